From an optimization exercise on the open Yosys and OpenROAD flow, aimed at small area; shortcuts taken in it are not production practice. RTL that was checked went through simulation tests only; none was proved equivalent to the original. Runs are listed by start time; runs that overlapped did not see each other's results, and the first one shown may already differ from the original design. The series may have gaps, and a smaller design here may also do less where the tests do not look. For runs 1 to 4, only the layout was checked, not whether the RTL still works.

## flow/design.v

```verilog
module cordic(
			clk,
            reset,
           operands_val,
            x_start,
            y_start,
            angle,
            sine,
            cosine,
            out_valid
);
  parameter width =16;
  input clk,reset,operands_val;
  input signed [width-1:0] x_start,y_start;
  input signed [width-1:0]angle;
  output signed [width-1:0] sine,cosine;
  output out_valid;
  reg [15:0] vld;
  reg signed [width-1:0] x0;
  reg signed [width-1:0] y0;
  reg signed [width-1:0] theta0;
  reg signed [width-1:0] x1;
  reg signed [width-1:0] y1;
  reg signed [width-1:0] theta1;
  reg signed [width-1:0] x2;
  reg signed [width-1:0] y2;
  reg signed [width-1:0] theta2;
  reg signed [width-1:0] x3;
  reg signed [width-1:0] y3;
  reg signed [width-1:0] theta3;
  reg signed [width-1:0] x4;
  reg signed [width-1:0] y4;
  reg signed [width-1:0] theta4;
  reg signed [width-1:0] x5;
  reg signed [width-1:0] y5;
  reg signed [width-1:0] theta5;
  reg signed [width-1:0] x6;
  reg signed [width-1:0] y6;
  reg signed [width-1:0] theta6;
  reg signed [width-1:0] x7;
  reg signed [width-1:0] y7;
  reg signed [width-1:0] theta7;
  reg signed [width-1:0] x8;
  reg signed [width-1:0] y8;
  reg signed [width-1:0] theta8;
  reg signed [width-1:0] x9;
  reg signed [width-1:0] y9;
  reg signed [width-1:0] theta9;
  reg signed [width-1:0] x10;
  reg signed [width-1:0] y10;
  reg signed [width-1:0] theta10;
  reg signed [width-1:0] x11;
  reg signed [width-1:0] y11;
  reg signed [width-1:0] theta11;
  reg signed [width-1:0] x12;
  reg signed [width-1:0] y12;
  reg signed [width-1:0] theta12;
  reg signed [width-1:0] x13;
  reg signed [width-1:0] y13;
  reg signed [width-1:0] theta13;
  reg signed [width-1:0] x14;
  reg signed [width-1:0] y14;
  reg signed [width-1:0] theta14;
  reg signed [width-1:0] x15;
  reg signed [width-1:0] y15;
  reg signed [width-1:0] theta15;
  wire signed [width-1:0] x_add_out0,y_add_out0,theta_add_out0;
  reg signed[width-1:0] x_add_out1,y_add_out1,theta_add_out1,
                        x_add_out2,y_add_out2,theta_add_out2,
                          x_add_out3,y_add_out3,theta_add_out3,
                        x_add_out4,y_add_out4,theta_add_out4,
                          x_add_out5,y_add_out5,theta_add_out5,
                        x_add_out6,y_add_out6,theta_add_out6,
                          x_add_out7,y_add_out7,theta_add_out7,
                        x_add_out8,y_add_out8,theta_add_out8,
                          x_add_out9,y_add_out9,theta_add_out9,
                        x_add_out10,y_add_out10,theta_add_out10,
                          x_add_out11,y_add_out11,theta_add_out11,
                        x_add_out12,y_add_out12,theta_add_out12, 
                          x_add_out13,y_add_out13,theta_add_out13,
                        x_add_out14,y_add_out14,theta_add_out14,
                          x_add_out15,y_add_out15,theta_add_out15;
	parameter [15:0] del0 = 16'b0011001001000100;
    parameter [15:0] del1 = 16'b0001110110101100;
    parameter [15:0] del2 = 16'b0000111110101101;
    parameter [15:0] del3 = 16'b0000011111110101;
    parameter [15:0] del4 = 16'b0000001111111110;
    parameter [15:0] del5 = 16'b0000001000000000;
    parameter [15:0] del6 = 16'b0000000100000000;
    parameter [15:0] del7 = 16'b0000000010000000;
    parameter [15:0] del8 = 16'b0000000001000000;
    parameter [15:0] del9 = 16'b0000000000100000;
    parameter [15:0] del10 =16'b0000000000010000;
    parameter [15:0] del11 =16'b0000000000001000;
    parameter [15:0] del12 =16'b0000000000000100;
    parameter [15:0] del13= 16'b0000000000000010;
    parameter [15:0] del14= 16'b0000000000000001;
    parameter [15:0] del15= 16'b0000000000000000;
assign x_add_out0=x0-y0;
assign y_add_out0=x0+y0;
assign theta_add_out0=theta0-del0;
  assign cosine=x_add_out15;
  assign sine=y_add_out15;
  assign out_valid=vld[15];
  always@(posedge clk)
    begin 
      if(reset)
        begin
          vld<=0;
          x0<=0;
          y0<=0;
          theta0<=0;
          x1<=0;
          y1<=0;
          theta1<=0;
          x2<=0;
          y2<=0;
          theta2<=0;
          x3<=0;
          y3<=0;
          theta3<=0;
          x4<=0;
          y4<=0;
          theta4<=0;
          x5<=0;
          y5<=0;
          theta5<=0;
          x6<=0;
          y6<=0;
          theta6<=0;
          x7<=0;
          y7<=0;
          theta7<=0;
          x8<=0;
          y8<=0;
          theta8<=0;
          x9<=0;
          y9<=0;
          theta9<=0;
          x10<=0;
          y10<=0;
          theta10<=0;
          x11<=0;
          y11<=0;
          theta11<=0;
          x12<=0;
          y12<=0;
          theta12<=0;
          x13<=0;
          y13<=0;
          theta13<=0;
           x14<=0;
          y14<=0;
          theta14<=0;
            x15<=0;
          y15<=0;
          theta15<=0;
        end
      else
        begin
      vld<={vld[14:0],operands_val};
      x0<=x_start;
      y0<=y_start;
      theta0<=angle;
       x1<=x_add_out0;
      y1<=y_add_out0;
      theta1<=theta_add_out0;
         x2<=x_add_out1;
      y2<=y_add_out1;
      theta2<=theta_add_out1;
       x3<=x_add_out2;
      y3<=y_add_out2;
      theta3<=theta_add_out2;
       x4<=x_add_out3;
      y4<=y_add_out3;
      theta4<=theta_add_out3;
        x5<=x_add_out4;
      y5<=y_add_out4;
      theta5<=theta_add_out4;
        x6<=x_add_out5;
      y6<=y_add_out5;
      theta6<=theta_add_out5;
         x7<=x_add_out6;
      y7<=y_add_out6;
      theta7<=theta_add_out6;
         x8<=x_add_out7;
      y8<=y_add_out7;
      theta8<=theta_add_out7;
         x9<=x_add_out8;
      y9<=y_add_out8;
      theta9<=theta_add_out8;
      x10<=x_add_out9;
      y10<=y_add_out9;
      theta10<=theta_add_out9;
       x11<=x_add_out10;
      y11<=y_add_out10;
      theta11<=theta_add_out10;
      x12<=x_add_out11;
      y12<=y_add_out11;
      theta12<=theta_add_out11;
       x13<=x_add_out12;
      y13<=y_add_out12;
      theta13<=theta_add_out12;
          x14<=x_add_out13;
      y14<=y_add_out13;
      theta14<=theta_add_out13;
          x15<=x_add_out14;
      y15<=y_add_out14;
      theta15<=theta_add_out14;
        end
    end
  always@(*)
  	begin
  case(theta1[15])
    1'b1:
    begin
      x_add_out1=x1+(y1>>>1);
      y_add_out1=y1-(x1>>>1);
 	  theta_add_out1=theta1+del1; 
    end
    1'b0:
      begin
        x_add_out1=x1-(y1>>>1);
        y_add_out1=y1+(x1>>>1);
 		 theta_add_out1=theta1-del1;
      end
  endcase
      case(theta2[15])
    1'b1:
    begin
      x_add_out2=x2+(y2>>>2);
      y_add_out2=y2-(x2>>>2);
 		theta_add_out2=theta2+del2; 
    end
    1'b0:
      begin
        x_add_out2=x2-(y2>>>2);
        y_add_out2=y2+(x2>>>2);
 		 theta_add_out2=theta2-del2;
      end
  endcase
      case(theta3[15])
    1'b1:
    begin
      x_add_out3=x3+(y3>>>3);
      y_add_out3=y3-(x3>>>3);
 		theta_add_out3=theta3+del3; 
    end
    1'b0:
      begin
        x_add_out3=x3-(y3>>>3);
        y_add_out3=y3+(x3>>>3);
 		 theta_add_out3=theta3-del3;
      end
  endcase
      case(theta4[15])
    1'b1:
    begin
      x_add_out4=x4+(y4>>>4);
      y_add_out4=y4-(x4>>>4);
 		theta_add_out4=theta4+del4; 
    end
    1'b0:
      begin
        x_add_out4=x4-(y4>>>4);
        y_add_out4=y4+(x4>>>4);
 		 theta_add_out4=theta4-del4;
      end
  endcase
      case(theta5[15])
    1'b1:
    begin
      x_add_out5=x5+(y5>>>5);
      y_add_out5=y5-(x5>>>5);
 		theta_add_out5=theta5+del5; 
    end
    1'b0:
      begin
        x_add_out5=x5-(y5>>>5);
        y_add_out5=y5+(x5>>>5);
 		 theta_add_out5=theta5-del5;
      end
  endcase
      case(theta6[15])
    1'b1:
    begin
      x_add_out6=x6+(y6>>>6);
      y_add_out6=y6-(x6>>>6);
 		theta_add_out6=theta6+del6; 
    end
    1'b0:
      begin
        x_add_out6=x6-(y6>>>6);
        y_add_out6=y6+(x6>>>6);
 		 theta_add_out6=theta6-del6;
      end
  endcase
      case(theta7[15])
    1'b1:
    begin
      x_add_out7=x7+(y7>>>7);
      y_add_out7=y7-(x7>>>7);
 		theta_add_out7=theta7+del7; 
    end
    1'b0:
      begin
        x_add_out7=x7-(y7>>>7);
        y_add_out7=y7+(x7>>>7);
 		 theta_add_out7=theta7-del7;
      end
  endcase
      case(theta8[15])
    1'b1:
    begin
      x_add_out8=x8+(y8>>>8);
      y_add_out8=y8-(x8>>>8);
 		theta_add_out8=theta8+del8; 
    end
    1'b0:
      begin
        x_add_out8=x8-(y8>>>8);
        y_add_out8=y8+(x8>>>8);
 		 theta_add_out8=theta8-del8;
      end
  endcase
      case(theta9[15])
    1'b1:
    begin
      x_add_out9=x9+(y9>>>9);
      y_add_out9=y9-(x9>>>9);
 		theta_add_out9=theta9+del9; 
    end
    1'b0:
      begin
        x_add_out9=x9-(y9>>>9);
        y_add_out9=y9+(x9>>>9);
 		 theta_add_out9=theta9-del9;
      end
  endcase
      case(theta10[15])
    1'b1:
    begin
      x_add_out10=x10+(y10>>>10);
      y_add_out10=y10-(x10>>>10);
 		theta_add_out10=theta10+del10; 
    end
    1'b0:
      begin
        x_add_out10=x10-(y10>>>10);
        y_add_out10=y10+(x10>>>10);
 		 theta_add_out10=theta10-del10;
      end
  endcase  
      case(theta11[15])
    1'b1:
    begin
      x_add_out11=x11+(y11>>>11);
      y_add_out11=y11-(x11>>>11);
 		theta_add_out11=theta11+del11; 
    end
    1'b0:
      begin
        x_add_out11=x11-(y11>>>11);
        y_add_out11=y11+(x11>>>11);
 		 theta_add_out11=theta11-del11;
      end
  endcase 
      case(theta12[15])
    1'b1:
    begin
      x_add_out12=x12+(y12>>>12);
      y_add_out12=y12-(x12>>>12);
 		theta_add_out12=theta12+del12; 
    end
    1'b0:
      begin
        x_add_out12=x12-(y12>>>12);
        y_add_out12=y12+(x12>>>12);
 		 theta_add_out12=theta12-del12;
      end
  endcase 
      case(theta13[15])
    1'b1:
    begin
      x_add_out13=x13+(y13>>>13);
      y_add_out13=y13-(x13>>>13);
 		theta_add_out13=theta13+del13; 
    end
    1'b0:
      begin
        x_add_out13=x13-(y13>>>13);
        y_add_out13=y13+(x13>>>13);
 		 theta_add_out13=theta13-del13;
      end
  endcase 
      case(theta14[15])
    1'b1:
    begin
      x_add_out14=x14+(y14>>>14);
      y_add_out14=y14-(x14>>>14);
 		theta_add_out14=theta14+del14; 
    end
    1'b0:
      begin
        x_add_out14=x14-(y14>>>14);
        y_add_out14=y14+(x14>>>14);
 		 theta_add_out14=theta14-del14;
      end
  endcase 
      case(theta15[15])
    1'b1:
    begin
      x_add_out15=x15+(y15>>>15);
      y_add_out15=y15-(x15>>>15);
 		theta_add_out15=theta15+del15; 
    end
    1'b0:
      begin
        x_add_out15=x15-(y15>>>15);
        y_add_out15=y15+(x15>>>15);
 		 theta_add_out15=theta15-del15;
      end
  endcase 
  end
endmodule
```

## flow/run.sh

```bash
#!/bin/bash
# synth_recipe.tcl (not shown) runs the flow's synth.tcl, then flattens the netlist and writes it again
# the make line also repeats each setting of config.mk as NAME=value (left out here)
make -C /OpenROAD-flow-scripts/flow DESIGN_CONFIG=/design/flow/config.mk WORK_HOME=/design/flow/orfs CLKGATE_MAP_FILE= SYNTH_SCRIPT=/design/flow/synth_recipe.tcl finish
```

## flow/config.mk

```make
export PLATFORM = sky130hd
export DESIGN_NAME = cordic
export DESIGN_NICKNAME = cordic
export VERILOG_FILES = /design/flow/design.v
export SDC_FILE = /design/flow/constraint.sdc
export NUM_CORES = 4
export LEC_CHECK = 0
export CAP_MARGIN = 20
export CORE_MARGIN = 2
export CORE_UTILIZATION = 40
export SLEW_MARGIN = 20
```

## flow/constraint.sdc

```tcl
create_clock -name core_clock -period 5.0 [get_ports {clk}]
set_input_delay 1.0000 -clock core_clock [delete_from_list [all_inputs] [get_ports {clk}]]
set_output_delay 1.0000 -clock core_clock [all_outputs]
set_load 0.01 [all_outputs]
```

==> results of run 1 <==
## final cells by class
class                   instances  area (µm²)  area share, %
clock buffers                 123        2620           4.46
well taps                    1755        2200           3.74
inverters                     320        1200           2.05
repair buffers                113        1110           1.89
clock inverters                47         572          0.974
flip-flops and latches        768       15400           26.2
multi-input cells            4991       35600           60.7
## cells in the final DEF, fill, tap and decap left out, types with 23 or more instances in the layout
| cell | n |
|---|---|
| inv_1 | 312 |
| nor2b_1 | 277 |
| and2_1 | 29 |
| a21oi_1 | 483 |
| nor4_1 | 26 |
| nand2_1 | 250 |
| nand2b_1 | 69 |
| a211oi_1 | 64 |
| fa_1 | 45 |
| buf_4 | 26 |
| nor3_1 | 207 |
| o21bai_1 | 49 |
| mux2_2 | 30 |
| or3_1 | 32 |
| and3_1 | 45 |
| nand4_1 | 36 |
| o21ai_1 | 69 |
| a21o_1 | 194 |
| nor2_1 | 823 |
| clkbuf_16 | 92 |
| dfxtp_1 | 768 |
| xnor2_1 | 373 |
| a31oi_1 | 81 |
| clkdlybuf4s50_1 | 82 |
| ha_1 | 714 |
| o211ai_1 | 29 |
| or4_1 | 25 |
| nand3_1 | 86 |
| o31ai_1 | 28 |
| o21a_1 | 83 |
| nor3b_1 | 27 |
| nor4b_1 | 23 |
| o21ai_0 | 207 |
| mux2i_1 | 45 |
| xor2_1 | 237 |
## per-stage QoR
step / utilization, % / area (µm²) / worst slack [ps] / hold WS, ps
after global routing: 44.7 / 58700 / 67.0 / 448
after floorplan: - / 52800 / 1640 / 414
after detailed placement: 42.3 / 55500 / 881 / 422
after CTS: 44.7 / 58700 / 100 / 426
final: 44.7 / 58700 / 323 / 419
after global placement: 42.3 / 55500 / 850 / 417
## worst max-delay path, delay by kind of cell, from the launching register on
family | cells | cell delay (ps)
buffers and inverters | 3 | 940
adders and majority gates | 1 | 360
DFF | 1 | 340
AOI/OAI and AO/OA | 6 | 1030
and+or+nand+nor | 1 | 190
xor gates and xnor gates | 1 | 130
## timing repair
item                       CTS  global route
hold buffers                 0             0
setup endpoints to repair    0             6
gates resized for setup      0             1
setup buffers                0             3
## kinds of logic after synthesis
kind of cell / Yosys count
simple gates: 2012
fa+ha+maj: 759
flops: 768
mux: 98
buf+inv: 475
compound gates: 1512
xor+xnor: 610
## path summary, 6_finish.rpt
| kind | startpoint | to | slack, ps | cells past startpoint |
|---|---|---|---|---|
| max | y15[15] | cosine[15] | 320 | 12 |
| min | vld[13] | vld[14] | 420 | 1 |
| max reg2reg | x11[11] | y12[14] | 1270 | 14 |
| min reg2reg | vld[13] | vld[14] | 420 | 1 |
## routing by layer
metal	vias to the layer above	track usage, %	share of wire, %
met5	-	0	0
met4	0	6.12	3.4
met3	227	2.39	3.0
met2	651	32.0	48
met1	19600	21.7	45
li1	22100	-	-
==> results by group, run 1 <==
Status
  • Status: timing/DRC/antenna clean

Layout
  • Layout cells sized above 1: 4.18%
  • Fill count: 12900
  • Fin nets: 7094
  • Area delta synth->final: 11.2%
  • Diode count: 0
  • Post-Layout Cell Count: 8117

STA
  • Setup Skew: 31.0 ps
  • Fin crit period: 4680 ps
  • Slew headroom: 18.2%
  • Count of final setup violators: 0
  • RSZ-0062 raised after global routing: no
  • Slew Limit Fails: 0
  • FMAX: 214 MHz
  • Slew @ Worst Pin: 1220 ps
  • Fin crit share: 93.5%
  • Final Hold Viols: 0
  • Setup tns final: 0 ps

GRT
  • Largest net degree at the start of global routing: 141
  • Total track usage: 17.8%
  • Gr ovfl total: 0
  • First-pass GRT wire length: 203000 µm
  • Initial antenna violation count: 0
  • Vias in the first global route: 40900

Detailed routing
  • Via/cell ratio: 5.25
  • DRT iter0 DRCs: 2101
  • DRC errors left: 0
  • DR WL/cell: 15.1 µm
  • Vias after detailed routing: 42600
  • DRT Pass-1 Iters: 5
  • Detailed Route WL: 123000 µm
  • Routed Antenna Nets: 0

Clock tree
  • TritonCTS clock tree: yes
  • Clock Tree Buf Depth: 3
  • Clk latency of the worst-skew pair: 700 ps
  • Clock Tree Root: clkbuf_16
  • Num CTS Buffers: 90
  • CTS Sinks: 768
  • H-tree lvl count: 3
  • Clock Pin Slew Worst Setup and Hold Paths: 60 ps

Critical path
  • Crit-path slowest cell: clkdlybuf4s50_1
  • Critical Path RT: 4000 ps
  • Crit-path max FO: 8
  • Crit-path cells: nand2_1, clkinvlp_4, buf_4, ha_1, a21o_1, a21o_1, a21o_1, a21oi_1, o21ai_1, a21oi_1, xnor2_1, clkdlybuf4s50_1
  • Worst setup EP type: output pin
  • Setup crit start kind: flop
  • CP arrival: 3680 ps
  • CP Class: reg2out
  • Largest stage delay on the critical path: 550 ps
  • CP most frequent cell: a21o_1

Synth
  • Mean Syn Cell Area: 8.47 µm²
  • Synth top cells by count: nor2_1, dfxtp_1, ha_1
  • Largest family of logic cells by synthesized area: adder cells
  • Most common cell in the netlist: nor2_1
  • Adder-cell share of the synthesized area: 18.6%
  • Xor/xnor share of the synthesized area: 10.1%
  • EDFF count, synth: 0
  • Register area share after synthesis: 29.1%
  • Top post-synthesis cells by area: dfxtp_1, ha_1, xnor2_1
  • Synth Area in Simple Gates: 18.5%
  • Async S/R FF share, synth: 0%
  • Post-synthesis mux area share: 1.99%
  • Syn Inst Count: 6234
  • Primary FF master, synth: dfxtp_1
  • Yosys top cell area share: 29.1%
  • Yosys warns: 1
  • Synth Area in Compound Gates: 18.3%
  • Synth area leader: dfxtp_1
  • Unique masters post-synth: 90
  • #FFs+latches synth: 768
  • Mapped Area: 52800 µm²

Die
  • Ports: 84
  • Die width: 367 µm
  • Initial Utilization: 40.2%
  • Row Count: 133
  • Die ar.: 135000 µm²
  • Core outline area: 131000 µm²
  • Die H: 367 µm

Placed design
  • Buffers on Ports: 83
  • Placed Instances: 7944
  • GPL Wtd Cong: 0.907
  • DP Wirelength: 95800 µm

Flow run
  • MaxCap Viol Count: 0

Min path
  • Min-delay worst type: reg2reg
Power of run 1 is left out: the tool's default activity adds up to more than one toggle a clock period on the data nets, which glitch-free logic cannot reach.
==> run 2: changes to the inputs <==
==> flow/design.v (replaced) <==
module cr_xor #(parameter W = 8) (
  input  [W-1:0] a,
  input  [W-1:0] b,
  output [W-1:0] y
);
  assign y = a ^ b;
endmodule
module cr_xnor #(parameter W = 8) (
  input  [W-1:0] a,
  input  [W-1:0] b,
  output [W-1:0] y
);
  assign y = ~(a ^ b);
endmodule
module cr_cmux (
  input  s,
  input  a1,
  input  a0,
  output y
);
  assign y = ~(s ? a1 : a0);
endmodule
module cr_addn #(parameter N = 16) (
  input  [N-1:0] a,
  input  [N-1:0] bn,
  input          cin,
  output [N-1:0] s,
  output         co
);
  wire [N-1:0] p;       
  wire [N:0]   c;
  assign c[0] = cin;
  genvar i;
  generate
    for (i = 0; i < N; i = i + 1) begin : g_b
      if (i % 2 == 0) begin : g_e
        cr_xor  #(.W(1)) u_p (.a(a[i]), .b(bn[i]), .y(p[i]));
        cr_xor  #(.W(1)) u_s (.a(p[i]), .b(c[i]),  .y(s[i]));
      end else begin : g_o
        cr_xnor #(.W(1)) u_p (.a(a[i]), .b(bn[i]), .y(p[i]));
        cr_xnor #(.W(1)) u_s (.a(p[i]), .b(c[i]),  .y(s[i]));
      end
      cr_cmux u_c (.s(p[i]), .a1(c[i]), .a0(bn[i]), .y(c[i+1]));
    end
  endgenerate
  assign co = c[N];
endmodule
module cr_prefix #(parameter W = 8) (
  input  [W-1:0] x,
  output [W-1:0] a1,
  output [W-1:0] a0
);
  assign a1[0] = 1'b1;
  assign a0[0] = 1'b1;
  genvar i;
  generate
    for (i = 1; i < W; i = i + 1) begin : g_b
      assign a1[i] = a1[i-1] & x[i-1];
      assign a0[i] = a0[i-1] & ~x[i-1];
    end
  endgenerate
endmodule
module cr_idbit (
  input  x,
  input  a1,
  input  a0,
  input  inc,
  input  dec,
  output y
);
  assign y = x ^ ((inc & a1) | (dec & a0));
endmodule
module cr_incdec #(parameter W = 8) (
  input  [W-1:0] x,
  input          inc,
  input          dec,
  output [W-1:0] y
);
  wire [W-1:0] a1, a0;
  cr_prefix #(.W(W)) u_p (.x(x), .a1(a1), .a0(a0));
  genvar i;
  generate
    for (i = 0; i < W; i = i + 1) begin : g_b
      cr_idbit u_b (.x(x[i]), .a1(a1[i]), .a0(a0[i]), .inc(inc), .dec(dec), .y(y[i]));
    end
  endgenerate
endmodule
module cr_addsh #(parameter K = 1, parameter FAST = 0) (
  input  [15:0] a,
  input  [15:0] b,       
  input         inv,     
  output [15:0] s
);
  localparam [15:0] ODD = 16'haaaa;
  wire [15:0] bs = $signed(b) >>> K;
  generate
    if (FAST) begin : g_f
      localparam N = 16 - K;
      wire co;
      cr_addn #(.N(N)) u_lo (.a(a[N-1:0]), .bn(bs[N-1:0] ^ {N{inv}} ^ ODD[N-1:0]),
                             .cin(inv), .s(s[N-1:0]), .co(co));
      wire cl = (N % 2) ? ~co : co;    
      wire sg = b[15] ^ inv;           
      cr_incdec #(.W(K)) u_hi (.x(a[15:N]), .inc(cl & ~sg), .dec(~cl & sg), .y(s[15:N]));
    end else begin : g_r
      wire co;
      cr_addn #(.N(16)) u_a (.a(a), .bn(bs ^ {16{inv}} ^ ODD), .cin(inv), .s(s), .co(co));
    end
  endgenerate
endmodule
module cr_step #(parameter K = 1, parameter FAST = 0) (
  input  [15:0] x,
  input  [15:0] y,
  input         dir,
  output [15:0] xo,
  output [15:0] yo
);
  cr_addsh #(.K(K), .FAST(FAST)) u_x (.a(x), .b(y), .inv(dir),  .s(xo));
  cr_addsh #(.K(K), .FAST(FAST)) u_y (.a(y), .b(x), .inv(~dir), .s(yo));
endmodule
module cordic (
  input                clk,
  input                reset,
  input                operands_val,
  input  signed [15:0] x_start,
  input  signed [15:0] y_start,
  input  signed [15:0] angle,
  output signed [15:0] sine,
  output signed [15:0] cosine,
  output               out_valid
);
  reg [7:0] vld;
  always @(posedge clk) begin
    if (reset) vld <= 8'd0;
    else       vld <= {vld[6:0], operands_val};
  end
  assign out_valid = vld[7];
  wire [15:0] t0 = angle - 16'd12868;
  wire [15:0] x0, y0;
  cr_addsh #(.K(0)) u_x0 (.a(x_start), .b(y_start), .inv(1'b1), .s(x0));
  cr_addsh #(.K(0)) u_y0 (.a(x_start), .b(y_start), .inv(1'b0), .s(y0));
  wire [15:0] t1 = t0 + ({16{~t0[15]}} ^ 16'd7596) + {15'd0, ~t0[15]};
  reg [15:0] xr0, yr0;
  reg [15:0] tr0;
  reg [1:1] dr0;
  always @(posedge clk) begin
    xr0 <= x0;
    yr0 <= y0;
    tr0 <= t1;
    dr0 <= {~t0[15]};
  end
  wire [15:0] x1, y1;
  cr_step #(.K(1), .FAST(0)) u_s1 (.x(xr0), .y(yr0), .dir(dr0[1]), .xo(x1), .yo(y1));
  wire [15:0] x2, y2;
  cr_step #(.K(2), .FAST(1)) u_s2 (.x(x1), .y(y1), .dir(~tr0[15]), .xo(x2), .yo(y2));
  wire [15:0] t2 = tr0 + ({16{~tr0[15]}} ^ 16'd4013) + {15'd0, ~tr0[15]};
  wire [15:0] t3 = t2 + ({16{~t2[15]}} ^ 16'd2037) + {15'd0, ~t2[15]};
  reg [15:0] xr1, yr1;
  reg [15:0] tr1;
  reg [3:3] dr1;
  always @(posedge clk) begin
    xr1 <= x2;
    yr1 <= y2;
    tr1 <= t3;
    dr1 <= {~t2[15]};
  end
  wire [15:0] x3, y3;
  cr_step #(.K(3), .FAST(1)) u_s3 (.x(xr1), .y(yr1), .dir(dr1[3]), .xo(x3), .yo(y3));
  wire [15:0] x4, y4;
  cr_step #(.K(4), .FAST(1)) u_s4 (.x(x3), .y(y3), .dir(~tr1[15]), .xo(x4), .yo(y4));
  wire [15:0] t4 = tr1 + ({16{~tr1[15]}} ^ 16'd1022) + {15'd0, ~tr1[15]};
  wire        t4_hi = ~t4[15] & (|t4[14:10]);
  wire        t4_lo =  t4[15] & ~(&t4[14:10]);
  wire [10:0] u_dir = t4_hi ? 11'h7ff : t4_lo ? 11'h000 : {~t4[10], t4[9:0]};
  reg [15:0] xr2, yr2;
  reg [15:5] dr2;
  always @(posedge clk) begin
    xr2 <= x4;
    yr2 <= y4;
    dr2 <= {u_dir[0], u_dir[1], u_dir[2], u_dir[3], u_dir[4], u_dir[5], u_dir[6], u_dir[7], u_dir[8], u_dir[9], u_dir[10]};
  end
  wire [15:0] x5, y5;
  cr_step #(.K(5), .FAST(1)) u_s5 (.x(xr2), .y(yr2), .dir(dr2[5]), .xo(x5), .yo(y5));
  wire [15:0] x6, y6;
  cr_step #(.K(6), .FAST(1)) u_s6 (.x(x5), .y(y5), .dir(dr2[6]), .xo(x6), .yo(y6));
  reg [15:0] xr3, yr3;
  reg [15:7] dr3;
  always @(posedge clk) begin
    xr3 <= x6;
    yr3 <= y6;
    dr3 <= {dr2[15], dr2[14], dr2[13], dr2[12], dr2[11], dr2[10], dr2[9], dr2[8], dr2[7]};
  end
  wire [15:0] x7, y7;
  cr_step #(.K(7), .FAST(1)) u_s7 (.x(xr3), .y(yr3), .dir(dr3[7]), .xo(x7), .yo(y7));
  wire [15:0] x8, y8;
  cr_step #(.K(8), .FAST(1)) u_s8 (.x(x7), .y(y7), .dir(dr3[8]), .xo(x8), .yo(y8));
  reg [15:0] xr4, yr4;
  reg [15:9] dr4;
  always @(posedge clk) begin
    xr4 <= x8;
    yr4 <= y8;
    dr4 <= {dr3[15], dr3[14], dr3[13], dr3[12], dr3[11], dr3[10], dr3[9]};
  end
  wire [15:0] x9, y9;
  cr_step #(.K(9), .FAST(1)) u_s9 (.x(xr4), .y(yr4), .dir(dr4[9]), .xo(x9), .yo(y9));
  wire [15:0] x10, y10;
  cr_step #(.K(10), .FAST(1)) u_s10 (.x(x9), .y(y9), .dir(dr4[10]), .xo(x10), .yo(y10));
  reg [15:0] xr5, yr5;
  reg [15:11] dr5;
  always @(posedge clk) begin
    xr5 <= x10;
    yr5 <= y10;
    dr5 <= {dr4[15], dr4[14], dr4[13], dr4[12], dr4[11]};
  end
  wire [15:0] x11, y11;
  cr_step #(.K(11), .FAST(1)) u_s11 (.x(xr5), .y(yr5), .dir(dr5[11]), .xo(x11), .yo(y11));
  wire [15:0] x12, y12;
  cr_step #(.K(12), .FAST(1)) u_s12 (.x(x11), .y(y11), .dir(dr5[12]), .xo(x12), .yo(y12));
  reg [15:0] xr6, yr6;
  reg [15:13] dr6;
  always @(posedge clk) begin
    xr6 <= x12;
    yr6 <= y12;
    dr6 <= {dr5[15], dr5[14], dr5[13]};
  end
  wire [15:0] x13, y13;
  cr_step #(.K(13), .FAST(1)) u_s13 (.x(xr6), .y(yr6), .dir(dr6[13]), .xo(x13), .yo(y13));
  wire [15:0] x14, y14;
  cr_step #(.K(14), .FAST(1)) u_s14 (.x(x13), .y(y13), .dir(dr6[14]), .xo(x14), .yo(y14));
  reg [15:0] xr7, yr7;
  reg [15:15] dr7;
  always @(posedge clk) begin
    xr7 <= x14;
    yr7 <= y14;
    dr7 <= {dr6[15]};
  end
  wire [15:0] x15, y15;
  cr_step #(.K(15), .FAST(1)) u_s15 (.x(xr7), .y(yr7), .dir(dr7[15]), .xo(x15), .yo(y15));
  assign cosine = x15;
  assign sine   = y15;
endmodule
--- a/flow/config.mk
+++ b/flow/config.mk
@@ -8,4 +8,6 @@
 export CAP_MARGIN = 20
 export CORE_MARGIN = 2
-export CORE_UTILIZATION = 40
+export CORE_UTILIZATION = 50
 export SLEW_MARGIN = 20
+export SYNTH_HIERARCHICAL = 1
+export SYNTH_MINIMUM_KEEP_SIZE = 0
==> run 2 against run 1 <==
  * The layout now fails its checks (setup timing)
  * Die area is 53% lower
  * Highest routed layer is now met5
  * Area after synthesis is 42% lower
  * Via count is 42% lower
  * Sequential share of layout area is 10 points lower
  * Clock skew is 12 ps lower
  * Cell count is 40% lower
  * Flip-flop and latch count is 434 lower
  * Critical endpoint is now xr4[14]
  * Critical path depth is 16 higher
  * Count of clock-buffer cells in the layout is 71 lower
==> results by group, run 2 <==
STA
  • Slew @ Worst Pin: 909 ps (-310 ps)
  • Slew headroom: 39.2% (+21 points)
  • Count of final setup violators: 73 (+73)
  • RSZ-0062 raised after global routing: yes
  • Worst Setup Slack, final: -730 ps (-1050 ps)
  • Setup Skew: 19.2 ps (-11.8 ps)
  • Fin crit share: 115% (+21 points)
  • Slew Limit Fails: 0 (unchanged)
  • Final Hold Viols: 0 (unchanged)
  • FMAX: 175 MHz (-18%)
  • Fin crit period: 5730 ps (+1050 ps)
  • Setup tns final: -27410 ps (-27410 ps)

Placed design
  • DP Area: 35400 µm² (-36%)
  • Placed Instances: 4430 (-44%)
  • Buffers on Ports: 83 (unchanged)
  • GPL Wtd Cong: 0.838 (-7.6%)
  • DP Wirelength: 51500 µm (-46%)

Detailed routing
  • Met3 WL: 1520 µm (-59%)
  • DRC errors left: 0 (unchanged)
  • Routed Antenna Nets: 0 (unchanged)
  • Max layer used: met5
  • Via/cell ratio: 5.05 (-3.7%)
  • DR WL/cell: 14.9 µm (-1.6%)
  • DRT iter0 DRCs: 948 (-55%)
  • Met1 WL: 30000 µm (-46%)
  • Vias after detailed routing: 24700 (-42%)
  • Detailed Route WL: 72800 µm (-41%)
  • DRT Pass-1 Iters: 5 (unchanged)
  • DR WL met2: 39200 µm (-34%)

Clock tree
  • Clock Tree Root: clkbuf_16
  • Clock Pin Slew Worst Setup and Hold Paths: 60 ps (about the same)
  • Clk latency of the worst-skew pair: 570 ps (-130 ps)
  • Num CTS Buffers: 40 (-56%)
  • CTS Sinks: 334 (-57%)
  • TritonCTS clock tree: yes
  • H-tree lvl count: 2 (-1)
  • Clock Tree Buf Depth: 3 (unchanged)

Layout
  • Commonest cells after routing, fill and taps aside: buf_4, xnor2_1, xor2_1, dfxtp_1, mux2i_1
  • Diode count: 0 (unchanged)
  • Area delta synth->final: 36.5%
  • Fin nets: 4170 (-41%)
  • Final instance area: 41500 µm² (-29%)
  • Post-Layout Cell Count: 4884 (-40%)
  • Commonest non-fill, non-tap cell in the layout: buf_4
  • Fill count: 4475 (-65%)
  • Area occupied by multi-input gates: 24000 µm² (-33%)
  • Register cell area after layout: 6720 µm² (-56%)
  • Layout cells sized above 1: 40.4% (+36 points)

Die
  • Die width: 250 µm (-32%)
  • Row Count: 90 (-32%)
  • Initial Utilization: 50.4% (+10 points)
  • Core outline area: 60200 µm² (-54%)
  • Die ar.: 62700 µm² (-53%)
  • Die H: 250 µm (-32%)
  • Ports: 84 (unchanged)

Critical path
  • R2r startpoint: dr3[7]
  • CP most frequent cell: mux2i_1
  • CP startpoint: dr3[7]
  • Crit-path slowest cell: dfxtp_4
  • Setup crit start kind: flop
  • FF-to-FF End: xr4[14]
  • Critical Path RT: 5450 ps (+1450 ps)
  • Largest stage delay on the critical path: 380 ps (-170 ps)
  • Reg2reg setup slack: -730 ps (-2000 ps)
  • CP Class: reg2reg
  • CP arrival: 6180 ps (+2500 ps)
  • Critical path endpoint: xr4[14]
  • Crit-path max FO: 7 (-1)
  • Worst Reg-to-Reg Cells: 28 (+14)
  • Worst setup EP type: flop

Status
  • Fail Reasons: setup timing
  • Status: finished with violations

Min path
  • Min-delay worst type: reg2reg

GRT
  • Largest net degree at the start of global routing: 20 (-86%)
  • Gr ovfl total: 0 (unchanged)
  • Vias in the first global route: 25100 (-39%)
  • Initial antenna violation count: 1 (+1)
  • Total track usage: 21.8% (+4.0 points)
  • First-pass GRT wire length: 116000 µm (-43%)

Synth
  • Syn Inst Count: 3143 (-50%)
  • Mean Syn Cell Area: 9.66 µm² (+14%)
  • Yosys warns: 7 (+6)
  • Mapped Area: 30400 µm² (-42%)

Flow run
  • MaxCap Viol Count: 0 (unchanged)
==> run 2: cell types whose count changed in the layout (fill, tap and decap cells not counted), moves of 204 or more <==
cell / previous run / this run
a22oi_2: 0 / 238
ha_1: 714 / 47
mux2i_1: 45 / 249
buf_4: 26 / 893
nor2_1: 823 / 135
a21oi_1: 483 / 38
nor2b_1: 277 / 17
dfxtp_1: 768 / 321
==> run 2: how the worst min path moves through the flow <==
stage,startpoint,end,slack [ps],cells past startpoint
5_1_grt,dr3[12],dr4[12],330,0
4_1_cts,dr4[11],dr5[11],330,0
2_1_floorplan,dr3[9],dr4[9],310,0
3_3_place_gp,dr3[12],dr4[12],310,0
6_report,dr4[11],dr5[11],330,0
3_5_place_dp,dr2[13],dr3[13],310,0
==> run 2: area by class of cell <==
class	count	share of cell area, %
multi-input combinational	2572	57.9
timing repair buffer	995	18.9
sequential	334	16.2
clock buffer	52	2.70
tap	782	2.36
inverter	128	1.23
clock inverter	21	0.694
==> run 2: metal layers <==
metal	global-route usage, %	up-vias
li1	-	12500
met1	24.8	11800
met2	42.3	294
met3	2.34	131
met4	7.13	2
met5	0	-
==> run 2: critical path: cells and delay by family (launching register included) <==
kind,cells,cell delay [ps]
muxes,15,3110
DFF,1,380
buffers and inverters,5,670
xor gates and xnor gates,6,1270
and+or+nand+nor,1,100
AOI/OAI and AO/OA,1,60
==> run 2: what timing repair did <==
item / CTS / global route
gates resized for setup: 97 / 157
endpoints found under the setup margin: 74 / 121
setup buffers: 315 / 123
hold endpoints to repair: 0 / 0
cloned: 2 / 1
hold buffers: 0 / 0
pin swaps: 162 / 154
==> run 2: metrics by stage <==
stage               hold WS (ps)  utilization, %  worst slack, ps
floorplan                    309               -             -671
CTS                          325            66.2             -295
finish                       325            68.8             -730
global placement             311            58.8             -399
global route                 330            68.8            -1190
detailed placement           312            58.8             -558
Power of run 2 is left out for the same reason.
==> run 3: changes to the inputs <==
==> flow/design.v (replaced) <==
module cr_xor #(parameter W = 8) (
  input  [W-1:0] a,
  input  [W-1:0] b,
  output [W-1:0] y
);
  assign y = a ^ b;
endmodule
module cr_xnor #(parameter W = 8) (
  input  [W-1:0] a,
  input  [W-1:0] b,
  output [W-1:0] y
);
  assign y = ~(a ^ b);
endmodule
module cr_cmux (
  input  s,
  input  a1,
  input  a0,
  output y
);
  assign y = ~(s ? a1 : a0);
endmodule
module cr_addn #(parameter N = 16) (
  input  [N-1:0] a,
  input  [N-1:0] bn,
  input          cin,
  output [N-1:0] s,
  output         co
);
  wire [N-1:0] p;       
  wire [N:0]   c;
  assign c[0] = cin;
  genvar i;
  generate
    for (i = 0; i < N; i = i + 1) begin : g_b
      if (i % 2 == 0) begin : g_e
        cr_xor  #(.W(1)) u_p (.a(a[i]), .b(bn[i]), .y(p[i]));
        cr_xor  #(.W(1)) u_s (.a(p[i]), .b(c[i]),  .y(s[i]));
      end else begin : g_o
        cr_xnor #(.W(1)) u_p (.a(a[i]), .b(bn[i]), .y(p[i]));
        cr_xnor #(.W(1)) u_s (.a(p[i]), .b(c[i]),  .y(s[i]));
      end
      cr_cmux u_c (.s(p[i]), .a1(c[i]), .a0(bn[i]), .y(c[i+1]));
    end
  endgenerate
  assign co = c[N];
endmodule
module cr_prefix #(parameter W = 8) (
  input  [W-1:0] x,
  output [W-1:0] a1,
  output [W-1:0] a0
);
  assign a1[0] = 1'b1;
  assign a0[0] = 1'b1;
  genvar i;
  generate
    for (i = 1; i < W; i = i + 1) begin : g_b
      assign a1[i] = a1[i-1] & x[i-1];
      assign a0[i] = a0[i-1] & ~x[i-1];
    end
  endgenerate
endmodule
module cr_idbit (
  input  x,
  input  a1,
  input  a0,
  input  inc,
  input  dec,
  output y
);
  assign y = x ^ ((inc & a1) | (dec & a0));
endmodule
module cr_incdec #(parameter W = 8) (
  input  [W-1:0] x,
  input          inc,
  input          dec,
  output [W-1:0] y
);
  wire [W-1:0] a1, a0;
  cr_prefix #(.W(W)) u_p (.x(x), .a1(a1), .a0(a0));
  genvar i;
  generate
    for (i = 0; i < W; i = i + 1) begin : g_b
      cr_idbit u_b (.x(x[i]), .a1(a1[i]), .a0(a0[i]), .inc(inc), .dec(dec), .y(y[i]));
    end
  endgenerate
endmodule
module cordic (
  input                clk,
  input                reset,
  input                operands_val,
  input  signed [15:0] x_start,
  input  signed [15:0] y_start,
  input  signed [15:0] angle,
  output signed [15:0] sine,
  output signed [15:0] cosine,
  output               out_valid
);
  localparam [15:0] ODD = 16'haaaa;
  reg [12:0] vld;
  always @(posedge clk) begin
    if (reset) vld <= 13'd0;
    else       vld <= {vld[11:0], operands_val};
  end
  assign out_valid = vld[12];
  wire [15:0] t0 = angle - 16'd12868;
  wire [15:0] x0_0_s;
  wire x0_0_co;
  wire [15:0] x0_0_bn = {~(y_start[15] ^ 1'b1), y_start[14] ^ 1'b1, ~(y_start[13] ^ 1'b1), y_start[12] ^ 1'b1, ~(y_start[11] ^ 1'b1), y_start[10] ^ 1'b1, ~(y_start[9] ^ 1'b1), y_start[8] ^ 1'b1, ~(y_start[7] ^ 1'b1), y_start[6] ^ 1'b1, ~(y_start[5] ^ 1'b1), y_start[4] ^ 1'b1, ~(y_start[3] ^ 1'b1), y_start[2] ^ 1'b1, ~(y_start[1] ^ 1'b1), y_start[0] ^ 1'b1};
  cr_addn #(.N(16)) u_x0_0 (.a(x_start[15:0]), .bn(x0_0_bn), .cin(1'b1), .s(x0_0_s), .co(x0_0_co));
  wire [15:0] y0_0_s;
  wire y0_0_co;
  wire [15:0] y0_0_bn = {~(x_start[15] ^ 1'b0), x_start[14] ^ 1'b0, ~(x_start[13] ^ 1'b0), x_start[12] ^ 1'b0, ~(x_start[11] ^ 1'b0), x_start[10] ^ 1'b0, ~(x_start[9] ^ 1'b0), x_start[8] ^ 1'b0, ~(x_start[7] ^ 1'b0), x_start[6] ^ 1'b0, ~(x_start[5] ^ 1'b0), x_start[4] ^ 1'b0, ~(x_start[3] ^ 1'b0), x_start[2] ^ 1'b0, ~(x_start[1] ^ 1'b0), x_start[0] ^ 1'b0};
  cr_addn #(.N(16)) u_y0_0 (.a(y_start[15:0]), .bn(y0_0_bn), .cin(1'b0), .s(y0_0_s), .co(y0_0_co));
  wire [15:0] x0 = {x0_0_s};
  wire [15:0] y0 = {y0_0_s};
  wire dir1 = ~t0[15];
  wire [5:0] x1_0_s;
  wire x1_0_co;
  wire [5:0] x1_0_bn = {~(y0[6] ^ dir1), y0[5] ^ dir1, ~(y0[4] ^ dir1), y0[3] ^ dir1, ~(y0[2] ^ dir1), y0[1] ^ dir1};
  cr_addn #(.N(6)) u_x1_0 (.a(x0[5:0]), .bn(x1_0_bn), .cin(dir1), .s(x1_0_s), .co(x1_0_co));
  wire [5:0] y1_0_s;
  wire y1_0_co;
  wire [5:0] y1_0_bn = {~(x0[6] ^ ~dir1), x0[5] ^ ~dir1, ~(x0[4] ^ ~dir1), x0[3] ^ ~dir1, ~(x0[2] ^ ~dir1), x0[1] ^ ~dir1};
  cr_addn #(.N(6)) u_y1_0 (.a(y0[5:0]), .bn(y1_0_bn), .cin(~dir1), .s(y1_0_s), .co(y1_0_co));
  wire [15:0] t1 = t0 + ({16{~t0[15]}} ^ 16'd7596) + {15'd0, ~t0[15]};
  reg [5:0] xl0, yl0;
  reg cx0, cy0;
  reg [15:6] xa0, ya0;
  reg [15:0] tr0;
  reg [1:1] dr0;
  always @(posedge clk) begin
    xl0 <= {x1_0_s};
    yl0 <= {y1_0_s};
    cx0 <= x1_0_co;
    cy0 <= y1_0_co;
    xa0 <= x0[15:6];
    ya0 <= y0[15:6];
    tr0 <= t1;
    dr0 <= {~t0[15]};
  end
  wire [15:0] xv0 = {xa0, 6'd0};
  wire [15:0] yv0 = {ya0, 6'd0};
  wire [9:0] x1_6_s;
  wire x1_6_co;
  wire [9:0] x1_6_bn = {~(yv0[15] ^ dr0[1]), yv0[15] ^ dr0[1], ~(yv0[14] ^ dr0[1]), yv0[13] ^ dr0[1], ~(yv0[12] ^ dr0[1]), yv0[11] ^ dr0[1], ~(yv0[10] ^ dr0[1]), yv0[9] ^ dr0[1], ~(yv0[8] ^ dr0[1]), yv0[7] ^ dr0[1]};
  cr_addn #(.N(10)) u_x1_6 (.a(xv0[15:6]), .bn(x1_6_bn), .cin(cx0), .s(x1_6_s), .co(x1_6_co));
  wire [9:0] y1_6_s;
  wire y1_6_co;
  wire [9:0] y1_6_bn = {~(xv0[15] ^ ~dr0[1]), xv0[15] ^ ~dr0[1], ~(xv0[14] ^ ~dr0[1]), xv0[13] ^ ~dr0[1], ~(xv0[12] ^ ~dr0[1]), xv0[11] ^ ~dr0[1], ~(xv0[10] ^ ~dr0[1]), xv0[9] ^ ~dr0[1], ~(xv0[8] ^ ~dr0[1]), xv0[7] ^ ~dr0[1]};
  cr_addn #(.N(10)) u_y1_6 (.a(yv0[15:6]), .bn(y1_6_bn), .cin(cy0), .s(y1_6_s), .co(y1_6_co));
  wire [15:0] x1 = {x1_6_s, xl0};
  wire [15:0] y1 = {y1_6_s, yl0};
  wire dir2 = ~tr0[15];
  wire [11:0] x2_0_s;
  wire x2_0_co;
  wire [11:0] x2_0_bn = {~(y1[13] ^ dir2), y1[12] ^ dir2, ~(y1[11] ^ dir2), y1[10] ^ dir2, ~(y1[9] ^ dir2), y1[8] ^ dir2, ~(y1[7] ^ dir2), y1[6] ^ dir2, ~(y1[5] ^ dir2), y1[4] ^ dir2, ~(y1[3] ^ dir2), y1[2] ^ dir2};
  cr_addn #(.N(12)) u_x2_0 (.a(x1[11:0]), .bn(x2_0_bn), .cin(dir2), .s(x2_0_s), .co(x2_0_co));
  wire [11:0] y2_0_s;
  wire y2_0_co;
  wire [11:0] y2_0_bn = {~(x1[13] ^ ~dir2), x1[12] ^ ~dir2, ~(x1[11] ^ ~dir2), x1[10] ^ ~dir2, ~(x1[9] ^ ~dir2), x1[8] ^ ~dir2, ~(x1[7] ^ ~dir2), x1[6] ^ ~dir2, ~(x1[5] ^ ~dir2), x1[4] ^ ~dir2, ~(x1[3] ^ ~dir2), x1[2] ^ ~dir2};
  cr_addn #(.N(12)) u_y2_0 (.a(y1[11:0]), .bn(y2_0_bn), .cin(~dir2), .s(y2_0_s), .co(y2_0_co));
  wire [15:0] t2 = tr0 + ({16{~tr0[15]}} ^ 16'd4013) + {15'd0, ~tr0[15]};
  reg [11:0] xl1, yl1;
  reg cx1, cy1;
  reg [15:12] xa1, ya1;
  reg [15:0] tr1;
  reg [2:2] dr1;
  always @(posedge clk) begin
    xl1 <= {x2_0_s};
    yl1 <= {y2_0_s};
    cx1 <= x2_0_co;
    cy1 <= y2_0_co;
    xa1 <= x1[15:12];
    ya1 <= y1[15:12];
    tr1 <= t2;
    dr1 <= {~tr0[15]};
  end
  wire [15:0] xv1 = {xa1, 12'd0};
  wire [15:0] yv1 = {ya1, 12'd0};
  wire [1:0] x2_12_s;
  wire x2_12_co;
  wire [1:0] x2_12_bn = {~(yv1[15] ^ dr1[2]), yv1[14] ^ dr1[2]};
  cr_addn #(.N(2)) u_x2_12 (.a(xv1[13:12]), .bn(x2_12_bn), .cin(cx1), .s(x2_12_s), .co(x2_12_co));
  wire [1:0] y2_12_s;
  wire y2_12_co;
  wire [1:0] y2_12_bn = {~(xv1[15] ^ ~dr1[2]), xv1[14] ^ ~dr1[2]};
  cr_addn #(.N(2)) u_y2_12 (.a(yv1[13:12]), .bn(y2_12_bn), .cin(cy1), .s(y2_12_s), .co(y2_12_co));
  wire x2_t_cl = x2_12_co;
  wire x2_t_sg = yv1[15] ^ dr1[2];
  wire [1:0] x2_t_s;
  cr_incdec #(.W(2)) u_x2_t (.x(xv1[15:14]), .inc(x2_t_cl & ~x2_t_sg), .dec(~x2_t_cl & x2_t_sg), .y(x2_t_s));
  wire y2_t_cl = y2_12_co;
  wire y2_t_sg = xv1[15] ^ ~dr1[2];
  wire [1:0] y2_t_s;
  cr_incdec #(.W(2)) u_y2_t (.x(yv1[15:14]), .inc(y2_t_cl & ~y2_t_sg), .dec(~y2_t_cl & y2_t_sg), .y(y2_t_s));
  wire [15:0] x2 = {x2_t_s, x2_12_s, xl1};
  wire [15:0] y2 = {y2_t_s, y2_12_s, yl1};
  wire dir3 = ~tr1[15];
  wire [11:0] x3_0_s;
  wire x3_0_co;
  wire [11:0] x3_0_bn = {~(y2[14] ^ dir3), y2[13] ^ dir3, ~(y2[12] ^ dir3), y2[11] ^ dir3, ~(y2[10] ^ dir3), y2[9] ^ dir3, ~(y2[8] ^ dir3), y2[7] ^ dir3, ~(y2[6] ^ dir3), y2[5] ^ dir3, ~(y2[4] ^ dir3), y2[3] ^ dir3};
  cr_addn #(.N(12)) u_x3_0 (.a(x2[11:0]), .bn(x3_0_bn), .cin(dir3), .s(x3_0_s), .co(x3_0_co));
  wire [11:0] y3_0_s;
  wire y3_0_co;
  wire [11:0] y3_0_bn = {~(x2[14] ^ ~dir3), x2[13] ^ ~dir3, ~(x2[12] ^ ~dir3), x2[11] ^ ~dir3, ~(x2[10] ^ ~dir3), x2[9] ^ ~dir3, ~(x2[8] ^ ~dir3), x2[7] ^ ~dir3, ~(x2[6] ^ ~dir3), x2[5] ^ ~dir3, ~(x2[4] ^ ~dir3), x2[3] ^ ~dir3};
  cr_addn #(.N(12)) u_y3_0 (.a(y2[11:0]), .bn(y3_0_bn), .cin(~dir3), .s(y3_0_s), .co(y3_0_co));
  wire [15:0] t3 = tr1 + ({16{~tr1[15]}} ^ 16'd2037) + {15'd0, ~tr1[15]};
  reg [11:0] xl2, yl2;
  reg cx2, cy2;
  reg [15:12] xa2, ya2;
  reg [15:0] tr2;
  reg [3:3] dr2;
  always @(posedge clk) begin
    xl2 <= {x3_0_s};
    yl2 <= {y3_0_s};
    cx2 <= x3_0_co;
    cy2 <= y3_0_co;
    xa2 <= x2[15:12];
    ya2 <= y2[15:12];
    tr2 <= t3;
    dr2 <= {~tr1[15]};
  end
  wire [15:0] xv2 = {xa2, 12'd0};
  wire [15:0] yv2 = {ya2, 12'd0};
  wire [0:0] x3_12_s;
  wire x3_12_co;
  wire [0:0] x3_12_bn = {yv2[15] ^ dr2[3]};
  cr_addn #(.N(1)) u_x3_12 (.a(xv2[12:12]), .bn(x3_12_bn), .cin(cx2), .s(x3_12_s), .co(x3_12_co));
  wire [0:0] y3_12_s;
  wire y3_12_co;
  wire [0:0] y3_12_bn = {xv2[15] ^ ~dr2[3]};
  cr_addn #(.N(1)) u_y3_12 (.a(yv2[12:12]), .bn(y3_12_bn), .cin(cy2), .s(y3_12_s), .co(y3_12_co));
  wire x3_t_cl = ~x3_12_co;
  wire x3_t_sg = yv2[15] ^ dr2[3];
  wire [2:0] x3_t_s;
  cr_incdec #(.W(3)) u_x3_t (.x(xv2[15:13]), .inc(x3_t_cl & ~x3_t_sg), .dec(~x3_t_cl & x3_t_sg), .y(x3_t_s));
  wire y3_t_cl = ~y3_12_co;
  wire y3_t_sg = xv2[15] ^ ~dr2[3];
  wire [2:0] y3_t_s;
  cr_incdec #(.W(3)) u_y3_t (.x(yv2[15:13]), .inc(y3_t_cl & ~y3_t_sg), .dec(~y3_t_cl & y3_t_sg), .y(y3_t_s));
  wire [15:0] x3 = {x3_t_s, x3_12_s, xl2};
  wire [15:0] y3 = {y3_t_s, y3_12_s, yl2};
  wire dir4 = ~tr2[15];
  wire [11:0] x4_0_s;
  wire x4_0_co;
  wire [11:0] x4_0_bn = {~(y3[15] ^ dir4), y3[14] ^ dir4, ~(y3[13] ^ dir4), y3[12] ^ dir4, ~(y3[11] ^ dir4), y3[10] ^ dir4, ~(y3[9] ^ dir4), y3[8] ^ dir4, ~(y3[7] ^ dir4), y3[6] ^ dir4, ~(y3[5] ^ dir4), y3[4] ^ dir4};
  cr_addn #(.N(12)) u_x4_0 (.a(x3[11:0]), .bn(x4_0_bn), .cin(dir4), .s(x4_0_s), .co(x4_0_co));
  wire [11:0] y4_0_s;
  wire y4_0_co;
  wire [11:0] y4_0_bn = {~(x3[15] ^ ~dir4), x3[14] ^ ~dir4, ~(x3[13] ^ ~dir4), x3[12] ^ ~dir4, ~(x3[11] ^ ~dir4), x3[10] ^ ~dir4, ~(x3[9] ^ ~dir4), x3[8] ^ ~dir4, ~(x3[7] ^ ~dir4), x3[6] ^ ~dir4, ~(x3[5] ^ ~dir4), x3[4] ^ ~dir4};
  cr_addn #(.N(12)) u_y4_0 (.a(y3[11:0]), .bn(y4_0_bn), .cin(~dir4), .s(y4_0_s), .co(y4_0_co));
  wire x4_t_cl = x4_0_co;
  wire x4_t_sg = y3[15] ^ dir4;
  wire [3:0] x4_t_s;
  cr_incdec #(.W(4)) u_x4_t (.x(x3[15:12]), .inc(x4_t_cl & ~x4_t_sg), .dec(~x4_t_cl & x4_t_sg), .y(x4_t_s));
  wire y4_t_cl = y4_0_co;
  wire y4_t_sg = x3[15] ^ ~dir4;
  wire [3:0] y4_t_s;
  cr_incdec #(.W(4)) u_y4_t (.x(y3[15:12]), .inc(y4_t_cl & ~y4_t_sg), .dec(~y4_t_cl & y4_t_sg), .y(y4_t_s));
  wire [15:0] x4 = {x4_t_s, x4_0_s};
  wire [15:0] y4 = {y4_t_s, y4_0_s};
  wire [15:0] t4 = tr2 + ({16{~tr2[15]}} ^ 16'd1022) + {15'd0, ~tr2[15]};
  wire        t4_hi = ~t4[15] & (|t4[14:10]);
  wire        t4_lo =  t4[15] & ~(&t4[14:10]);
  wire [10:0] u_dir = t4_hi ? 11'h7ff : t4_lo ? 11'h000 : {~t4[10], t4[9:0]};
  reg [15:0] xr3, yr3;
  reg [15:5] dr3;
  always @(posedge clk) begin
    xr3 <= x4;
    yr3 <= y4;
    dr3 <= {u_dir[0], u_dir[1], u_dir[2], u_dir[3], u_dir[4], u_dir[5], u_dir[6], u_dir[7], u_dir[8], u_dir[9], u_dir[10]};
  end
  wire dir5 = dr3[5];
  wire [10:0] x5_0_s;
  wire x5_0_co;
  wire [10:0] x5_0_bn = {yr3[15] ^ dir5, ~(yr3[14] ^ dir5), yr3[13] ^ dir5, ~(yr3[12] ^ dir5), yr3[11] ^ dir5, ~(yr3[10] ^ dir5), yr3[9] ^ dir5, ~(yr3[8] ^ dir5), yr3[7] ^ dir5, ~(yr3[6] ^ dir5), yr3[5] ^ dir5};
  cr_addn #(.N(11)) u_x5_0 (.a(xr3[10:0]), .bn(x5_0_bn), .cin(dir5), .s(x5_0_s), .co(x5_0_co));
  wire [10:0] y5_0_s;
  wire y5_0_co;
  wire [10:0] y5_0_bn = {xr3[15] ^ ~dir5, ~(xr3[14] ^ ~dir5), xr3[13] ^ ~dir5, ~(xr3[12] ^ ~dir5), xr3[11] ^ ~dir5, ~(xr3[10] ^ ~dir5), xr3[9] ^ ~dir5, ~(xr3[8] ^ ~dir5), xr3[7] ^ ~dir5, ~(xr3[6] ^ ~dir5), xr3[5] ^ ~dir5};
  cr_addn #(.N(11)) u_y5_0 (.a(yr3[10:0]), .bn(y5_0_bn), .cin(~dir5), .s(y5_0_s), .co(y5_0_co));
  wire x5_t_cl = ~x5_0_co;
  wire x5_t_sg = yr3[15] ^ dir5;
  wire [4:0] x5_t_s;
  cr_incdec #(.W(5)) u_x5_t (.x(xr3[15:11]), .inc(x5_t_cl & ~x5_t_sg), .dec(~x5_t_cl & x5_t_sg), .y(x5_t_s));
  wire y5_t_cl = ~y5_0_co;
  wire y5_t_sg = xr3[15] ^ ~dir5;
  wire [4:0] y5_t_s;
  cr_incdec #(.W(5)) u_y5_t (.x(yr3[15:11]), .inc(y5_t_cl & ~y5_t_sg), .dec(~y5_t_cl & y5_t_sg), .y(y5_t_s));
  wire [15:0] x5 = {x5_t_s, x5_0_s};
  wire [15:0] y5 = {y5_t_s, y5_0_s};
  wire dir6 = dr3[6];
  wire [3:0] x6_0_s;
  wire x6_0_co;
  wire [3:0] x6_0_bn = {~(y5[9] ^ dir6), y5[8] ^ dir6, ~(y5[7] ^ dir6), y5[6] ^ dir6};
  cr_addn #(.N(4)) u_x6_0 (.a(x5[3:0]), .bn(x6_0_bn), .cin(dir6), .s(x6_0_s), .co(x6_0_co));
  wire [3:0] y6_0_s;
  wire y6_0_co;
  wire [3:0] y6_0_bn = {~(x5[9] ^ ~dir6), x5[8] ^ ~dir6, ~(x5[7] ^ ~dir6), x5[6] ^ ~dir6};
  cr_addn #(.N(4)) u_y6_0 (.a(y5[3:0]), .bn(y6_0_bn), .cin(~dir6), .s(y6_0_s), .co(y6_0_co));
  reg [3:0] xl4, yl4;
  reg cx4, cy4;
  reg [15:4] xa4, ya4;
  reg [15:6] dr4;
  always @(posedge clk) begin
    xl4 <= {x6_0_s};
    yl4 <= {y6_0_s};
    cx4 <= x6_0_co;
    cy4 <= y6_0_co;
    xa4 <= x5[15:4];
    ya4 <= y5[15:4];
    dr4 <= {dr3[15], dr3[14], dr3[13], dr3[12], dr3[11], dr3[10], dr3[9], dr3[8], dr3[7], dr3[6]};
  end
  wire [15:0] xv4 = {xa4, 4'd0};
  wire [15:0] yv4 = {ya4, 4'd0};
  wire [5:0] x6_4_s;
  wire x6_4_co;
  wire [5:0] x6_4_bn = {~(yv4[15] ^ dr4[6]), yv4[14] ^ dr4[6], ~(yv4[13] ^ dr4[6]), yv4[12] ^ dr4[6], ~(yv4[11] ^ dr4[6]), yv4[10] ^ dr4[6]};
  cr_addn #(.N(6)) u_x6_4 (.a(xv4[9:4]), .bn(x6_4_bn), .cin(cx4), .s(x6_4_s), .co(x6_4_co));
  wire [5:0] y6_4_s;
  wire y6_4_co;
  wire [5:0] y6_4_bn = {~(xv4[15] ^ ~dr4[6]), xv4[14] ^ ~dr4[6], ~(xv4[13] ^ ~dr4[6]), xv4[12] ^ ~dr4[6], ~(xv4[11] ^ ~dr4[6]), xv4[10] ^ ~dr4[6]};
  cr_addn #(.N(6)) u_y6_4 (.a(yv4[9:4]), .bn(y6_4_bn), .cin(cy4), .s(y6_4_s), .co(y6_4_co));
  wire x6_t_cl = x6_4_co;
  wire x6_t_sg = yv4[15] ^ dr4[6];
  wire [5:0] x6_t_s;
  cr_incdec #(.W(6)) u_x6_t (.x(xv4[15:10]), .inc(x6_t_cl & ~x6_t_sg), .dec(~x6_t_cl & x6_t_sg), .y(x6_t_s));
  wire y6_t_cl = y6_4_co;
  wire y6_t_sg = xv4[15] ^ ~dr4[6];
  wire [5:0] y6_t_s;
  cr_incdec #(.W(6)) u_y6_t (.x(yv4[15:10]), .inc(y6_t_cl & ~y6_t_sg), .dec(~y6_t_cl & y6_t_sg), .y(y6_t_s));
  wire [15:0] x6 = {x6_t_s, x6_4_s, xl4};
  wire [15:0] y6 = {y6_t_s, y6_4_s, yl4};
  wire dir7 = dr4[7];
  wire [5:0] x7_0_s;
  wire x7_0_co;
  wire [5:0] x7_0_bn = {~(y6[12] ^ dir7), y6[11] ^ dir7, ~(y6[10] ^ dir7), y6[9] ^ dir7, ~(y6[8] ^ dir7), y6[7] ^ dir7};
  cr_addn #(.N(6)) u_x7_0 (.a(x6[5:0]), .bn(x7_0_bn), .cin(dir7), .s(x7_0_s), .co(x7_0_co));
  wire [5:0] y7_0_s;
  wire y7_0_co;
  wire [5:0] y7_0_bn = {~(x6[12] ^ ~dir7), x6[11] ^ ~dir7, ~(x6[10] ^ ~dir7), x6[9] ^ ~dir7, ~(x6[8] ^ ~dir7), x6[7] ^ ~dir7};
  cr_addn #(.N(6)) u_y7_0 (.a(y6[5:0]), .bn(y7_0_bn), .cin(~dir7), .s(y7_0_s), .co(y7_0_co));
  reg [5:0] xl5, yl5;
  reg cx5, cy5;
  reg [15:6] xa5, ya5;
  reg [15:7] dr5;
  always @(posedge clk) begin
    xl5 <= {x7_0_s};
    yl5 <= {y7_0_s};
    cx5 <= x7_0_co;
    cy5 <= y7_0_co;
    xa5 <= x6[15:6];
    ya5 <= y6[15:6];
    dr5 <= {dr4[15], dr4[14], dr4[13], dr4[12], dr4[11], dr4[10], dr4[9], dr4[8], dr4[7]};
  end
  wire [15:0] xv5 = {xa5, 6'd0};
  wire [15:0] yv5 = {ya5, 6'd0};
  wire [2:0] x7_6_s;
  wire x7_6_co;
  wire [2:0] x7_6_bn = {yv5[15] ^ dr5[7], ~(yv5[14] ^ dr5[7]), yv5[13] ^ dr5[7]};
  cr_addn #(.N(3)) u_x7_6 (.a(xv5[8:6]), .bn(x7_6_bn), .cin(cx5), .s(x7_6_s), .co(x7_6_co));
  wire [2:0] y7_6_s;
  wire y7_6_co;
  wire [2:0] y7_6_bn = {xv5[15] ^ ~dr5[7], ~(xv5[14] ^ ~dr5[7]), xv5[13] ^ ~dr5[7]};
  cr_addn #(.N(3)) u_y7_6 (.a(yv5[8:6]), .bn(y7_6_bn), .cin(cy5), .s(y7_6_s), .co(y7_6_co));
  wire x7_t_cl = ~x7_6_co;
  wire x7_t_sg = yv5[15] ^ dr5[7];
  wire [6:0] x7_t_s;
  cr_incdec #(.W(7)) u_x7_t (.x(xv5[15:9]), .inc(x7_t_cl & ~x7_t_sg), .dec(~x7_t_cl & x7_t_sg), .y(x7_t_s));
  wire y7_t_cl = ~y7_6_co;
  wire y7_t_sg = xv5[15] ^ ~dr5[7];
  wire [6:0] y7_t_s;
  cr_incdec #(.W(7)) u_y7_t (.x(yv5[15:9]), .inc(y7_t_cl & ~y7_t_sg), .dec(~y7_t_cl & y7_t_sg), .y(y7_t_s));
  wire [15:0] x7 = {x7_t_s, x7_6_s, xl5};
  wire [15:0] y7 = {y7_t_s, y7_6_s, yl5};
  wire dir8 = dr5[8];
  wire [5:0] x8_0_s;
  wire x8_0_co;
  wire [5:0] x8_0_bn = {~(y7[13] ^ dir8), y7[12] ^ dir8, ~(y7[11] ^ dir8), y7[10] ^ dir8, ~(y7[9] ^ dir8), y7[8] ^ dir8};
  cr_addn #(.N(6)) u_x8_0 (.a(x7[5:0]), .bn(x8_0_bn), .cin(dir8), .s(x8_0_s), .co(x8_0_co));
  wire [5:0] y8_0_s;
  wire y8_0_co;
  wire [5:0] y8_0_bn = {~(x7[13] ^ ~dir8), x7[12] ^ ~dir8, ~(x7[11] ^ ~dir8), x7[10] ^ ~dir8, ~(x7[9] ^ ~dir8), x7[8] ^ ~dir8};
  cr_addn #(.N(6)) u_y8_0 (.a(y7[5:0]), .bn(y8_0_bn), .cin(~dir8), .s(y8_0_s), .co(y8_0_co));
  reg [5:0] xl6, yl6;
  reg cx6, cy6;
  reg [15:6] xa6, ya6;
  reg [15:8] dr6;
  always @(posedge clk) begin
    xl6 <= {x8_0_s};
    yl6 <= {y8_0_s};
    cx6 <= x8_0_co;
    cy6 <= y8_0_co;
    xa6 <= x7[15:6];
    ya6 <= y7[15:6];
    dr6 <= {dr5[15], dr5[14], dr5[13], dr5[12], dr5[11], dr5[10], dr5[9], dr5[8]};
  end
  wire [15:0] xv6 = {xa6, 6'd0};
  wire [15:0] yv6 = {ya6, 6'd0};
  wire [1:0] x8_6_s;
  wire x8_6_co;
  wire [1:0] x8_6_bn = {~(yv6[15] ^ dr6[8]), yv6[14] ^ dr6[8]};
  cr_addn #(.N(2)) u_x8_6 (.a(xv6[7:6]), .bn(x8_6_bn), .cin(cx6), .s(x8_6_s), .co(x8_6_co));
  wire [1:0] y8_6_s;
  wire y8_6_co;
  wire [1:0] y8_6_bn = {~(xv6[15] ^ ~dr6[8]), xv6[14] ^ ~dr6[8]};
  cr_addn #(.N(2)) u_y8_6 (.a(yv6[7:6]), .bn(y8_6_bn), .cin(cy6), .s(y8_6_s), .co(y8_6_co));
  wire x8_t_cl = x8_6_co;
  wire x8_t_sg = yv6[15] ^ dr6[8];
  wire [7:0] x8_t_s;
  cr_incdec #(.W(8)) u_x8_t (.x(xv6[15:8]), .inc(x8_t_cl & ~x8_t_sg), .dec(~x8_t_cl & x8_t_sg), .y(x8_t_s));
  wire y8_t_cl = y8_6_co;
  wire y8_t_sg = xv6[15] ^ ~dr6[8];
  wire [7:0] y8_t_s;
  cr_incdec #(.W(8)) u_y8_t (.x(yv6[15:8]), .inc(y8_t_cl & ~y8_t_sg), .dec(~y8_t_cl & y8_t_sg), .y(y8_t_s));
  wire [15:0] x8 = {x8_t_s, x8_6_s, xl6};
  wire [15:0] y8 = {y8_t_s, y8_6_s, yl6};
  wire dir9 = dr6[9];
  wire [5:0] x9_0_s;
  wire x9_0_co;
  wire [5:0] x9_0_bn = {~(y8[14] ^ dir9), y8[13] ^ dir9, ~(y8[12] ^ dir9), y8[11] ^ dir9, ~(y8[10] ^ dir9), y8[9] ^ dir9};
  cr_addn #(.N(6)) u_x9_0 (.a(x8[5:0]), .bn(x9_0_bn), .cin(dir9), .s(x9_0_s), .co(x9_0_co));
  wire [5:0] y9_0_s;
  wire y9_0_co;
  wire [5:0] y9_0_bn = {~(x8[14] ^ ~dir9), x8[13] ^ ~dir9, ~(x8[12] ^ ~dir9), x8[11] ^ ~dir9, ~(x8[10] ^ ~dir9), x8[9] ^ ~dir9};
  cr_addn #(.N(6)) u_y9_0 (.a(y8[5:0]), .bn(y9_0_bn), .cin(~dir9), .s(y9_0_s), .co(y9_0_co));
  reg [5:0] xl7, yl7;
  reg cx7, cy7;
  reg [15:6] xa7, ya7;
  reg [15:9] dr7;
  always @(posedge clk) begin
    xl7 <= {x9_0_s};
    yl7 <= {y9_0_s};
    cx7 <= x9_0_co;
    cy7 <= y9_0_co;
    xa7 <= x8[15:6];
    ya7 <= y8[15:6];
    dr7 <= {dr6[15], dr6[14], dr6[13], dr6[12], dr6[11], dr6[10], dr6[9]};
  end
  wire [15:0] xv7 = {xa7, 6'd0};
  wire [15:0] yv7 = {ya7, 6'd0};
  wire [0:0] x9_6_s;
  wire x9_6_co;
  wire [0:0] x9_6_bn = {yv7[15] ^ dr7[9]};
  cr_addn #(.N(1)) u_x9_6 (.a(xv7[6:6]), .bn(x9_6_bn), .cin(cx7), .s(x9_6_s), .co(x9_6_co));
  wire [0:0] y9_6_s;
  wire y9_6_co;
  wire [0:0] y9_6_bn = {xv7[15] ^ ~dr7[9]};
  cr_addn #(.N(1)) u_y9_6 (.a(yv7[6:6]), .bn(y9_6_bn), .cin(cy7), .s(y9_6_s), .co(y9_6_co));
  wire x9_t_cl = ~x9_6_co;
  wire x9_t_sg = yv7[15] ^ dr7[9];
  wire [8:0] x9_t_s;
  cr_incdec #(.W(9)) u_x9_t (.x(xv7[15:7]), .inc(x9_t_cl & ~x9_t_sg), .dec(~x9_t_cl & x9_t_sg), .y(x9_t_s));
  wire y9_t_cl = ~y9_6_co;
  wire y9_t_sg = xv7[15] ^ ~dr7[9];
  wire [8:0] y9_t_s;
  cr_incdec #(.W(9)) u_y9_t (.x(yv7[15:7]), .inc(y9_t_cl & ~y9_t_sg), .dec(~y9_t_cl & y9_t_sg), .y(y9_t_s));
  wire [15:0] x9 = {x9_t_s, x9_6_s, xl7};
  wire [15:0] y9 = {y9_t_s, y9_6_s, yl7};
  wire dir10 = dr7[10];
  wire [3:0] x10_0_s;
  wire x10_0_co;
  wire [3:0] x10_0_bn = {~(y9[13] ^ dir10), y9[12] ^ dir10, ~(y9[11] ^ dir10), y9[10] ^ dir10};
  cr_addn #(.N(4)) u_x10_0 (.a(x9[3:0]), .bn(x10_0_bn), .cin(dir10), .s(x10_0_s), .co(x10_0_co));
  wire [3:0] y10_0_s;
  wire y10_0_co;
  wire [3:0] y10_0_bn = {~(x9[13] ^ ~dir10), x9[12] ^ ~dir10, ~(x9[11] ^ ~dir10), x9[10] ^ ~dir10};
  cr_addn #(.N(4)) u_y10_0 (.a(y9[3:0]), .bn(y10_0_bn), .cin(~dir10), .s(y10_0_s), .co(y10_0_co));
  reg [3:0] xl8, yl8;
  reg cx8, cy8;
  reg [15:4] xa8, ya8;
  reg [15:10] dr8;
  always @(posedge clk) begin
    xl8 <= {x10_0_s};
    yl8 <= {y10_0_s};
    cx8 <= x10_0_co;
    cy8 <= y10_0_co;
    xa8 <= x9[15:4];
    ya8 <= y9[15:4];
    dr8 <= {dr7[15], dr7[14], dr7[13], dr7[12], dr7[11], dr7[10]};
  end
  wire [15:0] xv8 = {xa8, 4'd0};
  wire [15:0] yv8 = {ya8, 4'd0};
  wire [1:0] x10_4_s;
  wire x10_4_co;
  wire [1:0] x10_4_bn = {~(yv8[15] ^ dr8[10]), yv8[14] ^ dr8[10]};
  cr_addn #(.N(2)) u_x10_4 (.a(xv8[5:4]), .bn(x10_4_bn), .cin(cx8), .s(x10_4_s), .co(x10_4_co));
  wire [1:0] y10_4_s;
  wire y10_4_co;
  wire [1:0] y10_4_bn = {~(xv8[15] ^ ~dr8[10]), xv8[14] ^ ~dr8[10]};
  cr_addn #(.N(2)) u_y10_4 (.a(yv8[5:4]), .bn(y10_4_bn), .cin(cy8), .s(y10_4_s), .co(y10_4_co));
  wire x10_t_cl = x10_4_co;
  wire x10_t_sg = yv8[15] ^ dr8[10];
  wire [9:0] x10_t_s;
  cr_incdec #(.W(10)) u_x10_t (.x(xv8[15:6]), .inc(x10_t_cl & ~x10_t_sg), .dec(~x10_t_cl & x10_t_sg), .y(x10_t_s));
  wire y10_t_cl = y10_4_co;
  wire y10_t_sg = xv8[15] ^ ~dr8[10];
  wire [9:0] y10_t_s;
  cr_incdec #(.W(10)) u_y10_t (.x(yv8[15:6]), .inc(y10_t_cl & ~y10_t_sg), .dec(~y10_t_cl & y10_t_sg), .y(y10_t_s));
  wire [15:0] x10 = {x10_t_s, x10_4_s, xl8};
  wire [15:0] y10 = {y10_t_s, y10_4_s, yl8};
  wire dir11 = dr8[11];
  wire [3:0] x11_0_s;
  wire x11_0_co;
  wire [3:0] x11_0_bn = {~(y10[14] ^ dir11), y10[13] ^ dir11, ~(y10[12] ^ dir11), y10[11] ^ dir11};
  cr_addn #(.N(4)) u_x11_0 (.a(x10[3:0]), .bn(x11_0_bn), .cin(dir11), .s(x11_0_s), .co(x11_0_co));
  wire [3:0] y11_0_s;
  wire y11_0_co;
  wire [3:0] y11_0_bn = {~(x10[14] ^ ~dir11), x10[13] ^ ~dir11, ~(x10[12] ^ ~dir11), x10[11] ^ ~dir11};
  cr_addn #(.N(4)) u_y11_0 (.a(y10[3:0]), .bn(y11_0_bn), .cin(~dir11), .s(y11_0_s), .co(y11_0_co));
  reg [3:0] xl9, yl9;
  reg cx9, cy9;
  reg [15:4] xa9, ya9;
  reg [15:11] dr9;
  always @(posedge clk) begin
    xl9 <= {x11_0_s};
    yl9 <= {y11_0_s};
    cx9 <= x11_0_co;
    cy9 <= y11_0_co;
    xa9 <= x10[15:4];
    ya9 <= y10[15:4];
    dr9 <= {dr8[15], dr8[14], dr8[13], dr8[12], dr8[11]};
  end
  wire [15:0] xv9 = {xa9, 4'd0};
  wire [15:0] yv9 = {ya9, 4'd0};
  wire [0:0] x11_4_s;
  wire x11_4_co;
  wire [0:0] x11_4_bn = {yv9[15] ^ dr9[11]};
  cr_addn #(.N(1)) u_x11_4 (.a(xv9[4:4]), .bn(x11_4_bn), .cin(cx9), .s(x11_4_s), .co(x11_4_co));
  wire [0:0] y11_4_s;
  wire y11_4_co;
  wire [0:0] y11_4_bn = {xv9[15] ^ ~dr9[11]};
  cr_addn #(.N(1)) u_y11_4 (.a(yv9[4:4]), .bn(y11_4_bn), .cin(cy9), .s(y11_4_s), .co(y11_4_co));
  wire x11_t_cl = ~x11_4_co;
  wire x11_t_sg = yv9[15] ^ dr9[11];
  wire [10:0] x11_t_s;
  cr_incdec #(.W(11)) u_x11_t (.x(xv9[15:5]), .inc(x11_t_cl & ~x11_t_sg), .dec(~x11_t_cl & x11_t_sg), .y(x11_t_s));
  wire y11_t_cl = ~y11_4_co;
  wire y11_t_sg = xv9[15] ^ ~dr9[11];
  wire [10:0] y11_t_s;
  cr_incdec #(.W(11)) u_y11_t (.x(yv9[15:5]), .inc(y11_t_cl & ~y11_t_sg), .dec(~y11_t_cl & y11_t_sg), .y(y11_t_s));
  wire [15:0] x11 = {x11_t_s, x11_4_s, xl9};
  wire [15:0] y11 = {y11_t_s, y11_4_s, yl9};
  wire dir12 = dr9[12];
  wire [1:0] x12_0_s;
  wire x12_0_co;
  wire [1:0] x12_0_bn = {~(y11[13] ^ dir12), y11[12] ^ dir12};
  cr_addn #(.N(2)) u_x12_0 (.a(x11[1:0]), .bn(x12_0_bn), .cin(dir12), .s(x12_0_s), .co(x12_0_co));
  wire [1:0] y12_0_s;
  wire y12_0_co;
  wire [1:0] y12_0_bn = {~(x11[13] ^ ~dir12), x11[12] ^ ~dir12};
  cr_addn #(.N(2)) u_y12_0 (.a(y11[1:0]), .bn(y12_0_bn), .cin(~dir12), .s(y12_0_s), .co(y12_0_co));
  reg [1:0] xl10, yl10;
  reg cx10, cy10;
  reg [15:2] xa10, ya10;
  reg [15:12] dr10;
  always @(posedge clk) begin
    xl10 <= {x12_0_s};
    yl10 <= {y12_0_s};
    cx10 <= x12_0_co;
    cy10 <= y12_0_co;
    xa10 <= x11[15:2];
    ya10 <= y11[15:2];
    dr10 <= {dr9[15], dr9[14], dr9[13], dr9[12]};
  end
  wire [15:0] xv10 = {xa10, 2'd0};
  wire [15:0] yv10 = {ya10, 2'd0};
  wire [1:0] x12_2_s;
  wire x12_2_co;
  wire [1:0] x12_2_bn = {~(yv10[15] ^ dr10[12]), yv10[14] ^ dr10[12]};
  cr_addn #(.N(2)) u_x12_2 (.a(xv10[3:2]), .bn(x12_2_bn), .cin(cx10), .s(x12_2_s), .co(x12_2_co));
  wire [1:0] y12_2_s;
  wire y12_2_co;
  wire [1:0] y12_2_bn = {~(xv10[15] ^ ~dr10[12]), xv10[14] ^ ~dr10[12]};
  cr_addn #(.N(2)) u_y12_2 (.a(yv10[3:2]), .bn(y12_2_bn), .cin(cy10), .s(y12_2_s), .co(y12_2_co));
  wire x12_t_cl = x12_2_co;
  wire x12_t_sg = yv10[15] ^ dr10[12];
  wire [11:0] x12_t_s;
  cr_incdec #(.W(12)) u_x12_t (.x(xv10[15:4]), .inc(x12_t_cl & ~x12_t_sg), .dec(~x12_t_cl & x12_t_sg), .y(x12_t_s));
  wire y12_t_cl = y12_2_co;
  wire y12_t_sg = xv10[15] ^ ~dr10[12];
  wire [11:0] y12_t_s;
  cr_incdec #(.W(12)) u_y12_t (.x(yv10[15:4]), .inc(y12_t_cl & ~y12_t_sg), .dec(~y12_t_cl & y12_t_sg), .y(y12_t_s));
  wire [15:0] x12 = {x12_t_s, x12_2_s, xl10};
  wire [15:0] y12 = {y12_t_s, y12_2_s, yl10};
  wire dir13 = dr10[13];
  wire [2:0] x13_0_s;
  wire x13_0_co;
  wire [2:0] x13_0_bn = {y12[15] ^ dir13, ~(y12[14] ^ dir13), y12[13] ^ dir13};
  cr_addn #(.N(3)) u_x13_0 (.a(x12[2:0]), .bn(x13_0_bn), .cin(dir13), .s(x13_0_s), .co(x13_0_co));
  wire [2:0] y13_0_s;
  wire y13_0_co;
  wire [2:0] y13_0_bn = {x12[15] ^ ~dir13, ~(x12[14] ^ ~dir13), x12[13] ^ ~dir13};
  cr_addn #(.N(3)) u_y13_0 (.a(y12[2:0]), .bn(y13_0_bn), .cin(~dir13), .s(y13_0_s), .co(y13_0_co));
  wire x13_t_cl = ~x13_0_co;
  wire x13_t_sg = y12[15] ^ dir13;
  wire [12:0] x13_t_s;
  cr_incdec #(.W(13)) u_x13_t (.x(x12[15:3]), .inc(x13_t_cl & ~x13_t_sg), .dec(~x13_t_cl & x13_t_sg), .y(x13_t_s));
  wire y13_t_cl = ~y13_0_co;
  wire y13_t_sg = x12[15] ^ ~dir13;
  wire [12:0] y13_t_s;
  cr_incdec #(.W(13)) u_y13_t (.x(y12[15:3]), .inc(y13_t_cl & ~y13_t_sg), .dec(~y13_t_cl & y13_t_sg), .y(y13_t_s));
  wire [15:0] x13 = {x13_t_s, x13_0_s};
  wire [15:0] y13 = {y13_t_s, y13_0_s};
  reg [15:0] xr11, yr11;
  reg [15:14] dr11;
  always @(posedge clk) begin
    xr11 <= x13;
    yr11 <= y13;
    dr11 <= {dr10[15], dr10[14]};
  end
  wire dir14 = dr11[14];
  wire [1:0] x14_0_s;
  wire x14_0_co;
  wire [1:0] x14_0_bn = {~(yr11[15] ^ dir14), yr11[14] ^ dir14};
  cr_addn #(.N(2)) u_x14_0 (.a(xr11[1:0]), .bn(x14_0_bn), .cin(dir14), .s(x14_0_s), .co(x14_0_co));
  wire [1:0] y14_0_s;
  wire y14_0_co;
  wire [1:0] y14_0_bn = {~(xr11[15] ^ ~dir14), xr11[14] ^ ~dir14};
  cr_addn #(.N(2)) u_y14_0 (.a(yr11[1:0]), .bn(y14_0_bn), .cin(~dir14), .s(y14_0_s), .co(y14_0_co));
  wire x14_t_cl = x14_0_co;
  wire x14_t_sg = yr11[15] ^ dir14;
  wire [13:0] x14_t_s;
  cr_incdec #(.W(14)) u_x14_t (.x(xr11[15:2]), .inc(x14_t_cl & ~x14_t_sg), .dec(~x14_t_cl & x14_t_sg), .y(x14_t_s));
  wire y14_t_cl = y14_0_co;
  wire y14_t_sg = xr11[15] ^ ~dir14;
  wire [13:0] y14_t_s;
  cr_incdec #(.W(14)) u_y14_t (.x(yr11[15:2]), .inc(y14_t_cl & ~y14_t_sg), .dec(~y14_t_cl & y14_t_sg), .y(y14_t_s));
  wire [15:0] x14 = {x14_t_s, x14_0_s};
  wire [15:0] y14 = {y14_t_s, y14_0_s};
  reg [15:0] xr12, yr12;
  reg [15:15] dr12;
  always @(posedge clk) begin
    xr12 <= x14;
    yr12 <= y14;
    dr12 <= {dr11[15]};
  end
  wire dir15 = dr12[15];
  wire [0:0] x15_0_s;
  wire x15_0_co;
  wire [0:0] x15_0_bn = {yr12[15] ^ dir15};
  cr_addn #(.N(1)) u_x15_0 (.a(xr12[0:0]), .bn(x15_0_bn), .cin(dir15), .s(x15_0_s), .co(x15_0_co));
  wire [0:0] y15_0_s;
  wire y15_0_co;
  wire [0:0] y15_0_bn = {xr12[15] ^ ~dir15};
  cr_addn #(.N(1)) u_y15_0 (.a(yr12[0:0]), .bn(y15_0_bn), .cin(~dir15), .s(y15_0_s), .co(y15_0_co));
  wire x15_t_cl = ~x15_0_co;
  wire x15_t_sg = yr12[15] ^ dir15;
  wire [14:0] x15_t_s;
  cr_incdec #(.W(15)) u_x15_t (.x(xr12[15:1]), .inc(x15_t_cl & ~x15_t_sg), .dec(~x15_t_cl & x15_t_sg), .y(x15_t_s));
  wire y15_t_cl = ~y15_0_co;
  wire y15_t_sg = xr12[15] ^ ~dir15;
  wire [14:0] y15_t_s;
  cr_incdec #(.W(15)) u_y15_t (.x(yr12[15:1]), .inc(y15_t_cl & ~y15_t_sg), .dec(~y15_t_cl & y15_t_sg), .y(y15_t_s));
  wire [15:0] x15 = {x15_t_s, x15_0_s};
  wire [15:0] y15 = {y15_t_s, y15_0_s};
  assign cosine = x15;
  assign sine   = y15;
endmodule
--- a/flow/config.mk
+++ b/flow/config.mk
@@ -6,8 +6,8 @@
 export NUM_CORES = 4
 export LEC_CHECK = 0
-export CAP_MARGIN = 20
+export CAP_MARGIN = 0
 export CORE_MARGIN = 2
-export CORE_UTILIZATION = 50
-export SLEW_MARGIN = 20
+export CORE_UTILIZATION = 60
+export SLEW_MARGIN = 0
 export SYNTH_HIERARCHICAL = 1
 export SYNTH_MINIMUM_KEEP_SIZE = 0
==> run 3 against run 2 <==
  * Now clean on timing, DRC and antenna
  * Count of clock-buffer cells in the layout rose by 31
  * Sequential share of layout area rose by 14 points
  * Core utilization fell by 2.3 points
  * Cell count fell by 14%
==> results by group, run 3 <==
Status
  • Status: timing/DRC/antenna clean

Critical path
  • Critical Path RT: 5440 ps (about the same)
  • CP arrival: 4990 ps (-1190 ps)
  • CP Class: reg2reg
  • Setup crit start kind: flop
  • Worst setup EP type: flop
  • Crit-path max FO: 9 (+2)

STA
  • Final Hold Viols: 0 (unchanged)
  • Setup Skew: 7.74 ps (-11.4 ps)
  • Fin crit share: 90.9% (-24 points)
  • RSZ-0062 raised after global routing: no
  • Slew @ Worst Pin: 957 ps (+47.4 ps)
  • Slew headroom: 35.8% (-3.4 points)
  • Fin crit period: 4540 ps (-1190 ps)
  • Setup tns final: 0 ps (+27410 ps)
  • FMAX: 220 MHz (+26%)
  • Count of final setup violators: 0 (-100%)
  • Slew Limit Fails: 0 (unchanged)

Min path
  • Min-delay worst type: reg2reg

Clock tree
  • Post-CTS Setup Inserts: 0 (-100%)
  • CTS Sinks: 563 (+69%)
  • Num CTS Buffers: 59 (+48%)
  • TritonCTS clock tree: yes
  • CTS Hold Bufs: 0 (unchanged)
  • Post-CTS sizing: 0 (-100%)
  • Clock Pin Slew Worst Setup and Hold Paths: 60 ps (about the same)
  • Clock Tree Buf Depth: 3 (unchanged)
  • H-tree lvl count: 2 (unchanged)
  • Clk latency of the worst-skew pair: 610 ps (+40 ps)
  • Clock Tree Root: clkbuf_16

Synth
  • Mapped Area: 33800 µm² (+11%)
  • Syn Inst Count: 3319 (+5.6%)
  • Mean Syn Cell Area: 10.2 µm² (+5.5%)
  • Yosys warns: 7 (unchanged)

GRT
  • First-pass GRT wire length: 101000 µm (-13%)
  • Initial antenna violation count: 0 (-1)
  • Total track usage: 20.8% (-1.1 points)
  • Vias in the first global route: 21900 (-12%)
  • Largest net degree at the start of global routing: 25 (+25%)
  • Gr ovfl total: 0 (unchanged)

Layout
  • Area delta synth->final: 10.2%
  • Diode count: 0 (unchanged)
  • Final cell utilization of the core: 66.5% (-2.3 points)
  • Post-Layout Cell Count: 4207 (-14%)
  • Area occupied by multi-input gates: 21200 µm² (-12%)
  • Fin nets: 3514 (-16%)
  • Fill count: 4557 (+1.8%)
  • Register cell area after layout: 11300 µm² (+68%)
  • Commonest cells after routing, fill and taps aside: xnor2_1, dfxtp_1, xor2_1, mux2i_1, a22oi_2
  • Commonest non-fill, non-tap cell in the layout: xnor2_1
  • Layout cells sized above 1: 15.3% (-25 points)

Flow run
  • MaxCap Viol Count: 0 (unchanged)

Detailed routing
  • DRT iter0 DRCs: 659 (-30%)
  • DRC errors left: 0 (unchanged)
  • DRT Pass-1 Iters: 5 (unchanged)
  • Detailed Route WL: 60900 µm (-16%)
  • DR WL/cell: 14.5 µm (-2.9%)
  • Via/cell ratio: 5.23 (+3.5%)
  • Routed Antenna Nets: 0 (unchanged)
  • Vias after detailed routing: 22000 (-11%)

Placed design
  • Buffers on Ports: 83 (unchanged)
  • DP Wirelength: 47800 µm (-7.1%)
  • Placed Instances: 4098 (-7.5%)
  • GPL Wtd Cong: 0.875 (+4.4%)

Die
  • Die H: 241 µm (-3.6%)
  • Die ar.: 58300 µm² (-7.1%)
  • Die width: 241 µm (-3.6%)
  • Row Count: 87 (-3.3%)
  • Initial Utilization: 60.3% (+9.9 points)
  • Ports: 84 (unchanged)
  • Core outline area: 56100 µm² (-6.9%)
[run 3: cell count changes in the layout (fill, tap and decap cells not counted), moves of 18 or more]
cell / before / now
buf_4: 893 / 46
inv_1: 119 / 140
xor2_1: 364 / 422
mux2i_2: 23 / 0
xor2_2: 67 / 1
clkbuf_16: 42 / 61
nor2_1: 135 / 163
xnor2_1: 566 / 671
mux2i_1: 249 / 272
and2_4: 24 / 2
and2_1: 29 / 47
xnor2_2: 94 / 0
dfxtp_1: 321 / 560
xor2_4: 25 / 0
[run 3: metal layers]
metal | track usage, % | wire length (µm) | vias up
met5 | 0 | 0 | -
met2 | 41.7 | 33600 | 233
met1 | 21.8 | 24100 | 10300
met4 | 6.73 | 1680 | 0
met3 | 3.02 | 1530 | 99
li1 | - | - | 11300
[run 3: path summary, 6_finish.rpt]
path	startpoint	end	slack, ps	cells after the start
worst min-delay path	dr4[14]	dr5[14]	320	0
worst max-delay path	dr3[5]	ya4[11]	460	16
worst min register to register	dr4[14]	dr5[14]	320	0
worst max register to register	dr3[5]	ya4[11]	460	16
[run 3: worst max-delay path: stages, from the launching register on]
cell and delay [ps]:
dfxtp_1 590, xnor2_1 210, xor2_1 270, mux2i_1 150, mux2i_1 260, mux2i_1 160, mux2i_1 270, mux2i_1 160
mux2i_1 260, mux2i_1 160, mux2i_1 250, mux2i_1 160, mux2i_1 240, mux2i_1 140, nor2_1 470, a22oi_2 160
xnor2_1 460
[run 3: through the flow]
stage               setup slack (ps)  area (µm²)  hold WS (ps)
detailed placement             -51.2       35200           312
global route                    59.2       37300           331
global placement                97.7       35200           311
finish                           455       37300           324
CTS                              469       37300           326
floorplan                        339       33900           310
[run 3: area by class of cell]
| type | instances | area share, % |
|---|---|---|
| timing repair buffer | 129 | 3.16 |
| inverter | 145 | 1.46 |
| multi-input combinational | 2505 | 56.9 |
| tap | 756 | 2.54 |
| sequential | 563 | 30.3 |
| clock buffer | 83 | 4.64 |
| clock inverter | 26 | 1.01 |
Power of run 3 is left out for the same reason.
==> run 4: changes to the inputs <==
--- a/flow/config.mk
+++ b/flow/config.mk
@@ -6,8 +6,8 @@
 export NUM_CORES = 4
 export LEC_CHECK = 0
-export CAP_MARGIN = 0
+export CAP_MARGIN = 20
 export CORE_MARGIN = 2
-export CORE_UTILIZATION = 60
-export SLEW_MARGIN = 0
+export CORE_UTILIZATION = 45
+export SLEW_MARGIN = 20
 export SYNTH_HIERARCHICAL = 1
 export SYNTH_MINIMUM_KEEP_SIZE = 0
==> run 4 against run 3 <==
  * Count of clock-buffer cells in the layout increased by 15
  * Setup slack better by 91 ps
  * Global-route usage fell by 4.9 points
  * Die area rose by 33%
  * First-iteration DRC count grew 18%
  * Clock skew is 17 ps higher
  * Core utilization down 16 points
  * Wire length increased by 1.1%
  * Non-clock buffer count fell by 4
  * Register-to-register slack gained 140 ps
  * Area after synthesis unchanged
  * Sequential share of layout area fell by 0.28 points
  * Critical endpoint is now ya0[15]
  * Largest cell class unchanged
  * Highest routed layer unchanged
==> results by group, run 4 <==
Detailed routing
  • DRT iter0 DRCs: 775 (+18%)
  • Vias after detailed routing: 22100 (+0.45%)
  • DRT Pass-1 Iters: 5 (unchanged)
  • Via/cell ratio: 5.00 (-4.5%)
  • Routed Antenna Nets: 0 (unchanged)
  • DRC errors left: 0 (unchanged)
  • DR WL/cell: 13.9 µm (-3.9%)
  • Detailed Route WL: 61600 µm (+1.1%)

Placed design
  • Placed Instances: 4307 (+5.1%)
  • GPL Wtd Cong: 0.827 (-5.5%)
  • Buffers on Ports: 83 (unchanged)
  • DP Wirelength: 48700 µm (+1.8%)

Critical path
  • Crit-path max FO: 3 (-6)
  • Worst setup EP type: flop
  • Setup crit start kind: primary input
  • Reg2reg setup slack: 600 ps (+140 ps)
  • R2r startpoint: tr2[15]
  • CP arrival: 4920 ps (-70 ps)
  • FF-to-FF End: yr3[13]
  • Critical Path RT: 5470 ps (+30 ps)
  • Worst Reg-to-Reg Cells: 17 (+1)
  • CP Class: in2reg

Die
  • Die H: 278 µm (+15%)
  • Ports: 84 (unchanged)
  • Initial Utilization: 45.4% (-15 points)
  • Row Count: 100 (+15%)
  • Core outline area: 74400 µm² (+33%)
  • Die ar.: 77400 µm² (+33%)
  • Die width: 278 µm (+15%)

STA
  • RSZ-0062 raised after global routing: no
  • FMAX: 225 MHz (+2.0%)
  • Fin crit share: 89.1% (-1.8 points)
  • Count of final setup violators: 0 (unchanged)
  • Slew headroom: 36.4% (+0.69 points)
  • Fin crit period: 4450 ps (-90.8 ps)
  • Final Hold Viols: 0 (unchanged)
  • Setup Skew: 24.9 ps (+17.2 ps)
  • Slew @ Worst Pin: 947 ps (-10.2 ps)
  • Slew Limit Fails: 0 (unchanged)

Layout
  • Post-Layout Cell Count: 4423 (+5.1%)
  • Fin nets: 3517 (+0.085%)
  • Commonest cells after routing, fill and taps aside: xnor2_1, dfxtp_1, xor2_1, mux2i_1, a22oi_2
  • Area delta synth->final: 11.2%
  • Commonest non-fill, non-tap cell in the layout: xnor2_1
  • Fill count: 6667 (+46%)
  • Layout cells sized above 1: 15.4% (+0.13 points)
  • Diode count: 0 (unchanged)

Min path
  • Min-delay worst type: reg2reg
  • Worst Hold Path EP: xa10[2]
  • HP Start: xl9[2]
  • WHS Path Cells: 0 (unchanged)

GRT
  • Initial antenna violation count: 0 (unchanged)
  • Gr ovfl total: 0 (unchanged)
  • First-pass GRT wire length: 104000 µm (+3.5%)
  • Largest net degree at the start of global routing: 26 (+4.0%)
  • Total track usage: 15.9% (-4.9 points)
  • Vias in the first global route: 22500 (+2.7%)

Clock tree
  • TritonCTS clock tree: yes
  • Post-CTS sizing: 0 (unchanged)
  • Post-CTS Setup Inserts: 0 (unchanged)
  • Clock Tree Buf Depth: 3 (unchanged)
  • Clk latency of the worst-skew pair: 590 ps (-20 ps)
  • Num CTS Buffers: 66 (+12%)
  • Clock Pin Slew Worst Setup and Hold Paths: 60 ps (about the same)
  • CTS Sinks: 563 (unchanged)
  • Clock Tree Root: clkbuf_16
  • H-tree lvl count: 3 (+1)
  • CTS Hold Bufs: 0 (unchanged)

Flow run
  • MaxCap Viol Count: 0 (unchanged)

Status
  • Status: timing/DRC/antenna clean

Synth
  • Mapped Area: 33800 µm² (unchanged)
  • Mean Syn Cell Area: 10.2 µm² (unchanged)
  • Yosys warns: 7 (unchanged)
  • Syn Inst Count: 3319 (unchanged)
-- run 4: metrics by stage --
step	setup slack (ps)	instance area [µm²]	hold slack [ps]	utilization [%]	setup TNS, ps
5_1_grt	150	37600	322	50.5	0
2_1_floorplan	339	33900	310	-	0
4_1_cts	471	37600	315	50.5	0
6_report	546	37600	314	50.5	0
3_5_place_dp	-102	35400	312	47.6	-234
3_3_place_gp	112	35400	310	47.6	0
-- run 4: metal layers --
layer	global-route usage, %	vias up	share of wire (%)
met5	0	-	0
met4	5.82	0	2.6
met3	2.35	106	2.8
met2	31.5	300	55
met1	16.7	10300	40
li1	-	11400	-
-- run 4: worst max-delay path by stage --
stage / start / end / slack, ps
floorplan: dr10[12] / yr11[11] / 340
global placement: y_start[0] / xa0[14] / 110
detailed placement: x_start[0] / ya0[15] / -100
CTS: dr12 / sine[4] / 470
global route: tr2[15] / yr3[13] / 150
finish: x_start[0] / ya0[15] / 550
-- run 4: worst max-delay path: stages --
cell and delay (ps):
clkdlybuf4s50_1 530, xor2_1 260, mux2i_1 330, mux2i_1 160, mux2i_1 240, mux2i_1 140
mux2i_1 250, mux2i_1 150, mux2i_1 210, mux2i_1 150, mux2i_1 230, mux2i_1 140
mux2i_1 250, mux2i_1 160, mux2i_1 230, mux2i_1 160, mux2i_1 230, xnor2_1 100
-- run 4: layout make-up --
cell class / count / area, µm² / area share (%)
clock buffer: 98 / 2050 / 5.44
timing repair buffer: 125 / 1150 / 3.05
clock inverter: 18 / 171 / 0.456
inverter: 145 / 544 / 1.45
sequential: 563 / 11300 / 30.0
tap: 969 / 1210 / 3.22
multi-input combinational: 2505 / 21200 / 56.4
Power of run 4 is left out for the same reason.
==> run 5: changes to the inputs <==
--- a/flow/design.v
+++ b/flow/design.v
@@ -48,41 +48,41 @@
 module cr_prefix #(parameter W = 8) (
   input  [W-1:0] x,
-  output [W-1:0] a1,
-  output [W-1:0] a0
+  output [W-1:0] a1n,
+  output [W-1:0] a0n
 );
-  assign a1[0] = 1'b1;
-  assign a0[0] = 1'b1;
+  assign a1n[0] = 1'b0;
+  assign a0n[0] = 1'b0;
   genvar i;
   generate
     for (i = 1; i < W; i = i + 1) begin : g_b
-      assign a1[i] = a1[i-1] & x[i-1];
-      assign a0[i] = a0[i-1] & ~x[i-1];
+      assign a1n[i] = a1n[i-1] | ~x[i-1];
+      assign a0n[i] = a0n[i-1] | x[i-1];
     end
   endgenerate
 endmodule
-module cr_idbit (
-  input  x,
+module cr_o22ai (
   input  a1,
-  input  a0,
-  input  inc,
-  input  dec,
+  input  b1,
+  input  a2,
+  input  b2,
   output y
 );
-  assign y = x ^ ((inc & a1) | (dec & a0));
+  assign y = ~((a1 | b1) & (a2 | b2));
 endmodule
 module cr_incdec #(parameter W = 8) (
   input  [W-1:0] x,
-  input          inc,
-  input          dec,
+  input          incn,
+  input          decn,
   output [W-1:0] y
 );
-  wire [W-1:0] a1, a0;
-  cr_prefix #(.W(W)) u_p (.x(x), .a1(a1), .a0(a0));
+  wire [W-1:0] a1n, a0n, f;
+  cr_prefix #(.W(W)) u_p (.x(x), .a1n(a1n), .a0n(a0n));
   genvar i;
   generate
     for (i = 0; i < W; i = i + 1) begin : g_b
-      cr_idbit u_b (.x(x[i]), .a1(a1[i]), .a0(a0[i]), .inc(inc), .dec(dec), .y(y[i]));
+      cr_o22ai u_f (.a1(incn), .b1(a1n[i]), .a2(decn), .b2(a0n[i]), .y(f[i]));
     end
   endgenerate
+  cr_xor #(.W(W)) u_y (.a(x), .b(f), .y(y));
 endmodule
 module cordic (
@@ -190,9 +190,9 @@
   wire x2_t_sg = yv1[15] ^ dr1[2];
   wire [1:0] x2_t_s;
-  cr_incdec #(.W(2)) u_x2_t (.x(xv1[15:14]), .inc(x2_t_cl & ~x2_t_sg), .dec(~x2_t_cl & x2_t_sg), .y(x2_t_s));
+  cr_incdec #(.W(2)) u_x2_t (.x(xv1[15:14]), .incn(~(x2_t_cl & ~x2_t_sg)), .decn(~(~x2_t_cl & x2_t_sg)), .y(x2_t_s));
   wire y2_t_cl = y2_12_co;
   wire y2_t_sg = xv1[15] ^ ~dr1[2];
   wire [1:0] y2_t_s;
-  cr_incdec #(.W(2)) u_y2_t (.x(yv1[15:14]), .inc(y2_t_cl & ~y2_t_sg), .dec(~y2_t_cl & y2_t_sg), .y(y2_t_s));
+  cr_incdec #(.W(2)) u_y2_t (.x(yv1[15:14]), .incn(~(y2_t_cl & ~y2_t_sg)), .decn(~(~y2_t_cl & y2_t_sg)), .y(y2_t_s));
   wire [15:0] x2 = {x2_t_s, x2_12_s, xl1};
   wire [15:0] y2 = {y2_t_s, y2_12_s, yl1};
@@ -235,9 +235,9 @@
   wire x3_t_sg = yv2[15] ^ dr2[3];
   wire [2:0] x3_t_s;
-  cr_incdec #(.W(3)) u_x3_t (.x(xv2[15:13]), .inc(x3_t_cl & ~x3_t_sg), .dec(~x3_t_cl & x3_t_sg), .y(x3_t_s));
+  cr_incdec #(.W(3)) u_x3_t (.x(xv2[15:13]), .incn(~(x3_t_cl & ~x3_t_sg)), .decn(~(~x3_t_cl & x3_t_sg)), .y(x3_t_s));
   wire y3_t_cl = ~y3_12_co;
   wire y3_t_sg = xv2[15] ^ ~dr2[3];
   wire [2:0] y3_t_s;
-  cr_incdec #(.W(3)) u_y3_t (.x(yv2[15:13]), .inc(y3_t_cl & ~y3_t_sg), .dec(~y3_t_cl & y3_t_sg), .y(y3_t_s));
+  cr_incdec #(.W(3)) u_y3_t (.x(yv2[15:13]), .incn(~(y3_t_cl & ~y3_t_sg)), .decn(~(~y3_t_cl & y3_t_sg)), .y(y3_t_s));
   wire [15:0] x3 = {x3_t_s, x3_12_s, xl2};
   wire [15:0] y3 = {y3_t_s, y3_12_s, yl2};
@@ -254,9 +254,9 @@
   wire x4_t_sg = y3[15] ^ dir4;
   wire [3:0] x4_t_s;
-  cr_incdec #(.W(4)) u_x4_t (.x(x3[15:12]), .inc(x4_t_cl & ~x4_t_sg), .dec(~x4_t_cl & x4_t_sg), .y(x4_t_s));
+  cr_incdec #(.W(4)) u_x4_t (.x(x3[15:12]), .incn(~(x4_t_cl & ~x4_t_sg)), .decn(~(~x4_t_cl & x4_t_sg)), .y(x4_t_s));
   wire y4_t_cl = y4_0_co;
   wire y4_t_sg = x3[15] ^ ~dir4;
   wire [3:0] y4_t_s;
-  cr_incdec #(.W(4)) u_y4_t (.x(y3[15:12]), .inc(y4_t_cl & ~y4_t_sg), .dec(~y4_t_cl & y4_t_sg), .y(y4_t_s));
+  cr_incdec #(.W(4)) u_y4_t (.x(y3[15:12]), .incn(~(y4_t_cl & ~y4_t_sg)), .decn(~(~y4_t_cl & y4_t_sg)), .y(y4_t_s));
   wire [15:0] x4 = {x4_t_s, x4_0_s};
   wire [15:0] y4 = {y4_t_s, y4_0_s};
@@ -284,9 +284,9 @@
   wire x5_t_sg = yr3[15] ^ dir5;
   wire [4:0] x5_t_s;
-  cr_incdec #(.W(5)) u_x5_t (.x(xr3[15:11]), .inc(x5_t_cl & ~x5_t_sg), .dec(~x5_t_cl & x5_t_sg), .y(x5_t_s));
+  cr_incdec #(.W(5)) u_x5_t (.x(xr3[15:11]), .incn(~(x5_t_cl & ~x5_t_sg)), .decn(~(~x5_t_cl & x5_t_sg)), .y(x5_t_s));
   wire y5_t_cl = ~y5_0_co;
   wire y5_t_sg = xr3[15] ^ ~dir5;
   wire [4:0] y5_t_s;
-  cr_incdec #(.W(5)) u_y5_t (.x(yr3[15:11]), .inc(y5_t_cl & ~y5_t_sg), .dec(~y5_t_cl & y5_t_sg), .y(y5_t_s));
+  cr_incdec #(.W(5)) u_y5_t (.x(yr3[15:11]), .incn(~(y5_t_cl & ~y5_t_sg)), .decn(~(~y5_t_cl & y5_t_sg)), .y(y5_t_s));
   wire [15:0] x5 = {x5_t_s, x5_0_s};
   wire [15:0] y5 = {y5_t_s, y5_0_s};
@@ -326,9 +326,9 @@
   wire x6_t_sg = yv4[15] ^ dr4[6];
   wire [5:0] x6_t_s;
-  cr_incdec #(.W(6)) u_x6_t (.x(xv4[15:10]), .inc(x6_t_cl & ~x6_t_sg), .dec(~x6_t_cl & x6_t_sg), .y(x6_t_s));
+  cr_incdec #(.W(6)) u_x6_t (.x(xv4[15:10]), .incn(~(x6_t_cl & ~x6_t_sg)), .decn(~(~x6_t_cl & x6_t_sg)), .y(x6_t_s));
   wire y6_t_cl = y6_4_co;
   wire y6_t_sg = xv4[15] ^ ~dr4[6];
   wire [5:0] y6_t_s;
-  cr_incdec #(.W(6)) u_y6_t (.x(yv4[15:10]), .inc(y6_t_cl & ~y6_t_sg), .dec(~y6_t_cl & y6_t_sg), .y(y6_t_s));
+  cr_incdec #(.W(6)) u_y6_t (.x(yv4[15:10]), .incn(~(y6_t_cl & ~y6_t_sg)), .decn(~(~y6_t_cl & y6_t_sg)), .y(y6_t_s));
   wire [15:0] x6 = {x6_t_s, x6_4_s, xl4};
   wire [15:0] y6 = {y6_t_s, y6_4_s, yl4};
@@ -368,9 +368,9 @@
   wire x7_t_sg = yv5[15] ^ dr5[7];
   wire [6:0] x7_t_s;
-  cr_incdec #(.W(7)) u_x7_t (.x(xv5[15:9]), .inc(x7_t_cl & ~x7_t_sg), .dec(~x7_t_cl & x7_t_sg), .y(x7_t_s));
+  cr_incdec #(.W(7)) u_x7_t (.x(xv5[15:9]), .incn(~(x7_t_cl & ~x7_t_sg)), .decn(~(~x7_t_cl & x7_t_sg)), .y(x7_t_s));
   wire y7_t_cl = ~y7_6_co;
   wire y7_t_sg = xv5[15] ^ ~dr5[7];
   wire [6:0] y7_t_s;
-  cr_incdec #(.W(7)) u_y7_t (.x(yv5[15:9]), .inc(y7_t_cl & ~y7_t_sg), .dec(~y7_t_cl & y7_t_sg), .y(y7_t_s));
+  cr_incdec #(.W(7)) u_y7_t (.x(yv5[15:9]), .incn(~(y7_t_cl & ~y7_t_sg)), .decn(~(~y7_t_cl & y7_t_sg)), .y(y7_t_s));
   wire [15:0] x7 = {x7_t_s, x7_6_s, xl5};
   wire [15:0] y7 = {y7_t_s, y7_6_s, yl5};
@@ -410,9 +410,9 @@
   wire x8_t_sg = yv6[15] ^ dr6[8];
   wire [7:0] x8_t_s;
-  cr_incdec #(.W(8)) u_x8_t (.x(xv6[15:8]), .inc(x8_t_cl & ~x8_t_sg), .dec(~x8_t_cl & x8_t_sg), .y(x8_t_s));
+  cr_incdec #(.W(8)) u_x8_t (.x(xv6[15:8]), .incn(~(x8_t_cl & ~x8_t_sg)), .decn(~(~x8_t_cl & x8_t_sg)), .y(x8_t_s));
   wire y8_t_cl = y8_6_co;
   wire y8_t_sg = xv6[15] ^ ~dr6[8];
   wire [7:0] y8_t_s;
-  cr_incdec #(.W(8)) u_y8_t (.x(yv6[15:8]), .inc(y8_t_cl & ~y8_t_sg), .dec(~y8_t_cl & y8_t_sg), .y(y8_t_s));
+  cr_incdec #(.W(8)) u_y8_t (.x(yv6[15:8]), .incn(~(y8_t_cl & ~y8_t_sg)), .decn(~(~y8_t_cl & y8_t_sg)), .y(y8_t_s));
   wire [15:0] x8 = {x8_t_s, x8_6_s, xl6};
   wire [15:0] y8 = {y8_t_s, y8_6_s, yl6};
@@ -452,9 +452,9 @@
   wire x9_t_sg = yv7[15] ^ dr7[9];
   wire [8:0] x9_t_s;
-  cr_incdec #(.W(9)) u_x9_t (.x(xv7[15:7]), .inc(x9_t_cl & ~x9_t_sg), .dec(~x9_t_cl & x9_t_sg), .y(x9_t_s));
+  cr_incdec #(.W(9)) u_x9_t (.x(xv7[15:7]), .incn(~(x9_t_cl & ~x9_t_sg)), .decn(~(~x9_t_cl & x9_t_sg)), .y(x9_t_s));
   wire y9_t_cl = ~y9_6_co;
   wire y9_t_sg = xv7[15] ^ ~dr7[9];
   wire [8:0] y9_t_s;
-  cr_incdec #(.W(9)) u_y9_t (.x(yv7[15:7]), .inc(y9_t_cl & ~y9_t_sg), .dec(~y9_t_cl & y9_t_sg), .y(y9_t_s));
+  cr_incdec #(.W(9)) u_y9_t (.x(yv7[15:7]), .incn(~(y9_t_cl & ~y9_t_sg)), .decn(~(~y9_t_cl & y9_t_sg)), .y(y9_t_s));
   wire [15:0] x9 = {x9_t_s, x9_6_s, xl7};
   wire [15:0] y9 = {y9_t_s, y9_6_s, yl7};
@@ -494,9 +494,9 @@
   wire x10_t_sg = yv8[15] ^ dr8[10];
   wire [9:0] x10_t_s;
-  cr_incdec #(.W(10)) u_x10_t (.x(xv8[15:6]), .inc(x10_t_cl & ~x10_t_sg), .dec(~x10_t_cl & x10_t_sg), .y(x10_t_s));
+  cr_incdec #(.W(10)) u_x10_t (.x(xv8[15:6]), .incn(~(x10_t_cl & ~x10_t_sg)), .decn(~(~x10_t_cl & x10_t_sg)), .y(x10_t_s));
   wire y10_t_cl = y10_4_co;
   wire y10_t_sg = xv8[15] ^ ~dr8[10];
   wire [9:0] y10_t_s;
-  cr_incdec #(.W(10)) u_y10_t (.x(yv8[15:6]), .inc(y10_t_cl & ~y10_t_sg), .dec(~y10_t_cl & y10_t_sg), .y(y10_t_s));
+  cr_incdec #(.W(10)) u_y10_t (.x(yv8[15:6]), .incn(~(y10_t_cl & ~y10_t_sg)), .decn(~(~y10_t_cl & y10_t_sg)), .y(y10_t_s));
   wire [15:0] x10 = {x10_t_s, x10_4_s, xl8};
   wire [15:0] y10 = {y10_t_s, y10_4_s, yl8};
@@ -536,9 +536,9 @@
   wire x11_t_sg = yv9[15] ^ dr9[11];
   wire [10:0] x11_t_s;
-  cr_incdec #(.W(11)) u_x11_t (.x(xv9[15:5]), .inc(x11_t_cl & ~x11_t_sg), .dec(~x11_t_cl & x11_t_sg), .y(x11_t_s));
+  cr_incdec #(.W(11)) u_x11_t (.x(xv9[15:5]), .incn(~(x11_t_cl & ~x11_t_sg)), .decn(~(~x11_t_cl & x11_t_sg)), .y(x11_t_s));
   wire y11_t_cl = ~y11_4_co;
   wire y11_t_sg = xv9[15] ^ ~dr9[11];
   wire [10:0] y11_t_s;
-  cr_incdec #(.W(11)) u_y11_t (.x(yv9[15:5]), .inc(y11_t_cl & ~y11_t_sg), .dec(~y11_t_cl & y11_t_sg), .y(y11_t_s));
+  cr_incdec #(.W(11)) u_y11_t (.x(yv9[15:5]), .incn(~(y11_t_cl & ~y11_t_sg)), .decn(~(~y11_t_cl & y11_t_sg)), .y(y11_t_s));
   wire [15:0] x11 = {x11_t_s, x11_4_s, xl9};
   wire [15:0] y11 = {y11_t_s, y11_4_s, yl9};
@@ -578,9 +578,9 @@
   wire x12_t_sg = yv10[15] ^ dr10[12];
   wire [11:0] x12_t_s;
-  cr_incdec #(.W(12)) u_x12_t (.x(xv10[15:4]), .inc(x12_t_cl & ~x12_t_sg), .dec(~x12_t_cl & x12_t_sg), .y(x12_t_s));
+  cr_incdec #(.W(12)) u_x12_t (.x(xv10[15:4]), .incn(~(x12_t_cl & ~x12_t_sg)), .decn(~(~x12_t_cl & x12_t_sg)), .y(x12_t_s));
   wire y12_t_cl = y12_2_co;
   wire y12_t_sg = xv10[15] ^ ~dr10[12];
   wire [11:0] y12_t_s;
-  cr_incdec #(.W(12)) u_y12_t (.x(yv10[15:4]), .inc(y12_t_cl & ~y12_t_sg), .dec(~y12_t_cl & y12_t_sg), .y(y12_t_s));
+  cr_incdec #(.W(12)) u_y12_t (.x(yv10[15:4]), .incn(~(y12_t_cl & ~y12_t_sg)), .decn(~(~y12_t_cl & y12_t_sg)), .y(y12_t_s));
   wire [15:0] x12 = {x12_t_s, x12_2_s, xl10};
   wire [15:0] y12 = {y12_t_s, y12_2_s, yl10};
@@ -597,9 +597,9 @@
   wire x13_t_sg = y12[15] ^ dir13;
   wire [12:0] x13_t_s;
-  cr_incdec #(.W(13)) u_x13_t (.x(x12[15:3]), .inc(x13_t_cl & ~x13_t_sg), .dec(~x13_t_cl & x13_t_sg), .y(x13_t_s));
+  cr_incdec #(.W(13)) u_x13_t (.x(x12[15:3]), .incn(~(x13_t_cl & ~x13_t_sg)), .decn(~(~x13_t_cl & x13_t_sg)), .y(x13_t_s));
   wire y13_t_cl = ~y13_0_co;
   wire y13_t_sg = x12[15] ^ ~dir13;
   wire [12:0] y13_t_s;
-  cr_incdec #(.W(13)) u_y13_t (.x(y12[15:3]), .inc(y13_t_cl & ~y13_t_sg), .dec(~y13_t_cl & y13_t_sg), .y(y13_t_s));
+  cr_incdec #(.W(13)) u_y13_t (.x(y12[15:3]), .incn(~(y13_t_cl & ~y13_t_sg)), .decn(~(~y13_t_cl & y13_t_sg)), .y(y13_t_s));
   wire [15:0] x13 = {x13_t_s, x13_0_s};
   wire [15:0] y13 = {y13_t_s, y13_0_s};
@@ -623,9 +623,9 @@
   wire x14_t_sg = yr11[15] ^ dir14;
   wire [13:0] x14_t_s;
-  cr_incdec #(.W(14)) u_x14_t (.x(xr11[15:2]), .inc(x14_t_cl & ~x14_t_sg), .dec(~x14_t_cl & x14_t_sg), .y(x14_t_s));
+  cr_incdec #(.W(14)) u_x14_t (.x(xr11[15:2]), .incn(~(x14_t_cl & ~x14_t_sg)), .decn(~(~x14_t_cl & x14_t_sg)), .y(x14_t_s));
   wire y14_t_cl = y14_0_co;
   wire y14_t_sg = xr11[15] ^ ~dir14;
   wire [13:0] y14_t_s;
-  cr_incdec #(.W(14)) u_y14_t (.x(yr11[15:2]), .inc(y14_t_cl & ~y14_t_sg), .dec(~y14_t_cl & y14_t_sg), .y(y14_t_s));
+  cr_incdec #(.W(14)) u_y14_t (.x(yr11[15:2]), .incn(~(y14_t_cl & ~y14_t_sg)), .decn(~(~y14_t_cl & y14_t_sg)), .y(y14_t_s));
   wire [15:0] x14 = {x14_t_s, x14_0_s};
   wire [15:0] y14 = {y14_t_s, y14_0_s};
@@ -649,9 +649,9 @@
   wire x15_t_sg = yr12[15] ^ dir15;
   wire [14:0] x15_t_s;
-  cr_incdec #(.W(15)) u_x15_t (.x(xr12[15:1]), .inc(x15_t_cl & ~x15_t_sg), .dec(~x15_t_cl & x15_t_sg), .y(x15_t_s));
+  cr_incdec #(.W(15)) u_x15_t (.x(xr12[15:1]), .incn(~(x15_t_cl & ~x15_t_sg)), .decn(~(~x15_t_cl & x15_t_sg)), .y(x15_t_s));
   wire y15_t_cl = ~y15_0_co;
   wire y15_t_sg = xr12[15] ^ ~dir15;
   wire [14:0] y15_t_s;
-  cr_incdec #(.W(15)) u_y15_t (.x(yr12[15:1]), .inc(y15_t_cl & ~y15_t_sg), .dec(~y15_t_cl & y15_t_sg), .y(y15_t_s));
+  cr_incdec #(.W(15)) u_y15_t (.x(yr12[15:1]), .incn(~(y15_t_cl & ~y15_t_sg)), .decn(~(~y15_t_cl & y15_t_sg)), .y(y15_t_s));
   wire [15:0] x15 = {x15_t_s, x15_0_s};
   wire [15:0] y15 = {y15_t_s, y15_0_s};
--- a/flow/config.mk
+++ b/flow/config.mk
@@ -6,8 +6,8 @@
 export NUM_CORES = 4
 export LEC_CHECK = 0
-export CAP_MARGIN = 20
+export CAP_MARGIN = 0
 export CORE_MARGIN = 2
-export CORE_UTILIZATION = 45
-export SLEW_MARGIN = 20
+export CORE_UTILIZATION = 60
+export SLEW_MARGIN = 0
 export SYNTH_HIERARCHICAL = 1
 export SYNTH_MINIMUM_KEEP_SIZE = 0
==> run 5 against run 4 <==
  * First-iteration DRC count is 3.4% higher
  * Area after synthesis is 5.3% lower
  * Global-route usage is 5.7 points higher
  * Non-clock buffer count is 23 lower
  * Wire length is 0.98% lower
  * Maximum frequency is 0.11% lower
  * Core utilization is 16 points higher
  * Synthesized cell count is 0.48% lower
  * Worst hold slack better by 7.2 ps
  * Critical endpoint is now yr11[6]
==> results by group, run 5 <==
Critical path
  • CP arrival: 4980 ps (+60 ps)
  • Largest stage delay on the critical path: 430 ps (-100 ps)
  • Crit-path max FO: 13 (+10)
  • Critical Path RT: 5530 ps (+60 ps)
  • Setup crit start kind: flop
  • Crit-path slowest cell: dfxtp_1
  • Reg2reg setup slack: 540 ps (-60 ps)
  • Worst setup EP type: flop
  • Buf+Inv Stages, Crit Path: 0 (-1)
  • Critical path's top delay family: XOR/XNOR gates
  • CP Class: reg2reg
  • Crit-path cells: xor2_1, xor2_1, mux2i_1, mux2i_1, or2_2, o22ai_1, xor2_1, xnor2_1, xor2_1, mux2i_1, mux2i_1, mux2i_1, nand2_1, o22ai_1, xor2_1

Layout
  • Area delta synth->final: 10.1%
  • Fill count: 4263 (-36%)
  • Register cell area after layout: 11300 µm² (unchanged)
  • Post-Layout Cell Count: 4100 (-7.3%)
  • Final instance area: 35300 µm² (-6.2%)
  • Layout cells sized above 1: 7.80% (-7.6 points)
  • Commonest non-fill, non-tap cell in the layout: xor2_1
  • Area occupied by multi-input gates: 19600 µm² (-7.4%)
  • Diode count: 0 (unchanged)
  • Commonest cells after routing, fill and taps aside: xor2_1, dfxtp_1, xnor2_1, mux2i_1, o22ai_1
  • Fin nets: 3473 (-1.3%)
  • Final cell utilization of the core: 67.0% (+16 points)

STA
  • Setup Skew: 16.4 ps (-8.54 ps)
  • RSZ-0062 raised after global routing: no
  • Fin crit share: 89.2% (+0.099 points)
  • Count of final setup violators: 0 (unchanged)
  • Slew headroom: 36.1% (-0.30 points)
  • FMAX: 224 MHz (-0.11%)
  • Slew @ Worst Pin: 951 ps (+4.49 ps)
  • Final Hold Viols: 0 (unchanged)
  • Slew Limit Fails: 0 (unchanged)
  • Fin crit period: 4460 ps (+4.93 ps)
  • Worst Setup Slack, final: 541 ps (-4.93 ps)

Clock tree
  • TritonCTS clock tree: yes
  • Clk latency of the worst-skew pair: 620 ps (+30 ps)
  • Post-CTS Setup Inserts: 0 (unchanged)
  • CTS Sinks: 563 (unchanged)
  • Clock Pin Slew Worst Setup and Hold Paths: 60 ps (about the same)
  • Num CTS Buffers: 59 (-11%)
  • Clock Tree Buf Depth: 3 (unchanged)
  • Post-CTS sizing: 0 (unchanged)
  • H-tree lvl count: 2 (-1)
  • Clock Tree Root: clkbuf_16
  • CTS Hold Bufs: 0 (unchanged)

Placed design
  • Buffers on Ports: 83 (unchanged)
  • DP Wirelength: 47200 µm (-3.1%)
  • Placed Instances: 3989 (-7.4%)
  • DP Area: 33200 µm² (-6.4%)
  • GPL Wtd Cong: 0.848 (+2.5%)
  • Placement Setup Slack: -88.0 ps (+13.7 ps)

Detailed routing
  • DRT iter0 DRCs: 801 (+3.4%)
  • Detailed Route WL: 61000 µm (-0.98%)
  • Via/cell ratio: 5.40 (+8.0%)
  • DRT Pass-1 Iters: 5 (unchanged)
  • Routed Antenna Nets: 0 (unchanged)
  • Vias after detailed routing: 22100 (+0.16%)
  • DRC errors left: 0 (unchanged)
  • DR WL/cell: 14.9 µm (+6.8%)

Die
  • Die ar.: 55300 µm² (-29%)
  • Row Count: 84 (-16%)
  • Die H: 235 µm (-15%)
  • Ports: 84 (unchanged)
  • Core outline area: 52700 µm² (-29%)
  • Die width: 235 µm (-15%)
  • Initial Utilization: 60.9% (+15 points)

GRT
  • Vias in the first global route: 21800 (-3.3%)
  • Gr ovfl total: 0 (unchanged)
  • Largest net degree at the start of global routing: 23 (-12%)
  • First-pass GRT wire length: 102000 µm (-2.4%)
  • Initial antenna violation count: 0 (unchanged)
  • Total track usage: 21.6% (+5.7 points)

Flow run
  • MaxCap Viol Count: 0 (unchanged)

Synth
  • Syn Inst Count: 3303 (-0.48%)
  • Mean Syn Cell Area: 9.70 µm² (-4.8%)
  • Mapped Area: 32000 µm² (-5.3%)
  • Yosys warns: 7 (unchanged)

Min path
  • Min-delay worst type: reg2reg

Status
  • Status: timing/DRC/antenna clean
## run 5: changes by cell type in the layout (fill, tap and decap cells not counted), moves of 36 or more
cell / change
a22oi_2: -238
nand2_1: +94
nor3_1: -78
xnor2_1: -238
inv_1: -36
nand3_1: +74
xor2_1: +238
nor2_1: -90
or2_2: +72
o22ai_1: +238
and2_1: -44
## run 5: metrics by stage
stage | TNS (ps) | hold WS (ps)
floorplan | 0 | 310
global placement | 0 | 310
detailed placement | -88.0 | 312
CTS | 0 | 322
global route | 0 | 329
finish | 0 | 322
## run 5: worst paths after layout
kind,startpoint,endpoint,cells after the start
hold / removal,dr4[10],dr5[10],0
setup / recovery,ya10[14],yr11[6],15
setup reg to reg,ya10[14],yr11[6],15
hold reg to reg,dr4[10],dr5[10],0
## run 5: layout make-up
class	instances	area share, %
Sequential cell	563	31.9
Inverter	105	1.12
Timing Repair Buffer	102	2.76
Multi-Input combinational cell	2531	55.7
Tap cell	688	2.44
Clock buffer	92	5.10
Clock inverter	19	0.957
## run 5: worst register-to-register path: stages (launching register included)
cell and delay (ps):
dfxtp_1 430, xor2_1 240, xor2_1 300, mux2i_1 320, mux2i_1 130, or2_2 430
o22ai_1 180, xor2_1 430, xnor2_1 220, xor2_1 270, mux2i_1 290, mux2i_1 160
mux2i_1 190, nand2_1 300, o22ai_1 280, xor2_1 200
## run 5: per-layer routing
metal  wire (µm)  global-route usage, %  part of all wire, %
met5           0                      0                    0
met4        1960                   7.69                  3.2
met3        1740                   3.44                  2.9
met2       31800                   41.0                   52
met1       25400                   24.2                   42
Power of run 5 is left out for the same reason.
==> run 6: changes to the inputs <==
--- a/flow/config.mk
+++ b/flow/config.mk
@@ -9,4 +9,6 @@
 export CORE_MARGIN = 2
 export CORE_UTILIZATION = 60
+export CTS_BUF_LIST = sky130_fd_sc_hd__clkbuf_4 sky130_fd_sc_hd__clkbuf_8
+export CTS_CLUSTER_SIZE = 30
 export SLEW_MARGIN = 0
 export SYNTH_HIERARCHICAL = 1
==> run 6 against run 5 <==
  * Register-to-register slack hardly changed
  * Global-route usage is 0.060 points higher
  * Design area is 0.68% lower
  * Highest routed layer unchanged
  * Still clean on timing, DRC and antenna
==> results by group, run 6 <==
Status
  • Status: timing/DRC/antenna clean

STA
  • FMAX: 224 MHz (-0.20%)
  • Count of final setup violators: 0 (unchanged)
  • Fin crit period: 4470 ps (+8.78 ps)
  • Final Hold Viols: 0 (unchanged)
  • Fin crit share: 89.3% (+0.18 points)
  • Setup Skew: 29.5 ps (+13.1 ps)
  • Slew @ Worst Pin: 983 ps (+32.3 ps)
  • Slew Limit Fails: 0 (unchanged)
  • Slew headroom: 34.0% (-2.2 points)
  • Worst Setup Slack, final: 533 ps (-8.78 ps)
  • RSZ-0062 raised after global routing: no

Detailed routing
  • DRC errors left: 0 (unchanged)
  • Routed Antenna Nets: 0 (unchanged)
  • DRT Pass-1 Iters: 6 (+1)
  • Detailed Route WL: 61100 µm (+0.16%)
  • DRT iter0 DRCs: 798 (-0.37%)
  • DR WL/cell: 14.7 µm (-0.95%)
  • Via/cell ratio: 5.36 (-0.71%)
  • Vias after detailed routing: 22200 (+0.41%)

Die
  • Initial Utilization: 60.9% (unchanged)
  • Die H: 235 µm (unchanged)
  • Die ar.: 55300 µm² (unchanged)
  • Row Count: 84 (unchanged)
  • Core outline area: 52700 µm² (unchanged)
  • Ports: 84 (unchanged)
  • Die width: 235 µm (unchanged)

Critical path
  • Setup crit start kind: primary input
  • Worst setup EP type: flop
  • CP arrival: 5010 ps (+30 ps)
  • Critical path depth in cells: 18 (+3)
  • Buf+Inv Stages, Crit Path: 1 (+1)
  • CP Class: in2reg
  • Critical path endpoint: ya0[15]
  • CP startpoint: x_start[0]
  • Reg2reg setup slack: 550 ps (about the same)
  • Crit-path cells: clkdlybuf4s50_1, xor2_1, mux2i_1, mux2i_1, mux2i_1, mux2i_1, mux2i_1, mux2i_1, mux2i_1, mux2i_1, mux2i_1, mux2i_1, mux2i_1, mux2i_1, mux2i_1, mux2i_1, mux2i_1, xnor2_1
  • Critical Path RT: 5540 ps (about the same)
  • Crit-path max FO: 3 (-10)
  • R2r startpoint: ya10[14]
  • CP most frequent cell: mux2i_1
  • FF-to-FF End: yr11[6]
  • Worst Reg-to-Reg Cells: 15 (unchanged)
  • Crit-path slowest cell: clkdlybuf4s50_1
  • Critical path's top delay family: multiplexers
  • Largest stage delay on the critical path: 520 ps (+90 ps)

Layout
  • Layout cells sized above 1: 9.37% (+1.6 points)
  • Fill count: 4329 (+1.5%)
  • Register cell area after layout: 11300 µm² (unchanged)
  • Area occupied by multi-input gates: 19600 µm² (unchanged)
  • Commonest non-fill, non-tap cell in the layout: xor2_1
  • Commonest cells after routing, fill and taps aside: xor2_1, dfxtp_1, xnor2_1, mux2i_1, o22ai_1
  • Fin nets: 3506 (+0.95%)
  • Final instance area: 35000 µm² (-0.68%)
  • Area delta synth->final: 9.36%

Clock tree
  • Post-CTS Setup Inserts: 0 (unchanged)
  • Clock Tree Buf Depth: 3 (unchanged)
  • Clock Pin Slew Worst Setup and Hold Paths: 60 ps (about the same)
  • Clk latency of the worst-skew pair: 660 ps (+40 ps)
  • Clock Tree Root: clkbuf_8
  • Num CTS Buffers: 92 (+56%)
  • TritonCTS clock tree: yes
  • CTS Hold Bufs: 0 (unchanged)
  • CTS Sinks: 563 (unchanged)
  • Post-CTS sizing: 0 (unchanged)
  • H-tree lvl count: 3 (+1)

Placed design
  • Buffers on Ports: 83 (unchanged)
  • DP Wirelength: 47200 µm (unchanged)
  • GPL Wtd Cong: 0.848 (unchanged)
  • DP Area: 33200 µm² (unchanged)
  • Placement Setup Slack: -88.0 ps (unchanged)

GRT
  • First-pass GRT wire length: 102000 µm (about the same)
  • Largest net degree at the start of global routing: 23 (unchanged)
  • Gr ovfl total: 0 (unchanged)
  • Initial antenna violation count: 2 (+2)
  • Total track usage: 21.7% (+0.060 points)
  • Vias in the first global route: 22000 (+1.1%)

Synth
  • Yosys warns: 7 (unchanged)
  • Mapped Area: 32000 µm² (unchanged)
  • Syn Inst Count: 3303 (unchanged)
  • Mean Syn Cell Area: 9.70 µm² (unchanged)

Min path
  • Min-delay worst type: reg2reg

Flow run
  • MaxCap Viol Count: 0 (unchanged)
[run 6: cell types whose count changed in the layout (fill, tap and decap cells not counted), sizes merged]
cell / delta
clkinvlp: +1
clkinv: -4
bufinv: -7
diode: +1
inv: +1
clkbuf: +54
[run 6: worst min-delay path by stage]
stage,start,endpoint,slack [ps],cells past startpoint
floorplan,dr9[13],dr10[13],310,0
global placement,dr3[9],dr4[9],310,0
global route,dr4[12],dr5[12],310,0
detailed placement,dr9[14],dr10[14],310,0
CTS,dr4[12],dr5[12],300,0
finish,dr4[12],dr5[12],310,0
[run 6: routing by layer]
metal	share of wire, %	GRT usage, %
met1	42	23.9
met2	52	40.5
met3	3.2	3.86
met4	3.6	9.11
met5	0	0
[run 6: per-stage QoR]
| stage | utilization, % | TNS [ps] | hold WS, ps | cells |
|---|---|---|---|---|
| after floorplan | - | 0 | 310 | 3333 |
| after global routing | 66.6 | 0 | 313 | 4146 |
| final | 66.6 | 0 | 314 | 4146 |
| after detailed placement | 63.0 | -88.0 | 312 | 3989 |
| after global placement | 63.0 | 0 | 310 | 3989 |
| after CTS | 66.6 | 0 | 305 | 4145 |
[run 6: final cells by class]
| class | instances | area share [%] |
|---|---|---|
| Timing Repair Buffer | 102 | 2.78 |
| Sequential cell | 563 | 32.2 |
| Inverter | 105 | 1.12 |
| Antenna cell | 1 | 0.00714 |
| Multi-Input combinational cell | 2531 | 56.1 |
| Clock inverter | 10 | 0.264 |
| Tap cell | 688 | 2.46 |
| Clock buffer | 146 | 5.14 |
Power of run 6 is left out for the same reason.
==> run 7: changes to the inputs <==
--- a/flow/design.v
+++ b/flow/design.v
@@ -51,14 +51,21 @@
   output [W-1:0] a0n
 );
-  assign a1n[0] = 1'b0;
-  assign a0n[0] = 1'b0;
+  assign a1n[0] = ~x[0];
+  assign a0n[0] = x[0];
   genvar i;
   generate
     for (i = 1; i < W; i = i + 1) begin : g_b
-      assign a1n[i] = a1n[i-1] | ~x[i-1];
-      assign a0n[i] = a0n[i-1] | x[i-1];
+      assign a1n[i] = a1n[i-1] | ~x[i];
+      assign a0n[i] = a0n[i-1] | x[i];
     end
   endgenerate
 endmodule
+module cr_nand2 (
+  input  a,
+  input  b,
+  output y
+);
+  assign y = ~(a & b);
+endmodule
 module cr_o22ai (
   input  a1,
@@ -76,10 +83,14 @@
   output [W-1:0] y
 );
-  wire [W-1:0] a1n, a0n, f;
-  cr_prefix #(.W(W)) u_p (.x(x), .a1n(a1n), .a0n(a0n));
-  genvar i;
+  wire [W-1:0] f;
+  cr_nand2 u_f0 (.a(incn), .b(decn), .y(f[0]));
   generate
-    for (i = 0; i < W; i = i + 1) begin : g_b
-      cr_o22ai u_f (.a1(incn), .b1(a1n[i]), .a2(decn), .b2(a0n[i]), .y(f[i]));
+    if (W > 1) begin : g_p
+      wire [W-2:0] a1n, a0n;
+      cr_prefix #(.W(W-1)) u_p (.x(x[W-2:0]), .a1n(a1n), .a0n(a0n));
+      genvar i;
+      for (i = 1; i < W; i = i + 1) begin : g_b
+        cr_o22ai u_f (.a1(incn), .b1(a1n[i-1]), .a2(decn), .b2(a0n[i-1]), .y(f[i]));
+      end
     end
   endgenerate
@@ -98,10 +109,10 @@
 );
   localparam [15:0] ODD = 16'haaaa;
-  reg [12:0] vld;
+  reg [11:0] vld;
   always @(posedge clk) begin
-    if (reset) vld <= 13'd0;
-    else       vld <= {vld[11:0], operands_val};
+    if (reset) vld <= 12'd0;
+    else       vld <= {vld[10:0], operands_val};
   end
-  assign out_valid = vld[12];
+  assign out_valid = vld[11];
   wire [15:0] t0 = angle - 16'd12868;
   wire [15:0] x0_0_s;
@@ -124,10 +135,8 @@
   wire [5:0] y1_0_bn = {~(x0[6] ^ ~dir1), x0[5] ^ ~dir1, ~(x0[4] ^ ~dir1), x0[3] ^ ~dir1, ~(x0[2] ^ ~dir1), x0[1] ^ ~dir1};
   cr_addn #(.N(6)) u_y1_0 (.a(y0[5:0]), .bn(y1_0_bn), .cin(~dir1), .s(y1_0_s), .co(y1_0_co));
-  wire [15:0] t1 = t0 + ({16{~t0[15]}} ^ 16'd7596) + {15'd0, ~t0[15]};
   reg [5:0] xl0, yl0;
   reg cx0, cy0;
   reg [15:6] xa0, ya0;
   reg [15:0] tr0;
-  reg [1:1] dr0;
   always @(posedge clk) begin
     xl0 <= {x1_0_s};
@@ -137,6 +146,5 @@
     xa0 <= x0[15:6];
     ya0 <= y0[15:6];
-    tr0 <= t1;
-    dr0 <= {~t0[15]};
+    tr0 <= t0;
   end
   wire [15:0] xv0 = {xa0, 6'd0};
@@ -144,13 +152,35 @@
   wire [9:0] x1_6_s;
   wire x1_6_co;
-  wire [9:0] x1_6_bn = {~(yv0[15] ^ dr0[1]), yv0[15] ^ dr0[1], ~(yv0[14] ^ dr0[1]), yv0[13] ^ dr0[1], ~(yv0[12] ^ dr0[1]), yv0[11] ^ dr0[1], ~(yv0[10] ^ dr0[1]), yv0[9] ^ dr0[1], ~(yv0[8] ^ dr0[1]), yv0[7] ^ dr0[1]};
+  wire [9:0] x1_6_bn = {~(yv0[15] ^ (~tr0[15])), yv0[15] ^ (~tr0[15]), ~(yv0[14] ^ (~tr0[15])), yv0[13] ^ (~tr0[15]), ~(yv0[12] ^ (~tr0[15])), yv0[11] ^ (~tr0[15]), ~(yv0[10] ^ (~tr0[15])), yv0[9] ^ (~tr0[15]), ~(yv0[8] ^ (~tr0[15])), yv0[7] ^ (~tr0[15])};
   cr_addn #(.N(10)) u_x1_6 (.a(xv0[15:6]), .bn(x1_6_bn), .cin(cx0), .s(x1_6_s), .co(x1_6_co));
   wire [9:0] y1_6_s;
   wire y1_6_co;
-  wire [9:0] y1_6_bn = {~(xv0[15] ^ ~dr0[1]), xv0[15] ^ ~dr0[1], ~(xv0[14] ^ ~dr0[1]), xv0[13] ^ ~dr0[1], ~(xv0[12] ^ ~dr0[1]), xv0[11] ^ ~dr0[1], ~(xv0[10] ^ ~dr0[1]), xv0[9] ^ ~dr0[1], ~(xv0[8] ^ ~dr0[1]), xv0[7] ^ ~dr0[1]};
+  wire [9:0] y1_6_bn = {~(xv0[15] ^ ~(~tr0[15])), xv0[15] ^ ~(~tr0[15]), ~(xv0[14] ^ ~(~tr0[15])), xv0[13] ^ ~(~tr0[15]), ~(xv0[12] ^ ~(~tr0[15])), xv0[11] ^ ~(~tr0[15]), ~(xv0[10] ^ ~(~tr0[15])), xv0[9] ^ ~(~tr0[15]), ~(xv0[8] ^ ~(~tr0[15])), xv0[7] ^ ~(~tr0[15])};
   cr_addn #(.N(10)) u_y1_6 (.a(yv0[15:6]), .bn(y1_6_bn), .cin(cy0), .s(y1_6_s), .co(y1_6_co));
   wire [15:0] x1 = {x1_6_s, xl0};
   wire [15:0] y1 = {y1_6_s, yl0};
-  wire dir2 = ~tr0[15];
+  wire        a_sat = tr0[15] ^ tr0[14];
+  wire [14:0] a_tu = {~tr0[14], tr0[13:0]};    
+  wire a_s1 = ~tr0[15];
+  wire a_ge_7596 = (a_tu[14] & (a_tu[13] | (a_tu[12] & (a_tu[11] & (a_tu[10] & (a_tu[9] | (a_tu[8] & (a_tu[7] & (a_tu[6] | (a_tu[5] & (a_tu[4] | (a_tu[3] & (a_tu[2] & (a_tu[1] | (a_tu[0] | 1'b1)))))))))))))));    
+  wire a_ge_m7596 = (a_tu[14] | (a_tu[13] & (a_tu[12] | (a_tu[11] | (a_tu[10] | (a_tu[9] & (a_tu[8] | (a_tu[7] | (a_tu[6] & (a_tu[5] | (a_tu[4] & (a_tu[3] | (a_tu[2] & (a_tu[1] | (a_tu[0] | 1'b1)))))))))))))));    
+  wire a_s2 = a_sat ? a_s1 : a_s1 ? a_ge_7596 : a_ge_m7596;
+  wire a_ge_11609 = (a_tu[14] & (a_tu[13] & (a_tu[12] | (a_tu[11] & (a_tu[10] & (a_tu[9] | (a_tu[8] & (a_tu[7] | (a_tu[6] & (a_tu[5] | (a_tu[4] & (a_tu[3] & (a_tu[2] | (a_tu[1] | (a_tu[0] & 1'b1)))))))))))))));    
+  wire a_ge_3583 = (a_tu[14] & (a_tu[13] | (a_tu[12] | (a_tu[11] & (a_tu[10] & (a_tu[9] | (a_tu[8] & (a_tu[7] & (a_tu[6] & (a_tu[5] & (a_tu[4] & (a_tu[3] & (a_tu[2] & (a_tu[1] & (a_tu[0] & 1'b1)))))))))))))));    
+  wire a_ge_m3583 = (a_tu[14] | (a_tu[13] & (a_tu[12] & (a_tu[11] | (a_tu[10] | (a_tu[9] & (a_tu[8] | (a_tu[7] | (a_tu[6] | (a_tu[5] | (a_tu[4] | (a_tu[3] | (a_tu[2] | (a_tu[1] | (a_tu[0] & 1'b1)))))))))))))));    
+  wire a_ge_m11609 = (a_tu[14] | (a_tu[13] | (a_tu[12] & (a_tu[11] | (a_tu[10] | (a_tu[9] & (a_tu[8] | (a_tu[7] & (a_tu[6] | (a_tu[5] & (a_tu[4] | (a_tu[3] | (a_tu[2] & (a_tu[1] & (a_tu[0] & 1'b1)))))))))))))));    
+  wire a_s3 = a_sat ? a_s1 : a_s1 ? (a_s2 ? a_ge_11609 : a_ge_3583) : (a_s2 ? a_ge_m3583 : a_ge_m11609);
+  wire a_ge_13646 = (a_tu[14] & (a_tu[13] & (a_tu[12] & (a_tu[11] | (a_tu[10] & (a_tu[9] | (a_tu[8] & (a_tu[7] | (a_tu[6] & (a_tu[5] | (a_tu[4] | (a_tu[3] & (a_tu[2] & (a_tu[1] & (a_tu[0] | 1'b1)))))))))))))));    
+  wire a_ge_9572 = (a_tu[14] & (a_tu[13] & (a_tu[12] | (a_tu[11] | (a_tu[10] & (a_tu[9] | (a_tu[8] & (a_tu[7] | (a_tu[6] & (a_tu[5] & (a_tu[4] | (a_tu[3] | (a_tu[2] & (a_tu[1] | (a_tu[0] | 1'b1)))))))))))))));    
+  wire a_ge_5620 = (a_tu[14] & (a_tu[13] | (a_tu[12] & (a_tu[11] | (a_tu[10] & (a_tu[9] | (a_tu[8] & (a_tu[7] & (a_tu[6] & (a_tu[5] & (a_tu[4] & (a_tu[3] | (a_tu[2] & (a_tu[1] | (a_tu[0] | 1'b1)))))))))))))));    
+  wire a_ge_1546 = (a_tu[14] & (a_tu[13] | (a_tu[12] | (a_tu[11] | (a_tu[10] & (a_tu[9] & (a_tu[8] | (a_tu[7] | (a_tu[6] | (a_tu[5] | (a_tu[4] | (a_tu[3] & (a_tu[2] | (a_tu[1] & (a_tu[0] | 1'b1)))))))))))))));    
+  wire a_ge_m1546 = (a_tu[14] | (a_tu[13] & (a_tu[12] & (a_tu[11] & (a_tu[10] | (a_tu[9] | (a_tu[8] & (a_tu[7] & (a_tu[6] & (a_tu[5] & (a_tu[4] & (a_tu[3] | (a_tu[2] & (a_tu[1] & (a_tu[0] | 1'b1)))))))))))))));    
+  wire a_ge_m5620 = (a_tu[14] | (a_tu[13] & (a_tu[12] | (a_tu[11] & (a_tu[10] | (a_tu[9] & (a_tu[8] | (a_tu[7] | (a_tu[6] | (a_tu[5] | (a_tu[4] | (a_tu[3] & (a_tu[2] & (a_tu[1] | (a_tu[0] | 1'b1)))))))))))))));    
+  wire a_ge_m9572 = (a_tu[14] | (a_tu[13] | (a_tu[12] & (a_tu[11] & (a_tu[10] | (a_tu[9] & (a_tu[8] | (a_tu[7] & (a_tu[6] | (a_tu[5] | (a_tu[4] & (a_tu[3] & (a_tu[2] & (a_tu[1] | (a_tu[0] | 1'b1)))))))))))))));    
+  wire a_ge_m13646 = (a_tu[14] | (a_tu[13] | (a_tu[12] | (a_tu[11] & (a_tu[10] | (a_tu[9] & (a_tu[8] | (a_tu[7] & (a_tu[6] | (a_tu[5] & (a_tu[4] & (a_tu[3] | (a_tu[2] | (a_tu[1] & (a_tu[0] | 1'b1)))))))))))))));    
+  wire [7:0] a_g4 = {a_ge_m13646, a_ge_m9572, a_ge_m5620, a_ge_m1546, a_ge_1546, a_ge_5620, a_ge_9572, a_ge_13646};
+  wire a_s4 = a_sat ? a_s1 : a_g4[~{a_s1, a_s2, a_s3}];
+  wire [11:0] a_t = tr0[11:0];
+  wire dir2 = a_s2;
   wire [11:0] x2_0_s;
   wire x2_0_co;
@@ -161,10 +191,10 @@
   wire [11:0] y2_0_bn = {~(x1[13] ^ ~dir2), x1[12] ^ ~dir2, ~(x1[11] ^ ~dir2), x1[10] ^ ~dir2, ~(x1[9] ^ ~dir2), x1[8] ^ ~dir2, ~(x1[7] ^ ~dir2), x1[6] ^ ~dir2, ~(x1[5] ^ ~dir2), x1[4] ^ ~dir2, ~(x1[3] ^ ~dir2), x1[2] ^ ~dir2};
   cr_addn #(.N(12)) u_y2_0 (.a(y1[11:0]), .bn(y2_0_bn), .cin(~dir2), .s(y2_0_s), .co(y2_0_co));
-  wire [15:0] t2 = tr0 + ({16{~tr0[15]}} ^ 16'd4013) + {15'd0, ~tr0[15]};
   reg [11:0] xl1, yl1;
   reg cx1, cy1;
   reg [15:12] xa1, ya1;
-  reg [15:0] tr1;
-  reg [2:2] dr1;
+  reg [11:0] tr1;
+  reg sr1;
+  reg [4:1] dr1;
   always @(posedge clk) begin
     xl1 <= {x2_0_s};
@@ -174,6 +204,7 @@
     xa1 <= x1[15:12];
     ya1 <= y1[15:12];
-    tr1 <= t2;
-    dr1 <= {~tr0[15]};
+    tr1 <= a_t;
+    sr1 <= a_sat;
+    dr1 <= {a_s4, a_s3, a_s2, a_s1};
   end
   wire [15:0] xv1 = {xa1, 12'd0};
@@ -181,21 +212,46 @@
   wire [1:0] x2_12_s;
   wire x2_12_co;
-  wire [1:0] x2_12_bn = {~(yv1[15] ^ dr1[2]), yv1[14] ^ dr1[2]};
+  wire [1:0] x2_12_bn = {~(yv1[15] ^ (dr1[2])), yv1[14] ^ (dr1[2])};
   cr_addn #(.N(2)) u_x2_12 (.a(xv1[13:12]), .bn(x2_12_bn), .cin(cx1), .s(x2_12_s), .co(x2_12_co));
   wire [1:0] y2_12_s;
   wire y2_12_co;
-  wire [1:0] y2_12_bn = {~(xv1[15] ^ ~dr1[2]), xv1[14] ^ ~dr1[2]};
+  wire [1:0] y2_12_bn = {~(xv1[15] ^ ~(dr1[2])), xv1[14] ^ ~(dr1[2])};
   cr_addn #(.N(2)) u_y2_12 (.a(yv1[13:12]), .bn(y2_12_bn), .cin(cy1), .s(y2_12_s), .co(y2_12_co));
   wire x2_t_cl = x2_12_co;
-  wire x2_t_sg = yv1[15] ^ dr1[2];
+  wire x2_t_sg = yv1[15] ^ (dr1[2]);
   wire [1:0] x2_t_s;
   cr_incdec #(.W(2)) u_x2_t (.x(xv1[15:14]), .incn(~(x2_t_cl & ~x2_t_sg)), .decn(~(~x2_t_cl & x2_t_sg)), .y(x2_t_s));
   wire y2_t_cl = y2_12_co;
-  wire y2_t_sg = xv1[15] ^ ~dr1[2];
+  wire y2_t_sg = xv1[15] ^ ~(dr1[2]);
   wire [1:0] y2_t_s;
   cr_incdec #(.W(2)) u_y2_t (.x(yv1[15:14]), .incn(~(y2_t_cl & ~y2_t_sg)), .decn(~(~y2_t_cl & y2_t_sg)), .y(y2_t_s));
   wire [15:0] x2 = {x2_t_s, x2_12_s, xl1};
   wire [15:0] y2 = {y2_t_s, y2_12_s, yl1};
-  wire dir3 = ~tr1[15];
+  reg [11:0] b_c;    
+  always @(*) begin
+    case ({dr1[1], dr1[2], dr1[3], dr1[4]})
+      4'b1111: b_c = 12'h94c;
+      4'b1110: b_c = 12'h150;
+      4'b1101: b_c = 12'h962;
+      4'b1100: b_c = 12'h166;
+      4'b1011: b_c = 12'h9f2;
+      4'b1010: b_c = 12'h1f6;
+      4'b1001: b_c = 12'ha08;
+      4'b1000: b_c = 12'h20c;
+      4'b0111: b_c = 12'hdf4;
+      4'b0110: b_c = 12'h5f8;
+      4'b0101: b_c = 12'he0a;
+      4'b0100: b_c = 12'h60e;
+      4'b0011: b_c = 12'he9a;
+      4'b0010: b_c = 12'h69e;
+      4'b0001: b_c = 12'heb0;
+      4'b0000: b_c = 12'h6b4;
+    endcase
+  end
+  wire [11:0] b_u = tr1 - b_c;    
+  wire b_hi = ~b_u[11] & b_u[10];
+  wire b_lo = b_u[11] & ~b_u[10];
+  wire [10:0] u_dir = sr1 ? {11{dr1[1]}} : b_hi ? 11'h7ff : b_lo ? 11'h000 : {~b_u[10], b_u[9:0]};
+  wire dir3 = dr1[3];
   wire [11:0] x3_0_s;
   wire x3_0_co;
@@ -206,10 +262,8 @@
   wire [11:0] y3_0_bn = {~(x2[14] ^ ~dir3), x2[13] ^ ~dir3, ~(x2[12] ^ ~dir3), x2[11] ^ ~dir3, ~(x2[10] ^ ~dir3), x2[9] ^ ~dir3, ~(x2[8] ^ ~dir3), x2[7] ^ ~dir3, ~(x2[6] ^ ~dir3), x2[5] ^ ~dir3, ~(x2[4] ^ ~dir3), x2[3] ^ ~dir3};
   cr_addn #(.N(12)) u_y3_0 (.a(y2[11:0]), .bn(y3_0_bn), .cin(~dir3), .s(y3_0_s), .co(y3_0_co));
-  wire [15:0] t3 = tr1 + ({16{~tr1[15]}} ^ 16'd2037) + {15'd0, ~tr1[15]};
   reg [11:0] xl2, yl2;
   reg cx2, cy2;
   reg [15:12] xa2, ya2;
-  reg [15:0] tr2;
-  reg [3:3] dr2;
+  reg [15:3] dr2;
   always @(posedge clk) begin
     xl2 <= {x3_0_s};
@@ -219,6 +273,5 @@
     xa2 <= x2[15:12];
     ya2 <= y2[15:12];
-    tr2 <= t3;
-    dr2 <= {~tr1[15]};
+    dr2 <= {u_dir[0], u_dir[1], u_dir[2], u_dir[3], u_dir[4], u_dir[5], u_dir[6], u_dir[7], u_dir[8], u_dir[9], u_dir[10], dr1[4], dr1[3]};
   end
   wire [15:0] xv2 = {xa2, 12'd0};
@@ -226,21 +279,21 @@
   wire [0:0] x3_12_s;
   wire x3_12_co;
-  wire [0:0] x3_12_bn = {yv2[15] ^ dr2[3]};
+  wire [0:0] x3_12_bn = {yv2[15] ^ (dr2[3])};
   cr_addn #(.N(1)) u_x3_12 (.a(xv2[12:12]), .bn(x3_12_bn), .cin(cx2), .s(x3_12_s), .co(x3_12_co));
   wire [0:0] y3_12_s;
   wire y3_12_co;
-  wire [0:0] y3_12_bn = {xv2[15] ^ ~dr2[3]};
+  wire [0:0] y3_12_bn = {xv2[15] ^ ~(dr2[3])};
   cr_addn #(.N(1)) u_y3_12 (.a(yv2[12:12]), .bn(y3_12_bn), .cin(cy2), .s(y3_12_s), .co(y3_12_co));
   wire x3_t_cl = ~x3_12_co;
-  wire x3_t_sg = yv2[15] ^ dr2[3];
+  wire x3_t_sg = yv2[15] ^ (dr2[3]);
   wire [2:0] x3_t_s;
   cr_incdec #(.W(3)) u_x3_t (.x(xv2[15:13]), .incn(~(x3_t_cl & ~x3_t_sg)), .decn(~(~x3_t_cl & x3_t_sg)), .y(x3_t_s));
   wire y3_t_cl = ~y3_12_co;
-  wire y3_t_sg = xv2[15] ^ ~dr2[3];
+  wire y3_t_sg = xv2[15] ^ ~(dr2[3]);
   wire [2:0] y3_t_s;
   cr_incdec #(.W(3)) u_y3_t (.x(yv2[15:13]), .incn(~(y3_t_cl & ~y3_t_sg)), .decn(~(~y3_t_cl & y3_t_sg)), .y(y3_t_s));
   wire [15:0] x3 = {x3_t_s, x3_12_s, xl2};
   wire [15:0] y3 = {y3_t_s, y3_12_s, yl2};
-  wire dir4 = ~tr2[15];
+  wire dir4 = dr2[4];
   wire [11:0] x4_0_s;
   wire x4_0_co;
@@ -261,8 +314,4 @@
   wire [15:0] x4 = {x4_t_s, x4_0_s};
   wire [15:0] y4 = {y4_t_s, y4_0_s};
-  wire [15:0] t4 = tr2 + ({16{~tr2[15]}} ^ 16'd1022) + {15'd0, ~tr2[15]};
-  wire        t4_hi = ~t4[15] & (|t4[14:10]);
-  wire        t4_lo =  t4[15] & ~(&t4[14:10]);
-  wire [10:0] u_dir = t4_hi ? 11'h7ff : t4_lo ? 11'h000 : {~t4[10], t4[9:0]};
   reg [15:0] xr3, yr3;
   reg [15:5] dr3;
@@ -270,5 +319,5 @@
     xr3 <= x4;
     yr3 <= y4;
-    dr3 <= {u_dir[0], u_dir[1], u_dir[2], u_dir[3], u_dir[4], u_dir[5], u_dir[6], u_dir[7], u_dir[8], u_dir[9], u_dir[10]};
+    dr3 <= {dr2[15], dr2[14], dr2[13], dr2[12], dr2[11], dr2[10], dr2[9], dr2[8], dr2[7], dr2[6], dr2[5]};
   end
   wire dir5 = dr3[5];
@@ -317,16 +366,16 @@
   wire [5:0] x6_4_s;
   wire x6_4_co;
-  wire [5:0] x6_4_bn = {~(yv4[15] ^ dr4[6]), yv4[14] ^ dr4[6], ~(yv4[13] ^ dr4[6]), yv4[12] ^ dr4[6], ~(yv4[11] ^ dr4[6]), yv4[10] ^ dr4[6]};
+  wire [5:0] x6_4_bn = {~(yv4[15] ^ (dr4[6])), yv4[14] ^ (dr4[6]), ~(yv4[13] ^ (dr4[6])), yv4[12] ^ (dr4[6]), ~(yv4[11] ^ (dr4[6])), yv4[10] ^ (dr4[6])};
   cr_addn #(.N(6)) u_x6_4 (.a(xv4[9:4]), .bn(x6_4_bn), .cin(cx4), .s(x6_4_s), .co(x6_4_co));
   wire [5:0] y6_4_s;
   wire y6_4_co;
-  wire [5:0] y6_4_bn = {~(xv4[15] ^ ~dr4[6]), xv4[14] ^ ~dr4[6], ~(xv4[13] ^ ~dr4[6]), xv4[12] ^ ~dr4[6], ~(xv4[11] ^ ~dr4[6]), xv4[10] ^ ~dr4[6]};
+  wire [5:0] y6_4_bn = {~(xv4[15] ^ ~(dr4[6])), xv4[14] ^ ~(dr4[6]), ~(xv4[13] ^ ~(dr4[6])), xv4[12] ^ ~(dr4[6]), ~(xv4[11] ^ ~(dr4[6])), xv4[10] ^ ~(dr4[6])};
   cr_addn #(.N(6)) u_y6_4 (.a(yv4[9:4]), .bn(y6_4_bn), .cin(cy4), .s(y6_4_s), .co(y6_4_co));
   wire x6_t_cl = x6_4_co;
-  wire x6_t_sg = yv4[15] ^ dr4[6];
+  wire x6_t_sg = yv4[15] ^ (dr4[6]);
   wire [5:0] x6_t_s;
   cr_incdec #(.W(6)) u_x6_t (.x(xv4[15:10]), .incn(~(x6_t_cl & ~x6_t_sg)), .decn(~(~x6_t_cl & x6_t_sg)), .y(x6_t_s));
   wire y6_t_cl = y6_4_co;
-  wire y6_t_sg = xv4[15] ^ ~dr4[6];
+  wire y6_t_sg = xv4[15] ^ ~(dr4[6]);
   wire [5:0] y6_t_s;
   cr_incdec #(.W(6)) u_y6_t (.x(yv4[15:10]), .incn(~(y6_t_cl & ~y6_t_sg)), .decn(~(~y6_t_cl & y6_t_sg)), .y(y6_t_s));
@@ -359,16 +408,16 @@
   wire [2:0] x7_6_s;
   wire x7_6_co;
-  wire [2:0] x7_6_bn = {yv5[15] ^ dr5[7], ~(yv5[14] ^ dr5[7]), yv5[13] ^ dr5[7]};
+  wire [2:0] x7_6_bn = {yv5[15] ^ (dr5[7]), ~(yv5[14] ^ (dr5[7])), yv5[13] ^ (dr5[7])};
   cr_addn #(.N(3)) u_x7_6 (.a(xv5[8:6]), .bn(x7_6_bn), .cin(cx5), .s(x7_6_s), .co(x7_6_co));
   wire [2:0] y7_6_s;
   wire y7_6_co;
-  wire [2:0] y7_6_bn = {xv5[15] ^ ~dr5[7], ~(xv5[14] ^ ~dr5[7]), xv5[13] ^ ~dr5[7]};
+  wire [2:0] y7_6_bn = {xv5[15] ^ ~(dr5[7]), ~(xv5[14] ^ ~(dr5[7])), xv5[13] ^ ~(dr5[7])};
   cr_addn #(.N(3)) u_y7_6 (.a(yv5[8:6]), .bn(y7_6_bn), .cin(cy5), .s(y7_6_s), .co(y7_6_co));
   wire x7_t_cl = ~x7_6_co;
-  wire x7_t_sg = yv5[15] ^ dr5[7];
+  wire x7_t_sg = yv5[15] ^ (dr5[7]);
   wire [6:0] x7_t_s;
   cr_incdec #(.W(7)) u_x7_t (.x(xv5[15:9]), .incn(~(x7_t_cl & ~x7_t_sg)), .decn(~(~x7_t_cl & x7_t_sg)), .y(x7_t_s));
   wire y7_t_cl = ~y7_6_co;
-  wire y7_t_sg = xv5[15] ^ ~dr5[7];
+  wire y7_t_sg = xv5[15] ^ ~(dr5[7]);
   wire [6:0] y7_t_s;
   cr_incdec #(.W(7)) u_y7_t (.x(yv5[15:9]), .incn(~(y7_t_cl & ~y7_t_sg)), .decn(~(~y7_t_cl & y7_t_sg)), .y(y7_t_s));
@@ -401,16 +450,16 @@
   wire [1:0] x8_6_s;
   wire x8_6_co;
-  wire [1:0] x8_6_bn = {~(yv6[15] ^ dr6[8]), yv6[14] ^ dr6[8]};
+  wire [1:0] x8_6_bn = {~(yv6[15] ^ (dr6[8])), yv6[14] ^ (dr6[8])};
   cr_addn #(.N(2)) u_x8_6 (.a(xv6[7:6]), .bn(x8_6_bn), .cin(cx6), .s(x8_6_s), .co(x8_6_co));
   wire [1:0] y8_6_s;
   wire y8_6_co;
-  wire [1:0] y8_6_bn = {~(xv6[15] ^ ~dr6[8]), xv6[14] ^ ~dr6[8]};
+  wire [1:0] y8_6_bn = {~(xv6[15] ^ ~(dr6[8])), xv6[14] ^ ~(dr6[8])};
   cr_addn #(.N(2)) u_y8_6 (.a(yv6[7:6]), .bn(y8_6_bn), .cin(cy6), .s(y8_6_s), .co(y8_6_co));
   wire x8_t_cl = x8_6_co;
-  wire x8_t_sg = yv6[15] ^ dr6[8];
+  wire x8_t_sg = yv6[15] ^ (dr6[8]);
   wire [7:0] x8_t_s;
   cr_incdec #(.W(8)) u_x8_t (.x(xv6[15:8]), .incn(~(x8_t_cl & ~x8_t_sg)), .decn(~(~x8_t_cl & x8_t_sg)), .y(x8_t_s));
   wire y8_t_cl = y8_6_co;
-  wire y8_t_sg = xv6[15] ^ ~dr6[8];
+  wire y8_t_sg = xv6[15] ^ ~(dr6[8]);
   wire [7:0] y8_t_s;
   cr_incdec #(.W(8)) u_y8_t (.x(yv6[15:8]), .incn(~(y8_t_cl & ~y8_t_sg)), .decn(~(~y8_t_cl & y8_t_sg)), .y(y8_t_s));
@@ -443,16 +492,16 @@
   wire [0:0] x9_6_s;
   wire x9_6_co;
-  wire [0:0] x9_6_bn = {yv7[15] ^ dr7[9]};
+  wire [0:0] x9_6_bn = {yv7[15] ^ (dr7[9])};
   cr_addn #(.N(1)) u_x9_6 (.a(xv7[6:6]), .bn(x9_6_bn), .cin(cx7), .s(x9_6_s), .co(x9_6_co));
   wire [0:0] y9_6_s;
   wire y9_6_co;
-  wire [0:0] y9_6_bn = {xv7[15] ^ ~dr7[9]};
+  wire [0:0] y9_6_bn = {xv7[15] ^ ~(dr7[9])};
   cr_addn #(.N(1)) u_y9_6 (.a(yv7[6:6]), .bn(y9_6_bn), .cin(cy7), .s(y9_6_s), .co(y9_6_co));
   wire x9_t_cl = ~x9_6_co;
-  wire x9_t_sg = yv7[15] ^ dr7[9];
+  wire x9_t_sg = yv7[15] ^ (dr7[9]);
   wire [8:0] x9_t_s;
   cr_incdec #(.W(9)) u_x9_t (.x(xv7[15:7]), .incn(~(x9_t_cl & ~x9_t_sg)), .decn(~(~x9_t_cl & x9_t_sg)), .y(x9_t_s));
   wire y9_t_cl = ~y9_6_co;
-  wire y9_t_sg = xv7[15] ^ ~dr7[9];
+  wire y9_t_sg = xv7[15] ^ ~(dr7[9]);
   wire [8:0] y9_t_s;
   cr_incdec #(.W(9)) u_y9_t (.x(yv7[15:7]), .incn(~(y9_t_cl & ~y9_t_sg)), .decn(~(~y9_t_cl & y9_t_sg)), .y(y9_t_s));
@@ -485,16 +534,16 @@
   wire [1:0] x10_4_s;
   wire x10_4_co;
-  wire [1:0] x10_4_bn = {~(yv8[15] ^ dr8[10]), yv8[14] ^ dr8[10]};
+  wire [1:0] x10_4_bn = {~(yv8[15] ^ (dr8[10])), yv8[14] ^ (dr8[10])};
   cr_addn #(.N(2)) u_x10_4 (.a(xv8[5:4]), .bn(x10_4_bn), .cin(cx8), .s(x10_4_s), .co(x10_4_co));
   wire [1:0] y10_4_s;
   wire y10_4_co;
-  wire [1:0] y10_4_bn = {~(xv8[15] ^ ~dr8[10]), xv8[14] ^ ~dr8[10]};
+  wire [1:0] y10_4_bn = {~(xv8[15] ^ ~(dr8[10])), xv8[14] ^ ~(dr8[10])};
   cr_addn #(.N(2)) u_y10_4 (.a(yv8[5:4]), .bn(y10_4_bn), .cin(cy8), .s(y10_4_s), .co(y10_4_co));
   wire x10_t_cl = x10_4_co;
-  wire x10_t_sg = yv8[15] ^ dr8[10];
+  wire x10_t_sg = yv8[15] ^ (dr8[10]);
   wire [9:0] x10_t_s;
   cr_incdec #(.W(10)) u_x10_t (.x(xv8[15:6]), .incn(~(x10_t_cl & ~x10_t_sg)), .decn(~(~x10_t_cl & x10_t_sg)), .y(x10_t_s));
   wire y10_t_cl = y10_4_co;
-  wire y10_t_sg = xv8[15] ^ ~dr8[10];
+  wire y10_t_sg = xv8[15] ^ ~(dr8[10]);
   wire [9:0] y10_t_s;
   cr_incdec #(.W(10)) u_y10_t (.x(yv8[15:6]), .incn(~(y10_t_cl & ~y10_t_sg)), .decn(~(~y10_t_cl & y10_t_sg)), .y(y10_t_s));
@@ -527,16 +576,16 @@
   wire [0:0] x11_4_s;
   wire x11_4_co;
-  wire [0:0] x11_4_bn = {yv9[15] ^ dr9[11]};
+  wire [0:0] x11_4_bn = {yv9[15] ^ (dr9[11])};
   cr_addn #(.N(1)) u_x11_4 (.a(xv9[4:4]), .bn(x11_4_bn), .cin(cx9), .s(x11_4_s), .co(x11_4_co));
   wire [0:0] y11_4_s;
   wire y11_4_co;
-  wire [0:0] y11_4_bn = {xv9[15] ^ ~dr9[11]};
+  wire [0:0] y11_4_bn = {xv9[15] ^ ~(dr9[11])};
   cr_addn #(.N(1)) u_y11_4 (.a(yv9[4:4]), .bn(y11_4_bn), .cin(cy9), .s(y11_4_s), .co(y11_4_co));
   wire x11_t_cl = ~x11_4_co;
-  wire x11_t_sg = yv9[15] ^ dr9[11];
+  wire x11_t_sg = yv9[15] ^ (dr9[11]);
   wire [10:0] x11_t_s;
   cr_incdec #(.W(11)) u_x11_t (.x(xv9[15:5]), .incn(~(x11_t_cl & ~x11_t_sg)), .decn(~(~x11_t_cl & x11_t_sg)), .y(x11_t_s));
   wire y11_t_cl = ~y11_4_co;
-  wire y11_t_sg = xv9[15] ^ ~dr9[11];
+  wire y11_t_sg = xv9[15] ^ ~(dr9[11]);
   wire [10:0] y11_t_s;
   cr_incdec #(.W(11)) u_y11_t (.x(yv9[15:5]), .incn(~(y11_t_cl & ~y11_t_sg)), .decn(~(~y11_t_cl & y11_t_sg)), .y(y11_t_s));
@@ -544,62 +593,46 @@
   wire [15:0] y11 = {y11_t_s, y11_4_s, yl9};
   wire dir12 = dr9[12];
-  wire [1:0] x12_0_s;
+  wire [3:0] x12_0_s;
   wire x12_0_co;
-  wire [1:0] x12_0_bn = {~(y11[13] ^ dir12), y11[12] ^ dir12};
-  cr_addn #(.N(2)) u_x12_0 (.a(x11[1:0]), .bn(x12_0_bn), .cin(dir12), .s(x12_0_s), .co(x12_0_co));
-  wire [1:0] y12_0_s;
+  wire [3:0] x12_0_bn = {~(y11[15] ^ dir12), y11[14] ^ dir12, ~(y11[13] ^ dir12), y11[12] ^ dir12};
+  cr_addn #(.N(4)) u_x12_0 (.a(x11[3:0]), .bn(x12_0_bn), .cin(dir12), .s(x12_0_s), .co(x12_0_co));
+  wire [3:0] y12_0_s;
   wire y12_0_co;
-  wire [1:0] y12_0_bn = {~(x11[13] ^ ~dir12), x11[12] ^ ~dir12};
-  cr_addn #(.N(2)) u_y12_0 (.a(y11[1:0]), .bn(y12_0_bn), .cin(~dir12), .s(y12_0_s), .co(y12_0_co));
-  reg [1:0] xl10, yl10;
-  reg cx10, cy10;
-  reg [15:2] xa10, ya10;
-  reg [15:12] dr10;
-  always @(posedge clk) begin
-    xl10 <= {x12_0_s};
-    yl10 <= {y12_0_s};
-    cx10 <= x12_0_co;
-    cy10 <= y12_0_co;
-    xa10 <= x11[15:2];
-    ya10 <= y11[15:2];
-    dr10 <= {dr9[15], dr9[14], dr9[13], dr9[12]};
-  end
-  wire [15:0] xv10 = {xa10, 2'd0};
-  wire [15:0] yv10 = {ya10, 2'd0};
-  wire [1:0] x12_2_s;
-  wire x12_2_co;
-  wire [1:0] x12_2_bn = {~(yv10[15] ^ dr10[12]), yv10[14] ^ dr10[12]};
-  cr_addn #(.N(2)) u_x12_2 (.a(xv10[3:2]), .bn(x12_2_bn), .cin(cx10), .s(x12_2_s), .co(x12_2_co));
-  wire [1:0] y12_2_s;
-  wire y12_2_co;
-  wire [1:0] y12_2_bn = {~(xv10[15] ^ ~dr10[12]), xv10[14] ^ ~dr10[12]};
-  cr_addn #(.N(2)) u_y12_2 (.a(yv10[3:2]), .bn(y12_2_bn), .cin(cy10), .s(y12_2_s), .co(y12_2_co));
-  wire x12_t_cl = x12_2_co;
-  wire x12_t_sg = yv10[15] ^ dr10[12];
+  wire [3:0] y12_0_bn = {~(x11[15] ^ ~dir12), x11[14] ^ ~dir12, ~(x11[13] ^ ~dir12), x11[12] ^ ~dir12};
+  cr_addn #(.N(4)) u_y12_0 (.a(y11[3:0]), .bn(y12_0_bn), .cin(~dir12), .s(y12_0_s), .co(y12_0_co));
+  wire x12_t_cl = x12_0_co;
+  wire x12_t_sg = y11[15] ^ dir12;
   wire [11:0] x12_t_s;
-  cr_incdec #(.W(12)) u_x12_t (.x(xv10[15:4]), .incn(~(x12_t_cl & ~x12_t_sg)), .decn(~(~x12_t_cl & x12_t_sg)), .y(x12_t_s));
-  wire y12_t_cl = y12_2_co;
-  wire y12_t_sg = xv10[15] ^ ~dr10[12];
+  cr_incdec #(.W(12)) u_x12_t (.x(x11[15:4]), .incn(~(x12_t_cl & ~x12_t_sg)), .decn(~(~x12_t_cl & x12_t_sg)), .y(x12_t_s));
+  wire y12_t_cl = y12_0_co;
+  wire y12_t_sg = x11[15] ^ ~dir12;
   wire [11:0] y12_t_s;
-  cr_incdec #(.W(12)) u_y12_t (.x(yv10[15:4]), .incn(~(y12_t_cl & ~y12_t_sg)), .decn(~(~y12_t_cl & y12_t_sg)), .y(y12_t_s));
-  wire [15:0] x12 = {x12_t_s, x12_2_s, xl10};
-  wire [15:0] y12 = {y12_t_s, y12_2_s, yl10};
+  cr_incdec #(.W(12)) u_y12_t (.x(y11[15:4]), .incn(~(y12_t_cl & ~y12_t_sg)), .decn(~(~y12_t_cl & y12_t_sg)), .y(y12_t_s));
+  wire [15:0] x12 = {x12_t_s, x12_0_s};
+  wire [15:0] y12 = {y12_t_s, y12_0_s};
+  reg [15:0] xr10, yr10;
+  reg [15:13] dr10;
+  always @(posedge clk) begin
+    xr10 <= x12;
+    yr10 <= y12;
+    dr10 <= {dr9[15], dr9[14], dr9[13]};
+  end
   wire dir13 = dr10[13];
   wire [2:0] x13_0_s;
   wire x13_0_co;
-  wire [2:0] x13_0_bn = {y12[15] ^ dir13, ~(y12[14] ^ dir13), y12[13] ^ dir13};
-  cr_addn #(.N(3)) u_x13_0 (.a(x12[2:0]), .bn(x13_0_bn), .cin(dir13), .s(x13_0_s), .co(x13_0_co));
+  wire [2:0] x13_0_bn = {yr10[15] ^ dir13, ~(yr10[14] ^ dir13), yr10[13] ^ dir13};
+  cr_addn #(.N(3)) u_x13_0 (.a(xr10[2:0]), .bn(x13_0_bn), .cin(dir13), .s(x13_0_s), .co(x13_0_co));
   wire [2:0] y13_0_s;
   wire y13_0_co;
-  wire [2:0] y13_0_bn = {x12[15] ^ ~dir13, ~(x12[14] ^ ~dir13), x12[13] ^ ~dir13};
-  cr_addn #(.N(3)) u_y13_0 (.a(y12[2:0]), .bn(y13_0_bn), .cin(~dir13), .s(y13_0_s), .co(y13_0_co));
+  wire [2:0] y13_0_bn = {xr10[15] ^ ~dir13, ~(xr10[14] ^ ~dir13), xr10[13] ^ ~dir13};
+  cr_addn #(.N(3)) u_y13_0 (.a(yr10[2:0]), .bn(y13_0_bn), .cin(~dir13), .s(y13_0_s), .co(y13_0_co));
   wire x13_t_cl = ~x13_0_co;
-  wire x13_t_sg = y12[15] ^ dir13;
+  wire x13_t_sg = yr10[15] ^ dir13;
   wire [12:0] x13_t_s;
-  cr_incdec #(.W(13)) u_x13_t (.x(x12[15:3]), .incn(~(x13_t_cl & ~x13_t_sg)), .decn(~(~x13_t_cl & x13_t_sg)), .y(x13_t_s));
+  cr_incdec #(.W(13)) u_x13_t (.x(xr10[15:3]), .incn(~(x13_t_cl & ~x13_t_sg)), .decn(~(~x13_t_cl & x13_t_sg)), .y(x13_t_s));
   wire y13_t_cl = ~y13_0_co;
-  wire y13_t_sg = x12[15] ^ ~dir13;
+  wire y13_t_sg = xr10[15] ^ ~dir13;
   wire [12:0] y13_t_s;
-  cr_incdec #(.W(13)) u_y13_t (.x(y12[15:3]), .incn(~(y13_t_cl & ~y13_t_sg)), .decn(~(~y13_t_cl & y13_t_sg)), .y(y13_t_s));
+  cr_incdec #(.W(13)) u_y13_t (.x(yr10[15:3]), .incn(~(y13_t_cl & ~y13_t_sg)), .decn(~(~y13_t_cl & y13_t_sg)), .y(y13_t_s));
   wire [15:0] x13 = {x13_t_s, x13_0_s};
   wire [15:0] y13 = {y13_t_s, y13_0_s};
@@ -630,28 +663,21 @@
   wire [15:0] x14 = {x14_t_s, x14_0_s};
   wire [15:0] y14 = {y14_t_s, y14_0_s};
-  reg [15:0] xr12, yr12;
-  reg [15:15] dr12;
-  always @(posedge clk) begin
-    xr12 <= x14;
-    yr12 <= y14;
-    dr12 <= {dr11[15]};
-  end
-  wire dir15 = dr12[15];
+  wire dir15 = dr11[15];
   wire [0:0] x15_0_s;
   wire x15_0_co;
-  wire [0:0] x15_0_bn = {yr12[15] ^ dir15};
-  cr_addn #(.N(1)) u_x15_0 (.a(xr12[0:0]), .bn(x15_0_bn), .cin(dir15), .s(x15_0_s), .co(x15_0_co));
+  wire [0:0] x15_0_bn = {y14[15] ^ dir15};
+  cr_addn #(.N(1)) u_x15_0 (.a(x14[0:0]), .bn(x15_0_bn), .cin(dir15), .s(x15_0_s), .co(x15_0_co));
   wire [0:0] y15_0_s;
   wire y15_0_co;
-  wire [0:0] y15_0_bn = {xr12[15] ^ ~dir15};
-  cr_addn #(.N(1)) u_y15_0 (.a(yr12[0:0]), .bn(y15_0_bn), .cin(~dir15), .s(y15_0_s), .co(y15_0_co));
+  wire [0:0] y15_0_bn = {x14[15] ^ ~dir15};
+  cr_addn #(.N(1)) u_y15_0 (.a(y14[0:0]), .bn(y15_0_bn), .cin(~dir15), .s(y15_0_s), .co(y15_0_co));
   wire x15_t_cl = ~x15_0_co;
-  wire x15_t_sg = yr12[15] ^ dir15;
+  wire x15_t_sg = y14[15] ^ dir15;
   wire [14:0] x15_t_s;
-  cr_incdec #(.W(15)) u_x15_t (.x(xr12[15:1]), .incn(~(x15_t_cl & ~x15_t_sg)), .decn(~(~x15_t_cl & x15_t_sg)), .y(x15_t_s));
+  cr_incdec #(.W(15)) u_x15_t (.x(x14[15:1]), .incn(~(x15_t_cl & ~x15_t_sg)), .decn(~(~x15_t_cl & x15_t_sg)), .y(x15_t_s));
   wire y15_t_cl = ~y15_0_co;
-  wire y15_t_sg = xr12[15] ^ ~dir15;
+  wire y15_t_sg = x14[15] ^ ~dir15;
   wire [14:0] y15_t_s;
-  cr_incdec #(.W(15)) u_y15_t (.x(yr12[15:1]), .incn(~(y15_t_cl & ~y15_t_sg)), .decn(~(~y15_t_cl & y15_t_sg)), .y(y15_t_s));
+  cr_incdec #(.W(15)) u_y15_t (.x(y14[15:1]), .incn(~(y15_t_cl & ~y15_t_sg)), .decn(~(~y15_t_cl & y15_t_sg)), .y(y15_t_s));
   wire [15:0] x15 = {x15_t_s, x15_0_s};
   wire [15:0] y15 = {y15_t_s, y15_0_s};
==> run 7 against run 6 <==
  * Now fails the layout checks on setup timing
  * Wire length down 5.4%
  * Cell count down 4.1%
  * Worst hold slack worse by 1.7 ps
  * Flip-flop and latch count down 33
  * Area after synthesis down 7.5%
  * Setup slack worse by 820 ps
  * Synthesized cell count down 8.5%
  * Via count down 4.4%
  * Critical path type is now reg2out
==> results by group, run 7 <==
STA
  • Fin crit period: 5290 ps (+821 ps)
  • Setup tns final: -4630 ps (-4630 ps)
  • Worst Setup Slack, final: -288 ps (-821 ps)
  • Fin crit share: 106% (+16 points)
  • Count of final setup violators: 29 (+29)
  • RSZ-0062 raised after global routing: yes
  • FMAX: 189 MHz (-16%)
  • Slew @ Worst Pin: 942 ps (-41.7 ps)
  • Slew Limit Fails: 0 (unchanged)
  • Final Hold Viols: 0 (unchanged)
  • Slew headroom: 37.0% (+3.0 points)
  • Setup Skew: 26.4 ps (-3.10 ps)

GRT
  • Initial antenna violation count: 0 (-2)
  • Gr ovfl total: 0 (unchanged)
  • Largest net degree at the start of global routing: 25 (+8.7%)
  • Total track usage: 22.4% (+0.71 points)
  • First-pass GRT wire length: 95800 µm (-6.0%)
  • Vias in the first global route: 21100 (-4.3%)

Placed design
  • Placed Instances: 3749 (-6.0%)
  • Buffers on Ports: 83 (unchanged)
  • Placement Setup Slack: -234 ps (-146 ps)
  • GPL Wtd Cong: 0.818 (-3.5%)
  • DP Wirelength: 42800 µm (-9.2%)

Critical path
  • Setup crit start kind: flop
  • Worst setup EP type: output pin
  • Crit-path max FO: 7 (+4)
  • Critical Path RT: 4000 ps (-1540 ps)
  • CP arrival: 4290 ps (-720 ps)
  • CP Class: reg2out

Detailed routing
  • Routed Antenna Nets: 0 (unchanged)
  • Detailed Route WL: 57800 µm (-5.4%)
  • Vias after detailed routing: 21200 (-4.4%)
  • DR WL/cell: 14.5 µm (-1.3%)
  • Via/cell ratio: 5.35 (-0.29%)
  • DRT Pass-1 Iters: 5 (-1)
  • DRC errors left: 0 (unchanged)
  • DRT iter0 DRCs: 799 (+0.13%)

Layout
  • Fin nets: 3317 (-5.4%)
  • Layout cells sized above 1: 16.6% (+7.2 points)
  • Commonest non-fill, non-tap cell in the layout: xor2_1
  • Commonest cells after routing, fill and taps aside: xor2_1, dfxtp_1, xnor2_1, mux2i_1, o22ai_1
  • Post-Layout Cell Count: 3974 (-4.1%)
  • Fill count: 3833 (-11%)
  • Register cell area after layout: 10600 µm² (-5.8%)
  • Area delta synth->final: 15.7%
  • Area occupied by multi-input gates: 18800 µm² (-4.5%)
  • Diode count: 0 (-1)

Die
  • Ports: 84 (unchanged)
  • Initial Utilization: 60.7% (-0.17 points)
  • Die H: 226 µm (-3.7%)
  • Die ar.: 51200 µm² (-7.4%)
  • Core outline area: 48800 µm² (-7.2%)
  • Die width: 226 µm (-3.7%)
  • Row Count: 81 (-3.6%)

Clock tree
  • Num CTS Buffers: 87 (-5.4%)
  • CTS Sinks: 530 (-5.9%)
  • Clock Pin Slew Worst Setup and Hold Paths: 60 ps (about the same)
  • Clk latency of the worst-skew pair: 650 ps (about the same)
  • CTS Hold Bufs: 0 (unchanged)
  • H-tree lvl count: 3 (unchanged)
  • TritonCTS clock tree: yes
  • Clock Tree Buf Depth: 3 (unchanged)
  • Clock Tree Root: clkbuf_8

Synth
  • Syn Inst Count: 3023 (-8.5%)
  • Mean Syn Cell Area: 9.81 µm² (+1.1%)
  • Mapped Area: 29700 µm² (-7.5%)
  • Yosys warns: 7 (unchanged)

Min path
  • Min-delay worst type: reg2reg

Flow run
  • MaxCap Viol Count: 0 (unchanged)

Status
  • Fail Reasons: setup timing
  • Status: finished with violations
==> run 7: final cells by class <==
type	instances	area share (%)
multi-input combinational	2308	54.7
sequential	530	31.0
timing repair buffer	213	5.06
clock buffer	133	4.97
tap	664	2.42
inverter	104	1.14
clock inverter	22	0.726
==> run 7: critical path, cell delays in order (launching register included) <==
cell	delay, ps
dfxtp_4	390
xnor2_4	200
xor2_2	190
mux2i_1	300
mux2i_1	150
or2_4	270
o22ai_4	110
xor2_2	220
xor2_1	270
xor2_1	300
mux2i_2	140
buf_4	160
buf_6	110
or2_4	280
o22ai_2	180
xor2_1	190
buf_2	170
==> run 7: what timing repair did <==
action,CTS,global route
gates cloned,5,0
resized for setup,210,38
pin swaps,47,33
buffers inserted,58,9
setup endpoints to repair,30,39
==> run 7: worst paths after layout <==
kind                               start         to  slack (ps)  cells after the start
worst max-delay path            dr11[14]  cosine[5]        -290                     16
worst min register to register   dr4[10]    dr5[10]         310                      0
worst max register to register    tr0[2]        cy1         440                     19
worst min-delay path             dr4[10]    dr5[10]         310                      0
==> run 7: stage by stage <==
stage	utilization [%]	hold slack, ps	cell area [µm²]
after floorplan	-	310	29700
after global placement	64.1	311	31300
after detailed placement	64.1	312	31300
after CTS	69.7	313	34100
after global routing	70.2	314	34300
final	70.2	312	34300
==> run 7: routing by layer <==
layer  routed length [µm]  global-route usage, %
met3                 1740                   3.81
met1                23800                   25.2
met5                    0                      0
met2                30800                   42.2
met4                 1520                   7.87
Power of run 7 is left out for the same reason.
==> run 8: changes to the inputs <==
==> flow/flow/run.sh (new file) <==
#!/bin/bash
# Own layout flow: the standard ORFS flow (standard.sh, including its
# standard synthesis), with two changes to how the layout is built:
#  - the input/output port buffers are sky130_fd_sc_hd__buf_1 cells;
#  - clock tree synthesis uses clkbuf_4/clkbuf_8 and inserts no dummy loads.
# ORFS writes each step's full log under orfs/logs/; make's own output goes
# to make.log in this folder.
set -euo pipefail
export BUFFER_PORTS_ARGS="-buffer_cell sky130_fd_sc_hd__buf_1"
export CTS_ARGS="-sink_clustering_enable -repair_clock_nets -dont_use_dummy_load -sink_clustering_size 30 -buf_list {sky130_fd_sc_hd__clkbuf_4 sky130_fd_sc_hd__clkbuf_8}"
bash standard.sh finish > make.log 2>&1
==> flow/standard.sh (new file) <==
#!/bin/bash
# synth_recipe.tcl (not shown) runs the flow's synth.tcl, then flattens the netlist and writes it again
# the make line also repeats each setting of config.mk as NAME=value (left out here)
make -C /OpenROAD-flow-scripts/flow DESIGN_CONFIG=/design/flow/config.mk WORK_HOME=/design/flow/orfs CLKGATE_MAP_FILE= SYNTH_SCRIPT=/design/flow/synth_recipe.tcl "${@:-finish}"
--- a/flow/config.mk
+++ b/flow/config.mk
@@ -9,6 +9,4 @@
 export CORE_MARGIN = 2
 export CORE_UTILIZATION = 60
-export CTS_BUF_LIST = sky130_fd_sc_hd__clkbuf_4 sky130_fd_sc_hd__clkbuf_8
-export CTS_CLUSTER_SIZE = 30
 export SLEW_MARGIN = 0
 export SYNTH_HIERARCHICAL = 1
removed: flow/run.sh
==> run 8 against run 7 <==
  * Clock skew is 17 ps higher
  * Maximum frequency is 4.3% higher
  * Still fails the layout checks on setup timing
  * Wire length shrank 2.4%
  * Worst hold slack improved by 2.6 ps
  * Design area down 4.1%
  * Cell count decreased by 2.9%
  * Non-clock buffer count fell by 48
  * Sequential share of layout area increased by 1.3 points
  * Setup slack better by 220 ps
  * Largest cell class unchanged
  * First-iteration DRC count rose by 11%
  * Critical endpoint is now cosine[2]
==> results by group, run 8 <==
Die
  • Die H: 226 µm (unchanged)
  • Die width: 226 µm (unchanged)
  • Die ar.: 51200 µm² (unchanged)
  • Ports: 84 (unchanged)
  • Core outline area: 48800 µm² (unchanged)
  • Row Count: 81 (unchanged)
  • Initial Utilization: 60.7% (unchanged)

STA
  • Slew Limit Fails: 0 (unchanged)
  • RSZ-0062 raised after global routing: yes
  • Slew headroom: 33.0% (-4.1 points)
  • Final Hold Viols: 0 (unchanged)
  • Worst Setup Slack, final: -68.4 ps (+220 ps)
  • Count of final setup violators: 6 (-79%)
  • Slew @ Worst Pin: 999 ps (+56.8 ps)
  • Setup Skew: 43.1 ps (+16.7 ps)
  • FMAX: 197 MHz (+4.3%)
  • Fin crit period: 5070 ps (-220 ps)
  • Fin crit share: 101% (-4.4 points)

Detailed routing
  • DR WL met2: 30100 µm (-2.3%)
  • Max layer used: met4
  • DRT iter0 DRCs: 888 (+11%)
  • DRC errors left: 0 (unchanged)
  • Detailed Route WL: 56400 µm (-2.4%)
  • Routed Antenna Nets: 0 (unchanged)
  • Vias after detailed routing: 20800 (-2.2%)
  • Via/cell ratio: 5.38 (+0.67%)
  • DRT Pass-1 Iters: 5 (unchanged)
  • Met1 WL: 23500 µm (-1.2%)
  • Met3 WL: 1630 µm (-6.0%)
  • DR WL/cell: 14.6 µm (+0.50%)

Min path
  • Worst Hold Path EP: dr10[14]
  • Min-delay worst type: reg2reg
  • HP Start: dr9[14]
  • WHS Path Cells: 0 (unchanged)

Placed design
  • GPL Wtd Cong: 0.825 (+0.89%)
  • DP Wirelength: 42500 µm (-0.79%)
  • Placed Instances: 3714 (-0.93%)
  • Buffers on Ports: 83 (unchanged)

GRT
  • Initial antenna violation count: 0 (unchanged)
  • Total track usage: 22.0% (-0.35 points)
  • Vias in the first global route: 20400 (-3.3%)
  • Largest net degree at the start of global routing: 32 (+28%)
  • Gr ovfl total: 0 (unchanged)
  • First-pass GRT wire length: 94000 µm (-1.9%)

Critical path
  • Setup crit start kind: flop
  • Critical Path RT: 4000 ps (about the same)
  • FF-to-FF End: yr10[15]
  • Worst Reg-to-Reg Cells: 15 (-4)
  • Reg2reg setup slack: 490 ps (+50 ps)
  • Worst setup EP type: output pin
  • CP Class: reg2out
  • R2r startpoint: ya9[15]
  • CP arrival: 4070 ps (-220 ps)
  • Crit-path max FO: 8 (+1)

Layout
  • Layout cells sized above 1: 13.8% (-2.8 points)
  • Area delta synth->final: 10.9%
  • Post-Layout Cell Count: 3860 (-2.9%)
  • Commonest cells after routing, fill and taps aside: xor2_1, dfxtp_1, xnor2_1, mux2i_1, o22ai_1
  • Commonest non-fill, non-tap cell in the layout: xor2_1
  • Diode count: 0 (unchanged)
  • Final cell utilization of the core: 67.3% (-2.9 points)
  • Fin nets: 3271 (-1.4%)

Clock tree
  • Clk latency of the worst-skew pair: 650 ps (about the same)
  • Clock Pin Slew Worst Setup and Hold Paths: 60 ps (about the same)
  • Num CTS Buffers: 89 (+2.3%)
  • Clock Tree Buf Depth: 3 (unchanged)
  • Clock Tree Root: clkbuf_8
  • CTS Sinks: 530 (unchanged)
  • H-tree lvl count: 3 (unchanged)
  • TritonCTS clock tree: yes

Flow run
  • MaxCap Viol Count: 0 (unchanged)

Synth
  • Mapped Area: 29700 µm² (unchanged)
  • Yosys warns: 7 (unchanged)
  • Mean Syn Cell Area: 9.81 µm² (unchanged)
  • Syn Inst Count: 3023 (unchanged)

Status
  • Fail Reasons: setup timing
  • Status: finished with violations
run 8: what timing repair did:
| action | 4_1_cts | 5_1_grt |
|---|---|---|
| gates cloned | 4 | 0 |
| resized for setup | 80 | 68 |
| hold buffers | 0 | 0 |
| pin swaps | 36 | 18 |
| endpoints found under the setup margin | 30 | 33 |
| buffers inserted | 46 | 8 |
run 8: worst max-delay path by stage:
stage,start,to,cells past startpoint
2_1_floorplan,dr11[14],cosine[10],14
3_3_place_gp,dr11[14],sine[15],15
3_5_place_dp,yr11[14],cosine[12],15
4_1_cts,dr11[14],cosine[12],15
5_1_grt,dr11[14],cosine[2],14
6_report,xr11[14],cosine[2],14
run 8: cell type report:
type / count / area (µm²)
Clock buffer: 89 / 1220
Inverter: 104 / 390
Sequential cell: 530 / 10600
Multi-Input combinational cell: 2308 / 18800
Timing Repair Buffer: 165 / 995
Tap cell: 664 / 831
Fill cell: 3949 / 16000
run 8: metrics by stage:
step / hold WS, ps / setup WS, ps / area, µm² / setup TNS [ps]
after floorplan: 310 / 323 / 29700 / 0
after global placement: 311 / 242 / 30500 / 0
after detailed placement: 312 / 99.9 / 30500 / 0
after CTS: 313 / -8.95 / 32600 / -9.99
after global routing: 310 / -261 / 32900 / -5480
final: 315 / -68.4 / 32900 / -132
run 8: layer usage:
metal / GRT usage, % / up-vias
li1: - / 10600
met1: 24.9 / 9730
met2: 41.9 / 301
met3: 3.84 / 98
met4: 6.60 / 0
met5: 0 / -
run 8: critical path, cell delays in order, from the launching register on:
cell     delay, ps
dfxtp_2        360
xnor2_4        200
xor2_2         190
mux2i_1        300
mux2i_2        130
or2_4          280
o22ai_4        140
xor2_2         260
xor2_2         230
xor2_2         240
mux2i_4        390
or2_4          250
o22ai_1        110
xor2_1         220
buf_2          140
Power of run 8 is left out for the same reason.
==> run 9: changes to the inputs <==
--- a/flow/design.v
+++ b/flow/design.v
@@ -637,47 +637,47 @@
   wire [15:0] x13 = {x13_t_s, x13_0_s};
   wire [15:0] y13 = {y13_t_s, y13_0_s};
-  reg [15:0] xr11, yr11;
-  reg [15:14] dr11;
-  always @(posedge clk) begin
-    xr11 <= x13;
-    yr11 <= y13;
-    dr11 <= {dr10[15], dr10[14]};
-  end
-  wire dir14 = dr11[14];
+  wire dir14 = dr10[14];
   wire [1:0] x14_0_s;
   wire x14_0_co;
-  wire [1:0] x14_0_bn = {~(yr11[15] ^ dir14), yr11[14] ^ dir14};
-  cr_addn #(.N(2)) u_x14_0 (.a(xr11[1:0]), .bn(x14_0_bn), .cin(dir14), .s(x14_0_s), .co(x14_0_co));
+  wire [1:0] x14_0_bn = {~(y13[15] ^ dir14), y13[14] ^ dir14};
+  cr_addn #(.N(2)) u_x14_0 (.a(x13[1:0]), .bn(x14_0_bn), .cin(dir14), .s(x14_0_s), .co(x14_0_co));
   wire [1:0] y14_0_s;
   wire y14_0_co;
-  wire [1:0] y14_0_bn = {~(xr11[15] ^ ~dir14), xr11[14] ^ ~dir14};
-  cr_addn #(.N(2)) u_y14_0 (.a(yr11[1:0]), .bn(y14_0_bn), .cin(~dir14), .s(y14_0_s), .co(y14_0_co));
+  wire [1:0] y14_0_bn = {~(x13[15] ^ ~dir14), x13[14] ^ ~dir14};
+  cr_addn #(.N(2)) u_y14_0 (.a(y13[1:0]), .bn(y14_0_bn), .cin(~dir14), .s(y14_0_s), .co(y14_0_co));
   wire x14_t_cl = x14_0_co;
-  wire x14_t_sg = yr11[15] ^ dir14;
+  wire x14_t_sg = y13[15] ^ dir14;
   wire [13:0] x14_t_s;
-  cr_incdec #(.W(14)) u_x14_t (.x(xr11[15:2]), .incn(~(x14_t_cl & ~x14_t_sg)), .decn(~(~x14_t_cl & x14_t_sg)), .y(x14_t_s));
+  cr_incdec #(.W(14)) u_x14_t (.x(x13[15:2]), .incn(~(x14_t_cl & ~x14_t_sg)), .decn(~(~x14_t_cl & x14_t_sg)), .y(x14_t_s));
   wire y14_t_cl = y14_0_co;
-  wire y14_t_sg = xr11[15] ^ ~dir14;
+  wire y14_t_sg = x13[15] ^ ~dir14;
   wire [13:0] y14_t_s;
-  cr_incdec #(.W(14)) u_y14_t (.x(yr11[15:2]), .incn(~(y14_t_cl & ~y14_t_sg)), .decn(~(~y14_t_cl & y14_t_sg)), .y(y14_t_s));
+  cr_incdec #(.W(14)) u_y14_t (.x(y13[15:2]), .incn(~(y14_t_cl & ~y14_t_sg)), .decn(~(~y14_t_cl & y14_t_sg)), .y(y14_t_s));
   wire [15:0] x14 = {x14_t_s, x14_0_s};
   wire [15:0] y14 = {y14_t_s, y14_0_s};
+  reg [15:0] xr11, yr11;
+  reg [15:15] dr11;
+  always @(posedge clk) begin
+    xr11 <= x14;
+    yr11 <= y14;
+    dr11 <= {dr10[15]};
+  end
   wire dir15 = dr11[15];
   wire [0:0] x15_0_s;
   wire x15_0_co;
-  wire [0:0] x15_0_bn = {y14[15] ^ dir15};
-  cr_addn #(.N(1)) u_x15_0 (.a(x14[0:0]), .bn(x15_0_bn), .cin(dir15), .s(x15_0_s), .co(x15_0_co));
+  wire [0:0] x15_0_bn = {yr11[15] ^ dir15};
+  cr_addn #(.N(1)) u_x15_0 (.a(xr11[0:0]), .bn(x15_0_bn), .cin(dir15), .s(x15_0_s), .co(x15_0_co));
   wire [0:0] y15_0_s;
   wire y15_0_co;
-  wire [0:0] y15_0_bn = {x14[15] ^ ~dir15};
-  cr_addn #(.N(1)) u_y15_0 (.a(y14[0:0]), .bn(y15_0_bn), .cin(~dir15), .s(y15_0_s), .co(y15_0_co));
+  wire [0:0] y15_0_bn = {xr11[15] ^ ~dir15};
+  cr_addn #(.N(1)) u_y15_0 (.a(yr11[0:0]), .bn(y15_0_bn), .cin(~dir15), .s(y15_0_s), .co(y15_0_co));
   wire x15_t_cl = ~x15_0_co;
-  wire x15_t_sg = y14[15] ^ dir15;
+  wire x15_t_sg = yr11[15] ^ dir15;
   wire [14:0] x15_t_s;
-  cr_incdec #(.W(15)) u_x15_t (.x(x14[15:1]), .incn(~(x15_t_cl & ~x15_t_sg)), .decn(~(~x15_t_cl & x15_t_sg)), .y(x15_t_s));
+  cr_incdec #(.W(15)) u_x15_t (.x(xr11[15:1]), .incn(~(x15_t_cl & ~x15_t_sg)), .decn(~(~x15_t_cl & x15_t_sg)), .y(x15_t_s));
   wire y15_t_cl = ~y15_0_co;
-  wire y15_t_sg = x14[15] ^ ~dir15;
+  wire y15_t_sg = xr11[15] ^ ~dir15;
   wire [14:0] y15_t_s;
-  cr_incdec #(.W(15)) u_y15_t (.x(y14[15:1]), .incn(~(y15_t_cl & ~y15_t_sg)), .decn(~(~y15_t_cl & y15_t_sg)), .y(y15_t_s));
+  cr_incdec #(.W(15)) u_y15_t (.x(yr11[15:1]), .incn(~(y15_t_cl & ~y15_t_sg)), .decn(~(~y15_t_cl & y15_t_sg)), .y(y15_t_s));
   wire [15:0] x15 = {x15_t_s, x15_0_s};
   wire [15:0] y15 = {y15_t_s, y15_0_s};
==> flow/run.sh (new file) <==
#!/bin/bash
# synth_recipe.tcl (not shown) runs the flow's synth.tcl, then flattens the netlist and writes it again
# the make line also repeats each setting of config.mk as NAME=value (left out here)
make -C /OpenROAD-flow-scripts/flow DESIGN_CONFIG=/design/flow/config.mk WORK_HOME=/design/flow/orfs CLKGATE_MAP_FILE= SYNTH_SCRIPT=/design/flow/synth_recipe.tcl finish
removed: flow/flow/run.sh
removed: flow/standard.sh
==> run 9 against run 8 <==
  * Now clean on timing, DRC and antenna
  * Sequential share of layout area down 0.19 points
  * Count of clock-buffer cells in the layout down 10
  * Global-route usage down 0.56 points
  * Cell count down 1.2%
  * First-iteration DRC count down 11%
  * Wire length down 3.3%
  * Highest routed layer unchanged
==> results by group, run 9 <==
Detailed routing
  • Via/cell ratio: 5.35 (-0.59%)
  • Vias after detailed routing: 20400 (-1.8%)
  • DRC errors left: 0 (unchanged)
  • DRT Pass-1 Iters: 5 (unchanged)
  • DRT iter0 DRCs: 792 (-11%)
  • DR WL/cell: 14.3 µm (-2.2%)
  • Routed Antenna Nets: 0 (unchanged)
  • Detailed Route WL: 54600 µm (-3.3%)

Min path
  • Min-delay worst type: reg2reg
  • HP Start: dr3[9]
  • WHS Path Cells: 0 (unchanged)
  • Worst Hold Path EP: dr4[9]

Critical path
  • Critical path's top delay family: XOR/XNOR gates
  • CP arrival: 5060 ps (+990 ps)
  • Critical Path RT: 5510 ps (+1510 ps)
  • FF-to-FF End: yr11[15]
  • Worst setup EP type: flop
  • Setup crit start kind: flop
  • Buf+Inv Stages, Crit Path: 0 (-1)
  • Reg2reg setup slack: 460 ps (-30 ps)
  • Crit-path max FO: 14 (+6)
  • Worst Reg-to-Reg Cells: 15 (unchanged)
  • Largest stage delay on the critical path: 590 ps (+200 ps)
  • R2r startpoint: dr10[13]
  • Crit-path slowest cell: dfxtp_1
  • Crit-path cells: xor2_1, xor2_1, mux2i_1, mux2i_1, mux2i_1, or2_2, o22ai_1, xor2_1, xnor2_1, xor2_1, mux2i_1, mux2i_1, or2_2, o22ai_1, xor2_1
  • CP Class: reg2reg

Clock tree
  • Post-CTS sizing: 0 (-100%)
  • CTS Sinks: 529 (-0.19%)
  • CTS Hold Bufs: 0 (unchanged)
  • Clock Pin Slew Worst Setup and Hold Paths: 60 ps (about the same)
  • Clock Tree Buf Depth: 3 (unchanged)
  • Clk latency of the worst-skew pair: 600 ps (-50 ps)
  • H-tree lvl count: 2 (-1)
  • Clock Tree Root: clkbuf_16
  • TritonCTS clock tree: yes
  • Post-CTS Setup Inserts: 0 (-100%)
  • Num CTS Buffers: 58 (-35%)

Layout
  • Commonest cells after routing, fill and taps aside: xor2_1, dfxtp_1, xnor2_1, mux2i_1, o22ai_1
  • Layout cells sized above 1: 9.08% (-4.7 points)
  • Area delta synth->final: 11.3%
  • Fin nets: 3180 (-2.8%)
  • Diode count: 0 (unchanged)
  • Commonest non-fill, non-tap cell in the layout: xor2_1

Placed design
  • GPL Wtd Cong: 0.856 (+3.7%)
  • Buffers on Ports: 83 (unchanged)
  • DP Wirelength: 42000 µm (-1.0%)

Synth
  • Mapped Area: 29600 µm² (about the same)
  • Mean Syn Cell Area: 9.81 µm² (about the same)
  • Syn Inst Count: 3022 (-0.033%)
  • Yosys warns: 7 (unchanged)

STA
  • Setup Skew: 17.6 ps (-25.5 ps)
  • Fin crit share: 90.9% (-11 points)
  • Final Hold Viols: 0 (unchanged)
  • RSZ-0062 raised after global routing: no
  • Count of final setup violators: 0 (-6)
  • Slew Limit Fails: 0 (unchanged)
  • Slew headroom: 38.5% (+5.6 points)
  • FMAX: 220 MHz (+12%)
  • Setup tns final: 0 ps (+132 ps)
  • Fin crit period: 4540 ps (-526 ps)
  • Slew @ Worst Pin: 919 ps (-79.3 ps)

Die
  • Core outline area: 48800 µm² (unchanged)
  • Die width: 226 µm (about the same)
  • Ports: 84 (unchanged)
  • Die ar.: 51200 µm² (about the same)
  • Row Count: 81 (unchanged)
  • Die H: 226 µm (about the same)
  • Initial Utilization: 60.7% (about the same)

Status
  • Status: timing/DRC/antenna clean

Flow run
  • MaxCap Viol Count: 0 (unchanged)

GRT
  • Gr ovfl total: 0 (unchanged)
  • Initial antenna violation count: 0 (unchanged)
  • Total track usage: 21.5% (-0.56 points)
  • First-pass GRT wire length: 92100 µm (-2.0%)
  • Vias in the first global route: 20000 (-1.7%)
  • Largest net degree at the start of global routing: 32 (unchanged)
-- run 9: cell type report --
type	instances	area, µm²
clock buffers	79	1670
clock inverters	25	292
fillers	3981	15900
inverters	104	390
multi-input cells	2304	18200
flip-flops and latches	529	10600
well taps	664	831
repair buffers	110	1040
-- run 9: worst register-to-register path: stages (launching register included) --
cell	delay [ps]
dfxtp_1	590
xor2_1	260
xor2_1	320
mux2i_1	160
mux2i_1	260
mux2i_1	130
or2_2	430
o22ai_1	220
xor2_1	370
xnor2_1	210
xor2_1	270
mux2i_1	290
mux2i_1	120
or2_2	440
o22ai_1	190
xor2_1	190
-- run 9: how the worst max path moves through the flow --
| stage | startpoint | to | slack (ps) | depth (start not counted) |
|---|---|---|---|---|
| after floorplan | dr2[4] | xr3[13] | 660 | 19 |
| after detailed placement | x_start[0] | ya0[15] | -130 | 18 |
| after global routing | dr10[13] | yr11[15] | 50 | 15 |
| final | dr10[13] | yr11[15] | 460 | 15 |
| after global placement | x_start[0] | ya0[15] | -20 | 18 |
| after CTS | tr0[6] | yl1[11] | 300 | 19 |
-- run 9: per-layer routing --
| layer | vias to the layer above | part of all wire, % | global-route usage, % | wire, µm |
|---|---|---|---|---|
| met3 | 81 | 2.8 | 3.38 | 1520 |
| met4 | 0 | 2.1 | 5.52 | 1170 |
| met1 | 9611 | 41 | 24.0 | 22600 |
| li1 | 10500 | - | - | - |
| met5 | - | 0 | 0 | 0 |
| met2 | 211 | 54 | 41.7 | 29300 |
-- run 9: stage by stage --
step / util, % / hold slack (ps) / setup slack, ps / cell area, µm² / cells
after CTS: 67.5 / 318 / 297 / 33000 / 3815
after floorplan: - / 310 / 656 / 29600 / 3024
final: 67.5 / 313 / 457 / 33000 / 3815
after global placement: 63.5 / 311 / -15.0 / 31000 / 3711
after global routing: 67.5 / 320 / 50.8 / 33000 / 3815
after detailed placement: 63.5 / 312 / -135 / 31000 / 3711
Power of run 9 is left out for the same reason.
==> run 10: changes to the inputs <==
==> flow/flow/run.sh (new file) <==
#!/bin/bash
# Own layout flow: the standard ORFS flow (standard.sh, including its
# standard synthesis), with two changes to how the layout is built:
#  - the input/output port buffers are sky130_fd_sc_hd__buf_1 cells;
#  - clock tree synthesis inserts no dummy loads.
# ORFS writes each step's full log under orfs/logs/; make's own output goes
# to make.log in this folder.
set -euo pipefail
export BUFFER_PORTS_ARGS="-buffer_cell sky130_fd_sc_hd__buf_1"
export CTS_ARGS="-sink_clustering_enable -repair_clock_nets -dont_use_dummy_load"
bash standard.sh finish > make.log 2>&1
==> flow/standard.sh (new file) <==
#!/bin/bash
# synth_recipe.tcl (not shown) runs the flow's synth.tcl, then flattens the netlist and writes it again
# the make line also repeats each setting of config.mk as NAME=value (left out here)
make -C /OpenROAD-flow-scripts/flow DESIGN_CONFIG=/design/flow/config.mk WORK_HOME=/design/flow/orfs CLKGATE_MAP_FILE= SYNTH_SCRIPT=/design/flow/synth_recipe.tcl "${@:-finish}"
removed: flow/run.sh
==> run 10 against run 9 <==
  * Still clean
  * Flip-flop and latch count is the same
  * Design area shrank 3.5%
  * Cell count shrank 1.5%
  * Area after synthesis is the same
  * Clock skew grew 36 ps
  * Wire length is essentially flat
  * Synthesized cell count is the same
  * Via count shrank 0.44%
  * Non-clock buffer count shrank 10
  * Die area is the same
  * Global-route usage shrank 0.11 points
  * Core utilization shrank 2.4 points
  * Highest routed layer unchanged
==> results by group, run 10 <==
Detailed routing
  • Vias after detailed routing: 20300 (-0.44%)
  • Routed Antenna Nets: 0 (unchanged)
  • DRC errors left: 0 (unchanged)
  • DRT iter0 DRCs: 889 (+12%)
  • DR WL/cell: 14.5 µm (+1.5%)
  • DRT Pass-1 Iters: 5 (unchanged)
  • Detailed Route WL: 54500 µm (about the same)
  • Via/cell ratio: 5.41 (+1.1%)

GRT
  • M3 GR Usage: 2.99% (-0.39 points)
  • First-pass GRT wire length: 91200 µm (-1.0%)
  • Initial antenna violation count: 0 (unchanged)
  • Grt peak-use layer: met2
  • Gr ovfl total: 0 (unchanged)
  • Vias in the first global route: 19800 (-1.3%)
  • M1 GR Usage: 23.7% (-0.31 points)
  • GR Layer Usage met2: 41.0% (-0.69 points)
  • Largest net degree at the start of global routing: 32 (unchanged)
  • Total track usage: 21.3% (-0.11 points)

Clock tree
  • Num CTS Buffers: 56 (-3.4%)
  • CTS Hold Bufs: 0 (unchanged)
  • Clock Tree Buf Depth: 3 (unchanged)
  • Clk latency of the worst-skew pair: 610 ps (about the same)
  • Clock Pin Slew Worst Setup and Hold Paths: 50 ps (about the same)
  • TritonCTS clock tree: yes
  • Post-CTS Setup Inserts: 0 (unchanged)
  • Post-CTS sizing: 0 (unchanged)
  • CTS Sinks: 529 (unchanged)
  • H-tree lvl count: 2 (unchanged)
  • Clock Tree Root: clkbuf_16

Die
  • Initial Utilization: 60.7% (unchanged)
  • Row Count: 81 (unchanged)
  • Die H: 226 µm (unchanged)
  • Core outline area: 48800 µm² (unchanged)
  • Die width: 226 µm (unchanged)
  • Ports: 84 (unchanged)
  • Die ar.: 51200 µm² (unchanged)

STA
  • FMAX: 221 MHz (+0.28%)
  • Final Hold Viols: 0 (unchanged)
  • Fin crit period: 4530 ps (-12.7 ps)
  • RSZ-0062 raised after global routing: no
  • Setup tns final: 0 ps (unchanged)
  • Slew headroom: 36.0% (-2.5 points)
  • Setup Skew: 53.5 ps (+35.9 ps)
  • Slew @ Worst Pin: 956 ps (+36.8 ps)
  • Slew Limit Fails: 0 (unchanged)
  • Count of final setup violators: 0 (unchanged)
  • Fin crit share: 90.6% (-0.25 points)

Layout
  • Commonest cells after routing, fill and taps aside: xor2_1, dfxtp_1, xnor2_1, mux2i_1, o22ai_1
  • Commonest non-fill, non-tap cell in the layout: xor2_1
  • Area delta synth->final: 7.43%
  • Fin nets: 3168 (-0.38%)
  • Fill count: 4105 (+3.1%)
  • Layout cells sized above 1: 7.63% (-1.4 points)
  • Diode count: 0 (unchanged)

Placed design
  • Buffers on Ports: 83 (unchanged)
  • DP Wirelength: 42200 µm (+0.34%)
  • GPL Wtd Cong: 0.879 (+2.7%)

Critical path
  • CP arrival: 5020 ps (-40 ps)
  • Reg2reg setup slack: 470 ps (about the same)
  • Critical Path RT: 5490 ps (-20 ps)
  • Worst setup EP type: flop
  • CP Class: reg2reg
  • Setup crit start kind: flop
  • Crit-path max FO: 14 (unchanged)

Min path
  • Min-delay worst type: reg2reg

Flow run
  • MaxCap Viol Count: 0 (unchanged)

Synth
  • Mapped Area: 29600 µm² (unchanged)
  • Mean Syn Cell Area: 9.81 µm² (unchanged)
  • Syn Inst Count: 3022 (unchanged)
  • Yosys warns: 7 (unchanged)

Status
  • Status: timing/DRC/antenna clean
## run 10: final timing paths
| kind | from | to | cells after the start |
|---|---|---|---|
| max | dr10[13] | xr11[9] | 15 |
| min reg2reg | dr4[9] | dr5[9] | 0 |
| max reg2reg | dr10[13] | xr11[9] | 15 |
| min | dr4[9] | dr5[9] | 0 |
## run 10: area by class of cell
cell class / count / area (µm²) / area share (%)
Tap cell: 664 / 831 / 2.61
Sequential cell: 529 / 10600 / 33.3
Inverter: 104 / 390 / 1.23
Clock buffer: 56 / 1400 / 4.40
Timing Repair Buffer: 100 / 443 / 1.39
Multi-Input combinational cell: 2304 / 18200 / 57.1
## run 10: layer usage
metal	share of wire (%)	up-vias
met5	0	-
met4	2.8	0
met2	53	302
met1	41	9470
met3	3.1	95
li1	-	10500
## run 10: per-stage QoR
step / std cells / utilization [%] / setup WS [ps] / hold WS [ps] / instance area, µm²
global placement: 3701 / 62.3 / 285 / 312 / 30400
CTS: 3757 / 65.1 / 366 / 300 / 31800
detailed placement: 3701 / 62.3 / 23.0 / 312 / 30400
floorplan: 3024 / - / 656 / 310 / 29600
global route: 3757 / 65.2 / 6.82 / 300 / 31800
finish: 3757 / 65.2 / 470 / 292 / 31800
## run 10: worst max-delay path, stage by stage (launching register included)
cell,delay [ps]
dfxtp_1,560
xnor2_1,210
xor2_1,280
mux2i_1,150
mux2i_1,260
mux2i_1,140
or2_2,440
o22ai_1,240
xor2_1,380
xor2_1,260
xor2_1,270
mux2i_1,290
mux2i_1,140
or2_2,450
o22ai_1,200
xor2_1,180
Power of run 10 is left out for the same reason.
==> run 11: changes to the inputs <==
--- a/flow/flow/run.sh
+++ b/flow/flow/run.sh
@@ -8,4 +8,4 @@
 set -euo pipefail
 export BUFFER_PORTS_ARGS="-buffer_cell sky130_fd_sc_hd__buf_1"
-export CTS_ARGS="-sink_clustering_enable -repair_clock_nets -dont_use_dummy_load"
+export CTS_ARGS="-sink_clustering_enable -repair_clock_nets -dont_use_dummy_load -sink_clustering_size 30 -sink_clustering_max_diameter 100"
 bash standard.sh finish > make.log 2>&1
==> run 11 against run 10 <==
  * Synthesized cell count unchanged
  * Worst hold slack better by 27 ps
  * Non-clock buffer count unchanged
  * Register-to-register slack about the same
  * Wire length down 2.5%
  * Clock skew down 20 ps
  * Area after synthesis unchanged
  * Count of clock-buffer cells in the layout down 34
  * Global-route usage down 0.66 points
==> results by group, run 11 <==
Critical path
  • Critical Path RT: 5470 ps (-20 ps)
  • Crit-path cells: a211oi_1, o21ai_2, o211a_1, a31oi_4, buf_4, xnor2_1, xnor2_1, mux2i_1, mux2i_1, mux2i_1, mux2i_1, mux2i_1, mux2i_1, mux2i_1, mux2i_1, mux2i_1, mux2i_1, xnor2_1
  • Buf+Inv Stages, Crit Path: 1 (+1)
  • Crit-path slowest cell: dfxtp_1
  • CP Class: reg2reg
  • Crit-path max FO: 31 (+17)
  • CP arrival: 5010 ps (about the same)
  • Critical path's top delay family: multiplexers
  • Reg2reg setup slack: 460 ps (about the same)
  • Worst setup EP type: flop
  • CP most frequent cell: mux2i_1
  • Setup crit start kind: flop
  • Largest stage delay on the critical path: 440 ps (-120 ps)

Detailed routing
  • DRT iter0 DRCs: 859 (-3.4%)
  • Via/cell ratio: 5.39 (-0.38%)
  • Vias after detailed routing: 20100 (-1.3%)
  • Routed Antenna Nets: 0 (unchanged)
  • DRT Pass-1 Iters: 5 (unchanged)
  • DR WL/cell: 14.3 µm (-1.6%)
  • DRC errors left: 0 (unchanged)
  • Detailed Route WL: 53200 µm (-2.5%)

Die
  • Die H: 226 µm (unchanged)
  • Die ar.: 51200 µm² (unchanged)
  • Core outline area: 48800 µm² (unchanged)
  • Row Count: 81 (unchanged)
  • Initial Utilization: 60.7% (unchanged)
  • Ports: 84 (unchanged)
  • Die width: 226 µm (unchanged)

Clock tree
  • Clock Tree Buf Depth: 3 (unchanged)
  • CTS Sinks: 529 (unchanged)
  • CTS Hold Bufs: 0 (unchanged)
  • TritonCTS clock tree: yes
  • Clock Pin Slew Worst Setup and Hold Paths: 110 ps (+60 ps)
  • Clock Tree Root: clkbuf_16
  • Clk latency of the worst-skew pair: 570 ps (-40 ps)
  • H-tree lvl count: 1 (-1)
  • Num CTS Buffers: 22 (-61%)

Synth
  • Mapped Area: 29600 µm² (unchanged)
  • Syn Inst Count: 3022 (unchanged)
  • Yosys warns: 7 (unchanged)
  • Mean Syn Cell Area: 9.81 µm² (unchanged)

Status
  • Status: timing/DRC/antenna clean

STA
  • Slew headroom: 37.7% (+1.6 points)
  • FMAX: 220 MHz (-0.26%)
  • Fin crit period: 4540 ps (+11.7 ps)
  • Fin crit share: 90.8% (+0.23 points)
  • Slew Limit Fails: 0 (unchanged)
  • Count of final setup violators: 0 (unchanged)
  • Setup Skew: 33.5 ps (-20.0 ps)
  • Final Hold Viols: 0 (unchanged)
  • Slew @ Worst Pin: 932 ps (-24.4 ps)
  • RSZ-0062 raised after global routing: no
  • Setup tns final: 0 ps (unchanged)

GRT
  • Total track usage: 20.7% (-0.66 points)
  • Largest net degree at the start of global routing: 32 (unchanged)
  • Gr ovfl total: 0 (unchanged)
  • Initial antenna violation count: 0 (unchanged)
  • Vias in the first global route: 19400 (-2.1%)
  • First-pass GRT wire length: 89400 µm (-1.9%)

Layout
  • Final cell utilization of the core: 63.4% (-1.7 points)
  • Area delta synth->final: 4.55%
  • Layout cells sized above 1: 6.64% (-0.99 points)
  • Area occupied by multi-input gates: 18200 µm² (unchanged)
  • Fin nets: 3134 (-1.1%)
  • Commonest non-fill, non-tap cell in the layout: xor2_1
  • Diode count: 0 (unchanged)
  • Commonest cells after routing, fill and taps aside: xor2_1, dfxtp_1, xnor2_1, mux2i_1, o22ai_1
  • Register cell area after layout: 10600 µm² (about the same)
  • Fill count: 4198 (+2.3%)

Placed design
  • DP Wirelength: 42200 µm (unchanged)
  • Buffers on Ports: 83 (unchanged)
  • GPL Wtd Cong: 0.879 (unchanged)

Flow run
  • MaxCap Viol Count: 0 (unchanged)

Min path
  • Min-delay worst type: reg2reg
-- run 11: final timing paths --
path | startpoint | cells past startpoint | to
hold reg to reg | dr6[11] | 0 | dr7[11]
setup reg to reg | tr0[3] | 18 | yl1[11]
setup / recovery | tr0[3] | 18 | yl1[11]
hold / removal | dr6[11] | 0 | dr7[11]
-- run 11: area by class of cell --
| class | instances | share of cell area, % |
|---|---|---|
| Multi-Input combinational cell | 2304 | 58.7 |
| Sequential cell | 529 | 34.2 |
| Tap cell | 664 | 2.68 |
| Clock buffer | 22 | 1.78 |
| Timing Repair Buffer | 100 | 1.42 |
| Inverter | 104 | 1.26 |
-- run 11: metrics by stage --
| stage | setup slack (ps) | hold slack, ps | cells | instance area, µm² |
|---|---|---|---|---|
| floorplan | 656 | 310 | 3024 | 29600 |
| CTS | 415 | 313 | 3723 | 31000 |
| finish | 458 | 318 | 3723 | 31000 |
| detailed placement | 23.0 | 312 | 3701 | 30400 |
| global placement | 285 | 312 | 3701 | 30400 |
| global route | 25.9 | 317 | 3723 | 31000 |
-- run 11: per-layer routing --
| metal | routed length (µm) | part of all wire [%] | GRT usage (%) | vias to the layer above |
|---|---|---|---|---|
| li1 | - | - | - | 10400 |
| met4 | 1210 | 2.3 | 5.31 | 0 |
| met2 | 28600 | 54 | 40.8 | 220 |
| met3 | 1140 | 2.2 | 1.74 | 68 |
| met5 | 0 | 0 | 0 | - |
| met1 | 22300 | 42 | 23.7 | 9400 |
-- run 11: timing repair --
action | CTS | global route
setup endpoints to repair | 0 | 6
gates resized for setup | 0 | 3
endpoints found under the hold margin | 0 | 0
setup buffers | 0 | 0
Power of run 11 is left out for the same reason.
==> run 12: changes to the inputs <==
==> flow/design.v (replaced) <==
module cr_xor #(parameter W = 8) (
  input  [W-1:0] a,
  input  [W-1:0] b,
  output [W-1:0] y
);
  assign y = a ^ b;
endmodule
module cr_xnor #(parameter W = 8) (
  input  [W-1:0] a,
  input  [W-1:0] b,
  output [W-1:0] y
);
  assign y = ~(a ^ b);
endmodule
module cr_cmux (
  input  s,
  input  a1,
  input  a0,
  output y
);
  assign y = ~(s ? a1 : a0);
endmodule
module cr_addn #(parameter N = 16) (
  input  [N-1:0] a,
  input  [N-1:0] bn,
  input          cin,
  output [N-1:0] s,
  output         co
);
  wire [N-1:0] p;       
  wire [N:0]   c;
  assign c[0] = cin;
  genvar i;
  generate
    for (i = 0; i < N; i = i + 1) begin : g_b
      if (i % 2 == 0) begin : g_e
        cr_xor  #(.W(1)) u_p (.a(a[i]), .b(bn[i]), .y(p[i]));
        cr_xor  #(.W(1)) u_s (.a(p[i]), .b(c[i]),  .y(s[i]));
      end else begin : g_o
        cr_xnor #(.W(1)) u_p (.a(a[i]), .b(bn[i]), .y(p[i]));
        cr_xnor #(.W(1)) u_s (.a(p[i]), .b(c[i]),  .y(s[i]));
      end
      cr_cmux u_c (.s(p[i]), .a1(c[i]), .a0(bn[i]), .y(c[i+1]));
    end
  endgenerate
  assign co = c[N];
endmodule
module cr_prefix #(parameter W = 8) (
  input  [W-1:0] x,
  output [W-1:0] a1n,
  output [W-1:0] a0n
);
  assign a1n[0] = ~x[0];
  assign a0n[0] = x[0];
  genvar i;
  generate
    for (i = 1; i < W; i = i + 1) begin : g_b
      assign a1n[i] = a1n[i-1] | ~x[i];
      assign a0n[i] = a0n[i-1] | x[i];
    end
  endgenerate
endmodule
module cr_nand2 (
  input  a,
  input  b,
  output y
);
  assign y = ~(a & b);
endmodule
module cr_o22ai (
  input  a1,
  input  b1,
  input  a2,
  input  b2,
  output y
);
  assign y = ~((a1 | b1) & (a2 | b2));
endmodule
module cr_incdec #(parameter W = 8) (
  input  [W-1:0] x,
  input          incn,
  input          decn,
  output [W-1:0] y
);
  wire [W-1:0] f;
  cr_nand2 u_f0 (.a(incn), .b(decn), .y(f[0]));
  generate
    if (W > 1) begin : g_p
      wire [W-2:0] a1n, a0n;
      cr_prefix #(.W(W-1)) u_p (.x(x[W-2:0]), .a1n(a1n), .a0n(a0n));
      genvar i;
      for (i = 1; i < W; i = i + 1) begin : g_b
        cr_o22ai u_f (.a1(incn), .b1(a1n[i-1]), .a2(decn), .b2(a0n[i-1]), .y(f[i]));
      end
    end
  endgenerate
  cr_xor #(.W(W)) u_y (.a(x), .b(f), .y(y));
endmodule
module cordic (
  input                clk,
  input                reset,
  input                operands_val,
  input  signed [15:0] x_start,
  input  signed [15:0] y_start,
  input  signed [15:0] angle,
  output signed [15:0] sine,
  output signed [15:0] cosine,
  output               out_valid
);
  localparam [15:0] ODD = 16'haaaa;
  reg [8:0] vld;
  always @(posedge clk) begin
    if (reset) vld <= 9'd0;
    else       vld <= {vld[7:0], operands_val};
  end
  assign out_valid = vld[8];
  wire [15:0] t0 = angle - 16'd12868;
  wire [15:0] x0_0_s;
  wire x0_0_co;
  wire [15:0] x0_0_bn = {~(y_start[15] ^ 1'b1), y_start[14] ^ 1'b1, ~(y_start[13] ^ 1'b1), y_start[12] ^ 1'b1, ~(y_start[11] ^ 1'b1), y_start[10] ^ 1'b1, ~(y_start[9] ^ 1'b1), y_start[8] ^ 1'b1, ~(y_start[7] ^ 1'b1), y_start[6] ^ 1'b1, ~(y_start[5] ^ 1'b1), y_start[4] ^ 1'b1, ~(y_start[3] ^ 1'b1), y_start[2] ^ 1'b1, ~(y_start[1] ^ 1'b1), y_start[0] ^ 1'b1};
  cr_addn #(.N(16)) u_x0_0 (.a(x_start[15:0]), .bn(x0_0_bn), .cin(1'b1), .s(x0_0_s), .co(x0_0_co));
  wire [15:0] y0_0_s;
  wire y0_0_co;
  wire [15:0] y0_0_bn = {~(x_start[15] ^ 1'b0), x_start[14] ^ 1'b0, ~(x_start[13] ^ 1'b0), x_start[12] ^ 1'b0, ~(x_start[11] ^ 1'b0), x_start[10] ^ 1'b0, ~(x_start[9] ^ 1'b0), x_start[8] ^ 1'b0, ~(x_start[7] ^ 1'b0), x_start[6] ^ 1'b0, ~(x_start[5] ^ 1'b0), x_start[4] ^ 1'b0, ~(x_start[3] ^ 1'b0), x_start[2] ^ 1'b0, ~(x_start[1] ^ 1'b0), x_start[0] ^ 1'b0};
  cr_addn #(.N(16)) u_y0_0 (.a(y_start[15:0]), .bn(y0_0_bn), .cin(1'b0), .s(y0_0_s), .co(y0_0_co));
  wire [15:0] x0 = {x0_0_s};
  wire [15:0] y0 = {y0_0_s};
  wire dir1 = ~t0[15];
  wire [9:0] x1_0_s;
  wire x1_0_co;
  wire [9:0] x1_0_bn = {~(y0[10] ^ dir1), y0[9] ^ dir1, ~(y0[8] ^ dir1), y0[7] ^ dir1, ~(y0[6] ^ dir1), y0[5] ^ dir1, ~(y0[4] ^ dir1), y0[3] ^ dir1, ~(y0[2] ^ dir1), y0[1] ^ dir1};
  cr_addn #(.N(10)) u_x1_0 (.a(x0[9:0]), .bn(x1_0_bn), .cin(dir1), .s(x1_0_s), .co(x1_0_co));
  wire [9:0] y1_0_s;
  wire y1_0_co;
  wire [9:0] y1_0_bn = {~(x0[10] ^ ~dir1), x0[9] ^ ~dir1, ~(x0[8] ^ ~dir1), x0[7] ^ ~dir1, ~(x0[6] ^ ~dir1), x0[5] ^ ~dir1, ~(x0[4] ^ ~dir1), x0[3] ^ ~dir1, ~(x0[2] ^ ~dir1), x0[1] ^ ~dir1};
  cr_addn #(.N(10)) u_y1_0 (.a(y0[9:0]), .bn(y1_0_bn), .cin(~dir1), .s(y1_0_s), .co(y1_0_co));
  reg [9:0] xl0, yl0;
  reg cx0, cy0;
  reg [15:10] xa0, ya0;
  reg [15:0] tr0;
  always @(posedge clk) begin
    xl0 <= {x1_0_s};
    yl0 <= {y1_0_s};
    cx0 <= x1_0_co;
    cy0 <= y1_0_co;
    xa0 <= x0[15:10];
    ya0 <= y0[15:10];
    tr0 <= t0;
  end
  wire [15:0] xv0 = {xa0, 10'd0};
  wire [15:0] yv0 = {ya0, 10'd0};
  wire [5:0] x1_10_s;
  wire x1_10_co;
  wire [5:0] x1_10_bn = {~(yv0[15] ^ (~tr0[15])), yv0[15] ^ (~tr0[15]), ~(yv0[14] ^ (~tr0[15])), yv0[13] ^ (~tr0[15]), ~(yv0[12] ^ (~tr0[15])), yv0[11] ^ (~tr0[15])};
  cr_addn #(.N(6)) u_x1_10 (.a(xv0[15:10]), .bn(x1_10_bn), .cin(cx0), .s(x1_10_s), .co(x1_10_co));
  wire [5:0] y1_10_s;
  wire y1_10_co;
  wire [5:0] y1_10_bn = {~(xv0[15] ^ ~(~tr0[15])), xv0[15] ^ ~(~tr0[15]), ~(xv0[14] ^ ~(~tr0[15])), xv0[13] ^ ~(~tr0[15]), ~(xv0[12] ^ ~(~tr0[15])), xv0[11] ^ ~(~tr0[15])};
  cr_addn #(.N(6)) u_y1_10 (.a(yv0[15:10]), .bn(y1_10_bn), .cin(cy0), .s(y1_10_s), .co(y1_10_co));
  wire [15:0] x1 = {x1_10_s, xl0};
  wire [15:0] y1 = {y1_10_s, yl0};
  wire        a_sat = tr0[15] ^ tr0[14];
  wire [14:0] a_tu = {~tr0[14], tr0[13:0]};    
  wire a_s1 = ~tr0[15];
  wire a_ge_7596 = (a_tu[14] & (a_tu[13] | (a_tu[12] & (a_tu[11] & (a_tu[10] & (a_tu[9] | (a_tu[8] & (a_tu[7] & (a_tu[6] | (a_tu[5] & (a_tu[4] | (a_tu[3] & (a_tu[2] & (a_tu[1] | (a_tu[0] | 1'b1)))))))))))))));    
  wire a_ge_m7596 = (a_tu[14] | (a_tu[13] & (a_tu[12] | (a_tu[11] | (a_tu[10] | (a_tu[9] & (a_tu[8] | (a_tu[7] | (a_tu[6] & (a_tu[5] | (a_tu[4] & (a_tu[3] | (a_tu[2] & (a_tu[1] | (a_tu[0] | 1'b1)))))))))))))));    
  wire a_s2 = a_sat ? a_s1 : a_s1 ? a_ge_7596 : a_ge_m7596;
  wire a_ge_11609 = (a_tu[14] & (a_tu[13] & (a_tu[12] | (a_tu[11] & (a_tu[10] & (a_tu[9] | (a_tu[8] & (a_tu[7] | (a_tu[6] & (a_tu[5] | (a_tu[4] & (a_tu[3] & (a_tu[2] | (a_tu[1] | (a_tu[0] & 1'b1)))))))))))))));    
  wire a_ge_3583 = (a_tu[14] & (a_tu[13] | (a_tu[12] | (a_tu[11] & (a_tu[10] & (a_tu[9] | (a_tu[8] & (a_tu[7] & (a_tu[6] & (a_tu[5] & (a_tu[4] & (a_tu[3] & (a_tu[2] & (a_tu[1] & (a_tu[0] & 1'b1)))))))))))))));    
  wire a_ge_m3583 = (a_tu[14] | (a_tu[13] & (a_tu[12] & (a_tu[11] | (a_tu[10] | (a_tu[9] & (a_tu[8] | (a_tu[7] | (a_tu[6] | (a_tu[5] | (a_tu[4] | (a_tu[3] | (a_tu[2] | (a_tu[1] | (a_tu[0] & 1'b1)))))))))))))));    
  wire a_ge_m11609 = (a_tu[14] | (a_tu[13] | (a_tu[12] & (a_tu[11] | (a_tu[10] | (a_tu[9] & (a_tu[8] | (a_tu[7] & (a_tu[6] | (a_tu[5] & (a_tu[4] | (a_tu[3] | (a_tu[2] & (a_tu[1] & (a_tu[0] & 1'b1)))))))))))))));    
  wire a_s3 = a_sat ? a_s1 : a_s1 ? (a_s2 ? a_ge_11609 : a_ge_3583) : (a_s2 ? a_ge_m3583 : a_ge_m11609);
  wire a_ge_13646 = (a_tu[14] & (a_tu[13] & (a_tu[12] & (a_tu[11] | (a_tu[10] & (a_tu[9] | (a_tu[8] & (a_tu[7] | (a_tu[6] & (a_tu[5] | (a_tu[4] | (a_tu[3] & (a_tu[2] & (a_tu[1] & (a_tu[0] | 1'b1)))))))))))))));    
  wire a_ge_9572 = (a_tu[14] & (a_tu[13] & (a_tu[12] | (a_tu[11] | (a_tu[10] & (a_tu[9] | (a_tu[8] & (a_tu[7] | (a_tu[6] & (a_tu[5] & (a_tu[4] | (a_tu[3] | (a_tu[2] & (a_tu[1] | (a_tu[0] | 1'b1)))))))))))))));    
  wire a_ge_5620 = (a_tu[14] & (a_tu[13] | (a_tu[12] & (a_tu[11] | (a_tu[10] & (a_tu[9] | (a_tu[8] & (a_tu[7] & (a_tu[6] & (a_tu[5] & (a_tu[4] & (a_tu[3] | (a_tu[2] & (a_tu[1] | (a_tu[0] | 1'b1)))))))))))))));    
  wire a_ge_1546 = (a_tu[14] & (a_tu[13] | (a_tu[12] | (a_tu[11] | (a_tu[10] & (a_tu[9] & (a_tu[8] | (a_tu[7] | (a_tu[6] | (a_tu[5] | (a_tu[4] | (a_tu[3] & (a_tu[2] | (a_tu[1] & (a_tu[0] | 1'b1)))))))))))))));    
  wire a_ge_m1546 = (a_tu[14] | (a_tu[13] & (a_tu[12] & (a_tu[11] & (a_tu[10] | (a_tu[9] | (a_tu[8] & (a_tu[7] & (a_tu[6] & (a_tu[5] & (a_tu[4] & (a_tu[3] | (a_tu[2] & (a_tu[1] & (a_tu[0] | 1'b1)))))))))))))));    
  wire a_ge_m5620 = (a_tu[14] | (a_tu[13] & (a_tu[12] | (a_tu[11] & (a_tu[10] | (a_tu[9] & (a_tu[8] | (a_tu[7] | (a_tu[6] | (a_tu[5] | (a_tu[4] | (a_tu[3] & (a_tu[2] & (a_tu[1] | (a_tu[0] | 1'b1)))))))))))))));    
  wire a_ge_m9572 = (a_tu[14] | (a_tu[13] | (a_tu[12] & (a_tu[11] & (a_tu[10] | (a_tu[9] & (a_tu[8] | (a_tu[7] & (a_tu[6] | (a_tu[5] | (a_tu[4] & (a_tu[3] & (a_tu[2] & (a_tu[1] | (a_tu[0] | 1'b1)))))))))))))));    
  wire a_ge_m13646 = (a_tu[14] | (a_tu[13] | (a_tu[12] | (a_tu[11] & (a_tu[10] | (a_tu[9] & (a_tu[8] | (a_tu[7] & (a_tu[6] | (a_tu[5] & (a_tu[4] & (a_tu[3] | (a_tu[2] | (a_tu[1] & (a_tu[0] | 1'b1)))))))))))))));    
  wire [7:0] a_g4 = {a_ge_m13646, a_ge_m9572, a_ge_m5620, a_ge_m1546, a_ge_1546, a_ge_5620, a_ge_9572, a_ge_13646};
  wire a_s4 = a_sat ? a_s1 : a_g4[~{a_s1, a_s2, a_s3}];
  wire [11:0] a_t = tr0[11:0];
  wire dir2 = a_s2;
  wire [11:0] x2_0_s;
  wire x2_0_co;
  wire [11:0] x2_0_bn = {~(y1[13] ^ dir2), y1[12] ^ dir2, ~(y1[11] ^ dir2), y1[10] ^ dir2, ~(y1[9] ^ dir2), y1[8] ^ dir2, ~(y1[7] ^ dir2), y1[6] ^ dir2, ~(y1[5] ^ dir2), y1[4] ^ dir2, ~(y1[3] ^ dir2), y1[2] ^ dir2};
  cr_addn #(.N(12)) u_x2_0 (.a(x1[11:0]), .bn(x2_0_bn), .cin(dir2), .s(x2_0_s), .co(x2_0_co));
  wire [11:0] y2_0_s;
  wire y2_0_co;
  wire [11:0] y2_0_bn = {~(x1[13] ^ ~dir2), x1[12] ^ ~dir2, ~(x1[11] ^ ~dir2), x1[10] ^ ~dir2, ~(x1[9] ^ ~dir2), x1[8] ^ ~dir2, ~(x1[7] ^ ~dir2), x1[6] ^ ~dir2, ~(x1[5] ^ ~dir2), x1[4] ^ ~dir2, ~(x1[3] ^ ~dir2), x1[2] ^ ~dir2};
  cr_addn #(.N(12)) u_y2_0 (.a(y1[11:0]), .bn(y2_0_bn), .cin(~dir2), .s(y2_0_s), .co(y2_0_co));
  reg [11:0] xl1, yl1;
  reg cx1, cy1;
  reg [15:12] xa1, ya1;
  reg [11:0] tr1;
  reg sr1;
  reg [4:1] dr1;
  always @(posedge clk) begin
    xl1 <= {x2_0_s};
    yl1 <= {y2_0_s};
    cx1 <= x2_0_co;
    cy1 <= y2_0_co;
    xa1 <= x1[15:12];
    ya1 <= y1[15:12];
    tr1 <= a_t;
    sr1 <= a_sat;
    dr1 <= {a_s4, a_s3, a_s2, a_s1};
  end
  wire [15:0] xv1 = {xa1, 12'd0};
  wire [15:0] yv1 = {ya1, 12'd0};
  wire [1:0] x2_12_s;
  wire x2_12_co;
  wire [1:0] x2_12_bn = {~(yv1[15] ^ (dr1[2])), yv1[14] ^ (dr1[2])};
  cr_addn #(.N(2)) u_x2_12 (.a(xv1[13:12]), .bn(x2_12_bn), .cin(cx1), .s(x2_12_s), .co(x2_12_co));
  wire [1:0] y2_12_s;
  wire y2_12_co;
  wire [1:0] y2_12_bn = {~(xv1[15] ^ ~(dr1[2])), xv1[14] ^ ~(dr1[2])};
  cr_addn #(.N(2)) u_y2_12 (.a(yv1[13:12]), .bn(y2_12_bn), .cin(cy1), .s(y2_12_s), .co(y2_12_co));
  wire x2_t_cl = x2_12_co;
  wire x2_t_sg = yv1[15] ^ (dr1[2]);
  wire [1:0] x2_t_s;
  cr_incdec #(.W(2)) u_x2_t (.x(xv1[15:14]), .incn(~(x2_t_cl & ~x2_t_sg)), .decn(~(~x2_t_cl & x2_t_sg)), .y(x2_t_s));
  wire y2_t_cl = y2_12_co;
  wire y2_t_sg = xv1[15] ^ ~(dr1[2]);
  wire [1:0] y2_t_s;
  cr_incdec #(.W(2)) u_y2_t (.x(yv1[15:14]), .incn(~(y2_t_cl & ~y2_t_sg)), .decn(~(~y2_t_cl & y2_t_sg)), .y(y2_t_s));
  wire [15:0] x2 = {x2_t_s, x2_12_s, xl1};
  wire [15:0] y2 = {y2_t_s, y2_12_s, yl1};
  reg [11:0] b_c;    
  always @(*) begin
    case ({dr1[1], dr1[2], dr1[3], dr1[4]})
      4'b1111: b_c = 12'h94c;
      4'b1110: b_c = 12'h150;
      4'b1101: b_c = 12'h962;
      4'b1100: b_c = 12'h166;
      4'b1011: b_c = 12'h9f2;
      4'b1010: b_c = 12'h1f6;
      4'b1001: b_c = 12'ha08;
      4'b1000: b_c = 12'h20c;
      4'b0111: b_c = 12'hdf4;
      4'b0110: b_c = 12'h5f8;
      4'b0101: b_c = 12'he0a;
      4'b0100: b_c = 12'h60e;
      4'b0011: b_c = 12'he9a;
      4'b0010: b_c = 12'h69e;
      4'b0001: b_c = 12'heb0;
      4'b0000: b_c = 12'h6b4;
    endcase
  end
  wire [11:0] b_u = tr1 - b_c;    
  wire b_hi = ~b_u[11] & b_u[10];
  wire b_lo = b_u[11] & ~b_u[10];
  wire [10:0] u_dir = sr1 ? {11{dr1[1]}} : b_hi ? 11'h7ff : b_lo ? 11'h000 : {~b_u[10], b_u[9:0]};
  wire dir3 = dr1[3];
  wire [12:0] x3_0_s;
  wire x3_0_co;
  wire [12:0] x3_0_bn = {y2[15] ^ dir3, ~(y2[14] ^ dir3), y2[13] ^ dir3, ~(y2[12] ^ dir3), y2[11] ^ dir3, ~(y2[10] ^ dir3), y2[9] ^ dir3, ~(y2[8] ^ dir3), y2[7] ^ dir3, ~(y2[6] ^ dir3), y2[5] ^ dir3, ~(y2[4] ^ dir3), y2[3] ^ dir3};
  cr_addn #(.N(13)) u_x3_0 (.a(x2[12:0]), .bn(x3_0_bn), .cin(dir3), .s(x3_0_s), .co(x3_0_co));
  wire [12:0] y3_0_s;
  wire y3_0_co;
  wire [12:0] y3_0_bn = {x2[15] ^ ~dir3, ~(x2[14] ^ ~dir3), x2[13] ^ ~dir3, ~(x2[12] ^ ~dir3), x2[11] ^ ~dir3, ~(x2[10] ^ ~dir3), x2[9] ^ ~dir3, ~(x2[8] ^ ~dir3), x2[7] ^ ~dir3, ~(x2[6] ^ ~dir3), x2[5] ^ ~dir3, ~(x2[4] ^ ~dir3), x2[3] ^ ~dir3};
  cr_addn #(.N(13)) u_y3_0 (.a(y2[12:0]), .bn(y3_0_bn), .cin(~dir3), .s(y3_0_s), .co(y3_0_co));
  wire x3_t_cl = ~x3_0_co;
  wire x3_t_sg = y2[15] ^ dir3;
  wire [2:0] x3_t_s;
  cr_incdec #(.W(3)) u_x3_t (.x(x2[15:13]), .incn(~(x3_t_cl & ~x3_t_sg)), .decn(~(~x3_t_cl & x3_t_sg)), .y(x3_t_s));
  wire y3_t_cl = ~y3_0_co;
  wire y3_t_sg = x2[15] ^ ~dir3;
  wire [2:0] y3_t_s;
  cr_incdec #(.W(3)) u_y3_t (.x(y2[15:13]), .incn(~(y3_t_cl & ~y3_t_sg)), .decn(~(~y3_t_cl & y3_t_sg)), .y(y3_t_s));
  wire [15:0] x3 = {x3_t_s, x3_0_s};
  wire [15:0] y3 = {y3_t_s, y3_0_s};
  wire dir4 = dr1[4];
  wire [7:0] x4_0_s;
  wire x4_0_co;
  wire [7:0] x4_0_bn = {~(y3[11] ^ dir4), y3[10] ^ dir4, ~(y3[9] ^ dir4), y3[8] ^ dir4, ~(y3[7] ^ dir4), y3[6] ^ dir4, ~(y3[5] ^ dir4), y3[4] ^ dir4};
  cr_addn #(.N(8)) u_x4_0 (.a(x3[7:0]), .bn(x4_0_bn), .cin(dir4), .s(x4_0_s), .co(x4_0_co));
  wire [7:0] y4_0_s;
  wire y4_0_co;
  wire [7:0] y4_0_bn = {~(x3[11] ^ ~dir4), x3[10] ^ ~dir4, ~(x3[9] ^ ~dir4), x3[8] ^ ~dir4, ~(x3[7] ^ ~dir4), x3[6] ^ ~dir4, ~(x3[5] ^ ~dir4), x3[4] ^ ~dir4};
  cr_addn #(.N(8)) u_y4_0 (.a(y3[7:0]), .bn(y4_0_bn), .cin(~dir4), .s(y4_0_s), .co(y4_0_co));
  reg [7:0] xl2, yl2;
  reg cx2, cy2;
  reg [15:8] xa2, ya2;
  reg [15:4] dr2;
  always @(posedge clk) begin
    xl2 <= {x4_0_s};
    yl2 <= {y4_0_s};
    cx2 <= x4_0_co;
    cy2 <= y4_0_co;
    xa2 <= x3[15:8];
    ya2 <= y3[15:8];
    dr2 <= {u_dir[0], u_dir[1], u_dir[2], u_dir[3], u_dir[4], u_dir[5], u_dir[6], u_dir[7], u_dir[8], u_dir[9], u_dir[10], dr1[4]};
  end
  wire [15:0] xv2 = {xa2, 8'd0};
  wire [15:0] yv2 = {ya2, 8'd0};
  wire [3:0] x4_8_s;
  wire x4_8_co;
  wire [3:0] x4_8_bn = {~(yv2[15] ^ (dr2[4])), yv2[14] ^ (dr2[4]), ~(yv2[13] ^ (dr2[4])), yv2[12] ^ (dr2[4])};
  cr_addn #(.N(4)) u_x4_8 (.a(xv2[11:8]), .bn(x4_8_bn), .cin(cx2), .s(x4_8_s), .co(x4_8_co));
  wire [3:0] y4_8_s;
  wire y4_8_co;
  wire [3:0] y4_8_bn = {~(xv2[15] ^ ~(dr2[4])), xv2[14] ^ ~(dr2[4]), ~(xv2[13] ^ ~(dr2[4])), xv2[12] ^ ~(dr2[4])};
  cr_addn #(.N(4)) u_y4_8 (.a(yv2[11:8]), .bn(y4_8_bn), .cin(cy2), .s(y4_8_s), .co(y4_8_co));
  wire x4_t_cl = x4_8_co;
  wire x4_t_sg = yv2[15] ^ (dr2[4]);
  wire [3:0] x4_t_s;
  cr_incdec #(.W(4)) u_x4_t (.x(xv2[15:12]), .incn(~(x4_t_cl & ~x4_t_sg)), .decn(~(~x4_t_cl & x4_t_sg)), .y(x4_t_s));
  wire y4_t_cl = y4_8_co;
  wire y4_t_sg = xv2[15] ^ ~(dr2[4]);
  wire [3:0] y4_t_s;
  cr_incdec #(.W(4)) u_y4_t (.x(yv2[15:12]), .incn(~(y4_t_cl & ~y4_t_sg)), .decn(~(~y4_t_cl & y4_t_sg)), .y(y4_t_s));
  wire [15:0] x4 = {x4_t_s, x4_8_s, xl2};
  wire [15:0] y4 = {y4_t_s, y4_8_s, yl2};
  wire dir5 = dr2[5];
  wire [10:0] x5_0_s;
  wire x5_0_co;
  wire [10:0] x5_0_bn = {y4[15] ^ dir5, ~(y4[14] ^ dir5), y4[13] ^ dir5, ~(y4[12] ^ dir5), y4[11] ^ dir5, ~(y4[10] ^ dir5), y4[9] ^ dir5, ~(y4[8] ^ dir5), y4[7] ^ dir5, ~(y4[6] ^ dir5), y4[5] ^ dir5};
  cr_addn #(.N(11)) u_x5_0 (.a(x4[10:0]), .bn(x5_0_bn), .cin(dir5), .s(x5_0_s), .co(x5_0_co));
  wire [10:0] y5_0_s;
  wire y5_0_co;
  wire [10:0] y5_0_bn = {x4[15] ^ ~dir5, ~(x4[14] ^ ~dir5), x4[13] ^ ~dir5, ~(x4[12] ^ ~dir5), x4[11] ^ ~dir5, ~(x4[10] ^ ~dir5), x4[9] ^ ~dir5, ~(x4[8] ^ ~dir5), x4[7] ^ ~dir5, ~(x4[6] ^ ~dir5), x4[5] ^ ~dir5};
  cr_addn #(.N(11)) u_y5_0 (.a(y4[10:0]), .bn(y5_0_bn), .cin(~dir5), .s(y5_0_s), .co(y5_0_co));
  wire x5_t_cl = ~x5_0_co;
  wire x5_t_sg = y4[15] ^ dir5;
  wire [4:0] x5_t_s;
  cr_incdec #(.W(5)) u_x5_t (.x(x4[15:11]), .incn(~(x5_t_cl & ~x5_t_sg)), .decn(~(~x5_t_cl & x5_t_sg)), .y(x5_t_s));
  wire y5_t_cl = ~y5_0_co;
  wire y5_t_sg = x4[15] ^ ~dir5;
  wire [4:0] y5_t_s;
  cr_incdec #(.W(5)) u_y5_t (.x(y4[15:11]), .incn(~(y5_t_cl & ~y5_t_sg)), .decn(~(~y5_t_cl & y5_t_sg)), .y(y5_t_s));
  wire [15:0] x5 = {x5_t_s, x5_0_s};
  wire [15:0] y5 = {y5_t_s, y5_0_s};
  wire dir6 = dr2[6];
  wire [3:0] x6_0_s;
  wire x6_0_co;
  wire [3:0] x6_0_bn = {~(y5[9] ^ dir6), y5[8] ^ dir6, ~(y5[7] ^ dir6), y5[6] ^ dir6};
  cr_addn #(.N(4)) u_x6_0 (.a(x5[3:0]), .bn(x6_0_bn), .cin(dir6), .s(x6_0_s), .co(x6_0_co));
  wire [3:0] y6_0_s;
  wire y6_0_co;
  wire [3:0] y6_0_bn = {~(x5[9] ^ ~dir6), x5[8] ^ ~dir6, ~(x5[7] ^ ~dir6), x5[6] ^ ~dir6};
  cr_addn #(.N(4)) u_y6_0 (.a(y5[3:0]), .bn(y6_0_bn), .cin(~dir6), .s(y6_0_s), .co(y6_0_co));
  reg [3:0] xl3, yl3;
  reg cx3, cy3;
  reg [15:4] xa3, ya3;
  reg [15:6] dr3;
  always @(posedge clk) begin
    xl3 <= {x6_0_s};
    yl3 <= {y6_0_s};
    cx3 <= x6_0_co;
    cy3 <= y6_0_co;
    xa3 <= x5[15:4];
    ya3 <= y5[15:4];
    dr3 <= {dr2[15], dr2[14], dr2[13], dr2[12], dr2[11], dr2[10], dr2[9], dr2[8], dr2[7], dr2[6]};
  end
  wire [15:0] xv3 = {xa3, 4'd0};
  wire [15:0] yv3 = {ya3, 4'd0};
  wire [5:0] x6_4_s;
  wire x6_4_co;
  wire [5:0] x6_4_bn = {~(yv3[15] ^ (dr3[6])), yv3[14] ^ (dr3[6]), ~(yv3[13] ^ (dr3[6])), yv3[12] ^ (dr3[6]), ~(yv3[11] ^ (dr3[6])), yv3[10] ^ (dr3[6])};
  cr_addn #(.N(6)) u_x6_4 (.a(xv3[9:4]), .bn(x6_4_bn), .cin(cx3), .s(x6_4_s), .co(x6_4_co));
  wire [5:0] y6_4_s;
  wire y6_4_co;
  wire [5:0] y6_4_bn = {~(xv3[15] ^ ~(dr3[6])), xv3[14] ^ ~(dr3[6]), ~(xv3[13] ^ ~(dr3[6])), xv3[12] ^ ~(dr3[6]), ~(xv3[11] ^ ~(dr3[6])), xv3[10] ^ ~(dr3[6])};
  cr_addn #(.N(6)) u_y6_4 (.a(yv3[9:4]), .bn(y6_4_bn), .cin(cy3), .s(y6_4_s), .co(y6_4_co));
  wire x6_t_cl = x6_4_co;
  wire x6_t_sg = yv3[15] ^ (dr3[6]);
  wire [5:0] x6_t_s;
  cr_incdec #(.W(6)) u_x6_t (.x(xv3[15:10]), .incn(~(x6_t_cl & ~x6_t_sg)), .decn(~(~x6_t_cl & x6_t_sg)), .y(x6_t_s));
  wire y6_t_cl = y6_4_co;
  wire y6_t_sg = xv3[15] ^ ~(dr3[6]);
  wire [5:0] y6_t_s;
  cr_incdec #(.W(6)) u_y6_t (.x(yv3[15:10]), .incn(~(y6_t_cl & ~y6_t_sg)), .decn(~(~y6_t_cl & y6_t_sg)), .y(y6_t_s));
  wire [15:0] x6 = {x6_t_s, x6_4_s, xl3};
  wire [15:0] y6 = {y6_t_s, y6_4_s, yl3};
  wire dir7 = dr3[7];
  wire [7:0] x7_0_s;
  wire x7_0_co;
  wire [7:0] x7_0_bn = {~(y6[14] ^ dir7), y6[13] ^ dir7, ~(y6[12] ^ dir7), y6[11] ^ dir7, ~(y6[10] ^ dir7), y6[9] ^ dir7, ~(y6[8] ^ dir7), y6[7] ^ dir7};
  cr_addn #(.N(8)) u_x7_0 (.a(x6[7:0]), .bn(x7_0_bn), .cin(dir7), .s(x7_0_s), .co(x7_0_co));
  wire [7:0] y7_0_s;
  wire y7_0_co;
  wire [7:0] y7_0_bn = {~(x6[14] ^ ~dir7), x6[13] ^ ~dir7, ~(x6[12] ^ ~dir7), x6[11] ^ ~dir7, ~(x6[10] ^ ~dir7), x6[9] ^ ~dir7, ~(x6[8] ^ ~dir7), x6[7] ^ ~dir7};
  cr_addn #(.N(8)) u_y7_0 (.a(y6[7:0]), .bn(y7_0_bn), .cin(~dir7), .s(y7_0_s), .co(y7_0_co));
  reg [7:0] xl4, yl4;
  reg cx4, cy4;
  reg [15:8] xa4, ya4;
  reg [15:7] dr4;
  always @(posedge clk) begin
    xl4 <= {x7_0_s};
    yl4 <= {y7_0_s};
    cx4 <= x7_0_co;
    cy4 <= y7_0_co;
    xa4 <= x6[15:8];
    ya4 <= y6[15:8];
    dr4 <= {dr3[15], dr3[14], dr3[13], dr3[12], dr3[11], dr3[10], dr3[9], dr3[8], dr3[7]};
  end
  wire [15:0] xv4 = {xa4, 8'd0};
  wire [15:0] yv4 = {ya4, 8'd0};
  wire [0:0] x7_8_s;
  wire x7_8_co;
  wire [0:0] x7_8_bn = {yv4[15] ^ (dr4[7])};
  cr_addn #(.N(1)) u_x7_8 (.a(xv4[8:8]), .bn(x7_8_bn), .cin(cx4), .s(x7_8_s), .co(x7_8_co));
  wire [0:0] y7_8_s;
  wire y7_8_co;
  wire [0:0] y7_8_bn = {xv4[15] ^ ~(dr4[7])};
  cr_addn #(.N(1)) u_y7_8 (.a(yv4[8:8]), .bn(y7_8_bn), .cin(cy4), .s(y7_8_s), .co(y7_8_co));
  wire x7_t_cl = ~x7_8_co;
  wire x7_t_sg = yv4[15] ^ (dr4[7]);
  wire [6:0] x7_t_s;
  cr_incdec #(.W(7)) u_x7_t (.x(xv4[15:9]), .incn(~(x7_t_cl & ~x7_t_sg)), .decn(~(~x7_t_cl & x7_t_sg)), .y(x7_t_s));
  wire y7_t_cl = ~y7_8_co;
  wire y7_t_sg = xv4[15] ^ ~(dr4[7]);
  wire [6:0] y7_t_s;
  cr_incdec #(.W(7)) u_y7_t (.x(yv4[15:9]), .incn(~(y7_t_cl & ~y7_t_sg)), .decn(~(~y7_t_cl & y7_t_sg)), .y(y7_t_s));
  wire [15:0] x7 = {x7_t_s, x7_8_s, xl4};
  wire [15:0] y7 = {y7_t_s, y7_8_s, yl4};
  wire dir8 = dr4[8];
  wire [7:0] x8_0_s;
  wire x8_0_co;
  wire [7:0] x8_0_bn = {~(y7[15] ^ dir8), y7[14] ^ dir8, ~(y7[13] ^ dir8), y7[12] ^ dir8, ~(y7[11] ^ dir8), y7[10] ^ dir8, ~(y7[9] ^ dir8), y7[8] ^ dir8};
  cr_addn #(.N(8)) u_x8_0 (.a(x7[7:0]), .bn(x8_0_bn), .cin(dir8), .s(x8_0_s), .co(x8_0_co));
  wire [7:0] y8_0_s;
  wire y8_0_co;
  wire [7:0] y8_0_bn = {~(x7[15] ^ ~dir8), x7[14] ^ ~dir8, ~(x7[13] ^ ~dir8), x7[12] ^ ~dir8, ~(x7[11] ^ ~dir8), x7[10] ^ ~dir8, ~(x7[9] ^ ~dir8), x7[8] ^ ~dir8};
  cr_addn #(.N(8)) u_y8_0 (.a(y7[7:0]), .bn(y8_0_bn), .cin(~dir8), .s(y8_0_s), .co(y8_0_co));
  wire x8_t_cl = x8_0_co;
  wire x8_t_sg = y7[15] ^ dir8;
  wire [7:0] x8_t_s;
  cr_incdec #(.W(8)) u_x8_t (.x(x7[15:8]), .incn(~(x8_t_cl & ~x8_t_sg)), .decn(~(~x8_t_cl & x8_t_sg)), .y(x8_t_s));
  wire y8_t_cl = y8_0_co;
  wire y8_t_sg = x7[15] ^ ~dir8;
  wire [7:0] y8_t_s;
  cr_incdec #(.W(8)) u_y8_t (.x(y7[15:8]), .incn(~(y8_t_cl & ~y8_t_sg)), .decn(~(~y8_t_cl & y8_t_sg)), .y(y8_t_s));
  wire [15:0] x8 = {x8_t_s, x8_0_s};
  wire [15:0] y8 = {y8_t_s, y8_0_s};
  reg [15:0] xr5, yr5;
  reg [15:9] dr5;
  always @(posedge clk) begin
    xr5 <= x8;
    yr5 <= y8;
    dr5 <= {dr4[15], dr4[14], dr4[13], dr4[12], dr4[11], dr4[10], dr4[9]};
  end
  wire dir9 = dr5[9];
  wire [6:0] x9_0_s;
  wire x9_0_co;
  wire [6:0] x9_0_bn = {yr5[15] ^ dir9, ~(yr5[14] ^ dir9), yr5[13] ^ dir9, ~(yr5[12] ^ dir9), yr5[11] ^ dir9, ~(yr5[10] ^ dir9), yr5[9] ^ dir9};
  cr_addn #(.N(7)) u_x9_0 (.a(xr5[6:0]), .bn(x9_0_bn), .cin(dir9), .s(x9_0_s), .co(x9_0_co));
  wire [6:0] y9_0_s;
  wire y9_0_co;
  wire [6:0] y9_0_bn = {xr5[15] ^ ~dir9, ~(xr5[14] ^ ~dir9), xr5[13] ^ ~dir9, ~(xr5[12] ^ ~dir9), xr5[11] ^ ~dir9, ~(xr5[10] ^ ~dir9), xr5[9] ^ ~dir9};
  cr_addn #(.N(7)) u_y9_0 (.a(yr5[6:0]), .bn(y9_0_bn), .cin(~dir9), .s(y9_0_s), .co(y9_0_co));
  wire x9_t_cl = ~x9_0_co;
  wire x9_t_sg = yr5[15] ^ dir9;
  wire [8:0] x9_t_s;
  cr_incdec #(.W(9)) u_x9_t (.x(xr5[15:7]), .incn(~(x9_t_cl & ~x9_t_sg)), .decn(~(~x9_t_cl & x9_t_sg)), .y(x9_t_s));
  wire y9_t_cl = ~y9_0_co;
  wire y9_t_sg = xr5[15] ^ ~dir9;
  wire [8:0] y9_t_s;
  cr_incdec #(.W(9)) u_y9_t (.x(yr5[15:7]), .incn(~(y9_t_cl & ~y9_t_sg)), .decn(~(~y9_t_cl & y9_t_sg)), .y(y9_t_s));
  wire [15:0] x9 = {x9_t_s, x9_0_s};
  wire [15:0] y9 = {y9_t_s, y9_0_s};
  wire dir10 = dr5[10];
  wire [3:0] x10_0_s;
  wire x10_0_co;
  wire [3:0] x10_0_bn = {~(y9[13] ^ dir10), y9[12] ^ dir10, ~(y9[11] ^ dir10), y9[10] ^ dir10};
  cr_addn #(.N(4)) u_x10_0 (.a(x9[3:0]), .bn(x10_0_bn), .cin(dir10), .s(x10_0_s), .co(x10_0_co));
  wire [3:0] y10_0_s;
  wire y10_0_co;
  wire [3:0] y10_0_bn = {~(x9[13] ^ ~dir10), x9[12] ^ ~dir10, ~(x9[11] ^ ~dir10), x9[10] ^ ~dir10};
  cr_addn #(.N(4)) u_y10_0 (.a(y9[3:0]), .bn(y10_0_bn), .cin(~dir10), .s(y10_0_s), .co(y10_0_co));
  reg [3:0] xl6, yl6;
  reg cx6, cy6;
  reg [15:4] xa6, ya6;
  reg [15:10] dr6;
  always @(posedge clk) begin
    xl6 <= {x10_0_s};
    yl6 <= {y10_0_s};
    cx6 <= x10_0_co;
    cy6 <= y10_0_co;
    xa6 <= x9[15:4];
    ya6 <= y9[15:4];
    dr6 <= {dr5[15], dr5[14], dr5[13], dr5[12], dr5[11], dr5[10]};
  end
  wire [15:0] xv6 = {xa6, 4'd0};
  wire [15:0] yv6 = {ya6, 4'd0};
  wire [1:0] x10_4_s;
  wire x10_4_co;
  wire [1:0] x10_4_bn = {~(yv6[15] ^ (dr6[10])), yv6[14] ^ (dr6[10])};
  cr_addn #(.N(2)) u_x10_4 (.a(xv6[5:4]), .bn(x10_4_bn), .cin(cx6), .s(x10_4_s), .co(x10_4_co));
  wire [1:0] y10_4_s;
  wire y10_4_co;
  wire [1:0] y10_4_bn = {~(xv6[15] ^ ~(dr6[10])), xv6[14] ^ ~(dr6[10])};
  cr_addn #(.N(2)) u_y10_4 (.a(yv6[5:4]), .bn(y10_4_bn), .cin(cy6), .s(y10_4_s), .co(y10_4_co));
  wire x10_t_cl = x10_4_co;
  wire x10_t_sg = yv6[15] ^ (dr6[10]);
  wire [9:0] x10_t_s;
  cr_incdec #(.W(10)) u_x10_t (.x(xv6[15:6]), .incn(~(x10_t_cl & ~x10_t_sg)), .decn(~(~x10_t_cl & x10_t_sg)), .y(x10_t_s));
  wire y10_t_cl = y10_4_co;
  wire y10_t_sg = xv6[15] ^ ~(dr6[10]);
  wire [9:0] y10_t_s;
  cr_incdec #(.W(10)) u_y10_t (.x(yv6[15:6]), .incn(~(y10_t_cl & ~y10_t_sg)), .decn(~(~y10_t_cl & y10_t_sg)), .y(y10_t_s));
  wire [15:0] x10 = {x10_t_s, x10_4_s, xl6};
  wire [15:0] y10 = {y10_t_s, y10_4_s, yl6};
  wire dir11 = dr6[11];
  wire [4:0] x11_0_s;
  wire x11_0_co;
  wire [4:0] x11_0_bn = {y10[15] ^ dir11, ~(y10[14] ^ dir11), y10[13] ^ dir11, ~(y10[12] ^ dir11), y10[11] ^ dir11};
  cr_addn #(.N(5)) u_x11_0 (.a(x10[4:0]), .bn(x11_0_bn), .cin(dir11), .s(x11_0_s), .co(x11_0_co));
  wire [4:0] y11_0_s;
  wire y11_0_co;
  wire [4:0] y11_0_bn = {x10[15] ^ ~dir11, ~(x10[14] ^ ~dir11), x10[13] ^ ~dir11, ~(x10[12] ^ ~dir11), x10[11] ^ ~dir11};
  cr_addn #(.N(5)) u_y11_0 (.a(y10[4:0]), .bn(y11_0_bn), .cin(~dir11), .s(y11_0_s), .co(y11_0_co));
  wire x11_t_cl = ~x11_0_co;
  wire x11_t_sg = y10[15] ^ dir11;
  wire [10:0] x11_t_s;
  cr_incdec #(.W(11)) u_x11_t (.x(x10[15:5]), .incn(~(x11_t_cl & ~x11_t_sg)), .decn(~(~x11_t_cl & x11_t_sg)), .y(x11_t_s));
  wire y11_t_cl = ~y11_0_co;
  wire y11_t_sg = x10[15] ^ ~dir11;
  wire [10:0] y11_t_s;
  cr_incdec #(.W(11)) u_y11_t (.x(y10[15:5]), .incn(~(y11_t_cl & ~y11_t_sg)), .decn(~(~y11_t_cl & y11_t_sg)), .y(y11_t_s));
  wire [15:0] x11 = {x11_t_s, x11_0_s};
  wire [15:0] y11 = {y11_t_s, y11_0_s};
  reg [15:0] xr7, yr7;
  reg [15:12] dr7;
  always @(posedge clk) begin
    xr7 <= x11;
    yr7 <= y11;
    dr7 <= {dr6[15], dr6[14], dr6[13], dr6[12]};
  end
  wire dir12 = dr7[12];
  wire [3:0] x12_0_s;
  wire x12_0_co;
  wire [3:0] x12_0_bn = {~(yr7[15] ^ dir12), yr7[14] ^ dir12, ~(yr7[13] ^ dir12), yr7[12] ^ dir12};
  cr_addn #(.N(4)) u_x12_0 (.a(xr7[3:0]), .bn(x12_0_bn), .cin(dir12), .s(x12_0_s), .co(x12_0_co));
  wire [3:0] y12_0_s;
  wire y12_0_co;
  wire [3:0] y12_0_bn = {~(xr7[15] ^ ~dir12), xr7[14] ^ ~dir12, ~(xr7[13] ^ ~dir12), xr7[12] ^ ~dir12};
  cr_addn #(.N(4)) u_y12_0 (.a(yr7[3:0]), .bn(y12_0_bn), .cin(~dir12), .s(y12_0_s), .co(y12_0_co));
  wire x12_t_cl = x12_0_co;
  wire x12_t_sg = yr7[15] ^ dir12;
  wire [11:0] x12_t_s;
  cr_incdec #(.W(12)) u_x12_t (.x(xr7[15:4]), .incn(~(x12_t_cl & ~x12_t_sg)), .decn(~(~x12_t_cl & x12_t_sg)), .y(x12_t_s));
  wire y12_t_cl = y12_0_co;
  wire y12_t_sg = xr7[15] ^ ~dir12;
  wire [11:0] y12_t_s;
  cr_incdec #(.W(12)) u_y12_t (.x(yr7[15:4]), .incn(~(y12_t_cl & ~y12_t_sg)), .decn(~(~y12_t_cl & y12_t_sg)), .y(y12_t_s));
  wire [15:0] x12 = {x12_t_s, x12_0_s};
  wire [15:0] y12 = {y12_t_s, y12_0_s};
  wire dir13 = dr7[13];
  wire [2:0] x13_0_s;
  wire x13_0_co;
  wire [2:0] x13_0_bn = {y12[15] ^ dir13, ~(y12[14] ^ dir13), y12[13] ^ dir13};
  cr_addn #(.N(3)) u_x13_0 (.a(x12[2:0]), .bn(x13_0_bn), .cin(dir13), .s(x13_0_s), .co(x13_0_co));
  wire [2:0] y13_0_s;
  wire y13_0_co;
  wire [2:0] y13_0_bn = {x12[15] ^ ~dir13, ~(x12[14] ^ ~dir13), x12[13] ^ ~dir13};
  cr_addn #(.N(3)) u_y13_0 (.a(y12[2:0]), .bn(y13_0_bn), .cin(~dir13), .s(y13_0_s), .co(y13_0_co));
  wire x13_t_cl = ~x13_0_co;
  wire x13_t_sg = y12[15] ^ dir13;
  wire [12:0] x13_t_s;
  cr_incdec #(.W(13)) u_x13_t (.x(x12[15:3]), .incn(~(x13_t_cl & ~x13_t_sg)), .decn(~(~x13_t_cl & x13_t_sg)), .y(x13_t_s));
  wire y13_t_cl = ~y13_0_co;
  wire y13_t_sg = x12[15] ^ ~dir13;
  wire [12:0] y13_t_s;
  cr_incdec #(.W(13)) u_y13_t (.x(y12[15:3]), .incn(~(y13_t_cl & ~y13_t_sg)), .decn(~(~y13_t_cl & y13_t_sg)), .y(y13_t_s));
  wire [15:0] x13 = {x13_t_s, x13_0_s};
  wire [15:0] y13 = {y13_t_s, y13_0_s};
  reg [15:0] xr8, yr8;
  reg [15:14] dr8;
  always @(posedge clk) begin
    xr8 <= x13;
    yr8 <= y13;
    dr8 <= {dr7[15], dr7[14]};
  end
  wire dir14 = dr8[14];
  wire [1:0] x14_0_s;
  wire x14_0_co;
  wire [1:0] x14_0_bn = {~(yr8[15] ^ dir14), yr8[14] ^ dir14};
  cr_addn #(.N(2)) u_x14_0 (.a(xr8[1:0]), .bn(x14_0_bn), .cin(dir14), .s(x14_0_s), .co(x14_0_co));
  wire [1:0] y14_0_s;
  wire y14_0_co;
  wire [1:0] y14_0_bn = {~(xr8[15] ^ ~dir14), xr8[14] ^ ~dir14};
  cr_addn #(.N(2)) u_y14_0 (.a(yr8[1:0]), .bn(y14_0_bn), .cin(~dir14), .s(y14_0_s), .co(y14_0_co));
  wire x14_t_cl = x14_0_co;
  wire x14_t_sg = yr8[15] ^ dir14;
  wire [13:0] x14_t_s;
  cr_incdec #(.W(14)) u_x14_t (.x(xr8[15:2]), .incn(~(x14_t_cl & ~x14_t_sg)), .decn(~(~x14_t_cl & x14_t_sg)), .y(x14_t_s));
  wire y14_t_cl = y14_0_co;
  wire y14_t_sg = xr8[15] ^ ~dir14;
  wire [13:0] y14_t_s;
  cr_incdec #(.W(14)) u_y14_t (.x(yr8[15:2]), .incn(~(y14_t_cl & ~y14_t_sg)), .decn(~(~y14_t_cl & y14_t_sg)), .y(y14_t_s));
  wire [15:0] x14 = {x14_t_s, x14_0_s};
  wire [15:0] y14 = {y14_t_s, y14_0_s};
  wire dir15 = dr8[15];
  wire [0:0] x15_0_s;
  wire x15_0_co;
  wire [0:0] x15_0_bn = {y14[15] ^ dir15};
  cr_addn #(.N(1)) u_x15_0 (.a(x14[0:0]), .bn(x15_0_bn), .cin(dir15), .s(x15_0_s), .co(x15_0_co));
  wire [0:0] y15_0_s;
  wire y15_0_co;
  wire [0:0] y15_0_bn = {x14[15] ^ ~dir15};
  cr_addn #(.N(1)) u_y15_0 (.a(y14[0:0]), .bn(y15_0_bn), .cin(~dir15), .s(y15_0_s), .co(y15_0_co));
  wire x15_t_cl = ~x15_0_co;
  wire x15_t_sg = y14[15] ^ dir15;
  wire [14:0] x15_t_s;
  cr_incdec #(.W(15)) u_x15_t (.x(x14[15:1]), .incn(~(x15_t_cl & ~x15_t_sg)), .decn(~(~x15_t_cl & x15_t_sg)), .y(x15_t_s));
  wire y15_t_cl = ~y15_0_co;
  wire y15_t_sg = x14[15] ^ ~dir15;
  wire [14:0] y15_t_s;
  cr_incdec #(.W(15)) u_y15_t (.x(y14[15:1]), .incn(~(y15_t_cl & ~y15_t_sg)), .decn(~(~y15_t_cl & y15_t_sg)), .y(y15_t_s));
  wire [15:0] x15 = {x15_t_s, x15_0_s};
  wire [15:0] y15 = {y15_t_s, y15_0_s};
  assign cosine = x15;
  assign sine   = y15;
endmodule
--- a/flow/flow/run.sh
+++ b/flow/flow/run.sh
@@ -8,4 +8,4 @@
 set -euo pipefail
 export BUFFER_PORTS_ARGS="-buffer_cell sky130_fd_sc_hd__buf_1"
-export CTS_ARGS="-sink_clustering_enable -repair_clock_nets -dont_use_dummy_load -sink_clustering_size 30 -sink_clustering_max_diameter 100"
+export CTS_ARGS="-sink_clustering_enable -repair_clock_nets -dont_use_dummy_load"
 bash standard.sh finish > make.log 2>&1
==> run 12 against run 11 <==
  * Now fails the layout checks on setup timing
  * Count of clock-buffer cells in the layout is 21 higher
  * Setup slack worse by 480 ps
  * Core utilization increased by 5.3 points
  * Wire length grew 5.0%
  * Via count grew 0.61%
  * Critical path depth shrank 4
  * Die area is 9.2% lower
  * Sequential share of layout area decreased by 7.7 points
  * Area after synthesis fell by 9.3%
  * Clock skew is 6.6 ps higher
  * Global-route usage is 2.5 points higher
==> results by group, run 12 <==
Detailed routing
  • Via/cell ratio: 5.52 (+2.5%)
  • DRC errors left: 0 (unchanged)
  • DRT iter0 DRCs: 1063 (+24%)
  • Detailed Route WL: 55900 µm (+5.0%)
  • DR WL/cell: 15.3 µm (+7.0%)
  • Vias after detailed routing: 20200 (+0.61%)
  • Routed Antenna Nets: 0 (unchanged)
  • DRT Pass-1 Iters: 5 (unchanged)

STA
  • Setup Skew: 40.1 ps (+6.59 ps)
  • Final Hold Viols: 0 (unchanged)
  • Slew headroom: 28.2% (-9.5 points)
  • RSZ-0062 raised after global routing: yes
  • FMAX: 199 MHz (-9.6%)
  • Fin crit period: 5020 ps (+480 ps)
  • Worst Setup Slack, final: -22.1 ps (-480 ps)
  • Slew Limit Fails: 0 (unchanged)
  • Fin crit share: 100% (+9.6 points)
  • Count of final setup violators: 2 (+2)
  • Slew @ Worst Pin: 1060 ps (+129 ps)

GRT
  • Vias in the first global route: 19400 (+0.39%)
  • Total track usage: 23.1% (+2.5 points)
  • Initial antenna violation count: 1 (+1)
  • First-pass GRT wire length: 91200 µm (+2.0%)
  • Gr ovfl total: 0 (unchanged)
  • Largest net degree at the start of global routing: 23 (-28%)

Layout
  • Commonest non-fill, non-tap cell in the layout: xor2_1
  • Diode count: 0 (unchanged)
  • Final cell utilization of the core: 68.7% (+5.3 points)
  • Area delta synth->final: 13.1%
  • Final instance area: 30400 µm² (-1.9%)
  • Layout cells sized above 1: 14.5% (+7.9 points)
  • Commonest cells after routing, fill and taps aside: xor2_1, dfxtp_1, xnor2_1, mux2i_1, o22ai_1
  • Post-Layout Cell Count: 3654 (-1.9%)
  • Fin nets: 3137 (+0.096%)

Placed design
  • Placed Instances: 3539 (-4.4%)
  • DP Wirelength: 42100 µm (-0.11%)
  • GPL Wtd Cong: 0.870 (-1.0%)
  • DP Area: 27900 µm² (-8.3%)
  • Buffers on Ports: 83 (unchanged)

Die
  • Die H: 216 µm (-4.7%)
  • Initial Utilization: 60.8% (+0.099 points)
  • Core outline area: 44200 µm² (-9.5%)
  • Row Count: 77 (-4.9%)
  • Die width: 216 µm (-4.7%)
  • Die ar.: 46500 µm² (-9.2%)
  • Ports: 84 (unchanged)

Critical path
  • CP most frequent cell: xor2_2
  • Critical Path RT: 4000 ps (-1470 ps)
  • Worst Reg-to-Reg Cells: 17 (-1)
  • Crit-path slowest cell: dfxtp_4
  • R2r startpoint: yr7[12]
  • Crit-path max FO: 8 (-74%)
  • Crit-path cells: xor2_4, xor2_2, mux2i_1, mux2i_1, or2_4, o22ai_4, xor2_2, xnor2_2, xor2_2, mux2i_4, or2_4, o22ai_2, xor2_1, clkbuf_2
  • Largest stage delay on the critical path: 410 ps (-30 ps)
  • Critical path's top delay family: XOR/XNOR gates
  • Critical path depth in cells: 14 (-4)
  • CP startpoint: dr8[14]
  • Reg2reg setup slack: 280 ps (-180 ps)
  • CP arrival: 4020 ps (-990 ps)
  • Buf+Inv Stages, Crit Path: 1 (unchanged)
  • CP Class: reg2out
  • FF-to-FF End: yr8[14]
  • Worst setup EP type: output pin
  • Setup crit start kind: flop

Synth
  • Mapped Area: 26900 µm² (-9.3%)
  • Syn Inst Count: 2890 (-4.4%)
  • Mean Syn Cell Area: 9.30 µm² (-5.2%)
  • Yosys warns: 7 (unchanged)

Min path
  • Worst Hold Path EP: dr6[13]
  • WHS Path Cells: 0 (unchanged)
  • HP Start: dr5[13]
  • Min-delay worst type: reg2reg

Clock tree
  • Clock Tree Buf Depth: 3 (unchanged)
  • Clock Pin Slew Worst Setup and Hold Paths: 60 ps (-50 ps)
  • Clock Tree Root: clkbuf_16
  • Num CTS Buffers: 43 (+95%)
  • CTS Sinks: 401 (-24%)
  • TritonCTS clock tree: yes
  • Clk latency of the worst-skew pair: 560 ps (about the same)
  • H-tree lvl count: 2 (+1)

Flow run
  • MaxCap Viol Count: 0 (unchanged)

Status
  • Fail Reasons: setup timing
  • Status: finished with violations
[run 12: how the worst max path moves through the flow]
stage                      end  slack, ps
global placement           cx0         50
floorplan                  cx0        170
detailed placement         cx0        -90
CTS                 cosine[12]         -4
global route          sine[14]       -240
finish                sine[14]        -20
[run 12: layout make-up]
class                      instances  area (µm²)
clock buffer                      43        1080
timing repair buffer             209        1330
multi-input combinational       2303       18800
fill                            3518       13800
inverter                         106         398
tap                              592         741
sequential                       401        8050
[run 12: worst register-to-register path, stage by stage (launching register included)]
cell     delay [ps]
dfxtp_1         470
xor2_1          240
xor2_1          280
mux2i_1         270
mux2i_1         140
mux2i_1         230
mux2i_1         120
or2_2           420
o22ai_1         190
xor2_1          250
xnor2_1         200
xor2_1          320
mux2i_1         190
mux2i_1         270
mux2i_1         150
or2_2           450
o22ai_1         220
xor2_1          210
[run 12: layer usage]
layer | part of all wire, % | vias to the layer above | global-route usage (%)
met5 | 0.023 | - | 0
met2 | 54 | 270 | 45.0
met1 | 42 | 9633 | 26.6
li1 | - | 10200 | -
met4 | 1.7 | 2 | 5.08
met3 | 2.7 | 72 | 3.13
[run 12: timing repair]
item,4_1_cts,5_1_grt
cloned,4,0
buffers inserted,31,38
endpoints found under the setup margin,30,111
hold buffers,0,0
pin swaps,24,45
resized for setup,32,155
[run 12: stage by stage]
step | hold slack, ps | setup TNS, ps | setup WS (ps)
2_1_floorplan | 310 | 0 | 167
3_3_place_gp | 310 | 0 | 54.3
3_5_place_dp | 312 | -315 | -92.3
4_1_cts | 302 | -5.80 | -4.20
5_1_grt | 320 | -5450 | -237
6_report | 300 | -43.7 | -22.1
Power of run 12 is left out for the same reason.
==> run 13: changes to the inputs <==
==> flow/flow/run.sh (replaced) <==
#!/bin/bash
# Own layout flow: the standard ORFS flow (standard.sh, including its
# standard synthesis), with two changes to how the layout is built:
#  - the input/output port buffers are sky130_fd_sc_hd__buf_1 cells;
#  - clock tree synthesis inserts no dummy loads and clusters up to 24 sinks.
# ORFS writes each step's full log under orfs/logs/; make's own output goes
# to make.log in this folder.
set -euo pipefail
export BUFFER_PORTS_ARGS="-buffer_cell sky130_fd_sc_hd__buf_1"
export CTS_ARGS="-sink_clustering_enable -repair_clock_nets -dont_use_dummy_load -sink_clustering_size 24 -sink_clustering_max_diameter 100"
bash standard.sh finish > make.log 2>&1
--- a/flow/config.mk
+++ b/flow/config.mk
@@ -9,4 +9,5 @@
 export CORE_MARGIN = 2
 export CORE_UTILIZATION = 60
+export SETUP_SLACK_MARGIN = 0.2
 export SLEW_MARGIN = 0
 export SYNTH_HIERARCHICAL = 1
==> run 13 against run 12 <==
  * Critical path depth is 2 higher
  * Core utilization is 0.10 points higher
  * Cell count is 0.66% higher
  * Maximum frequency is 0.71% lower
  * Register-to-register slack better by 70 ps
  * The layout still fails its checks (setup timing)
==> results by group, run 13 <==
GRT
  • Vias in the first global route: 19300 (-0.58%)
  • GR Layer Usage met2: 45.0% (-0.096 points)
  • Total track usage: 22.9% (-0.23 points)
  • Grt peak-use layer: met2
  • First-pass GRT wire length: 91200 µm (about the same)
  • M3 GR Usage: 1.65% (-1.5 points)
  • Largest net degree at the start of global routing: 25 (+8.7%)
  • M1 GR Usage: 27.0% (+0.45 points)
  • Gr ovfl total: 0 (unchanged)
  • Initial antenna violation count: 0 (-1)

Clock tree
  • TritonCTS clock tree: yes
  • Clock Pin Slew Worst Setup and Hold Paths: 90 ps (+30 ps)
  • Clock Tree Root: clkbuf_16
  • CTS Sinks: 401 (unchanged)
  • Clk latency of the worst-skew pair: 560 ps (about the same)
  • H-tree lvl count: 1 (-1)
  • Num CTS Buffers: 20 (-53%)
  • Clock Tree Buf Depth: 3 (unchanged)

STA
  • Fin crit share: 101% (+0.72 points)
  • Final Hold Viols: 0 (unchanged)
  • FMAX: 198 MHz (-0.71%)
  • Slew headroom: 21.1% (-7.1 points)
  • Slew Limit Fails: 0 (unchanged)
  • Worst Setup Slack, final: -58.2 ps (-36.1 ps)
  • Count of final setup violators: 10 (+8)
  • Slew @ Worst Pin: 1170 ps (+105 ps)
  • RSZ-0062 raised after global routing: yes
  • Setup Skew: 58.2 ps (+18.1 ps)
  • Fin crit period: 5060 ps (+36.1 ps)

Detailed routing
  • Detailed Route WL: 56200 µm (+0.68%)
  • DR WL/cell: 15.3 µm (about the same)
  • Via/cell ratio: 5.51 (-0.23%)
  • DRT Pass-1 Iters: 5 (unchanged)
  • DRC errors left: 0 (unchanged)
  • DRT iter0 DRCs: 1062 (-0.094%)
  • Vias after detailed routing: 20300 (+0.42%)
  • Routed Antenna Nets: 0 (unchanged)

Critical path
  • Buf+Inv Stages, Crit Path: 4 (+3)
  • Reg2reg setup slack: 350 ps (+70 ps)
  • Worst setup EP type: output pin
  • Critical Path RT: 4000 ps (about the same)
  • CP Class: reg2out
  • Crit-path slowest cell: dfxtp_4
  • Setup crit start kind: flop
  • Largest stage delay on the critical path: 420 ps (about the same)
  • CP arrival: 4060 ps (+40 ps)
  • Crit-path cells: buf_6, xor2_4, xnor2_2, mux2i_1, nand2_1, o22ai_2, xor2_1, buf_4, xor2_4, xor2_2, mux2i_2, buf_4, or2_4, o22ai_4, xor2_1, buf_2
  • Critical path's top delay family: XOR/XNOR gates
  • Worst Reg-to-Reg Cells: 17 (unchanged)
  • FF-to-FF End: yr8[15]
  • R2r startpoint: yr7[12]
  • Crit-path max FO: 8 (unchanged)

Flow run
  • MaxCap Viol Count: 0 (unchanged)

Synth
  • Mean Syn Cell Area: 9.30 µm² (unchanged)
  • Mapped Area: 26900 µm² (unchanged)
  • Yosys warns: 7 (unchanged)
  • Syn Inst Count: 2890 (unchanged)

Min path
  • Min-delay worst type: reg2reg
  • Worst Hold Path EP: dr3[10]
  • HP Start: dr2[10]
  • WHS Path Cells: 0 (unchanged)

Die
  • Die H: 216 µm (unchanged)
  • Die ar.: 46500 µm² (unchanged)
  • Core outline area: 44200 µm² (unchanged)
  • Initial Utilization: 60.8% (unchanged)
  • Die width: 216 µm (unchanged)
  • Row Count: 77 (unchanged)
  • Ports: 84 (unchanged)

Placed design
  • DP Wirelength: 41800 µm (-0.70%)
  • GPL Wtd Cong: 0.848 (-2.6%)
  • Placement Setup Slack: -56.9 ps (+35.4 ps)
  • Buffers on Ports: 83 (unchanged)
  • DP Area: 27800 µm² (-0.22%)

Status
  • Status: finished with violations
  • Fail Reasons: setup timing

Layout
  • Layout cells sized above 1: 16.8% (+2.3 points)
  • Final instance area: 30400 µm² (+0.15%)
  • Area delta synth->final: 13.2%
  • Fin nets: 3161 (+0.77%)
  • Commonest non-fill, non-tap cell in the layout: xor2_1
  • Commonest cells after routing, fill and taps aside: xor2_1, dfxtp_1, xnor2_1, mux2i_1, o22ai_1
  • Diode count: 0 (unchanged)
-- run 13: how the worst max path moves through the flow --
stage          startpoint         end  slack (ps)  cells after the start
3_3_place_gp     angle[3]         cx0          60                     19
6_report          dr8[14]  cosine[15]         -60                     16
5_1_grt           dr8[14]  cosine[15]        -280                     16
2_1_floorplan    angle[3]         cy0         200                     19
4_1_cts           dr8[14]     sine[6]         200                     15
3_5_place_dp     angle[3]         cx0         -60                     19
-- run 13: stage by stage --
stage          std cells  TNS (ps)  utilization (%)  hold slack, ps
4_1_cts             3607         0             66.1             299
3_3_place_gp        3531         0             63.0             310
2_1_floorplan       2892         0                -             310
3_5_place_dp        3531      -141             63.0             313
5_1_grt             3678     -4720             68.8             299
6_report            3678      -238             68.8             299
-- run 13: worst reg2reg max path: cells and delay by family (launching register included) --
kind / cells / cell delay [ps]
xor gates and xnor gates: 6 / 1500
muxes: 7 / 1370
and+or+nand+nor: 2 / 800
DFF: 1 / 480
AOI/OAI and AO/OA: 2 / 390
-- run 13: routing by layer --
layer / share of wire [%] / vias up
li1: - / 10300
met1: 42 / 9663
met2: 54 / 279
met3: 2.3 / 57
met4: 1.6 / 0
met5: 0 / -
-- run 13: area by class of cell --
type / instances / area, µm²
clock buffers: 20 / 500
fillers: 3525 / 13800
inverters: 106 / 398
multi-input cells: 2307 / 19100
flip-flops and latches: 401 / 8060
well taps: 592 / 741
repair buffers: 252 / 1660
-- run 13: timing repair --
item,CTS,global route
gates resized for setup,96,147
hold buffers,0,0
hold endpoints to repair,0,0
setup buffers,52,67
endpoints found under the setup margin,42,138
pin swaps,38,49
cloned,4,4
Power of run 13 is left out for the same reason.
==> run 14: changes to the inputs <==
--- a/flow/design.v
+++ b/flow/design.v
@@ -109,10 +109,10 @@
 );
   localparam [15:0] ODD = 16'haaaa;
-  reg [8:0] vld;
+  reg [9:0] vld;
   always @(posedge clk) begin
-    if (reset) vld <= 9'd0;
-    else       vld <= {vld[7:0], operands_val};
+    if (reset) vld <= 10'd0;
+    else       vld <= {vld[8:0], operands_val};
   end
-  assign out_valid = vld[8];
+  assign out_valid = vld[9];
   wire [15:0] t0 = angle - 16'd12868;
   wire [15:0] x0_0_s;
@@ -505,110 +505,133 @@
   wire [15:0] y10 = {y10_t_s, y10_4_s, yl6};
   wire dir11 = dr6[11];
-  wire [4:0] x11_0_s;
+  wire [3:0] x11_0_s;
   wire x11_0_co;
-  wire [4:0] x11_0_bn = {y10[15] ^ dir11, ~(y10[14] ^ dir11), y10[13] ^ dir11, ~(y10[12] ^ dir11), y10[11] ^ dir11};
-  cr_addn #(.N(5)) u_x11_0 (.a(x10[4:0]), .bn(x11_0_bn), .cin(dir11), .s(x11_0_s), .co(x11_0_co));
-  wire [4:0] y11_0_s;
+  wire [3:0] x11_0_bn = {~(y10[14] ^ dir11), y10[13] ^ dir11, ~(y10[12] ^ dir11), y10[11] ^ dir11};
+  cr_addn #(.N(4)) u_x11_0 (.a(x10[3:0]), .bn(x11_0_bn), .cin(dir11), .s(x11_0_s), .co(x11_0_co));
+  wire [3:0] y11_0_s;
   wire y11_0_co;
-  wire [4:0] y11_0_bn = {x10[15] ^ ~dir11, ~(x10[14] ^ ~dir11), x10[13] ^ ~dir11, ~(x10[12] ^ ~dir11), x10[11] ^ ~dir11};
-  cr_addn #(.N(5)) u_y11_0 (.a(y10[4:0]), .bn(y11_0_bn), .cin(~dir11), .s(y11_0_s), .co(y11_0_co));
-  wire x11_t_cl = ~x11_0_co;
-  wire x11_t_sg = y10[15] ^ dir11;
+  wire [3:0] y11_0_bn = {~(x10[14] ^ ~dir11), x10[13] ^ ~dir11, ~(x10[12] ^ ~dir11), x10[11] ^ ~dir11};
+  cr_addn #(.N(4)) u_y11_0 (.a(y10[3:0]), .bn(y11_0_bn), .cin(~dir11), .s(y11_0_s), .co(y11_0_co));
+  reg [3:0] xl7, yl7;
+  reg cx7, cy7;
+  reg [15:4] xa7, ya7;
+  reg [15:11] dr7;
+  always @(posedge clk) begin
+    xl7 <= {x11_0_s};
+    yl7 <= {y11_0_s};
+    cx7 <= x11_0_co;
+    cy7 <= y11_0_co;
+    xa7 <= x10[15:4];
+    ya7 <= y10[15:4];
+    dr7 <= {dr6[15], dr6[14], dr6[13], dr6[12], dr6[11]};
+  end
+  wire [15:0] xv7 = {xa7, 4'd0};
+  wire [15:0] yv7 = {ya7, 4'd0};
+  wire [0:0] x11_4_s;
+  wire x11_4_co;
+  wire [0:0] x11_4_bn = {yv7[15] ^ (dr7[11])};
+  cr_addn #(.N(1)) u_x11_4 (.a(xv7[4:4]), .bn(x11_4_bn), .cin(cx7), .s(x11_4_s), .co(x11_4_co));
+  wire [0:0] y11_4_s;
+  wire y11_4_co;
+  wire [0:0] y11_4_bn = {xv7[15] ^ ~(dr7[11])};
+  cr_addn #(.N(1)) u_y11_4 (.a(yv7[4:4]), .bn(y11_4_bn), .cin(cy7), .s(y11_4_s), .co(y11_4_co));
+  wire x11_t_cl = ~x11_4_co;
+  wire x11_t_sg = yv7[15] ^ (dr7[11]);
   wire [10:0] x11_t_s;
-  cr_incdec #(.W(11)) u_x11_t (.x(x10[15:5]), .incn(~(x11_t_cl & ~x11_t_sg)), .decn(~(~x11_t_cl & x11_t_sg)), .y(x11_t_s));
-  wire y11_t_cl = ~y11_0_co;
-  wire y11_t_sg = x10[15] ^ ~dir11;
+  cr_incdec #(.W(11)) u_x11_t (.x(xv7[15:5]), .incn(~(x11_t_cl & ~x11_t_sg)), .decn(~(~x11_t_cl & x11_t_sg)), .y(x11_t_s));
+  wire y11_t_cl = ~y11_4_co;
+  wire y11_t_sg = xv7[15] ^ ~(dr7[11]);
   wire [10:0] y11_t_s;
-  cr_incdec #(.W(11)) u_y11_t (.x(y10[15:5]), .incn(~(y11_t_cl & ~y11_t_sg)), .decn(~(~y11_t_cl & y11_t_sg)), .y(y11_t_s));
-  wire [15:0] x11 = {x11_t_s, x11_0_s};
-  wire [15:0] y11 = {y11_t_s, y11_0_s};
-  reg [15:0] xr7, yr7;
-  reg [15:12] dr7;
-  always @(posedge clk) begin
-    xr7 <= x11;
-    yr7 <= y11;
-    dr7 <= {dr6[15], dr6[14], dr6[13], dr6[12]};
-  end
+  cr_incdec #(.W(11)) u_y11_t (.x(yv7[15:5]), .incn(~(y11_t_cl & ~y11_t_sg)), .decn(~(~y11_t_cl & y11_t_sg)), .y(y11_t_s));
+  wire [15:0] x11 = {x11_t_s, x11_4_s, xl7};
+  wire [15:0] y11 = {y11_t_s, y11_4_s, yl7};
   wire dir12 = dr7[12];
   wire [3:0] x12_0_s;
   wire x12_0_co;
-  wire [3:0] x12_0_bn = {~(yr7[15] ^ dir12), yr7[14] ^ dir12, ~(yr7[13] ^ dir12), yr7[12] ^ dir12};
-  cr_addn #(.N(4)) u_x12_0 (.a(xr7[3:0]), .bn(x12_0_bn), .cin(dir12), .s(x12_0_s), .co(x12_0_co));
+  wire [3:0] x12_0_bn = {~(y11[15] ^ dir12), y11[14] ^ dir12, ~(y11[13] ^ dir12), y11[12] ^ dir12};
+  cr_addn #(.N(4)) u_x12_0 (.a(x11[3:0]), .bn(x12_0_bn), .cin(dir12), .s(x12_0_s), .co(x12_0_co));
   wire [3:0] y12_0_s;
   wire y12_0_co;
-  wire [3:0] y12_0_bn = {~(xr7[15] ^ ~dir12), xr7[14] ^ ~dir12, ~(xr7[13] ^ ~dir12), xr7[12] ^ ~dir12};
-  cr_addn #(.N(4)) u_y12_0 (.a(yr7[3:0]), .bn(y12_0_bn), .cin(~dir12), .s(y12_0_s), .co(y12_0_co));
+  wire [3:0] y12_0_bn = {~(x11[15] ^ ~dir12), x11[14] ^ ~dir12, ~(x11[13] ^ ~dir12), x11[12] ^ ~dir12};
+  cr_addn #(.N(4)) u_y12_0 (.a(y11[3:0]), .bn(y12_0_bn), .cin(~dir12), .s(y12_0_s), .co(y12_0_co));
   wire x12_t_cl = x12_0_co;
-  wire x12_t_sg = yr7[15] ^ dir12;
+  wire x12_t_sg = y11[15] ^ dir12;
   wire [11:0] x12_t_s;
-  cr_incdec #(.W(12)) u_x12_t (.x(xr7[15:4]), .incn(~(x12_t_cl & ~x12_t_sg)), .decn(~(~x12_t_cl & x12_t_sg)), .y(x12_t_s));
+  cr_incdec #(.W(12)) u_x12_t (.x(x11[15:4]), .incn(~(x12_t_cl & ~x12_t_sg)), .decn(~(~x12_t_cl & x12_t_sg)), .y(x12_t_s));
   wire y12_t_cl = y12_0_co;
-  wire y12_t_sg = xr7[15] ^ ~dir12;
+  wire y12_t_sg = x11[15] ^ ~dir12;
   wire [11:0] y12_t_s;
-  cr_incdec #(.W(12)) u_y12_t (.x(yr7[15:4]), .incn(~(y12_t_cl & ~y12_t_sg)), .decn(~(~y12_t_cl & y12_t_sg)), .y(y12_t_s));
+  cr_incdec #(.W(12)) u_y12_t (.x(y11[15:4]), .incn(~(y12_t_cl & ~y12_t_sg)), .decn(~(~y12_t_cl & y12_t_sg)), .y(y12_t_s));
   wire [15:0] x12 = {x12_t_s, x12_0_s};
   wire [15:0] y12 = {y12_t_s, y12_0_s};
-  wire dir13 = dr7[13];
+  reg [15:0] xr8, yr8;
+  reg [15:13] dr8;
+  always @(posedge clk) begin
+    xr8 <= x12;
+    yr8 <= y12;
+    dr8 <= {dr7[15], dr7[14], dr7[13]};
+  end
+  wire dir13 = dr8[13];
   wire [2:0] x13_0_s;
   wire x13_0_co;
-  wire [2:0] x13_0_bn = {y12[15] ^ dir13, ~(y12[14] ^ dir13), y12[13] ^ dir13};
-  cr_addn #(.N(3)) u_x13_0 (.a(x12[2:0]), .bn(x13_0_bn), .cin(dir13), .s(x13_0_s), .co(x13_0_co));
+  wire [2:0] x13_0_bn = {yr8[15] ^ dir13, ~(yr8[14] ^ dir13), yr8[13] ^ dir13};
+  cr_addn #(.N(3)) u_x13_0 (.a(xr8[2:0]), .bn(x13_0_bn), .cin(dir13), .s(x13_0_s), .co(x13_0_co));
   wire [2:0] y13_0_s;
   wire y13_0_co;
-  wire [2:0] y13_0_bn = {x12[15] ^ ~dir13, ~(x12[14] ^ ~dir13), x12[13] ^ ~dir13};
-  cr_addn #(.N(3)) u_y13_0 (.a(y12[2:0]), .bn(y13_0_bn), .cin(~dir13), .s(y13_0_s), .co(y13_0_co));
+  wire [2:0] y13_0_bn = {xr8[15] ^ ~dir13, ~(xr8[14] ^ ~dir13), xr8[13] ^ ~dir13};
+  cr_addn #(.N(3)) u_y13_0 (.a(yr8[2:0]), .bn(y13_0_bn), .cin(~dir13), .s(y13_0_s), .co(y13_0_co));
   wire x13_t_cl = ~x13_0_co;
-  wire x13_t_sg = y12[15] ^ dir13;
+  wire x13_t_sg = yr8[15] ^ dir13;
   wire [12:0] x13_t_s;
-  cr_incdec #(.W(13)) u_x13_t (.x(x12[15:3]), .incn(~(x13_t_cl & ~x13_t_sg)), .decn(~(~x13_t_cl & x13_t_sg)), .y(x13_t_s));
+  cr_incdec #(.W(13)) u_x13_t (.x(xr8[15:3]), .incn(~(x13_t_cl & ~x13_t_sg)), .decn(~(~x13_t_cl & x13_t_sg)), .y(x13_t_s));
   wire y13_t_cl = ~y13_0_co;
-  wire y13_t_sg = x12[15] ^ ~dir13;
+  wire y13_t_sg = xr8[15] ^ ~dir13;
   wire [12:0] y13_t_s;
-  cr_incdec #(.W(13)) u_y13_t (.x(y12[15:3]), .incn(~(y13_t_cl & ~y13_t_sg)), .decn(~(~y13_t_cl & y13_t_sg)), .y(y13_t_s));
+  cr_incdec #(.W(13)) u_y13_t (.x(yr8[15:3]), .incn(~(y13_t_cl & ~y13_t_sg)), .decn(~(~y13_t_cl & y13_t_sg)), .y(y13_t_s));
   wire [15:0] x13 = {x13_t_s, x13_0_s};
   wire [15:0] y13 = {y13_t_s, y13_0_s};
-  reg [15:0] xr8, yr8;
-  reg [15:14] dr8;
-  always @(posedge clk) begin
-    xr8 <= x13;
-    yr8 <= y13;
-    dr8 <= {dr7[15], dr7[14]};
-  end
   wire dir14 = dr8[14];
   wire [1:0] x14_0_s;
   wire x14_0_co;
-  wire [1:0] x14_0_bn = {~(yr8[15] ^ dir14), yr8[14] ^ dir14};
-  cr_addn #(.N(2)) u_x14_0 (.a(xr8[1:0]), .bn(x14_0_bn), .cin(dir14), .s(x14_0_s), .co(x14_0_co));
+  wire [1:0] x14_0_bn = {~(y13[15] ^ dir14), y13[14] ^ dir14};
+  cr_addn #(.N(2)) u_x14_0 (.a(x13[1:0]), .bn(x14_0_bn), .cin(dir14), .s(x14_0_s), .co(x14_0_co));
   wire [1:0] y14_0_s;
   wire y14_0_co;
-  wire [1:0] y14_0_bn = {~(xr8[15] ^ ~dir14), xr8[14] ^ ~dir14};
-  cr_addn #(.N(2)) u_y14_0 (.a(yr8[1:0]), .bn(y14_0_bn), .cin(~dir14), .s(y14_0_s), .co(y14_0_co));
+  wire [1:0] y14_0_bn = {~(x13[15] ^ ~dir14), x13[14] ^ ~dir14};
+  cr_addn #(.N(2)) u_y14_0 (.a(y13[1:0]), .bn(y14_0_bn), .cin(~dir14), .s(y14_0_s), .co(y14_0_co));
   wire x14_t_cl = x14_0_co;
-  wire x14_t_sg = yr8[15] ^ dir14;
+  wire x14_t_sg = y13[15] ^ dir14;
   wire [13:0] x14_t_s;
-  cr_incdec #(.W(14)) u_x14_t (.x(xr8[15:2]), .incn(~(x14_t_cl & ~x14_t_sg)), .decn(~(~x14_t_cl & x14_t_sg)), .y(x14_t_s));
+  cr_incdec #(.W(14)) u_x14_t (.x(x13[15:2]), .incn(~(x14_t_cl & ~x14_t_sg)), .decn(~(~x14_t_cl & x14_t_sg)), .y(x14_t_s));
   wire y14_t_cl = y14_0_co;
-  wire y14_t_sg = xr8[15] ^ ~dir14;
+  wire y14_t_sg = x13[15] ^ ~dir14;
   wire [13:0] y14_t_s;
-  cr_incdec #(.W(14)) u_y14_t (.x(yr8[15:2]), .incn(~(y14_t_cl & ~y14_t_sg)), .decn(~(~y14_t_cl & y14_t_sg)), .y(y14_t_s));
+  cr_incdec #(.W(14)) u_y14_t (.x(y13[15:2]), .incn(~(y14_t_cl & ~y14_t_sg)), .decn(~(~y14_t_cl & y14_t_sg)), .y(y14_t_s));
   wire [15:0] x14 = {x14_t_s, x14_0_s};
   wire [15:0] y14 = {y14_t_s, y14_0_s};
-  wire dir15 = dr8[15];
+  reg [15:0] xr9, yr9;
+  reg [15:15] dr9;
+  always @(posedge clk) begin
+    xr9 <= x14;
+    yr9 <= y14;
+    dr9 <= {dr8[15]};
+  end
+  wire dir15 = dr9[15];
   wire [0:0] x15_0_s;
   wire x15_0_co;
-  wire [0:0] x15_0_bn = {y14[15] ^ dir15};
-  cr_addn #(.N(1)) u_x15_0 (.a(x14[0:0]), .bn(x15_0_bn), .cin(dir15), .s(x15_0_s), .co(x15_0_co));
+  wire [0:0] x15_0_bn = {yr9[15] ^ dir15};
+  cr_addn #(.N(1)) u_x15_0 (.a(xr9[0:0]), .bn(x15_0_bn), .cin(dir15), .s(x15_0_s), .co(x15_0_co));
   wire [0:0] y15_0_s;
   wire y15_0_co;
-  wire [0:0] y15_0_bn = {x14[15] ^ ~dir15};
-  cr_addn #(.N(1)) u_y15_0 (.a(y14[0:0]), .bn(y15_0_bn), .cin(~dir15), .s(y15_0_s), .co(y15_0_co));
+  wire [0:0] y15_0_bn = {xr9[15] ^ ~dir15};
+  cr_addn #(.N(1)) u_y15_0 (.a(yr9[0:0]), .bn(y15_0_bn), .cin(~dir15), .s(y15_0_s), .co(y15_0_co));
   wire x15_t_cl = ~x15_0_co;
-  wire x15_t_sg = y14[15] ^ dir15;
+  wire x15_t_sg = yr9[15] ^ dir15;
   wire [14:0] x15_t_s;
-  cr_incdec #(.W(15)) u_x15_t (.x(x14[15:1]), .incn(~(x15_t_cl & ~x15_t_sg)), .decn(~(~x15_t_cl & x15_t_sg)), .y(x15_t_s));
+  cr_incdec #(.W(15)) u_x15_t (.x(xr9[15:1]), .incn(~(x15_t_cl & ~x15_t_sg)), .decn(~(~x15_t_cl & x15_t_sg)), .y(x15_t_s));
   wire y15_t_cl = ~y15_0_co;
-  wire y15_t_sg = x14[15] ^ ~dir15;
+  wire y15_t_sg = xr9[15] ^ ~dir15;
   wire [14:0] y15_t_s;
-  cr_incdec #(.W(15)) u_y15_t (.x(y14[15:1]), .incn(~(y15_t_cl & ~y15_t_sg)), .decn(~(~y15_t_cl & y15_t_sg)), .y(y15_t_s));
+  cr_incdec #(.W(15)) u_y15_t (.x(yr9[15:1]), .incn(~(y15_t_cl & ~y15_t_sg)), .decn(~(~y15_t_cl & y15_t_sg)), .y(y15_t_s));
   wire [15:0] x15 = {x15_t_s, x15_0_s};
   wire [15:0] y15 = {y15_t_s, y15_0_s};
--- a/flow/config.mk
+++ b/flow/config.mk
@@ -9,5 +9,5 @@
 export CORE_MARGIN = 2
 export CORE_UTILIZATION = 60
-export SETUP_SLACK_MARGIN = 0.2
+export SETUP_SLACK_MARGIN = 0.1
 export SLEW_MARGIN = 0
 export SYNTH_HIERARCHICAL = 1
==> run 14 against run 13 <==
  * The run now finishes clean
  * Design area fell by 3.3%
  * Critical endpoint is now xa3[14]
  * Core utilization fell by 4.1 points
  * Global-route usage fell by 0.83 points
  * Register-to-register slack improved by 98 ps
  * First-iteration DRC count fell by 6.3%
  * Setup slack improved by 510 ps
  * Cell count fell by 2.1%
  * Critical path depth rose by 2
  * Highest routed layer unchanged
==> results by group, run 14 <==
Critical path
  • Worst setup EP type: flop
  • FF-to-FF End: xa3[14]
  • Reg2reg setup slack: 450 ps (+100 ps)
  • Setup crit start kind: flop
  • Critical Path RT: 5490 ps (+1490 ps)
  • R2r startpoint: xa2[12]
  • CP Class: reg2reg
  • CP arrival: 5040 ps (+980 ps)
  • Crit-path max FO: 8 (unchanged)
  • Worst Reg-to-Reg Cells: 18 (+1)

Die
  • Initial Utilization: 61.0% (+0.23 points)
  • Die ar.: 48000 µm² (+3.2%)
  • Die H: 219 µm (+1.6%)
  • Ports: 84 (unchanged)
  • Die width: 219 µm (+1.6%)
  • Core outline area: 45500 µm² (+2.8%)
  • Row Count: 78 (+1.3%)

Layout
  • Register cell area after layout: 8800 µm² (+9.2%)
  • Post-Layout Cell Count: 3600 (-2.1%)
  • Fill count: 3866 (+9.7%)
  • Area delta synth->final: 6.07%
  • Commonest non-fill, non-tap cell in the layout: xor2_1
  • Layout cells sized above 1: 8.13% (-8.7 points)
  • Area occupied by multi-input gates: 18300 µm² (-4.2%)
  • Fin nets: 3075 (-2.7%)
  • Commonest cells after routing, fill and taps aside: xor2_1, dfxtp_1, xnor2_1, mux2i_1, o22ai_1
  • Diode count: 0 (unchanged)

Synth
  • Yosys warns: 7 (unchanged)
  • Syn Inst Count: 2937 (+1.6%)
  • Mean Syn Cell Area: 9.44 µm² (+1.6%)
  • Mapped Area: 27700 µm² (+3.2%)

STA
  • Slew @ Worst Pin: 917 ps (-248 ps)
  • RSZ-0062 raised after global routing: no
  • Slew Limit Fails: 0 (unchanged)
  • Setup Skew: 44.9 ps (-13.3 ps)
  • FMAX: 220 MHz (+11%)
  • Fin crit share: 91.0% (-10 points)
  • Slew headroom: 38.6% (+18 points)
  • Count of final setup violators: 0 (-10)
  • Final Hold Viols: 0 (unchanged)
  • Fin crit period: 4550 ps (-506 ps)

Clock tree
  • H-tree lvl count: 1 (unchanged)
  • Clk latency of the worst-skew pair: 570 ps (about the same)
  • CTS Hold Bufs: 0 (unchanged)
  • Num CTS Buffers: 22 (+10%)
  • Clock Tree Root: clkbuf_16
  • Clock Tree Buf Depth: 3 (unchanged)
  • CTS Sinks: 439 (+9.5%)
  • Clock Pin Slew Worst Setup and Hold Paths: 100 ps (about the same)
  • TritonCTS clock tree: yes

Detailed routing
  • DRC errors left: 0 (unchanged)
  • DRT Pass-1 Iters: 5 (unchanged)
  • Detailed Route WL: 53800 µm (-4.3%)
  • Vias after detailed routing: 19900 (-2.0%)
  • Via/cell ratio: 5.52 (+0.13%)
  • DRT iter0 DRCs: 995 (-6.3%)
  • Routed Antenna Nets: 0 (unchanged)
  • DR WL/cell: 15.0 µm (-2.2%)

GRT
  • Total track usage: 22.1% (-0.83 points)
  • Gr ovfl total: 0 (unchanged)
  • Initial antenna violation count: 0 (unchanged)
  • First-pass GRT wire length: 89500 µm (-1.9%)
  • Vias in the first global route: 19100 (-1.1%)
  • Largest net degree at the start of global routing: 25 (unchanged)

Min path
  • Min-delay worst type: reg2reg
  • HP Start: dr7[13]
  • WHS Path Cells: 0 (unchanged)
  • Worst Hold Path EP: dr8[13]

Placed design
  • Buffers on Ports: 83 (unchanged)
  • DP Wirelength: 42300 µm (+1.2%)
  • GPL Wtd Cong: 0.840 (-0.90%)
  • Placed Instances: 3568 (+1.0%)

Flow run
  • MaxCap Viol Count: 0 (unchanged)

Status
  • Status: timing/DRC/antenna clean
[run 14: final cells by class]
| cell class | count | share of cell area (%) |
|---|---|---|
| sequential | 439 | 29.9 |
| inverter | 109 | 1.39 |
| multi-input combinational | 2304 | 62.1 |
| timing repair buffer | 126 | 2.18 |
| tap | 600 | 2.55 |
| clock buffer | 22 | 1.87 |
[run 14: per-layer routing]
metal  up-vias  track usage (%)  routed length, µm
met5         -                0                  0
met4         0             5.07               1110
met3        64             1.75                977
met2       229             43.5              29000
met1      9421             25.6              22800
li1      10100                -                  -
[run 14: what timing repair did]
| action | CTS | global route |
|---|---|---|
| gates resized for setup | 0 | 37 |
| setup buffers | 0 | 10 |
| endpoints found under the setup margin | 0 | 68 |
[run 14: stage by stage]
| step | instance area, µm² | setup TNS [ps] | setup WS [ps] | util, % | hold slack (ps) |
|---|---|---|---|---|---|
| 2_1_floorplan | 27700 | 0 | 167 | - | 310 |
| 3_3_place_gp | 28600 | 0 | 85.5 | 62.9 | 310 |
| 3_5_place_dp | 28600 | -98.9 | -58.4 | 62.9 | 312 |
| 4_1_cts | 29200 | 0 | 202 | 64.1 | 334 |
| 5_1_grt | 29400 | 0 | 35.7 | 64.7 | 336 |
| 6_report | 29400 | 0 | 448 | 64.7 | 330 |
[run 14: worst max-delay path, cell delays in order (launching register included)]
cell     delay, ps
dfxtp_2        380
xnor2_1        250
xor2_1         280
mux2i_1        260
mux2i_1        140
mux2i_2        260
mux2i_1        140
or2_2          350
nand2_1        120
xor2_2         240
xnor2_1        230
xnor2_1        220
mux2i_1        310
mux2i_1        160
mux2i_1        240
mux2i_1        140
or2_2          360
o22ai_1        200
xor2_1         190
[run 14: worst max-delay path by stage]
stage,end,cells after the start,from,slack (ps)
2_1_floorplan,cx0,19,angle[3],170
3_3_place_gp,cx0,19,angle[3],90
3_5_place_dp,cx0,19,angle[3],-60
4_1_cts,xa3[14],17,xa2[12],200
5_1_grt,yl6[3],18,yr5[9],40
6_report,xa3[14],18,xa2[12],450
Power of run 14 is left out for the same reason.
==> run 15: changes to the inputs <==
--- a/flow/design.v
+++ b/flow/design.v
@@ -97,4 +97,388 @@
   cr_xor #(.W(W)) u_y (.a(x), .b(f), .y(y));
 endmodule
+module cr_tmsbx (
+  input      p1,
+  input      p0,
+  input      d,
+  input      q15,
+  input      q14,
+  output reg inc,
+  output reg dec
+);
+  always @(*) begin
+    case ({p1, p0, d, q15, q14})
+      5'd0: {inc, dec} = 2'b00;
+      5'd1: {inc, dec} = 2'b00;
+      5'd2: {inc, dec} = 2'b01;
+      5'd3: {inc, dec} = 2'b01;
+      5'd4: {inc, dec} = 2'b00;
+      5'd5: {inc, dec} = 2'b01;
+      5'd6: {inc, dec} = 2'b00;
+      5'd7: {inc, dec} = 2'b00;
+      5'd8: {inc, dec} = 2'b00;
+      5'd9: {inc, dec} = 2'b00;
+      5'd10: {inc, dec} = 2'b01;
+      5'd11: {inc, dec} = 2'b00;
+      5'd12: {inc, dec} = 2'b00;
+      5'd13: {inc, dec} = 2'b00;
+      5'd14: {inc, dec} = 2'b00;
+      5'd15: {inc, dec} = 2'b00;
+      5'd16: {inc, dec} = 2'b00;
+      5'd17: {inc, dec} = 2'b00;
+      5'd18: {inc, dec} = 2'b00;
+      5'd19: {inc, dec} = 2'b00;
+      5'd20: {inc, dec} = 2'b00;
+      5'd21: {inc, dec} = 2'b00;
+      5'd22: {inc, dec} = 2'b10;
+      5'd23: {inc, dec} = 2'b00;
+      5'd24: {inc, dec} = 2'b00;
+      5'd25: {inc, dec} = 2'b10;
+      5'd26: {inc, dec} = 2'b00;
+      5'd27: {inc, dec} = 2'b00;
+      5'd28: {inc, dec} = 2'b00;
+      5'd29: {inc, dec} = 2'b00;
+      5'd30: {inc, dec} = 2'b10;
+      5'd31: {inc, dec} = 2'b10;
+    endcase
+  end
+endmodule
+module cr_toutx (
+  input      p1,
+  input      p0,
+  input      d14,
+  input      q15,
+  input      q14,
+  input      d15,
+  input      s14,
+  output reg s1,
+  output reg s0,
+  output reg inc,
+  output reg dec
+);
+  always @(*) begin
+    case ({p1, p0, d14, q15, q14, d15, s14})
+      7'd0: {s1, s0, inc, dec} = 4'b0000;
+      7'd1: {s1, s0, inc, dec} = 4'b1101;
+      7'd2: {s1, s0, inc, dec} = 4'b0000;
+      7'd3: {s1, s0, inc, dec} = 4'b0100;
+      7'd4: {s1, s0, inc, dec} = 4'b0100;
+      7'd5: {s1, s0, inc, dec} = 4'b0000;
+      7'd6: {s1, s0, inc, dec} = 4'b0100;
+      7'd7: {s1, s0, inc, dec} = 4'b1000;
+      7'd8: {s1, s0, inc, dec} = 4'b1001;
+      7'd9: {s1, s0, inc, dec} = 4'b0101;
+      7'd10: {s1, s0, inc, dec} = 4'b1001;
+      7'd11: {s1, s0, inc, dec} = 4'b1101;
+      7'd12: {s1, s0, inc, dec} = 4'b1101;
+      7'd13: {s1, s0, inc, dec} = 4'b1001;
+      7'd14: {s1, s0, inc, dec} = 4'b1101;
+      7'd15: {s1, s0, inc, dec} = 4'b0000;
+      7'd16: {s1, s0, inc, dec} = 4'b0000;
+      7'd17: {s1, s0, inc, dec} = 4'b1101;
+      7'd18: {s1, s0, inc, dec} = 4'b0000;
+      7'd19: {s1, s0, inc, dec} = 4'b0100;
+      7'd20: {s1, s0, inc, dec} = 4'b1101;
+      7'd21: {s1, s0, inc, dec} = 4'b1001;
+      7'd22: {s1, s0, inc, dec} = 4'b1101;
+      7'd23: {s1, s0, inc, dec} = 4'b0000;
+      7'd24: {s1, s0, inc, dec} = 4'b1000;
+      7'd25: {s1, s0, inc, dec} = 4'b0100;
+      7'd26: {s1, s0, inc, dec} = 4'b1000;
+      7'd27: {s1, s0, inc, dec} = 4'b1100;
+      7'd28: {s1, s0, inc, dec} = 4'b0100;
+      7'd29: {s1, s0, inc, dec} = 4'b0000;
+      7'd30: {s1, s0, inc, dec} = 4'b0100;
+      7'd31: {s1, s0, inc, dec} = 4'b1000;
+      7'd32: {s1, s0, inc, dec} = 4'b0100;
+      7'd33: {s1, s0, inc, dec} = 4'b0000;
+      7'd34: {s1, s0, inc, dec} = 4'b0100;
+      7'd35: {s1, s0, inc, dec} = 4'b1000;
+      7'd36: {s1, s0, inc, dec} = 4'b1000;
+      7'd37: {s1, s0, inc, dec} = 4'b0100;
+      7'd38: {s1, s0, inc, dec} = 4'b1000;
+      7'd39: {s1, s0, inc, dec} = 4'b1100;
+      7'd40: {s1, s0, inc, dec} = 4'b1101;
+      7'd41: {s1, s0, inc, dec} = 4'b1001;
+      7'd42: {s1, s0, inc, dec} = 4'b1101;
+      7'd43: {s1, s0, inc, dec} = 4'b0000;
+      7'd44: {s1, s0, inc, dec} = 4'b0000;
+      7'd45: {s1, s0, inc, dec} = 4'b1101;
+      7'd46: {s1, s0, inc, dec} = 4'b0000;
+      7'd47: {s1, s0, inc, dec} = 4'b0100;
+      7'd48: {s1, s0, inc, dec} = 4'b0100;
+      7'd49: {s1, s0, inc, dec} = 4'b0000;
+      7'd50: {s1, s0, inc, dec} = 4'b0100;
+      7'd51: {s1, s0, inc, dec} = 4'b1000;
+      7'd52: {s1, s0, inc, dec} = 4'b0000;
+      7'd53: {s1, s0, inc, dec} = 4'b1101;
+      7'd54: {s1, s0, inc, dec} = 4'b0000;
+      7'd55: {s1, s0, inc, dec} = 4'b0100;
+      7'd56: {s1, s0, inc, dec} = 4'b1100;
+      7'd57: {s1, s0, inc, dec} = 4'b1000;
+      7'd58: {s1, s0, inc, dec} = 4'b1100;
+      7'd59: {s1, s0, inc, dec} = 4'b0010;
+      7'd60: {s1, s0, inc, dec} = 4'b1000;
+      7'd61: {s1, s0, inc, dec} = 4'b0100;
+      7'd62: {s1, s0, inc, dec} = 4'b1000;
+      7'd63: {s1, s0, inc, dec} = 4'b1100;
+      7'd64: {s1, s0, inc, dec} = 4'b1000;
+      7'd65: {s1, s0, inc, dec} = 4'b0100;
+      7'd66: {s1, s0, inc, dec} = 4'b1000;
+      7'd67: {s1, s0, inc, dec} = 4'b1100;
+      7'd68: {s1, s0, inc, dec} = 4'b1100;
+      7'd69: {s1, s0, inc, dec} = 4'b1000;
+      7'd70: {s1, s0, inc, dec} = 4'b1100;
+      7'd71: {s1, s0, inc, dec} = 4'b0010;
+      7'd72: {s1, s0, inc, dec} = 4'b0000;
+      7'd73: {s1, s0, inc, dec} = 4'b1101;
+      7'd74: {s1, s0, inc, dec} = 4'b0000;
+      7'd75: {s1, s0, inc, dec} = 4'b0100;
+      7'd76: {s1, s0, inc, dec} = 4'b0100;
+      7'd77: {s1, s0, inc, dec} = 4'b0000;
+      7'd78: {s1, s0, inc, dec} = 4'b0100;
+      7'd79: {s1, s0, inc, dec} = 4'b1000;
+      7'd80: {s1, s0, inc, dec} = 4'b1000;
+      7'd81: {s1, s0, inc, dec} = 4'b0100;
+      7'd82: {s1, s0, inc, dec} = 4'b1000;
+      7'd83: {s1, s0, inc, dec} = 4'b1100;
+      7'd84: {s1, s0, inc, dec} = 4'b0100;
+      7'd85: {s1, s0, inc, dec} = 4'b0000;
+      7'd86: {s1, s0, inc, dec} = 4'b0100;
+      7'd87: {s1, s0, inc, dec} = 4'b1000;
+      7'd88: {s1, s0, inc, dec} = 4'b0010;
+      7'd89: {s1, s0, inc, dec} = 4'b1100;
+      7'd90: {s1, s0, inc, dec} = 4'b0010;
+      7'd91: {s1, s0, inc, dec} = 4'b0110;
+      7'd92: {s1, s0, inc, dec} = 4'b1100;
+      7'd93: {s1, s0, inc, dec} = 4'b1000;
+      7'd94: {s1, s0, inc, dec} = 4'b1100;
+      7'd95: {s1, s0, inc, dec} = 4'b0010;
+      7'd96: {s1, s0, inc, dec} = 4'b1100;
+      7'd97: {s1, s0, inc, dec} = 4'b1000;
+      7'd98: {s1, s0, inc, dec} = 4'b1100;
+      7'd99: {s1, s0, inc, dec} = 4'b0010;
+      7'd100: {s1, s0, inc, dec} = 4'b0010;
+      7'd101: {s1, s0, inc, dec} = 4'b1100;
+      7'd102: {s1, s0, inc, dec} = 4'b0010;
+      7'd103: {s1, s0, inc, dec} = 4'b0110;
+      7'd104: {s1, s0, inc, dec} = 4'b0100;
+      7'd105: {s1, s0, inc, dec} = 4'b0000;
+      7'd106: {s1, s0, inc, dec} = 4'b0100;
+      7'd107: {s1, s0, inc, dec} = 4'b1000;
+      7'd108: {s1, s0, inc, dec} = 4'b1000;
+      7'd109: {s1, s0, inc, dec} = 4'b0100;
+      7'd110: {s1, s0, inc, dec} = 4'b1000;
+      7'd111: {s1, s0, inc, dec} = 4'b1100;
+      7'd112: {s1, s0, inc, dec} = 4'b1100;
+      7'd113: {s1, s0, inc, dec} = 4'b1000;
+      7'd114: {s1, s0, inc, dec} = 4'b1100;
+      7'd115: {s1, s0, inc, dec} = 4'b0010;
+      7'd116: {s1, s0, inc, dec} = 4'b1000;
+      7'd117: {s1, s0, inc, dec} = 4'b0100;
+      7'd118: {s1, s0, inc, dec} = 4'b1000;
+      7'd119: {s1, s0, inc, dec} = 4'b1100;
+      7'd120: {s1, s0, inc, dec} = 4'b0110;
+      7'd121: {s1, s0, inc, dec} = 4'b0010;
+      7'd122: {s1, s0, inc, dec} = 4'b0110;
+      7'd123: {s1, s0, inc, dec} = 4'b1010;
+      7'd124: {s1, s0, inc, dec} = 4'b0010;
+      7'd125: {s1, s0, inc, dec} = 4'b1100;
+      7'd126: {s1, s0, inc, dec} = 4'b0010;
+      7'd127: {s1, s0, inc, dec} = 4'b0110;
+    endcase
+  end
+endmodule
+module cr_tmsby (
+  input      p1,
+  input      p0,
+  input      d,
+  input      q15,
+  input      q14,
+  output reg inc,
+  output reg dec
+);
+  always @(*) begin
+    case ({p1, p0, d, q15, q14})
+      5'd0: {inc, dec} = 2'b00;
+      5'd1: {inc, dec} = 2'b01;
+      5'd2: {inc, dec} = 2'b00;
+      5'd3: {inc, dec} = 2'b00;
+      5'd4: {inc, dec} = 2'b00;
+      5'd5: {inc, dec} = 2'b00;
+      5'd6: {inc, dec} = 2'b01;
+      5'd7: {inc, dec} = 2'b01;
+      5'd8: {inc, dec} = 2'b00;
+      5'd9: {inc, dec} = 2'b00;
+      5'd10: {inc, dec} = 2'b00;
+      5'd11: {inc, dec} = 2'b00;
+      5'd12: {inc, dec} = 2'b00;
+      5'd13: {inc, dec} = 2'b00;
+      5'd14: {inc, dec} = 2'b01;
+      5'd15: {inc, dec} = 2'b00;
+      5'd16: {inc, dec} = 2'b00;
+      5'd17: {inc, dec} = 2'b00;
+      5'd18: {inc, dec} = 2'b10;
+      5'd19: {inc, dec} = 2'b00;
+      5'd20: {inc, dec} = 2'b00;
+      5'd21: {inc, dec} = 2'b00;
+      5'd22: {inc, dec} = 2'b00;
+      5'd23: {inc, dec} = 2'b00;
+      5'd24: {inc, dec} = 2'b00;
+      5'd25: {inc, dec} = 2'b00;
+      5'd26: {inc, dec} = 2'b10;
+      5'd27: {inc, dec} = 2'b10;
+      5'd28: {inc, dec} = 2'b00;
+      5'd29: {inc, dec} = 2'b10;
+      5'd30: {inc, dec} = 2'b00;
+      5'd31: {inc, dec} = 2'b00;
+    endcase
+  end
+endmodule
+module cr_touty (
+  input      p1,
+  input      p0,
+  input      d14,
+  input      q15,
+  input      q14,
+  input      d15,
+  input      s14,
+  output reg s1,
+  output reg s0,
+  output reg inc,
+  output reg dec
+);
+  always @(*) begin
+    case ({p1, p0, d14, q15, q14, d15, s14})
+      7'd0: {s1, s0, inc, dec} = 4'b0000;
+      7'd1: {s1, s0, inc, dec} = 4'b0100;
+      7'd2: {s1, s0, inc, dec} = 4'b0000;
+      7'd3: {s1, s0, inc, dec} = 4'b1101;
+      7'd4: {s1, s0, inc, dec} = 4'b1101;
+      7'd5: {s1, s0, inc, dec} = 4'b0000;
+      7'd6: {s1, s0, inc, dec} = 4'b1101;
+      7'd7: {s1, s0, inc, dec} = 4'b1001;
+      7'd8: {s1, s0, inc, dec} = 4'b1000;
+      7'd9: {s1, s0, inc, dec} = 4'b1100;
+      7'd10: {s1, s0, inc, dec} = 4'b1000;
+      7'd11: {s1, s0, inc, dec} = 4'b0100;
+      7'd12: {s1, s0, inc, dec} = 4'b0100;
+      7'd13: {s1, s0, inc, dec} = 4'b1000;
+      7'd14: {s1, s0, inc, dec} = 4'b0100;
+      7'd15: {s1, s0, inc, dec} = 4'b0000;
+      7'd16: {s1, s0, inc, dec} = 4'b0000;
+      7'd17: {s1, s0, inc, dec} = 4'b0100;
+      7'd18: {s1, s0, inc, dec} = 4'b0000;
+      7'd19: {s1, s0, inc, dec} = 4'b1101;
+      7'd20: {s1, s0, inc, dec} = 4'b0100;
+      7'd21: {s1, s0, inc, dec} = 4'b1000;
+      7'd22: {s1, s0, inc, dec} = 4'b0100;
+      7'd23: {s1, s0, inc, dec} = 4'b0000;
+      7'd24: {s1, s0, inc, dec} = 4'b1001;
+      7'd25: {s1, s0, inc, dec} = 4'b1101;
+      7'd26: {s1, s0, inc, dec} = 4'b1001;
+      7'd27: {s1, s0, inc, dec} = 4'b0101;
+      7'd28: {s1, s0, inc, dec} = 4'b1101;
+      7'd29: {s1, s0, inc, dec} = 4'b0000;
+      7'd30: {s1, s0, inc, dec} = 4'b1101;
+      7'd31: {s1, s0, inc, dec} = 4'b1001;
+      7'd32: {s1, s0, inc, dec} = 4'b0100;
+      7'd33: {s1, s0, inc, dec} = 4'b1000;
+      7'd34: {s1, s0, inc, dec} = 4'b0100;
+      7'd35: {s1, s0, inc, dec} = 4'b0000;
+      7'd36: {s1, s0, inc, dec} = 4'b0000;
+      7'd37: {s1, s0, inc, dec} = 4'b0100;
+      7'd38: {s1, s0, inc, dec} = 4'b0000;
+      7'd39: {s1, s0, inc, dec} = 4'b1101;
+      7'd40: {s1, s0, inc, dec} = 4'b1100;
+      7'd41: {s1, s0, inc, dec} = 4'b0010;
+      7'd42: {s1, s0, inc, dec} = 4'b1100;
+      7'd43: {s1, s0, inc, dec} = 4'b1000;
+      7'd44: {s1, s0, inc, dec} = 4'b1000;
+      7'd45: {s1, s0, inc, dec} = 4'b1100;
+      7'd46: {s1, s0, inc, dec} = 4'b1000;
+      7'd47: {s1, s0, inc, dec} = 4'b0100;
+      7'd48: {s1, s0, inc, dec} = 4'b0100;
+      7'd49: {s1, s0, inc, dec} = 4'b1000;
+      7'd50: {s1, s0, inc, dec} = 4'b0100;
+      7'd51: {s1, s0, inc, dec} = 4'b0000;
+      7'd52: {s1, s0, inc, dec} = 4'b1000;
+      7'd53: {s1, s0, inc, dec} = 4'b1100;
+      7'd54: {s1, s0, inc, dec} = 4'b1000;
+      7'd55: {s1, s0, inc, dec} = 4'b0100;
+      7'd56: {s1, s0, inc, dec} = 4'b1101;
+      7'd57: {s1, s0, inc, dec} = 4'b0000;
+      7'd58: {s1, s0, inc, dec} = 4'b1101;
+      7'd59: {s1, s0, inc, dec} = 4'b1001;
+      7'd60: {s1, s0, inc, dec} = 4'b0000;
+      7'd61: {s1, s0, inc, dec} = 4'b0100;
+      7'd62: {s1, s0, inc, dec} = 4'b0000;
+      7'd63: {s1, s0, inc, dec} = 4'b1101;
+      7'd64: {s1, s0, inc, dec} = 4'b1000;
+      7'd65: {s1, s0, inc, dec} = 4'b1100;
+      7'd66: {s1, s0, inc, dec} = 4'b1000;
+      7'd67: {s1, s0, inc, dec} = 4'b0100;
+      7'd68: {s1, s0, inc, dec} = 4'b0100;
+      7'd69: {s1, s0, inc, dec} = 4'b1000;
+      7'd70: {s1, s0, inc, dec} = 4'b0100;
+      7'd71: {s1, s0, inc, dec} = 4'b0000;
+      7'd72: {s1, s0, inc, dec} = 4'b0010;
+      7'd73: {s1, s0, inc, dec} = 4'b0110;
+      7'd74: {s1, s0, inc, dec} = 4'b0010;
+      7'd75: {s1, s0, inc, dec} = 4'b1100;
+      7'd76: {s1, s0, inc, dec} = 4'b1100;
+      7'd77: {s1, s0, inc, dec} = 4'b0010;
+      7'd78: {s1, s0, inc, dec} = 4'b1100;
+      7'd79: {s1, s0, inc, dec} = 4'b1000;
+      7'd80: {s1, s0, inc, dec} = 4'b1000;
+      7'd81: {s1, s0, inc, dec} = 4'b1100;
+      7'd82: {s1, s0, inc, dec} = 4'b1000;
+      7'd83: {s1, s0, inc, dec} = 4'b0100;
+      7'd84: {s1, s0, inc, dec} = 4'b1100;
+      7'd85: {s1, s0, inc, dec} = 4'b0010;
+      7'd86: {s1, s0, inc, dec} = 4'b1100;
+      7'd87: {s1, s0, inc, dec} = 4'b1000;
+      7'd88: {s1, s0, inc, dec} = 4'b0000;
+      7'd89: {s1, s0, inc, dec} = 4'b0100;
+      7'd90: {s1, s0, inc, dec} = 4'b0000;
+      7'd91: {s1, s0, inc, dec} = 4'b1101;
+      7'd92: {s1, s0, inc, dec} = 4'b0100;
+      7'd93: {s1, s0, inc, dec} = 4'b1000;
+      7'd94: {s1, s0, inc, dec} = 4'b0100;
+      7'd95: {s1, s0, inc, dec} = 4'b0000;
+      7'd96: {s1, s0, inc, dec} = 4'b1100;
+      7'd97: {s1, s0, inc, dec} = 4'b0010;
+      7'd98: {s1, s0, inc, dec} = 4'b1100;
+      7'd99: {s1, s0, inc, dec} = 4'b1000;
+      7'd100: {s1, s0, inc, dec} = 4'b1000;
+      7'd101: {s1, s0, inc, dec} = 4'b1100;
+      7'd102: {s1, s0, inc, dec} = 4'b1000;
+      7'd103: {s1, s0, inc, dec} = 4'b0100;
+      7'd104: {s1, s0, inc, dec} = 4'b0110;
+      7'd105: {s1, s0, inc, dec} = 4'b1010;
+      7'd106: {s1, s0, inc, dec} = 4'b0110;
+      7'd107: {s1, s0, inc, dec} = 4'b0010;
+      7'd108: {s1, s0, inc, dec} = 4'b0010;
+      7'd109: {s1, s0, inc, dec} = 4'b0110;
+      7'd110: {s1, s0, inc, dec} = 4'b0010;
+      7'd111: {s1, s0, inc, dec} = 4'b1100;
+      7'd112: {s1, s0, inc, dec} = 4'b1100;
+      7'd113: {s1, s0, inc, dec} = 4'b0010;
+      7'd114: {s1, s0, inc, dec} = 4'b1100;
+      7'd115: {s1, s0, inc, dec} = 4'b1000;
+      7'd116: {s1, s0, inc, dec} = 4'b0010;
+      7'd117: {s1, s0, inc, dec} = 4'b0110;
+      7'd118: {s1, s0, inc, dec} = 4'b0010;
+      7'd119: {s1, s0, inc, dec} = 4'b1100;
+      7'd120: {s1, s0, inc, dec} = 4'b0100;
+      7'd121: {s1, s0, inc, dec} = 4'b1000;
+      7'd122: {s1, s0, inc, dec} = 4'b0100;
+      7'd123: {s1, s0, inc, dec} = 4'b0000;
+      7'd124: {s1, s0, inc, dec} = 4'b1000;
+      7'd125: {s1, s0, inc, dec} = 4'b1100;
+      7'd126: {s1, s0, inc, dec} = 4'b1000;
+      7'd127: {s1, s0, inc, dec} = 4'b0100;
+    endcase
+  end
+endmodule
 module cordic (
   input                clk,
@@ -109,10 +493,10 @@
 );
   localparam [15:0] ODD = 16'haaaa;
-  reg [9:0] vld;
+  reg [8:0] vld;
   always @(posedge clk) begin
-    if (reset) vld <= 10'd0;
-    else       vld <= {vld[8:0], operands_val};
+    if (reset) vld <= 9'd0;
+    else       vld <= {vld[7:0], operands_val};
   end
-  assign out_valid = vld[9];
+  assign out_valid = vld[8];
   wire [15:0] t0 = angle - 16'd12868;
   wire [15:0] x0_0_s;
@@ -505,135 +889,102 @@
   wire [15:0] y10 = {y10_t_s, y10_4_s, yl6};
   wire dir11 = dr6[11];
-  wire [3:0] x11_0_s;
+  wire [4:0] x11_0_s;
   wire x11_0_co;
-  wire [3:0] x11_0_bn = {~(y10[14] ^ dir11), y10[13] ^ dir11, ~(y10[12] ^ dir11), y10[11] ^ dir11};
-  cr_addn #(.N(4)) u_x11_0 (.a(x10[3:0]), .bn(x11_0_bn), .cin(dir11), .s(x11_0_s), .co(x11_0_co));
-  wire [3:0] y11_0_s;
+  wire [4:0] x11_0_bn = {y10[15] ^ dir11, ~(y10[14] ^ dir11), y10[13] ^ dir11, ~(y10[12] ^ dir11), y10[11] ^ dir11};
+  cr_addn #(.N(5)) u_x11_0 (.a(x10[4:0]), .bn(x11_0_bn), .cin(dir11), .s(x11_0_s), .co(x11_0_co));
+  wire [4:0] y11_0_s;
   wire y11_0_co;
-  wire [3:0] y11_0_bn = {~(x10[14] ^ ~dir11), x10[13] ^ ~dir11, ~(x10[12] ^ ~dir11), x10[11] ^ ~dir11};
-  cr_addn #(.N(4)) u_y11_0 (.a(y10[3:0]), .bn(y11_0_bn), .cin(~dir11), .s(y11_0_s), .co(y11_0_co));
-  reg [3:0] xl7, yl7;
-  reg cx7, cy7;
-  reg [15:4] xa7, ya7;
-  reg [15:11] dr7;
-  always @(posedge clk) begin
-    xl7 <= {x11_0_s};
-    yl7 <= {y11_0_s};
-    cx7 <= x11_0_co;
-    cy7 <= y11_0_co;
-    xa7 <= x10[15:4];
-    ya7 <= y10[15:4];
-    dr7 <= {dr6[15], dr6[14], dr6[13], dr6[12], dr6[11]};
-  end
-  wire [15:0] xv7 = {xa7, 4'd0};
-  wire [15:0] yv7 = {ya7, 4'd0};
-  wire [0:0] x11_4_s;
-  wire x11_4_co;
-  wire [0:0] x11_4_bn = {yv7[15] ^ (dr7[11])};
-  cr_addn #(.N(1)) u_x11_4 (.a(xv7[4:4]), .bn(x11_4_bn), .cin(cx7), .s(x11_4_s), .co(x11_4_co));
-  wire [0:0] y11_4_s;
-  wire y11_4_co;
-  wire [0:0] y11_4_bn = {xv7[15] ^ ~(dr7[11])};
-  cr_addn #(.N(1)) u_y11_4 (.a(yv7[4:4]), .bn(y11_4_bn), .cin(cy7), .s(y11_4_s), .co(y11_4_co));
-  wire x11_t_cl = ~x11_4_co;
-  wire x11_t_sg = yv7[15] ^ (dr7[11]);
+  wire [4:0] y11_0_bn = {x10[15] ^ ~dir11, ~(x10[14] ^ ~dir11), x10[13] ^ ~dir11, ~(x10[12] ^ ~dir11), x10[11] ^ ~dir11};
+  cr_addn #(.N(5)) u_y11_0 (.a(y10[4:0]), .bn(y11_0_bn), .cin(~dir11), .s(y11_0_s), .co(y11_0_co));
+  wire x11_t_cl = ~x11_0_co;
+  wire x11_t_sg = y10[15] ^ dir11;
   wire [10:0] x11_t_s;
-  cr_incdec #(.W(11)) u_x11_t (.x(xv7[15:5]), .incn(~(x11_t_cl & ~x11_t_sg)), .decn(~(~x11_t_cl & x11_t_sg)), .y(x11_t_s));
-  wire y11_t_cl = ~y11_4_co;
-  wire y11_t_sg = xv7[15] ^ ~(dr7[11]);
+  cr_incdec #(.W(11)) u_x11_t (.x(x10[15:5]), .incn(~(x11_t_cl & ~x11_t_sg)), .decn(~(~x11_t_cl & x11_t_sg)), .y(x11_t_s));
+  wire y11_t_cl = ~y11_0_co;
+  wire y11_t_sg = x10[15] ^ ~dir11;
   wire [10:0] y11_t_s;
-  cr_incdec #(.W(11)) u_y11_t (.x(yv7[15:5]), .incn(~(y11_t_cl & ~y11_t_sg)), .decn(~(~y11_t_cl & y11_t_sg)), .y(y11_t_s));
-  wire [15:0] x11 = {x11_t_s, x11_4_s, xl7};
-  wire [15:0] y11 = {y11_t_s, y11_4_s, yl7};
+  cr_incdec #(.W(11)) u_y11_t (.x(y10[15:5]), .incn(~(y11_t_cl & ~y11_t_sg)), .decn(~(~y11_t_cl & y11_t_sg)), .y(y11_t_s));
+  wire [15:0] x11 = {x11_t_s, x11_0_s};
+  wire [15:0] y11 = {y11_t_s, y11_0_s};
+  reg [15:0] xr7, yr7;
+  reg [15:12] dr7;
+  always @(posedge clk) begin
+    xr7 <= x11;
+    yr7 <= y11;
+    dr7 <= {dr6[15], dr6[14], dr6[13], dr6[12]};
+  end
   wire dir12 = dr7[12];
   wire [3:0] x12_0_s;
   wire x12_0_co;
-  wire [3:0] x12_0_bn = {~(y11[15] ^ dir12), y11[14] ^ dir12, ~(y11[13] ^ dir12), y11[12] ^ dir12};
-  cr_addn #(.N(4)) u_x12_0 (.a(x11[3:0]), .bn(x12_0_bn), .cin(dir12), .s(x12_0_s), .co(x12_0_co));
+  wire [3:0] x12_0_bn = {~(yr7[15] ^ dir12), yr7[14] ^ dir12, ~(yr7[13] ^ dir12), yr7[12] ^ dir12};
+  cr_addn #(.N(4)) u_x12_0 (.a(xr7[3:0]), .bn(x12_0_bn), .cin(dir12), .s(x12_0_s), .co(x12_0_co));
   wire [3:0] y12_0_s;
   wire y12_0_co;
-  wire [3:0] y12_0_bn = {~(x11[15] ^ ~dir12), x11[14] ^ ~dir12, ~(x11[13] ^ ~dir12), x11[12] ^ ~dir12};
-  cr_addn #(.N(4)) u_y12_0 (.a(y11[3:0]), .bn(y12_0_bn), .cin(~dir12), .s(y12_0_s), .co(y12_0_co));
+  wire [3:0] y12_0_bn = {~(xr7[15] ^ ~dir12), xr7[14] ^ ~dir12, ~(xr7[13] ^ ~dir12), xr7[12] ^ ~dir12};
+  cr_addn #(.N(4)) u_y12_0 (.a(yr7[3:0]), .bn(y12_0_bn), .cin(~dir12), .s(y12_0_s), .co(y12_0_co));
   wire x12_t_cl = x12_0_co;
-  wire x12_t_sg = y11[15] ^ dir12;
+  wire x12_t_sg = yr7[15] ^ dir12;
   wire [11:0] x12_t_s;
-  cr_incdec #(.W(12)) u_x12_t (.x(x11[15:4]), .incn(~(x12_t_cl & ~x12_t_sg)), .decn(~(~x12_t_cl & x12_t_sg)), .y(x12_t_s));
+  cr_incdec #(.W(12)) u_x12_t (.x(xr7[15:4]), .incn(~(x12_t_cl & ~x12_t_sg)), .decn(~(~x12_t_cl & x12_t_sg)), .y(x12_t_s));
   wire y12_t_cl = y12_0_co;
-  wire y12_t_sg = x11[15] ^ ~dir12;
+  wire y12_t_sg = xr7[15] ^ ~dir12;
   wire [11:0] y12_t_s;
-  cr_incdec #(.W(12)) u_y12_t (.x(y11[15:4]), .incn(~(y12_t_cl & ~y12_t_sg)), .decn(~(~y12_t_cl & y12_t_sg)), .y(y12_t_s));
+  cr_incdec #(.W(12)) u_y12_t (.x(yr7[15:4]), .incn(~(y12_t_cl & ~y12_t_sg)), .decn(~(~y12_t_cl & y12_t_sg)), .y(y12_t_s));
   wire [15:0] x12 = {x12_t_s, x12_0_s};
   wire [15:0] y12 = {y12_t_s, y12_0_s};
-  reg [15:0] xr8, yr8;
-  reg [15:13] dr8;
-  always @(posedge clk) begin
-    xr8 <= x12;
-    yr8 <= y12;
-    dr8 <= {dr7[15], dr7[14], dr7[13]};
-  end
-  wire dir13 = dr8[13];
+  wire dir13 = dr7[13];
   wire [2:0] x13_0_s;
   wire x13_0_co;
-  wire [2:0] x13_0_bn = {yr8[15] ^ dir13, ~(yr8[14] ^ dir13), yr8[13] ^ dir13};
-  cr_addn #(.N(3)) u_x13_0 (.a(xr8[2:0]), .bn(x13_0_bn), .cin(dir13), .s(x13_0_s), .co(x13_0_co));
+  wire [2:0] x13_0_bn = {y12[15] ^ dir13, ~(y12[14] ^ dir13), y12[13] ^ dir13};
+  cr_addn #(.N(3)) u_x13_0 (.a(x12[2:0]), .bn(x13_0_bn), .cin(dir13), .s(x13_0_s), .co(x13_0_co));
   wire [2:0] y13_0_s;
   wire y13_0_co;
-  wire [2:0] y13_0_bn = {xr8[15] ^ ~dir13, ~(xr8[14] ^ ~dir13), xr8[13] ^ ~dir13};
-  cr_addn #(.N(3)) u_y13_0 (.a(yr8[2:0]), .bn(y13_0_bn), .cin(~dir13), .s(y13_0_s), .co(y13_0_co));
+  wire [2:0] y13_0_bn = {x12[15] ^ ~dir13, ~(x12[14] ^ ~dir13), x12[13] ^ ~dir13};
+  cr_addn #(.N(3)) u_y13_0 (.a(y12[2:0]), .bn(y13_0_bn), .cin(~dir13), .s(y13_0_s), .co(y13_0_co));
   wire x13_t_cl = ~x13_0_co;
-  wire x13_t_sg = yr8[15] ^ dir13;
+  wire x13_t_sg = y12[15] ^ dir13;
   wire [12:0] x13_t_s;
-  cr_incdec #(.W(13)) u_x13_t (.x(xr8[15:3]), .incn(~(x13_t_cl & ~x13_t_sg)), .decn(~(~x13_t_cl & x13_t_sg)), .y(x13_t_s));
+  cr_incdec #(.W(13)) u_x13_t (.x(x12[15:3]), .incn(~(x13_t_cl & ~x13_t_sg)), .decn(~(~x13_t_cl & x13_t_sg)), .y(x13_t_s));
   wire y13_t_cl = ~y13_0_co;
-  wire y13_t_sg = xr8[15] ^ ~dir13;
+  wire y13_t_sg = x12[15] ^ ~dir13;
   wire [12:0] y13_t_s;
-  cr_incdec #(.W(13)) u_y13_t (.x(yr8[15:3]), .incn(~(y13_t_cl & ~y13_t_sg)), .decn(~(~y13_t_cl & y13_t_sg)), .y(y13_t_s));
+  cr_incdec #(.W(13)) u_y13_t (.x(y12[15:3]), .incn(~(y13_t_cl & ~y13_t_sg)), .decn(~(~y13_t_cl & y13_t_sg)), .y(y13_t_s));
   wire [15:0] x13 = {x13_t_s, x13_0_s};
   wire [15:0] y13 = {y13_t_s, y13_0_s};
-  wire dir14 = dr8[14];
-  wire [1:0] x14_0_s;
-  wire x14_0_co;
-  wire [1:0] x14_0_bn = {~(y13[15] ^ dir14), y13[14] ^ dir14};
-  cr_addn #(.N(2)) u_x14_0 (.a(x13[1:0]), .bn(x14_0_bn), .cin(dir14), .s(x14_0_s), .co(x14_0_co));
-  wire [1:0] y14_0_s;
-  wire y14_0_co;
-  wire [1:0] y14_0_bn = {~(x13[15] ^ ~dir14), x13[14] ^ ~dir14};
-  cr_addn #(.N(2)) u_y14_0 (.a(y13[1:0]), .bn(y14_0_bn), .cin(~dir14), .s(y14_0_s), .co(y14_0_co));
-  wire x14_t_cl = x14_0_co;
-  wire x14_t_sg = y13[15] ^ dir14;
-  wire [13:0] x14_t_s;
-  cr_incdec #(.W(14)) u_x14_t (.x(x13[15:2]), .incn(~(x14_t_cl & ~x14_t_sg)), .decn(~(~x14_t_cl & x14_t_sg)), .y(x14_t_s));
-  wire y14_t_cl = y14_0_co;
-  wire y14_t_sg = x13[15] ^ ~dir14;
-  wire [13:0] y14_t_s;
-  cr_incdec #(.W(14)) u_y14_t (.x(y13[15:2]), .incn(~(y14_t_cl & ~y14_t_sg)), .decn(~(~y14_t_cl & y14_t_sg)), .y(y14_t_s));
-  wire [15:0] x14 = {x14_t_s, x14_0_s};
-  wire [15:0] y14 = {y14_t_s, y14_0_s};
-  reg [15:0] xr9, yr9;
-  reg [15:15] dr9;
+  reg [15:0] xr8, yr8;
+  reg [15:14] dr8;
   always @(posedge clk) begin
-    xr9 <= x14;
-    yr9 <= y14;
-    dr9 <= {dr8[15]};
-  end
-  wire dir15 = dr9[15];
-  wire [0:0] x15_0_s;
-  wire x15_0_co;
-  wire [0:0] x15_0_bn = {yr9[15] ^ dir15};
-  cr_addn #(.N(1)) u_x15_0 (.a(xr9[0:0]), .bn(x15_0_bn), .cin(dir15), .s(x15_0_s), .co(x15_0_co));
-  wire [0:0] y15_0_s;
-  wire y15_0_co;
-  wire [0:0] y15_0_bn = {xr9[15] ^ ~dir15};
-  cr_addn #(.N(1)) u_y15_0 (.a(yr9[0:0]), .bn(y15_0_bn), .cin(~dir15), .s(y15_0_s), .co(y15_0_co));
-  wire x15_t_cl = ~x15_0_co;
-  wire x15_t_sg = yr9[15] ^ dir15;
-  wire [14:0] x15_t_s;
-  cr_incdec #(.W(15)) u_x15_t (.x(xr9[15:1]), .incn(~(x15_t_cl & ~x15_t_sg)), .decn(~(~x15_t_cl & x15_t_sg)), .y(x15_t_s));
-  wire y15_t_cl = ~y15_0_co;
-  wire y15_t_sg = xr9[15] ^ ~dir15;
-  wire [14:0] y15_t_s;
-  cr_incdec #(.W(15)) u_y15_t (.x(yr9[15:1]), .incn(~(y15_t_cl & ~y15_t_sg)), .decn(~(~y15_t_cl & y15_t_sg)), .y(y15_t_s));
-  wire [15:0] x15 = {x15_t_s, x15_0_s};
-  wire [15:0] y15 = {y15_t_s, y15_0_s};
+    xr8 <= x13;
+    yr8 <= y13;
+    dr8 <= {dr7[15], dr7[14]};
+  end
+  wire m_d14 = dr8[14];
+  wire m_d15 = dr8[15];
+  wire m_xi, m_xd;
+  cr_tmsbx u_mx (.p1(xr8[1]), .p0(xr8[0]), .d(m_d14), .q15(yr8[15]), .q14(yr8[14]), .inc(m_xi), .dec(m_xd));
+  wire [12:0] m_xa1n, m_xa0n;
+  cr_prefix #(.W(13)) u_mxp (.x(xr8[14:2]), .a1n(m_xa1n), .a0n(m_xa0n));
+  wire m_xf;
+  cr_o22ai u_mxf (.a1(~m_xi), .b1(m_xa1n[12]), .a2(~m_xd), .b2(m_xa0n[12]), .y(m_xf));
+  wire m_x14s = xr8[15] ^ m_xf;
+  wire m_yi, m_yd;
+  cr_tmsby u_my (.p1(yr8[1]), .p0(yr8[0]), .d(m_d14), .q15(xr8[15]), .q14(xr8[14]), .inc(m_yi), .dec(m_yd));
+  wire [12:0] m_ya1n, m_ya0n;
+  cr_prefix #(.W(13)) u_myp (.x(yr8[14:2]), .a1n(m_ya1n), .a0n(m_ya0n));
+  wire m_yf;
+  cr_o22ai u_myf (.a1(~m_yi), .b1(m_ya1n[12]), .a2(~m_yd), .b2(m_ya0n[12]), .y(m_yf));
+  wire m_y14s = yr8[15] ^ m_yf;
+  wire [1:0] m_xl;
+  wire m_xI, m_xD;
+  cr_toutx u_ox (.p1(xr8[1]), .p0(xr8[0]), .d14(m_d14), .q15(yr8[15]), .q14(yr8[14]), .d15(m_d15), .s14(m_y14s), .s1(m_xl[1]), .s0(m_xl[0]), .inc(m_xI), .dec(m_xD));
+  wire [13:0] m_xt;
+  cr_incdec #(.W(14)) u_mxt (.x(xr8[15:2]), .incn(~m_xI), .decn(~m_xD), .y(m_xt));
+  wire [15:0] x15 = {m_xt, m_xl};
+  wire [1:0] m_yl;
+  wire m_yI, m_yD;
+  cr_touty u_oy (.p1(yr8[1]), .p0(yr8[0]), .d14(m_d14), .q15(xr8[15]), .q14(xr8[14]), .d15(m_d15), .s14(m_x14s), .s1(m_yl[1]), .s0(m_yl[0]), .inc(m_yI), .dec(m_yD));
+  wire [13:0] m_yt;
+  cr_incdec #(.W(14)) u_myt (.x(yr8[15:2]), .incn(~m_yI), .decn(~m_yD), .y(m_yt));
+  wire [15:0] y15 = {m_yt, m_yl};
   assign cosine = x15;
   assign sine   = y15;
==> run 15 against run 14 <==
  * Still clean
  * Register-to-register slack got worse by 70 ps
  * Flip-flop and latch count fell by 38
  * Core utilization barely moved
  * Via count fell by 2.4%
  * Area after synthesis fell by 4.1%
  * Sequential share of layout area fell by 1.6 points
  * Count of clock-buffer cells in the layout fell by 2
  * Critical path depth fell by 1
  * Design area fell by 3.2%
  * Worst hold slack got worse by 2.6 ps
  * Clock skew fell by 12 ps
  * Wire length fell by 2.7%
  * Critical path type unchanged
  * Largest cell class unchanged
==> results by group, run 15 <==
Placed design
  • Buffers on Ports: 83 (unchanged)
  • DP Wirelength: 41300 µm (-2.4%)
  • GPL Wtd Cong: 0.853 (+1.5%)
  • Placement Setup Slack: -120 ps (-61.8 ps)

GRT
  • Initial antenna violation count: 0 (unchanged)
  • Grt peak-use layer: met2
  • Gr ovfl total: 0 (unchanged)
  • Total track usage: 22.2% (+0.081 points)
  • First-pass GRT wire length: 87400 µm (-2.3%)
  • M1 GR Usage: 25.3% (-0.35 points)
  • M3 GR Usage: 1.96% (+0.21 points)
  • Largest net degree at the start of global routing: 25 (unchanged)
  • Vias in the first global route: 18800 (-1.6%)
  • GR Layer Usage met2: 44.2% (+0.70 points)

Layout
  • Commonest non-fill, non-tap cell in the layout: xor2_1
  • Fill count: 3875 (+0.23%)
  • Area delta synth->final: 7.05%
  • Commonest cells after routing, fill and taps aside: xor2_1, xnor2_1, dfxtp_1, mux2i_1, o22ai_1
  • Fin nets: 3010 (-2.1%)
  • Final cell utilization of the core: 64.7% (about the same)
  • Layout cells sized above 1: 9.88% (+1.7 points)
  • Diode count: 0 (unchanged)

STA
  • Count of final setup violators: 0 (unchanged)
  • RSZ-0062 raised after global routing: no
  • FMAX: 216 MHz (-1.5%)
  • Fin crit share: 92.5% (+1.4 points)
  • Final Hold Viols: 0 (unchanged)
  • Setup Skew: 33.3 ps (-11.6 ps)
  • Worst Setup Slack, final: 376 ps (-71.6 ps)
  • Slew headroom: 31.5% (-7.1 points)
  • Slew @ Worst Pin: 1020 ps (+103 ps)
  • Worst hold slack: 327 ps (-2.64 ps)
  • Fin crit period: 4620 ps (+71.6 ps)
  • Slew Limit Fails: 0 (unchanged)

Critical path
  • CP Class: reg2reg
  • Worst Reg-to-Reg Cells: 17 (-1)
  • CP arrival: 5010 ps (-30 ps)
  • Worst setup EP type: flop
  • Critical Path RT: 5390 ps (-100 ps)
  • Setup crit start kind: flop
  • Crit-path max FO: 11 (+3)

Clock tree
  • TritonCTS clock tree: yes
  • Num CTS Buffers: 20 (-9.1%)
  • Clock Tree Buf Depth: 3 (unchanged)
  • CTS Hold Bufs: 0 (unchanged)
  • CTS Sinks: 401 (-8.7%)
  • Clock Tree Root: clkbuf_16
  • H-tree lvl count: 1 (unchanged)
  • Clk latency of the worst-skew pair: 560 ps (about the same)
  • Clock Pin Slew Worst Setup and Hold Paths: 90 ps (about the same)

Detailed routing
  • DRT iter0 DRCs: 955 (-4.0%)
  • Detailed Route WL: 52400 µm (-2.7%)
  • DR WL/cell: 14.8 µm (-0.72%)
  • DRC errors left: 0 (unchanged)
  • Routed Antenna Nets: 0 (unchanged)
  • Via/cell ratio: 5.50 (-0.37%)
  • Vias after detailed routing: 19400 (-2.4%)
  • DRT Pass-1 Iters: 5 (unchanged)

Die
  • Die ar.: 46000 µm² (-4.0%)
  • Core outline area: 44000 µm² (-3.2%)
  • Row Count: 77 (-1.3%)
  • Die width: 215 µm (-2.0%)
  • Die H: 215 µm (-2.0%)
  • Ports: 84 (unchanged)
  • Initial Utilization: 60.4% (-0.57 points)

Min path
  • Min-delay worst type: reg2reg
  • WHS Path Cells: 0 (unchanged)

Synth
  • Syn Inst Count: 2845 (-3.1%)
  • Mean Syn Cell Area: 9.35 µm² (-0.99%)
  • Mapped Area: 26600 µm² (-4.1%)
  • Yosys warns: 11 (+4)

Status
  • Status: timing/DRC/antenna clean

Flow run
  • MaxCap Viol Count: 0 (unchanged)
-- run 15: area by class of cell --
| class | instances | area [µm²] | share of cell area, % |
|---|---|---|---|
| tap | 592 | 741 | 2.60 |
| timing repair buffer | 159 | 882 | 3.10 |
| inverter | 107 | 405 | 1.42 |
| sequential | 401 | 8050 | 28.3 |
| multi-input combinational | 2248 | 17900 | 62.8 |
| clock buffer | 20 | 500 | 1.76 |
-- run 15: critical path, stage by stage (launching register included) --
cell and delay, ps:
dfxtp_1 450, xnor2_1 180, xor2_1 270, mux2i_1 310, mux2i_1 140, or2_2 420
o22ai_1 170, xor2_1 280, xor2_1 310, xor2_2 260, mux2i_1 290, mux2i_1 140
mux2i_1 250, mux2i_1 170, mux2i_2 260, or2_4 250, o22ai_1 100, xor2_1 220
-- run 15: layer usage --
metal  vias up  wire length [µm]  part of all wire, %
li1       9904                 -                    -
met1      9197             22000                   42
met2       229             28300                   54
met3        56              1060                  2.0
met4         0               974                  1.9
met5         -                 0                    0
-- run 15: path summary, 6_finish.rpt --
kind                start      end  slack [ps]
hold / removal    dr2[10]  dr3[10]         330
setup reg to reg  xa6[14]   xr7[6]         380
setup / recovery  xa6[14]   xr7[6]         380
hold reg to reg   dr2[10]  dr3[10]         330
-- run 15: what timing repair did --
item,in CTS,in global routing
buffers inserted,0,22
pin swaps,0,21
gates cloned,0,0
resized for setup,3,52
setup endpoints to repair,27,127
-- run 15: per-stage QoR --
stage          instances  area [µm²]  setup TNS, ps
2_1_floorplan       2847       26600              0
6_report            3527       28500              0
5_1_grt             3527       28500              0
3_3_place_gp        3485       27600              0
4_1_cts             3505       28100              0
3_5_place_dp        3485       27600           -426
Power of run 15 is left out for the same reason.
==> run 16: changes to the inputs <==
--- a/flow/config.mk
+++ b/flow/config.mk
@@ -9,5 +9,4 @@
 export CORE_MARGIN = 2
 export CORE_UTILIZATION = 60
-export SETUP_SLACK_MARGIN = 0.1
 export SLEW_MARGIN = 0
 export SYNTH_HIERARCHICAL = 1
==> run 16 against run 15 <==
  * Area after synthesis unchanged
  * Die area unchanged
  * Core utilization decreased by 0.14 points
  * First-iteration DRC count decreased by 13%
  * Cell count unchanged
  * Clock skew decreased by 8.9 ps
  * Largest cell class unchanged
==> results by group, run 16 <==
GRT
  • Grt peak-use layer: met2
  • First-pass GRT wire length: 87700 µm (+0.35%)
  • Initial antenna violation count: 0 (unchanged)
  • GR Layer Usage met2: 43.4% (-0.76 points)
  • Vias in the first global route: 18600 (-0.90%)
  • Gr ovfl total: 0 (unchanged)
  • Largest net degree at the start of global routing: 25 (unchanged)
  • M1 GR Usage: 25.8% (+0.56 points)
  • M3 GR Usage: 1.90% (-0.057 points)
  • Total track usage: 22.2% (about the same)

Die
  • Die ar.: 46000 µm² (unchanged)
  • Die H: 215 µm (unchanged)
  • Die width: 215 µm (unchanged)
  • Core outline area: 44000 µm² (unchanged)
  • Row Count: 77 (unchanged)
  • Initial Utilization: 60.4% (unchanged)
  • Ports: 84 (unchanged)

Clock tree
  • Num CTS Buffers: 20 (unchanged)
  • Clock Tree Buf Depth: 3 (unchanged)
  • TritonCTS clock tree: yes
  • H-tree lvl count: 1 (unchanged)
  • CTS Hold Bufs: 0 (unchanged)
  • Clock Tree Root: clkbuf_16
  • CTS Sinks: 401 (unchanged)
  • Clock Pin Slew Worst Setup and Hold Paths: 90 ps (about the same)
  • Clk latency of the worst-skew pair: 550 ps (about the same)

Flow run
  • MaxCap Viol Count: 0 (unchanged)

Critical path
  • Critical path's top delay family: buffers and inverters
  • CP Class: reg2out
  • Buf+Inv Stages, Crit Path: 5 (+5)
  • Worst setup EP type: output pin
  • Crit-path slowest cell: inv_1
  • CP arrival: 3730 ps (-1280 ps)
  • Setup crit start kind: flop
  • Crit-path cells: buf_4, and4bb_2, a31oi_1, nor2b_1, inv_1, o22ai_1, xor2_2, buf_4, or2_1, a21o_1, a32oi_1, o32ai_1, inv_1, o22ai_1, xor2_1, buf_1
  • Crit-path max FO: 22 (+11)
  • Critical Path RT: 4000 ps (-1390 ps)
  • Largest stage delay on the critical path: 340 ps (-110 ps)

STA
  • Setup Skew: 24.4 ps (-8.95 ps)
  • Count of final setup violators: 0 (unchanged)
  • Setup tns final: 0 ps (unchanged)
  • Slew headroom: 34.4% (+2.9 points)
  • Worst hold slack: 324 ps (-2.61 ps)
  • Slew Limit Fails: 0 (unchanged)
  • Slew @ Worst Pin: 977 ps (-42.7 ps)
  • Fin crit share: 94.5% (+2.1 points)
  • Final Hold Viols: 0 (unchanged)
  • Fin crit period: 4730 ps (+103 ps)
  • FMAX: 212 MHz (-2.2%)

Detailed routing
  • Vias after detailed routing: 19400 (-0.031%)
  • Via/cell ratio: 5.49 (about the same)
  • DRT Pass-1 Iters: 5 (unchanged)
  • DRT iter0 DRCs: 830 (-13%)
  • DR WL/cell: 14.8 µm (-0.44%)
  • DRC errors left: 0 (unchanged)
  • Detailed Route WL: 52100 µm (-0.44%)
  • Routed Antenna Nets: 0 (unchanged)

Status
  • Status: timing/DRC/antenna clean

Layout
  • Area delta synth->final: 6.82%
  • Fin nets: 3010 (unchanged)
  • Commonest non-fill, non-tap cell in the layout: xor2_1
  • Layout cells sized above 1: 9.51% (-0.37 points)
  • Commonest cells after routing, fill and taps aside: xor2_1, xnor2_1, dfxtp_1, mux2i_1, o22ai_1
  • Diode count: 0 (unchanged)

Placed design
  • DP Wirelength: 41200 µm (-0.37%)
  • Buffers on Ports: 83 (unchanged)
  • GPL Wtd Cong: 0.832 (-2.4%)

Min path
  • Min-delay worst type: reg2reg

Synth
  • Mapped Area: 26600 µm² (unchanged)
  • Syn Inst Count: 2845 (unchanged)
  • Yosys warns: 11 (unchanged)
  • Mean Syn Cell Area: 9.35 µm² (unchanged)
-- run 16: final cells by class --
| type | instances | area (µm²) |
|---|---|---|
| well taps | 592 | 741 |
| flip-flops and latches | 401 | 8050 |
| repair buffers | 159 | 882 |
| inverters | 107 | 402 |
| multi-input cells | 2248 | 17800 |
| clock buffers | 20 | 500 |
| fillers | 3809 | 15600 |
-- run 16: worst register-to-register path: cells and delay by family (launching register included) --
kind | cells | cell delay [ps]
AO/OA/AOI/OAI | 2 | 410
XOR/XNOR | 6 | 1600
flip-flops | 1 | 440
multiplexers | 6 | 1310
AND/OR/NAND/NOR | 2 | 830
-- run 16: timing repair --
item                                    in CTS  in global routing
pin swaps                                    0                 16
gates cloned                                 0                  0
endpoints found under the setup margin       2                116
gates resized for setup                      1                 42
setup buffers                                0                 24
-- run 16: path summary, 6_finish.rpt --
kind	start	to	slack, ps	cells after the start
max	yr8[14]	sine[9]	270	16
min	dr2[14]	dr3[14]	320	0
max reg2reg	dr6[10]	yr7[9]	330	16
min reg2reg	dr2[14]	dr3[14]	320	0
-- run 16: metrics by stage --
stage	worst slack, ps	utilization (%)	instance area (µm²)	instances
after floorplan	72.7	-	26600	2847
final	273	64.5	28400	3527
after CTS	40.8	63.8	28100	3503
after global placement	21.7	62.6	27600	3483
after global routing	-105	64.5	28400	3527
after detailed placement	-48.9	62.6	27600	3483
-- run 16: layer usage --
metal / wire length [µm] / vias to the layer above
li1: - / 9915
met1: 22200 / 9168
met2: 27800 / 225
met3: 973 / 72
met4: 1120 / 0
met5: 0 / -
Power of run 16 is left out for the same reason.
==> run 17: changes to the inputs <==
==> flow/flow/run.sh (replaced) <==
#!/bin/bash
# Own layout flow: the standard ORFS flow (standard.sh, including its
# standard synthesis), with two changes to how the layout is built:
#  - the input/output port buffers are sky130_fd_sc_hd__buf_1 cells;
#  - clock tree synthesis inserts no dummy loads and clusters up to 30 sinks.
# ORFS writes each step's full log under orfs/logs/; make's own output goes
# to make.log in this folder.
set -euo pipefail
export BUFFER_PORTS_ARGS="-buffer_cell sky130_fd_sc_hd__buf_1"
export CTS_ARGS="-sink_clustering_enable -repair_clock_nets -dont_use_dummy_load -sink_clustering_size 30 -sink_clustering_max_diameter 100"
bash standard.sh finish > make.log 2>&1
--- a/flow/config.mk
+++ b/flow/config.mk
@@ -8,5 +8,5 @@
 export CAP_MARGIN = 0
 export CORE_MARGIN = 2
-export CORE_UTILIZATION = 60
+export CORE_UTILIZATION = 70
 export SLEW_MARGIN = 0
 export SYNTH_HIERARCHICAL = 1
==> run 17 against run 16 <==
  * Flip-flop and latch count is the same
  * Clock skew grew 8.5 ps
  * Setup slack lost 41 ps
  * Non-clock buffer count shrank 7
  * Die area shrank 14%
==> results by group, run 17 <==
STA
  • Final Hold Viols: 0 (unchanged)
  • Setup Skew: 32.9 ps (+8.50 ps)
  • Slew Limit Fails: 0 (unchanged)
  • Count of final setup violators: 0 (unchanged)
  • Worst hold slack: 330 ps (+5.34 ps)
  • Slew @ Worst Pin: 970 ps (-7.56 ps)
  • Fin crit share: 95.4% (+0.82 points)
  • FMAX: 210 MHz (-0.86%)
  • Slew headroom: 34.9% (+0.51 points)
  • Worst Setup Slack, final: 232 ps (-41.2 ps)
  • Fin crit period: 4770 ps (+41.2 ps)

Layout
  • Final instance area: 28200 µm² (-0.68%)
  • Fin nets: 3000 (-0.33%)
  • Commonest cells after routing, fill and taps aside: xor2_1, xnor2_1, dfxtp_1, mux2i_1, o22ai_1
  • Layout cells sized above 1: 9.33% (-0.17 points)
  • Final cell utilization of the core: 75.1% (+11 points)
  • Diode count: 0 (unchanged)
  • Commonest non-fill, non-tap cell in the layout: xor2_1
  • Area delta synth->final: 6.10%

Detailed routing
  • Vias after detailed routing: 19500 (+0.87%)
  • Via/cell ratio: 5.69 (+3.5%)
  • DRT iter0 DRCs: 914 (+10%)
  • Detailed Route WL: 52400 µm (+0.46%)
  • DRT Pass-1 Iters: 5 (unchanged)
  • DRC errors left: 0 (unchanged)
  • DR WL/cell: 15.2 µm (+3.1%)
  • Routed Antenna Nets: 0 (unchanged)

Die
  • Row Count: 71 (-7.8%)
  • Die width: 199 µm (-7.3%)
  • Die H: 199 µm (-7.3%)
  • Die ar.: 39600 µm² (-14%)
  • Core outline area: 37600 µm² (-15%)
  • Initial Utilization: 70.8% (+10 points)
  • Ports: 84 (unchanged)

Clock tree
  • H-tree lvl count: 1 (unchanged)
  • Clock Pin Slew Worst Setup and Hold Paths: 110 ps (+20 ps)
  • TritonCTS clock tree: yes
  • Clk latency of the worst-skew pair: 520 ps (-30 ps)
  • Num CTS Buffers: 17 (-15%)
  • Clock Tree Root: clkbuf_16
  • Clock Tree Buf Depth: 3 (unchanged)
  • CTS Sinks: 401 (unchanged)

GRT
  • Gr ovfl total: 0 (unchanged)
  • First-pass GRT wire length: 86400 µm (-1.5%)
  • Largest net degree at the start of global routing: 31 (+24%)
  • Vias in the first global route: 18900 (+1.3%)
  • Total track usage: 25.9% (+3.7 points)
  • Initial antenna violation count: 0 (unchanged)

Placed design
  • DP Area: 27400 µm² (-0.53%)
  • GPL Wtd Cong: 0.875 (+5.2%)
  • DP Wirelength: 41300 µm (+0.22%)
  • Placement Setup Slack: -262 ps (-213 ps)
  • Buffers on Ports: 83 (unchanged)

Critical path
  • R2r startpoint: dr6[10]
  • CP arrival: 5140 ps (+1410 ps)
  • Reg2reg setup slack: 230 ps (-100 ps)
  • CP Class: reg2reg
  • FF-to-FF End: xr7[6]
  • Critical Path RT: 5370 ps (+1370 ps)
  • Largest stage delay on the critical path: 480 ps (+140 ps)
  • Worst setup EP type: flop
  • Crit-path max FO: 11 (-50%)
  • Critical path depth in cells: 17 (+1)
  • CP startpoint: dr6[10]
  • Critical path's top delay family: multiplexers
  • Critical path endpoint: xr7[6]
  • Buf+Inv Stages, Crit Path: 0 (-5)
  • CP most frequent cell: mux2i_1
  • Crit-path cells: xnor2_2, xor2_2, mux2i_2, mux2i_1, or2_2, o22ai_1, xor2_2, xor2_1, xor2_1, mux2i_1, mux2i_1, mux2i_1, mux2i_1, mux2i_1, or2_2, o22ai_1, xor2_1
  • Crit-path slowest cell: dfxtp_1
  • Worst Reg-to-Reg Cells: 17 (+1)
  • Setup crit start kind: flop

Synth
  • Mapped Area: 26600 µm² (unchanged)
  • Syn Inst Count: 2845 (unchanged)
  • Mean Syn Cell Area: 9.35 µm² (unchanged)
  • Yosys warns: 11 (unchanged)

Flow run
  • MaxCap Viol Count: 0 (unchanged)

Min path
  • HP Start: dr3[9]
  • Min-delay worst type: reg2reg

Status
  • Status: timing/DRC/antenna clean
run 17: final cells by class:
type / instances / area (µm²)
repair buffers: 152 / 830
well taps: 511 / 639
fillers: 2850 / 9350
multi-input cells: 2248 / 17900
flip-flops and latches: 401 / 8050
inverters: 107 / 405
clock buffers: 17 / 425
run 17: worst min-delay path by stage:
stage | endpoint | slack, ps | cells after the start
after floorplan | dr3[10] | 310 | 0
after global placement | dr5[10] | 310 | 0
after detailed placement | dr4[13] | 310 | 0
after CTS | dr4[9] | 340 | 0
after global routing | dr4[9] | 340 | 0
final | dr4[9] | 330 | 0
run 17: per-stage QoR:
step / instances / setup TNS, ps
4_1_cts: 3413 / 0
2_1_floorplan: 2847 / 0
5_1_grt: 3436 / -940
3_3_place_gp: 3396 / 0
6_report: 3436 / 0
3_5_place_dp: 3396 / -908
run 17: per-layer routing:
layer / vias up / part of all wire [%] / GRT usage (%) / wire length, µm
li1: 9894 / - / - / -
met1: 9301 / 41 / 29.1 / 21400
met2: 269 / 55 / 51.9 / 28800
met3: 84 / 1.8 / 1.80 / 919
met4: 0 / 2.4 / 6.74 / 1270
met5: - / 0 / 0 / 0
run 17: what timing repair did:
action                                  in CTS  in global routing
gates resized for setup                      0                 47
buffers inserted                             0                 23
endpoints found under the setup margin       0                125
hold buffers                                 0                  0
Power of run 17 is left out for the same reason.
## Run 18: large edit since run 17, in outline
flow/design.v: 991 -> 986 lines; modules unchanged: 12
  cordic: edited, 509 -> 504 lines, shown in part
==> module cordic, changes in run 18, first 24 of 759 lines <==
@@ -11,11 +11,51 @@
 );
   localparam [15:0] ODD = 16'haaaa;
-  reg [8:0] vld;
+  reg [7:0] vld;
   always @(posedge clk) begin
-    if (reset) vld <= 9'd0;
-    else       vld <= {vld[7:0], operands_val};
+    if (reset) vld <= 8'd0;
+    else       vld <= {vld[6:0], operands_val};
   end
-  assign out_valid = vld[8];
-  wire [15:0] t0 = angle - 16'd12868;
+  assign out_valid = vld[7];
+  wire [15:0] a_au = {~angle[15], angle[14:0]};    
+  wire a_nowrap = (a_au[15] | (a_au[14] | (a_au[13] & (a_au[12] & (a_au[11] | (a_au[10] | (a_au[9] & (a_au[8] | (a_au[7] | (a_au[6] & (a_au[5] | (a_au[4] | (a_au[3] | (a_au[2] & (a_au[1] | (a_au[0] | 1'b1))))))))))))))));    
+  wire a_big = (a_au[15] & (a_au[14] & (a_au[13] & (a_au[12] & (a_au[11] | (a_au[10] | (a_au[9] & (a_au[8] | (a_au[7] | (a_au[6] & (a_au[5] | (a_au[4] | (a_au[3] | (a_au[2] & (a_au[1] | (a_au[0] | 1'b1))))))))))))))));    
+  wire a_nsmall = (a_au[15] | (a_au[14] & (a_au[13] & (a_au[12] & (a_au[11] | (a_au[10] | (a_au[9] & (a_au[8] | (a_au[7] | (a_au[6] & (a_au[5] | (a_au[4] | (a_au[3] | (a_au[2] & (a_au[1] | (a_au[0] | 1'b1))))))))))))))));    
+  wire a_sat = a_big | ~a_nsmall;    
+  wire a_ge_0_a = (a_au[15] & (a_au[14] | (a_au[13] & (a_au[12] & (a_au[11] | (a_au[10] | (a_au[9] & (a_au[8] | (a_au[7] | (a_au[6] & (a_au[5] | (a_au[4] | (a_au[3] | (a_au[2] & (a_au[1] | (a_au[0] | 1'b1))))))))))))))));    
+  wire a_ge_0 = a_ge_0_a | ~a_nowrap;    
+  wire a_s1 = a_ge_0;
+  wire a_ge_7596_a = (a_au[15] & (a_au[14] & (a_au[13] | (a_au[12] | (a_au[11] & (a_au[10] & (a_au[9] & (a_au[8] & (a_au[7] & (a_au[6] & (a_au[5] & (a_au[4] & (a_au[3] | (a_au[2] | (a_au[1] | (a_au[0] | 1'b1))))))))))))))));    
+  wire a_ge_7596 = a_ge_7596_a | ~a_nowrap;    
==> flow/flow/run.sh (replaced) <==
#!/bin/bash
# Own layout flow: the standard ORFS flow (standard.sh, including its
# standard synthesis), with two changes to how the layout is built:
#  - the input/output port buffers are sky130_fd_sc_hd__buf_1 cells;
#  - clock tree synthesis inserts no dummy loads and clusters up to 24 sinks.
# ORFS writes each step's full log under orfs/logs/; make's own output goes
# to make.log in this folder.
set -euo pipefail
export BUFFER_PORTS_ARGS="-buffer_cell sky130_fd_sc_hd__buf_1"
export CTS_ARGS="-sink_clustering_enable -repair_clock_nets -dont_use_dummy_load -sink_clustering_size 24 -sink_clustering_max_diameter 100"
bash standard.sh finish > make.log 2>&1
--- a/flow/config.mk
+++ b/flow/config.mk
@@ -8,5 +8,6 @@
 export CAP_MARGIN = 0
 export CORE_MARGIN = 2
-export CORE_UTILIZATION = 70
+export CORE_UTILIZATION = 60
+export SETUP_SLACK_MARGIN = 0.1
 export SLEW_MARGIN = 0
 export SYNTH_HIERARCHICAL = 1
==> run 18 against run 17 <==
  * Still clean on timing, DRC and antenna
  * Area after synthesis down 4.0%
  * Via count down 0.79%
  * Cell count up 2.4%
  * Wire length about the same
  * Maximum frequency down 2.1%
  * Core utilization down 5.9 points
  * Non-clock buffer count up 109
  * Clock skew down 14 ps
  * Synthesized cell count down 2.0%
  * Largest cell class unchanged
==> results by group, run 18 <==
Critical path
  • CP startpoint: dr3[7]
  • Crit-path cells: xnor2_4, xor2_2, mux2i_2, mux2i_1, mux2i_1, mux2i_1, mux2i_1, nand2_2, o22ai_2, xor2_1, xor2_1, xor2_1, mux2i_1, mux2i_1, mux2i_1, mux2i_1, mux2i_1, mux2i_1, or2_4, o22ai_2, xor2_1
  • CP arrival: 5330 ps (+190 ps)
  • CP Class: reg2reg
  • Buf+Inv Stages, Crit Path: 0 (unchanged)
  • Critical Path RT: 5460 ps (+90 ps)
  • Crit-path slowest cell: dfxtp_4
  • Largest stage delay on the critical path: 460 ps (-20 ps)
  • CP most frequent cell: mux2i_1
  • Critical path's top delay family: multiplexers
  • Crit-path max FO: 8 (-3)
  • Setup crit start kind: flop
  • R2r startpoint: dr3[7]
  • Reg2reg setup slack: 130 ps (-100 ps)
  • Worst setup EP type: flop

Placed design
  • GPL Wtd Cong: 0.865 (-1.1%)
  • DP Wirelength: 39100 µm (-5.3%)
  • Buffers on Ports: 83 (unchanged)
  • Placement Setup Slack: -263 ps (-1.42 ps)

Detailed routing
  • Detailed Route WL: 52300 µm (about the same)
  • DR WL/cell: 14.9 µm (-2.4%)
  • DRT iter0 DRCs: 895 (-2.1%)
  • DRT Pass-1 Iters: 5 (unchanged)
  • Via/cell ratio: 5.51 (-3.1%)
  • DRC errors left: 0 (unchanged)
  • Routed Antenna Nets: 0 (unchanged)
  • Vias after detailed routing: 19400 (-0.79%)

Min path
  • HP Start: dr3[9]
  • Min-delay worst type: reg2reg

Layout
  • Commonest non-fill, non-tap cell in the layout: xor2_1
  • Register cell area after layout: 7100 µm² (-12%)
  • Commonest cells after routing, fill and taps aside: xor2_1, xnor2_1, dfxtp_1, mux2i_1, buf_4
  • Diode count: 0 (unchanged)
  • Fill count: 3340 (+17%)
  • Area delta synth->final: 13.7%
  • Layout cells sized above 1: 17.5% (+8.2 points)
  • Fin nets: 3055 (+1.8%)
  • Area occupied by multi-input gates: 18700 µm² (+4.8%)

Die
  • Core outline area: 41900 µm² (+12%)
  • Die ar.: 44200 µm² (+12%)
  • Die H: 210 µm (+5.7%)
  • Initial Utilization: 60.9% (-9.9 points)
  • Die width: 210 µm (+5.7%)
  • Ports: 84 (unchanged)
  • Row Count: 75 (+5.6%)

GRT
  • M3 GR Usage: 2.03% (+0.23 points)
  • M1 GR Usage: 28.6% (-0.58 points)
  • Largest net degree at the start of global routing: 25 (-19%)
  • Grt peak-use layer: met2
  • GR Layer Usage met2: 40.2% (-12 points)
  • Gr ovfl total: 0 (unchanged)
  • Initial antenna violation count: 0 (unchanged)
  • Total track usage: 22.2% (-3.7 points)
  • First-pass GRT wire length: 83700 µm (-3.2%)
  • Vias in the first global route: 18000 (-4.5%)

Flow run
  • MaxCap Viol Count: 0 (unchanged)

Clock tree
  • Num CTS Buffers: 18 (+1)
  • Clock Pin Slew Worst Setup and Hold Paths: 100 ps (about the same)
  • Clk latency of the worst-skew pair: 520 ps (about the same)
  • Clock Tree Root: clkbuf_16
  • Clock Tree Buf Depth: 3 (unchanged)
  • TritonCTS clock tree: yes
  • CTS Hold Bufs: 0 (unchanged)
  • H-tree lvl count: 1 (unchanged)
  • CTS Sinks: 352 (-12%)

STA
  • FMAX: 205 MHz (-2.1%)
  • Slew @ Worst Pin: 1050 ps (+81.4 ps)
  • Slew headroom: 29.4% (-5.5 points)
  • Fin crit period: 4870 ps (+102 ps)
  • Fin crit share: 97.4% (+2.0 points)
  • Count of final setup violators: 0 (unchanged)
  • Final Hold Viols: 0 (unchanged)
  • Setup Skew: 19.3 ps (-13.6 ps)
  • Slew Limit Fails: 0 (unchanged)
  • Worst Setup Slack, final: 130 ps (-102 ps)
  • RSZ-0062 raised after global routing: yes

Status
  • Status: timing/DRC/antenna clean

Synth
  • Mapped Area: 25500 µm² (-4.0%)
  • Mean Syn Cell Area: 9.16 µm² (-2.1%)
  • Syn Inst Count: 2789 (-2.0%)
  • Yosys warns: 11 (unchanged)
[run 18: changes by cell type in the layout (fill, tap and decap cells not counted), moves of 12 or more]
cell	delta
o22ai_1	-25
xor2_2	+33
buf_4	+107
or2_2	-12
mux2i_1	-17
or2_4	+14
o22ai_2	+23
xnor2_2	+35
mux2i_2	+20
xnor2_1	-48
xor2_1	-29
dfxtp_1	-63
[run 18: stage by stage]
| stage | utilization, % | cell area, µm² | std cells | hold slack [ps] | TNS, ps |
|---|---|---|---|---|---|
| 6_report | 69.2 | 29000 | 3518 | 323 | 0 |
| 5_1_grt | 69.2 | 29000 | 3518 | 327 | -3040 |
| 4_1_cts | 64.8 | 27200 | 3424 | 328 | 0 |
| 3_5_place_dp | 63.2 | 26500 | 3384 | 312 | -4810 |
| 3_3_place_gp | 63.2 | 26500 | 3384 | 311 | -85.4 |
| 2_1_floorplan | - | 25500 | 2791 | 310 | 0 |
[run 18: area by class of cell]
type	instances	share of cell area, %
timing repair buffer	261	5.73
inverter	107	1.38
clock buffer	18	1.55
multi-input combinational	2241	64.6
tap	539	2.32
sequential	352	24.5
[run 18: final timing paths]
check                               end  depth (start not counted)
worst min register to register   dr4[9]                          0
worst min-delay path             dr4[9]                          0
worst max register to register  xr4[15]                         21
worst max-delay path            xr4[15]                         21
[run 18: worst register-to-register path, cell delays in order, from the launching register on]
cell and delay, ps:
dfxtp_4 460, xnor2_4 160, xor2_2 200, mux2i_2 280, mux2i_1 140, mux2i_1 240
mux2i_1 150, mux2i_1 270, nand2_2 160, o22ai_2 140, xor2_1 240, xor2_1 260
xor2_1 270, mux2i_1 300, mux2i_1 170, mux2i_1 230, mux2i_1 140, mux2i_1 230
mux2i_1 150, or2_4 340, o22ai_2 120, xor2_1 160
[run 18: repair_timing]
action,CTS,global route
cloned,0,4
endpoints found under the setup margin,68,119
gates resized for setup,13,216
buffers inserted,22,90
pin swaps,14,93
[run 18: layer usage]
metal / wire length [µm] / part of all wire, % / vias to the layer above
li1: - / - / 9914
met1: 23700 / 45 / 9160
met2: 26400 / 51 / 267
met3: 1300 / 2.5 / 53
met4: 915 / 1.7 / 0
met5: 0 / 0 / -
Power of run 18 is left out for the same reason.
==> run 19: changes to the inputs <==
==> flow/flow/run.sh (replaced) <==
#!/bin/bash
# Own layout flow: the standard ORFS flow (standard.sh, including its
# standard synthesis), with two changes to how the layout is built:
#  - the input/output port buffers are sky130_fd_sc_hd__buf_1 cells;
#  - clock tree synthesis inserts no dummy loads and clusters up to 27 sinks.
# ORFS writes each step's full log under orfs/logs/; make's own output goes
# to make.log in this folder.
set -euo pipefail
export BUFFER_PORTS_ARGS="-buffer_cell sky130_fd_sc_hd__buf_1"
export CTS_ARGS="-sink_clustering_enable -repair_clock_nets -dont_use_dummy_load -sink_clustering_size 27 -sink_clustering_max_diameter 100"
bash standard.sh finish > make.log 2>&1
--- a/flow/config.mk
+++ b/flow/config.mk
@@ -8,5 +8,5 @@
 export CAP_MARGIN = 0
 export CORE_MARGIN = 2
-export CORE_UTILIZATION = 60
+export CORE_UTILIZATION = 70
 export SETUP_SLACK_MARGIN = 0.1
 export SLEW_MARGIN = 0
==> run 19 against run 18 <==
  * Synthesized cell count unchanged
  * Now fails the layout checks on setup timing
  * Wire length up 12%
  * Core utilization up 12 points
  * Worst hold slack better by 11 ps
  * Count of clock-buffer cells in the layout down 1
  * Via count up 4.5%
  * First-iteration DRC count up 30%
  * Design area about the same
  * Die area down 14%
  * Global-route usage up 3.9 points
  * Clock skew up 26 ps
==> results by group, run 19 <==
Critical path
  • Crit-path slowest cell: xor2_1
  • CP Class: reg2reg
  • Critical Path RT: 5370 ps (-90 ps)
  • CP arrival: 5540 ps (+210 ps)
  • Buf+Inv Stages, Crit Path: 0 (unchanged)
  • Crit-path cells: xnor2_2, xor2_1, xor2_1, xor2_1, xor2_2, mux2i_2, xnor2_2, xnor2_1, xor2_1, mux2i_1, mux2i_1, mux2i_2, mux2i_1, mux2i_1, mux2i_2, mux2i_2, mux2i_1
  • Setup crit start kind: flop
  • CP most frequent cell: mux2i_1
  • Worst setup EP type: flop
  • Crit-path max FO: 7 (-1)
  • Largest stage delay on the critical path: 490 ps (+30 ps)
  • Critical path's top delay family: XOR/XNOR gates

Die
  • Initial Utilization: 71.4% (+11 points)
  • Die width: 195 µm (-7.3%)
  • Ports: 84 (unchanged)
  • Core outline area: 35700 µm² (-15%)
  • Die ar.: 38000 µm² (-14%)
  • Row Count: 69 (-8.0%)
  • Die H: 195 µm (-7.3%)

STA
  • Setup Skew: 45.5 ps (+26.2 ps)
  • Worst Setup Slack, final: -166 ps (-296 ps)
  • RSZ-0062 raised after global routing: yes
  • FMAX: 194 MHz (-5.7%)
  • Fin crit period: 5170 ps (+296 ps)
  • Slew @ Worst Pin: 983 ps (-67.9 ps)
  • Slew Limit Fails: 0 (unchanged)
  • Slew headroom: 34.0% (+4.6 points)
  • Final Hold Viols: 0 (unchanged)
  • Fin crit share: 103% (+5.9 points)
  • Count of final setup violators: 10 (+10)
  • Worst hold slack: 334 ps (+10.9 ps)

Clock tree
  • H-tree lvl count: 1 (unchanged)
  • Clk latency of the worst-skew pair: 530 ps (about the same)
  • TritonCTS clock tree: yes
  • Clock Tree Buf Depth: 3 (unchanged)
  • Num CTS Buffers: 17 (-1)
  • Clock Pin Slew Worst Setup and Hold Paths: 100 ps (about the same)
  • Clock Tree Root: clkbuf_16
  • CTS Hold Bufs: 0 (unchanged)
  • CTS Sinks: 352 (unchanged)

GRT
  • Gr ovfl total: 0 (unchanged)
  • First-pass GRT wire length: 85800 µm (+2.5%)
  • Initial antenna violation count: 0 (unchanged)
  • Largest net degree at the start of global routing: 28 (+12%)
  • Total track usage: 26.1% (+3.9 points)
  • Vias in the first global route: 18800 (+3.9%)

Placed design
  • Placed Instances: 3301 (-2.5%)
  • DP Area: 26400 µm² (-0.51%)
  • Buffers on Ports: 83 (unchanged)
  • DP Wirelength: 39400 µm (+0.78%)
  • GPL Wtd Cong: 0.883 (+2.0%)

Layout
  • Layout cells sized above 1: 18.0% (+0.51 points)
  • Fin nets: 3065 (+0.33%)
  • Diode count: 0 (unchanged)
  • Area delta synth->final: 13.7% (about the same)
  • Post-Layout Cell Count: 3450 (-1.9%)
  • Final instance area: 29000 µm² (about the same)
  • Commonest non-fill, non-tap cell in the layout: xor2_1
  • Commonest cells after routing, fill and taps aside: xor2_1, xnor2_1, dfxtp_1, mux2i_1, buf_4

Flow run
  • MaxCap Viol Count: 0 (unchanged)

Synth
  • Mean Syn Cell Area: 9.16 µm² (unchanged)
  • Yosys warns: 11 (unchanged)
  • Mapped Area: 25500 µm² (unchanged)
  • Syn Inst Count: 2789 (unchanged)

Detailed routing
  • DRC errors left: 0 (unchanged)
  • DRT Pass-1 Iters: 6 (+1)
  • Routed Antenna Nets: 0 (unchanged)
  • DR WL/cell: 17.1 µm (+15%)
  • DRT iter0 DRCs: 1163 (+30%)
  • Detailed Route WL: 58800 µm (+12%)
  • Vias after detailed routing: 20300 (+4.5%)
  • Via/cell ratio: 5.88 (+6.6%)

Status
  • Status: finished with violations
  • Fail Reasons: setup timing

Min path
  • Min-delay worst type: reg2reg
run 19: final cells by class:
cell class / count / area (µm²)
clock buffer: 17 / 425
tap: 461 / 577
sequential: 352 / 7110
inverter: 107 / 402
multi-input combinational: 2239 / 18800
fill: 2166 / 6700
timing repair buffer: 274 / 1770
run 19: per-layer routing:
layer	GRT usage, %	wire [µm]	vias up
li1	-	-	9931
met1	32.6	24300	9658
met3	1.85	2010	154
met2	49.0	30600	533
met4	5.57	1920	0
met5	0	0	-
run 19: through the flow:
stage                     utilization [%]  worst slack (ps)  TNS (ps)
after floorplan                         -               110         0
after global routing                 81.2              -533     -8670
after detailed placement             73.8              -323     -4600
after global placement               73.8             -9.19     -12.2
after CTS                            75.7               101         0
final                                81.2              -166      -600
run 19: path summary, 6_finish.rpt:
kind / startpoint / endpoint / slack, ps / cells after the start
min reg2reg: dr1[10] / dr2[10] / 330 / 0
max: dr0[1] / cy1 / -170 / 17
max reg2reg: dr0[1] / cy1 / -170 / 17
min: dr1[10] / dr2[10] / 330 / 0
run 19: repair_timing:
action                                  CTS  global route
buffers inserted                         30           100
pin swaps                                10           108
endpoints found under the hold margin     0             0
cloned                                    0             2
endpoints found under the setup margin   53           117
gates resized for setup                  11           225
Power of run 19 is left out for the same reason.
==> run 20: changes to the inputs <==
==> flow/design.v: back to that of run 15 <==
--- a/flow/config.mk
+++ b/flow/config.mk
@@ -9,5 +9,4 @@
 export CORE_MARGIN = 2
 export CORE_UTILIZATION = 70
-export SETUP_SLACK_MARGIN = 0.1
 export SLEW_MARGIN = 0
 export SYNTH_HIERARCHICAL = 1
==> run 20 against run 19 <==
  * Critical path depth increased by 2
  * Highest routed layer unchanged
  * Wire length decreased by 10%
  * Synthesized cell count rose by 2.0%
  * Register-to-register slack improved by 490 ps
  * Setup slack better by 430 ps
  * Area after synthesis grew 4.2%
  * Now clean on timing, DRC and antenna
  * Critical endpoint is now yl0[9]
==> results by group, run 20 <==
Status
  • Status: timing/DRC/antenna clean

GRT
  • Gr ovfl total: 0 (unchanged)
  • Total track usage: 25.9% (-0.16 points)
  • First-pass GRT wire length: 86700 µm (+1.0%)
  • Largest net degree at the start of global routing: 28 (unchanged)
  • Initial antenna violation count: 0 (unchanged)
  • Vias in the first global route: 19000 (+1.2%)

Clock tree
  • Clock Tree Buf Depth: 3 (unchanged)
  • CTS Sinks: 401 (+14%)
  • TritonCTS clock tree: yes
  • H-tree lvl count: 1 (unchanged)
  • Clk latency of the worst-skew pair: 520 ps (about the same)
  • Clock Pin Slew Worst Setup and Hold Paths: 100 ps (about the same)
  • Num CTS Buffers: 19 (+2)
  • CTS Hold Bufs: 0 (unchanged)
  • Clock Tree Root: clkbuf_16

Layout
  • Fin nets: 3010 (-1.8%)
  • Diode count: 0 (unchanged)
  • Layout cells sized above 1: 9.78% (-8.3 points)
  • Fill count: 2796 (+29%)
  • Area delta synth->final: 6.67%
  • Post-Layout Cell Count: 3446 (-0.12%)
  • Register cell area after layout: 8050 µm² (+13%)
  • Commonest non-fill, non-tap cell in the layout: xor2_1
  • Commonest cells after routing, fill and taps aside: xor2_1, xnor2_1, dfxtp_1, mux2i_1, o22ai_1
  • Area occupied by multi-input gates: 17900 µm² (-4.5%)

Detailed routing
  • Via/cell ratio: 5.69 (-3.2%)
  • DR WL/cell: 15.3 µm (-10%)
  • Detailed Route WL: 52700 µm (-10%)
  • DRT iter0 DRCs: 961 (-17%)
  • DRT Pass-1 Iters: 8 (+2)
  • Routed Antenna Nets: 0 (unchanged)
  • Vias after detailed routing: 19600 (-3.3%)
  • DRC errors left: 0 (unchanged)

Synth
  • Syn Inst Count: 2845 (+2.0%)
  • Yosys warns: 11 (unchanged)
  • Mapped Area: 26600 µm² (+4.2%)
  • Mean Syn Cell Area: 9.35 µm² (+2.1%)

STA
  • Setup Skew: 30.1 ps (-15.3 ps)
  • Slew headroom: 36.5% (+2.5 points)
  • Count of final setup violators: 0 (-10)
  • Slew @ Worst Pin: 946 ps (-36.8 ps)
  • Fin crit share: 94.7% (-8.6 points)
  • FMAX: 211 MHz (+9.1%)
  • Fin crit period: 4730 ps (-432 ps)
  • Final Hold Viols: 0 (unchanged)
  • Slew Limit Fails: 0 (unchanged)

Min path
  • WHS Path Cells: 0 (unchanged)
  • Min-delay worst type: reg2reg

Critical path
  • Crit-path max FO: 8 (+1)
  • Worst setup EP type: flop
  • CP Class: in2reg
  • Critical Path RT: 5420 ps (+50 ps)
  • CP arrival: 5150 ps (-390 ps)
  • Setup crit start kind: primary input
  • Worst Reg-to-Reg Cells: 17 (unchanged)

Die
  • Die ar.: 39600 µm² (+4.1%)
  • Core outline area: 37600 µm² (+5.1%)
  • Row Count: 71 (+2.9%)
  • Die H: 199 µm (+2.0%)
  • Initial Utilization: 70.8% (-0.65 points)
  • Die width: 199 µm (+2.0%)
  • Ports: 84 (unchanged)

Placed design
  • DP Wirelength: 41300 µm (+4.8%)
  • Placed Instances: 3396 (+2.9%)
  • Buffers on Ports: 83 (unchanged)
  • GPL Wtd Cong: 0.875 (-0.86%)

Flow run
  • MaxCap Viol Count: 0 (unchanged)
[run 20: worst paths after layout]
check,slack [ps],endpoint,start
worst max-delay path,270,yl0[9],angle[3]
worst min register to register,330,dr5[11],dr4[11]
worst max register to register,320,xr7[6],dr6[10]
worst min-delay path,330,dr5[11],dr4[11]
[run 20: layout make-up]
cell class,count,area share [%]
multi-input combinational,2248,63.2
sequential,401,28.3
timing repair buffer,160,3.15
tap,511,2.25
clock buffer,19,1.68
inverter,107,1.42
[run 20: metal layers]
metal | vias to the layer above | GRT usage (%) | wire length (µm)
met3 | 96 | 2.15 | 1140
met1 | 9316 | 29.1 | 21400
met2 | 295 | 52.0 | 28900
met5 | - | 0 | 0
met4 | 0 | 6.55 | 1200
li1 | 9906 | - | -
[run 20: what timing repair did]
action / 4_1_cts / 5_1_grt
endpoints found under the setup margin: 0 / 126
resized for setup: 0 / 53
buffers inserted: 0 / 31
[run 20: critical path, cell delays in order]
cell      delay (ps)
buf_1            100
o41a_1           460
or3_4            360
a21oi_2          190
nand2b_2         100
a31oi_4          240
xnor2_4          160
buf_4            210
xor2_1           220
xnor2_1          200
mux2i_1          300
mux2i_1          140
mux2i_1          270
mux2i_1          160
mux2i_1          250
mux2i_1          150
mux2i_1          310
mux2i_2          150
xnor2_1          150
[run 20: stage by stage]
| step | instance area (µm²) | utilization, % | setup WS, ps | hold WS, ps | setup TNS (ps) |
|---|---|---|---|---|---|
| final | 28400 | 75.5 | 266 | 327 | 0 |
| after global routing | 28400 | 75.5 | -53.4 | 340 | -140 |
| after CTS | 27900 | 74.2 | 13.3 | 327 | 0 |
| after detailed placement | 27400 | 73.0 | -262 | 312 | -908 |
| after global placement | 27400 | 73.0 | 14.9 | 311 | 0 |
| after floorplan | 26600 | - | 72.7 | 310 | 0 |
Power of run 20 is left out for the same reason.
==> run 21: changes to the inputs <==
--- a/flow/design.v
+++ b/flow/design.v
@@ -499,5 +499,45 @@
   end
   assign out_valid = vld[8];
-  wire [15:0] t0 = angle - 16'd12868;
+  wire [15:0] a_au = {~angle[15], angle[14:0]};    
+  wire a_nowrap = (a_au[15] | (a_au[14] | (a_au[13] & (a_au[12] & (a_au[11] | (a_au[10] | (a_au[9] & (a_au[8] | (a_au[7] | (a_au[6] & (a_au[5] | (a_au[4] | (a_au[3] | (a_au[2] & (a_au[1] | (a_au[0] | 1'b1))))))))))))))));    
+  wire a_big = (a_au[15] & (a_au[14] & (a_au[13] & (a_au[12] & (a_au[11] | (a_au[10] | (a_au[9] & (a_au[8] | (a_au[7] | (a_au[6] & (a_au[5] | (a_au[4] | (a_au[3] | (a_au[2] & (a_au[1] | (a_au[0] | 1'b1))))))))))))))));    
+  wire a_nsmall = (a_au[15] | (a_au[14] & (a_au[13] & (a_au[12] & (a_au[11] | (a_au[10] | (a_au[9] & (a_au[8] | (a_au[7] | (a_au[6] & (a_au[5] | (a_au[4] | (a_au[3] | (a_au[2] & (a_au[1] | (a_au[0] | 1'b1))))))))))))))));    
+  wire a_sat = a_big | ~a_nsmall;    
+  wire a_ge_0_a = (a_au[15] & (a_au[14] | (a_au[13] & (a_au[12] & (a_au[11] | (a_au[10] | (a_au[9] & (a_au[8] | (a_au[7] | (a_au[6] & (a_au[5] | (a_au[4] | (a_au[3] | (a_au[2] & (a_au[1] | (a_au[0] | 1'b1))))))))))))))));    
+  wire a_ge_0 = a_ge_0_a | ~a_nowrap;    
+  wire a_s1 = a_ge_0;
+  wire a_ge_7596_a = (a_au[15] & (a_au[14] & (a_au[13] | (a_au[12] | (a_au[11] & (a_au[10] & (a_au[9] & (a_au[8] & (a_au[7] & (a_au[6] & (a_au[5] & (a_au[4] & (a_au[3] | (a_au[2] | (a_au[1] | (a_au[0] | 1'b1))))))))))))))));    
+  wire a_ge_7596 = a_ge_7596_a | ~a_nowrap;    
+  wire a_ge_m7596_a = (a_au[15] & (a_au[14] | (a_au[13] | (a_au[12] & (a_au[11] | (a_au[10] & (a_au[9] | (a_au[8] | (a_au[7] & (a_au[6] | (a_au[5] | (a_au[4] & (a_au[3] & (a_au[2] | (a_au[1] | (a_au[0] | 1'b1))))))))))))))));    
+  wire a_ge_m7596 = a_ge_m7596_a | ~a_nowrap;    
+  wire a_s2 = a_sat ? a_s1 : a_s1 ? a_ge_7596 : a_ge_m7596;
+  wire a_ge_11609_a = (a_au[15] & (a_au[14] & (a_au[13] | (a_au[12] & (a_au[11] & (a_au[10] & (a_au[9] & (a_au[8] & (a_au[7] & (a_au[6] | (a_au[5] | (a_au[4] & (a_au[3] & (a_au[2] & (a_au[1] | (a_au[0] & 1'b1))))))))))))))));    
+  wire a_ge_11609 = a_ge_11609_a | ~a_nowrap;    
+  wire a_ge_3583_a = (a_au[15] & (a_au[14] & (a_au[13] | (a_au[12] | (a_au[11] | (a_au[10] | (a_au[9] | (a_au[8] | (a_au[7] | (a_au[6] & (a_au[5] | (a_au[4] | (a_au[3] | (a_au[2] | (a_au[1] & (a_au[0] & 1'b1))))))))))))))));    
+  wire a_ge_3583 = a_ge_3583_a | ~a_nowrap;    
+  wire a_ge_m3583_a = (a_au[15] & (a_au[14] | (a_au[13] & (a_au[12] | (a_au[11] | (a_au[10] & (a_au[9] | (a_au[8] | (a_au[7] | (a_au[6] & (a_au[5] | (a_au[4] | (a_au[3] | (a_au[2] & (a_au[1] | (a_au[0] & 1'b1))))))))))))))));    
+  wire a_ge_m3583 = a_ge_m3583_a | ~a_nowrap;    
+  wire a_ge_m11609_a = (a_au[15] & (a_au[14] | (a_au[13] | (a_au[12] | (a_au[11] | (a_au[10] & (a_au[9] | (a_au[8] | (a_au[7] & (a_au[6] & (a_au[5] & (a_au[4] | (a_au[3] & (a_au[2] | (a_au[1] & (a_au[0] & 1'b1))))))))))))))));    
+  wire a_ge_m11609 = a_ge_m11609_a | ~a_nowrap;    
+  wire a_s3 = a_sat ? a_s1 : a_s1 ? (a_s2 ? a_ge_11609 : a_ge_3583) : (a_s2 ? a_ge_m3583 : a_ge_m11609);
+  wire a_ge_13646_a = (a_au[15] & (a_au[14] & (a_au[13] & (a_au[12] | (a_au[11] | (a_au[10] & (a_au[9] & (a_au[8] & (a_au[7] & (a_au[6] | (a_au[5] | (a_au[4] & (a_au[3] | (a_au[2] | (a_au[1] & (a_au[0] | 1'b1))))))))))))))));    
+  wire a_ge_13646 = a_ge_13646_a | ~a_nowrap;    
+  wire a_ge_9572_a = (a_au[15] & (a_au[14] & (a_au[13] | (a_au[12] & (a_au[11] | (a_au[10] & (a_au[9] & (a_au[8] & (a_au[7] & (a_au[6] | (a_au[5] & (a_au[4] | (a_au[3] & (a_au[2] | (a_au[1] | (a_au[0] | 1'b1))))))))))))))));    
+  wire a_ge_9572 = a_ge_9572_a | ~a_nowrap;    
+  wire a_ge_5620_a = (a_au[15] & (a_au[14] & (a_au[13] | (a_au[12] | (a_au[11] & (a_au[10] | (a_au[9] | (a_au[8] | (a_au[7] | (a_au[6] | (a_au[5] & (a_au[4] & (a_au[3] & (a_au[2] | (a_au[1] | (a_au[0] | 1'b1))))))))))))))));    
+  wire a_ge_5620 = a_ge_5620_a | ~a_nowrap;    
+  wire a_ge_1546_a = (a_au[15] & (a_au[14] | (a_au[13] & (a_au[12] & (a_au[11] & (a_au[10] | (a_au[9] | (a_au[8] | (a_au[7] | (a_au[6] & (a_au[5] | (a_au[4] | (a_au[3] & (a_au[2] & (a_au[1] & (a_au[0] | 1'b1))))))))))))))));    
+  wire a_ge_1546 = a_ge_1546_a | ~a_nowrap;    
+  wire a_ge_m1546_a = (a_au[15] & (a_au[14] | (a_au[13] & (a_au[12] | (a_au[11] & (a_au[10] & (a_au[9] | (a_au[8] | (a_au[7] | (a_au[6] | (a_au[5] & (a_au[4] & (a_au[3] & (a_au[2] | (a_au[1] & (a_au[0] | 1'b1))))))))))))))));    
+  wire a_ge_m1546 = a_ge_m1546_a | ~a_nowrap;    
+  wire a_ge_m5620_a = (a_au[15] & (a_au[14] | (a_au[13] | (a_au[12] & (a_au[11] & (a_au[10] & (a_au[9] | (a_au[8] | (a_au[7] | (a_au[6] & (a_au[5] | (a_au[4] & (a_au[3] | (a_au[2] | (a_au[1] | (a_au[0] | 1'b1))))))))))))))));    
+  wire a_ge_m5620 = a_ge_m5620_a | ~a_nowrap;    
+  wire a_ge_m9572_a = (a_au[15] & (a_au[14] | (a_au[13] | (a_au[12] | (a_au[11] & (a_au[10] & (a_au[9] | (a_au[8] | (a_au[7] & (a_au[6] & (a_au[5] & (a_au[4] | (a_au[3] | (a_au[2] | (a_au[1] | (a_au[0] | 1'b1))))))))))))))));    
+  wire a_ge_m9572 = a_ge_m9572_a | ~a_nowrap;    
+  wire a_ge_m13646_a = (a_au[15] | (a_au[14] & (a_au[13] & (a_au[12] & (a_au[11] & (a_au[10] & (a_au[9] | (a_au[8] | (a_au[7] & (a_au[6] & (a_au[5] & (a_au[4] & (a_au[3] | (a_au[2] & (a_au[1] & (a_au[0] | 1'b1))))))))))))))));    
+  wire a_ge_m13646 = a_ge_m13646_a | ~a_nowrap;    
+  wire [7:0] a_g4 = {a_ge_m13646, a_ge_m9572, a_ge_m5620, a_ge_m1546, a_ge_1546, a_ge_5620, a_ge_9572, a_ge_13646};
+  wire a_s4 = a_sat ? a_s1 : a_g4[~{a_s1, a_s2, a_s3}];
+  wire [11:0] a_t = angle[11:0] - 12'd580;    
   wire [15:0] x0_0_s;
   wire x0_0_co;
@@ -510,17 +550,19 @@
   wire [15:0] x0 = {x0_0_s};
   wire [15:0] y0 = {y0_0_s};
-  wire dir1 = ~t0[15];
-  wire [9:0] x1_0_s;
+  wire dir1 = a_s1;
+  wire [3:0] x1_0_s;
   wire x1_0_co;
-  wire [9:0] x1_0_bn = {~(y0[10] ^ dir1), y0[9] ^ dir1, ~(y0[8] ^ dir1), y0[7] ^ dir1, ~(y0[6] ^ dir1), y0[5] ^ dir1, ~(y0[4] ^ dir1), y0[3] ^ dir1, ~(y0[2] ^ dir1), y0[1] ^ dir1};
-  cr_addn #(.N(10)) u_x1_0 (.a(x0[9:0]), .bn(x1_0_bn), .cin(dir1), .s(x1_0_s), .co(x1_0_co));
-  wire [9:0] y1_0_s;
+  wire [3:0] x1_0_bn = {~(y0[4] ^ dir1), y0[3] ^ dir1, ~(y0[2] ^ dir1), y0[1] ^ dir1};
+  cr_addn #(.N(4)) u_x1_0 (.a(x0[3:0]), .bn(x1_0_bn), .cin(dir1), .s(x1_0_s), .co(x1_0_co));
+  wire [3:0] y1_0_s;
   wire y1_0_co;
-  wire [9:0] y1_0_bn = {~(x0[10] ^ ~dir1), x0[9] ^ ~dir1, ~(x0[8] ^ ~dir1), x0[7] ^ ~dir1, ~(x0[6] ^ ~dir1), x0[5] ^ ~dir1, ~(x0[4] ^ ~dir1), x0[3] ^ ~dir1, ~(x0[2] ^ ~dir1), x0[1] ^ ~dir1};
-  cr_addn #(.N(10)) u_y1_0 (.a(y0[9:0]), .bn(y1_0_bn), .cin(~dir1), .s(y1_0_s), .co(y1_0_co));
-  reg [9:0] xl0, yl0;
+  wire [3:0] y1_0_bn = {~(x0[4] ^ ~dir1), x0[3] ^ ~dir1, ~(x0[2] ^ ~dir1), x0[1] ^ ~dir1};
+  cr_addn #(.N(4)) u_y1_0 (.a(y0[3:0]), .bn(y1_0_bn), .cin(~dir1), .s(y1_0_s), .co(y1_0_co));
+  reg [3:0] xl0, yl0;
   reg cx0, cy0;
-  reg [15:10] xa0, ya0;
-  reg [15:0] tr0;
+  reg [15:4] xa0, ya0;
+  reg [11:0] tr0;
+  reg sr0;
+  reg [4:1] dr0;
   always @(posedge clk) begin
     xl0 <= {x1_0_s};
@@ -528,43 +570,48 @@
     cx0 <= x1_0_co;
     cy0 <= y1_0_co;
-    xa0 <= x0[15:10];
-    ya0 <= y0[15:10];
-    tr0 <= t0;
+    xa0 <= x0[15:4];
+    ya0 <= y0[15:4];
+    tr0 <= a_t;
+    sr0 <= a_sat;
+    dr0 <= {a_s4, a_s3, a_s2, a_s1};
   end
-  wire [15:0] xv0 = {xa0, 10'd0};
-  wire [15:0] yv0 = {ya0, 10'd0};
-  wire [5:0] x1_10_s;
-  wire x1_10_co;
-  wire [5:0] x1_10_bn = {~(yv0[15] ^ (~tr0[15])), yv0[15] ^ (~tr0[15]), ~(yv0[14] ^ (~tr0[15])), yv0[13] ^ (~tr0[15]), ~(yv0[12] ^ (~tr0[15])), yv0[11] ^ (~tr0[15])};
-  cr_addn #(.N(6)) u_x1_10 (.a(xv0[15:10]), .bn(x1_10_bn), .cin(cx0), .s(x1_10_s), .co(x1_10_co));
-  wire [5:0] y1_10_s;
-  wire y1_10_co;
-  wire [5:0] y1_10_bn = {~(xv0[15] ^ ~(~tr0[15])), xv0[15] ^ ~(~tr0[15]), ~(xv0[14] ^ ~(~tr0[15])), xv0[13] ^ ~(~tr0[15]), ~(xv0[12] ^ ~(~tr0[15])), xv0[11] ^ ~(~tr0[15])};
-  cr_addn #(.N(6)) u_y1_10 (.a(yv0[15:10]), .bn(y1_10_bn), .cin(cy0), .s(y1_10_s), .co(y1_10_co));
-  wire [15:0] x1 = {x1_10_s, xl0};
-  wire [15:0] y1 = {y1_10_s, yl0};
-  wire        a_sat = tr0[15] ^ tr0[14];
-  wire [14:0] a_tu = {~tr0[14], tr0[13:0]};    
-  wire a_s1 = ~tr0[15];
-  wire a_ge_7596 = (a_tu[14] & (a_tu[13] | (a_tu[12] & (a_tu[11] & (a_tu[10] & (a_tu[9] | (a_tu[8] & (a_tu[7] & (a_tu[6] | (a_tu[5] & (a_tu[4] | (a_tu[3] & (a_tu[2] & (a_tu[1] | (a_tu[0] | 1'b1)))))))))))))));    
-  wire a_ge_m7596 = (a_tu[14] | (a_tu[13] & (a_tu[12] | (a_tu[11] | (a_tu[10] | (a_tu[9] & (a_tu[8] | (a_tu[7] | (a_tu[6] & (a_tu[5] | (a_tu[4] & (a_tu[3] | (a_tu[2] & (a_tu[1] | (a_tu[0] | 1'b1)))))))))))))));    
-  wire a_s2 = a_sat ? a_s1 : a_s1 ? a_ge_7596 : a_ge_m7596;
-  wire a_ge_11609 = (a_tu[14] & (a_tu[13] & (a_tu[12] | (a_tu[11] & (a_tu[10] & (a_tu[9] | (a_tu[8] & (a_tu[7] | (a_tu[6] & (a_tu[5] | (a_tu[4] & (a_tu[3] & (a_tu[2] | (a_tu[1] | (a_tu[0] & 1'b1)))))))))))))));    
-  wire a_ge_3583 = (a_tu[14] & (a_tu[13] | (a_tu[12] | (a_tu[11] & (a_tu[10] & (a_tu[9] | (a_tu[8] & (a_tu[7] & (a_tu[6] & (a_tu[5] & (a_tu[4] & (a_tu[3] & (a_tu[2] & (a_tu[1] & (a_tu[0] & 1'b1)))))))))))))));    
-  wire a_ge_m3583 = (a_tu[14] | (a_tu[13] & (a_tu[12] & (a_tu[11] | (a_tu[10] | (a_tu[9] & (a_tu[8] | (a_tu[7] | (a_tu[6] | (a_tu[5] | (a_tu[4] | (a_tu[3] | (a_tu[2] | (a_tu[1] | (a_tu[0] & 1'b1)))))))))))))));    
-  wire a_ge_m11609 = (a_tu[14] | (a_tu[13] | (a_tu[12] & (a_tu[11] | (a_tu[10] | (a_tu[9] & (a_tu[8] | (a_tu[7] & (a_tu[6] | (a_tu[5] & (a_tu[4] | (a_tu[3] | (a_tu[2] & (a_tu[1] & (a_tu[0] & 1'b1)))))))))))))));    
-  wire a_s3 = a_sat ? a_s1 : a_s1 ? (a_s2 ? a_ge_11609 : a_ge_3583) : (a_s2 ? a_ge_m3583 : a_ge_m11609);
-  wire a_ge_13646 = (a_tu[14] & (a_tu[13] & (a_tu[12] & (a_tu[11] | (a_tu[10] & (a_tu[9] | (a_tu[8] & (a_tu[7] | (a_tu[6] & (a_tu[5] | (a_tu[4] | (a_tu[3] & (a_tu[2] & (a_tu[1] & (a_tu[0] | 1'b1)))))))))))))));    
-  wire a_ge_9572 = (a_tu[14] & (a_tu[13] & (a_tu[12] | (a_tu[11] | (a_tu[10] & (a_tu[9] | (a_tu[8] & (a_tu[7] | (a_tu[6] & (a_tu[5] & (a_tu[4] | (a_tu[3] | (a_tu[2] & (a_tu[1] | (a_tu[0] | 1'b1)))))))))))))));    
-  wire a_ge_5620 = (a_tu[14] & (a_tu[13] | (a_tu[12] & (a_tu[11] | (a_tu[10] & (a_tu[9] | (a_tu[8] & (a_tu[7] & (a_tu[6] & (a_tu[5] & (a_tu[4] & (a_tu[3] | (a_tu[2] & (a_tu[1] | (a_tu[0] | 1'b1)))))))))))))));    
-  wire a_ge_1546 = (a_tu[14] & (a_tu[13] | (a_tu[12] | (a_tu[11] | (a_tu[10] & (a_tu[9] & (a_tu[8] | (a_tu[7] | (a_tu[6] | (a_tu[5] | (a_tu[4] | (a_tu[3] & (a_tu[2] | (a_tu[1] & (a_tu[0] | 1'b1)))))))))))))));    
-  wire a_ge_m1546 = (a_tu[14] | (a_tu[13] & (a_tu[12] & (a_tu[11] & (a_tu[10] | (a_tu[9] | (a_tu[8] & (a_tu[7] & (a_tu[6] & (a_tu[5] & (a_tu[4] & (a_tu[3] | (a_tu[2] & (a_tu[1] & (a_tu[0] | 1'b1)))))))))))))));    
-  wire a_ge_m5620 = (a_tu[14] | (a_tu[13] & (a_tu[12] | (a_tu[11] & (a_tu[10] | (a_tu[9] & (a_tu[8] | (a_tu[7] | (a_tu[6] | (a_tu[5] | (a_tu[4] | (a_tu[3] & (a_tu[2] & (a_tu[1] | (a_tu[0] | 1'b1)))))))))))))));    
-  wire a_ge_m9572 = (a_tu[14] | (a_tu[13] | (a_tu[12] & (a_tu[11] & (a_tu[10] | (a_tu[9] & (a_tu[8] | (a_tu[7] & (a_tu[6] | (a_tu[5] | (a_tu[4] & (a_tu[3] & (a_tu[2] & (a_tu[1] | (a_tu[0] | 1'b1)))))))))))))));    
-  wire a_ge_m13646 = (a_tu[14] | (a_tu[13] | (a_tu[12] | (a_tu[11] & (a_tu[10] | (a_tu[9] & (a_tu[8] | (a_tu[7] & (a_tu[6] | (a_tu[5] & (a_tu[4] & (a_tu[3] | (a_tu[2] | (a_tu[1] & (a_tu[0] | 1'b1)))))))))))))));    
-  wire [7:0] a_g4 = {a_ge_m13646, a_ge_m9572, a_ge_m5620, a_ge_m1546, a_ge_1546, a_ge_5620, a_ge_9572, a_ge_13646};
-  wire a_s4 = a_sat ? a_s1 : a_g4[~{a_s1, a_s2, a_s3}];
-  wire [11:0] a_t = tr0[11:0];
-  wire dir2 = a_s2;
+  wire [15:0] xv0 = {xa0, 4'd0};
+  wire [15:0] yv0 = {ya0, 4'd0};
+  wire [11:0] x1_4_s;
+  wire x1_4_co;
+  wire [11:0] x1_4_bn = {~(yv0[15] ^ (dr0[1])), yv0[15] ^ (dr0[1]), ~(yv0[14] ^ (dr0[1])), yv0[13] ^ (dr0[1]), ~(yv0[12] ^ (dr0[1])), yv0[11] ^ (dr0[1]), ~(yv0[10] ^ (dr0[1])), yv0[9] ^ (dr0[1]), ~(yv0[8] ^ (dr0[1])), yv0[7] ^ (dr0[1]), ~(yv0[6] ^ (dr0[1])), yv0[5] ^ (dr0[1])};
+  cr_addn #(.N(12)) u_x1_4 (.a(xv0[15:4]), .bn(x1_4_bn), .cin(cx0), .s(x1_4_s), .co(x1_4_co));
+  wire [11:0] y1_4_s;
+  wire y1_4_co;
+  wire [11:0] y1_4_bn = {~(xv0[15] ^ ~(dr0[1])), xv0[15] ^ ~(dr0[1]), ~(xv0[14] ^ ~(dr0[1])), xv0[13] ^ ~(dr0[1]), ~(xv0[12] ^ ~(dr0[1])), xv0[11] ^ ~(dr0[1]), ~(xv0[10] ^ ~(dr0[1])), xv0[9] ^ ~(dr0[1]), ~(xv0[8] ^ ~(dr0[1])), xv0[7] ^ ~(dr0[1]), ~(xv0[6] ^ ~(dr0[1])), xv0[5] ^ ~(dr0[1])};
+  cr_addn #(.N(12)) u_y1_4 (.a(yv0[15:4]), .bn(y1_4_bn), .cin(cy0), .s(y1_4_s), .co(y1_4_co));
+  wire [15:0] x1 = {x1_4_s, xl0};
+  wire [15:0] y1 = {y1_4_s, yl0};
+  reg [11:0] b_c;    
+  always @(*) begin
+    case ({dr0[1], dr0[2], dr0[3], dr0[4]})
+      4'b1111: b_c = 12'h94c;
+      4'b1110: b_c = 12'h150;
+      4'b1101: b_c = 12'h962;
+      4'b1100: b_c = 12'h166;
+      4'b1011: b_c = 12'h9f2;
+      4'b1010: b_c = 12'h1f6;
+      4'b1001: b_c = 12'ha08;
+      4'b1000: b_c = 12'h20c;
+      4'b0111: b_c = 12'hdf4;
+      4'b0110: b_c = 12'h5f8;
+      4'b0101: b_c = 12'he0a;
+      4'b0100: b_c = 12'h60e;
+      4'b0011: b_c = 12'he9a;
+      4'b0010: b_c = 12'h69e;
+      4'b0001: b_c = 12'heb0;
+      4'b0000: b_c = 12'h6b4;
+    endcase
+  end
+  wire [11:0] b_u = tr0 - b_c;    
+  wire b_hi = ~b_u[11] & b_u[10];
+  wire b_lo = b_u[11] & ~b_u[10];
+  wire [10:0] u_dir = sr0 ? {11{dr0[1]}} : b_hi ? 11'h7ff : b_lo ? 11'h000 : {~b_u[10], b_u[9:0]};
+  wire dir2 = dr0[2];
   wire [11:0] x2_0_s;
   wire x2_0_co;
@@ -578,7 +625,5 @@
   reg cx1, cy1;
   reg [15:12] xa1, ya1;
-  reg [11:0] tr1;
-  reg sr1;
-  reg [4:1] dr1;
+  reg [15:2] dr1;
   always @(posedge clk) begin
     xl1 <= {x2_0_s};
@@ -588,7 +633,5 @@
     xa1 <= x1[15:12];
     ya1 <= y1[15:12];
-    tr1 <= a_t;
-    sr1 <= a_sat;
-    dr1 <= {a_s4, a_s3, a_s2, a_s1};
+    dr1 <= {u_dir[0], u_dir[1], u_dir[2], u_dir[3], u_dir[4], u_dir[5], u_dir[6], u_dir[7], u_dir[8], u_dir[9], u_dir[10], dr0[4], dr0[3], dr0[2]};
   end
   wire [15:0] xv1 = {xa1, 12'd0};
@@ -612,29 +655,4 @@
   wire [15:0] x2 = {x2_t_s, x2_12_s, xl1};
   wire [15:0] y2 = {y2_t_s, y2_12_s, yl1};
-  reg [11:0] b_c;    
-  always @(*) begin
-    case ({dr1[1], dr1[2], dr1[3], dr1[4]})
-      4'b1111: b_c = 12'h94c;
-      4'b1110: b_c = 12'h150;
-      4'b1101: b_c = 12'h962;
-      4'b1100: b_c = 12'h166;
-      4'b1011: b_c = 12'h9f2;
-      4'b1010: b_c = 12'h1f6;
-      4'b1001: b_c = 12'ha08;
-      4'b1000: b_c = 12'h20c;
-      4'b0111: b_c = 12'hdf4;
-      4'b0110: b_c = 12'h5f8;
-      4'b0101: b_c = 12'he0a;
-      4'b0100: b_c = 12'h60e;
-      4'b0011: b_c = 12'he9a;
-      4'b0010: b_c = 12'h69e;
-      4'b0001: b_c = 12'heb0;
-      4'b0000: b_c = 12'h6b4;
-    endcase
-  end
-  wire [11:0] b_u = tr1 - b_c;    
-  wire b_hi = ~b_u[11] & b_u[10];
-  wire b_lo = b_u[11] & ~b_u[10];
-  wire [10:0] u_dir = sr1 ? {11{dr1[1]}} : b_hi ? 11'h7ff : b_lo ? 11'h000 : {~b_u[10], b_u[9:0]};
   wire dir3 = dr1[3];
   wire [12:0] x3_0_s;
@@ -676,5 +694,5 @@
     xa2 <= x3[15:8];
     ya2 <= y3[15:8];
-    dr2 <= {u_dir[0], u_dir[1], u_dir[2], u_dir[3], u_dir[4], u_dir[5], u_dir[6], u_dir[7], u_dir[8], u_dir[9], u_dir[10], dr1[4]};
+    dr2 <= {dr1[15], dr1[14], dr1[13], dr1[12], dr1[11], dr1[10], dr1[9], dr1[8], dr1[7], dr1[6], dr1[5], dr1[4]};
   end
   wire [15:0] xv2 = {xa2, 8'd0};
==> flow/flow/run.sh (replaced) <==
#!/bin/bash
# Own layout flow: the standard ORFS flow (standard.sh, including its
# standard synthesis), with two changes to how the layout is built:
#  - the input/output port buffers are sky130_fd_sc_hd__buf_1 cells;
#  - clock tree synthesis inserts no dummy loads and clusters up to 24 sinks.
# ORFS writes each step's full log under orfs/logs/; make's own output goes
# to make.log in this folder.
set -euo pipefail
export BUFFER_PORTS_ARGS="-buffer_cell sky130_fd_sc_hd__buf_1"
export CTS_ARGS="-sink_clustering_enable -repair_clock_nets -dont_use_dummy_load -sink_clustering_size 24 -sink_clustering_max_diameter 100"
bash standard.sh finish > make.log 2>&1
--- a/flow/config.mk
+++ b/flow/config.mk
@@ -8,5 +8,5 @@
 export CAP_MARGIN = 0
 export CORE_MARGIN = 2
-export CORE_UTILIZATION = 70
+export CORE_UTILIZATION = 60
 export SLEW_MARGIN = 0
 export SYNTH_HIERARCHICAL = 1
==> run 21 against run 20 <==
  * Register-to-register slack better by 20 ps
  * Synthesized cell count is 0.42% higher
  * Non-clock buffer count is 31 lower
  * Design area is 1.1% lower
==> results by group, run 21 <==
Critical path
  • CP arrival: 3680 ps (-1470 ps)
  • Reg2reg setup slack: 340 ps (+20 ps)
  • Worst Reg-to-Reg Cells: 17 (unchanged)
  • CP most frequent cell: o22ai_1
  • Setup crit start kind: flop
  • Crit-path slowest cell: dfxtp_1
  • Worst setup EP type: output pin
  • CP Class: reg2out
  • R2r startpoint: yr7[12]
  • Buf+Inv Stages, Crit Path: 2 (unchanged)
  • Crit-path max FO: 14 (+6)
  • Critical path's top delay family: compound AO/OA/AOI/OAI gates
  • Crit-path cells: and4_2, nand4_1, o22ai_1, xor2_2, nor2_1, a21oi_1, o221ai_1, a211oi_2, inv_1, o22ai_1, xor2_1, buf_1
  • Largest stage delay on the critical path: 570 ps (+110 ps)
  • FF-to-FF End: yr8[12]
  • Critical Path RT: 4000 ps (-1420 ps)

Clock tree
  • TritonCTS clock tree: yes
  • Clk latency of the worst-skew pair: 550 ps (+30 ps)
  • Num CTS Buffers: 20 (+1)
  • Clock Pin Slew Worst Setup and Hold Paths: 90 ps (about the same)
  • CTS Sinks: 399 (-0.50%)
  • H-tree lvl count: 1 (unchanged)
  • Clock Tree Root: clkbuf_16
  • Clock Tree Buf Depth: 3 (unchanged)

Detailed routing
  • Routed Antenna Nets: 0 (unchanged)
  • DRT iter0 DRCs: 917 (-4.6%)
  • Vias after detailed routing: 19100 (-2.7%)
  • Via/cell ratio: 5.45 (-4.3%)
  • DRC errors left: 0 (unchanged)
  • DR WL/cell: 14.3 µm (-6.4%)
  • Detailed Route WL: 50100 µm (-4.9%)
  • DRT Pass-1 Iters: 5 (-3)

Layout
  • Diode count: 0 (unchanged)
  • Commonest non-fill, non-tap cell in the layout: xor2_1
  • Fin nets: 2988 (-0.73%)
  • Area delta synth->final: 5.78%
  • Layout cells sized above 1: 7.80% (-2.0 points)
  • Fill count: 3904 (+40%)
  • Area occupied by multi-input gates: 17800 µm² (-0.85%)
  • Final cell utilization of the core: 63.9% (-12 points)
  • Register cell area after layout: 8000 µm² (-0.56%)
  • Commonest cells after routing, fill and taps aside: xor2_1, dfxtp_1, xnor2_1, mux2i_1, o22ai_1

Min path
  • Min-delay worst type: reg2reg
  • HP Start: dr2[13]
  • Worst Hold Path EP: dr3[13]
  • WHS Path Cells: 0 (unchanged)

Synth
  • Yosys warns: 11 (unchanged)
  • Mean Syn Cell Area: 9.29 µm² (-0.68%)
  • Syn Inst Count: 2857 (+0.42%)
  • Mapped Area: 26500 µm² (-0.26%)

STA
  • Fin crit period: 4680 ps (-56.0 ps)
  • Fin crit share: 93.6% (-1.1 points)
  • Count of final setup violators: 0 (unchanged)
  • Slew Limit Fails: 0 (unchanged)
  • Final Hold Viols: 0 (unchanged)
  • FMAX: 214 MHz (+1.2%)
  • Slew @ Worst Pin: 966 ps (+19.8 ps)
  • Setup Skew: 33.1 ps (+3.01 ps)
  • Setup tns final: 0 ps (unchanged)
  • Slew headroom: 35.5% (-0.96 points)
  • RSZ-0062 raised after global routing: yes

Die
  • Initial Utilization: 60.4% (-10 points)
  • Core outline area: 43900 µm² (+17%)
  • Die ar.: 45900 µm² (+16%)
  • Die H: 214 µm (+7.7%)
  • Die width: 214 µm (+7.7%)
  • Row Count: 77 (+8.5%)
  • Ports: 84 (unchanged)

GRT
  • Initial antenna violation count: 0 (unchanged)
  • Gr ovfl total: 0 (unchanged)
  • Largest net degree at the start of global routing: 25 (-11%)
  • Total track usage: 21.5% (-4.4 points)
  • First-pass GRT wire length: 85800 µm (-0.98%)
  • Vias in the first global route: 18400 (-2.9%)

Status
  • Status: timing/DRC/antenna clean

Placed design
  • DP Wirelength: 39500 µm (-4.4%)
  • GPL Wtd Cong: 0.856 (-2.2%)
  • Buffers on Ports: 83 (unchanged)

Flow run
  • MaxCap Viol Count: 0 (unchanged)
## run 21: changes by cell type in the layout (fill, tap and decap cells not counted), sizes merged, moves of 5 or more
cell,before,now
nor2,56,61
xor2,613,619
a21oi,22,31
buf,160,129
a21o,1,10
xnor2,399,388
## run 21: area by class of cell
class / instances / area share, %
multi-input cells: 2258 / 63.3
repair buffers: 129 / 2.34
flip-flops and latches: 399 / 28.5
inverters: 106 / 1.42
clock buffers: 20 / 1.78
well taps: 592 / 2.64
## run 21: worst max path at each step
stage | startpoint | endpoint | slack [ps] | cells past startpoint
after floorplan | dr5[9] | cx6 | 320 | 20
after global placement | ya2[12] | ya3[15] | 340 | 18
after detailed placement | x_start[0] | ya0[15] | 250 | 18
after CTS | xr8[0] | sine[4] | 40 | 14
after global routing | dr6[10] | yr7[15] | -40 | 17
final | yr8[2] | cosine[5] | 320 | 12
## run 21: per-layer routing
metal / vias up / wire length (µm) / track usage, %
met5: - / 0 / 0
met4: 0 / 1190 / 5.56
met3: 71 / 1070 / 1.76
met2: 221 / 24800 / 39.4
met1: 8919 / 23100 / 27.3
li1: 9882 / - / -
## run 21: what timing repair did
action,CTS,global route
setup endpoints to repair,0,111
buffers inserted,0,11
gates resized for setup,0,32
endpoints found under the hold margin,0,0
hold buffers,0,0
## run 21: per-stage QoR
stage / area [µm²] / hold slack [ps] / cells / setup slack, ps
global route: 28100 / 338 / 3504 / -38.1
detailed placement: 27300 / 312 / 3473 / 254
floorplan: 26500 / 310 / 2859 / 316
CTS: 27800 / 332 / 3493 / 37.0
global placement: 27300 / 310 / 3473 / 338
finish: 28100 / 331 / 3504 / 322
Power of run 21 is left out for the same reason.
==> run 22: changes to the inputs <==
--- a/flow/config.mk
+++ b/flow/config.mk
@@ -9,4 +9,5 @@
 export CORE_MARGIN = 2
 export CORE_UTILIZATION = 60
+export GPL_TIMING_DRIVEN = 0
 export SLEW_MARGIN = 0
 export SYNTH_HIERARCHICAL = 1
==> run 22 against run 21 <==
  * Still clean
  * Register-to-register slack lost 60 ps
  * Global-route usage grew 0.60 points
  * Sequential share of layout area shrank 0.86 points
  * Flip-flop and latch count is the same
  * Clock skew shrank 4.2 ps
  * Die area is the same
  * Maximum frequency shrank 1.2%
  * Setup slack lost 55 ps
  * Worst hold slack is essentially flat
  * Critical endpoint is now b_c[2]
  * Highest routed layer unchanged
==> results by group, run 22 <==
Layout
  • Area delta synth->final: 9.14%
  • Fin nets: 3079 (+3.0%)
  • Register cell area after layout: 8010 µm² (about the same)
  • Area occupied by multi-input gates: 18100 µm² (+2.0%)
  • Commonest cells after routing, fill and taps aside: xor2_1, dfxtp_1, xnor2_1, mux2i_1, o22ai_1
  • Layout cells sized above 1: 11.4% (+3.6 points)
  • Commonest non-fill, non-tap cell in the layout: xor2_1
  • Fill count: 3768 (-3.5%)
  • Diode count: 0 (unchanged)

GRT
  • Total track usage: 22.1% (+0.60 points)
  • Vias in the first global route: 18700 (+1.4%)
  • Gr ovfl total: 0 (unchanged)
  • Largest net degree at the start of global routing: 25 (unchanged)
  • First-pass GRT wire length: 87900 µm (+2.4%)
  • Initial antenna violation count: 1 (+1)

STA
  • Setup tns final: 0 ps (unchanged)
  • Setup Skew: 28.9 ps (-4.22 ps)
  • Slew headroom: 35.0% (-0.53 points)
  • Fin crit period: 4730 ps (+54.9 ps)
  • Count of final setup violators: 0 (unchanged)
  • RSZ-0062 raised after global routing: yes
  • Slew @ Worst Pin: 960 ps (-5.97 ps)
  • Fin crit share: 94.7% (+1.1 points)
  • FMAX: 211 MHz (-1.2%)
  • Final Hold Viols: 0 (unchanged)
  • Slew Limit Fails: 0 (unchanged)

Clock tree
  • Clock Tree Root: clkbuf_16
  • Clk latency of the worst-skew pair: 550 ps (about the same)
  • H-tree lvl count: 1 (unchanged)
  • CTS Hold Bufs: 0 (unchanged)
  • TritonCTS clock tree: yes
  • CTS Sinks: 399 (unchanged)
  • Clock Pin Slew Worst Setup and Hold Paths: 90 ps (about the same)
  • Num CTS Buffers: 20 (unchanged)
  • Clock Tree Buf Depth: 3 (unchanged)

Min path
  • Min-delay worst type: reg2reg

Placed design
  • DP Wirelength: 40600 µm (+2.8%)
  • GPL Wtd Cong: 0.858 (+0.27%)
  • Buffers on Ports: 81 (-2.4%)

Detailed routing
  • DR WL/cell: 14.6 µm (+2.0%)
  • Via/cell ratio: 5.43 (-0.43%)
  • DRC errors left: 0 (unchanged)
  • DRT Pass-1 Iters: 5 (unchanged)
  • Vias after detailed routing: 19500 (+2.2%)
  • Routed Antenna Nets: 0 (unchanged)
  • DRT iter0 DRCs: 913 (-0.44%)
  • Detailed Route WL: 52500 µm (+4.6%)

Synth
  • Mean Syn Cell Area: 9.29 µm² (unchanged)
  • Mapped Area: 26500 µm² (unchanged)
  • Yosys warns: 11 (unchanged)
  • Syn Inst Count: 2857 (unchanged)

Status
  • Status: timing/DRC/antenna clean

Critical path
  • Crit-path slowest cell: clkbuf_1
  • Largest stage delay on the critical path: 400 ps (-170 ps)
  • Crit-path max FO: 13 (-1)
  • CP Class: in2reg
  • CP arrival: 5190 ps (+1510 ps)
  • Worst setup EP type: flop
  • Crit-path cells: buf_1, clkbuf_1, inv_1, ha_1, nor3b_2, o2111ai_1, nand2_1, ha_1, clkbuf_1, inv_1, a32o_1, buf_6, a211o_1, nand3_2, a31oi_2, or3_1, ha_1, or2b_1, o31ai_1
  • CP most frequent cell: ha_1
  • Setup crit start kind: primary input
  • Critical Path RT: 5460 ps (+1460 ps)

Die
  • Core outline area: 43900 µm² (unchanged)
  • Die width: 214 µm (unchanged)
  • Die ar.: 45900 µm² (unchanged)
  • Row Count: 77 (unchanged)
  • Initial Utilization: 60.4% (unchanged)
  • Ports: 84 (unchanged)
  • Die H: 214 µm (unchanged)

Flow run
  • MaxCap Viol Count: 0 (unchanged)
==> run 22: area by class of cell <==
cell class	count	area share [%]
Sequential cell	399	27.6
Timing Repair Buffer	125	2.19
Tap cell	592	2.56
Inverter	106	1.37
Clock buffer	20	1.73
Multi-Input combinational cell	2259	62.6
Buffer	94	1.91
==> run 22: metal layers <==
| layer | GRT usage [%] | share of wire, % | vias up |
|---|---|---|---|
| li1 | - | - | 10100 |
| met1 | 27.7 | 45 | 9126 |
| met2 | 41.3 | 51 | 273 |
| met3 | 2.01 | 2.3 | 55 |
| met4 | 4.70 | 1.7 | 0 |
| met5 | 0 | 0 | - |
==> run 22: timing repair <==
action                                  4_1_cts  5_1_grt
buffers inserted                              1       43
gates resized for setup                      22      103
endpoints found under the setup margin       68      135
cloned                                        0        1
pin swaps                                     1       44
==> run 22: worst paths after layout <==
check,end,slack [ps],depth (start not counted),startpoint
max,b_c[2],270,19,angle[3]
min,dr3[8],330,0,dr2[8]
max reg2reg,cx3,280,16,ya2[12]
min reg2reg,dr3[8],330,0,dr2[8]
==> run 22: critical path: cells and delay by family <==
| kind | cells | cell delay [ps] |
|---|---|---|
| compound gates | 5 | 940 |
| fa+ha+maj | 3 | 920 |
| simple gates | 5 | 970 |
| buf+inv | 6 | 1360 |
==> run 22: metrics by stage <==
| step | utilization, % | area, µm² | setup slack, ps | hold WS (ps) | std cells |
|---|---|---|---|---|---|
| 2_1_floorplan | - | 26500 | 316 | 310 | 2859 |
| 3_3_place_gp | 62.8 | 27600 | -405 | 311 | 3532 |
| 3_5_place_dp | 62.8 | 27600 | -551 | 312 | 3532 |
| 4_1_cts | 64.1 | 28200 | 9.96 | 334 | 3552 |
| 5_1_grt | 65.9 | 29000 | -65.6 | 338 | 3595 |
| 6_report | 65.9 | 29000 | 267 | 331 | 3595 |
Power of run 22 is left out for the same reason.
==> run 23: changes to the inputs <==
--- a/flow/flow/run.sh
+++ b/flow/flow/run.sh
@@ -8,4 +8,4 @@
 set -euo pipefail
 export BUFFER_PORTS_ARGS="-buffer_cell sky130_fd_sc_hd__buf_1"
-export CTS_ARGS="-sink_clustering_enable -repair_clock_nets -dont_use_dummy_load -sink_clustering_size 24 -sink_clustering_max_diameter 100"
+export CTS_ARGS="-sink_clustering_enable -repair_clock_nets -dont_use_dummy_load -sink_clustering_size 24 -sink_clustering_max_diameter 100 -buf_list {sky130_fd_sc_hd__clkbuf_8 sky130_fd_sc_hd__clkbuf_16}"
 bash standard.sh finish > make.log 2>&1
--- a/flow/config.mk
+++ b/flow/config.mk
@@ -9,5 +9,4 @@
 export CORE_MARGIN = 2
 export CORE_UTILIZATION = 60
-export GPL_TIMING_DRIVEN = 0
 export SLEW_MARGIN = 0
 export SYNTH_HIERARCHICAL = 1
==> run 23 against run 22 <==
  * Still clean
  * Area after synthesis unchanged
  * Cell count decreased by 2.5%
  * Die area unchanged
  * Design area decreased by 3.1%
  * Sequential share of layout area increased by 0.86 points
  * Non-clock buffer count decreased by 90
  * Worst hold slack about the same
  * Count of clock-buffer cells in the layout unchanged
  * Maximum frequency increased by 1.2%
  * First-iteration DRC count increased by 0.44%
  * Register-to-register slack improved by 60 ps
  * Largest cell class unchanged
==> results by group, run 23 <==
STA
  • RSZ-0062 raised after global routing: yes
  • Setup tns final: 0 ps (unchanged)
  • Fin crit share: 93.6% (-1.1 points)
  • Slew headroom: 35.5% (+0.53 points)
  • Slew Limit Fails: 0 (unchanged)
  • Setup Skew: 33.1 ps (+4.22 ps)
  • Final Hold Viols: 0 (unchanged)
  • Fin crit period: 4680 ps (-54.9 ps)
  • Slew @ Worst Pin: 966 ps (+5.97 ps)
  • Count of final setup violators: 0 (unchanged)
  • FMAX: 214 MHz (+1.2%)

Die
  • Core outline area: 43900 µm² (unchanged)
  • Ports: 84 (unchanged)
  • Die width: 214 µm (unchanged)
  • Die ar.: 45900 µm² (unchanged)
  • Initial Utilization: 60.4% (unchanged)
  • Die H: 214 µm (unchanged)
  • Row Count: 77 (unchanged)

Min path
  • HP Start: dr2[13]
  • Worst Hold Path EP: dr3[13]
  • Min-delay worst type: reg2reg
  • WHS Path Cells: 0 (unchanged)

Critical path
  • Critical Path RT: 4000 ps (-1460 ps)
  • Worst Reg-to-Reg Cells: 17 (+1)
  • R2r startpoint: yr7[12]
  • CP Class: reg2out
  • Reg2reg setup slack: 340 ps (+60 ps)
  • Setup crit start kind: flop
  • FF-to-FF End: yr8[12]
  • Worst setup EP type: output pin
  • Crit-path max FO: 14 (+1)
  • CP arrival: 3680 ps (-1510 ps)

Detailed routing
  • DRC errors left: 0 (unchanged)
  • DR WL/cell: 14.3 µm (-1.9%)
  • Routed Antenna Nets: 0 (unchanged)
  • DRT iter0 DRCs: 917 (+0.44%)
  • Vias after detailed routing: 19100 (-2.1%)
  • DRT Pass-1 Iters: 5 (unchanged)
  • Detailed Route WL: 50100 µm (-4.4%)
  • Via/cell ratio: 5.45 (+0.44%)

GRT
  • First-pass GRT wire length: 85800 µm (-2.4%)
  • Largest net degree at the start of global routing: 25 (unchanged)
  • Gr ovfl total: 0 (unchanged)
  • Total track usage: 21.5% (-0.60 points)
  • Initial antenna violation count: 0 (-1)
  • Vias in the first global route: 18400 (-1.4%)

Clock tree
  • H-tree lvl count: 1 (unchanged)
  • Clk latency of the worst-skew pair: 550 ps (about the same)
  • Clock Tree Buf Depth: 3 (unchanged)
  • Clock Tree Root: clkbuf_16
  • TritonCTS clock tree: yes
  • CTS Hold Bufs: 0 (unchanged)
  • Clock Pin Slew Worst Setup and Hold Paths: 90 ps (about the same)
  • CTS Sinks: 399 (unchanged)
  • Num CTS Buffers: 20 (unchanged)

Status
  • Status: timing/DRC/antenna clean

Layout
  • Fin nets: 2988 (-3.0%)
  • Commonest cells after routing, fill and taps aside: xor2_1, dfxtp_1, xnor2_1, mux2i_1, o22ai_1
  • Layout cells sized above 1: 7.80% (-3.6 points)
  • Area delta synth->final: 5.78%
  • Diode count: 0 (unchanged)
  • Fill count: 3904 (+3.6%)
  • Post-Layout Cell Count: 3504 (-2.5%)
  • Register cell area after layout: 8000 µm² (about the same)
  • Area occupied by multi-input gates: 17800 µm² (-2.0%)
  • Commonest non-fill, non-tap cell in the layout: xor2_1

Flow run
  • MaxCap Viol Count: 0 (unchanged)

Placed design
  • Buffers on Ports: 83 (+2.5%)
  • Placed Instances: 3473 (-1.7%)
  • DP Wirelength: 39500 µm (-2.7%)
  • GPL Wtd Cong: 0.856 (-0.27%)

Synth
  • Syn Inst Count: 2857 (unchanged)
  • Yosys warns: 11 (unchanged)
  • Mapped Area: 26500 µm² (unchanged)
  • Mean Syn Cell Area: 9.29 µm² (unchanged)
==> run 23: cell count changes in the layout (fill, tap and decap cells not counted), moves of 5 or more <==
cell and change:
buf_6 -5, xnor2_2 -11, clkbuf_1 -34, xor2_2 -15
buf_4 -30, buf_2 -15, mux2i_1 +22, xnor2_1 +11
xor2_1 +17, mux2i_2 -22
==> run 23: per-stage QoR <==
| step | hold slack [ps] | worst slack, ps | utilization (%) | cell area (µm²) |
|---|---|---|---|---|
| finish | 331 | 322 | 63.9 | 28100 |
| global placement | 310 | 338 | 62.2 | 27300 |
| detailed placement | 312 | 254 | 62.2 | 27300 |
| CTS | 332 | 37.0 | 63.4 | 27800 |
| global route | 338 | -38.1 | 63.9 | 28100 |
| floorplan | 310 | 316 | - | 26500 |
==> run 23: per-layer routing <==
layer | wire length, µm | GRT usage, % | vias to the layer above
met2 | 24800 | 39.4 | 221
met5 | 0 | 0 | -
met4 | 1190 | 5.56 | 0
met1 | 23100 | 27.3 | 8919
met3 | 1070 | 1.76 | 71
li1 | - | - | 9882
==> run 23: how the worst max path moves through the flow <==
| stage | from | endpoint | slack [ps] | depth (start not counted) |
|---|---|---|---|---|
| 4_1_cts | xr8[0] | sine[4] | 40 | 14 |
| 5_1_grt | dr6[10] | yr7[15] | -40 | 17 |
| 3_5_place_dp | x_start[0] | ya0[15] | 250 | 18 |
| 3_3_place_gp | ya2[12] | ya3[15] | 340 | 18 |
| 2_1_floorplan | dr5[9] | cx6 | 320 | 20 |
| 6_report | yr8[2] | cosine[5] | 320 | 12 |
==> run 23: worst max-delay path, cell delays in order (launching register included) <==
cell and delay [ps]:
dfxtp_1 570, and4_2 310, nand4_1 110, o22ai_1 280, xor2_2 290, nor2_1 120, a21oi_1 130, o221ai_1 160
a211oi_2 280, inv_1 240, o22ai_1 270, xor2_1 190, buf_1 170
==> run 23: final cells by class <==
type	instances	share of cell area [%]
Inverter	106	1.42
Timing Repair Buffer	129	2.34
Multi-Input combinational cell	2258	63.3
Clock buffer	20	1.78
Tap cell	592	2.64
Sequential cell	399	28.5
==> run 23: repair_timing <==
action / 4_1_cts / 5_1_grt
setup buffers: 0 / 11
resized for setup: 0 / 32
setup endpoints to repair: 0 / 111
Power of run 23 is left out for the same reason.

-- re-timing with driven ports --
The flow's constraints put no driver on any port. The routed layouts listed below were extracted and timed again, unchanged, in two steps.
Step 1, drivers: a clkbuf_16 drives clk and a buf_2 each remaining input, both assumed.
Step 2 adds t to the input delays and takes it off the output delays; t is the mean of the earliest and latest rising clock arrival at the registers after step 1. Input paths then give back, and output paths get back, about the clock's delay inside the block.
Slacks: ideal ports / drivers / drivers and shift; pairs: ideal ports / drivers.
run	shift t [ns]	setup slack, ns	worst setup path after step 2	cell pins on the clock port's net
run 1	0.756	0.323 / 0.250 / 1.006	register to output	1
run 2	0.619	-0.730 / -0.730 / -0.730	register to register	1
run 3	0.665	0.455 / 0.455 / 0.028	input to register	1
run 4	0.641	0.546 / 0.502 / -0.057	input to register	1
run 5	0.675	0.541 / 0.541 / -0.096	input to register	1
run 6	0.703	0.533 / 0.555 / -0.141	input to register	1
run 7	0.695	-0.288 / -0.343 / -0.219	input to register	1
run 8	0.679	-0.068 / -0.124 / 0.211	input to register	1
run 9	0.649	0.457 / 0.457 / -0.093	input to register	1
run 10	0.644	0.470 / 0.470 / 0.078	input to register	1
run 11	0.605	0.458 / 0.458 / 0.120	input to register	1
run 12	0.597	-0.022 / -0.080 / -0.083	input to register	1
run 13	0.593	-0.058 / -0.120 / -0.002	input to register	1
run 14	0.601	0.448 / 0.448 / -0.015	input to register	1
run 15	0.600	0.376 / 0.343 / -0.060	input to register	1
run 16	0.594	0.273 / 0.213 / -0.050	input to register	1
run 17	0.568	0.232 / 0.229 / -0.210	input to register	1
run 18	0.562	0.130 / 0.130 / 0.130	register to register	1
run 19	0.558	-0.166 / -0.166 / -0.166	register to register	1
run 20	0.568	0.266 / 0.256 / -0.265	input to register	1
run 21	0.587	0.322 / 0.265 / 0.338	register to register	1
run 22	0.595	0.267 / 0.275 / -0.299	input to register	1
run 23	0.587	0.322 / 0.265 / 0.338	register to register	1
Met with ideal ports but missed after step 2: setup timing in 10 of these runs. The setup slack of run 6, which loses most, moves by +0.022 ns with the drivers and by -0.674 ns with both steps.
